From an optimization exercise on the open Yosys and OpenROAD flow, aimed at small area and a short achievable clock period; shortcuts taken in it are not production practice. At most, simulation tests tie the RTL to the original design; equivalence was not proved. Runs are listed by start time; runs that overlapped did not see each other's results, and the first one shown may already differ from the original design. Not every run is shown, and edits may drop behaviour that the tests do not exercise. Function not checked in runs 3, 20, 25, 27, 28, 32, 34 to 36, 38 and 40: the RTL went through the layout flow alone. Power is estimated from default activity; no workload was simulated.

**flow/run.sh**
```bash
#!/bin/bash
# synth_recipe.tcl (not shown) runs the flow's synth.tcl, then flattens the netlist and writes it again
# the make line also repeats each setting of config.mk as NAME=value (left out here)
make -C /OpenROAD-flow-scripts/flow DESIGN_CONFIG=/design/flow/config.mk WORK_HOME=/design/flow/orfs CLKGATE_MAP_FILE= SYNTH_SCRIPT=/design/flow/synth_recipe.tcl finish
```
**flow/config.mk**
```make
export PLATFORM = sky130hd
export DESIGN_NAME = synthesis_direct_FIR
export DESIGN_NICKNAME = synthesis_direct_FIR
export VERILOG_FILES = /design/flow/design.v
export SDC_FILE = /design/flow/constraint.sdc
export NUM_CORES = 4
export LEC_CHECK = 0
export CAP_MARGIN = 20
export CORE_MARGIN = 2
export CORE_UTILIZATION = 40
export SLEW_MARGIN = 20
```
**flow/constraint.sdc**
```tcl
create_clock -name core_clock -period 11.5 [get_ports {clk}]
set_input_delay 2.3000 -clock core_clock [delete_from_list [all_inputs] [get_ports {clk}]]
set_output_delay 2.3000 -clock core_clock [all_outputs]
set_load 0.01 [all_outputs]
```
**flow/design.v**
```verilog
module DFF_8bit(out, inp, clk, rstn);
    output reg [8-1:0] out;
    input [8-1:0] inp;
    input clk, rstn;
    always @ (posedge clk) begin
        if(!rstn) begin
            out <= 8'b0;
        end
        else begin
            out <= inp;
        end
    end
endmodule
module DFF_16bit(out, inp, clk, rstn);
    output reg [16-1:0] out;
    input [16-1:0] inp;
    input clk, rstn;
    always @ (posedge clk) begin
        if(!rstn) begin
            out <= 16'b0;
        end
        else begin
            out <= inp;
        end
    end
endmodule
module DFF_19bit(out, inp, clk, rstn);
    output reg [19-1:0] out;
    input [19-1:0] inp;
    input clk, rstn;
    always @ (posedge clk) begin
        if(!rstn) begin
            out <= 19'b0;
        end
        else begin
            out <= inp;
        end
    end
endmodule
module DFF_20bit(out, inp, clk, rstn);
    output reg [20-1:0] out;
    input [20-1:0] inp;
    input clk, rstn;
    always @ (posedge clk) begin
        if(!rstn) begin
            out <= 20'b0;
        end
        else begin
            out <= inp;
        end
    end
endmodule
module DFF_26bit(out, inp, clk, rstn);
    output reg [26-1:0] out;
    input [26-1:0] inp;
    input clk, rstn;
    always @ (posedge clk) begin
        if(!rstn) begin
            out <= 26'b0;
        end
        else begin
            out <= inp;
        end
    end
endmodule
module DFF_30bit(out, inp, clk, rstn);
    output reg [30-1:0] out;
    input [30-1:0] inp;
    input clk, rstn;
    always @ (posedge clk) begin
        if(!rstn) begin
            out <= 30'b0;
        end
        else begin
            out <= inp;
        end
    end
endmodule
module direct_FIR (out, inp, c0, c1, c2, c3, c4, c5, cnt, clk, rstn);
    localparam INP_SIZE = 16;  
    localparam COEFF_SIZE = 14;  
    localparam ADD_SIZE = 24;  
    localparam OUT_SIZE = 26;  
    localparam CNT_SIZE = 10;
    localparam A_SIZE = 20;
    localparam B_SIZE = 19;
    localparam C_SIZE = 20;
    output signed [OUT_SIZE-1:0] out;
    input signed [INP_SIZE-1:0] inp;
    input [CNT_SIZE-1:0] cnt;
    input [COEFF_SIZE-1:0] c0, c1, c2, c3, c4, c5;
    input clk, rstn;
    wire signed [INP_SIZE-1:0] X[0:6];
    assign X[0] = inp;
    DFF_16bit DFF_INP_0 (X[1], X[0], clk, rstn);
    DFF_16bit DFF_INP_1 (X[2], X[1], clk, rstn);
    DFF_16bit DFF_INP_2 (X[3], X[2], clk, rstn);
    DFF_16bit DFF_INP_3 (X[4], X[3], clk, rstn);
    DFF_16bit DFF_INP_4 (X[5], X[4], clk, rstn);
    DFF_16bit DFF_INP_5 (X[6], X[5], clk, rstn);
    wire signed [A_SIZE-1:0] A[0:3];
    wire signed [B_SIZE-1:0] B[0:3];
    wire signed [C_SIZE-1:0] C[0:5];
    assign A[0] = (X[1]<<3) + (X[1]<<2) + (X[1]);
    assign B[0] = (X[1]<<2) + (X[1]);
    assign C[0] = (X[1]<<3) - (X[1]);
    DFF_20bit DFF_A_0 (A[1], A[0], clk, rstn);
    DFF_20bit DFF_A_1 (A[2], A[1], clk, rstn);
    DFF_20bit DFF_A_2 (A[3], A[2], clk, rstn);
    DFF_19bit DFF_B_0 (B[1], B[0], clk, rstn);
    DFF_19bit DFF_B_1 (B[2], B[1], clk, rstn);
    DFF_19bit DFF_B_2 (B[3], B[2], clk, rstn);
    DFF_20bit DFF_C_0 (C[1], C[0], clk, rstn);
    DFF_20bit DFF_C_1 (C[2], C[1], clk, rstn);
    DFF_20bit DFF_C_2 (C[3], C[2], clk, rstn);
    DFF_20bit DFF_C_3 (C[4], C[3], clk, rstn);
    DFF_20bit DFF_C_4 (C[5], C[4], clk, rstn);
    wire signed [30-1:0] after_mul[0:5];
    assign after_mul[0] = -(X[1]<<13) + (A[0]<<9) + (B[0]<<5) + (X[1]<<2);
    assign after_mul[1] = (B[1]<<10) + (C[1]<<3) - (B[1]);
    assign after_mul[2] = (C[2]<<9) + (C[2]<<3) - (X[3]);
    assign after_mul[3] = (A[3]<<9) + (B[3]<<4) + (C[3]);
    assign after_mul[4] = (C[4]<<8) + (X[5]<<9) + (X[5]<<4) + (C[4]);
    assign after_mul[5] = -(C[5]<<10) + (X[6]<<11) + (C[5]<<2) + (X[6]);
    wire signed [ADD_SIZE-1:0] after_mul_round_off[0:5];  
    assign after_mul_round_off[0] = after_mul[0][28:5] + {23'b0, after_mul[0][4]};
    assign after_mul_round_off[1] = after_mul[1][28:5] + {23'b0, after_mul[1][4]};
    assign after_mul_round_off[2] = after_mul[2][28:5] + {23'b0, after_mul[2][4]};
    assign after_mul_round_off[3] = after_mul[3][28:5] + {23'b0, after_mul[3][4]};
    assign after_mul_round_off[4] = after_mul[4][28:5] + {23'b0, after_mul[4][4]};
    assign after_mul_round_off[5] = after_mul[5][28:5] + {23'b0, after_mul[5][4]};
    wire signed [OUT_SIZE-1:0] after_add;
    assign after_add = after_mul_round_off[0] + after_mul_round_off[1] + after_mul_round_off[2] + after_mul_round_off[3] + after_mul_round_off[4] + after_mul_round_off[5]; 
    DFF_26bit DFF_OUT (out, after_add, clk, rstn); 
endmodule
module synthesis_direct_FIR(out, inp, clk, rstn);
    localparam X_SIZE = 16;    
    localparam Y_SIZE = 26;    
    output [Y_SIZE-1:0] out;
    input [X_SIZE-1:0] inp;
    input clk, rstn;
    localparam [13:0] C_TIE = 14'd0;
    localparam [9:0] CNT_TIE = 10'd0;
    wire [X_SIZE-1:0] DIRECT_input;
    DFF_16bit DFFINPUT (DIRECT_input, inp, clk, rstn);
    wire [Y_SIZE-1:0] direct_out;
    direct_FIR DIR_FIR(.out(direct_out), .inp(DIRECT_input), .c0(C_TIE), .c1(C_TIE), .c2(C_TIE), .c3(C_TIE), .c4(C_TIE), .c5(C_TIE), .cnt(CNT_TIE), .clk(clk), .rstn(rstn));
    DFF_26bit DFFOUTPUT(out, direct_out, clk, rstn);
endmodule
```
==> flow_summary_export.csv, run 1 <==
group,metric,value,unit
run_status,status,"timing/DRC/antenna clean",
floorplanning,die-area,75900,sq um
worst_hold_path,min_delay_path_depth,1,
clocking,cts.sinks,355,
final_layout,fillCellCount,7093,
synthesis,ys.flop_type,"dfxtp_1",
synthesis,ys_seq_area_share,24.1,%
global_route,grt_pass1_wl,114000,um
timing,fin_crit,10.75,ns
timing,maxSlewHeadroom,27.4,%
synthesis,avgSynthCellArea,9.15,sq um
final_layout,synthToLayoutAreaGrowth,10.2,%
floorplanning,ios,44,
clocking,postCtsHoldBufs,0,
clocking,clk_latency,0.61,ns
timing,period_share,93.5,%
routing,dr.pass1.iters,5,
routing,drc,0,
timing,fmax,0.0930,GHz
timing,maxSlewViolCount,0,
synthesis,synth_nets,3811,
routing,avgViaCountPerCell,4.99,
floorplanning,start_util,40.4,%
routing,postRouteAntennaNets,0,
worst_hold_path,min_path_type,"reg2reg",
clocking,cts_tree,"done",
critical_path,criticalPathCategory,"reg2reg",
synthesis,synth_edf_count,0,
routing,vias,21236,
worst_hold_path,worstHoldEndpoint,"DFFOUTPUT.out[4]",
floorplanning,die_w,276,um
floorplanning,die_h,276,um
final_layout,final_nets,3850,
routing,wl_met1,33400,um
critical_path,crit_path_max_fanout,5,
global_route,grt_max_degree,122,
final_layout,drive_gt1_share,3.76,%
synthesis,synth_area,29500,sq um
routing,wl_met2,34100,um
routing,first_iter_violations,1234,
flow_run,cap_violations,0,
global_route,grt-ovfl-total,0,
critical_path,reg2reg_slack,0.75,ns
synthesis,yosysWarnings,5,
timing,setup_viol,0,
synthesis,ys_ff_latch,355,
critical_path,cp-start-kind,"flip-flop",
placed_design,io_buffers,43,
floorplanning,core_area,73000,sq um
synthesis,yosysUniqueCellTypes,82,
synthesis,async_reset_ff_share,0,%
critical_path,path_common_cell,"fa_1",
routing,top_layer_used,"met4",
timing,worst_slew_pin_slew,1.08,ns
critical_path,cp.required,11.95,ns
critical_path,r2r_start,"DIR_FIR.DFF_INP_0.out[2]",
routing,wl_met3,2380,um
worst_hold_path,worstHoldStart,"DIR_FIR.DFF_OUT.out[4]",
timing,clock_skew,0.0409,ns
global_route,antenna_found_initial,2,
placed_design,gp_routability_congestion,0.898,
critical_path,critPathSlowestCell,"fa_1",
placed_design,place.detailed.hpwl,58800,um
clocking,cts.path.max_buffers,3,
clocking,cts_max_level,2,
critical_path,rr_worst_depth,47,
timing,report.final.hold_viol_count,0,
clocking,cts_buffers,43,
floorplanning,rows,99,
critical_path,cp-end-kind,"flip-flop",
routing,postRouteWirelength,71400,um
timing,setup-tns-final,0,ns
timing,grt_setup_unrepaired,"false",
clocking,clk_pin_slew,0.06,ns
critical_path,r2r_end,"DIR_FIR.DFF_OUT.out[25]",
critical_path,cpPeakStageDelay,0.54,ns
routing,detail_route.wl_per_cell,16.8,um
global_route,grt_pass1_vias,21628,
global_route,grt.total_usage,19.2,%
synthesis,syn_inst,3224,
clocking,cts_root_buffer,"clkbuf_16",
critical_path,worstPathArrival,11.20,ns
[cell families (layout without fill, tap and decap cells)]
kind of cell,count (synthesis),count (layout),synth area share (%)
other,0,1,0
and+or+nand+nor,949,949,16.9
muxes,7,7,0.242
buffers and inverters,458,528,5.88
AOI/OAI and AO/OA,542,542,12.2
xor gates and xnor gates,344,344,10.2
adders and majority gates,569,569,30.5
DFF,355,355,24.1
[critical path: cells and delay by family, from the launching register on]
kind / cells / cell delay (ns)
buffers and inverters: 3 / 0.15
flip-flops: 1 / 0.31
XOR/XNOR: 3 / 0.61
multiplexers: 1 / 0.13
AO/OA/AOI/OAI: 19 / 3.40
AND/OR/NAND/NOR: 11 / 1.90
adder cells (fa/ha/maj): 10 / 4.08
[synth_stat cells, types with 9 or more instances]
cell | instances | area [sq um]
nor3_1 | 55 | 275
nand2_1 | 129 | 484
dfxtp_1 | 355 | 7110
inv_1 | 398 | 1490
o21bai_1 | 29 | 218
a211o_1 | 15 | 131
xnor2_1 | 210 | 1840
a21boi_0 | 11 | 82.6
nand4_1 | 28 | 175
nor2_1 | 256 | 961
o21a_1 | 35 | 263
o21ai_0 | 97 | 485
o31ai_1 | 10 | 75.1
and2_1 | 227 | 1420
nand2b_1 | 35 | 219
nand3_1 | 71 | 355
nor2b_1 | 29 | 181
clkbuf_1 | 56 | 210
nor3b_1 | 12 | 90.1
and3_1 | 29 | 181
ha_1 | 321 | 4020
a211oi_1 | 21 | 158
a21o_1 | 61 | 458
or3_1 | 16 | 100
xor2_1 | 134 | 1170
a31oi_1 | 16 | 100
a21oi_1 | 150 | 751
o211ai_1 | 9 | 67.6
fa_1 | 248 | 4960
or2_2 | 11 | 68.8
[per-stage QoR]
| step | hold WS, ns | util (%) | area, sq um | cells | worst slack [ns] |
|---|---|---|---|---|---|
| after detailed placement | 0.417 | 42.4 | 31000 | 4177 | 0.470 |
| after floorplan | 0.412 | - | 29500 | 3224 | 1.34 |
| final | 0.424 | 44.6 | 32500 | 4254 | 0.749 |
| after CTS | 0.429 | 44.5 | 32500 | 4253 | 0.399 |
| after global routing | 0.437 | 44.6 | 32500 | 4253 | 0.00978 |
| after global placement | 0.413 | 42.4 | 31000 | 4177 | 0.602 |
[state kept, by name (all words and copies together) (netlist names)]
name and cells:
DIR_FIR.DFF_C_2.out 20, DIR_FIR.DFF_C_3.out 20, DIR_FIR.DFF_INP_3.out 13, DIR_FIR.DFF_B_0.out 18, DIR_FIR.DFF_INP_0.out 16, DIR_FIR.DFF_A_2.out 16
DIR_FIR.DFF_C_0.out 20, DIR_FIR.DFF_B_1.out 18, DIR_FIR.DFF_OUT.out 26, DIR_FIR.DFF_C_1.out 20, DIR_FIR.DFF_B_2.out 18, DIR_FIR.DFF_INP_2.out 13
DIR_FIR.DFF_INP_5.out 15, DIR_FIR.DFF_A_1.out 16, DIR_FIR.DFF_INP_1.out 13, DFFINPUT.out 16, DIR_FIR.DFF_INP_4.out 15, DIR_FIR.DFF_A_0.out 16
DFFOUTPUT.out 26, DIR_FIR.DFF_C_4.out 20
[placed cells by master (no fill, tap or decap), drive strengths merged, types with 10 or more instances in the layout]
cell type and count:
nor3b 12, nor2 256, a21oi 150, nor3 56
ha 321, nor2b 29, or2 11, fa 248
nand2b 35, o21a 35, a21boi 12, clkdlybuf4s50 42
and3 29, dfxtp 355, or3 16, nand3 71
buf 11, xor2 134, inv 405, nand4 28
clkbuf 52, a211oi 21, o21bai 29, o21ai 98
o31ai 11, and2 228, a21o 62, a211o 15
nor4 10, nand2 129, xnor2 210, a31oi 16
[worst max path at each step]
stage | startpoint | endpoint | slack [ns]
after global routing | DIR_FIR.DFF_INP_0.out[2] | DIR_FIR.DFF_OUT.out[25] | 0.01
after global placement | DIR_FIR.DFF_INP_0.out[3] | DIR_FIR.DFF_OUT.out[25] | 0.60
after floorplan | DIR_FIR.DFF_INP_0.out[2] | DIR_FIR.DFF_OUT.out[25] | 1.34
after CTS | DIR_FIR.DFF_INP_0.out[3] | DIR_FIR.DFF_OUT.out[25] | 0.40
after detailed placement | DIR_FIR.DFF_INP_0.out[3] | DIR_FIR.DFF_OUT.out[25] | 0.47
final | DIR_FIR.DFF_INP_0.out[2] | DIR_FIR.DFF_OUT.out[25] | 0.75
[final cells by class]
cell class | count | area, sq um | area share, %
multi-input combinational | 2411 | 20700 | 63.6
sequential | 355 | 7110 | 21.9
inverter | 399 | 1500 | 4.62
tap | 959 | 1200 | 3.69
clock buffer | 52 | 1190 | 3.66
timing repair buffer | 53 | 507 | 1.56
clock inverter | 24 | 332 | 1.02
antenna | 1 | 2.50 | 0.00770
[layer usage]
metal | up-vias | GRT usage, %
li1 | 10819 | -
met1 | 9975 | 25.1
met2 | 351 | 33.6
met3 | 91 | 2.46
met4 | 0 | 4.24
met5 | - | 0
[what timing repair did]
action,4_1_cts,5_1_grt
setup buffers,0,0
setup endpoints to repair,0,1
resized for setup,0,8
Power of run 1 is left out: the tool's default activity adds up to more than one toggle a clock period on the data nets, which glitch-free logic cannot reach.
==> run 2, diff against run 1 <==
==> flow/design.v (replaced) <==
module direct_FIR (out, inp, clk, rstn);
    output [25:0] out;
    input [15:0] inp;
    input clk, rstn;
    reg [15:0] x0;
    reg [15:0] x1;
    reg [15:0] x2;
    reg [15:0] x3;
    reg [15:0] x4;
    reg [15:0] x5;
    reg [25:0] out;
    always @(posedge clk) begin
        x0 <= rstn ? inp : 16'd0;
        x1 <= x0;
        x2 <= x1;
        x3 <= x2;
        x4 <= x3;
        x5 <= x4;
    end
    wire s1;
    wire c2;
    wire s3;
    wire c4;
    wire s5;
    wire c6;
    wire s7;
    wire c8;
    wire s9;
    wire c10;
    wire s11;
    wire c12;
    wire s13;
    wire c14;
    wire s15;
    wire c16;
    wire s17;
    wire c18;
    wire s19;
    wire c20;
    wire s21;
    wire c22;
    wire s23;
    wire c24;
    wire s25;
    wire c26;
    wire s27;
    wire c28;
    wire s29;
    wire c30;
    wire s31;
    wire c32;
    wire s33;
    wire c34;
    wire s35;
    wire c36;
    wire s37;
    wire c38;
    wire s39;
    wire c40;
    wire s41;
    wire c42;
    wire s43;
    wire c44;
    wire s45;
    wire c46;
    wire s47;
    wire c48;
    wire s49;
    wire c50;
    wire s51;
    wire c52;
    wire s53;
    wire c54;
    wire s55;
    wire c56;
    wire s57;
    wire c58;
    wire s59;
    wire c60;
    wire s61;
    wire c62;
    wire s63;
    wire c64;
    wire s65;
    wire c66;
    wire s67;
    wire c68;
    wire s69;
    wire c70;
    wire s71;
    wire c72;
    wire s73;
    wire c74;
    wire s75;
    wire c76;
    wire s77;
    wire c78;
    wire s79;
    wire c80;
    wire s81;
    wire c82;
    wire s83;
    wire c84;
    wire s85;
    wire c86;
    wire s87;
    wire c88;
    wire s89;
    wire c90;
    wire s91;
    wire c92;
    wire s93;
    wire c94;
    wire s95;
    wire c96;
    wire s97;
    wire c98;
    wire s99;
    wire c100;
    wire s101;
    wire c102;
    wire s103;
    wire c104;
    wire s105;
    wire c106;
    wire s107;
    wire c108;
    wire s109;
    wire c110;
    wire s111;
    wire c112;
    wire s113;
    wire c114;
    wire s115;
    wire c116;
    wire s117;
    wire c118;
    wire s119;
    wire c120;
    wire s121;
    wire c122;
    wire s123;
    wire c124;
    wire s125;
    wire c126;
    wire s127;
    wire c128;
    wire s129;
    wire c130;
    wire s131;
    wire c132;
    wire s133;
    wire c134;
    wire s135;
    wire c136;
    wire s137;
    wire c138;
    wire s139;
    wire c140;
    wire s141;
    wire c142;
    wire s143;
    wire c144;
    wire s145;
    wire c146;
    wire s147;
    wire c148;
    wire s149;
    wire c150;
    wire s151;
    wire c152;
    wire s153;
    wire c154;
    wire s155;
    wire c156;
    wire s157;
    wire c158;
    wire s159;
    wire c160;
    wire s161;
    wire c162;
    wire s163;
    wire c164;
    wire s165;
    wire c166;
    wire s167;
    wire c168;
    wire s169;
    wire c170;
    wire s171;
    wire c172;
    wire s173;
    wire c174;
    wire s175;
    wire c176;
    wire s177;
    wire c178;
    wire s179;
    wire c180;
    wire s181;
    wire c182;
    wire s183;
    wire c184;
    wire s185;
    wire c186;
    wire s187;
    wire c188;
    wire s189;
    wire c190;
    wire s191;
    wire c192;
    wire s193;
    wire c194;
    wire s195;
    wire c196;
    wire s197;
    wire c198;
    wire s199;
    wire c200;
    wire s201;
    wire c202;
    wire s203;
    wire c204;
    wire s205;
    wire c206;
    wire s207;
    wire c208;
    wire s209;
    wire c210;
    wire s211;
    wire c212;
    wire s213;
    wire c214;
    wire s215;
    wire c216;
    wire s217;
    wire c218;
    wire s219;
    wire c220;
    wire s221;
    wire c222;
    wire s223;
    wire c224;
    wire s225;
    wire c226;
    wire s227;
    wire c228;
    wire s229;
    wire c230;
    wire s231;
    wire c232;
    wire s233;
    wire c234;
    wire s235;
    wire c236;
    wire s237;
    wire c238;
    wire s239;
    wire c240;
    wire s241;
    wire c242;
    wire s243;
    wire c244;
    wire s245;
    wire c246;
    wire s247;
    wire c248;
    wire s249;
    wire c250;
    wire s251;
    wire c252;
    wire s253;
    wire c254;
    wire s255;
    wire c256;
    wire s257;
    wire c258;
    wire s259;
    wire c260;
    wire s261;
    wire c262;
    wire s263;
    wire c264;
    wire s265;
    wire c266;
    wire s267;
    wire c268;
    wire s269;
    wire c270;
    wire s271;
    wire c272;
    wire s273;
    wire c274;
    wire s275;
    wire c276;
    wire s277;
    wire c278;
    wire s279;
    wire c280;
    wire s281;
    wire c282;
    wire s283;
    wire c284;
    wire s285;
    wire c286;
    wire s287;
    wire c288;
    wire s289;
    wire c290;
    wire s291;
    wire c292;
    wire s293;
    wire c294;
    wire s295;
    wire c296;
    wire s297;
    wire c298;
    wire s299;
    wire c300;
    wire s301;
    wire c302;
    wire s303;
    wire c304;
    wire s305;
    wire c306;
    wire s307;
    wire c308;
    wire s309;
    wire c310;
    wire s311;
    wire c312;
    wire s313;
    wire c314;
    wire s315;
    wire c316;
    wire s317;
    wire c318;
    wire s319;
    wire c320;
    wire s321;
    wire c322;
    wire s323;
    wire c324;
    wire s325;
    wire c326;
    wire s327;
    wire c328;
    wire s329;
    wire c330;
    wire s331;
    wire c332;
    wire s333;
    wire c334;
    wire s335;
    wire c336;
    wire s337;
    wire c338;
    wire s339;
    wire c340;
    wire s341;
    wire c342;
    wire s343;
    wire c344;
    wire s345;
    wire c346;
    wire s347;
    wire c348;
    wire s349;
    wire c350;
    wire s351;
    wire c352;
    wire s353;
    wire c354;
    wire s355;
    wire c356;
    wire s357;
    wire c358;
    wire s359;
    wire c360;
    wire s361;
    wire c362;
    wire s363;
    wire c364;
    wire s365;
    wire c366;
    wire s367;
    wire c368;
    wire s369;
    wire c370;
    wire s371;
    wire c372;
    wire s373;
    wire c374;
    wire s375;
    wire c376;
    wire s377;
    wire c378;
    wire s379;
    wire c380;
    wire s381;
    wire c382;
    wire s383;
    wire c384;
    wire s385;
    wire c386;
    wire s387;
    wire c388;
    wire s389;
    wire c390;
    wire s391;
    wire c392;
    wire s393;
    wire c394;
    wire s395;
    wire c396;
    wire s397;
    wire c398;
    wire s399;
    wire c400;
    wire s401;
    wire c402;
    wire s403;
    wire c404;
    wire s405;
    wire c406;
    wire s407;
    wire c408;
    wire s409;
    wire c410;
    wire s411;
    wire c412;
    wire s413;
    wire c414;
    wire s415;
    wire c416;
    wire s417;
    wire c418;
    wire s419;
    wire c420;
    wire s421;
    wire c422;
    wire s423;
    wire c424;
    wire s425;
    wire c426;
    wire s427;
    wire c428;
    wire s429;
    wire c430;
    wire s431;
    wire c432;
    wire s433;
    wire c434;
    wire s435;
    wire c436;
    wire s437;
    wire c438;
    wire s439;
    wire c440;
    wire s441;
    wire c442;
    wire s443;
    wire c444;
    wire s445;
    wire c446;
    wire s447;
    wire c448;
    wire s449;
    wire c450;
    wire s451;
    wire c452;
    wire s453;
    wire c454;
    wire s455;
    wire c456;
    wire s457;
    wire c458;
    wire s459;
    wire c460;
    wire s461;
    wire c462;
    wire s463;
    wire c464;
    wire s465;
    wire c466;
    wire s467;
    wire c468;
    wire s469;
    wire c470;
    wire s471;
    wire c472;
    wire s473;
    wire c474;
    wire s475;
    wire c476;
    wire s477;
    wire c478;
    wire s479;
    wire c480;
    wire s481;
    wire c482;
    wire s483;
    wire c484;
    wire s485;
    wire c486;
    wire s487;
    wire c488;
    wire s489;
    wire c490;
    wire s491;
    wire c492;
    wire s493;
    wire c494;
    wire s495;
    wire c496;
    wire s497;
    wire c498;
    wire s499;
    wire c500;
    wire s501;
    wire c502;
    wire s503;
    wire c504;
    wire s505;
    wire c506;
    wire s507;
    wire c508;
    wire s509;
    wire c510;
    wire s511;
    wire c512;
    wire s513;
    wire c514;
    wire s515;
    wire c516;
    wire s517;
    wire c518;
    wire s519;
    wire c520;
    wire s521;
    wire c522;
    wire s523;
    wire c524;
    wire s525;
    wire c526;
    wire s527;
    wire c528;
    wire s529;
    wire c530;
    wire s531;
    wire c532;
    wire s533;
    wire c534;
    wire s535;
    wire c536;
    wire s537;
    wire c538;
    wire s539;
    wire c540;
    wire s541;
    wire c542;
    wire s543;
    wire c544;
    wire s545;
    wire c546;
    wire s547;
    wire c548;
    wire s549;
    wire c550;
    wire s551;
    wire c552;
    wire s553;
    wire c554;
    wire s555;
    wire c556;
    wire s557;
    wire c558;
    wire s559;
    wire c560;
    wire s561;
    wire c562;
    wire s563;
    wire c564;
    wire s565;
    wire c566;
    wire s567;
    wire c568;
    wire s569;
    wire c570;
    wire s571;
    wire c572;
    wire s573;
    wire c574;
    wire s575;
    wire c576;
    wire s577;
    wire c578;
    wire s579;
    wire c580;
    wire s581;
    wire c582;
    wire s583;
    wire c584;
    wire s585;
    wire c586;
    wire s587;
    wire c588;
    wire s589;
    wire c590;
    wire s591;
    wire c592;
    wire s593;
    wire c594;
    wire s595;
    wire c596;
    wire s597;
    wire c598;
    wire s599;
    wire c600;
    wire s601;
    wire c602;
    wire s603;
    wire c604;
    wire s605;
    wire c606;
    wire s607;
    wire c608;
    wire s609;
    wire c610;
    wire s611;
    wire c612;
    wire s613;
    wire c614;
    wire s615;
    wire c616;
    wire s617;
    wire c618;
    wire s619;
    wire c620;
    wire s621;
    wire c622;
    wire s623;
    wire c624;
    wire s625;
    wire c626;
    wire s627;
    wire c628;
    wire s629;
    wire c630;
    wire s631;
    wire c632;
    wire s633;
    wire c634;
    wire s635;
    wire c636;
    wire s637;
    wire c638;
    wire s639;
    wire c640;
    wire s641;
    wire c642;
    wire s643;
    wire c644;
    wire s645;
    wire c646;
    wire s647;
    wire c648;
    wire s649;
    wire c650;
    wire s651;
    wire c652;
    wire s653;
    wire c654;
    wire s655;
    wire c656;
    wire s657;
    wire c658;
    wire s659;
    wire c660;
    wire s661;
    wire c662;
    wire s663;
    wire c664;
    wire s665;
    wire c666;
    wire s667;
    wire c668;
    wire s669;
    wire c670;
    wire s671;
    wire c672;
    wire s673;
    wire c674;
    wire s675;
    wire c676;
    wire s677;
    wire c678;
    wire s679;
    wire c680;
    wire s681;
    wire c682;
    wire s683;
    wire c684;
    wire s685;
    wire c686;
    wire s687;
    wire c688;
    wire s689;
    wire c690;
    wire s691;
    wire c692;
    wire s693;
    wire c694;
    wire s695;
    wire c696;
    wire s697;
    wire c698;
    wire s699;
    wire c700;
    wire s701;
    wire c702;
    wire s703;
    wire c704;
    wire s705;
    wire c706;
    wire s707;
    wire c708;
    wire s709;
    wire c710;
    wire s711;
    wire c712;
    wire s713;
    wire c714;
    wire s715;
    wire c716;
    wire s717;
    wire c718;
    wire s719;
    wire c720;
    wire s721;
    wire c722;
    wire s723;
    wire c724;
    wire s725;
    wire c726;
    wire s727;
    wire c728;
    wire s729;
    wire c730;
    wire s731;
    wire c732;
    wire s733;
    wire c734;
    wire s735;
    wire c736;
    wire s737;
    wire c738;
    wire s739;
    wire c740;
    wire s741;
    wire c742;
    wire s743;
    wire c744;
    wire s745;
    wire c746;
    wire s747;
    wire c748;
    wire s749;
    wire c750;
    wire s751;
    wire c752;
    wire s753;
    wire c754;
    wire s755;
    wire c756;
    wire s757;
    wire c758;
    wire s759;
    wire c760;
    wire s761;
    wire c762;
    wire s763;
    wire c764;
    wire s765;
    wire c766;
    wire s767;
    wire c768;
    wire s769;
    wire c770;
    wire s771;
    wire c772;
    wire s773;
    wire c774;
    wire s775;
    wire c776;
    wire s777;
    wire c778;
    wire s779;
    wire c780;
    wire s781;
    wire c782;
    wire s783;
    wire c784;
    wire s785;
    wire c786;
    wire s787;
    wire c788;
    wire s789;
    wire c790;
    wire s791;
    wire c792;
    wire s793;
    wire c794;
    wire s795;
    wire c796;
    wire s797;
    wire c798;
    wire s799;
    wire c800;
    wire s801;
    wire c802;
    wire s803;
    wire c804;
    wire s805;
    wire c806;
    wire s807;
    wire c808;
    wire s809;
    wire c810;
    wire s811;
    wire c812;
    wire s813;
    wire c814;
    wire s815;
    wire c816;
    wire s817;
    wire c818;
    wire s819;
    wire c820;
    wire s821;
    wire c822;
    wire s823;
    wire c824;
    wire s825;
    wire c826;
    wire s827;
    wire c828;
    wire s829;
    wire c830;
    wire s831;
    wire c832;
    wire s833;
    wire c834;
    wire s835;
    wire c836;
    wire s837;
    wire c838;
    wire s839;
    wire c840;
    wire s841;
    wire c842;
    wire s843;
    wire c844;
    wire s845;
    wire c846;
    wire s847;
    wire c848;
    wire s849;
    wire c850;
    wire s851;
    wire c852;
    wire s853;
    wire c854;
    wire s855;
    wire c856;
    wire s857;
    wire c858;
    wire s859;
    wire c860;
    wire s861;
    wire c862;
    wire s863;
    wire c864;
    wire s865;
    wire c866;
    wire s867;
    wire c868;
    wire s869;
    wire c870;
    wire s871;
    wire c872;
    wire s873;
    wire c874;
    wire s875;
    wire c876;
    wire s877;
    wire c878;
    wire s879;
    wire c880;
    wire s881;
    wire c882;
    wire s883;
    wire c884;
    wire s885;
    wire c886;
    wire s887;
    wire c888;
    wire s889;
    wire c890;
    wire s891;
    wire c892;
    wire s893;
    wire c894;
    wire s895;
    wire c896;
    wire s897;
    wire c898;
    wire s899;
    wire c900;
    wire s901;
    wire c902;
    wire s903;
    wire c904;
    wire s905;
    wire c906;
    wire s907;
    wire c908;
    wire s909;
    wire c910;
    wire s911;
    wire c912;
    wire s913;
    wire c914;
    wire s915;
    wire c916;
    wire s917;
    wire c918;
    wire s919;
    wire c920;
    wire s921;
    wire c922;
    wire s923;
    wire c924;
    wire s925;
    wire c926;
    wire s927;
    wire c928;
    wire s929;
    wire c930;
    wire s931;
    wire c932;
    wire s933;
    wire c934;
    wire s935;
    wire c936;
    wire s937;
    wire c938;
    wire s939;
    wire c940;
    wire s941;
    wire c942;
    wire s943;
    wire c944;
    wire s945;
    wire c946;
    wire s947;
    wire c948;
    wire s949;
    wire c950;
    wire s951;
    wire c952;
    wire s953;
    wire c954;
    wire s955;
    wire c956;
    wire s957;
    wire c958;
    wire s959;
    wire c960;
    wire s961;
    wire c962;
    wire s963;
    wire c964;
    wire s965;
    wire c966;
    wire s967;
    wire c968;
    wire s969;
    wire c970;
    wire s971;
    wire c972;
    wire s973;
    wire c974;
    wire s975;
    wire c976;
    wire s977;
    wire c978;
    wire s979;
    wire c980;
    wire s981;
    wire c982;
    wire s983;
    wire c984;
    wire s985;
    wire c986;
    wire s987;
    wire c988;
    wire s989;
    wire c990;
    wire s991;
    wire c992;
    wire s993;
    wire c994;
    wire s995;
    wire c996;
    wire s997;
    wire c998;
    wire s999;
    wire c1000;
    wire s1001;
    wire c1002;
    wire s1003;
    wire c1004;
    wire s1005;
    wire c1006;
    wire s1007;
    wire c1008;
    wire s1009;
    wire c1010;
    wire s1011;
    wire c1012;
    wire s1013;
    wire c1014;
    wire s1015;
    wire c1016;
    wire s1017;
    wire c1018;
    wire s1019;
    wire c1020;
    wire s1021;
    wire c1022;
    wire s1023;
    wire c1024;
    assign s1 = x0[2] ^ ~1'b0;
    assign c2 = x0[2] & ~1'b0;
    assign s3 = ~x1[0] ^ ~1'b0;
    assign c4 = ~x1[0] & ~1'b0;
    assign s5 = ~x1[1] ^ c4;
    assign c6 = ~x1[1] & c4;
    fa3 us7 (.a(~x1[2]), .b(x1[0]), .c(c6), .s(s7), .co(c8));
    fa3 us9 (.a(~x1[3]), .b(x1[1]), .c(c8), .s(s9), .co(c10));
    fa3 us11 (.a(~x1[4]), .b(x1[2]), .c(~x1[0]), .s(s11), .co(c12));
    assign s13 = s11 ^ c10;
    assign c14 = s11 & c10;
    assign s15 = ~x2[0] ^ ~1'b0;
    assign c16 = ~x2[0] & ~1'b0;
    assign s17 = ~x2[1] ^ c16;
    assign c18 = ~x2[1] & c16;
    assign s19 = ~x2[2] ^ c18;
    assign c20 = ~x2[2] & c18;
    assign s21 = x2[3] ^ x2[0] ^ 1'b0;
    assign c22 = (x2[3] & x2[0]) | (x2[3] & 1'b0) | (x2[0] & 1'b0);
    assign s23 = ~s21 ^ c20;
    assign c24 = ~s21 & c20;
    assign s25 = x2[4] ^ x2[1] ^ 1'b0;
    assign c26 = (x2[4] & x2[1]) | (x2[4] & 1'b0) | (x2[1] & 1'b0);
    fa3 us27 (.a(~c22), .b(~s25), .c(c24), .s(s27), .co(c28));
    assign s29 = ~x3[0] ^ ~1'b0;
    assign c30 = ~x3[0] & ~1'b0;
    assign s31 = ~x3[1] ^ c30;
    assign c32 = ~x3[1] & c30;
    assign s33 = ~x3[2] ^ c32;
    assign c34 = ~x3[2] & c32;
    assign s35 = x3[3] ^ x3[0] ^ 1'b0;
    assign c36 = (x3[3] & x3[0]) | (x3[3] & 1'b0) | (x3[0] & 1'b0);
    assign s37 = ~s35 ^ c34;
    assign c38 = ~s35 & c34;
    assign s39 = x3[4] ^ x3[1] ^ 1'b0;
    assign c40 = (x3[4] & x3[1]) | (x3[4] & 1'b0) | (x3[1] & 1'b0);
    fa3 us41 (.a(~c36), .b(~s39), .c(c38), .s(s41), .co(c42));
    assign s43 = ~x4[0] ^ ~1'b0;
    assign c44 = ~x4[0] & ~1'b0;
    assign s45 = ~x4[1] ^ c44;
    assign c46 = ~x4[1] & c44;
    assign s47 = ~x4[2] ^ c46;
    assign c48 = ~x4[2] & c46;
    assign s49 = x4[3] ^ x4[0] ^ 1'b0;
    assign c50 = (x4[3] & x4[0]) | (x4[3] & 1'b0) | (x4[0] & 1'b0);
    assign s51 = ~s49 ^ c48;
    assign c52 = ~s49 & c48;
    assign s53 = x4[4] ^ x4[1] ^ 1'b0;
    assign c54 = (x4[4] & x4[1]) | (x4[4] & 1'b0) | (x4[1] & 1'b0);
    fa3 us55 (.a(~c50), .b(~s53), .c(c52), .s(s55), .co(c56));
    assign s57 = x5[2] ^ ~x5[0] ^ ~1'b0;
    assign c58 = (x5[2] & ~x5[0]) | (x5[2] & ~1'b0) | (~x5[0] & ~1'b0);
    fa3 us59 (.a(x5[3]), .b(~x5[1]), .c(c58), .s(s59), .co(c60));
    assign s61 = x5[4] ^ ~x5[2] ^ ~1'b0;
    assign c62 = (x5[4] & ~x5[2]) | (x5[4] & ~1'b0) | (~x5[2] & ~1'b0);
    assign s63 = s61 ^ c60;
    assign c64 = s61 & c60;
    assign s65 = x0[9] ^ x0[6];
    assign c66 = x0[9] & x0[6];
    fa3 us67 (.a(x0[10]), .b(x0[7]), .c(x0[5]), .s(s67), .co(c68));
    fa3 us69 (.a(x0[3]), .b(x1[10]), .c(x1[6]), .s(s69), .co(c70));
    assign s71 = ~x0[1] ^ ~x1[12];
    assign c72 = ~x0[1] & ~x1[12];
    fa3 us73 (.a(x0[11]), .b(x0[8]), .c(x0[6]), .s(s73), .co(c74));
    fa3 us75 (.a(x0[4]), .b(x1[11]), .c(x1[7]), .s(s75), .co(c76));
    fa3 us77 (.a(x1[3]), .b(x1[1]), .c(x2[7]), .s(s77), .co(c78));
    fa3 us79 (.a(x2[1]), .b(x3[6]), .c(x3[4]), .s(s79), .co(c80));
    assign s81 = ~x0[2] ^ ~x1[13];
    assign c82 = ~x0[2] & ~x1[13];
    fa3 us83 (.a(x0[12]), .b(x0[9]), .c(x0[7]), .s(s83), .co(c84));
    fa3 us85 (.a(x0[5]), .b(x1[12]), .c(x1[8]), .s(s85), .co(c86));
    fa3 us87 (.a(x1[4]), .b(x1[2]), .c(x2[8]), .s(s87), .co(c88));
    fa3 us89 (.a(x2[2]), .b(x3[7]), .c(x3[5]), .s(s89), .co(c90));
    fa3 us91 (.a(x3[1]), .b(x4[9]), .c(x4[6]), .s(s91), .co(c92));
    fa3 us93 (.a(x0[13]), .b(x0[10]), .c(x0[8]), .s(s93), .co(c94));
    fa3 us95 (.a(x0[6]), .b(x1[15]), .c(x1[13]), .s(s95), .co(c96));
    fa3 us97 (.a(x1[9]), .b(x1[5]), .c(x1[3]), .s(s97), .co(c98));
    fa3 us99 (.a(x2[15]), .b(x2[9]), .c(x2[3]), .s(s99), .co(c100));
    fa3 us101 (.a(x3[15]), .b(x3[8]), .c(x3[6]), .s(s101), .co(c102));
    assign s103 = ~x0[4] ^ ~x1[11];
    assign c104 = ~x0[4] & ~x1[11];
    fa3 us105 (.a(x0[14]), .b(x0[11]), .c(x0[9]), .s(s105), .co(c106));
    fa3 us107 (.a(x0[7]), .b(x1[14]), .c(x1[10]), .s(s107), .co(c108));
    fa3 us109 (.a(x1[6]), .b(x1[4]), .c(x2[10]), .s(s109), .co(c110));
    assign s111 = ~x0[5] ^ ~x1[12];
    assign c112 = ~x0[5] & ~x1[12];
    fa3 us113 (.a(x0[12]), .b(x0[10]), .c(x0[8]), .s(s113), .co(c114));
    fa3 us115 (.a(x1[11]), .b(x1[7]), .c(x1[5]), .s(s115), .co(c116));
    assign s117 = ~x0[15] ^ ~x0[6];
    assign c118 = ~x0[15] & ~x0[6];
    fa3 us119 (.a(x0[3]), .b(x0[0]), .c(x1[3]), .s(s119), .co(c120));
    fa3 us121 (.a(x4[0]), .b(x5[5]), .c(x5[0]), .s(s121), .co(c122));
    fa3 us123 (.a(x1[5]), .b(x1[1]), .c(x2[5]), .s(s123), .co(c124));
    fa3 us125 (.a(x2[2]), .b(x3[5]), .c(x3[2]), .s(s125), .co(c126));
    fa3 us127 (.a(x0[4]), .b(x0[1]), .c(x1[4]), .s(s127), .co(c128));
    fa3 us129 (.a(x1[0]), .b(x2[0]), .c(x4[1]), .s(s129), .co(c130));
    fa3 us131 (.a(x0[5]), .b(x0[2]), .c(x0[0]), .s(s131), .co(c132));
    assign s133 = ~x1[7] ^ x1[5];
    assign c134 = ~x1[7] & x1[5];
    fa3 us135 (.a(x0[6]), .b(x0[3]), .c(x0[1]), .s(s135), .co(c136));
    fa3 us137 (.a(x1[6]), .b(x1[2]), .c(x2[2]), .s(s137), .co(c138));
    fa3 us139 (.a(x0[7]), .b(x0[4]), .c(x0[2]), .s(s139), .co(c140));
    fa3 us141 (.a(x0[0]), .b(x1[7]), .c(x1[3]), .s(s141), .co(c142));
    fa3 us143 (.a(x2[3]), .b(x3[2]), .c(x3[0]), .s(s143), .co(c144));
    fa3 us145 (.a(x4[4]), .b(x4[1]), .c(x5[9]), .s(s145), .co(c146));
    fa3 us147 (.a(x0[8]), .b(x0[5]), .c(x0[3]), .s(s147), .co(c148));
    fa3 us149 (.a(x0[1]), .b(x1[8]), .c(x1[4]), .s(s149), .co(c150));
    fa3 us151 (.a(x1[0]), .b(x2[4]), .c(x3[3]), .s(s151), .co(c152));
    fa3 us153 (.a(x3[1]), .b(x4[5]), .c(x4[2]), .s(s153), .co(c154));
    fa3 us155 (.a(x1[10]), .b(x1[6]), .c(x2[10]), .s(s155), .co(c156));
    fa3 us157 (.a(x2[7]), .b(x2[1]), .c(x3[10]), .s(s157), .co(c158));
    fa3 us159 (.a(x0[4]), .b(x0[2]), .c(x1[9]), .s(s159), .co(c160));
    fa3 us161 (.a(x1[5]), .b(x1[1]), .c(x2[5]), .s(s161), .co(c162));
    fa3 us163 (.a(x3[4]), .b(x3[2]), .c(x4[6]), .s(s163), .co(c164));
    fa3 us165 (.a(x4[3]), .b(x4[0]), .c(x5[11]), .s(s165), .co(c166));
    fa3 us167 (.a(x0[0]), .b(x1[11]), .c(x1[7]), .s(s167), .co(c168));
    fa3 us169 (.a(x2[11]), .b(x2[8]), .c(x2[2]), .s(s169), .co(c170));
    fa3 us171 (.a(x3[11]), .b(x3[8]), .c(x3[6]), .s(s171), .co(c172));
    assign s173 = ~x3[0] ^ ~x4[11];
    assign c174 = ~x3[0] & ~x4[11];
    fa3 us175 (.a(x1[2]), .b(x1[0]), .c(x2[6]), .s(s175), .co(c176));
    fa3 us177 (.a(x2[0]), .b(x3[5]), .c(x3[3]), .s(s177), .co(c178));
    fa3 us179 (.a(x4[7]), .b(x4[4]), .c(x4[1]), .s(s179), .co(c180));
    fa3 us181 (.a(x1[8]), .b(x2[12]), .c(x2[9]), .s(s181), .co(c182));
    fa3 us183 (.a(x2[3]), .b(x3[12]), .c(x3[9]), .s(s183), .co(c184));
    fa3 us185 (.a(x3[7]), .b(x3[1]), .c(x4[12]), .s(s185), .co(c186));
    fa3 us187 (.a(x4[9]), .b(x5[10]), .c(x5[2]), .s(s187), .co(c188));
    fa3 us189 (.a(x5[12]), .b(x5[7]), .c(~x5[0]), .s(s189), .co(c190));
    assign s191 = c66 ^ s71;
    assign c192 = c66 & s71;
    fa3 us193 (.a(x3[0]), .b(x4[8]), .c(x4[5]), .s(s193), .co(c194));
    fa3 us195 (.a(x4[2]), .b(x5[13]), .c(x5[8]), .s(s195), .co(c196));
    fa3 us197 (.a(x1[9]), .b(x2[13]), .c(x2[10]), .s(s197), .co(c198));
    fa3 us199 (.a(x2[4]), .b(x3[13]), .c(x3[10]), .s(s199), .co(c200));
    fa3 us201 (.a(x3[8]), .b(x3[2]), .c(x4[13]), .s(s201), .co(c202));
    fa3 us203 (.a(x4[10]), .b(x5[11]), .c(x5[3]), .s(s203), .co(c204));
    assign s205 = ~x5[1] ^ ~1'b0 ^ c72;
    assign c206 = (~x5[1] & ~1'b0) | (~x5[1] & c72) | (~1'b0 & c72);
    fa3 us207 (.a(s81), .b(c68), .c(c70), .s(s207), .co(c208));
    fa3 us209 (.a(s73), .b(s75), .c(s77), .s(s209), .co(c210));
    fa3 us211 (.a(x4[3]), .b(x5[14]), .c(x5[9]), .s(s211), .co(c212));
    fa3 us213 (.a(x0[3]), .b(x1[14]), .c(x1[10]), .s(s213), .co(c214));
    fa3 us215 (.a(x2[14]), .b(x2[11]), .c(x2[5]), .s(s215), .co(c216));
    fa3 us217 (.a(x3[14]), .b(x3[11]), .c(x3[9]), .s(s217), .co(c218));
    fa3 us219 (.a(x3[3]), .b(x4[14]), .c(x4[11]), .s(s219), .co(c220));
    fa3 us221 (.a(x5[12]), .b(x5[4]), .c(x5[2]), .s(s221), .co(c222));
    fa3 us223 (.a(c82), .b(c74), .c(c76), .s(s223), .co(c224));
    fa3 us225 (.a(c78), .b(c80), .c(s83), .s(s225), .co(c226));
    fa3 us227 (.a(s85), .b(s87), .c(s89), .s(s227), .co(c228));
    fa3 us229 (.a(x3[2]), .b(x4[15]), .c(x4[10]), .s(s229), .co(c230));
    fa3 us231 (.a(x4[7]), .b(x4[4]), .c(x5[10]), .s(s231), .co(c232));
    fa3 us233 (.a(x2[12]), .b(x2[6]), .c(x3[12]), .s(s233), .co(c234));
    fa3 us235 (.a(x3[10]), .b(x3[4]), .c(x4[12]), .s(s235), .co(c236));
    fa3 us237 (.a(x5[15]), .b(x5[13]), .c(x5[5]), .s(s237), .co(c238));
    fa3 us239 (.a(s103), .b(c84), .c(c86), .s(s239), .co(c240));
    fa3 us241 (.a(c88), .b(c90), .c(c92), .s(s241), .co(c242));
    fa3 us243 (.a(s93), .b(s95), .c(s97), .s(s243), .co(c244));
    assign s245 = ~x5[3] ^ ~1'b0 ^ s99;
    assign c246 = (~x5[3] & ~1'b0) | (~x5[3] & s99) | (~1'b0 & s99);
    fa3 us247 (.a(x2[4]), .b(x3[9]), .c(x3[7]), .s(s247), .co(c248));
    fa3 us249 (.a(x3[3]), .b(x4[11]), .c(x4[8]), .s(s249), .co(c250));
    fa3 us251 (.a(x2[13]), .b(x2[7]), .c(x3[13]), .s(s251), .co(c252));
    fa3 us253 (.a(x3[11]), .b(x3[5]), .c(x4[13]), .s(s253), .co(c254));
    fa3 us255 (.a(x5[14]), .b(x5[6]), .c(x5[4]), .s(s255), .co(c256));
    assign s257 = x4[5] ^ x5[11] ^ ~1'b0;
    assign c258 = (x4[5] & x5[11]) | (x4[5] & ~1'b0) | (x5[11] & ~1'b0);
    fa3 us259 (.a(c104), .b(s111), .c(c94), .s(s259), .co(c260));
    fa3 us261 (.a(c96), .b(c98), .c(c100), .s(s261), .co(c262));
    fa3 us263 (.a(c102), .b(s105), .c(s107), .s(s263), .co(c264));
    fa3 us265 (.a(x2[11]), .b(x2[5]), .c(x3[10]), .s(s265), .co(c266));
    fa3 us267 (.a(x3[8]), .b(x3[4]), .c(x4[12]), .s(s267), .co(c268));
    fa3 us269 (.a(x4[9]), .b(x4[6]), .c(x5[15]), .s(s269), .co(c270));
    fa3 us271 (.a(x1[15]), .b(x1[13]), .c(x2[14]), .s(s271), .co(c272));
    fa3 us273 (.a(x2[8]), .b(x3[14]), .c(x3[12]), .s(s273), .co(c274));
    fa3 us275 (.a(x3[6]), .b(x4[14]), .c(x5[7]), .s(s275), .co(c276));
    assign s277 = x5[12] ^ ~x5[5] ^ ~1'b0;
    assign c278 = (x5[12] & ~x5[5]) | (x5[12] & ~1'b0) | (~x5[5] & ~1'b0);
    fa3 us279 (.a(c112), .b(s117), .c(c106), .s(s279), .co(c280));
    fa3 us281 (.a(c108), .b(c110), .c(s113), .s(s281), .co(c282));
    fa3 us283 (.a(x0[13]), .b(x0[11]), .c(x0[9]), .s(s283), .co(c284));
    fa3 us285 (.a(x1[12]), .b(x1[8]), .c(x1[6]), .s(s285), .co(c286));
    fa3 us287 (.a(x2[15]), .b(x2[12]), .c(x2[6]), .s(s287), .co(c288));
    fa3 us289 (.a(x3[15]), .b(x3[11]), .c(x3[9]), .s(s289), .co(c290));
    fa3 us291 (.a(x3[5]), .b(x4[15]), .c(x4[13]), .s(s291), .co(c292));
    fa3 us293 (.a(x4[10]), .b(x4[7]), .c(x5[13]), .s(s293), .co(c294));
    fa3 us295 (.a(x0[7]), .b(x1[14]), .c(x2[9]), .s(s295), .co(c296));
    fa3 us297 (.a(x3[13]), .b(x3[7]), .c(x5[8]), .s(s297), .co(c298));
    fa3 us299 (.a(c118), .b(c114), .c(c116), .s(s299), .co(c300));
    fa3 us301 (.a(x0[14]), .b(x0[12]), .c(x0[10]), .s(s301), .co(c302));
    fa3 us303 (.a(x1[15]), .b(x1[13]), .c(x1[9]), .s(s303), .co(c304));
    fa3 us305 (.a(x1[7]), .b(x2[13]), .c(x2[7]), .s(s305), .co(c306));
    fa3 us307 (.a(x3[12]), .b(x3[10]), .c(x3[6]), .s(s307), .co(c308));
    fa3 us309 (.a(x4[14]), .b(x4[11]), .c(x4[8]), .s(s309), .co(c310));
    fa3 us311 (.a(x0[8]), .b(x2[10]), .c(x3[14]), .s(s311), .co(c312));
    fa3 us313 (.a(x0[13]), .b(x0[11]), .c(x1[14]), .s(s313), .co(c314));
    fa3 us315 (.a(x1[10]), .b(x1[8]), .c(x2[14]), .s(s315), .co(c316));
    fa3 us317 (.a(x2[8]), .b(x3[15]), .c(x3[13]), .s(s317), .co(c318));
    fa3 us319 (.a(x3[11]), .b(x3[7]), .c(x4[12]), .s(s319), .co(c320));
    fa3 us321 (.a(x0[14]), .b(x0[12]), .c(x1[11]), .s(s321), .co(c322));
    assign s323 = ~x0[10] ^ ~x1[15];
    assign c324 = ~x0[10] & ~x1[15];
    fa3 us325 (.a(x3[0]), .b(x4[5]), .c(x4[2]), .s(s325), .co(c326));
    fa3 us327 (.a(x5[3]), .b(c26), .c(c40), .s(s327), .co(c328));
    fa3 us329 (.a(c2), .b(s119), .c(s121), .s(s329), .co(c330));
    fa3 us331 (.a(x1[6]), .b(x1[2]), .c(x2[6]), .s(s331), .co(c332));
    fa3 us333 (.a(x2[3]), .b(x3[6]), .c(x3[3]), .s(s333), .co(c334));
    fa3 us335 (.a(x3[1]), .b(x4[6]), .c(x4[3]), .s(s335), .co(c336));
    fa3 us337 (.a(x5[6]), .b(~x5[4]), .c(x5[1]), .s(s337), .co(c338));
    assign s339 = ~1'b0 ^ c120;
    assign c340 = ~1'b0 & c120;
    fa3 us341 (.a(x1[1]), .b(x2[1]), .c(x3[0]), .s(s341), .co(c342));
    fa3 us343 (.a(x4[2]), .b(x5[7]), .c(x5[2]), .s(s343), .co(c344));
    fa3 us345 (.a(x1[3]), .b(x2[7]), .c(x2[4]), .s(s345), .co(c346));
    fa3 us347 (.a(x3[7]), .b(x3[4]), .c(x3[2]), .s(s347), .co(c348));
    fa3 us349 (.a(x4[7]), .b(x4[4]), .c(x5[5]), .s(s349), .co(c350));
    assign s351 = s133 ^ c128;
    assign c352 = s133 & c128;
    fa3 us353 (.a(x3[1]), .b(x4[3]), .c(x4[0]), .s(s353), .co(c354));
    fa3 us355 (.a(x1[8]), .b(x1[4]), .c(x2[8]), .s(s355), .co(c356));
    fa3 us357 (.a(x2[5]), .b(x3[8]), .c(x3[5]), .s(s357), .co(c358));
    fa3 us359 (.a(x3[3]), .b(x4[8]), .c(x4[5]), .s(s359), .co(c360));
    fa3 us361 (.a(x5[8]), .b(~x5[6]), .c(x5[3]), .s(s361), .co(c362));
    fa3 us363 (.a(c134), .b(c132), .c(s135), .s(s363), .co(c364));
    fa3 us365 (.a(x1[9]), .b(x1[5]), .c(x2[9]), .s(s365), .co(c366));
    fa3 us367 (.a(x2[6]), .b(x2[0]), .c(x3[9]), .s(s367), .co(c368));
    fa3 us369 (.a(x3[6]), .b(x3[4]), .c(x4[9]), .s(s369), .co(c370));
    assign s371 = x4[6] ^ x5[7] ^ 1'b0;
    assign c372 = (x4[6] & x5[7]) | (x4[6] & 1'b0) | (x5[7] & 1'b0);
    fa3 us373 (.a(x5[4]), .b(c136), .c(c138), .s(s373), .co(c374));
    fa3 us375 (.a(s139), .b(s141), .c(s143), .s(s375), .co(c376));
    fa3 us377 (.a(x3[7]), .b(x3[5]), .c(x4[10]), .s(s377), .co(c378));
    fa3 us379 (.a(x4[7]), .b(x5[8]), .c(x5[0]), .s(s379), .co(c380));
    assign s381 = x5[10] ^ x5[5] ^ ~1'b0;
    assign c382 = (x5[10] & x5[5]) | (x5[10] & ~1'b0) | (x5[5] & ~1'b0);
    fa3 us383 (.a(c140), .b(c142), .c(c144), .s(s383), .co(c384));
    fa3 us385 (.a(c146), .b(s147), .c(s149), .s(s385), .co(c386));
    fa3 us387 (.a(s151), .b(s153), .c(~s155), .s(s387), .co(c388));
    fa3 us389 (.a(x4[8]), .b(x5[9]), .c(x5[1]), .s(s389), .co(c390));
    fa3 us391 (.a(x5[6]), .b(s173), .c(s65), .s(s391), .co(c392));
    fa3 us393 (.a(c148), .b(c150), .c(c152), .s(s393), .co(c394));
    fa3 us395 (.a(c154), .b(s159), .c(s161), .s(s395), .co(c396));
    fa3 us397 (.a(c156), .b(c158), .c(s167), .s(s397), .co(c398));
    fa3 us399 (.a(s163), .b(s165), .c(~s169), .s(s399), .co(c400));
    fa3 us401 (.a(c174), .b(c160), .c(c162), .s(s401), .co(c402));
    fa3 us403 (.a(c168), .b(c170), .c(c172), .s(s403), .co(c404));
    fa3 us405 (.a(c164), .b(c166), .c(s175), .s(s405), .co(c406));
    fa3 us407 (.a(s177), .b(s179), .c(s67), .s(s407), .co(c408));
    fa3 us409 (.a(s181), .b(s183), .c(s185), .s(s409), .co(c410));
    fa3 us411 (.a(s69), .b(s189), .c(s191), .s(s411), .co(c412));
    fa3 us413 (.a(c176), .b(c178), .c(c180), .s(s413), .co(c414));
    fa3 us415 (.a(c182), .b(c184), .c(c186), .s(s415), .co(c416));
    fa3 us417 (.a(s193), .b(s195), .c(s79), .s(s417), .co(c418));
    fa3 us419 (.a(c188), .b(s197), .c(s199), .s(s419), .co(c420));
    fa3 us421 (.a(~s201), .b(~s203), .c(c190), .s(s421), .co(c422));
    fa3 us423 (.a(c192), .b(s205), .c(s207), .s(s423), .co(c424));
    fa3 us425 (.a(c198), .b(c200), .c(c202), .s(s425), .co(c426));
    fa3 us427 (.a(c194), .b(c196), .c(s211), .s(s427), .co(c428));
    fa3 us429 (.a(c204), .b(s213), .c(s215), .s(s429), .co(c430));
    fa3 us431 (.a(s217), .b(s219), .c(s221), .s(s431), .co(c432));
    fa3 us433 (.a(s91), .b(c206), .c(c208), .s(s433), .co(c434));
    fa3 us435 (.a(c210), .b(s223), .c(s225), .s(s435), .co(c436));
    fa3 us437 (.a(c214), .b(c216), .c(c218), .s(s437), .co(c438));
    fa3 us439 (.a(c212), .b(s229), .c(s231), .s(s439), .co(c440));
    fa3 us441 (.a(c220), .b(c222), .c(s233), .s(s441), .co(c442));
    fa3 us443 (.a(~s235), .b(~s237), .c(s101), .s(s443), .co(c444));
    fa3 us445 (.a(c224), .b(c226), .c(c228), .s(s445), .co(c446));
    fa3 us447 (.a(s239), .b(s241), .c(s243), .s(s447), .co(c448));
    fa3 us449 (.a(c234), .b(c236), .c(c238), .s(s449), .co(c450));
    fa3 us451 (.a(c230), .b(c232), .c(s247), .s(s451), .co(c452));
    fa3 us453 (.a(s251), .b(s253), .c(s255), .s(s453), .co(c454));
    fa3 us455 (.a(s249), .b(s109), .c(s257), .s(s455), .co(c456));
    fa3 us457 (.a(c240), .b(c242), .c(c244), .s(s457), .co(c458));
    fa3 us459 (.a(s259), .b(s261), .c(s263), .s(s459), .co(c460));
    fa3 us461 (.a(c252), .b(c254), .c(c256), .s(s461), .co(c462));
    fa3 us463 (.a(c248), .b(c250), .c(s265), .s(s463), .co(c464));
    fa3 us465 (.a(s267), .b(s269), .c(s115), .s(s465), .co(c466));
    fa3 us467 (.a(s271), .b(s273), .c(s275), .s(s467), .co(c468));
    fa3 us469 (.a(c258), .b(s277), .c(c260), .s(s469), .co(c470));
    fa3 us471 (.a(c262), .b(c264), .c(s279), .s(s471), .co(c472));
    fa3 us473 (.a(c266), .b(c268), .c(c270), .s(s473), .co(c474));
    fa3 us475 (.a(x5[6]), .b(c272), .c(c274), .s(s475), .co(c476));
    fa3 us477 (.a(s283), .b(s285), .c(s287), .s(s477), .co(c478));
    fa3 us479 (.a(s289), .b(s291), .c(s293), .s(s479), .co(c480));
    fa3 us481 (.a(c276), .b(s295), .c(s297), .s(s481), .co(c482));
    fa3 us483 (.a(c278), .b(c280), .c(c282), .s(s483), .co(c484));
    fa3 us485 (.a(x3[8]), .b(x5[9]), .c(x5[7]), .s(s485), .co(c486));
    fa3 us487 (.a(x5[14]), .b(c284), .c(c286), .s(s487), .co(c488));
    fa3 us489 (.a(c288), .b(c290), .c(c292), .s(s489), .co(c490));
    fa3 us491 (.a(c294), .b(s301), .c(s303), .s(s491), .co(c492));
    fa3 us493 (.a(s305), .b(s307), .c(s309), .s(s493), .co(c494));
    fa3 us495 (.a(c296), .b(c298), .c(s311), .s(s495), .co(c496));
    fa3 us497 (.a(x0[15]), .b(x0[9]), .c(x2[11]), .s(s497), .co(c498));
    fa3 us499 (.a(x3[9]), .b(x4[15]), .c(x5[15]), .s(s499), .co(c500));
    fa3 us501 (.a(x4[9]), .b(~x5[10]), .c(~x5[8]), .s(s501), .co(c502));
    fa3 us503 (.a(c302), .b(c304), .c(c306), .s(s503), .co(c504));
    fa3 us505 (.a(c308), .b(c310), .c(s313), .s(s505), .co(c506));
    fa3 us507 (.a(s315), .b(s317), .c(s319), .s(s507), .co(c508));
    fa3 us509 (.a(x1[9]), .b(x2[9]), .c(x3[14]), .s(s509), .co(c510));
    fa3 us511 (.a(x3[12]), .b(x3[8]), .c(x4[13]), .s(s511), .co(c512));
    fa3 us513 (.a(x2[15]), .b(x2[12]), .c(x3[10]), .s(s513), .co(c514));
    assign s515 = x5[11] ^ x5[9] ^ 1'b0;
    assign c516 = (x5[11] & x5[9]) | (x5[11] & 1'b0) | (x5[9] & 1'b0);
    fa3 us517 (.a(x4[10]), .b(s323), .c(c314), .s(s517), .co(c518));
    fa3 us519 (.a(c316), .b(c318), .c(c320), .s(s519), .co(c520));
    fa3 us521 (.a(x0[13]), .b(x1[12]), .c(x1[10]), .s(s521), .co(c522));
    fa3 us523 (.a(x2[10]), .b(x3[13]), .c(x3[9]), .s(s523), .co(c524));
    fa3 us525 (.a(x0[15]), .b(x0[11]), .c(x2[13]), .s(s525), .co(c526));
    fa3 us527 (.a(x3[15]), .b(x3[11]), .c(x5[12]), .s(s527), .co(c528));
    fa3 us529 (.a(x4[14]), .b(x4[11]), .c(~x5[10]), .s(s529), .co(c530));
    assign s531 = ~1'b0 ^ c324;
    assign c532 = ~1'b0 & c324;
    fa3 us533 (.a(x0[14]), .b(x1[13]), .c(x1[11]), .s(s533), .co(c534));
    fa3 us535 (.a(x2[11]), .b(x3[14]), .c(x3[10]), .s(s535), .co(c536));
    fa3 us537 (.a(x0[12]), .b(x2[14]), .c(x3[12]), .s(s537), .co(c538));
    fa3 us539 (.a(x1[14]), .b(x1[12]), .c(x2[15]), .s(s539), .co(c540));
    assign s541 = ~x0[15] ^ ~x0[13];
    assign c542 = ~x0[15] & ~x0[13];
    fa3 us543 (.a(c54), .b(s325), .c(s123), .s(s543), .co(c544));
    fa3 us545 (.a(~s125), .b(c12), .c(c62), .s(s545), .co(c546));
    fa3 us547 (.a(c326), .b(c124), .c(c126), .s(s547), .co(c548));
    fa3 us549 (.a(c122), .b(s127), .c(s129), .s(s549), .co(c550));
    fa3 us551 (.a(s331), .b(s333), .c(s335), .s(s551), .co(c552));
    fa3 us553 (.a(c332), .b(c334), .c(c336), .s(s553), .co(c554));
    fa3 us555 (.a(c130), .b(s341), .c(s343), .s(s555), .co(c556));
    fa3 us557 (.a(s345), .b(s347), .c(s349), .s(s557), .co(c558));
    assign s559 = s131 ^ c338;
    assign c560 = s131 & c338;
    fa3 us561 (.a(c346), .b(c348), .c(c350), .s(s561), .co(c562));
    fa3 us563 (.a(c342), .b(c344), .c(s353), .s(s563), .co(c564));
    fa3 us565 (.a(s355), .b(s357), .c(s359), .s(s565), .co(c566));
    fa3 us567 (.a(s137), .b(s361), .c(c352), .s(s567), .co(c568));
    fa3 us569 (.a(c356), .b(c358), .c(c360), .s(s569), .co(c570));
    fa3 us571 (.a(s365), .b(s367), .c(s369), .s(s571), .co(c572));
    fa3 us573 (.a(c354), .b(s145), .c(c362), .s(s573), .co(c574));
    fa3 us575 (.a(c364), .b(s373), .c(s375), .s(s575), .co(c576));
    fa3 us577 (.a(c366), .b(c368), .c(c370), .s(s577), .co(c578));
    fa3 us579 (.a(c372), .b(s377), .c(s379), .s(s579), .co(c580));
    fa3 us581 (.a(s381), .b(c374), .c(c376), .s(s581), .co(c582));
    fa3 us583 (.a(s383), .b(s385), .c(s387), .s(s583), .co(c584));
    fa3 us585 (.a(c378), .b(c380), .c(s389), .s(s585), .co(c586));
    fa3 us587 (.a(c382), .b(s391), .c(c384), .s(s587), .co(c588));
    fa3 us589 (.a(c386), .b(s393), .c(s395), .s(s589), .co(c590));
    fa3 us591 (.a(~s171), .b(~s397), .c(c388), .s(s591), .co(c592));
    fa3 us593 (.a(~c390), .b(~s187), .c(c392), .s(s593), .co(c594));
    fa3 us595 (.a(c394), .b(c396), .c(s401), .s(s595), .co(c596));
    fa3 us597 (.a(c398), .b(s403), .c(s409), .s(s597), .co(c598));
    fa3 us599 (.a(s405), .b(s407), .c(c400), .s(s599), .co(c600));
    fa3 us601 (.a(c402), .b(c406), .c(c408), .s(s601), .co(c602));
    fa3 us603 (.a(c404), .b(c410), .c(s415), .s(s603), .co(c604));
    fa3 us605 (.a(s413), .b(s417), .c(s209), .s(s605), .co(c606));
    fa3 us607 (.a(~s419), .b(c412), .c(s421), .s(s607), .co(c608));
    fa3 us609 (.a(c416), .b(c420), .c(s425), .s(s609), .co(c610));
    fa3 us611 (.a(c414), .b(c418), .c(s427), .s(s611), .co(c612));
    fa3 us613 (.a(~s429), .b(~s431), .c(s227), .s(s613), .co(c614));
    fa3 us615 (.a(c422), .b(c424), .c(s433), .s(s615), .co(c616));
    fa3 us617 (.a(c426), .b(c430), .c(c432), .s(s617), .co(c618));
    fa3 us619 (.a(c428), .b(s439), .c(s443), .s(s619), .co(c620));
    fa3 us621 (.a(~s437), .b(~s441), .c(s245), .s(s621), .co(c622));
    fa3 us623 (.a(c434), .b(c436), .c(s445), .s(s623), .co(c624));
    fa3 us625 (.a(c438), .b(c442), .c(s449), .s(s625), .co(c626));
    fa3 us627 (.a(c440), .b(s451), .c(c444), .s(s627), .co(c628));
    fa3 us629 (.a(~s453), .b(c246), .c(s455), .s(s629), .co(c630));
    fa3 us631 (.a(c446), .b(c448), .c(s457), .s(s631), .co(c632));
    fa3 us633 (.a(c450), .b(c454), .c(s461), .s(s633), .co(c634));
    fa3 us635 (.a(c452), .b(s463), .c(s465), .s(s635), .co(c636));
    fa3 us637 (.a(~s467), .b(s281), .c(c456), .s(s637), .co(c638));
    fa3 us639 (.a(c458), .b(s469), .c(c460), .s(s639), .co(c640));
    fa3 us641 (.a(c464), .b(c466), .c(s473), .s(s641), .co(c642));
    fa3 us643 (.a(c462), .b(c468), .c(s475), .s(s643), .co(c644));
    fa3 us645 (.a(s299), .b(s477), .c(s479), .s(s645), .co(c646));
    fa3 us647 (.a(c470), .b(c472), .c(s483), .s(s647), .co(c648));
    fa3 us649 (.a(c474), .b(c300), .c(c478), .s(s649), .co(c650));
    fa3 us651 (.a(c480), .b(s487), .c(s489), .s(s651), .co(c652));
    fa3 us653 (.a(s485), .b(c476), .c(c482), .s(s653), .co(c654));
    fa3 us655 (.a(s491), .b(s493), .c(~s495), .s(s655), .co(c656));
    fa3 us657 (.a(c486), .b(c312), .c(s497), .s(s657), .co(c658));
    fa3 us659 (.a(s501), .b(c488), .c(c490), .s(s659), .co(c660));
    fa3 us661 (.a(c492), .b(c494), .c(s503), .s(s661), .co(c662));
    fa3 us663 (.a(~s499), .b(~c496), .c(s505), .s(s663), .co(c664));
    fa3 us665 (.a(s509), .b(s511), .c(s321), .s(s665), .co(c666));
    fa3 us667 (.a(c498), .b(c500), .c(s513), .s(s667), .co(c668));
    fa3 us669 (.a(c502), .b(c504), .c(c506), .s(s669), .co(c670));
    fa3 us671 (.a(c508), .b(s517), .c(s519), .s(s671), .co(c672));
    fa3 us673 (.a(c510), .b(c512), .c(c322), .s(s673), .co(c674));
    fa3 us675 (.a(c514), .b(c516), .c(s525), .s(s675), .co(c676));
    fa3 us677 (.a(s521), .b(s523), .c(s529), .s(s677), .co(c678));
    fa3 us679 (.a(s531), .b(c518), .c(c520), .s(s679), .co(c680));
    fa3 us681 (.a(x4[15]), .b(x5[13]), .c(x5[11]), .s(s681), .co(c682));
    fa3 us683 (.a(x4[12]), .b(c522), .c(c524), .s(s683), .co(c684));
    fa3 us685 (.a(c526), .b(c528), .c(s537), .s(s685), .co(c686));
    fa3 us687 (.a(s533), .b(s535), .c(c530), .s(s687), .co(c688));
    fa3 us689 (.a(x2[12]), .b(x3[11]), .c(x4[13]), .s(s689), .co(c690));
    fa3 us691 (.a(x3[15]), .b(x3[13]), .c(x5[14]), .s(s691), .co(c692));
    fa3 us693 (.a(s541), .b(c534), .c(c536), .s(s693), .co(c694));
    assign s695 = x5[12] ^ 1'b0 ^ c538;
    assign c696 = (x5[12] & 1'b0) | (x5[12] & c538) | (1'b0 & c538);
    fa3 us697 (.a(x1[13]), .b(x2[13]), .c(x3[12]), .s(s697), .co(c698));
    fa3 us699 (.a(x0[14]), .b(x1[15]), .c(x3[14]), .s(s699), .co(c700));
    fa3 us701 (.a(x4[14]), .b(x5[15]), .c(~x5[13]), .s(s701), .co(c702));
    assign s703 = ~1'b0 ^ c542;
    assign c704 = ~1'b0 & c542;
    fa3 us705 (.a(x0[15]), .b(x1[14]), .c(x2[14]), .s(s705), .co(c706));
    fa3 us707 (.a(~s327), .b(~s543), .c(s329), .s(s707), .co(c708));
    assign s709 = s545 ^ c64;
    assign c710 = s545 & c64;
    fa3 us711 (.a(s337), .b(s339), .c(c330), .s(s711), .co(c712));
    fa3 us713 (.a(c328), .b(c544), .c(s547), .s(s713), .co(c714));
    assign s715 = s549 ^ ~s551;
    assign c716 = s549 & ~s551;
    fa3 us717 (.a(c340), .b(s351), .c(s559), .s(s717), .co(c718));
    fa3 us719 (.a(c548), .b(c552), .c(s553), .s(s719), .co(c720));
    fa3 us721 (.a(c550), .b(s555), .c(~s557), .s(s721), .co(c722));
    fa3 us723 (.a(c554), .b(c558), .c(s561), .s(s723), .co(c724));
    fa3 us725 (.a(c560), .b(c556), .c(s563), .s(s725), .co(c726));
    fa3 us727 (.a(~s565), .b(s363), .c(s567), .s(s727), .co(c728));
    fa3 us729 (.a(s371), .b(c562), .c(c566), .s(s729), .co(c730));
    fa3 us731 (.a(c564), .b(~s569), .c(~s571), .s(s731), .co(c732));
    fa3 us733 (.a(s573), .b(c568), .c(s575), .s(s733), .co(c734));
    fa3 us735 (.a(s157), .b(c570), .c(c572), .s(s735), .co(c736));
    fa3 us737 (.a(~s577), .b(c574), .c(~s579), .s(s737), .co(c738));
    fa3 us739 (.a(c576), .b(s581), .c(s583), .s(s739), .co(c740));
    fa3 us741 (.a(c578), .b(c580), .c(s585), .s(s741), .co(c742));
    fa3 us743 (.a(s399), .b(c582), .c(s587), .s(s743), .co(c744));
    fa3 us745 (.a(s589), .b(c584), .c(s591), .s(s745), .co(c746));
    fa3 us747 (.a(s411), .b(c588), .c(s593), .s(s747), .co(c748));
    fa3 us749 (.a(c590), .b(s595), .c(s599), .s(s749), .co(c750));
    fa3 us751 (.a(~c586), .b(~s597), .c(c592), .s(s751), .co(c752));
    fa3 us753 (.a(c594), .b(c596), .c(s601), .s(s753), .co(c754));
    fa3 us755 (.a(s423), .b(c600), .c(s605), .s(s755), .co(c756));
    fa3 us757 (.a(~c598), .b(~s603), .c(s607), .s(s757), .co(c758));
    fa3 us759 (.a(c602), .b(c606), .c(s611), .s(s759), .co(c760));
    fa3 us761 (.a(~c604), .b(~s609), .c(s435), .s(s761), .co(c762));
    fa3 us763 (.a(s613), .b(c608), .c(s615), .s(s763), .co(c764));
    fa3 us765 (.a(c612), .b(s447), .c(c614), .s(s765), .co(c766));
    fa3 us767 (.a(~c610), .b(~s617), .c(s619), .s(s767), .co(c768));
    fa3 us769 (.a(s621), .b(c616), .c(s623), .s(s769), .co(c770));
    fa3 us771 (.a(s459), .b(c620), .c(s627), .s(s771), .co(c772));
    fa3 us773 (.a(~c618), .b(~s625), .c(c622), .s(s773), .co(c774));
    fa3 us775 (.a(s629), .b(c624), .c(s631), .s(s775), .co(c776));
    fa3 us777 (.a(s471), .b(c628), .c(s635), .s(s777), .co(c778));
    fa3 us779 (.a(~c626), .b(~s633), .c(c630), .s(s779), .co(c780));
    fa3 us781 (.a(s637), .b(c632), .c(s639), .s(s781), .co(c782));
    fa3 us783 (.a(s481), .b(c634), .c(s643), .s(s783), .co(c784));
    fa3 us785 (.a(c636), .b(s641), .c(s645), .s(s785), .co(c786));
    fa3 us787 (.a(c638), .b(c640), .c(s647), .s(s787), .co(c788));
    fa3 us789 (.a(c642), .b(c484), .c(c646), .s(s789), .co(c790));
    fa3 us791 (.a(~c644), .b(s649), .c(s651), .s(s791), .co(c792));
    fa3 us793 (.a(~s653), .b(s655), .c(c648), .s(s793), .co(c794));
    fa3 us795 (.a(s507), .b(c650), .c(c652), .s(s795), .co(c796));
    fa3 us797 (.a(~s657), .b(~c654), .c(s659), .s(s797), .co(c798));
    fa3 us799 (.a(s661), .b(c656), .c(s663), .s(s799), .co(c800));
    fa3 us801 (.a(s515), .b(c658), .c(s667), .s(s801), .co(c802));
    fa3 us803 (.a(s665), .b(c660), .c(c662), .s(s803), .co(c804));
    fa3 us805 (.a(s669), .b(s671), .c(c664), .s(s805), .co(c806));
    fa3 us807 (.a(s527), .b(c668), .c(s675), .s(s807), .co(c808));
    fa3 us809 (.a(c666), .b(s673), .c(s677), .s(s809), .co(c810));
    fa3 us811 (.a(c670), .b(c672), .c(s679), .s(s811), .co(c812));
    fa3 us813 (.a(c532), .b(c674), .c(s683), .s(s813), .co(c814));
    fa3 us815 (.a(s681), .b(c676), .c(s685), .s(s815), .co(c816));
    fa3 us817 (.a(s687), .b(c678), .c(c680), .s(s817), .co(c818));
    fa3 us819 (.a(~c682), .b(s689), .c(~s691), .s(s819), .co(c820));
    fa3 us821 (.a(s539), .b(c684), .c(s693), .s(s821), .co(c822));
    fa3 us823 (.a(~c686), .b(~s695), .c(c688), .s(s823), .co(c824));
    fa3 us825 (.a(c690), .b(c540), .c(s697), .s(s825), .co(c826));
    fa3 us827 (.a(~c692), .b(~s699), .c(s701), .s(s827), .co(c828));
    fa3 us829 (.a(s703), .b(c694), .c(~c696), .s(s829), .co(c830));
    fa3 us831 (.a(x3[15]), .b(x3[13]), .c(~x4[15]), .s(s831), .co(c832));
    fa3 us833 (.a(c698), .b(s705), .c(c702), .s(s833), .co(c834));
    fa3 us835 (.a(~x5[14]), .b(~c700), .c(c704), .s(s835), .co(c836));
    fa3 us837 (.a(~x1[15]), .b(~x2[15]), .c(x3[14]), .s(s837), .co(c838));
    fa3 us839 (.a(s707), .b(c28), .c(c42), .s(s839), .co(c840));
    fa3 us841 (.a(c546), .b(s715), .c(s711), .s(s841), .co(c842));
    assign s843 = ~s713 ^ c708;
    assign c844 = ~s713 & c708;
    fa3 us845 (.a(c716), .b(c712), .c(s717), .s(s845), .co(c846));
    fa3 us847 (.a(~c714), .b(~s719), .c(s721), .s(s847), .co(c848));
    fa3 us849 (.a(c718), .b(s725), .c(c722), .s(s849), .co(c850));
    fa3 us851 (.a(~c720), .b(~s723), .c(s727), .s(s851), .co(c852));
    fa3 us853 (.a(~c724), .b(c726), .c(~s729), .s(s853), .co(c854));
    fa3 us855 (.a(s731), .b(c728), .c(s733), .s(s855), .co(c856));
    fa3 us857 (.a(~c730), .b(~s735), .c(c732), .s(s857), .co(c858));
    fa3 us859 (.a(s737), .b(c734), .c(s739), .s(s859), .co(c860));
    fa3 us861 (.a(~c736), .b(~s741), .c(c738), .s(s861), .co(c862));
    fa3 us863 (.a(s743), .b(c740), .c(s745), .s(s863), .co(c864));
    fa3 us865 (.a(~c742), .b(c744), .c(s747), .s(s865), .co(c866));
    fa3 us867 (.a(s749), .b(c746), .c(s751), .s(s867), .co(c868));
    fa3 us869 (.a(c748), .b(s753), .c(s755), .s(s869), .co(c870));
    fa3 us871 (.a(c750), .b(c752), .c(s757), .s(s871), .co(c872));
    fa3 us873 (.a(c754), .b(c756), .c(s759), .s(s873), .co(c874));
    fa3 us875 (.a(s761), .b(c758), .c(s763), .s(s875), .co(c876));
    fa3 us877 (.a(c760), .b(s765), .c(c762), .s(s877), .co(c878));
    fa3 us879 (.a(s767), .b(c764), .c(s769), .s(s879), .co(c880));
    fa3 us881 (.a(c766), .b(s771), .c(c768), .s(s881), .co(c882));
    fa3 us883 (.a(s773), .b(c770), .c(s775), .s(s883), .co(c884));
    fa3 us885 (.a(s777), .b(c772), .c(c774), .s(s885), .co(c886));
    fa3 us887 (.a(s779), .b(c776), .c(s781), .s(s887), .co(c888));
    fa3 us889 (.a(c778), .b(~s783), .c(s785), .s(s889), .co(c890));
    fa3 us891 (.a(c780), .b(c782), .c(s787), .s(s891), .co(c892));
    fa3 us893 (.a(c786), .b(s789), .c(s791), .s(s893), .co(c894));
    fa3 us895 (.a(~c784), .b(c788), .c(s793), .s(s895), .co(c896));
    fa3 us897 (.a(s795), .b(c790), .c(s797), .s(s897), .co(c898));
    fa3 us899 (.a(c792), .b(s799), .c(c794), .s(s899), .co(c900));
    fa3 us901 (.a(c796), .b(s803), .c(c798), .s(s901), .co(c902));
    fa3 us903 (.a(~s801), .b(s805), .c(c800), .s(s903), .co(c904));
    fa3 us905 (.a(~c802), .b(~s807), .c(s809), .s(s905), .co(c906));
    fa3 us907 (.a(c804), .b(s811), .c(c806), .s(s907), .co(c908));
    fa3 us909 (.a(~c808), .b(s813), .c(~s815), .s(s909), .co(c910));
    fa3 us911 (.a(c810), .b(c812), .c(s817), .s(s911), .co(c912));
    fa3 us913 (.a(s819), .b(c814), .c(s821), .s(s913), .co(c914));
    fa3 us915 (.a(~c816), .b(s823), .c(c818), .s(s915), .co(c916));
    fa3 us917 (.a(s825), .b(c820), .c(s827), .s(s917), .co(c918));
    fa3 us919 (.a(c822), .b(s829), .c(c824), .s(s919), .co(c920));
    fa3 us921 (.a(s831), .b(c826), .c(s833), .s(s921), .co(c922));
    fa3 us923 (.a(c828), .b(s835), .c(c830), .s(s923), .co(c924));
    fa3 us925 (.a(x5[15]), .b(c706), .c(c832), .s(s925), .co(c926));
    fa3 us927 (.a(s837), .b(c834), .c(c836), .s(s927), .co(c928));
    assign s929 = c56 ^ s709;
    assign c930 = c56 & s709;
    fa3 us931 (.a(c710), .b(s843), .c(s841), .s(s931), .co(c932));
    fa3 us933 (.a(c844), .b(s845), .c(c842), .s(s933), .co(c934));
    fa3 us935 (.a(c846), .b(s849), .c(c848), .s(s935), .co(c936));
    fa3 us937 (.a(c850), .b(s853), .c(c852), .s(s937), .co(c938));
    fa3 us939 (.a(c854), .b(s857), .c(c856), .s(s939), .co(c940));
    fa3 us941 (.a(c858), .b(s861), .c(c860), .s(s941), .co(c942));
    fa3 us943 (.a(c862), .b(s865), .c(c864), .s(s943), .co(c944));
    fa3 us945 (.a(c866), .b(s869), .c(c868), .s(s945), .co(c946));
    fa3 us947 (.a(c870), .b(s873), .c(c872), .s(s947), .co(c948));
    fa3 us949 (.a(c874), .b(s877), .c(c876), .s(s949), .co(c950));
    fa3 us951 (.a(c878), .b(s881), .c(c880), .s(s951), .co(c952));
    fa3 us953 (.a(c882), .b(s885), .c(c884), .s(s953), .co(c954));
    fa3 us955 (.a(s889), .b(c886), .c(c888), .s(s955), .co(c956));
    fa3 us957 (.a(c890), .b(s893), .c(c892), .s(s957), .co(c958));
    fa3 us959 (.a(c894), .b(s897), .c(s899), .s(s959), .co(c960));
    fa3 us961 (.a(c898), .b(s901), .c(s903), .s(s961), .co(c962));
    fa3 us963 (.a(s905), .b(c902), .c(s907), .s(s963), .co(c964));
    fa3 us965 (.a(s909), .b(c906), .c(s911), .s(s965), .co(c966));
    fa3 us967 (.a(s913), .b(c910), .c(c912), .s(s967), .co(c968));
    fa3 us969 (.a(s917), .b(c914), .c(s919), .s(s969), .co(c970));
    fa3 us971 (.a(s921), .b(c918), .c(s923), .s(s971), .co(c972));
    fa3 us973 (.a(s925), .b(c922), .c(s927), .s(s973), .co(c974));
    fa3 us975 (.a(~x3[15]), .b(c838), .c(c926), .s(s975), .co(c976));
    assign s977 = c14 ^ s929;
    assign c978 = c14 & s929;
    fa3 us979 (.a(c930), .b(c840), .c(s931), .s(s979), .co(c980));
    fa3 us981 (.a(s847), .b(c932), .c(s933), .s(s981), .co(c982));
    fa3 us983 (.a(c934), .b(s851), .c(s935), .s(s983), .co(c984));
    fa3 us985 (.a(s855), .b(c936), .c(s937), .s(s985), .co(c986));
    fa3 us987 (.a(s859), .b(c938), .c(s939), .s(s987), .co(c988));
    fa3 us989 (.a(s863), .b(c940), .c(s941), .s(s989), .co(c990));
    fa3 us991 (.a(s867), .b(c942), .c(s943), .s(s991), .co(c992));
    fa3 us993 (.a(s871), .b(c944), .c(s945), .s(s993), .co(c994));
    fa3 us995 (.a(s875), .b(c946), .c(s947), .s(s995), .co(c996));
    fa3 us997 (.a(s879), .b(c948), .c(s949), .s(s997), .co(c998));
    fa3 us999 (.a(s883), .b(c950), .c(s951), .s(s999), .co(c1000));
    fa3 us1001 (.a(s887), .b(c952), .c(s953), .s(s1001), .co(c1002));
    fa3 us1003 (.a(s891), .b(c954), .c(s955), .s(s1003), .co(c1004));
    fa3 us1005 (.a(s895), .b(c956), .c(s957), .s(s1005), .co(c1006));
    fa3 us1007 (.a(c896), .b(c958), .c(s959), .s(s1007), .co(c1008));
    fa3 us1009 (.a(c900), .b(s961), .c(c960), .s(s1009), .co(c1010));
    fa3 us1011 (.a(c904), .b(s963), .c(c962), .s(s1011), .co(c1012));
    fa3 us1013 (.a(c908), .b(s965), .c(c964), .s(s1013), .co(c1014));
    fa3 us1015 (.a(s915), .b(c966), .c(s967), .s(s1015), .co(c1016));
    fa3 us1017 (.a(c916), .b(s969), .c(c968), .s(s1017), .co(c1018));
    fa3 us1019 (.a(c920), .b(s971), .c(c970), .s(s1019), .co(c1020));
    fa3 us1021 (.a(c924), .b(s973), .c(c972), .s(s1021), .co(c1022));
    fa3 us1023 (.a(c928), .b(s975), .c(c974), .s(s1023), .co(c1024));
    wire [25:0] ra = {~1'b0, c1024, c1022, c1020, c1018, c1016, c1014, c1012, c1010, c1008, c1006, c1004, c1002, c1000, c998, c996, c994, c992, c990, c988, c986, c984, c982, c980, c978, s977};
    wire [25:0] rb = {1'b0, c976, s1023, s1021, s1019, s1017, s1015, s1013, s1011, s1009, s1007, s1005, s1003, s1001, s999, s997, s995, s993, s991, s989, s987, s985, s983, s981, s979, s839};
    reg [25:0] pa, pb;
    always @(posedge clk) begin pa <= ra; pb <= rb; end
    wire [25:0] sum = pa + pb;
    always @(posedge clk) out <= sum;
endmodule
module fa3 (a, b, c, s, co);
    input a, b, c;
    output s, co;
    assign s = a ^ b ^ c;
    assign co = (a & b) | (a & c) | (b & c);
endmodule
module synthesis_direct_FIR(out, inp, clk, rstn);
    localparam X_SIZE = 16;    
    localparam Y_SIZE = 26;    
    output [Y_SIZE-1:0] out;
    input [X_SIZE-1:0] inp;
    input clk, rstn;
    direct_FIR DIR_FIR(.out(out), .inp(inp), .clk(clk), .rstn(rstn));
endmodule
--- a/flow/config.mk
+++ b/flow/config.mk
@@ -11 +11,3 @@
 export SLEW_MARGIN = 20
+export SYNTH_HIERARCHICAL = 1
+export SYNTH_MINIMUM_KEEP_SIZE = 0
==> run 2 against run 1 <==
Core utilization about the same. Worst setup slack better by 6.1 ns. First-iteration DRC count decreased by 55%. Sequential share of layout area down 1.2 points. Critical path depth down 39. Critical path type unchanged.
==> flow_summary_export.csv, run 2 <==
group,metric,value,unit
run_status,status,"timing/DRC/antenna clean",
final_layout,multi_input_area,11100,sq um
power_and_ir_drop,swShare,43.8,%
timing,clock_skew,0.0169,ns
flow_run,cap_violations,0,
timing,period_share,40.5,%
floorplanning,rows,71,
final_layout,fin_cells,1597,
power_and_ir_drop,p_sw,2.19,mW
final_layout,fillCellCount,3372,
placed_design,dp_slack,6.88,ns
global_route,grt-ovfl-total,0,
synthesis,ys_ff_latch,172,
synthesis,synth_area,15100,sq um
timing,maxSlewViolCount,0,
clocking,cts_root_buffer,"clkbuf_16",
synthesis,synth_top_area_share,61.0,%
clocking,cts_setup_buffers,0,
synthesis,avgSynthCellArea,14.8,sq um
synthesis,synthTopCellsByCount,"fa_1, dfxtp_1, inv_1, ha_1, a21oi_1",
timing,setup-tns-final,0,ns
clocking,cts.sinks,172,
synthesis,ys_seq_area_share,22.9,%
final_layout,synthToLayoutAreaGrowth,10.7,%
power_and_ir_drop,p_comb_share,68.6,%
synthesis,yosysUniqueCellTypes,42,
timing,fin_crit,4.65,ns
placed_design,io_buffers,43,
synthesis,synth.most_common_cell,"fa_1",
critical_path,cp_cell_sequence,"fa_1 -> fa_1 -> fa_1 -> fa_1 -> fa_1 -> fa_1 -> fa_1 -> fa_1",
floorplanning,start_util,40.3,%
floorplanning,die_w,198,um
timing,setup_viol,0,
global_route,grt_pass1_wl,61000,um
final_layout,seq_area,3440,sq um
floorplanning,die_h,198,um
floorplanning,core_area,37400,sq um
timing,fmax,0.215,GHz
final_layout,final_cell_mix,"fa_1, dfxtp_1, inv_1",
timing,whs,0.441,ns
critical_path,worstPathArrival,4.99,ns
synthesis,async_reset_ff_share,0,%
power_and_ir_drop,power_frac_seq,19.7,%
timing,worst_slack,6.85,ns
routing,vias,7949,
critical_path,cp-start-kind,"flip-flop",
synthesis,synth_area_leaders,"fa_1, dfxtp_1, ha_1",
synthesis,syn_inst,1018,
floorplanning,die-area,39200,sq um
worst_hold_path,min_path_type,"reg2reg",
synthesis,synth_edf_count,0,
routing,dr.pass1.iters,5,
global_route,antenna_found_initial,0,
critical_path,path_common_cell,"fa_1",
power_and_ir_drop,power_density,300,nW/um^2
global_route,grt.total_usage,22.7,%
critical_path,critPathSlowestCell,"dfxtp_1",
power_and_ir_drop,ir_worst_vdd,0.000212,V
timing,report.final.hold_viol_count,0,
timing,worst_slew_pin_slew,0.738,ns
routing,postRouteAntennaNets,0,
final_layout,drive_gt1_share,3.22,%
global_route,grt_pass1_vias,9481,
routing,postRouteWirelength,39800,um
global_route,grt_max_degree,17,
power_and_ir_drop,intPower,2.81,mW
placed_design,place_inst,1565,
critical_path,criticalPathCategory,"reg2reg",
floorplanning,ios,44,
routing,avgViaCountPerCell,4.98,
clocking,cts.path.max_buffers,2,
clocking,cts_max_level,4,
final_layout,n_antenna_cell,0,
final_layout,regMostFlops,"DIR_FIR.out",
clocking,postCtsHoldBufs,0,
timing,maxSlewHeadroom,50.7,%
final_layout,largest_register_ffs,26,
clocking,cts_buffers,17,
critical_path,crit_path_max_fanout,8,
critical_path,cp-startpoint,"DIR_FIR.x3[7]",
placed_design,place.detailed.hpwl,34600,um
clocking,cts_tree,"done",
critical_path,cpPeakStageDelay,0.72,ns
clocking,clk_latency,0.47,ns
critical_path,r2r_start,"DIR_FIR.x3[7]",
critical_path,reg2reg_slack,6.85,ns
placed_design,gp_routability_congestion,0.956,
critical_path,cp-end-kind,"flip-flop",
final_layout,layout_commonest_cell,"fa_1",
routing,detail_route.wl_per_cell,24.9,um
routing,drc,0,
final_layout,reg_top3,"DIR_FIR.out: 26 flops, DIR_FIR.pa: 25 flops, DIR_FIR.pb: 25 flops",
worst_hold_path,worstHoldStart,"DIR_FIR.pb[0]",
synthesis,ys.flop_type,"dfxtp_1",
power_and_ir_drop,leakage,7.17,nW
clocking,cts_resized,0,
power_and_ir_drop,p_clk_share,11.7,%
critical_path,cp.required,11.84,ns
routing,first_iter_violations,558,
synthesis,synth_largest_area_cell,"fa_1",
final_layout,final_nets,1608,
clocking,clk_pin_slew,0.08,ns
synthesis,yosysWarnings,7,
synthesis,synth_nets,1553,
timing,grt_setup_unrepaired,"false",
[run 2: changes by cell type after synthesis, sizes merged, moves of 56 or more]
| cell | delta |
|---|---|
| nand3 | -62 |
| nand2 | -110 |
| nor2 | -241 |
| a21oi | -127 |
| o21ai | -88 |
| fa | +211 |
| xor2 | -129 |
| ha | -263 |
| inv | -262 |
| nor3 | -56 |
| and2 | -210 |
| xnor2 | -195 |
| dfxtp | -183 |
[run 2: area by class of cell]
type                    count  share of cell area [%]
well taps                 511                    3.83
inverters                 137                    3.08
repair buffers             43                    2.58
multi-input cells         702                    66.4
clock inverters            14                   0.878
clock buffers              18                    2.57
flip-flops and latches    172                    20.6
[run 2: per-layer routing]
| metal | up-vias | part of all wire [%] | GRT usage (%) |
|---|---|---|---|
| li1 | 3241 | - | - |
| met1 | 4384 | 41 | 28.8 |
| met2 | 249 | 50 | 37.8 |
| met3 | 75 | 5.8 | 5.02 |
| met4 | 0 | 3.7 | 9.19 |
| met5 | - | 0 | 0 |
[run 2: critical path: cells and delay by family, from the launching register on]
| kind | cells | cell delay (ns) |
|---|---|---|
| DFF | 1 | 0.72 |
| adders and majority gates | 8 | 3.81 |
[run 2: Yosys stat by module, one instance, submodules excluded, excerpt]
module	cell area, sq um	flip-flops and latches
direct_FIR	5900	172
fa3	20.0	0
[run 2: stage by stage]
step	area, sq um	utilization [%]	power [mW]
2_1_floorplan	15100	-	3.51
4_1_cts	16700	44.6	5.14
3_3_place_gp	16100	43.0	4.45
5_1_grt	16700	44.6	5.71
3_5_place_dp	16100	43.0	4.54
6_report	16700	44.6	5.01
[run 2: worst paths after layout]
check | endpoint | cells past startpoint
worst max-delay path | DIR_FIR.pb[11] | 8
worst min-delay path | DIR_FIR.out[0] | 1
worst max register to register | DIR_FIR.pb[11] | 8
worst min register to register | DIR_FIR.out[0] | 1
[run 2: cell families (layout without fill, tap and decap cells)]
logic type                 Yosys count  after routing  synth area share, %
adders and majority gates          517            517                 65.8
DFF                                172            172                 22.9
buffers and inverters              144            212                 3.65
and+or+nand+nor                     87             87                 2.99
AOI/OAI and AO/OA                   78             78                 3.53
xor gates and xnor gates            20             20                 1.16
[run 2: power by group through the flow]
| stage | Clock (mW) | Sequential [mW] | Combinational (mW) |
|---|---|---|---|
| after floorplan | 0 | 0.984 | 2.53 |
| after global placement | 0 | 1.00 | 3.45 |
| after detailed placement | 0 | 1.00 | 3.54 |
| after CTS | 0.600 | 0.990 | 3.55 |
| after global routing | 0.623 | 1.01 | 4.08 |
| final | 0.587 | 0.985 | 3.43 |
==> run 3, diff against run 2 <==
--- a/flow/design.v
+++ b/flow/design.v
@@ -1611,5 +1611,3 @@
     wire [25:0] rb = {1'b0, c976, s1023, s1021, s1019, s1017, s1015, s1013, s1011, s1009, s1007, s1005, s1003, s1001, s999, s997, s995, s993, s991, s989, s987, s985, s983, s981, s979, s839};
-    reg [25:0] pa, pb;
-    always @(posedge clk) begin pa <= ra; pb <= rb; end
-    wire [25:0] sum = pa + pb;
+    wire [25:0] sum = ra + rb;
     always @(posedge clk) out <= sum;
==> run 3 against run 2 <==
Largest cell class unchanged. Sequential share of layout area is 4.8 points lower. Global-route usage is 0.17 points lower. Clock skew is 0.0020 ns lower. Register-to-register slack worse by 1.8 ns. Routed wire length is 7.0% lower. Core utilization is 0.37 points higher. Still clean on timing, DRC and antenna. Area after synthesis is 8.1% lower.
==> flow_summary_export.csv, run 3 <==
group,metric,value,unit
final_layout,n_antenna_cell,0,
global_route,grt.total_usage,22.5,%
critical_path,cp-end-kind,"flip-flop",
routing,avgViaCountPerCell,5.12,
synthesis,yosysUniqueCellTypes,37,
floorplanning,start_util,40.4,%
synthesis,ys.flop_type,"dfxtp_1",
final_layout,largest_register_ffs,26,
synthesis,synth_area_leaders,"fa_1, dfxtp_1, ha_1",
clocking,cts_buffers,17,
floorplanning,die_w,190,um
synthesis,synth_top_area_share,66.3,%
final_layout,fillCellCount,3079,
routing,postRouteWirelength,37000,um
timing,report.final.hold_viol_count,0,
floorplanning,ios,44,
timing,period_share,56.1,%
final_layout,synthToLayoutAreaGrowth,11.3,%
timing,fin_crit,6.46,ns
synthesis,synth_area,13800,sq um
synthesis,synthTopCellsByCount,"fa_1, inv_1, dfxtp_1, ha_1, a21oi_1",
synthesis,synth.most_common_cell,"fa_1",
critical_path,cp.required,11.82,ns
flow_run,cap_violations,0,
synthesis,async_reset_ff_share,0,%
timing,clock_skew,0.0150,ns
synthesis,synth_nets,1467,
synthesis,yosysWarnings,7,
critical_path,criticalPathCategory,"reg2reg",
clocking,clk_latency,0.43,ns
clocking,clk_pin_slew,0.06,ns
clocking,postCtsHoldBufs,0,
final_layout,regMostFlops,"DIR_FIR.out",
floorplanning,rows,68,
final_layout,post-route-cell-area,15400,sq um
global_route,grtUsageMet3,5.20,%
final_layout,layout_commonest_cell,"fa_1",
timing,grt_setup_unrepaired,"false",
clocking,cts_resized,0,
global_route,use_met1,28.1,%
placed_design,gp_routability_congestion,0.941,
routing,postRouteAntennaNets,0,
synthesis,syn_inst,932,
timing,maxSlewViolCount,0,
worst_hold_path,min_path_type,"reg2reg",
final_layout,final_nets,1522,
placed_design,place_area,14800,sq um
global_route,grt-ovfl-total,0,
synthesis,avgSynthCellArea,14.9,sq um
clocking,cts_setup_buffers,0,
critical_path,crit_path_max_fanout,8,
routing,first_iter_violations,520,
final_layout,final_core_util,45.0,%
floorplanning,die-area,36100,sq um
routing,detail_route.wl_per_cell,25.5,um
run_status,status,"timing/DRC/antenna clean",
clocking,cts.path.max_buffers,2,
timing,setup_viol,0,
placed_design,dp_slack,5.08,ns
routing,drc,0,
routing,dr.pass1.iters,6,
synthesis,synth_largest_area_cell,"fa_1",
critical_path,cp-startpoint,"DIR_FIR.x3[5]",
synthesis,synth_edf_count,0,
placed_design,place.detailed.hpwl,31500,um
critical_path,r2r_start,"DIR_FIR.x3[5]",
global_route,grt_pass1_wl,56100,um
critical_path,cp-start-kind,"flip-flop",
final_layout,drive_gt1_share,3.51,%
timing,worst_slew_pin_slew,0.881,ns
floorplanning,die_h,190,um
global_route,grt_use_met2,37.4,%
floorplanning,core_area,34300,sq um
final_layout,final_cell_mix,"fa_1, inv_1, dfxtp_1",
clocking,cts_tree,"done",
critical_path,endpoint,"DIR_FIR.out[20]",
timing,maxSlewHeadroom,41.2,%
timing,fmax,0.155,GHz
critical_path,reg2reg_slack,5.04,ns
clocking,cts_max_level,4,
critical_path,rr_worst_depth,16,
clocking,cts_root_buffer,"clkbuf_16",
global_route,antenna_found_initial,0,
clocking,cts.sinks,122,
timing,worst_slack,5.04,ns
synthesis,ys_ff_latch,122,
critical_path,r2r_end,"DIR_FIR.out[20]",
routing,vias,7441,
timing,setup-tns-final,0,ns
critical_path,worstPathArrival,6.78,ns
placed_design,io_buffers,43,
synthesis,ys_seq_area_share,17.6,%
global_route,grt_max_degree,17,
global_route,grt_pass1_vias,8931,
global_route,grt_busiest_layer,"met2",
==> run 3: cell count changes in the layout (fill, tap and decap cells not counted), moves of 4 or more <==
cell     before  now
dfxtp_1     172  122
inv_1       137  133
nand2_1      19   14
nor2_1       15   10
xnor2_1      15   11
xor2_1        5   10
==> run 3: cell families (layout without fill, tap and decap cells) <==
family	Yosys count	count (layout)	synth area share, %
compound gates	66	66	3.17
xor+xnor	21	21	1.33
buf+inv	140	205	3.79
simple gates	66	66	2.48
flops	122	122	17.6
fa+ha+maj	517	517	71.6
==> run 3: through the flow <==
| stage | cells | hold slack, ns |
|---|---|---|
| final | 1452 | 0.526 |
| after global placement | 1423 | 0.523 |
| after CTS | 1452 | 0.542 |
| after detailed placement | 1423 | 0.531 |
| after global routing | 1452 | 0.552 |
| after floorplan | 932 | 0.429 |
==> run 3: layer usage <==
layer | wire [um] | vias up | part of all wire, %
met5 | 0 | - | 0
met1 | 14000 | 4126 | 38
met2 | 19000 | 272 | 51
met4 | 1690 | 0 | 4.6
met3 | 2310 | 82 | 6.2
li1 | - | 2961 | -
==> run 3: final cells by class <==
| class | instances | area (sq um) | area share (%) |
|---|---|---|---|
| tap | 455 | 569 | 3.69 |
| multi-input combinational | 670 | 10900 | 70.6 |
| inverter | 133 | 499 | 3.24 |
| sequential | 122 | 2440 | 15.8 |
| clock buffer | 21 | 470 | 3.05 |
| clock inverter | 8 | 120 | 0.779 |
| timing repair buffer | 43 | 430 | 2.79 |
==> run 3: worst max-delay path, stage by stage, from the launching register on <==
cell and delay [ns]:
dfxtp_1 0.80, fa_1 0.55, fa_1 0.39, fa_1 0.47, fa_1 0.60, fa_1 0.47, fa_1 0.39, fa_1 0.51
fa_1 0.41, ha_1 0.40, nand2_1 0.09, nor2_1 0.05, a211oi_1 0.36, a21oi_1 0.24, o211ai_1 0.34, nand2_1 0.12
xnor2_1 0.14
==> run 3: how the worst min path moves through the flow <==
stage / start / endpoint / slack [ns] / cells past startpoint
2_1_floorplan: DIR_FIR.x0[1] / DIR_FIR.x1[1] / 0.43 / 0
3_3_place_gp: DIR_FIR.x0[1] / DIR_FIR.x1[1] / 0.52 / 0
3_5_place_dp: DIR_FIR.x0[0] / DIR_FIR.x1[0] / 0.53 / 0
4_1_cts: DIR_FIR.x0[1] / DIR_FIR.x1[1] / 0.54 / 0
5_1_grt: DIR_FIR.x0[1] / DIR_FIR.x1[1] / 0.55 / 0
6_report: DIR_FIR.x0[1] / DIR_FIR.x1[1] / 0.53 / 0
==> run 3: modules after synthesis (local to each module, per instance), a selection <==
module | cells inside | flip-flops and latches | copies in the design | area (sq um)
direct_FIR | 474 | 122 | 1 | 4680
fa3 | 1 | 0 | 458 | 20.0
Power of run 3 is left out: the tool's default activity adds up to more than one toggle a clock period on the data nets, which glitch-free logic cannot reach.
==> run 4, diff against run 3 <==
--- a/flow/design.v
+++ b/flow/design.v
@@ -19,2 +19,3 @@
     end
+    reg q0, q1, q2, q3, q4, q5, q6, q7, q8, q9, q10, q11, q12, q13, q14, q15, q16, q17, q18, q19, q20, q21, q22, q23, q24, q25, q26, q27, q28, q29, q30, q31, q32, q33, q34, q35, q36, q37, q38, q39, q40, q41, q42, q43, q44, q45, q46, q47, q48, q49, q50, q51, q52, q53, q54, q55, q56, q57, q58, q59, q60, q61, q62, q63, q64, q65, q66, q67, q68, q69, q70, q71, q72, q73, q74, q75, q76, q77, q78, q79, q80, q81, q82, q83, q84, q85, q86, q87, q88, q89, q90, q91, q92, q93, q94, q95;
     wire s1;
@@ -1559,54 +1560,152 @@
     fa3 us927 (.a(s837), .b(c834), .c(c836), .s(s927), .co(c928));
-    assign s929 = c56 ^ s709;
-    assign c930 = c56 & s709;
-    fa3 us931 (.a(c710), .b(s843), .c(s841), .s(s931), .co(c932));
-    fa3 us933 (.a(c844), .b(s845), .c(c842), .s(s933), .co(c934));
-    fa3 us935 (.a(c846), .b(s849), .c(c848), .s(s935), .co(c936));
-    fa3 us937 (.a(c850), .b(s853), .c(c852), .s(s937), .co(c938));
-    fa3 us939 (.a(c854), .b(s857), .c(c856), .s(s939), .co(c940));
-    fa3 us941 (.a(c858), .b(s861), .c(c860), .s(s941), .co(c942));
-    fa3 us943 (.a(c862), .b(s865), .c(c864), .s(s943), .co(c944));
-    fa3 us945 (.a(c866), .b(s869), .c(c868), .s(s945), .co(c946));
-    fa3 us947 (.a(c870), .b(s873), .c(c872), .s(s947), .co(c948));
-    fa3 us949 (.a(c874), .b(s877), .c(c876), .s(s949), .co(c950));
-    fa3 us951 (.a(c878), .b(s881), .c(c880), .s(s951), .co(c952));
-    fa3 us953 (.a(c882), .b(s885), .c(c884), .s(s953), .co(c954));
-    fa3 us955 (.a(s889), .b(c886), .c(c888), .s(s955), .co(c956));
-    fa3 us957 (.a(c890), .b(s893), .c(c892), .s(s957), .co(c958));
-    fa3 us959 (.a(c894), .b(s897), .c(s899), .s(s959), .co(c960));
-    fa3 us961 (.a(c898), .b(s901), .c(s903), .s(s961), .co(c962));
-    fa3 us963 (.a(s905), .b(c902), .c(s907), .s(s963), .co(c964));
-    fa3 us965 (.a(s909), .b(c906), .c(s911), .s(s965), .co(c966));
-    fa3 us967 (.a(s913), .b(c910), .c(c912), .s(s967), .co(c968));
-    fa3 us969 (.a(s917), .b(c914), .c(s919), .s(s969), .co(c970));
-    fa3 us971 (.a(s921), .b(c918), .c(s923), .s(s971), .co(c972));
-    fa3 us973 (.a(s925), .b(c922), .c(s927), .s(s973), .co(c974));
-    fa3 us975 (.a(~x3[15]), .b(c838), .c(c926), .s(s975), .co(c976));
-    assign s977 = c14 ^ s929;
-    assign c978 = c14 & s929;
-    fa3 us979 (.a(c930), .b(c840), .c(s931), .s(s979), .co(c980));
-    fa3 us981 (.a(s847), .b(c932), .c(s933), .s(s981), .co(c982));
-    fa3 us983 (.a(c934), .b(s851), .c(s935), .s(s983), .co(c984));
-    fa3 us985 (.a(s855), .b(c936), .c(s937), .s(s985), .co(c986));
-    fa3 us987 (.a(s859), .b(c938), .c(s939), .s(s987), .co(c988));
-    fa3 us989 (.a(s863), .b(c940), .c(s941), .s(s989), .co(c990));
-    fa3 us991 (.a(s867), .b(c942), .c(s943), .s(s991), .co(c992));
-    fa3 us993 (.a(s871), .b(c944), .c(s945), .s(s993), .co(c994));
-    fa3 us995 (.a(s875), .b(c946), .c(s947), .s(s995), .co(c996));
-    fa3 us997 (.a(s879), .b(c948), .c(s949), .s(s997), .co(c998));
-    fa3 us999 (.a(s883), .b(c950), .c(s951), .s(s999), .co(c1000));
-    fa3 us1001 (.a(s887), .b(c952), .c(s953), .s(s1001), .co(c1002));
-    fa3 us1003 (.a(s891), .b(c954), .c(s955), .s(s1003), .co(c1004));
-    fa3 us1005 (.a(s895), .b(c956), .c(s957), .s(s1005), .co(c1006));
-    fa3 us1007 (.a(c896), .b(c958), .c(s959), .s(s1007), .co(c1008));
-    fa3 us1009 (.a(c900), .b(s961), .c(c960), .s(s1009), .co(c1010));
-    fa3 us1011 (.a(c904), .b(s963), .c(c962), .s(s1011), .co(c1012));
-    fa3 us1013 (.a(c908), .b(s965), .c(c964), .s(s1013), .co(c1014));
-    fa3 us1015 (.a(s915), .b(c966), .c(s967), .s(s1015), .co(c1016));
-    fa3 us1017 (.a(c916), .b(s969), .c(c968), .s(s1017), .co(c1018));
-    fa3 us1019 (.a(c920), .b(s971), .c(c970), .s(s1019), .co(c1020));
-    fa3 us1021 (.a(c924), .b(s973), .c(c972), .s(s1021), .co(c1022));
-    fa3 us1023 (.a(c928), .b(s975), .c(c974), .s(s1023), .co(c1024));
+    assign s929 = q0 ^ q1;
+    assign c930 = q0 & q1;
+    fa3 us931 (.a(q4), .b(q5), .c(q6), .s(s931), .co(c932));
+    fa3 us933 (.a(q8), .b(q9), .c(q10), .s(s933), .co(c934));
+    fa3 us935 (.a(q12), .b(q13), .c(q14), .s(s935), .co(c936));
+    fa3 us937 (.a(q16), .b(q17), .c(q18), .s(s937), .co(c938));
+    fa3 us939 (.a(q20), .b(q21), .c(q22), .s(s939), .co(c940));
+    fa3 us941 (.a(q24), .b(q25), .c(q26), .s(s941), .co(c942));
+    fa3 us943 (.a(q28), .b(q29), .c(q30), .s(s943), .co(c944));
+    fa3 us945 (.a(q32), .b(q33), .c(q34), .s(s945), .co(c946));
+    fa3 us947 (.a(q36), .b(q37), .c(q38), .s(s947), .co(c948));
+    fa3 us949 (.a(q40), .b(q41), .c(q42), .s(s949), .co(c950));
+    fa3 us951 (.a(q44), .b(q45), .c(q46), .s(s951), .co(c952));
+    fa3 us953 (.a(q48), .b(q49), .c(q50), .s(s953), .co(c954));
+    fa3 us955 (.a(q52), .b(q53), .c(q54), .s(s955), .co(c956));
+    fa3 us957 (.a(q56), .b(q57), .c(q58), .s(s957), .co(c958));
+    fa3 us959 (.a(q60), .b(q61), .c(q62), .s(s959), .co(c960));
+    fa3 us961 (.a(q64), .b(q65), .c(q66), .s(s961), .co(c962));
+    fa3 us963 (.a(q68), .b(q69), .c(q70), .s(s963), .co(c964));
+    fa3 us965 (.a(q72), .b(q73), .c(q74), .s(s965), .co(c966));
+    fa3 us967 (.a(q76), .b(q77), .c(q78), .s(s967), .co(c968));
+    fa3 us969 (.a(q80), .b(q81), .c(q82), .s(s969), .co(c970));
+    fa3 us971 (.a(q84), .b(q85), .c(q86), .s(s971), .co(c972));
+    fa3 us973 (.a(q88), .b(q89), .c(q90), .s(s973), .co(c974));
+    fa3 us975 (.a(q92), .b(q93), .c(q95), .s(s975), .co(c976));
+    assign s977 = q2 ^ q3;
+    assign c978 = q2 & q3;
+    fa3 us979 (.a(q7), .b(c930), .c(s931), .s(s979), .co(c980));
+    fa3 us981 (.a(q11), .b(c932), .c(s933), .s(s981), .co(c982));
+    fa3 us983 (.a(q15), .b(c934), .c(s935), .s(s983), .co(c984));
+    fa3 us985 (.a(q19), .b(c936), .c(s937), .s(s985), .co(c986));
+    fa3 us987 (.a(q23), .b(c938), .c(s939), .s(s987), .co(c988));
+    fa3 us989 (.a(q27), .b(c940), .c(s941), .s(s989), .co(c990));
+    fa3 us991 (.a(q31), .b(c942), .c(s943), .s(s991), .co(c992));
+    fa3 us993 (.a(q35), .b(c944), .c(s945), .s(s993), .co(c994));
+    fa3 us995 (.a(q39), .b(c946), .c(s947), .s(s995), .co(c996));
+    fa3 us997 (.a(q43), .b(c948), .c(s949), .s(s997), .co(c998));
+    fa3 us999 (.a(q47), .b(c950), .c(s951), .s(s999), .co(c1000));
+    fa3 us1001 (.a(q51), .b(c952), .c(s953), .s(s1001), .co(c1002));
+    fa3 us1003 (.a(q55), .b(c954), .c(s955), .s(s1003), .co(c1004));
+    fa3 us1005 (.a(q59), .b(c956), .c(s957), .s(s1005), .co(c1006));
+    fa3 us1007 (.a(q63), .b(c958), .c(s959), .s(s1007), .co(c1008));
+    fa3 us1009 (.a(q67), .b(c960), .c(s961), .s(s1009), .co(c1010));
+    fa3 us1011 (.a(q71), .b(c962), .c(s963), .s(s1011), .co(c1012));
+    fa3 us1013 (.a(q75), .b(c964), .c(s965), .s(s1013), .co(c1014));
+    fa3 us1015 (.a(q79), .b(c966), .c(s967), .s(s1015), .co(c1016));
+    fa3 us1017 (.a(q83), .b(c968), .c(s969), .s(s1017), .co(c1018));
+    fa3 us1019 (.a(q87), .b(c970), .c(s971), .s(s1019), .co(c1020));
+    fa3 us1021 (.a(q91), .b(c972), .c(s973), .s(s1021), .co(c1022));
+    fa3 us1023 (.a(~q94), .b(c974), .c(s975), .s(s1023), .co(c1024));
     wire [25:0] ra = {~1'b0, c1024, c1022, c1020, c1018, c1016, c1014, c1012, c1010, c1008, c1006, c1004, c1002, c1000, c998, c996, c994, c992, c990, c988, c986, c984, c982, c980, c978, s977};
-    wire [25:0] rb = {1'b0, c976, s1023, s1021, s1019, s1017, s1015, s1013, s1011, s1009, s1007, s1005, s1003, s1001, s999, s997, s995, s993, s991, s989, s987, s985, s983, s981, s979, s839};
+    wire [25:0] rb = {1'b0, c976, s1023, s1021, s1019, s1017, s1015, s1013, s1011, s1009, s1007, s1005, s1003, s1001, s999, s997, s995, s993, s991, s989, s987, s985, s983, s981, s979, s929};
+    always @(posedge clk) begin
+        q0 <= s839;
+        q1 <= c56;
+        q2 <= s709;
+        q3 <= c14;
+        q4 <= c840;
+        q5 <= s841;
+        q6 <= s843;
+        q7 <= c710;
+        q8 <= c842;
+        q9 <= c844;
+        q10 <= s845;
+        q11 <= s847;
+        q12 <= c846;
+        q13 <= c848;
+        q14 <= s849;
+        q15 <= s851;
+        q16 <= c850;
+        q17 <= c852;
+        q18 <= s853;
+        q19 <= s855;
+        q20 <= c854;
+        q21 <= c856;
+        q22 <= s857;
+        q23 <= s859;
+        q24 <= c858;
+        q25 <= c860;
+        q26 <= s861;
+        q27 <= s863;
+        q28 <= c862;
+        q29 <= c864;
+        q30 <= s865;
+        q31 <= s867;
+        q32 <= c866;
+        q33 <= c868;
+        q34 <= s869;
+        q35 <= s871;
+        q36 <= c870;
+        q37 <= c872;
+        q38 <= s873;
+        q39 <= s875;
+        q40 <= c874;
+        q41 <= c876;
+        q42 <= s877;
+        q43 <= s879;
+        q44 <= c878;
+        q45 <= c880;
+        q46 <= s881;
+        q47 <= s883;
+        q48 <= c882;
+        q49 <= c884;
+        q50 <= s885;
+        q51 <= s887;
+        q52 <= c886;
+        q53 <= c888;
+        q54 <= s889;
+        q55 <= s891;
+        q56 <= c890;
+        q57 <= c892;
+        q58 <= s893;
+        q59 <= s895;
+        q60 <= c894;
+        q61 <= c896;
+        q62 <= s897;
+        q63 <= s899;
+        q64 <= c898;
+        q65 <= c900;
+        q66 <= s901;
+        q67 <= s903;
+        q68 <= c902;
+        q69 <= c904;
+        q70 <= s905;
+        q71 <= s907;
+        q72 <= c906;
+        q73 <= c908;
+        q74 <= s909;
+        q75 <= s911;
+        q76 <= c910;
+        q77 <= c912;
+        q78 <= s913;
+        q79 <= s915;
+        q80 <= c914;
+        q81 <= c916;
+        q82 <= s917;
+        q83 <= s919;
+        q84 <= c918;
+        q85 <= c920;
+        q86 <= s921;
+        q87 <= s923;
+        q88 <= c922;
+        q89 <= c924;
+        q90 <= s925;
+        q91 <= s927;
+        q92 <= c926;
+        q93 <= c928;
+        q94 <= x3[15];
+        q95 <= c838;
+    end
     wire [25:0] sum = ra + rb;
==> run 4 against run 3 <==
Die area rose by 15%. Highest routed layer unchanged. Fmax rose by 68%. Register-to-register slack improved by 2.6 ns. First-iteration DRC count fell by 0.19%. Worst hold slack improved by 0.015 ns. Still clean. Global-route usage rose by 0.12 points. Count of clock-buffer cells in the layout rose by 14. Area after synthesis rose by 15%. Flip-flop and latch count rose by 95.
==> flow_summary_export.csv, run 4 <==
group,metric,value,unit
synthesis,synth_largest_area_cell,"fa_1",
routing,vias,8300,
timing,maxSlewViolCount,0,
timing,setup_viol,0,
critical_path,worstPathArrival,4.26,ns
timing,clock_skew,0.0135,ns
timing,fmax,0.261,GHz
synthesis,synth.most_common_cell,"fa_1",
final_layout,layout_commonest_cell,"fa_1",
clocking,cts_tree,"done",
routing,wl_met1,16300,um
clocking,cts_root_buffer,"clkbuf_16",
timing,period_share,33.3,%
floorplanning,die_h,204,um
global_route,antenna_found_initial,1,
clocking,clk_pin_slew,0.06,ns
placed_design,gp_routability_congestion,0.916,
final_layout,synthToLayoutAreaGrowth,12.5,%
clocking,cts.path.max_buffers,3,
run_status,status,"timing/DRC/antenna clean",
routing,detail_route.wl_per_cell,25.5,um
final_layout,regMostFlops,"DIR_FIR.out",
routing,postRouteWirelength,42400,um
synthesis,ys.flop_type,"dfxtp_1",
synthesis,synth_edf_count,0,
synthesis,yosysWarnings,7,
timing,worst_slew_pin_slew,0.857,ns
worst_hold_path,min_path_type,"reg2reg",
synthesis,synth_area,16000,sq um
routing,first_iter_violations,519,
timing,grt_setup_unrepaired,"false",
critical_path,cp-start-kind,"flip-flop",
floorplanning,core_area,39500,sq um
clocking,cts_setup_buffers,0,
synthesis,yosysUniqueCellTypes,53,
routing,postRouteAntennaNets,0,
flow_run,cap_violations,0,
clocking,cts_resized,0,
floorplanning,die_w,204,um
critical_path,criticalPathCategory,"reg2reg",
placed_design,place.detailed.hpwl,35200,um
synthesis,synth_top_area_share,57.6,%
synthesis,ys_ff_latch,217,
placed_design,io_buffers,43,
clocking,clk_latency,0.55,ns
routing,dr.pass1.iters,5,
final_layout,fillCellCount,3530,
synthesis,avgSynthCellArea,15.2,sq um
final_layout,final_cell_mix,"fa_1, dfxtp_1, inv_1",
timing,report.final.hold_viol_count,0,
final_layout,largest_register_ffs,26,
critical_path,cp.required,11.93,ns
routing,avgViaCountPerCell,4.99,
global_route,grt-ovfl-total,0,
final_layout,drive_gt1_share,5.45,%
global_route,grt_pass1_vias,10170,
floorplanning,start_util,40.4,%
routing,drc,0,
timing,fin_crit,3.83,ns
synthesis,syn_inst,1050,
critical_path,crit_path_max_fanout,6,
final_layout,final_nets,1652,
floorplanning,die-area,41500,sq um
floorplanning,ios,44,
synthesis,async_reset_ff_share,0,%
clocking,cts_buffers,27,
critical_path,cp-end-kind,"flip-flop",
timing,setup-tns-final,0,ns
synthesis,synth_area_leaders,"fa_1, dfxtp_1, ha_1",
synthesis,ys_seq_area_share,27.2,%
timing,maxSlewHeadroom,42.8,%
global_route,grt_pass1_wl,65700,um
synthesis,synth_nets,1585,
global_route,grt.total_usage,22.6,%
clocking,cts_max_level,1,
final_layout,n_antenna_cell,0,
clocking,postCtsHoldBufs,0,
routing,top_layer_used,"met4",
global_route,grt_max_degree,17,
routing,wl_met2,21600,um
routing,wl_met3,2320,um
floorplanning,rows,73,
synthesis,synthTopCellsByCount,"fa_1, dfxtp_1, inv_1, ha_1, a21oi_1",
clocking,cts.sinks,217,
-- run 4: cell types whose count changed after synthesis, sizes merged, moves of 3 or more --
cell | before | now
a211oi | 7 | 2
xor2 | 10 | 4
inv | 133 | 136
dfxtp | 122 | 217
clkbuf | 7 | 3
or3 | 0 | 3
o21a | 0 | 5
a311o | 0 | 3
xnor2 | 11 | 15
nor2 | 10 | 18
-- run 4: path summary, 6_finish.rpt --
kind / slack (ns) / cells past startpoint / endpoint / startpoint
hold / removal: 0.54 / 0 / DIR_FIR.x1[1] / DIR_FIR.x0[1]
hold reg to reg: 0.54 / 0 / DIR_FIR.x1[1] / DIR_FIR.x0[1]
setup reg to reg: 7.67 / 6 / DIR_FIR.q43 / DIR_FIR.x0[11]
setup / recovery: 7.67 / 6 / DIR_FIR.q43 / DIR_FIR.x0[11]
-- run 4: area by class of cell --
cell class	instances	area [sq um]	area share (%)
Clock buffer	35	766	4.26
Clock inverter	14	170	0.947
Inverter	136	510	2.84
Multi-Input combinational cell	692	11100	61.7
Sequential cell	217	4340	24.2
Tap cell	525	657	3.66
Timing Repair Buffer	43	430	2.40
-- run 4: modules after synthesis, one instance, submodules excluded, excerpt --
module | cells | copies in the design | flops+latches | area, sq um
direct_FIR | 592 | 1 | 217 | 6800
fa3 | 1 | 458 | 0 | 20.0
-- run 4: per-stage QoR --
| step | setup WS (ns) | cell area [sq um] | util, % | hold WS (ns) | instances |
|---|---|---|---|---|---|
| after floorplan | 8.10 | 16000 | - | 0.429 | 1050 |
| after global placement | 7.65 | 17000 | 43.0 | 0.530 | 1613 |
| after detailed placement | 7.63 | 17000 | 43.0 | 0.530 | 1613 |
| after CTS | 7.63 | 18000 | 45.4 | 0.538 | 1662 |
| after global routing | 7.57 | 18000 | 45.4 | 0.563 | 1662 |
| final | 7.67 | 18000 | 45.4 | 0.541 | 1662 |
-- run 4: cells by family (layout without fill, tap and decap cells) --
family	Yosys count	in the layout	synth area share (%)
AO/OA/AOI/OAI	72	72	3.35
XOR/XNOR	19	19	1.04
flip-flops	217	217	27.2
multiplexers	1	1	0.0705
adder cells (fa/ha/maj)	517	517	62.1
buffers and inverters	141	228	3.38
AND/OR/NAND/NOR	83	83	2.84
-- run 4: routing by layer --
metal  track usage, %  vias to the layer above
met5                0                        -
met4             9.72                        0
met3             4.11                       87
met2             39.1                      251
met1             27.8                     4587
li1                 -                     3375
-- run 4: worst max-delay path, stage by stage (launching register included) --
cell and delay, ns:
dfxtp_1 0.74, fa_1 0.54, fa_1 0.46, fa_1 0.47, fa_1 0.50, fa_1 0.57, fa_1 0.44
Power of run 4 is not shown: the default activity estimate is doubtful for this run.
==> run 5, diff against run 4 <==
--- a/flow/config.mk
+++ b/flow/config.mk
@@ -10,2 +10,5 @@
 export CORE_UTILIZATION = 40
+export CTS_BUF_LIST = sky130_fd_sc_hd__clkbuf_4 sky130_fd_sc_hd__clkbuf_8
+export CTS_CLUSTER_DIAMETER = 60
+export CTS_CLUSTER_SIZE = 30
 export SLEW_MARGIN = 20
==> run 5 against run 4 <==
Largest cell class unchanged. Still clean on timing, DRC and antenna. Via count is 1.7% lower. Global-route usage fell by 0.21 points. Final area decreased by 1.9%. Critical endpoint unchanged. Synthesized cell count unchanged.
==> flow_summary_export.csv, run 5 <==
group,metric,value,unit
run_status,status,"timing/DRC/antenna clean",
clocking,cts.sinks,217,
global_route,grt_pass1_wl,65400,um
synthesis,synth_top_area_share,57.6,%
timing,fin_crit,3.85,ns
critical_path,rr_worst_depth,6,
floorplanning,start_util,40.4,%
synthesis,syn_inst,1050,
routing,vias,8159,
placed_design,place_area,17000,sq um
critical_path,r2r_start,"DIR_FIR.x0[11]",
timing,clock_skew,0.0306,ns
timing,setup_viol,0,
final_layout,layout_commonest_cell,"fa_1",
routing,postRouteAntennaNets,0,
timing,worst_slew_pin_slew,0.856,ns
worst_hold_path,worstHoldEndpoint,"DIR_FIR.x2[0]",
critical_path,r2r_end,"DIR_FIR.q43",
clocking,cts.path.max_buffers,3,
timing,grt_setup_unrepaired,"false",
final_layout,final_nets,1650,
synthesis,synth_nets,1585,
critical_path,reg2reg_slack,7.65,ns
routing,avgViaCountPerCell,4.92,
clocking,clk_latency,0.60,ns
final_layout,post-route-cell-area,17600,sq um
timing,maxSlewHeadroom,42.9,%
clocking,cts_buffers,25,
clocking,postCtsHoldBufs,0,
clocking,cts_resized,0,
critical_path,cp.required,11.98,ns
timing,setup-tns-final,0,ns
floorplanning,die_w,204,um
timing,maxSlewViolCount,0,
critical_path,cpPeakStageDelay,0.75,ns
floorplanning,rows,73,
clocking,cts_setup_buffers,0,
synthesis,ys_seq_area_share,27.2,%
floorplanning,ios,44,
placed_design,io_buffers,43,
global_route,grt_pass1_vias,10075,
worst_hold_path,min_path_type,"reg2reg",
clocking,cts_max_level,1,
global_route,grt.total_usage,22.4,%
synthesis,synth_area,16000,sq um
worst_hold_path,worstHoldStart,"DIR_FIR.x1[0]",
synthesis,yosysUniqueCellTypes,53,
routing,drc,0,
flow_run,cap_violations,0,
final_layout,drive_gt1_share,5.38,%
routing,first_iter_violations,472,
synthesis,ys.flop_type,"dfxtp_1",
final_layout,seq_area,4340,sq um
floorplanning,core_area,39500,sq um
critical_path,worstPathArrival,4.33,ns
critical_path,crit_path_max_fanout,7,
placed_design,place.detailed.hpwl,35200,um
synthesis,synth_largest_area_cell,"fa_1",
critical_path,critPathSlowestCell,"dfxtp_1",
synthesis,avgSynthCellArea,15.2,sq um
critical_path,cp_cell_sequence,"fa_1 -> fa_1 -> fa_1 -> fa_1 -> fa_1 -> fa_1",
global_route,antenna_found_initial,1,
timing,fmax,0.260,GHz
final_layout,fillCellCount,3579,
routing,detail_route.wl_per_cell,25.2,um
routing,postRouteWirelength,41800,um
worst_hold_path,min_delay_path_depth,0,
final_layout,synthToLayoutAreaGrowth,10.3,%
synthesis,yosysWarnings,7,
synthesis,synth_area_leaders,"fa_1, dfxtp_1, ha_1",
critical_path,cp-end-kind,"flip-flop",
clocking,cts_tree,"done",
synthesis,ys_ff_latch,217,
critical_path,path_common_cell,"fa_1",
final_layout,final_cell_mix,"fa_1, dfxtp_1, inv_1",
floorplanning,die_h,204,um
floorplanning,die-area,41500,sq um
clocking,clk_pin_slew,0.11,ns
clocking,cts_root_buffer,"clkbuf_8",
synthesis,synthTopCellsByCount,"fa_1, dfxtp_1, inv_1, ha_1, a21oi_1",
synthesis,synth_edf_count,0,
routing,dr.pass1.iters,4,
final_layout,multi_input_area,11100,sq um
global_route,grt_max_degree,19,
synthesis,async_reset_ff_share,0,%
final_layout,largest_register_ffs,26,
global_route,grt-ovfl-total,0,
timing,report.final.hold_viol_count,0,
timing,whs,0.530,ns
placed_design,gp_routability_congestion,0.916,
final_layout,regMostFlops,"DIR_FIR.out",
critical_path,cp-start-kind,"flip-flop",
timing,period_share,33.5,%
synthesis,synth.most_common_cell,"fa_1",
critical_path,criticalPathCategory,"reg2reg",
-- run 5: changes by cell type in the layout (fill, tap and decap cells not counted), sizes merged --
cell,before,now
bufinv,3,0
clkbuf,35,27
clkinv,8,9
clkinvlp,0,3
diode,0,1
inv,139,143
-- run 5: layout make-up --
type / count / area share, %
Multi-Input combinational cell: 692 / 62.9
Tap cell: 525 / 3.73
Clock buffer: 27 / 2.11
Sequential cell: 217 / 24.7
Clock inverter: 19 / 1.23
Inverter: 136 / 2.90
Antenna cell: 1 / 0.0142
Timing Repair Buffer: 43 / 2.44
-- run 5: logic make-up (layout without fill, tap and decap cells) --
| logic type | Yosys count | after routing | synth area share, % |
|---|---|---|---|
| xor gates and xnor gates | 19 | 19 | 1.04 |
| and+or+nand+nor | 83 | 83 | 2.84 |
| buffers and inverters | 141 | 225 | 3.38 |
| DFF | 217 | 217 | 27.2 |
| muxes | 1 | 1 | 0.0705 |
| other | 0 | 1 | 0 |
| adders and majority gates | 517 | 517 | 62.1 |
| AOI/OAI and AO/OA | 72 | 72 | 3.35 |
-- run 5: critical path, delay by kind of cell, from the launching register on --
kind                       cells  cell delay [ns]
adders and majority gates      6             2.99
DFF                            1             0.75
-- run 5: worst max-delay path by stage --
stage / start / to / slack [ns] / depth (start not counted)
6_report: DIR_FIR.x0[11] / DIR_FIR.q43 / 7.65 / 6
5_1_grt: DIR_FIR.out[25] / out[25] / 7.57 / 1
4_1_cts: DIR_FIR.out[25] / out[25] / 7.59 / 1
3_5_place_dp: DIR_FIR.x0[11] / DIR_FIR.q43 / 7.63 / 6
3_3_place_gp: DIR_FIR.x0[11] / DIR_FIR.q43 / 7.65 / 6
2_1_floorplan: DIR_FIR.x1[8] / DIR_FIR.q43 / 8.10 / 6
-- run 5: per-module statistics from Yosys (local to each module, per instance), a selection --
module / copies in the design / flip-flops and latches / area (sq um) / cells
direct_FIR: 1 / 217 / 6800 / 592
fa3: 458 / 0 / 20.0 / 1
-- run 5: per-stage QoR --
stage | std cells | setup slack [ns] | util [%]
finish | 1660 | 7.65 | 44.5
global route | 1659 | 7.57 | 44.5
CTS | 1659 | 7.59 | 44.5
detailed placement | 1613 | 7.63 | 43.0
global placement | 1613 | 7.65 | 43.0
floorplan | 1050 | 8.10 | -
-- run 5: routing by layer --
metal / up-vias / routed length (um) / share of wire, % / track usage, %
met3: 55 / 2000 / 4.8 / 2.92
met4: 0 / 1270 / 3.0 / 6.83
met5: - / 0 / 0 / 0
li1: 3369 / - / - / -
met2: 196 / 22100 / 53 / 40.3
met1: 4539 / 16500 / 39 / 28.1
Power of run 5 is not shown: the default activity estimate is doubtful for this run.
==> run 6, diff against run 5 <==
--- a/flow/config.mk
+++ b/flow/config.mk
@@ -10,5 +10,4 @@
 export CORE_UTILIZATION = 40
-export CTS_BUF_LIST = sky130_fd_sc_hd__clkbuf_4 sky130_fd_sc_hd__clkbuf_8
-export CTS_CLUSTER_DIAMETER = 60
-export CTS_CLUSTER_SIZE = 30
+export CTS_BUF_LIST = sky130_fd_sc_hd__clkbuf_8
+export CTS_CLUSTER_SIZE = 20
 export SLEW_MARGIN = 20
==> run 6 against run 5 <==
Core utilization rose by 0.66 points. Critical path depth unchanged. Synthesized cell count is the same. Fmax increased by 0.15%. Register-to-register slack about the same. Sequential share of layout area decreased by 0.36 points. Worst hold slack improved by 0.0046 ns. Final area up 1.5%. Global-route usage rose by 0.41 points. Die area unchanged. Still clean. Area after synthesis unchanged. Critical endpoint unchanged. Flip-flop and latch count did not move.
==> flow_summary_export.csv, run 6 <==
group,metric,value,unit
critical_path,cpPeakStageDelay,0.74,ns
global_route,grt_pass1_wl,65800,um
routing,detail_route.wl_per_cell,25.2,um
synthesis,synth.most_common_cell,"fa_1",
critical_path,r2r_end,"DIR_FIR.q43",
floorplanning,start_util,40.4,%
timing,grt_setup_unrepaired,"false",
global_route,grt_pass1_vias,10260,
synthesis,yosys.area_share.adder,62.1,%
synthesis,ys_seq_area_share,27.2,%
timing,report.final.hold_viol_count,0,
clocking,cts_tree,"done",
clocking,cts_resized,0,
global_route,grt_use_met2,39.4,%
synthesis,yosysUniqueCellTypes,53,
clocking,cts_root_buffer,"clkbuf_8",
synthesis,synth_top_area_share,57.6,%
synthesis,avgSynthCellArea,15.2,sq um
timing,maxSlewHeadroom,41.2,%
synthesis,synth_area,16000,sq um
global_route,antenna_found_initial,1,
global_route,grt_busiest_layer,"met2",
timing,setup-tns-final,0,ns
routing,postRouteWirelength,42500,um
clocking,clk_latency,0.59,ns
critical_path,path_common_cell,"fa_1",
critical_path,cp.required,11.95,ns
placed_design,place_inst,1613,
clocking,cts_buffers,41,
floorplanning,die-area,41500,sq um
synthesis,ys_ff_latch,217,
synthesis,synth-simple-area-share,2.84,%
worst_hold_path,worstHoldEndpoint,"DIR_FIR.x1[1]",
synthesis,synth_mux_area_share,0.0705,%
synthesis,synthTopCellsByCount,"fa_1, dfxtp_1, inv_1, ha_1, a21oi_1",
final_layout,regMostFlops,"DIR_FIR.out",
critical_path,critPathSlowestCell,"dfxtp_1",
critical_path,cp-start-kind,"flip-flop",
critical_path,path_buf_inv,0,
clocking,cts_max_level,2,
worst_hold_path,worstHoldStart,"DIR_FIR.x0[1]",
synthesis,synth_top_family_by_area,"adder cells",
timing,fmax,0.260,GHz
final_layout,final_cell_mix,"fa_1, dfxtp_1, inv_1",
critical_path,worstPathArrival,4.30,ns
final_layout,fin_cells,1684,
floorplanning,die_w,204,um
routing,first_iter_violations,497,
clocking,cts_setup_buffers,0,
worst_hold_path,min_delay_path_depth,0,
global_route,grtUsageMet3,4.28,%
floorplanning,core_area,39500,sq um
global_route,use_met1,27.6,%
critical_path,cp_cell_sequence,"fa_1 -> fa_1 -> fa_1 -> fa_1 -> fa_1 -> fa_1",
clocking,cts.path.max_buffers,3,
flow_run,cap_violations,0,
synthesis,synth_edf_count,0,
critical_path,crit_path_max_fanout,7,
synthesis,yosysWarnings,7,
final_layout,final_nets,1666,
timing,worst_slew_pin_slew,0.881,ns
critical_path,cp-end-kind,"flip-flop",
routing,postRouteAntennaNets,0,
synthesis,synth-xor-area-share,1.04,%
clocking,clk_pin_slew,0.06,ns
synthesis,synth_nets,1585,
floorplanning,die_h,204,um
placed_design,place.detailed.hpwl,35200,um
floorplanning,ios,44,
global_route,grt_max_degree,17,
synthesis,syn_inst,1050,
routing,vias,8294,
synthesis,synth_compound_area_share,3.35,%
routing,dr.pass1.iters,4,
run_status,status,"timing/DRC/antenna clean",
final_layout,drive_gt1_share,6.73,%
synthesis,async_reset_ff_share,0,%
final_layout,fillCellCount,3537,
global_route,grt.total_usage,22.8,%
placed_design,io_buffers,43,
routing,drc,0,
critical_path,crit_family,"adder cells",
timing,period_share,33.5,%
routing,avgViaCountPerCell,4.93,
global_route,grt-ovfl-total,0,
final_layout,largest_register_ffs,26,
timing,fin_crit,3.85,ns
critical_path,reg2reg_slack,7.65,ns
clocking,cts.sinks,217,
synthesis,ys.flop_type,"dfxtp_1",
floorplanning,rows,73,
synthesis,synth_largest_area_cell,"fa_1",
timing,maxSlewViolCount,0,
clocking,postCtsHoldBufs,0,
worst_hold_path,min_path_type,"reg2reg",
synthesis,synth_area_leaders,"fa_1, dfxtp_1, ha_1",
placed_design,gp_routability_congestion,0.916,
timing,setup_viol,0,
final_layout,layout_commonest_cell,"fa_1",
critical_path,r2r_start,"DIR_FIR.x1[8]",
final_layout,synthToLayoutAreaGrowth,12.0,%
critical_path,rr_worst_depth,6,
final_layout,n_antenna_cell,0,
timing,clock_skew,0.0207,ns
critical_path,criticalPathCategory,"reg2reg",
-- run 6: kinds of logic (layout without fill, tap and decap cells) --
family / Yosys count / after routing
AOI/OAI and AO/OA: 72 / 72
xor gates and xnor gates: 19 / 19
adders and majority gates: 517 / 517
buffers and inverters: 141 / 250
DFF: 217 / 217
muxes: 1 / 1
and+or+nand+nor: 83 / 83
-- run 6: Yosys stat by module, one instance, submodules excluded, a selection --
module,copies in the design,flops+latches,cells
fa3,458,0,1
direct_FIR,1,217,592
-- run 6: worst max path at each step --
| stage | start | to | slack (ns) | cells after the start |
|---|---|---|---|---|
| floorplan | DIR_FIR.x1[8] | DIR_FIR.q43 | 8.10 | 6 |
| global placement | DIR_FIR.x0[11] | DIR_FIR.q43 | 7.65 | 6 |
| CTS | DIR_FIR.x0[11] | DIR_FIR.q43 | 7.62 | 6 |
| finish | DIR_FIR.x1[8] | DIR_FIR.q43 | 7.65 | 6 |
| detailed placement | DIR_FIR.x0[11] | DIR_FIR.q43 | 7.63 | 6 |
| global route | DIR_FIR.x0[11] | DIR_FIR.q43 | 7.56 | 6 |
-- run 6: worst register-to-register path, cell delays in order, from the launching register on --
cell     delay [ns]
dfxtp_1        0.74
fa_1           0.58
fa_1           0.45
fa_1           0.51
fa_1           0.44
fa_1           0.56
fa_1           0.43
-- run 6: per-layer routing --
layer	routed length, um	part of all wire (%)	vias up
li1	-	-	3405
met1	16300	38	4548
met2	21700	51	245
met3	2320	5.5	96
met4	2140	5.0	0
met5	0	0	-
-- run 6: final cells by class --
cell class,instances,area (sq um),share of cell area (%)
sequential,217,4340,24.3
inverter,136,510,2.86
multi-input combinational,692,11100,62.0
clock inverter,22,178,0.994
tap,525,657,3.67
clock buffer,49,674,3.77
timing repair buffer,43,430,2.41
-- run 6: through the flow --
step	hold slack [ns]	setup WS (ns)	area, sq um	utilization (%)
6_report	0.535	7.65	17900	45.2
5_1_grt	0.554	7.56	17900	45.2
2_1_floorplan	0.429	8.10	16000	-
4_1_cts	0.536	7.62	17900	45.2
3_5_place_dp	0.530	7.63	17000	43.0
3_3_place_gp	0.530	7.65	17000	43.0
Power of run 6 is not shown: the default activity estimate is doubtful for this run.
==> run 7, diff against run 6 <==
==> flow/flow/run.sh (new file) <==
#!/bin/bash
# Own layout flow: the standard ORFS flow, with the port buffers built
# from regular buffers instead of delay buffers, and setup repair asked to
# leave a margin (SETUP_MARGIN ns) so that it also works on paths that
# already meet the design's clock period.
set -euo pipefail
cd "$(dirname "$0")/.."
export BUFFER_PORTS_ARGS="-buffer_cell sky130_fd_sc_hd__buf_4"
export SETUP_SLACK_MARGIN=${SETUP_MARGIN:-0}
bash standard.sh > standard_make.log 2>&1
==> flow/standard.sh (new file) <==
#!/bin/bash
# synth_recipe.tcl (not shown) runs the flow's synth.tcl, then flattens the netlist and writes it again
# the make line also repeats each setting of config.mk as NAME=value (left out here)
make -C /OpenROAD-flow-scripts/flow DESIGN_CONFIG=/design/flow/config.mk WORK_HOME=/design/flow/orfs CLKGATE_MAP_FILE= SYNTH_SCRIPT=/design/flow/synth_recipe.tcl "${@:-finish}"
--- a/flow/config.mk
+++ b/flow/config.mk
@@ -10,4 +10,5 @@
 export CORE_UTILIZATION = 40
-export CTS_BUF_LIST = sky130_fd_sc_hd__clkbuf_8
-export CTS_CLUSTER_SIZE = 20
+export CTS_BUF_LIST = sky130_fd_sc_hd__clkbuf_4 sky130_fd_sc_hd__clkbuf_8
+export CTS_CLUSTER_DIAMETER = 60
+export CTS_CLUSTER_SIZE = 30
 export SLEW_MARGIN = 20
removed: flow/run.sh
==> run 7 against run 6 <==
Sequential share of layout area increased by 0.52 points. Worst setup slack worse by 0.042 ns. Flip-flop and latch count is the same. Critical path depth is the same. Via count down 0.98%. Clock skew up 0.026 ns. Count of clock-buffer cells in the layout is 26 lower. Critical path type unchanged. Routed wire length shrank 2.1%. Still clean. Final cell count fell by 1.8%. Final area is 2.1% lower.
==> flow_summary_export.csv, run 7 <==
group,metric,value,unit
clocking,cts_tree,"done",
global_route,use_met1,28.5,%
global_route,grt_pass1_wl,65300,um
floorplanning,die-area,41500,sq um
global_route,grt.total_usage,22.3,%
clocking,cts_resized,0,
critical_path,worstPathArrival,4.34,ns
global_route,antenna_found_initial,1,
timing,maxSlewHeadroom,49.4,%
final_layout,fillCellCount,3548,
synthesis,ys.flop_type,"dfxtp_1",
timing,maxSlewViolCount,0,
routing,drc,0,
synthesis,synth_area,16000,sq um
critical_path,cpPeakStageDelay,0.75,ns
critical_path,r2r_end,"DIR_FIR.q43",
final_layout,drive_gt1_share,8.69,%
routing,avgViaCountPerCell,4.97,
placed_design,io_buffers,43,
global_route,grt_pass1_vias,10018,
timing,setup_viol,0,
global_route,grt_busiest_layer,"met2",
critical_path,cp-startpoint,"DIR_FIR.x0[8]",
critical_path,cp.required,11.96,ns
placed_design,place.detailed.hpwl,35200,um
final_layout,synthToLayoutAreaGrowth,9.62,%
synthesis,ys_seq_area_share,27.2,%
routing,first_iter_violations,444,
synthesis,yosysUniqueCellTypes,53,
run_status,status,"timing/DRC/antenna clean",
global_route,grtUsageMet3,2.84,%
routing,vias,8213,
critical_path,crit_path_max_fanout,6,
final_layout,final_cell_mix,"fa_1, dfxtp_1, inv_1",
routing,postRouteAntennaNets,0,
critical_path,cp-end-kind,"flip-flop",
clocking,cts_max_level,1,
floorplanning,die_h,204,um
routing,postRouteWirelength,41600,um
final_layout,final_nets,1647,
timing,worst_slew_pin_slew,0.758,ns
final_layout,layout_commonest_cell,"fa_1",
routing,dr.pass1.iters,5,
placed_design,gp_routability_congestion,0.930,
clocking,cts_root_buffer,"clkbuf_8",
timing,fmax,0.257,GHz
clocking,cts.path.max_buffers,3,
synthesis,synth_area_leaders,"fa_1, dfxtp_1, ha_1",
critical_path,path_common_cell,"fa_1",
synthesis,synth_edf_count,0,
synthesis,synth_top_area_share,57.6,%
clocking,cts_setup_buffers,0,
global_route,grt-ovfl-total,0,
synthesis,synth_largest_area_cell,"fa_1",
global_route,grt_max_degree,23,
clocking,clk_pin_slew,0.12,ns
critical_path,cp-start-kind,"flip-flop",
critical_path,critPathSlowestCell,"dfxtp_1",
clocking,clk_latency,0.59,ns
global_route,grt_use_met2,38.8,%
timing,fin_crit,3.89,ns
floorplanning,ios,44,
floorplanning,start_util,40.4,%
clocking,postCtsHoldBufs,0,
final_layout,n_antenna_cell,0,
synthesis,synth.most_common_cell,"fa_1",
floorplanning,core_area,39500,sq um
synthesis,syn_inst,1050,
timing,clock_skew,0.0465,ns
timing,period_share,33.8,%
final_layout,largest_register_ffs,26,
timing,report.final.hold_viol_count,0,
synthesis,avgSynthCellArea,15.2,sq um
floorplanning,rows,73,
timing,grt_setup_unrepaired,"false",
timing,setup-tns-final,0,ns
clocking,cts_buffers,22,
final_layout,multi_input_area,11100,sq um
clocking,cts.sinks,217,
synthesis,synthTopCellsByCount,"fa_1, dfxtp_1, inv_1, ha_1, a21oi_1",
floorplanning,die_w,204,um
worst_hold_path,min_delay_path_depth,0,
final_layout,regMostFlops,"DIR_FIR.out",
worst_hold_path,min_path_type,"reg2reg",
synthesis,async_reset_ff_share,0,%
critical_path,reg2reg_slack,7.61,ns
critical_path,cp_cell_sequence,"fa_1 -> fa_1 -> fa_1 -> fa_1 -> fa_1 -> fa_1",
synthesis,synth_nets,1585,
worst_hold_path,worstHoldStart,"DIR_FIR.x0[1]",
synthesis,ys_ff_latch,217,
final_layout,seq_area,4340,sq um
critical_path,criticalPathCategory,"reg2reg",
critical_path,rr_worst_depth,6,
critical_path,r2r_start,"DIR_FIR.x0[8]",
routing,detail_route.wl_per_cell,25.2,um
worst_hold_path,worstHoldEndpoint,"DIR_FIR.x1[1]",
flow_run,cap_violations,0,
synthesis,yosysWarnings,7,
## run 7: cell counts after synthesis
Identical to the previous run, type by type.
## run 7: metal layers
metal	part of all wire, %	vias up
met5	0	-
met4	3.9	0
met3	4.5	76
met2	52	228
met1	40	4539
li1	-	3370
## run 7: worst max-delay path by stage
stage             endpoint  slack (ns)  cells past startpoint
6_report       DIR_FIR.q43        7.61                      6
3_5_place_dp   DIR_FIR.q43        7.63                      6
5_1_grt        DIR_FIR.q43        7.49                      6
2_1_floorplan  DIR_FIR.q43        8.10                      6
3_3_place_gp   DIR_FIR.q43        7.67                      6
4_1_cts        DIR_FIR.q43        7.58                      6
## run 7: metrics by stage
step	hold slack, ns	setup slack [ns]	cells	util (%)	instance area (sq um)
2_1_floorplan	0.429	8.10	1050	-	16000
3_5_place_dp	0.510	7.63	1613	42.8	16900
5_1_grt	0.556	7.49	1653	44.3	17500
6_report	0.527	7.61	1653	44.3	17500
3_3_place_gp	0.501	7.67	1613	42.8	16900
4_1_cts	0.534	7.58	1653	44.3	17500
## run 7: per-module statistics from Yosys (local to each module, per instance), a selection
module / cells / times used / flip-flops and latches
direct_FIR: 592 / 1 / 217
fa3: 1 / 458 / 0
## run 7: cells by family (layout without fill, tap and decap cells)
| logic type | Yosys count | count (layout) | share of synthesized area, % |
|---|---|---|---|
| fa+ha+maj | 517 | 517 | 62.1 |
| flops | 217 | 217 | 27.2 |
| buf+inv | 141 | 219 | 3.38 |
| simple gates | 83 | 83 | 2.84 |
| compound gates | 72 | 72 | 3.35 |
| xor+xnor | 19 | 19 | 1.04 |
| mux | 1 | 1 | 0.0705 |
## run 7: cell type report
| cell class | instances | area share (%) |
|---|---|---|
| well taps | 525 | 3.75 |
| clock buffers | 23 | 1.81 |
| flip-flops and latches | 217 | 24.8 |
| multi-input cells | 692 | 63.3 |
| inverters | 136 | 2.92 |
| repair buffers | 43 | 1.84 |
| clock inverters | 17 | 1.53 |
## run 7: worst max-delay path, delay by kind of cell (launching register included)
family	cells	cell delay (ns)
adder cells (fa/ha/maj)	6	3.01
flip-flops	1	0.75
Power of run 7 is left out: the tool's default activity adds up to more than one toggle a clock period on the data nets, which glitch-free logic cannot reach.
==> run 8, diff against run 7 <==
--- a/flow/flow/run.sh
+++ b/flow/flow/run.sh
@@ -8,3 +8,3 @@
 export BUFFER_PORTS_ARGS="-buffer_cell sky130_fd_sc_hd__buf_4"
-export SETUP_SLACK_MARGIN=${SETUP_MARGIN:-0}
+export SETUP_SLACK_MARGIN=${SETUP_MARGIN:-8}
 bash standard.sh > standard_make.log 2>&1
==> run 8 against run 7 <==
Worst hold slack got worse by 0.12 ns. Final area increased by 2.5%. Core utilization increased by 1.1 points. Flip-flop and latch count unchanged. Clock skew increased by 0.0067 ns. Critical path depth unchanged. Count of clock-buffer cells in the layout unchanged.
==> flow_summary_export.csv, run 8 <==
group,metric,value,unit
routing,wl_met1,16900,um
synthesis,syn_inst,1050,
final_layout,layout_commonest_cell,"fa_1",
timing,setup-tns-final,0,ns
synthesis,synth_largest_area_cell,"fa_1",
routing,dr.pass1.iters,5,
clocking,postCtsHoldBufs,0,
synthesis,synth_top_area_share,57.6,%
clocking,cts_tree,"done",
clocking,cts_root_buffer,"clkbuf_8",
critical_path,path_common_cell,"fa_1",
timing,fin_crit,3.49,ns
critical_path,cpPeakStageDelay,0.74,ns
global_route,grt_pass1_vias,10000,
run_status,status,"timing/DRC/antenna clean",
floorplanning,die-area,41500,sq um
timing,maxSlewHeadroom,53.1,%
synthesis,async_reset_ff_share,0,%
synthesis,ys.flop_type,"dfxtp_1",
final_layout,synthToLayoutAreaGrowth,12.3,%
synthesis,ys_ff_latch,217,
final_layout,multi_input_area,11100,sq um
routing,postRouteWirelength,41800,um
timing,clock_skew,0.0532,ns
critical_path,cp-end-kind,"flip-flop",
timing,grt_setup_unrepaired,"true",
synthesis,yosysUniqueCellTypes,53,
placed_design,io_buffers,43,
critical_path,critPathSlowestCell,"dfxtp_1",
critical_path,crit_path_max_fanout,6,
final_layout,regMostFlops,"DIR_FIR.out",
final_layout,final_nets,1678,
synthesis,ys_seq_area_share,27.2,%
floorplanning,die_h,204,um
floorplanning,die_w,204,um
timing,maxSlewViolCount,0,
synthesis,synthTopCellsByCount,"fa_1, dfxtp_1, inv_1, ha_1, a21oi_1",
routing,detail_route.wl_per_cell,24.8,um
critical_path,worstPathArrival,3.94,ns
synthesis,synth_edf_count,0,
critical_path,cp_cell_sequence,"fa_1 -> fa_1 -> inv_1 -> fa_1 -> fa_1 -> fa_1",
routing,vias,8352,
timing,fmax,0.286,GHz
placed_design,place.detailed.hpwl,35200,um
floorplanning,ios,44,
routing,first_iter_violations,448,
clocking,cts_buffers,22,
clocking,clk_pin_slew,0.11,ns
global_route,antenna_found_initial,1,
final_layout,final_core_util,45.3,%
global_route,grt_pass1_wl,65200,um
worst_hold_path,min_path_type,"reg2reg",
critical_path,cp.required,11.95,ns
timing,period_share,30.4,%
routing,drc,0,
clocking,cts.path.max_buffers,3,
global_route,grt.total_usage,22.3,%
final_layout,largest_register_ffs,26,
synthesis,synth_area_leaders,"fa_1, dfxtp_1, ha_1",
timing,report.final.hold_viol_count,0,
synthesis,synth_nets,1585,
floorplanning,core_area,39500,sq um
final_layout,fillCellCount,3520,
synthesis,synth.most_common_cell,"fa_1",
global_route,grt-ovfl-total,0,
routing,avgViaCountPerCell,4.96,
timing,worst_slew_pin_slew,0.702,ns
routing,wl_met3,1740,um
final_layout,drive_gt1_share,17.0,%
synthesis,yosysWarnings,7,
clocking,cts.sinks,217,
routing,wl_met2,21400,um
clocking,cts_max_level,1,
final_layout,seq_area,4500,sq um
routing,top_layer_used,"met4",
routing,postRouteAntennaNets,0,
clocking,clk_latency,0.59,ns
final_layout,n_antenna_cell,0,
floorplanning,start_util,40.4,%
timing,setup_viol,0,
synthesis,synth_area,16000,sq um
final_layout,final_cell_mix,"fa_1, dfxtp_1, inv_1",
floorplanning,rows,73,
synthesis,avgSynthCellArea,15.2,sq um
placed_design,gp_routability_congestion,0.930,
critical_path,cp-start-kind,"flip-flop",
critical_path,criticalPathCategory,"reg2reg",
flow_run,cap_violations,0,
global_route,grt_max_degree,23,
## run 8: cell count changes in the layout (fill, tap and decap cells not counted)
cell,change
dfxtp_4,+33
dfxtp_1,-57
a21boi_2,-1
ha_4,+1
dfxtp_2,+24
fa_1,-10
a21boi_4,+1
fa_2,+10
ha_1,-1
buf_4,+31
## run 8: final timing paths
check / slack [ns] / startpoint / to / depth (start not counted)
worst max-delay path: 8.01 / DIR_FIR.x2[6] / DIR_FIR.q43 / 6
worst min-delay path: 0.41 / DIR_FIR.x1[4] / DIR_FIR.x2[4] / 0
worst max register to register: 8.01 / DIR_FIR.x2[6] / DIR_FIR.q43 / 6
worst min register to register: 0.41 / DIR_FIR.x1[4] / DIR_FIR.x2[4] / 0
## run 8: what timing repair did
action,4_1_cts,5_1_grt
setup endpoints to repair,24,15
setup buffers,3,28
resized for setup,59,43
cloned,0,0
pin swaps,2,8
## run 8: modules after synthesis (local to each module, per instance), excerpt
module	flops+latches	copies in the design	cells	cell area, sq um
direct_FIR	217	1	592	6800
fa3	0	458	1	20.0
## run 8: cell families after synthesis
family / synth area share, %
simple gates: 2.84
xor+xnor: 1.04
flops: 27.2
compound gates: 3.35
fa+ha+maj: 62.1
mux: 0.0705
buf+inv: 3.38
## run 8: area by class of cell
type / instances / share of cell area [%]
well taps: 525 / 3.66
repair buffers: 74 / 3.10
clock inverters: 17 / 1.49
clock buffers: 23 / 1.77
inverters: 136 / 2.85
flip-flops and latches: 217 / 25.1
multi-input cells: 692 / 62.0
## run 8: metal layers
layer	GRT usage, %	up-vias
li1	-	3430
met1	28.4	4624
met2	38.6	213
met3	3.07	85
met4	8.86	0
met5	0	-
## run 8: metrics by stage
stage / setup slack (ns) / std cells / hold slack (ns) / cell area [sq um]
floorplan: 8.10 / 1050 / 0.429 / 16000
global placement: 7.67 / 1613 / 0.501 / 16900
detailed placement: 7.63 / 1613 / 0.510 / 16900
CTS: 7.95 / 1656 / 0.458 / 17600
global route: 7.96 / 1684 / 0.420 / 17900
finish: 8.01 / 1684 / 0.412 / 17900
## run 8: critical path, delay by kind of cell (launching register included)
kind / cells / cell delay [ns]
fa+ha+maj: 5 / 2.57
flops: 1 / 0.74
buf+inv: 1 / 0.06
Power of run 8 is not shown: the default activity estimate is doubtful for this run.
## Run 9: large edit since run 8, in outline
flow/design.v: 1727 -> 1801 lines; modules unchanged: 2
  direct_FIR: edited, 1713 -> 1787 lines, shown in part
==> module direct_FIR, changes in run 9, first 3 of 573 lines <==
@@ -19,3 +19,3 @@
     end
-    reg q0, q1, q2, q3, q4, q5, q6, q7, q8, q9, q10, q11, q12, q13, q14, q15, q16, q17, q18, q19, q20, q21, q22, q23, q24, q25, q26, q27, q28, q29, q30, q31, q32, q33, q34, q35, q36, q37, q38, q39, q40, q41, q42, q43, q44, q45, q46, q47, q48, q49, q50, q51, q52, q53, q54, q55, q56, q57, q58, q59, q60, q61, q62, q63, q64, q65, q66, q67, q68, q69, q70, q71, q72, q73, q74, q75, q76, q77, q78, q79, q80, q81, q82, q83, q84, q85, q86, q87, q88, q89, q90, q91, q92, q93, q94, q95;
--- a/flow/config.mk
+++ b/flow/config.mk
@@ -10,5 +10,5 @@
 export CORE_UTILIZATION = 40
-export CTS_BUF_LIST = sky130_fd_sc_hd__clkbuf_4 sky130_fd_sc_hd__clkbuf_8
-export CTS_CLUSTER_DIAMETER = 60
-export CTS_CLUSTER_SIZE = 30
+export CTS_BUF_LIST = sky130_fd_sc_hd__clkbuf_8
+export CTS_CLUSTER_DIAMETER = 50
+export CTS_CLUSTER_SIZE = 20
 export SLEW_MARGIN = 20
==> run 9 against run 8 <==
Fmax up 1.1%. Worst setup slack better by 0.037 ns. Global-route usage down 0.39 points. Core utilization down 0.34 points. Critical endpoint is now DIR_FIR.q52.
==> flow_summary_export.csv, run 9 <==
group,metric,value,unit
synthesis,synth_edf_count,0,
floorplanning,core_area,39700,sq um
floorplanning,die_h,205,um
timing,period_share,30.0,%
placed_design,io_buffers,43,
floorplanning,die-area,41800,sq um
routing,detail_route.wl_per_cell,25.0,um
critical_path,worstPathArrival,3.95,ns
clocking,cts_max_level,1,
synthesis,ys_ff_latch,215,
synthesis,async_reset_ff_share,0,%
clocking,clk_pin_slew,0.10,ns
final_layout,fillCellCount,3572,
routing,drc,0,
timing,setup-tns-final,0,ns
global_route,grt_pass1_wl,64200,um
final_layout,final_nets,1689,
timing,grt_setup_unrepaired,"false",
run_status,status,"timing/DRC/antenna clean",
synthesis,synth_nets,1618,
global_route,grt_pass1_vias,10366,
global_route,antenna_found_initial,0,
placed_design,gp_routability_congestion,0.951,
clocking,cts.sinks,215,
routing,avgViaCountPerCell,5.03,
routing,vias,8451,
synthesis,avgSynthCellArea,15.1,sq um
floorplanning,die_w,205,um
synthesis,yosysWarnings,7,
routing,dr.pass1.iters,4,
timing,fmax,0.289,GHz
placed_design,place_inst,1627,
routing,first_iter_violations,480,
flow_run,cap_violations,0,
final_layout,largest_register_ffs,26,
synthesis,synth_top_area_share,57.0,%
timing,fin_crit,3.45,ns
critical_path,criticalPathCategory,"reg2reg",
clocking,cts_tree,"done",
timing,maxSlewHeadroom,51.8,%
floorplanning,ios,44,
global_route,grt-ovfl-total,0,
worst_hold_path,min_path_type,"reg2reg",
clocking,cts_buffers,29,
synthesis,ys_seq_area_share,26.8,%
timing,setup_viol,0,
placed_design,place.detailed.hpwl,34300,um
final_layout,synthToLayoutAreaGrowth,11.1,%
critical_path,cp.required,11.99,ns
timing,worst_slew_pin_slew,0.723,ns
routing,postRouteAntennaNets,0,
synthesis,synth_largest_area_cell,"fa_1",
critical_path,cp-start-kind,"flip-flop",
timing,maxSlewViolCount,0,
synthesis,ys.flop_type,"dfxtp_1",
synthesis,syn_inst,1064,
synthesis,synth_area_leaders,"fa_1, dfxtp_1, ha_1",
critical_path,crit_path_max_fanout,7,
synthesis,yosysUniqueCellTypes,46,
global_route,grt_max_degree,20,
synthesis,synth_area,16100,sq um
final_layout,n_antenna_cell,0,
final_layout,fin_cells,1680,
timing,report.final.hold_viol_count,0,
floorplanning,rows,73,
final_layout,regMostFlops,"DIR_FIR.out",
floorplanning,start_util,40.5,%
final_layout,layout_commonest_cell,"fa_1",
synthesis,synthTopCellsByCount,"fa_1, dfxtp_1, inv_1, ha_1, a21oi_1",
synthesis,synth.most_common_cell,"fa_1",
clocking,cts.path.max_buffers,3,
critical_path,cp-end-kind,"flip-flop",
final_layout,final_cell_mix,"fa_1, dfxtp_1, inv_1",
clocking,cts_root_buffer,"clkbuf_8",
global_route,grt.total_usage,21.9,%
final_layout,drive_gt1_share,12.2,%
routing,postRouteWirelength,42000,um
clocking,clk_latency,0.65,ns
timing,clock_skew,0.0568,ns
run 9: cell types whose count changed after synthesis, moves of 4 or more:
cell / before / now
xor2_1: 4 / 10
o21ai_0: 10 / 6
a21o_1: 11 / 3
ha_1: 58 / 78
nor2_1: 18 / 14
o21bai_1: 0 / 5
run 9: worst paths after layout:
| check | slack [ns] | endpoint | depth (start not counted) | start |
|---|---|---|---|---|
| max | 8.05 | DIR_FIR.q52 | 5 | DIR_FIR.x1[10] |
| min | 0.45 | DIR_FIR.out[0] | 1 | DIR_FIR.q1 |
| max reg2reg | 8.05 | DIR_FIR.q52 | 5 | DIR_FIR.x1[10] |
| min reg2reg | 0.45 | DIR_FIR.out[0] | 1 | DIR_FIR.q1 |
run 9: Yosys stat by module (local to each module, per instance), excerpt:
module      cells inside  flip-flops and latches  area, sq um  copies in the design
direct_FIR           607                     215         6940                     1
fa3                    1                       0         20.0                   457
run 9: routing by layer:
layer | vias to the layer above | track usage (%) | wire, um
met1 | 4564 | 25.8 | 15400
met5 | - | 0 | 0
met2 | 340 | 38.0 | 21300
li1 | 3444 | - | -
met4 | 0 | 10.5 | 2270
met3 | 103 | 4.80 | 3050
run 9: final cells by class:
type / instances / area (sq um) / share of cell area (%)
Clock buffer: 30 / 413 / 2.31
Clock inverter: 21 / 275 / 1.54
Inverter: 138 / 518 / 2.90
Multi-Input combinational cell: 706 / 11400 / 63.5
Sequential cell: 215 / 4330 / 24.2
Tap cell: 525 / 657 / 3.67
Timing Repair Buffer: 45 / 338 / 1.89
run 9: repair_timing:
item                                    in CTS  in global routing
hold buffers                                 0                  0
pin swaps                                    1                  4
endpoints found under the setup margin      12                 18
buffers inserted                             0                  2
gates resized for setup                     12                 29
run 9: critical path, cell delays in order, from the launching register on:
cell and delay, ns:
dfxtp_1 0.77, fa_1 0.55, fa_1 0.42, fa_1 0.55, fa_1 0.59, fa_1 0.42
run 9: cell families (layout without fill, tap and decap cells):
kind of cell,after synthesis,count (layout),synth area share (%)
DFF,215,215,26.8
xor gates and xnor gates,23,23,1.25
AOI/OAI and AO/OA,72,72,3.17
buffers and inverters,143,234,3.37
and+or+nand+nor,75,75,2.40
adders and majority gates,536,536,63.1
run 9: through the flow:
stage / utilization [%] / hold WS (ns) / setup WS (ns) / area [sq um]
2_1_floorplan: - / 0.420 / 8.38 / 16100
3_3_place_gp: 42.9 / 0.427 / 7.86 / 17000
3_5_place_dp: 42.9 / 0.438 / 7.82 / 17000
4_1_cts: 44.7 / 0.462 / 8.00 / 17800
5_1_grt: 45.0 / 0.463 / 8.00 / 17900
6_report: 45.0 / 0.453 / 8.05 / 17900
Power of run 9 is not shown: default switching activity piles up to over one toggle a cycle in this logic, so the estimate is an artifact.
==> run 10, diff against run 9 <==
--- a/flow/config.mk
+++ b/flow/config.mk
@@ -10,5 +10,4 @@
 export CORE_UTILIZATION = 40
-export CTS_BUF_LIST = sky130_fd_sc_hd__clkbuf_8
-export CTS_CLUSTER_DIAMETER = 50
-export CTS_CLUSTER_SIZE = 20
+export CTS_CLUSTER_DIAMETER = 60
+export CTS_CLUSTER_SIZE = 30
 export SLEW_MARGIN = 20
==> run 10 against run 9 <==
Non-clock buffer count did not move. Via count rose by 0.67%. Highest routed layer is now met5. Flip-flop and latch count did not move. Core utilization up 0.57 points. Global-route usage about the same. Final area up 1.3%. Critical path depth stayed put. Sequential share of layout area fell by 0.33 points. Routed wire length rose by 0.49%. Register-to-register slack about the same. First-iteration DRC count grew 17%.
==> flow_summary_export.csv, run 10 <==
group,metric,value,unit
run_status,status,"timing/DRC/antenna clean",
floorplanning,die_w,205,um
final_layout,final_cell_mix,"fa_1, dfxtp_1, inv_1",
critical_path,r2r_end,"DIR_FIR.q26",
critical_path,path_common_cell,"fa_1",
routing,drc,0,
synthesis,ys.flop_type,"dfxtp_1",
critical_path,critPathSlowestCell,"dfxtp_1",
timing,period_share,30.1,%
synthesis,synth_largest_area_cell,"fa_1",
placed_design,dp_slack,7.82,ns
synthesis,ys_ff_latch,215,
routing,vias,8508,
critical_path,cp.required,11.93,ns
global_route,grt_max_degree,28,
critical_path,rr_worst_depth,5,
timing,grt_setup_unrepaired,"true",
floorplanning,rows,73,
synthesis,synth_nets,1618,
critical_path,worstPathArrival,3.89,ns
floorplanning,core_area,39700,sq um
routing,postRouteAntennaNets,0,
critical_path,crit_path_max_fanout,6,
critical_path,reg2reg_slack,8.04,ns
final_layout,layout_commonest_cell,"fa_1",
placed_design,gp_routability_congestion,0.951,
synthesis,synth.most_common_cell,"fa_1",
synthesis,ys_seq_area_share,26.8,%
clocking,cts.path.max_buffers,3,
floorplanning,start_util,40.5,%
routing,avgViaCountPerCell,5.08,
timing,setup-tns-final,0,ns
synthesis,yosysWarnings,7,
critical_path,cpPeakStageDelay,0.75,ns
worst_hold_path,worstHoldEndpoint,"DIR_FIR.out[0]",
placed_design,io_buffers,43,
routing,dr.pass1.iters,4,
flow_run,cap_violations,0,
synthesis,synth_area_leaders,"fa_1, dfxtp_1, ha_1",
routing,postRouteWirelength,42200,um
final_layout,n_antenna_cell,0,
critical_path,cp_cell_sequence,"fa_1 -> fa_1 -> fa_1 -> fa_1 -> fa_1",
synthesis,synth_top_area_share,57.0,%
synthesis,yosysUniqueCellTypes,46,
floorplanning,ios,44,
timing,worst_slew_pin_slew,0.726,ns
worst_hold_path,min_delay_path_depth,1,
clocking,cts_buffers,25,
synthesis,synth_edf_count,0,
final_layout,regMostFlops,"DIR_FIR.out",
timing,maxSlewHeadroom,51.5,%
synthesis,syn_inst,1064,
synthesis,synth_area,16100,sq um
clocking,postCtsHoldBufs,0,
routing,detail_route.wl_per_cell,25.2,um
clocking,cts_root_buffer,"clkbuf_16",
floorplanning,die_h,205,um
routing,first_iter_violations,561,
floorplanning,die-area,41800,sq um
critical_path,cp-end-kind,"flip-flop",
global_route,grt_pass1_vias,10349,
clocking,cts_tree,"done",
timing,maxSlewViolCount,0,
timing,setup_viol,0,
critical_path,criticalPathCategory,"reg2reg",
critical_path,cp-startpoint,"DIR_FIR.x2[6]",
timing,fin_crit,3.46,ns
final_layout,drive_gt1_share,11.5,%
global_route,grt_pass1_wl,64400,um
timing,report.final.hold_viol_count,0,
placed_design,place.detailed.hpwl,34300,um
critical_path,r2r_start,"DIR_FIR.x2[6]",
worst_hold_path,min_path_type,"reg2reg",
final_layout,final_nets,1685,
global_route,grt-ovfl-total,0,
synthesis,async_reset_ff_share,0,%
clocking,clk_latency,0.59,ns
global_route,grt.total_usage,21.9,%
synthesis,synthTopCellsByCount,"fa_1, dfxtp_1, inv_1, ha_1, a21oi_1",
clocking,clk_pin_slew,0.09,ns
synthesis,avgSynthCellArea,15.1,sq um
final_layout,largest_register_ffs,26,
timing,worst_slack,8.04,ns
global_route,antenna_found_initial,0,
worst_hold_path,worstHoldStart,"DIR_FIR.q1",
critical_path,cp-start-kind,"flip-flop",
final_layout,fillCellCount,3545,
clocking,cts_max_level,1,
final_layout,synthToLayoutAreaGrowth,12.5,%
clocking,cts.sinks,215,
timing,fmax,0.289,GHz
timing,clock_skew,0.0403,ns
run 10: cell counts after synthesis:
Identical to the previous run, type by type.
run 10: stage by stage:
| stage | utilization [%] | std cells | instance area [sq um] | hold slack [ns] |
|---|---|---|---|---|
| after floorplan | - | 1064 | 16100 | 0.420 |
| after global placement | 42.9 | 1627 | 17000 | 0.427 |
| after detailed placement | 42.9 | 1627 | 17000 | 0.438 |
| after CTS | 45.3 | 1673 | 18000 | 0.457 |
| after global routing | 45.6 | 1675 | 18100 | 0.458 |
| final | 45.6 | 1675 | 18100 | 0.451 |
run 10: worst max path at each step:
stage / endpoint / cells past startpoint
2_1_floorplan: DIR_FIR.q88 / 6
3_3_place_gp: DIR_FIR.out[23] / 10
3_5_place_dp: DIR_FIR.out[23] / 10
4_1_cts: DIR_FIR.out[24] / 10
5_1_grt: DIR_FIR.out[22] / 10
6_report: DIR_FIR.q26 / 5
run 10: modules after synthesis (local to each module, per instance), a selection:
module,times used,cells
direct_FIR,1,607
fa3,457,1
run 10: logic make-up after synthesis:
group / share of synthesized area (%)
compound gates: 3.17
xor+xnor: 1.25
fa+ha+maj: 63.1
buf+inv: 3.37
flops: 26.8
simple gates: 2.40
run 10: timing repair:
| action | in CTS | in global routing |
|---|---|---|
| endpoints found under the setup margin | 9 | 23 |
| gates cloned | 0 | 0 |
| resized for setup | 7 | 30 |
| setup buffers | 0 | 2 |
| pin swaps | 1 | 4 |
run 10: layout make-up:
class                      count  area [sq um]  share of cell area [%]
multi-input combinational    706         11300                    62.7
sequential                   215          4320                    23.9
tap                          525           657                    3.63
clock buffer                  26           639                    3.53
inverter                     138           518                    2.86
timing repair buffer          45           338                    1.87
clock inverter                20           284                    1.57
run 10: worst max-delay path, delay by kind of cell (launching register included):
kind                     cells  cell delay [ns]
adder cells (fa/ha/maj)      5             2.55
flip-flops                   1             0.75
run 10: metal layers:
layer  up-vias  routed length [um]  global-route usage [%]
met5         -                  72                    1.31
met4         2                2280                    10.5
met3       101                2770                    4.44
met2       326               21200                    37.8
met1      4633               15800                    26.3
li1       3446                   -                       -
Power of run 10 is left out for the same reason.
==> run 11, diff against run 10 <==
--- a/flow/config.mk
+++ b/flow/config.mk
@@ -9,5 +9,6 @@
 export CORE_MARGIN = 2
-export CORE_UTILIZATION = 40
-export CTS_CLUSTER_DIAMETER = 60
-export CTS_CLUSTER_SIZE = 30
+export CORE_UTILIZATION = 65
+export CTS_BUF_LIST = sky130_fd_sc_hd__clkbuf_8
+export CTS_CLUSTER_DIAMETER = 50
+export CTS_CLUSTER_SIZE = 20
 export SLEW_MARGIN = 20
==> run 11 against run 10 <==
Final area is 2.9% lower. Synthesized cell count did not move. Critical path type unchanged. Core utilization rose by 27 points. Count of clock-buffer cells in the layout rose by 3. Sequential share of layout area increased by 0.66 points. Clock skew increased by 0.015 ns. Worst hold slack got worse by 0.012 ns. Global-route usage grew 11 points. Highest routed layer unchanged.
==> flow_summary_export.csv, run 11 <==
group,metric,value,unit
run_status,status,"timing/DRC/antenna clean",
routing,first_iter_violations,801,
floorplanning,core_area,24300,sq um
synthesis,ys_ff_latch,215,
clocking,clk_latency,0.63,ns
routing,vias,8557,
synthesis,async_reset_ff_share,0,%
synthesis,synth.most_common_cell,"fa_1",
final_layout,fin_cells,1478,
routing,avgViaCountPerCell,5.79,
routing,top_layer_used,"met5",
synthesis,synthTopCellsByCount,"fa_1, dfxtp_1, inv_1, ha_1, a21oi_1",
clocking,cts.sinks,215,
placed_design,dp_slack,7.99,ns
synthesis,ys.flop_type,"dfxtp_1",
critical_path,critPathSlowestCell,"dfxtp_1",
floorplanning,die_h,161,um
synthesis,synth_edf_count,0,
placed_design,place.detailed.hpwl,33400,um
worst_hold_path,min_path_type,"reg2reg",
final_layout,synthToLayoutAreaGrowth,9.31,%
clocking,cts.path.max_buffers,3,
timing,report.final.hold_viol_count,0,
timing,maxSlewHeadroom,52.6,%
global_route,grt_max_degree,21,
global_route,grt.total_usage,33.4,%
floorplanning,rows,57,
final_layout,largest_register_ffs,26,
global_route,grt-ovfl-total,0,
routing,detail_route.wl_per_cell,27.1,um
floorplanning,die_w,161,um
final_layout,drive_gt1_share,10.3,%
synthesis,synth_area,16100,sq um
timing,fin_crit,3.46,ns
timing,worst_slew_pin_slew,0.710,ns
floorplanning,start_util,66.2,%
clocking,cts_tree,"done",
synthesis,yosysWarnings,7,
timing,setup-tns-final,0,ns
critical_path,crit_path_max_fanout,8,
clocking,postCtsHoldBufs,0,
critical_path,cp-start-kind,"flip-flop",
clocking,cts_setup_buffers,0,
timing,maxSlewViolCount,0,
clocking,clk_pin_slew,0.11,ns
synthesis,synth_largest_area_cell,"fa_1",
timing,setup_viol,0,
synthesis,syn_inst,1064,
timing,fmax,0.289,GHz
global_route,grt_pass1_wl,61200,um
clocking,cts_buffers,28,
global_route,grt_pass1_vias,9734,
routing,dr.pass1.iters,5,
critical_path,cpPeakStageDelay,0.77,ns
timing,worst_slack,8.04,ns
final_layout,regMostFlops,"DIR_FIR.out",
final_layout,layout_commonest_cell,"fa_1",
routing,postRouteWirelength,40100,um
synthesis,yosysUniqueCellTypes,46,
floorplanning,die-area,26000,sq um
timing,clock_skew,0.0554,ns
synthesis,ys_seq_area_share,26.8,%
global_route,antenna_found_initial,0,
final_layout,final_cell_mix,"fa_1, dfxtp_1, inv_1",
routing,wl_met3,4960,um
synthesis,synth_area_leaders,"fa_1, dfxtp_1, ha_1",
timing,grt_setup_unrepaired,"true",
routing,wl_met1,16900,um
final_layout,n_antenna_cell,0,
routing,postRouteAntennaNets,0,
timing,period_share,30.1,%
final_layout,final_nets,1686,
synthesis,avgSynthCellArea,15.1,sq um
clocking,cts_max_level,1,
placed_design,io_buffers,43,
synthesis,synth_top_area_share,57.0,%
critical_path,worstPathArrival,3.92,ns
clocking,cts_root_buffer,"clkbuf_8",
critical_path,cp_cell_sequence,"fa_1 -> fa_1 -> fa_1 -> fa_1 -> fa_1",
routing,wl_met2,16700,um
floorplanning,ios,44,
routing,drc,0,
critical_path,path_common_cell,"fa_1",
critical_path,cp.required,11.96,ns
critical_path,path_buf_inv,0,
critical_path,cp-end-kind,"flip-flop",
placed_design,place_inst,1426,
critical_path,criticalPathCategory,"reg2reg",
synthesis,synth_nets,1618,
placed_design,gp_routability_congestion,1.01,
flow_run,cap_violations,0,
critical_path,crit_family,"adder cells",
==> run 11: cell counts after synthesis <==
No cell type changed its count.
==> run 11: stage by stage <==
stage | cell area [sq um] | utilization (%) | hold WS [ns]
after detailed placement | 16800 | 69.1 | 0.437
after CTS | 17600 | 72.2 | 0.445
after global placement | 16800 | 69.1 | 0.427
after floorplan | 16100 | - | 0.420
final | 17600 | 72.3 | 0.439
after global routing | 17600 | 72.3 | 0.441
==> run 11: modules after synthesis, one instance, submodules excluded, excerpt <==
| module | cell area, sq um | flops+latches | cells inside |
|---|---|---|---|
| direct_FIR | 6940 | 215 | 607 |
| fa3 | 20.0 | 0 | 1 |
==> run 11: worst paths after layout <==
| check | start | end | slack (ns) | cells after the start |
|---|---|---|---|---|
| worst max register to register | DIR_FIR.x3[9] | DIR_FIR.q57 | 8.04 | 5 |
| worst max-delay path | DIR_FIR.x3[9] | DIR_FIR.q57 | 8.04 | 5 |
| worst min register to register | DIR_FIR.q1 | DIR_FIR.out[0] | 0.44 | 1 |
| worst min-delay path | DIR_FIR.q1 | DIR_FIR.out[0] | 0.44 | 1 |
==> run 11: cell type report <==
type / instances / area [sq um]
multi-input combinational: 706 / 11300
clock buffer: 29 / 399
clock inverter: 23 / 358
fill: 1591 / 6730
timing repair buffer: 43 / 323
tap: 324 / 405
inverter: 138 / 518
sequential: 215 / 4320
==> run 11: worst register-to-register path: cells and delay by family (launching register included) <==
family / cells / cell delay, ns
DFF: 1 / 0.77
adders and majority gates: 5 / 2.52
==> run 11: what timing repair did <==
| action | in CTS | in global routing |
|---|---|---|
| pin swaps | 0 | 0 |
| gates cloned | 0 | 0 |
| setup endpoints to repair | 3 | 14 |
| resized for setup | 1 | 13 |
==> run 11: cell families after synthesis <==
group                    after synthesis  synth area share [%]
flip-flops                           215                  26.8
AO/OA/AOI/OAI                         72                  3.17
buffers and inverters                143                  3.37
XOR/XNOR                              23                  1.25
adder cells (fa/ha/maj)              536                  63.1
AND/OR/NAND/NOR                       75                  2.40
==> run 11: layer usage <==
| layer | vias to the layer above | global-route usage (%) |
|---|---|---|
| met5 | - | 0 |
| met4 | 2 | 11.0 |
| met3 | 103 | 12.5 |
| met2 | 501 | 46.6 |
| met1 | 4513 | 49.4 |
| li1 | 3438 | - |
Power of run 11 is left out for the same reason.
==> run 12, diff against run 11 <==
--- a/flow/flow/run.sh
+++ b/flow/flow/run.sh
@@ -8,3 +8,3 @@
 export BUFFER_PORTS_ARGS="-buffer_cell sky130_fd_sc_hd__buf_4"
-export SETUP_SLACK_MARGIN=${SETUP_MARGIN:-8}
+export SETUP_SLACK_MARGIN=${SETUP_MARGIN:-8.12}
 bash standard.sh > standard_make.log 2>&1
--- a/flow/config.mk
+++ b/flow/config.mk
@@ -9,3 +9,3 @@
 export CORE_MARGIN = 2
-export CORE_UTILIZATION = 65
+export CORE_UTILIZATION = 40
 export CTS_BUF_LIST = sky130_fd_sc_hd__clkbuf_8
==> run 12 against run 11 <==
Area after synthesis did not move. Die area rose by 61%. Count of clock-buffer cells in the layout rose by 1. Global-route usage fell by 11 points. Routed wire length rose by 5.2%. Clock skew rose by 0.0014 ns. Sequential share of layout area fell by 0.34 points. Final cell count rose by 14%. Non-clock buffer count rose by 9. Worst hold slack improved by 0.014 ns. Synthesized cell count did not move.
==> flow_summary_export.csv, run 12 <==
group,metric,value,unit
timing,period_share,29.4,%
final_layout,final_cell_mix,"fa_1, inv_1, dfxtp_1",
synthesis,ys_seq_area_share,26.8,%
routing,avgViaCountPerCell,5.03,
synthesis,synth_area,16100,sq um
final_layout,fin_cells,1687,
clocking,clk_pin_slew,0.10,ns
final_layout,synthToLayoutAreaGrowth,13.3,%
clocking,clk_latency,0.65,ns
synthesis,ys_ff_latch,215,
final_layout,final_nets,1696,
synthesis,yosysUniqueCellTypes,46,
timing,setup_viol,0,
floorplanning,rows,73,
critical_path,cp.required,9.20,ns
global_route,grt_max_degree,20,
synthesis,synth_largest_area_cell,"fa_1",
placed_design,place.detailed.hpwl,34300,um
final_layout,layout_commonest_cell,"fa_1",
clocking,cts_tree,"done",
global_route,grt_pass1_vias,10398,
routing,vias,8494,
routing,postRouteWirelength,42200,um
synthesis,synth_top_area_share,57.0,%
critical_path,cpPeakStageDelay,0.33,ns
final_layout,fillCellCount,3539,
synthesis,ys.flop_type,"dfxtp_1",
timing,report.final.hold_viol_count,0,
critical_path,criticalPathCategory,"reg2out",
synthesis,synth_nets,1618,
floorplanning,start_util,40.5,%
final_layout,largest_register_ffs,26,
placed_design,gp_routability_congestion,0.951,
routing,detail_route.wl_per_cell,25.0,um
timing,setup-tns-final,0,ns
critical_path,cp-start-kind,"flip-flop",
clocking,cts_root_buffer,"clkbuf_8",
synthesis,synthTopCellsByCount,"fa_1, dfxtp_1, inv_1, ha_1, a21oi_1",
timing,fmax,0.296,GHz
synthesis,synth_area_leaders,"fa_1, dfxtp_1, ha_1",
routing,postRouteAntennaNets,0,
floorplanning,die_w,205,um
timing,worst_slew_pin_slew,0.623,ns
placed_design,io_buffers,43,
critical_path,cp_cell_sequence,"buf_6",
routing,drc,0,
synthesis,avgSynthCellArea,15.1,sq um
floorplanning,core_area,39700,sq um
timing,maxSlewHeadroom,58.4,%
synthesis,synth.most_common_cell,"fa_1",
floorplanning,die_h,205,um
clocking,cts_buffers,29,
critical_path,crit_family,"flip-flops",
synthesis,synth_edf_count,0,
floorplanning,die-area,41800,sq um
routing,first_iter_violations,494,
timing,maxSlewViolCount,0,
critical_path,cp-end-kind,"output pin",
run_status,status,"timing/DRC/antenna clean",
global_route,grt.total_usage,22.0,%
clocking,cts.sinks,215,
global_route,antenna_found_initial,0,
timing,clock_skew,0.0568,ns
timing,fin_crit,3.38,ns
synthesis,syn_inst,1064,
placed_design,place_inst,1627,
final_layout,regMostFlops,"DIR_FIR.out",
global_route,grt-ovfl-total,0,
final_layout,drive_gt1_share,20.0,%
clocking,postCtsHoldBufs,0,
flow_run,cap_violations,0,
critical_path,path_buf_inv,1,
synthesis,async_reset_ff_share,0,%
critical_path,critPathSlowestCell,"dfxtp_2",
floorplanning,ios,44,
synthesis,yosysWarnings,7,
final_layout,final_core_util,45.9,%
worst_hold_path,min_path_type,"reg2reg",
critical_path,crit_path_max_fanout,1,
global_route,grt_pass1_wl,64500,um
placed_design,place_area,17000,sq um
clocking,cts_max_level,1,
critical_path,worstPathArrival,1.08,ns
routing,dr.pass1.iters,5,
timing,grt_setup_unrepaired,"true",
final_layout,n_antenna_cell,0,
clocking,cts.path.max_buffers,3,
final_layout,post-route-cell-area,18200,sq um
[run 12: cell counts after synthesis]
No cell type changed its count.
[run 12: per-stage QoR]
stage | hold WS, ns | setup WS, ns
final | 0.453 | 8.12
after global routing | 0.463 | 8.07
after CTS | 0.462 | 8.07
after detailed placement | 0.438 | 7.82
after global placement | 0.427 | 7.86
after floorplan | 0.420 | 8.38
[run 12: metal layers]
metal,wire [um],part of all wire [%],GRT usage (%),vias up
li1,-,-,-,3470
met1,15500,37,25.9,4584
met2,21400,51,38.2,335
met3,3060,7.3,4.82,105
met4,2210,5.2,10.5,0
met5,0,0,0,-
[run 12: cell families (layout without fill, tap and decap cells)]
group / count (synthesis) / count (layout) / synth area share, %
fa+ha+maj: 536 / 536 / 63.1
flops: 215 / 215 / 26.8
buf+inv: 143 / 241 / 3.37
simple gates: 75 / 75 / 2.40
compound gates: 72 / 72 / 3.17
xor+xnor: 23 / 23 / 1.25
[run 12: what timing repair did]
action | CTS | global route
gates resized for setup | 92 | 67
setup buffers | 0 | 9
pin swaps | 2 | 18
setup endpoints to repair | 69 | 54
[run 12: modules after synthesis (local to each module, per instance), a selection]
module | copies in the design | area [sq um] | cells inside | flops+latches
fa3 | 457 | 20.0 | 1 | 0
direct_FIR | 1 | 6940 | 607 | 215
[run 12: cell type report]
| cell class | instances | area (sq um) | share of cell area, % |
|---|---|---|---|
| multi-input combinational | 706 | 11500 | 62.9 |
| inverter | 138 | 518 | 2.84 |
| sequential | 215 | 4410 | 24.2 |
| clock inverter | 21 | 275 | 1.51 |
| timing repair buffer | 52 | 484 | 2.66 |
| clock buffer | 30 | 413 | 2.26 |
| tap | 525 | 657 | 3.60 |
[run 12: worst paths after layout]
| path | cells past startpoint | from | slack (ns) | endpoint |
|---|---|---|---|---|
| worst max-delay path | 1 | DIR_FIR.out[4] | 8.12 | out[4] |
| worst min-delay path | 1 | DIR_FIR.q1 | 0.45 | DIR_FIR.out[0] |
| worst max register to register | 10 | DIR_FIR.q27 | 8.14 | DIR_FIR.out[22] |
| worst min register to register | 1 | DIR_FIR.q1 | 0.45 | DIR_FIR.out[0] |
Power of run 12 is left out for the same reason.
==> run 13, diff against run 12 <==
--- a/flow/config.mk
+++ b/flow/config.mk
@@ -9,3 +9,3 @@
 export CORE_MARGIN = 2
-export CORE_UTILIZATION = 40
+export CORE_UTILIZATION = 65
 export CTS_BUF_LIST = sky130_fd_sc_hd__clkbuf_8
==> run 13 against run 12 <==
First-iteration DRC count rose by 53%. Global-route usage rose by 11 points. Synthesized cell count did not move. Final area fell by 2.7%. Final cell count fell by 12%. Worst hold slack got worse by 0.011 ns. Core utilization rose by 27 points. Clock skew fell by 0.0025 ns. Worst setup slack improved by 0.042 ns. Register-to-register slack improved by 0.02 ns. Via count rose by 1.4%. Critical endpoint is now DIR_FIR.q42.
==> flow_summary_export.csv, run 13 <==
group,metric,value,unit
synthesis,async_reset_ff_share,0,%
routing,avgViaCountPerCell,5.82,
critical_path,path_buf_inv,0,
critical_path,cp-start-kind,"flip-flop",
routing,detail_route.wl_per_cell,27.2,um
final_layout,drive_gt1_share,14.9,%
synthesis,yosysWarnings,7,
synthesis,synth.most_common_cell,"fa_1",
routing,dr.pass1.iters,5,
critical_path,crit_family,"adder cells",
synthesis,synth_top_area_share,57.0,%
routing,vias,8610,
worst_hold_path,min_path_type,"reg2reg",
critical_path,path_common_cell,"fa_1",
synthesis,synth_nets,1618,
critical_path,r2r_end,"DIR_FIR.q42",
timing,worst_slew_pin_slew,0.617,ns
global_route,grt-ovfl-total,0,
critical_path,reg2reg_slack,8.16,ns
timing,fmax,0.299,GHz
floorplanning,start_util,66.2,%
clocking,clk_latency,0.63,ns
clocking,cts_max_level,1,
synthesis,synth_largest_area_cell,"fa_1",
floorplanning,die_h,161,um
placed_design,place.detailed.hpwl,33400,um
routing,first_iter_violations,754,
synthesis,synth_area,16100,sq um
critical_path,worstPathArrival,3.82,ns
critical_path,cp-end-kind,"flip-flop",
timing,fin_crit,3.34,ns
final_layout,seq_area,4360,sq um
final_layout,synthToLayoutAreaGrowth,10.3,%
critical_path,r2r_start,"DIR_FIR.x2[3]",
flow_run,cap_violations,0,
final_layout,regMostFlops,"DIR_FIR.out",
clocking,cts_tree,"done",
timing,maxSlewViolCount,0,
run_status,status,"timing/DRC/antenna clean",
timing,setup-tns-final,0,ns
synthesis,syn_inst,1064,
final_layout,multi_input_area,11400,sq um
timing,worst_slack,8.16,ns
global_route,grt.total_usage,33.3,%
final_layout,final_cell_mix,"fa_1, dfxtp_1, inv_1",
routing,postRouteAntennaNets,0,
global_route,grt_pass1_wl,61100,um
critical_path,crit_path_max_fanout,6,
global_route,grt_max_degree,21,
floorplanning,die-area,26000,sq um
floorplanning,ios,44,
final_layout,final_nets,1687,
clocking,cts.path.max_buffers,3,
timing,maxSlewHeadroom,58.8,%
timing,setup_viol,0,
timing,grt_setup_unrepaired,"false",
clocking,clk_pin_slew,0.11,ns
critical_path,criticalPathCategory,"reg2reg",
placed_design,io_buffers,43,
placed_design,gp_routability_congestion,1.01,
final_layout,largest_register_ffs,26,
clocking,cts.sinks,215,
critical_path,cp.depth,5,
clocking,cts_buffers,28,
floorplanning,core_area,24300,sq um
routing,postRouteWirelength,40200,um
timing,period_share,29.0,%
critical_path,cpPeakStageDelay,0.65,ns
global_route,antenna_found_initial,0,
synthesis,synthTopCellsByCount,"fa_1, dfxtp_1, inv_1, ha_1, a21oi_1",
synthesis,ys_ff_latch,215,
final_layout,layout_commonest_cell,"fa_1",
floorplanning,die_w,161,um
synthesis,synth_area_leaders,"fa_1, dfxtp_1, ha_1",
critical_path,rr_worst_depth,5,
floorplanning,rows,57,
synthesis,avgSynthCellArea,15.1,sq um
clocking,postCtsHoldBufs,0,
placed_design,dp_slack,7.99,ns
synthesis,ys_seq_area_share,26.8,%
critical_path,cp-startpoint,"DIR_FIR.x2[3]",
timing,report.final.hold_viol_count,0,
final_layout,n_antenna_cell,0,
clocking,cts_root_buffer,"clkbuf_8",
routing,drc,0,
critical_path,endpoint,"DIR_FIR.q42",
synthesis,yosysUniqueCellTypes,46,
timing,clock_skew,0.0543,ns
critical_path,cp.required,11.98,ns
synthesis,ys.flop_type,"dfxtp_1",
critical_path,critPathSlowestCell,"dfxtp_1",
global_route,grt_pass1_vias,9719,
critical_path,cp_cell_sequence,"fa_1 -> fa_1 -> fa_1 -> fa_1 -> fa_1",
synthesis,synth_edf_count,0,
final_layout,fillCellCount,1572,
==> run 13: cell families (layout without fill, tap and decap cells) <==
kind of cell	after synthesis	count (layout)	share of synthesized area [%]
compound gates	72	72	3.17
xor+xnor	23	23	1.25
fa+ha+maj	536	536	63.1
buf+inv	143	234	3.37
flops	215	215	26.8
simple gates	75	75	2.40
==> run 13: repair_timing <==
| item | in CTS | in global routing |
|---|---|---|
| cloned | 0 | 0 |
| gates resized for setup | 21 | 53 |
| setup endpoints to repair | 20 | 38 |
| pin swaps | 0 | 8 |
| endpoints found under the hold margin | 0 | 0 |
| setup buffers | 0 | 1 |
==> run 13: worst min path at each step <==
stage | depth (start not counted) | slack, ns | from | to
final | 1 | 0.44 | DIR_FIR.q1 | DIR_FIR.out[0]
after global routing | 1 | 0.44 | DIR_FIR.q1 | DIR_FIR.out[0]
after CTS | 1 | 0.45 | DIR_FIR.q1 | DIR_FIR.out[0]
after detailed placement | 1 | 0.44 | DIR_FIR.q1 | DIR_FIR.out[0]
after global placement | 1 | 0.43 | DIR_FIR.q1 | DIR_FIR.out[0]
after floorplan | 1 | 0.42 | DIR_FIR.q1 | DIR_FIR.out[0]
==> run 13: metal layers <==
metal  up-vias  GRT usage [%]  wire [um]
met2       519           46.7      16800
met4         0           10.9       1480
met3       103           12.2       4930
met1      4545           49.5      17000
met5         -              0          0
li1       3443              -          -
==> run 13: metrics by stage <==
| stage | area, sq um | hold WS [ns] | instances | util [%] |
|---|---|---|---|---|
| after global routing | 17700 | 0.441 | 1479 | 73.0 |
| after detailed placement | 16800 | 0.437 | 1426 | 69.1 |
| after global placement | 16800 | 0.427 | 1426 | 69.1 |
| after floorplan | 16100 | 0.420 | 1064 | - |
| final | 17700 | 0.441 | 1479 | 73.0 |
| after CTS | 17600 | 0.445 | 1478 | 72.3 |
==> run 13: modules after synthesis (local to each module, per instance), a selection <==
module      copies in the design  cell area, sq um
direct_FIR                     1              6940
fa3                          457              20.0
==> run 13: cell type report <==
cell class / instances / area share (%)
Clock buffer: 29 / 2.25
Clock inverter: 23 / 2.02
Inverter: 138 / 2.92
Multi-Input combinational cell: 706 / 64.1
Sequential cell: 215 / 24.6
Tap cell: 324 / 2.28
Timing Repair Buffer: 44 / 1.88
Power of run 13 is left out for the same reason.
==> run 14, diff against run 13 <==
--- a/flow/config.mk
+++ b/flow/config.mk
@@ -10,5 +10,5 @@
 export CORE_UTILIZATION = 65
-export CTS_BUF_LIST = sky130_fd_sc_hd__clkbuf_8
-export CTS_CLUSTER_DIAMETER = 50
-export CTS_CLUSTER_SIZE = 20
+export CTS_BUF_LIST = sky130_fd_sc_hd__clkbuf_16
+export CTS_CLUSTER_DIAMETER = 80
+export CTS_CLUSTER_SIZE = 25
 export SLEW_MARGIN = 20
==> run 14 against run 13 <==
Still clean. Sequential share of layout area increased by 0.36 points. Core utilization decreased by 1.1 points. Die area unchanged. Count of clock-buffer cells in the layout decreased by 14. Global-route usage decreased by 0.13 points. Final area decreased by 1.5%. Worst hold slack improved by 0.012 ns. Synthesized cell count unchanged. Critical path depth unchanged. First-iteration DRC count decreased by 8.5%. Non-clock buffer count increased by 3.
==> flow_summary_export.csv, run 14 <==
group,metric,value,unit
global_route,antenna_found_initial,2,
synthesis,synth_area,16100,sq um
critical_path,cp_cell_sequence,"fa_1 -> fa_1 -> fa_1 -> fa_1 -> fa_1",
clocking,cts.sinks,215,
critical_path,rr_worst_depth,5,
critical_path,cp-start-kind,"flip-flop",
synthesis,yosysWarnings,7,
placed_design,io_buffers,43,
synthesis,yosys.area_share.adder,63.1,%
placed_design,place_inst,1426,
timing,setup-tns-final,0,ns
synthesis,syn_inst,1064,
final_layout,regMostFlops,"DIR_FIR.out",
final_layout,fillCellCount,1609,
floorplanning,start_util,66.2,%
global_route,grt.total_usage,33.2,%
clocking,clk_pin_slew,0.10,ns
clocking,cts_max_level,1,
critical_path,r2r_start,"DIR_FIR.x4[9]",
synthesis,synth_top_area_share,57.0,%
clocking,cts_tree,"done",
timing,clock_skew,0.0296,ns
final_layout,fin_cells,1455,
clocking,clk_latency,0.51,ns
synthesis,synth-simple-area-share,2.40,%
critical_path,crit_family,"adder cells",
timing,period_share,29.2,%
synthesis,ys.flop_type,"dfxtp_1",
worst_hold_path,min_path_type,"reg2reg",
floorplanning,die-area,26000,sq um
synthesis,ys_seq_area_share,26.8,%
synthesis,ys_ff_latch,215,
placed_design,place.detailed.hpwl,33400,um
timing,fin_crit,3.35,ns
timing,setup_viol,0,
routing,detail_route.wl_per_cell,27.5,um
critical_path,cp.required,11.88,ns
final_layout,drive_gt1_share,13.0,%
final_layout,n_antenna_cell,0,
synthesis,synth-xor-area-share,1.25,%
placed_design,gp_routability_congestion,1.01,
timing,fmax,0.298,GHz
critical_path,path_common_cell,"fa_1",
final_layout,final_cell_mix,"fa_1, dfxtp_1, inv_1",
synthesis,synthTopCellsByCount,"fa_1, dfxtp_1, inv_1, ha_1, a21oi_1",
timing,worst_slew_pin_slew,0.625,ns
timing,worst_slack,8.15,ns
global_route,grt-ovfl-total,0,
critical_path,cp-end-kind,"flip-flop",
synthesis,avgSynthCellArea,15.1,sq um
floorplanning,die_w,161,um
final_layout,layout_commonest_cell,"fa_1",
synthesis,synth_area_leaders,"fa_1, dfxtp_1, ha_1",
placed_design,dp_slack,7.99,ns
clocking,cts.path.max_buffers,3,
synthesis,synth.most_common_cell,"fa_1",
routing,drc,0,
critical_path,critPathSlowestCell,"dfxtp_1",
timing,grt_setup_unrepaired,"true",
synthesis,async_reset_ff_share,0,%
clocking,cts_buffers,15,
synthesis,synth_top_family_by_area,"adder cells",
synthesis,synth_nets,1618,
routing,postRouteWirelength,39900,um
critical_path,endpoint,"DIR_FIR.q52",
critical_path,cpPeakStageDelay,0.73,ns
floorplanning,core_area,24300,sq um
routing,postRouteAntennaNets,0,
synthesis,synth_compound_area_share,3.17,%
synthesis,synth_mux_area_share,0,%
final_layout,final_nets,1677,
routing,vias,8483,
critical_path,worstPathArrival,3.73,ns
flow_run,cap_violations,0,
global_route,grt_max_degree,26,
run_status,status,"timing/DRC/antenna clean",
worst_hold_path,worstHoldStart,"DIR_FIR.q1",
critical_path,crit_path_max_fanout,6,
global_route,grt_pass1_wl,60700,um
timing,maxSlewHeadroom,58.3,%
critical_path,cp-startpoint,"DIR_FIR.x4[9]",
routing,first_iter_violations,690,
clocking,cts_root_buffer,"clkbuf_16",
critical_path,path_buf_inv,0,
routing,dr.pass1.iters,5,
critical_path,r2r_end,"DIR_FIR.q52",
critical_path,criticalPathCategory,"reg2reg",
critical_path,reg2reg_slack,8.15,ns
floorplanning,rows,57,
floorplanning,ios,44,
global_route,grt_pass1_vias,9615,
final_layout,synthToLayoutAreaGrowth,8.71,%
final_layout,largest_register_ffs,26,
synthesis,yosysUniqueCellTypes,46,
synthesis,synth_largest_area_cell,"fa_1",
timing,maxSlewViolCount,0,
critical_path,cp.depth,5,
timing,report.final.hold_viol_count,0,
routing,avgViaCountPerCell,5.83,
floorplanning,die_h,161,um
synthesis,synth_edf_count,0,
run 14: cell counts after synthesis:
No cell type changed its count.
run 14: final cells by class:
class	count	area [sq um]	share of cell area (%)
timing repair buffer	47	353	2.02
inverter	138	518	2.96
clock buffer	15	375	2.15
tap	324	405	2.32
clock inverter	10	111	0.637
sequential	215	4360	24.9
multi-input combinational	706	11400	65.0
run 14: worst min-delay path by stage:
stage,endpoint,slack (ns),cells past startpoint
floorplan,DIR_FIR.out[0],0.42,1
global placement,DIR_FIR.out[0],0.43,1
detailed placement,DIR_FIR.out[0],0.44,1
CTS,DIR_FIR.out[0],0.46,1
global route,DIR_FIR.out[0],0.46,1
finish,DIR_FIR.out[0],0.45,1
run 14: metal layers:
layer	vias to the layer above	share of wire (%)	global-route usage, %
met3	94	12	12.5
met5	-	0.033	0
met2	501	42	47.2
met4	2	3.4	9.46
li1	3404	-	-
met1	4482	42	49.1
run 14: through the flow:
stage          utilization, %  hold WS, ns  instance area, sq um
2_1_floorplan               -        0.420                 16100
3_3_place_gp             69.1        0.427                 16800
3_5_place_dp             69.1        0.437                 16800
4_1_cts                  71.3        0.458                 17300
5_1_grt                  71.9        0.462                 17500
6_report                 71.9        0.454                 17500
run 14: kinds of logic (layout without fill, tap and decap cells):
family | count (synthesis) | in the layout
AND/OR/NAND/NOR | 75 | 75
AO/OA/AOI/OAI | 72 | 72
flip-flops | 215 | 215
adder cells (fa/ha/maj) | 536 | 536
XOR/XNOR | 23 | 23
buffers and inverters | 143 | 210
run 14: modules after synthesis, one instance, submodules excluded, excerpt:
module	area, sq um	cells	flops+latches
fa3	20.0	1	0
direct_FIR	6940	607	215
run 14: timing repair:
action | CTS | global route
hold buffers | 0 | 0
cloned | 0 | 0
buffers inserted | 0 | 4
gates resized for setup | 16 | 55
setup endpoints to repair | 17 | 33
pin swaps | 0 | 11
Power of run 14 is left out for the same reason.
==> run 15, diff against run 14 <==
--- a/flow/config.mk
+++ b/flow/config.mk
@@ -10,5 +10,4 @@
 export CORE_UTILIZATION = 65
-export CTS_BUF_LIST = sky130_fd_sc_hd__clkbuf_16
-export CTS_CLUSTER_DIAMETER = 80
-export CTS_CLUSTER_SIZE = 25
+export CTS_CLUSTER_DIAMETER = 70
+export CTS_CLUSTER_SIZE = 40
 export SLEW_MARGIN = 20
==> run 15 against run 14 <==
Still clean on timing, DRC and antenna. Via count hardly changed. First-iteration DRC count increased by 5.7%. Area after synthesis unchanged. Core utilization grew 0.37 points. Fmax rose by 0.45%. Non-clock buffer count is 1 lower.
==> flow_summary_export.csv, run 15 <==
group,metric,value,unit
run_status,status,"timing/DRC/antenna clean",
placed_design,io_buffers,43,
global_route,grt_max_degree,30,
synthesis,ys_ff_latch,215,
clocking,cts_buffers,16,
routing,avgViaCountPerCell,5.82,
clocking,cts_tree,"done",
critical_path,r2r_end,"DIR_FIR.q52",
timing,clock_skew,0.0137,ns
placed_design,place.detailed.hpwl,33400,um
synthesis,synth_compound_area_share,3.17,%
final_layout,fillCellCount,1585,
clocking,postCtsHoldBufs,0,
floorplanning,rows,57,
routing,dr.pass1.iters,5,
placed_design,gp_routability_congestion,1.01,
timing,maxSlewViolCount,0,
worst_hold_path,min_delay_path_depth,1,
worst_hold_path,worstHoldEndpoint,"DIR_FIR.out[0]",
synthesis,synth_mux_area_share,0,%
clocking,cts.sinks,215,
routing,postRouteWirelength,40400,um
floorplanning,core_area,24300,sq um
clocking,cts_root_buffer,"clkbuf_16",
critical_path,cp-start-kind,"flip-flop",
timing,report.final.hold_viol_count,0,
global_route,antenna_found_initial,1,
final_layout,largest_register_ffs,26,
timing,maxSlewHeadroom,56.7,%
final_layout,final_nets,1677,
synthesis,avgSynthCellArea,15.1,sq um
global_route,grt-ovfl-total,0,
routing,drc,0,
worst_hold_path,worstHoldStart,"DIR_FIR.q1",
synthesis,async_reset_ff_share,0,%
final_layout,layout_commonest_cell,"fa_1",
clocking,cts.path.max_buffers,3,
timing,grt_setup_unrepaired,"true",
synthesis,ys_seq_area_share,26.8,%
clocking,cts_max_level,1,
synthesis,synth_edf_count,0,
final_layout,n_antenna_cell,0,
routing,postRouteAntennaNets,0,
floorplanning,die_w,161,um
global_route,grt_pass1_wl,60900,um
final_layout,regMostFlops,"DIR_FIR.out",
critical_path,rr_worst_depth,5,
final_layout,final_cell_mix,"fa_1, dfxtp_1, inv_1",
critical_path,cp-end-kind,"flip-flop",
timing,worst_slew_pin_slew,0.648,ns
global_route,grt.total_usage,33.4,%
critical_path,r2r_start,"DIR_FIR.x4[9]",
critical_path,worstPathArrival,3.73,ns
synthesis,yosysUniqueCellTypes,46,
final_layout,multi_input_area,11400,sq um
critical_path,cp.required,11.89,ns
synthesis,synth-simple-area-share,2.40,%
final_layout,seq_area,4360,sq um
timing,setup-tns-final,0,ns
synthesis,syn_inst,1064,
clocking,clk_pin_slew,0.10,ns
floorplanning,ios,44,
synthesis,ys.flop_type,"dfxtp_1",
synthesis,synth_area,16100,sq um
synthesis,synth.most_common_cell,"fa_1",
final_layout,synthToLayoutAreaGrowth,9.27,%
timing,period_share,29.0,%
synthesis,synth_nets,1618,
synthesis,synthTopCellsByCount,"fa_1, dfxtp_1, inv_1, ha_1, a21oi_1",
critical_path,cp-startpoint,"DIR_FIR.x4[9]",
timing,setup_viol,0,
global_route,grt_pass1_vias,9673,
routing,detail_route.wl_per_cell,27.8,um
synthesis,synth-xor-area-share,1.25,%
synthesis,yosysWarnings,7,
timing,fin_crit,3.34,ns
routing,first_iter_violations,729,
floorplanning,start_util,66.2,%
timing,fmax,0.299,GHz
flow_run,cap_violations,0,
floorplanning,die-area,26000,sq um
synthesis,synth_largest_area_cell,"fa_1",
critical_path,criticalPathCategory,"reg2reg",
worst_hold_path,min_path_type,"reg2reg",
clocking,clk_latency,0.51,ns
synthesis,synth_top_family_by_area,"adder cells",
final_layout,drive_gt1_share,13.2,%
critical_path,reg2reg_slack,8.16,ns
synthesis,yosys.area_share.adder,63.1,%
synthesis,synth_area_leaders,"fa_1, dfxtp_1, ha_1",
critical_path,crit_path_max_fanout,6,
synthesis,synth_top_area_share,57.0,%
routing,vias,8475,
floorplanning,die_h,161,um
-- run 15: cell types whose count changed in the layout (fill, tap and decap cells not counted), moves of 2 or more --
cell and change:
inv_6 +2, clkinv_16 +2, clkbuf_16 +2, inv_12 -2, clkinv_8 -2
-- run 15: layout make-up --
cell class	count	share of cell area, %
clock buffer	19	2.52
tap	324	2.31
sequential	215	24.8
multi-input combinational	706	64.7
timing repair buffer	46	1.96
clock inverter	9	0.719
inverter	138	2.95
-- run 15: what timing repair did --
item / in CTS / in global routing
resized for setup: 18 / 55
setup endpoints to repair: 17 / 36
setup buffers: 0 / 3
pin swaps: 0 / 11
-- run 15: stage by stage --
| stage | worst slack, ns | instance area (sq um) | util, % | hold slack, ns | std cells |
|---|---|---|---|---|---|
| after floorplan | 8.38 | 16100 | - | 0.420 | 1064 |
| final | 8.16 | 17600 | 72.3 | 0.455 | 1457 |
| after detailed placement | 7.99 | 16800 | 69.1 | 0.437 | 1426 |
| after global placement | 8.04 | 16800 | 69.1 | 0.427 | 1426 |
| after CTS | 8.12 | 17400 | 71.6 | 0.460 | 1454 |
| after global routing | 8.08 | 17600 | 72.3 | 0.457 | 1457 |
-- run 15: critical path, cell delays in order (launching register included) --
cell,delay [ns]
dfxtp_1,0.75
fa_1,0.56
fa_1,0.54
fa_1,0.44
fa_1,0.52
fa_1,0.41
-- run 15: worst max-delay path by stage --
stage	endpoint	cells past startpoint
after global placement	DIR_FIR.out[21]	9
after global routing	DIR_FIR.out[23]	10
final	DIR_FIR.q52	5
after CTS	DIR_FIR.out[22]	10
after floorplan	DIR_FIR.q88	6
after detailed placement	DIR_FIR.out[21]	9
-- run 15: cells by family (layout without fill, tap and decap cells) --
logic type | after synthesis | in the layout
xor gates and xnor gates | 23 | 23
AOI/OAI and AO/OA | 72 | 72
adders and majority gates | 536 | 536
DFF | 215 | 215
and+or+nand+nor | 75 | 75
buffers and inverters | 143 | 212
-- run 15: per-layer routing --
metal	up-vias	GRT usage, %	routed length [um]
met4	0	9.29	1200
met1	4479	48.9	16800
li1	3410	-	-
met3	101	12.1	5010
met2	485	48.5	17400
met5	-	0	0
-- run 15: modules after synthesis (local to each module, per instance), a selection --
module | cell area, sq um | flops+latches
direct_FIR | 6940 | 215
fa3 | 20.0 | 0
Power of run 15 is left out for the same reason.
==> run 16, diff against run 15 <==
--- a/flow/flow/run.sh
+++ b/flow/flow/run.sh
@@ -8,3 +8,3 @@
 export BUFFER_PORTS_ARGS="-buffer_cell sky130_fd_sc_hd__buf_4"
-export SETUP_SLACK_MARGIN=${SETUP_MARGIN:-8.12}
+export SETUP_SLACK_MARGIN=${SETUP_MARGIN:-8.25}
 bash standard.sh > standard_make.log 2>&1
--- a/flow/config.mk
+++ b/flow/config.mk
@@ -10,3 +10,4 @@
 export CORE_UTILIZATION = 65
-export CTS_CLUSTER_DIAMETER = 70
+export CTS_BUF_LIST = sky130_fd_sc_hd__clkbuf_16
+export CTS_CLUSTER_DIAMETER = 100
 export CTS_CLUSTER_SIZE = 40
==> run 16 against run 15 <==
Clock skew increased by 0.014 ns. Global-route usage fell by 0.26 points. Routed wire length is 0.84% lower. Area after synthesis unchanged. Critical path type unchanged. Die area stayed put. Flip-flop and latch count did not move. Synthesized cell count unchanged. Final area up 0.12%. Fmax increased by 2.8%. First-iteration DRC count decreased by 6.9%. Non-clock buffer count is 7 higher. Sequential share of layout area grew 0.44 points.
==> flow_summary_export.csv, run 16 <==
group,metric,value,unit
timing,setup_viol,0,
final_layout,final_cell_mix,"fa_1, inv_1, dfxtp_1",
final_layout,regMostFlops,"DIR_FIR.out",
final_layout,largest_register_ffs,26,
final_layout,layout_commonest_cell,"fa_1",
placed_design,io_buffers,43,
global_route,grt_max_degree,32,
timing,maxSlewViolCount,0,
critical_path,criticalPathCategory,"reg2reg",
timing,report.final.hold_viol_count,0,
synthesis,synth_area,16100,sq um
routing,first_iter_violations,679,
routing,postRouteWirelength,40100,um
final_layout,drive_gt1_share,18.3,%
global_route,grt.total_usage,33.2,%
floorplanning,ios,44,
floorplanning,die-area,26000,sq um
clocking,cts.sinks,215,
final_layout,fillCellCount,1592,
floorplanning,core_area,24300,sq um
routing,postRouteAntennaNets,0,
routing,vias,8500,
synthesis,synth_nets,1618,
floorplanning,start_util,66.2,%
run_status,status,"timing/DRC/antenna clean",
placed_design,place.detailed.hpwl,33400,um
synthesis,synthTopCellsByCount,"fa_1, dfxtp_1, inv_1, ha_1, a21oi_1",
synthesis,synth.most_common_cell,"fa_1",
synthesis,ys.flop_type,"dfxtp_1",
global_route,grt_pass1_wl,60700,um
critical_path,crit_family,"adder cells",
critical_path,crit_path_max_fanout,5,
synthesis,synth_top_area_share,57.0,%
timing,period_share,28.2,%
global_route,antenna_found_initial,1,
clocking,clk_pin_slew,0.12,ns
floorplanning,rows,57,
critical_path,path_buf_inv,0,
placed_design,place_inst,1426,
clocking,cts.path.max_buffers,3,
final_layout,final_nets,1679,
timing,grt_setup_unrepaired,"true",
timing,maxSlewHeadroom,61.6,%
routing,detail_route.wl_per_cell,27.6,um
critical_path,cp-start-kind,"flip-flop",
synthesis,avgSynthCellArea,15.1,sq um
synthesis,async_reset_ff_share,0,%
final_layout,seq_area,4450,sq um
synthesis,synth_largest_area_cell,"fa_1",
placed_design,dp_slack,7.99,ns
synthesis,yosysWarnings,7,
final_layout,final_core_util,72.4,%
synthesis,synth_edf_count,0,
clocking,cts_tree,"done",
synthesis,yosysUniqueCellTypes,46,
synthesis,ys_ff_latch,215,
floorplanning,die_h,161,um
flow_run,cap_violations,0,
critical_path,worstPathArrival,3.63,ns
synthesis,syn_inst,1064,
timing,worst_slack,8.25,ns
timing,setup-tns-final,0,ns
critical_path,cp.required,11.88,ns
clocking,cts_max_level,1,
clocking,cts_root_buffer,"clkbuf_16",
synthesis,ys_seq_area_share,26.8,%
critical_path,cpPeakStageDelay,0.69,ns
clocking,clk_latency,0.50,ns
critical_path,path_common_cell,"fa_1",
routing,avgViaCountPerCell,5.85,
placed_design,gp_routability_congestion,1.01,
critical_path,critPathSlowestCell,"dfxtp_1",
final_layout,multi_input_area,11400,sq um
critical_path,cp-end-kind,"flip-flop",
clocking,cts_buffers,11,
timing,fin_crit,3.25,ns
synthesis,synth_area_leaders,"fa_1, dfxtp_1, ha_1",
global_route,grt-ovfl-total,0,
timing,worst_slew_pin_slew,0.575,ns
timing,clock_skew,0.0273,ns
global_route,grt_pass1_vias,9681,
floorplanning,die_w,161,um
routing,drc,0,
critical_path,cp_cell_sequence,"fa_1 -> fa_1 -> fa_1 -> fa_1 -> fa_1",
routing,dr.pass1.iters,4,
final_layout,fin_cells,1452,
worst_hold_path,min_path_type,"reg2reg",
final_layout,synthToLayoutAreaGrowth,9.40,%
timing,fmax,0.308,GHz
run 16: cell counts after synthesis:
No cell type changed its count.
run 16: worst reg2reg max path: cells and delay by family, from the launching register on:
family / cells / cell delay [ns]
fa+ha+maj: 5 / 2.44
flops: 1 / 0.69
run 16: worst paths after layout:
kind         slack [ns]      startpoint             to  depth (start not counted)
min                0.45   DIR_FIR.x2[0]  DIR_FIR.x3[0]                          0
max                8.25  DIR_FIR.x5[11]    DIR_FIR.q26                          5
max reg2reg        8.25  DIR_FIR.x5[11]    DIR_FIR.q26                          5
min reg2reg        0.45   DIR_FIR.x2[0]  DIR_FIR.x3[0]                          0
run 16: per-module statistics from Yosys (local to each module, per instance), a selection:
module	times used	cells inside
direct_FIR	1	607
fa3	457	1
run 16: logic make-up (layout without fill, tap and decap cells):
kind of cell / count (synthesis) / count (layout) / share of synthesized area [%]
AOI/OAI and AO/OA: 72 / 72 / 3.17
xor gates and xnor gates: 23 / 23 / 1.25
other: 0 / 1 / 0
and+or+nand+nor: 75 / 75 / 2.40
adders and majority gates: 536 / 536 / 63.1
DFF: 215 / 215 / 26.8
buffers and inverters: 143 / 206 / 3.37
run 16: final cells by class:
type / count / share of cell area (%)
inverter: 138 / 2.94
clock buffer: 11 / 1.56
tap: 324 / 2.30
multi-input combinational: 706 / 65.0
antenna: 1 / 0.0142
clock inverter: 4 / 0.249
timing repair buffer: 53 / 2.69
sequential: 215 / 25.3
run 16: stage by stage:
stage	cell area [sq um]	hold slack, ns
floorplan	16100	0.420
global placement	16800	0.427
detailed placement	16800	0.437
CTS	17300	0.462
global route	17600	0.453
finish	17600	0.448
run 16: timing repair:
item,4_1_cts,5_1_grt
hold buffers,0,0
setup buffers,3,7
gates resized for setup,89,77
pin swaps,9,10
endpoints found under the setup margin,58,58
run 16: metal layers:
layer / vias up / GRT usage [%] / part of all wire, %
met4: 0 / 9.98 / 3.5
li1: 3396 / - / -
met3: 102 / 11.8 / 12
met1: 4500 / 49.1 / 42
met2: 502 / 47.3 / 42
met5: - / 0 / 0
Power of run 16 is left out for the same reason.
==> run 17, diff against run 16 <==
--- a/flow/config.mk
+++ b/flow/config.mk
@@ -11,4 +11,4 @@
 export CTS_BUF_LIST = sky130_fd_sc_hd__clkbuf_16
-export CTS_CLUSTER_DIAMETER = 100
-export CTS_CLUSTER_SIZE = 40
+export CTS_CLUSTER_DIAMETER = 90
+export CTS_CLUSTER_SIZE = 32
 export SLEW_MARGIN = 20
==> run 17 against run 16 <==
Critical endpoint is now out[1]. Count of clock-buffer cells in the layout rose by 2. Final area grew 1.0%. Largest cell class unchanged. Highest routed layer unchanged. Non-clock buffer count did not move. Flip-flop and latch count is the same. Worst hold slack got worse by 0.012 ns. Core utilization grew 0.75 points. Global-route usage is 0.19 points higher. Sequential share of layout area fell by 0.22 points. Synthesized cell count did not move. Fmax is essentially flat.
==> flow_summary_export.csv, run 17 <==
group,metric,value,unit
critical_path,cp_cell_sequence,"buf_6",
synthesis,syn_inst,1064,
critical_path,cp.required,9.20,ns
worst_hold_path,min_delay_path_depth,0,
routing,first_iter_violations,680,
critical_path,cpPeakStageDelay,0.34,ns
timing,fin_crit,3.25,ns
synthesis,yosysUniqueCellTypes,46,
synthesis,synth_nets,1618,
floorplanning,die_w,161,um
final_layout,synthToLayoutAreaGrowth,10.5,%
routing,dr.pass1.iters,5,
placed_design,io_buffers,43,
synthesis,ys.flop_type,"dfxtp_1",
routing,drc,0,
synthesis,synth_area,16100,sq um
global_route,grt_pass1_wl,61000,um
critical_path,cp-end-kind,"output pin",
worst_hold_path,min_path_type,"reg2reg",
worst_hold_path,worstHoldEndpoint,"DIR_FIR.x1[15]",
final_layout,drive_gt1_share,19.7,%
final_layout,final_nets,1680,
timing,grt_setup_unrepaired,"true",
global_route,grt_max_degree,33,
clocking,cts.path.max_buffers,3,
timing,setup-tns-final,0,ns
global_route,grt.total_usage,33.4,%
synthesis,synthTopCellsByCount,"fa_1, dfxtp_1, inv_1, ha_1, a21oi_1",
floorplanning,core_area,24300,sq um
synthesis,synth.most_common_cell,"fa_1",
final_layout,final_cell_mix,"fa_1, inv_1, dfxtp_1",
final_layout,regMostFlops,"DIR_FIR.out",
critical_path,worstPathArrival,0.95,ns
clocking,cts_root_buffer,"clkbuf_16",
synthesis,ys_seq_area_share,26.8,%
synthesis,yosysWarnings,7,
critical_path,reg2reg_slack,8.25,ns
timing,maxSlewViolCount,0,
synthesis,async_reset_ff_share,0,%
synthesis,avgSynthCellArea,15.1,sq um
critical_path,criticalPathCategory,"reg2out",
synthesis,synth_edf_count,0,
synthesis,synth_top_area_share,57.0,%
floorplanning,die_h,161,um
critical_path,r2r_end,"DIR_FIR.out[23]",
timing,fmax,0.308,GHz
timing,clock_skew,0.0312,ns
global_route,grt_pass1_vias,9624,
final_layout,layout_commonest_cell,"fa_1",
routing,vias,8572,
global_route,antenna_found_initial,2,
synthesis,ys_ff_latch,215,
clocking,cts_max_level,1,
floorplanning,ios,44,
routing,postRouteAntennaNets,0,
critical_path,crit_family,"flip-flops",
critical_path,path_buf_inv,1,
timing,worst_slew_pin_slew,0.599,ns
synthesis,synth_area_leaders,"fa_1, dfxtp_1, ha_1",
critical_path,r2r_start,"DIR_FIR.q43",
clocking,cts_buffers,12,
placed_design,place.detailed.hpwl,33400,um
clocking,clk_pin_slew,0.12,ns
worst_hold_path,worstHoldStart,"DIR_FIR.x0[15]",
critical_path,critPathSlowestCell,"dfxtp_2",
timing,period_share,28.3,%
global_route,grt-ovfl-total,0,
clocking,clk_latency,0.51,ns
critical_path,crit_path_max_fanout,1,
placed_design,gp_routability_congestion,1.01,
routing,avgViaCountPerCell,5.89,
critical_path,rr_worst_depth,11,
routing,detail_route.wl_per_cell,27.7,um
timing,report.final.hold_viol_count,0,
timing,maxSlewHeadroom,60.0,%
floorplanning,die-area,26000,sq um
timing,setup_viol,0,
final_layout,largest_register_ffs,26,
run_status,status,"timing/DRC/antenna clean",
clocking,cts_tree,"done",
floorplanning,rows,57,
flow_run,cap_violations,0,
synthesis,synth_largest_area_cell,"fa_1",
critical_path,cp-start-kind,"flip-flop",
clocking,cts.sinks,215,
routing,postRouteWirelength,40300,um
floorplanning,start_util,66.2,%
run 17: cell counts after synthesis:
No cell type changed its count.
run 17: final cells by class:
type / count / area [sq um]
fillers: 1596 / 6540
well taps: 324 / 405
multi-input cells: 706 / 11500
diodes: 1 / 2.50
inverters: 138 / 518
clock inverters: 6 / 78.8
flip-flops and latches: 215 / 4450
clock buffers: 13 / 325
repair buffers: 53 / 499
run 17: cells by family (layout without fill, tap and decap cells):
kind of cell	after synthesis	count (layout)	synth area share, %
XOR/XNOR	23	23	1.25
AO/OA/AOI/OAI	72	72	3.17
flip-flops	215	215	26.8
buffers and inverters	143	210	3.37
adder cells (fa/ha/maj)	536	536	63.1
other	0	1	0
AND/OR/NAND/NOR	75	75	2.40
run 17: repair_timing:
action,in CTS,in global routing
setup endpoints to repair,63,70
hold buffers,0,0
gates resized for setup,101,88
buffers inserted,4,6
pin swaps,9,18
run 17: routing by layer:
| metal | wire length, um | track usage, % | up-vias |
|---|---|---|---|
| met5 | 0 | 0 | - |
| met4 | 1290 | 9.46 | 0 |
| met3 | 4990 | 12.1 | 94 |
| met2 | 17100 | 47.6 | 517 |
| met1 | 17000 | 49.5 | 4560 |
| li1 | - | - | 3401 |
run 17: worst max-delay path by stage:
stage | start | cells after the start | to
3_3_place_gp | DIR_FIR.q43 | 9 | DIR_FIR.out[21]
6_report | DIR_FIR.out[1] | 1 | out[1]
2_1_floorplan | DIR_FIR.x1[14] | 6 | DIR_FIR.q88
4_1_cts | DIR_FIR.q58 | 10 | DIR_FIR.out[23]
3_5_place_dp | DIR_FIR.q43 | 9 | DIR_FIR.out[21]
5_1_grt | DIR_FIR.q43 | 11 | DIR_FIR.out[23]
run 17: Yosys stat by module, one instance, submodules excluded, excerpt:
module	flip-flops and latches	cell area (sq um)
direct_FIR	215	6940
fa3	0	20.0
run 17: stage by stage:
step	hold WS [ns]	cell area [sq um]	util (%)	cells	worst slack (ns)
floorplan	0.420	16100	-	1064	8.38
global placement	0.427	16800	69.1	1426	8.04
detailed placement	0.437	16800	69.1	1426	7.99
CTS	0.462	17500	71.8	1449	8.21
global route	0.453	17800	73.1	1455	8.13
finish	0.436	17800	73.1	1456	8.25
Power of run 17 is left out for the same reason.
==> run 18, diff against run 17 <==
--- a/flow/config.mk
+++ b/flow/config.mk
@@ -11,4 +11,4 @@
 export CTS_BUF_LIST = sky130_fd_sc_hd__clkbuf_16
-export CTS_CLUSTER_DIAMETER = 90
-export CTS_CLUSTER_SIZE = 32
+export CTS_CLUSTER_DIAMETER = 100
+export CTS_CLUSTER_SIZE = 30
 export SLEW_MARGIN = 20
==> run 18 against run 17 <==
Clock skew is 0.0026 ns lower. Critical path type is now reg2reg. Critical path depth increased by 9. Flip-flop and latch count stayed put. Register-to-register slack lost 0.02 ns. Via count barely moved. Die area unchanged.
==> flow_summary_export.csv, run 18 <==
group,metric,value,unit
timing,setup_viol,0,
synthesis,synth_area_leaders,"fa_1, dfxtp_1, ha_1",
routing,dr.pass1.iters,5,
routing,postRouteWirelength,40500,um
routing,detail_route.wl_per_cell,27.9,um
floorplanning,core_area,24300,sq um
final_layout,fillCellCount,1571,
routing,first_iter_violations,741,
timing,worst_slew_pin_slew,0.581,ns
critical_path,criticalPathCategory,"reg2reg",
timing,maxSlewViolCount,0,
synthesis,synth_top_area_share,57.0,%
routing,avgViaCountPerCell,5.89,
final_layout,drive_gt1_share,18.9,%
synthesis,synth_nets,1618,
global_route,grt_pass1_wl,61100,um
critical_path,r2r_start,"DIR_FIR.q58",
global_route,grt_max_degree,31,
run_status,status,"timing/DRC/antenna clean",
floorplanning,die-area,26000,sq um
synthesis,avgSynthCellArea,15.1,sq um
global_route,grt_pass1_vias,9595,
final_layout,largest_register_ffs,26,
timing,setup-tns-final,0,ns
synthesis,synth_edf_count,0,
timing,report.final.hold_viol_count,0,
worst_hold_path,worstHoldEndpoint,"DIR_FIR.x1[15]",
floorplanning,die_w,161,um
clocking,cts_buffers,12,
synthesis,synth_largest_area_cell,"fa_1",
clocking,cts_root_buffer,"clkbuf_16",
final_layout,final_cell_mix,"fa_1, inv_1, dfxtp_1",
synthesis,ys_ff_latch,215,
timing,fin_crit,3.27,ns
flow_run,cap_violations,0,
clocking,postCtsHoldBufs,0,
placed_design,io_buffers,43,
final_layout,synthToLayoutAreaGrowth,10.1,%
synthesis,synthTopCellsByCount,"fa_1, dfxtp_1, inv_1, ha_1, a21oi_1",
clocking,clk_latency,0.51,ns
critical_path,worstPathArrival,3.71,ns
floorplanning,ios,44,
timing,fmax,0.305,GHz
clocking,clk_pin_slew,0.12,ns
critical_path,crit_path_max_fanout,5,
synthesis,synth.most_common_cell,"fa_1",
worst_hold_path,min_delay_path_depth,0,
synthesis,yosysUniqueCellTypes,46,
synthesis,synth_area,16100,sq um
clocking,cts_max_level,1,
timing,grt_setup_unrepaired,"true",
global_route,grt-ovfl-total,0,
critical_path,rr_worst_depth,10,
timing,period_share,28.5,%
critical_path,reg2reg_slack,8.23,ns
timing,clock_skew,0.0286,ns
critical_path,cp-end-kind,"flip-flop",
clocking,cts.path.max_buffers,3,
synthesis,ys_seq_area_share,26.8,%
floorplanning,start_util,66.2,%
worst_hold_path,worstHoldStart,"DIR_FIR.x0[15]",
global_route,antenna_found_initial,1,
critical_path,cp-start-kind,"flip-flop",
floorplanning,die_h,161,um
timing,maxSlewHeadroom,61.2,%
final_layout,layout_commonest_cell,"fa_1",
critical_path,r2r_end,"DIR_FIR.out[24]",
synthesis,ys.flop_type,"dfxtp_1",
final_layout,regMostFlops,"DIR_FIR.out",
synthesis,async_reset_ff_share,0,%
worst_hold_path,min_path_type,"reg2reg",
clocking,cts.sinks,215,
floorplanning,rows,57,
placed_design,place.detailed.hpwl,33400,um
placed_design,gp_routability_congestion,1.01,
global_route,grt.total_usage,33.4,%
routing,postRouteAntennaNets,0,
synthesis,yosysWarnings,7,
routing,drc,0,
routing,vias,8566,
final_layout,final_nets,1680,
synthesis,syn_inst,1064,
critical_path,cp.required,11.94,ns
clocking,cts_tree,"done",
==> run 18: per-module statistics from Yosys, one instance, submodules excluded, a selection <==
module      cells inside  copies in the design  flops+latches
fa3                    1                   457              0
direct_FIR           607                     1            215
==> run 18: how the worst max path moves through the flow <==
stage	startpoint	endpoint	slack, ns
after floorplan	DIR_FIR.x1[14]	DIR_FIR.q88	8.38
after global placement	DIR_FIR.q43	DIR_FIR.out[21]	8.04
after detailed placement	DIR_FIR.q43	DIR_FIR.out[21]	7.99
after CTS	DIR_FIR.x1[14]	DIR_FIR.q88	8.24
after global routing	DIR_FIR.q58	DIR_FIR.out[24]	8.14
final	DIR_FIR.q58	DIR_FIR.out[24]	8.23
==> run 18: per-stage QoR <==
step / util, % / hold WS (ns) / worst slack (ns) / area, sq um / instances
2_1_floorplan: - / 0.420 / 8.38 / 16100 / 1064
3_3_place_gp: 69.1 / 0.427 / 8.04 / 16800 / 1426
3_5_place_dp: 69.1 / 0.437 / 7.99 / 16800 / 1426
4_1_cts: 71.7 / 0.462 / 8.24 / 17400 / 1445
5_1_grt: 72.9 / 0.448 / 8.14 / 17700 / 1453
6_report: 72.9 / 0.433 / 8.23 / 17700 / 1454
==> run 18: layout make-up <==
type / count / area, sq um / area share [%]
antenna: 1 / 2.50 / 0.0141
timing repair buffer: 53 / 508 / 2.87
clock buffer: 13 / 325 / 1.84
sequential: 215 / 4450 / 25.1
tap: 324 / 405 / 2.29
multi-input combinational: 706 / 11400 / 64.6
inverter: 138 / 518 / 2.92
clock inverter: 4 / 65.1 / 0.367
==> run 18: routing by layer <==
layer  GRT usage [%]  up-vias  share of wire (%)
met1            50.5     4533                 42
met2            48.1      551                 43
li1                -     3402                  -
met3            10.9       80                 12
met5               0        -                  0
met4            8.12        0                2.8
==> run 18: worst max-delay path, cell delays in order (launching register included) <==
cell	delay [ns]
dfxtp_1	0.33
fa_1	0.43
fa_1	0.45
fa_1	0.55
ha_4	0.24
a21oi_2	0.19
o21ai_2	0.11
a311oi_2	0.42
nor3b_2	0.10
a211oi_2	0.24
xnor2_1	0.14
==> run 18: kinds of logic after synthesis <==
family	Yosys count	share of synthesized area (%)
flops	215	26.8
xor+xnor	23	1.25
compound gates	72	3.17
simple gates	75	2.40
buf+inv	143	3.37
fa+ha+maj	536	63.1
==> run 18: repair_timing <==
| item | in CTS | in global routing |
|---|---|---|
| pin swaps | 8 | 11 |
| resized for setup | 100 | 76 |
| setup buffers | 2 | 8 |
| setup endpoints to repair | 65 | 66 |
Power of run 18 is left out for the same reason.
==> run 19: too many edits to list; what changed since run 18 <==
flow/design.v: 1801 -> 1756 lines; modules unchanged: 2
  direct_FIR: edited, 1787 -> 1742 lines, shown in part
==> module direct_FIR as of run 19, first 21 of 1742 lines <==
module direct_FIR (out, inp, clk, rstn);
    output [25:0] out;
    input [15:0] inp;
    input clk, rstn;
    reg [15:0] x0;
    reg [15:0] x1;
    reg [15:0] x2;
    reg [15:0] x3;
    reg [15:0] x4;
    reg [15:0] x5;
    reg [25:0] out;
    always @(posedge clk) begin
        x0 <= rstn ? inp : 16'd0;
        x1 <= x0;
        x2 <= x1;
        x3 <= x2;
        x4 <= x3;
        x5 <= x4;
    end
    reg q0, q1, q2, q3, q4, q5, q6, q7, q8, q9, q10, q11, q12, q13, q14, q15, q16, q17, q18, q19, q20, q21, q22, q23, q24, q25, q26, q27, q28, q29, q30, q31, q32, q33, q34, q35, q36, q37, q38, q39, q40, q41, q42, q43, q44, q45, q46, q47, q48, q49, q50, q51, q52, q53, q54, q55, q56, q57, q58, q59, q60, q61, q62, q63, q64, q65, q66, q67, q68, q69, q70, q71, q72, q73, q74, q75, q76, q77, q78, q79, q80, q81, q82, q83, q84, q85, q86, q87, q88;
    wire s1;
--- a/flow/config.mk
+++ b/flow/config.mk
@@ -11,4 +11,4 @@
 export CTS_BUF_LIST = sky130_fd_sc_hd__clkbuf_16
-export CTS_CLUSTER_DIAMETER = 100
-export CTS_CLUSTER_SIZE = 30
+export CTS_CLUSTER_DIAMETER = 80
+export CTS_CLUSTER_SIZE = 25
 export SLEW_MARGIN = 20
==> run 19 against run 18 <==
Final area decreased by 1.0%. Core utilization fell by 0.32 points. Die area down 1.1%. Non-clock buffer count is 2 lower. Worst setup slack worse by 0.064 ns. Via count fell by 3.7%. Worst hold slack lost 0.0036 ns. Area after synthesis down 1.2%. Highest routed layer unchanged.
==> flow_summary_export.csv, run 19 <==
group,metric,value,unit
synthesis,ys_seq_area_share,26.6,%
timing,maxSlewHeadroom,69.7,%
global_route,grt_pass1_wl,60200,um
timing,setup-tns-final,0,ns
routing,postRouteWirelength,39000,um
clocking,cts_tree,"done",
synthesis,yosysWarnings,7,
final_layout,drive_gt1_share,19.6,%
critical_path,reg2reg_slack,8.16,ns
timing,period_share,29.0,%
global_route,grt.total_usage,32.8,%
flow_run,cap_violations,0,
clocking,cts_max_level,1,
synthesis,syn_inst,1057,
routing,vias,8250,
global_route,grt-ovfl-total,0,
run_status,status,"timing/DRC/antenna clean",
worst_hold_path,min_delay_path_depth,0,
synthesis,ys.flop_type,"dfxtp_1",
worst_hold_path,min_path_type,"reg2reg",
clocking,cts_buffers,13,
timing,worst_slew_pin_slew,0.453,ns
timing,report.final.hold_viol_count,0,
synthesis,synth_edf_count,0,
timing,maxSlewViolCount,0,
synthesis,synth_area,15900,sq um
critical_path,cp-start-kind,"flip-flop",
timing,clock_skew,0.0167,ns
critical_path,worstPathArrival,3.70,ns
synthesis,synth_area_leaders,"fa_1, dfxtp_1, ha_1",
synthesis,synth_largest_area_cell,"fa_1",
floorplanning,die_w,160,um
routing,avgViaCountPerCell,5.70,
synthesis,yosysUniqueCellTypes,46,
critical_path,criticalPathCategory,"reg2reg",
clocking,clk_pin_slew,0.09,ns
global_route,antenna_found_initial,0,
clocking,cts_root_buffer,"clkbuf_16",
synthesis,async_reset_ff_share,0,%
critical_path,cp.required,11.87,ns
routing,postRouteAntennaNets,0,
clocking,cts.sinks,211,
final_layout,final_cell_mix,"fa_1, inv_1, dfxtp_1",
final_layout,largest_register_ffs,26,
critical_path,cp-startpoint,"DIR_FIR.q34",
final_layout,n_antenna_cell,0,
synthesis,synthTopCellsByCount,"fa_1, dfxtp_1, inv_1, ha_1, a21oi_1",
routing,dr.pass1.iters,5,
floorplanning,rows,57,
synthesis,avgSynthCellArea,15.0,sq um
floorplanning,core_area,24200,sq um
global_route,grt_pass1_vias,9580,
critical_path,endpoint,"DIR_FIR.out[19]",
critical_path,rr_worst_depth,11,
floorplanning,ios,44,
timing,fmax,0.300,GHz
routing,detail_route.wl_per_cell,26.9,um
critical_path,crit_path_max_fanout,5,
final_layout,fillCellCount,1581,
routing,first_iter_violations,587,
synthesis,ys_ff_latch,211,
final_layout,layout_commonest_cell,"fa_1",
synthesis,synth_top_area_share,57.3,%
final_layout,final_nets,1663,
floorplanning,die-area,25700,sq um
final_layout,synthToLayoutAreaGrowth,10.3,%
timing,grt_setup_unrepaired,"true",
floorplanning,die_h,160,um
placed_design,io_buffers,43,
critical_path,r2r_end,"DIR_FIR.out[19]",
clocking,clk_latency,0.49,ns
critical_path,r2r_start,"DIR_FIR.q34",
global_route,grt_max_degree,26,
critical_path,cp-end-kind,"flip-flop",
placed_design,gp_routability_congestion,1.01,
clocking,cts.path.max_buffers,3,
timing,setup_viol,0,
clocking,postCtsHoldBufs,0,
final_layout,regMostFlops,"DIR_FIR.out",
synthesis,synth.most_common_cell,"fa_1",
routing,drc,0,
synthesis,synth_nets,1603,
placed_design,place.detailed.hpwl,33100,um
timing,fin_crit,3.34,ns
floorplanning,start_util,65.8,%
-- run 19: cell count changes in the layout (fill, tap and decap cells not counted), moves of 4 or more --
cell,before,now
dfxtp_2,91,65
dfxtp_4,9,32
buf_6,26,14
fa_1,455,443
buf_4,26,36
fa_2,3,12
ha_1,69,62
inv_1,138,142
-- run 19: logic make-up after synthesis --
logic type | count (synthesis) | synth area share, %
simple gates | 78 | 2.49
flops | 211 | 26.6
buf+inv | 146 | 3.49
fa+ha+maj | 528 | 63.0
xor+xnor | 23 | 1.27
compound gates | 71 | 3.16
-- run 19: how the worst min path moves through the flow --
stage                    endpoint           from  slack [ns]
floorplan           DIR_FIR.x1[0]  DIR_FIR.x0[0]        0.39
global placement    DIR_FIR.x1[1]  DIR_FIR.x0[1]        0.43
detailed placement  DIR_FIR.x1[1]  DIR_FIR.x0[1]        0.43
CTS                 DIR_FIR.x1[1]  DIR_FIR.x0[1]        0.44
global route        DIR_FIR.x1[1]  DIR_FIR.x0[1]        0.45
finish              DIR_FIR.x1[1]  DIR_FIR.x0[1]        0.43
-- run 19: modules after synthesis, one instance, submodules excluded, a selection --
module / area, sq um / copies in the design / flip-flops and latches
fa3: 20.0 / 454 / 0
direct_FIR: 6810 / 1 / 211
-- run 19: layout make-up --
cell class	instances	area, sq um	area share, %
multi-input combinational	700	11400	64.7
sequential	211	4430	25.2
inverter	140	526	3.00
timing repair buffer	51	448	2.55
tap	324	405	2.31
clock buffer	13	325	1.85
clock inverter	8	57.6	0.328
-- run 19: timing repair --
action / in CTS / in global routing
setup buffers: 3 / 5
setup endpoints to repair: 51 / 46
pin swaps: 2 / 9
gates resized for setup: 100 / 98
-- run 19: per-layer routing --
| metal | vias up | part of all wire, % | track usage (%) |
|---|---|---|---|
| li1 | 3375 | - | - |
| met1 | 4433 | 42 | 48.4 |
| met2 | 388 | 44 | 47.7 |
| met3 | 54 | 12 | 12.5 |
| met4 | 0 | 2.1 | 7.13 |
| met5 | - | 0 | 0 |
-- run 19: stage by stage --
stage               worst slack (ns)  instances  utilization, %  area [sq um]  hold slack [ns]
detailed placement              7.94       1418            68.7         16600            0.431
global route                    8.11       1447            72.6         17500            0.449
global placement                7.94       1418            68.7         16600            0.431
floorplan                       8.28       1057               -         15900            0.395
CTS                             8.24       1442            71.2         17200            0.436
finish                          8.16       1447            72.6         17500            0.430
-- run 19: worst max-delay path, cell delays in order, from the launching register on --
cell      delay (ns)
dfxtp_2         0.33
fa_1            0.48
fa_1            0.51
fa_2            0.46
ha_4            0.33
nand2_2         0.13
nor2_4          0.17
a31oi_2         0.12
buf_4           0.19
o31ai_4         0.25
a221oi_2        0.10
xnor2_1         0.14
Power of run 19 is left out for the same reason.
==> run 20: too many edits to list; what changed since run 19 <==
flow/design.v: 1756 -> 1768 lines; modules unchanged: 2
  direct_FIR: edited, 1742 -> 1754 lines, not shown
==> run 20 against run 19 <==
Core utilization is 0.75 points higher. Register-to-register slack improved by 0.04 ns. Routed wire length rose by 0.21%.
==> flow_summary_export.csv, run 20 <==
group,metric,value,unit
placed_design,place.detailed.hpwl,32700,um
clocking,clk_pin_slew,0.10,ns
timing,maxSlewHeadroom,63.9,%
synthesis,ys_ff_latch,211,
timing,grt_setup_unrepaired,"true",
clocking,cts_buffers,14,
clocking,cts_max_level,1,
global_route,grt_pass1_wl,59400,um
critical_path,cp-end-kind,"flip-flop",
critical_path,reg2reg_slack,8.20,ns
floorplanning,core_area,24100,sq um
final_layout,drive_gt1_share,21.6,%
timing,report.final.hold_viol_count,0,
placed_design,gp_routability_congestion,0.977,
timing,worst_slack,8.20,ns
placed_design,place_inst,1397,
critical_path,cp_cell_sequence,"fa_2 -> fa_1 -> fa_1 -> ha_4 -> nand4_1 -> buf_4 -> o311ai_4 -> a21oi_4 -> o21ai_2 -> a31oi_1 -> xnor2_1",
worst_hold_path,min_path_type,"reg2reg",
global_route,grt_pass1_vias,9472,
synthesis,synthTopCellsByCount,"fa_1, dfxtp_1, inv_1, ha_1, a21oi_1",
timing,maxSlewViolCount,0,
timing,fmax,0.303,GHz
routing,detail_route.wl_per_cell,27.2,um
final_layout,fin_cells,1435,
final_layout,final_nets,1654,
synthesis,synth_area,15800,sq um
critical_path,path_common_cell,"fa_1",
critical_path,crit_family,"adder cells",
clocking,clk_latency,0.50,ns
final_layout,fillCellCount,1575,
synthesis,yosysUniqueCellTypes,38,
clocking,cts_tree,"done",
critical_path,path_buf_inv,1,
final_layout,post-route-cell-area,17700,sq um
critical_path,cp.required,11.89,ns
placed_design,place_area,16500,sq um
global_route,grt.total_usage,32.8,%
timing,clock_skew,0.0161,ns
synthesis,async_reset_ff_share,0,%
critical_path,crit_path_max_fanout,4,
routing,postRouteAntennaNets,0,
floorplanning,die-area,25600,sq um
clocking,cts_root_buffer,"clkbuf_16",
global_route,grt_max_degree,26,
routing,dr.pass1.iters,6,
synthesis,avgSynthCellArea,15.3,sq um
global_route,grt-ovfl-total,0,
clocking,cts.sinks,211,
floorplanning,ios,44,
synthesis,synth_area_leaders,"fa_1, dfxtp_1, ha_1",
synthesis,synth.most_common_cell,"fa_1",
routing,vias,8236,
floorplanning,die_h,160,um
critical_path,worstPathArrival,3.68,ns
synthesis,syn_inst,1037,
final_layout,largest_register_ffs,26,
timing,fin_crit,3.30,ns
critical_path,cpPeakStageDelay,0.51,ns
critical_path,cp-start-kind,"flip-flop",
synthesis,synth_edf_count,0,
flow_run,cap_violations,0,
routing,drc,0,
timing,setup-tns-final,0,ns
critical_path,criticalPathCategory,"reg2reg",
placed_design,dp_slack,7.88,ns
placed_design,io_buffers,43,
final_layout,synthToLayoutAreaGrowth,11.6,%
synthesis,ys.flop_type,"dfxtp_1",
timing,period_share,28.7,%
synthesis,yosysWarnings,7,
routing,first_iter_violations,616,
clocking,cts.path.max_buffers,3,
synthesis,synth_largest_area_cell,"fa_1",
critical_path,critPathSlowestCell,"fa_1",
synthesis,synth_top_area_share,57.6,%
final_layout,n_antenna_cell,0,
synthesis,ys_seq_area_share,26.7,%
timing,setup_viol,0,
final_layout,final_cell_mix,"fa_1, inv_1, dfxtp_1",
final_layout,regMostFlops,"DIR_FIR.out",
floorplanning,start_util,65.7,%
floorplanning,die_w,160,um
routing,postRouteWirelength,39000,um
routing,avgViaCountPerCell,5.74,
floorplanning,rows,57,
global_route,antenna_found_initial,0,
clocking,postCtsHoldBufs,0,
final_layout,layout_commonest_cell,"fa_1",
synthesis,synth_nets,1586,
timing,worst_slew_pin_slew,0.541,ns
run_status,status,"timing/DRC/antenna clean",
-- run 20: changes by cell type in the layout (fill, tap and decap cells not counted), moves of 4 or more --
cell      change
buf_6         +9
nand2_1       -7
a21oi_2       +4
nand3_1       -5
ha_1          +5
dfxtp_1       -9
o211ai_1      -5
dfxtp_2       +9
nand4_1       +5
a21o_1        +6
inv_1        -11
-- run 20: layer usage --
| layer | GRT usage, % | routed length, um | up-vias |
|---|---|---|---|
| met5 | 2.27 | 76 | - |
| met4 | 7.86 | 1120 | 2 |
| met3 | 14.8 | 5110 | 75 |
| met2 | 46.8 | 16600 | 447 |
| met1 | 47.1 | 16100 | 4393 |
| li1 | - | - | 3319 |
-- run 20: cells by family after synthesis --
kind of cell / synth area share [%]
adders and majority gates: 63.6
xor gates and xnor gates: 1.33
buffers and inverters: 3.34
and+or+nand+nor: 2.44
AOI/OAI and AO/OA: 2.65
DFF: 26.7
-- run 20: Yosys stat by module, one instance, submodules excluded, a selection --
module / flip-flops and latches / cell area [sq um]
direct_FIR: 211 / 6740
fa3: 0 / 20.0
-- run 20: what timing repair did --
action                     4_1_cts  5_1_grt
pin swaps                       11       13
setup buffers                    8        8
resized for setup              119      102
cloned                           0        0
setup endpoints to repair       74       57
-- run 20: metrics by stage --
| stage | util (%) | hold WS, ns |
|---|---|---|
| 3_3_place_gp | 68.5 | 0.428 |
| 2_1_floorplan | - | 0.395 |
| 5_1_grt | 73.3 | 0.435 |
| 6_report | 73.3 | 0.433 |
| 3_5_place_dp | 68.5 | 0.440 |
| 4_1_cts | 71.8 | 0.446 |
-- run 20: worst paths after layout --
| check | start | end | cells past startpoint |
|---|---|---|---|
| max | DIR_FIR.q32 | DIR_FIR.out[22] | 11 |
| min | DIR_FIR.x2[2] | DIR_FIR.x3[2] | 0 |
| max reg2reg | DIR_FIR.q32 | DIR_FIR.out[22] | 11 |
| min reg2reg | DIR_FIR.x2[2] | DIR_FIR.x3[2] | 0 |
-- run 20: cell type report --
type | count | area (sq um) | area share, %
repair buffers | 59 | 542 | 3.07
flip-flops and latches | 211 | 4440 | 25.1
multi-input cells | 688 | 11300 | 64.2
well taps | 324 | 405 | 2.29
clock buffers | 15 | 375 | 2.12
clock inverters | 7 | 76.3 | 0.432
inverters | 131 | 492 | 2.78
Power of run 20 is left out for the same reason.
==> run 21, diff against run 20 <==
==> flow/design.v: back to that of run 9 <==
==> run 21 against run 20 <==
Synthesized cell count is 2.6% higher. Area after synthesis is 1.7% higher. Final cell count is 2.3% higher. Sequential share of layout area is 0.24 points lower.
==> flow_summary_export.csv, run 21 <==
group,metric,value,unit
run_status,status,"timing/DRC/antenna clean",
floorplanning,core_area,24300,sq um
global_route,grt_max_degree,26,
timing,fin_crit,3.24,ns
synthesis,avgSynthCellArea,15.1,sq um
routing,first_iter_violations,833,
critical_path,critPathSlowestCell,"fa_1",
critical_path,cp-start-kind,"flip-flop",
routing,postRouteWirelength,40300,um
placed_design,gp_routability_congestion,1.01,
final_layout,final_cell_mix,"fa_1, inv_1, dfxtp_1",
timing,setup-tns-final,0,ns
critical_path,crit_path_max_fanout,5,
critical_path,cp-end-kind,"flip-flop",
timing,grt_setup_unrepaired,"true",
routing,detail_route.wl_per_cell,27.5,um
clocking,cts_tree,"done",
timing,maxSlewViolCount,0,
synthesis,synth_top_area_share,57.0,%
critical_path,r2r_start,"DIR_FIR.q43",
placed_design,place_inst,1426,
floorplanning,start_util,66.2,%
critical_path,worstPathArrival,3.62,ns
synthesis,ys_ff_latch,215,
clocking,cts.path.max_buffers,3,
critical_path,criticalPathCategory,"reg2reg",
critical_path,cp.depth,11,
critical_path,endpoint,"DIR_FIR.out[23]",
synthesis,ys_seq_area_share,26.8,%
floorplanning,die_w,161,um
critical_path,rr_worst_depth,11,
timing,maxSlewHeadroom,61.4,%
routing,vias,8548,
synthesis,yosysWarnings,7,
final_layout,fin_cells,1468,
synthesis,async_reset_ff_share,0,%
clocking,cts_root_buffer,"clkbuf_16",
synthesis,synth_nets,1618,
timing,clock_skew,0.0276,ns
timing,worst_slew_pin_slew,0.579,ns
critical_path,cp_cell_sequence,"fa_2 -> fa_1 -> fa_1 -> ha_4 -> nand4_1 -> a211oi_2 -> a21oi_2 -> buf_4 -> o211ai_1 -> o211ai_1 -> xnor2_1",
clocking,cts_buffers,15,
timing,period_share,28.2,%
routing,dr.pass1.iters,7,
critical_path,crit_family,"adder cells",
final_layout,regMostFlops,"DIR_FIR.out",
synthesis,synth_edf_count,0,
global_route,antenna_found_initial,3,
clocking,clk_latency,0.51,ns
synthesis,synth_area_leaders,"fa_1, dfxtp_1, ha_1",
final_layout,drive_gt1_share,19.5,%
global_route,grt_pass1_vias,9665,
placed_design,io_buffers,43,
floorplanning,ios,44,
synthesis,syn_inst,1064,
final_layout,synthToLayoutAreaGrowth,10.9,%
synthesis,synth_area,16100,sq um
critical_path,cpPeakStageDelay,0.51,ns
critical_path,path_buf_inv,1,
synthesis,synth.most_common_cell,"fa_1",
critical_path,cp.required,11.88,ns
placed_design,place.detailed.hpwl,33400,um
worst_hold_path,min_path_type,"reg2reg",
flow_run,cap_violations,0,
clocking,cts_max_level,1,
global_route,grt.total_usage,33.3,%
final_layout,layout_commonest_cell,"fa_1",
final_layout,largest_register_ffs,26,
routing,postRouteAntennaNets,0,
timing,report.final.hold_viol_count,0,
synthesis,synth_largest_area_cell,"fa_1",
final_layout,final_nets,1687,
timing,fmax,0.309,GHz
routing,drc,0,
critical_path,cp-startpoint,"DIR_FIR.q43",
critical_path,reg2reg_slack,8.26,ns
clocking,clk_pin_slew,0.09,ns
routing,avgViaCountPerCell,5.82,
floorplanning,die-area,26000,sq um
floorplanning,rows,57,
clocking,cts.sinks,215,
global_route,grt-ovfl-total,0,
global_route,grt_pass1_wl,60700,um
timing,setup_viol,0,
synthesis,synthTopCellsByCount,"fa_1, dfxtp_1, inv_1, ha_1, a21oi_1",
critical_path,r2r_end,"DIR_FIR.out[23]",
floorplanning,die_h,161,um
synthesis,ys.flop_type,"dfxtp_1",
final_layout,fillCellCount,1569,
synthesis,yosysUniqueCellTypes,46,
run 21: final cells by class:
class / count / area, sq um / share of cell area [%]
Antenna cell: 3 / 7.51 / 0.0421
Clock buffer: 15 / 375 / 2.10
Clock inverter: 10 / 111 / 0.624
Inverter: 138 / 518 / 2.90
Multi-Input combinational cell: 706 / 11500 / 64.4
Sequential cell: 215 / 4440 / 24.9
Tap cell: 324 / 405 / 2.27
Timing Repair Buffer: 57 / 499 / 2.80
run 21: how the worst min path moves through the flow:
stage | startpoint | end | slack [ns] | depth (start not counted)
finish | DIR_FIR.q1 | DIR_FIR.out[0] | 0.45 | 1
global route | DIR_FIR.q1 | DIR_FIR.out[0] | 0.46 | 1
CTS | DIR_FIR.x1[15] | DIR_FIR.x2[15] | 0.46 | 0
detailed placement | DIR_FIR.q1 | DIR_FIR.out[0] | 0.44 | 1
global placement | DIR_FIR.q1 | DIR_FIR.out[0] | 0.43 | 1
floorplan | DIR_FIR.q1 | DIR_FIR.out[0] | 0.42 | 1
run 21: routing by layer:
metal  share of wire, %  GRT usage [%]  wire length [um]
met5                  0              0                 0
met4                3.9           10.7              1560
met3                 12           11.5              4930
met2                 42           47.0             17000
met1                 42           49.6             16900
run 21: through the flow:
stage          hold slack [ns]  util, %  setup WS (ns)  instance area (sq um)
2_1_floorplan            0.420        -           8.38                  16100
3_3_place_gp             0.427     69.1           8.04                  16800
3_5_place_dp             0.437     69.1           7.99                  16800
4_1_cts                  0.458     72.1           8.22                  17500
5_1_grt                  0.461     73.3           8.13                  17800
6_report                 0.454     73.4           8.26                  17800
run 21: Yosys stat by module, one instance, submodules excluded, excerpt:
module / cells inside / copies in the design / flops+latches
fa3: 1 / 457 / 0
direct_FIR: 607 / 1 / 215
run 21: logic make-up after synthesis:
family	synth area share (%)
AND/OR/NAND/NOR	2.40
XOR/XNOR	1.25
adder cells (fa/ha/maj)	63.1
buffers and inverters	3.37
AO/OA/AOI/OAI	3.17
flip-flops	26.8
run 21: repair_timing:
item	CTS	global route
setup endpoints to repair	59	58
hold buffers	0	0
setup buffers	4	10
gates resized for setup	94	75
pin swaps	13	21
Power of run 21 is left out for the same reason.
==> run 22, diff against run 21 <==
==> flow/design.v: back to that of run 19 <==
--- a/flow/flow/run.sh
+++ b/flow/flow/run.sh
@@ -8,3 +8,3 @@
 export BUFFER_PORTS_ARGS="-buffer_cell sky130_fd_sc_hd__buf_4"
-export SETUP_SLACK_MARGIN=${SETUP_MARGIN:-8.25}
+export SETUP_SLACK_MARGIN=${SETUP_MARGIN:-8.15}
 bash standard.sh > standard_make.log 2>&1
==> run 22 against run 21 <==
Still clean. First-iteration DRC count fell by 25%. Clock skew down 0.011 ns. Worst setup slack got worse by 0.064 ns. Final cell count is 1.5% lower. Final area decreased by 2.8%. Die area shrank 1.1%.
==> flow_summary_export.csv, run 22 <==
group,metric,value,unit
routing,first_iter_violations,628,
clocking,cts_buffers,13,
placed_design,io_buffers,43,
critical_path,worstPathArrival,3.65,ns
floorplanning,core_area,24200,sq um
synthesis,ys.flop_type,"dfxtp_1",
final_layout,largest_register_ffs,26,
synthesis,avgSynthCellArea,15.0,sq um
routing,postRouteWirelength,38500,um
timing,setup-tns-final,0,ns
timing,maxSlewViolCount,0,
global_route,grt.total_usage,32.7,%
timing,period_share,28.7,%
critical_path,cp-start-kind,"flip-flop",
synthesis,synth_top_area_share,57.3,%
clocking,cts.sinks,211,
clocking,clk_latency,0.49,ns
floorplanning,ios,44,
global_route,grt_pass1_vias,9532,
final_layout,seq_area,4340,sq um
final_layout,n_antenna_cell,0,
timing,worst_slew_pin_slew,0.563,ns
floorplanning,die_h,160,um
placed_design,gp_routability_congestion,1.01,
synthesis,synth_nets,1603,
global_route,grt_pass1_wl,59900,um
clocking,cts_max_level,1,
synthesis,synthTopCellsByCount,"fa_1, dfxtp_1, inv_1, ha_1, a21oi_1",
routing,dr.pass1.iters,7,
final_layout,regMostFlops,"DIR_FIR.out",
timing,report.final.hold_viol_count,0,
critical_path,criticalPathCategory,"reg2reg",
clocking,cts.path.max_buffers,3,
clocking,clk_pin_slew,0.11,ns
synthesis,synth.most_common_cell,"fa_1",
worst_hold_path,min_path_type,"reg2reg",
final_layout,layout_commonest_cell,"fa_1",
global_route,grt_max_degree,26,
synthesis,ys_seq_area_share,26.6,%
timing,maxSlewHeadroom,62.4,%
clocking,cts_root_buffer,"clkbuf_16",
timing,fmax,0.303,GHz
synthesis,synth_largest_area_cell,"fa_1",
synthesis,ys_ff_latch,211,
global_route,grt-ovfl-total,0,
synthesis,async_reset_ff_share,0,%
routing,vias,8211,
critical_path,crit_path_max_fanout,6,
timing,fin_crit,3.30,ns
floorplanning,die_w,160,um
floorplanning,rows,57,
timing,clock_skew,0.0171,ns
critical_path,reg2reg_slack,8.20,ns
clocking,cts_tree,"done",
final_layout,fillCellCount,1614,
synthesis,yosysUniqueCellTypes,46,
synthesis,synth_edf_count,0,
final_layout,final_nets,1662,
timing,grt_setup_unrepaired,"true",
routing,avgViaCountPerCell,5.68,
routing,detail_route.wl_per_cell,26.6,um
routing,postRouteAntennaNets,0,
global_route,antenna_found_initial,0,
floorplanning,die-area,25700,sq um
final_layout,final_cell_mix,"fa_1, inv_1, dfxtp_1",
timing,setup_viol,0,
final_layout,drive_gt1_share,16.4,%
critical_path,cp-end-kind,"flip-flop",
synthesis,synth_area_leaders,"fa_1, dfxtp_1, ha_1",
run_status,status,"timing/DRC/antenna clean",
floorplanning,start_util,65.8,%
synthesis,syn_inst,1057,
final_layout,multi_input_area,11300,sq um
placed_design,place.detailed.hpwl,33100,um
critical_path,cp.required,11.85,ns
routing,drc,0,
synthesis,yosysWarnings,7,
final_layout,synthToLayoutAreaGrowth,9.10,%
synthesis,synth_area,15900,sq um
flow_run,cap_violations,0,
-- run 22: changes by cell type in the layout (fill, tap and decap cells not counted), sizes merged, moves of 3 or more --
cell    delta
dfxtp      -4
clkinv     -4
ha         -5
inv        +3
fa         -3
nor4       -3
or2        +4
buf        -7
diode      -3
-- run 22: Yosys stat by module, one instance, submodules excluded, a selection --
module | cell area, sq um | copies in the design
direct_FIR | 6810 | 1
fa3 | 20.0 | 454
-- run 22: layout make-up --
type	count	share of cell area, %
Sequential cell	211	25.0
Multi-Input combinational cell	700	65.2
Tap cell	324	2.34
Clock inverter	8	0.332
Inverter	140	3.03
Clock buffer	13	1.88
Timing Repair Buffer	50	2.19
-- run 22: cells by family (layout without fill, tap and decap cells) --
kind of cell               count (synthesis)  count (layout)  synth area share, %
AOI/OAI and AO/OA                         71              71                 3.16
xor gates and xnor gates                  23              23                 1.27
adders and majority gates                528             528                 63.0
buffers and inverters                    146             211                 3.49
DFF                                      211             211                 26.6
and+or+nand+nor                           78              78                 2.49
-- run 22: final timing paths --
path                  from            end  depth (start not counted)
max          DIR_FIR.x4[3]     DIR_FIR.q9                          5
min          DIR_FIR.x0[1]  DIR_FIR.x1[1]                          0
max reg2reg  DIR_FIR.x4[3]     DIR_FIR.q9                          5
min reg2reg  DIR_FIR.x0[1]  DIR_FIR.x1[1]                          0
-- run 22: repair_timing --
action	CTS	global route
hold buffers	0	0
setup buffers	1	6
resized for setup	43	85
pin swaps	0	23
setup endpoints to repair	17	32
-- run 22: layer usage --
metal / routed length, um / vias to the layer above / global-route usage, % / part of all wire, %
met3: 4530 / 51 / 12.5 / 12
met5: 0 / - / 0 / 0
met1: 16500 / 4425 / 48.2 / 43
li1: - / 3364 / - / -
met2: 16600 / 371 / 47.6 / 43
met4: 920 / 0 / 6.63 / 2.4
-- run 22: through the flow --
stage	instances	hold WS [ns]	setup WS (ns)	utilization, %	cell area (sq um)
after floorplan	1057	0.395	8.28	-	15900
after global placement	1418	0.431	7.94	68.7	16600
after detailed placement	1418	0.431	7.94	68.7	16600
after CTS	1440	0.444	8.12	70.6	17100
after global routing	1446	0.450	8.09	71.7	17300
final	1446	0.430	8.20	71.7	17300
-- run 22: worst max-delay path: stages (launching register included) --
cell,delay [ns]
dfxtp_1,0.60
fa_1,0.56
fa_1,0.57
fa_1,0.52
fa_1,0.40
fa_1,0.50
Power of run 22 is left out for the same reason.
==> run 23, diff against run 22 <==
--- a/flow/flow/run.sh
+++ b/flow/flow/run.sh
@@ -7,4 +7,4 @@
 cd "$(dirname "$0")/.."
-export BUFFER_PORTS_ARGS="-buffer_cell sky130_fd_sc_hd__buf_4"
-export SETUP_SLACK_MARGIN=${SETUP_MARGIN:-8.15}
+export BUFFER_PORTS_ARGS="-buffer_cell sky130_fd_sc_hd__buf_2"
+export SETUP_SLACK_MARGIN=${SETUP_MARGIN:-8.25}
 bash standard.sh > standard_make.log 2>&1
--- a/flow/config.mk
+++ b/flow/config.mk
@@ -9,3 +9,3 @@
 export CORE_MARGIN = 2
-export CORE_UTILIZATION = 65
+export CORE_UTILIZATION = 80
 export CTS_BUF_LIST = sky130_fd_sc_hd__clkbuf_16
==> run 23 against run 22 <==
Still clean on timing, DRC and antenna. Synthesized cell count unchanged. Critical path depth up 6. Die area down 18%. Register-to-register slack worse by 0.34 ns. Critical path type unchanged. Highest routed layer is now met5.
==> flow_summary_export.csv, run 23 <==
group,metric,value,unit
run_status,status,"timing/DRC/antenna clean",
synthesis,synthTopCellsByCount,"fa_1, dfxtp_1, inv_1, ha_1, a21oi_1",
final_layout,regMostFlops,"DIR_FIR.out",
global_route,grt_pass1_wl,75800,um
clocking,clk_pin_slew,0.11,ns
synthesis,async_reset_ff_share,0,%
final_layout,post-route-cell-area,17800,sq um
final_layout,n_antenna_cell,0,
synthesis,synth_area,15900,sq um
final_layout,fillCellCount,533,
final_layout,largest_register_ffs,26,
final_layout,final_nets,1696,
synthesis,synth_area_leaders,"fa_1, dfxtp_1, ha_1",
synthesis,avgSynthCellArea,15.0,sq um
clocking,cts.path.max_buffers,3,
critical_path,cp-end-kind,"flip-flop",
floorplanning,ios,44,
timing,fin_crit,3.64,ns
flow_run,cap_violations,0,
routing,avgViaCountPerCell,7.56,
worst_hold_path,min_path_type,"reg2reg",
final_layout,seq_area,4470,sq um
synthesis,synth_largest_area_cell,"fa_1",
global_route,grt_max_degree,26,
critical_path,criticalPathCategory,"reg2reg",
timing,worst_slew_pin_slew,0.609,ns
synthesis,ys_ff_latch,211,
clocking,cts_buffers,13,
timing,clock_skew,0.0499,ns
critical_path,cp-start-kind,"flip-flop",
timing,setup_viol,0,
timing,fmax,0.275,GHz
clocking,cts_root_buffer,"clkbuf_16",
final_layout,synthToLayoutAreaGrowth,12.2,%
critical_path,rr_worst_depth,11,
timing,period_share,31.7,%
timing,maxSlewHeadroom,59.3,%
placed_design,place_area,16400,sq um
routing,first_iter_violations,1516,
routing,detail_route.wl_per_cell,41.4,um
floorplanning,die-area,21000,sq um
timing,grt_setup_unrepaired,"true",
floorplanning,core_area,19500,sq um
final_layout,final_cell_mix,"fa_1, inv_1, dfxtp_1",
global_route,grt_pass1_vias,11528,
clocking,cts.sinks,211,
timing,maxSlewViolCount,0,
floorplanning,die_h,145,um
placed_design,gp_routability_congestion,1.07,
synthesis,synth.most_common_cell,"fa_1",
floorplanning,start_util,81.7,%
synthesis,synth_nets,1603,
synthesis,synth_top_area_share,57.3,%
placed_design,place.detailed.hpwl,34600,um
synthesis,synth_edf_count,0,
synthesis,yosysUniqueCellTypes,46,
critical_path,reg2reg_slack,7.86,ns
critical_path,cp.required,11.89,ns
final_layout,layout_commonest_cell,"fa_1",
synthesis,ys.flop_type,"dfxtp_1",
critical_path,crit_path_max_fanout,7,
routing,postRouteWirelength,58800,um
global_route,grt.total_usage,51.5,%
clocking,clk_latency,0.53,ns
timing,worst_slack,7.86,ns
placed_design,dp_slack,7.89,ns
routing,drc,0,
global_route,antenna_found_initial,1,
floorplanning,die_w,145,um
synthesis,yosysWarnings,7,
final_layout,fin_cells,1421,
placed_design,place_inst,1359,
worst_hold_path,min_delay_path_depth,0,
floorplanning,rows,51,
routing,postRouteAntennaNets,0,
critical_path,worstPathArrival,4.03,ns
placed_design,io_buffers,43,
clocking,cts_tree,"done",
routing,vias,10744,
timing,report.final.hold_viol_count,0,
final_layout,multi_input_area,11500,sq um
timing,setup-tns-final,0,ns
synthesis,ys_seq_area_share,26.6,%
global_route,grt-ovfl-total,0,
clocking,cts_max_level,1,
routing,dr.pass1.iters,11,
final_layout,drive_gt1_share,24.8,%
synthesis,syn_inst,1057,
run 23: cell counts after synthesis:
No cell type changed its count.
run 23: worst max-delay path: stages, from the launching register on:
cell and delay [ns]:
dfxtp_2 0.36, inv_1 0.05, ha_1 0.25, fa_1 0.47, fa_1 0.43, ha_1 0.57
nand2_1 0.24, nor2_1 0.19, nand3_1 0.25, o211ai_1 0.39, o211ai_1 0.17, xnor2_1 0.16
run 23: Yosys stat by module (local to each module, per instance), excerpt:
module      cells  flip-flops and latches
fa3             1                       0
direct_FIR    603                     211
run 23: routing by layer:
layer / share of wire (%) / wire length, um / global-route usage [%] / up-vias
met2: 43 / 25300 / 80.1 / 1428
li1: - / - / - / 3439
met1: 29 / 17100 / 62.9 / 5280
met4: 12 / 6900 / 28.0 / 6
met3: 16 / 9300 / 20.6 / 591
met5: 0.30 / 174 / 0 / -
run 23: final timing paths:
kind,from,end
max,DIR_FIR.q68,DIR_FIR.out[23]
min,DIR_FIR.x1[12],DIR_FIR.x2[12]
max reg2reg,DIR_FIR.q68,DIR_FIR.out[23]
min reg2reg,DIR_FIR.x1[12],DIR_FIR.x2[12]
run 23: metrics by stage:
stage	hold slack [ns]	util, %
5_1_grt	0.430	91.7
6_report	0.424	91.7
4_1_cts	0.422	88.3
3_3_place_gp	0.425	84.4
3_5_place_dp	0.435	84.4
2_1_floorplan	0.395	-
run 23: cells by family after synthesis:
family	after synthesis	synth area share (%)
flops	211	26.6
compound gates	71	3.16
xor+xnor	23	1.27
simple gates	78	2.49
buf+inv	146	3.49
fa+ha+maj	528	63.0
run 23: timing repair:
action | CTS | global route
pin swaps | 8 | 35
setup buffers | 7 | 34
gates cloned | 0 | 0
hold buffers | 0 | 0
setup endpoints to repair | 73 | 51
gates resized for setup | 124 | 130
run 23: cell type report:
type	instances	share of cell area [%]
multi-input combinational	700	64.4
sequential	211	25.0
timing repair buffer	84	3.31
inverter	140	2.95
tap	265	1.86
clock buffer	13	1.82
clock inverter	8	0.617
Power of run 23 is left out for the same reason.
==> run 24, diff against run 23 <==
--- a/flow/config.mk
+++ b/flow/config.mk
@@ -9,3 +9,3 @@
 export CORE_MARGIN = 2
-export CORE_UTILIZATION = 80
+export CORE_UTILIZATION = 65
 export CTS_BUF_LIST = sky130_fd_sc_hd__clkbuf_16
==> run 24 against run 23 <==
Still clean on timing, DRC and antenna. Core utilization decreased by 19 points. Clock skew fell by 0.020 ns. Synthesized cell count did not move. Die area grew 22%.
==> flow_summary_export.csv, run 24 <==
group,metric,value,unit
clocking,cts_tree,"done",
final_layout,n_antenna_cell,0,
synthesis,async_reset_ff_share,0,%
floorplanning,start_util,65.8,%
routing,postRouteWirelength,39000,um
synthesis,synth_edf_count,0,
timing,grt_setup_unrepaired,"true",
synthesis,avgSynthCellArea,15.0,sq um
final_layout,largest_register_ffs,26,
critical_path,cp-end-kind,"output pin",
global_route,grt_pass1_vias,9477,
final_layout,final_cell_mix,"fa_1, inv_1, dfxtp_1",
critical_path,cp.depth,1,
timing,fmax,0.308,GHz
critical_path,endpoint,"out[1]",
timing,setup-tns-final,0,ns
placed_design,place.detailed.hpwl,33100,um
critical_path,critPathSlowestCell,"dfxtp_2",
routing,first_iter_violations,579,
critical_path,r2r_end,"DIR_FIR.q41",
worst_hold_path,min_delay_path_depth,0,
synthesis,syn_inst,1057,
synthesis,synthTopCellsByCount,"fa_1, dfxtp_1, inv_1, ha_1, a21oi_1",
critical_path,worstPathArrival,0.95,ns
synthesis,ys_ff_latch,211,
synthesis,yosysWarnings,7,
timing,clock_skew,0.0296,ns
synthesis,yosysUniqueCellTypes,46,
clocking,cts.sinks,211,
final_layout,layout_commonest_cell,"fa_1",
routing,dr.pass1.iters,5,
critical_path,r2r_start,"DIR_FIR.x5[7]",
clocking,cts_root_buffer,"clkbuf_16",
run_status,status,"timing/DRC/antenna clean",
timing,whs,0.424,ns
global_route,grt_pass1_wl,59300,um
floorplanning,die-area,25700,sq um
critical_path,path_buf_inv,1,
timing,maxSlewHeadroom,65.1,%
global_route,antenna_found_initial,0,
timing,setup_viol,0,
clocking,clk_pin_slew,0.10,ns
global_route,grt_max_degree,26,
timing,report.final.hold_viol_count,0,
routing,detail_route.wl_per_cell,26.8,um
critical_path,cp_cell_sequence,"buf_6",
synthesis,synth_top_area_share,57.3,%
routing,drc,0,
timing,maxSlewViolCount,0,
critical_path,reg2reg_slack,8.25,ns
final_layout,regMostFlops,"DIR_FIR.out",
final_layout,drive_gt1_share,20.1,%
synthesis,synth_area,15900,sq um
final_layout,final_nets,1670,
critical_path,rr_worst_depth,6,
floorplanning,die_w,160,um
global_route,grt-ovfl-total,0,
critical_path,cp.required,9.20,ns
critical_path,crit_path_max_fanout,1,
critical_path,cp-startpoint,"DIR_FIR.out[1]",
synthesis,synth_largest_area_cell,"fa_1",
clocking,clk_latency,0.52,ns
timing,period_share,28.3,%
routing,postRouteAntennaNets,0,
final_layout,fillCellCount,1588,
timing,worst_slew_pin_slew,0.521,ns
clocking,cts.path.max_buffers,3,
placed_design,io_buffers,43,
synthesis,synth_nets,1603,
clocking,cts_buffers,14,
critical_path,cpPeakStageDelay,0.33,ns
synthesis,synth_area_leaders,"fa_1, dfxtp_1, ha_1",
global_route,grt.total_usage,32.7,%
clocking,cts_max_level,1,
synthesis,synth.most_common_cell,"fa_1",
floorplanning,rows,57,
floorplanning,die_h,160,um
placed_design,gp_routability_congestion,1.03,
final_layout,seq_area,4430,sq um
flow_run,cap_violations,0,
synthesis,ys_seq_area_share,26.6,%
timing,fin_crit,3.25,ns
worst_hold_path,min_path_type,"reg2reg",
routing,avgViaCountPerCell,5.69,
synthesis,ys.flop_type,"dfxtp_1",
final_layout,multi_input_area,11400,sq um
critical_path,crit_family,"flip-flops",
final_layout,synthToLayoutAreaGrowth,10.4,%
floorplanning,core_area,24200,sq um
floorplanning,ios,44,
critical_path,cp-start-kind,"flip-flop",
routing,vias,8279,
critical_path,criticalPathCategory,"reg2out",
==> run 24: per-layer routing <==
layer  GRT usage, %  share of wire [%]  vias to the layer above  wire length (um)
li1               -                  -                     3393                 -
met1           45.7                 41                     4402             16100
met2           47.6                 43                      418             16700
met3           15.9                 14                       66              5300
met4           6.72                2.3                        0               902
met5              0                  0                        -                 0
==> run 24: logic make-up after synthesis <==
kind of cell | after synthesis | synth area share (%)
AO/OA/AOI/OAI | 71 | 3.16
flip-flops | 211 | 26.6
adder cells (fa/ha/maj) | 528 | 63.0
buffers and inverters | 146 | 3.49
XOR/XNOR | 23 | 1.27
AND/OR/NAND/NOR | 78 | 2.49
==> run 24: worst min-delay path by stage <==
stage	endpoint	start
global placement	DIR_FIR.out[0]	DIR_FIR.q1
CTS	DIR_FIR.x1[1]	DIR_FIR.x0[1]
detailed placement	DIR_FIR.x1[1]	DIR_FIR.x0[1]
global route	DIR_FIR.x1[1]	DIR_FIR.x0[1]
floorplan	DIR_FIR.x1[0]	DIR_FIR.x0[0]
finish	DIR_FIR.x1[1]	DIR_FIR.x0[1]
==> run 24: layout make-up <==
type	instances	area share [%]
multi-input combinational	700	64.8
sequential	211	25.2
inverter	140	2.99
tap	324	2.31
clock buffer	15	2.14
timing repair buffer	57	1.93
clock inverter	9	0.634
==> run 24: per-stage QoR <==
stage / setup slack (ns) / instances / area (sq um) / util (%)
6_report: 8.25 / 1456 / 17600 / 72.6
5_1_grt: 8.11 / 1456 / 17600 / 72.6
4_1_cts: 8.19 / 1443 / 17200 / 71.3
3_5_place_dp: 7.91 / 1418 / 16500 / 68.2
3_3_place_gp: 7.96 / 1418 / 16500 / 68.2
2_1_floorplan: 8.28 / 1057 / 15900 / -
==> run 24: Yosys stat by module (local to each module, per instance), a selection <==
module      flops+latches  area, sq um
direct_FIR            211         6810
fa3                     0         20.0
==> run 24: what timing repair did <==
action	CTS	global route
pin swaps	9	18
setup endpoints to repair	59	46
endpoints found under the hold margin	0	0
gates resized for setup	108	80
hold buffers	0	0
buffers inserted	1	13
Power of run 24 is left out for the same reason.
==> run 25: too many edits to list; what changed since run 24 <==
flow/design.v: 1756 -> 1710 lines; modules unchanged: 2
  direct_FIR: edited, 1742 -> 1696 lines, shown in part
==> module direct_FIR as of run 25, first 39 of 1696 lines <==
module direct_FIR (out, inp, clk, rstn);
    output [25:0] out;
    input [15:0] inp;
    input clk, rstn;
    reg [15:0] x0;
    reg [15:0] x1;
    reg [15:0] x2;
    reg [15:0] x3;
    reg [15:0] x4;
    reg [15:0] x5;
    reg [25:0] out;
    always @(posedge clk) begin
        x0 <= rstn ? inp : 16'd0;
        x1 <= x0;
        x2 <= x1;
        x3 <= x2;
        x4 <= x3;
        x5 <= x4;
    end
    reg q0, q1, q2, q3, q4, q5, q6, q7, q8, q9, q10, q11, q12, q13, q14, q15, q16, q17, q18, q19, q20, q21, q22, q23, q24, q25, q26, q27, q28, q29, q30, q31, q32, q33, q34, q35, q36, q37, q38, q39, q40, q41, q42, q43, q44, q45, q46, q47, q48, q49, q50, q51, q52, q53, q54, q55, q56, q57, q58, q59, q60, q61, q62, q63, q64, q65, q66, q67, q68, q69, q70, q71, q72, q73, q74, q75, q76, q77, q78, q79, q80, q81, q82, q83, q84, q85, q86, q87, q88, q89, q90, q91, q92;
    wire s1;
    wire c2;
    wire s3;
    wire c4;
    wire s5;
    wire c6;
    wire s7;
    wire c8;
    wire s9;
    wire c10;
    wire s11;
    wire c12;
    wire s13;
    wire c14;
    wire s15;
    wire c16;
    wire s17;
    wire c18;
    wire s19;
==> run 25 against run 24 <==
Synthesized cell count fell by 2.7%. First-iteration DRC count is 20% higher. Area after synthesis shrank 3.7%. Clock skew is 0.0041 ns lower.
==> flow_summary_export.csv, run 25 <==
group,metric,value,unit
timing,fmax,0.281,GHz
worst_hold_path,min_delay_path_depth,0,
final_layout,largest_register_ffs,26,
timing,fin_crit,3.56,ns
synthesis,synth_largest_area_cell,"fa_1",
clocking,cts_buffers,14,
synthesis,syn_inst,1028,
final_layout,n_antenna_cell,0,
timing,worst_slack,7.94,ns
final_layout,fin_cells,1423,
routing,vias,8008,
placed_design,place_area,15900,sq um
global_route,grt-ovfl-total,0,
final_layout,drive_gt1_share,21.1,%
timing,period_share,31.0,%
clocking,clk_latency,0.51,ns
routing,postRouteWirelength,37600,um
synthesis,synth_top_area_share,54.5,%
timing,worst_slew_pin_slew,0.507,ns
timing,report.final.hold_viol_count,0,
floorplanning,die_h,157,um
final_layout,layout_commonest_cell,"fa_1",
placed_design,place_inst,1385,
critical_path,cp_cell_sequence,"inv_2 -> ha_4 -> fa_1 -> fa_1 -> ha_4 -> a21o_1 -> a21o_1 -> a221o_1 -> a41oi_2 -> o21ai_2 -> a221oi_2 -> o21ai_1 -> xor2_1",
placed_design,gp_routability_congestion,1.00,
global_route,grt_max_degree,26,
synthesis,ys_ff_latch,215,
global_route,grt_pass1_vias,9195,
timing,maxSlewViolCount,0,
final_layout,final_cell_mix,"fa_1, inv_1, dfxtp_1",
critical_path,cpPeakStageDelay,0.55,ns
critical_path,cp.required,11.88,ns
synthesis,synth_edf_count,0,
synthesis,ys.flop_type,"dfxtp_1",
flow_run,cap_violations,0,
routing,detail_route.wl_per_cell,26.4,um
clocking,cts_root_buffer,"clkbuf_16",
synthesis,synth_nets,1551,
floorplanning,rows,56,
critical_path,cp-end-kind,"flip-flop",
clocking,cts_max_level,1,
synthesis,synth.most_common_cell,"fa_1",
synthesis,synthTopCellsByCount,"fa_1, dfxtp_1, inv_1, ha_1, a21oi_1",
synthesis,yosysUniqueCellTypes,36,
floorplanning,start_util,65.8,%
floorplanning,core_area,23300,sq um
worst_hold_path,min_path_type,"reg2reg",
run_status,status,"timing/DRC/antenna clean",
synthesis,avgSynthCellArea,14.9,sq um
global_route,grt_pass1_wl,56400,um
critical_path,cp-start-kind,"flip-flop",
routing,postRouteAntennaNets,0,
synthesis,synth_area_leaders,"fa_1, dfxtp_1, ha_1",
critical_path,crit_path_max_fanout,3,
floorplanning,die-area,24800,sq um
clocking,clk_pin_slew,0.10,ns
global_route,grt.total_usage,33.0,%
synthesis,synth_area,15300,sq um
worst_hold_path,worstHoldEndpoint,"DIR_FIR.x3[15]",
routing,drc,0,
floorplanning,die_w,157,um
global_route,antenna_found_initial,0,
clocking,cts_tree,"done",
floorplanning,ios,44,
final_layout,final_nets,1622,
timing,grt_setup_unrepaired,"true",
critical_path,criticalPathCategory,"reg2reg",
timing,setup-tns-final,0,ns
critical_path,r2r_end,"DIR_FIR.out[22]",
synthesis,yosysWarnings,7,
placed_design,io_buffers,43,
final_layout,fillCellCount,1548,
clocking,postCtsHoldBufs,0,
critical_path,rr_worst_depth,13,
timing,setup_viol,0,
critical_path,worstPathArrival,3.95,ns
final_layout,regMostFlops,"DIR_FIR.out",
final_layout,post-route-cell-area,17100,sq um
routing,avgViaCountPerCell,5.63,
clocking,cts.sinks,215,
clocking,cts.path.max_buffers,3,
critical_path,critPathSlowestCell,"fa_1",
final_layout,synthToLayoutAreaGrowth,11.6,%
routing,dr.pass1.iters,5,
critical_path,r2r_start,"DIR_FIR.q27",
routing,first_iter_violations,697,
critical_path,reg2reg_slack,7.94,ns
synthesis,async_reset_ff_share,0,%
synthesis,ys_seq_area_share,28.1,%
placed_design,place.detailed.hpwl,31600,um
timing,maxSlewHeadroom,66.2,%
timing,clock_skew,0.0255,ns
worst_hold_path,worstHoldStart,"DIR_FIR.x2[15]",
placed_design,dp_slack,7.88,ns
-- run 25: changes by cell type after synthesis, sizes merged, moves of 4 or more --
cell,delta
fa,-38
nor2,-5
a21o,+6
nand2,-4
ha,+15
dfxtp,+4
inv,+12
buf,-4
a21oi,-4
o211ai,-4
-- run 25: how the worst max path moves through the flow --
| stage | startpoint | end | slack [ns] | cells past startpoint |
|---|---|---|---|---|
| final | DIR_FIR.q27 | DIR_FIR.out[22] | 7.94 | 13 |
| after global routing | DIR_FIR.q27 | DIR_FIR.out[22] | 7.89 | 13 |
| after CTS | DIR_FIR.q27 | DIR_FIR.out[22] | 8.01 | 13 |
| after detailed placement | DIR_FIR.q33 | DIR_FIR.out[22] | 7.88 | 13 |
| after global placement | DIR_FIR.q33 | DIR_FIR.out[22] | 7.93 | 13 |
| after floorplan | DIR_FIR.q33 | DIR_FIR.out[22] | 8.08 | 13 |
-- run 25: critical path: cells and delay by family (launching register included) --
family                     cells  cell delay, ns
adders and majority gates      4            1.40
buffers and inverters          1            0.05
DFF                            1            0.34
xor gates and xnor gates       1            0.16
AOI/OAI and AO/OA              7            1.48
-- run 25: per-module statistics from Yosys, one instance, submodules excluded, a selection --
module      copies in the design  cells  flops+latches  cell area [sq um]
fa3                          416      1              0               20.0
direct_FIR                     1    612            215               6980
-- run 25: timing repair --
action,in CTS,in global routing
buffers inserted,3,14
pin swaps,11,16
setup endpoints to repair,58,56
gates cloned,0,0
gates resized for setup,93,106
-- run 25: final cells by class --
| type | count | area, sq um | area share (%) |
|---|---|---|---|
| Clock buffer | 15 | 375 | 2.20 |
| Clock inverter | 6 | 82.6 | 0.484 |
| Inverter | 152 | 571 | 3.34 |
| Multi-Input combinational cell | 656 | 10700 | 62.8 |
| Sequential cell | 215 | 4500 | 26.3 |
| Tap cell | 319 | 399 | 2.34 |
| Timing Repair Buffer | 60 | 430 | 2.52 |
-- run 25: cell families (layout without fill, tap and decap cells) --
kind of cell / Yosys count / in the layout / synth area share, %
adder cells (fa/ha/maj): 505 / 505 / 61.7
buffers and inverters: 157 / 233 / 3.85
flip-flops: 215 / 215 / 28.1
AND/OR/NAND/NOR: 67 / 67 / 2.31
AO/OA/AOI/OAI: 60 / 60 / 2.62
XOR/XNOR: 24 / 24 / 1.37
-- run 25: metrics by stage --
step	utilization, %	hold slack (ns)
3_3_place_gp	68.5	0.425
2_1_floorplan	-	0.387
4_1_cts	71.5	0.425
5_1_grt	73.4	0.424
3_5_place_dp	68.5	0.441
6_report	73.4	0.414
-- run 25: layer usage --
metal	part of all wire, %	GRT usage (%)	wire length, um	up-vias
li1	-	-	-	3293
met1	42	47.8	16000	4244
met2	43	46.9	16100	412
met3	13	14.6	4790	59
met4	2.0	7.40	746	0
met5	0	0	0	-
Power of run 25 is left out for the same reason.
## Run 26: large edit since run 25, in outline
flow/design.v: 1710 -> 1657 lines; modules unchanged: 2
  direct_FIR: edited, 1696 -> 1643 lines, shown in part
==> module direct_FIR as of run 26, first 40 of 1643 lines <==
module direct_FIR (out, inp, clk, rstn);
    output [25:0] out;
    input [15:0] inp;
    input clk, rstn;
    reg [15:0] x0;
    reg [15:0] x1;
    reg [15:0] x2;
    reg [15:0] x3;
    reg [15:0] x4;
    reg [15:0] x5;
    reg [25:0] out;
    always @(posedge clk) begin
        x0 <= rstn ? inp : 16'd0;
        x1 <= x0;
        x2 <= x1;
        x3 <= x2;
        x4 <= x3;
        x5 <= x4;
    end
    reg q0, q1, q2, q3, q4, q5, q6, q7, q8, q9, q10, q11, q12, q13, q14, q15, q16, q17, q18, q19, q20, q21, q22, q23, q24, q25, q26, q27, q28, q29, q30, q31, q32, q33, q34, q35, q36, q37, q38, q39, q40, q41, q42, q43, q44, q45, q46, q47, q48, q49, q50, q51, q52, q53, q54, q55, q56, q57, q58, q59, q60, q61, q62, q63, q64, q65, q66, q67, q68, q69, q70, q71, q72, q73, q74, q75, q76, q77, q78, q79, q80, q81, q82, q83, q84, q85, q86, q87, q88, q89, q90, q91;
    wire s1;
    wire c2;
    wire s3;
    wire c4;
    wire s5;
    wire c6;
    wire s7;
    wire c8;
    wire s9;
    wire c10;
    wire s11;
    wire c12;
    wire s13;
    wire c14;
    wire s15;
    wire c16;
    wire s17;
    wire c18;
    wire s19;
    wire c20;
==> run 26 against run 25 <==
Global-route usage up 0.83 points. Critical path depth down 12. Final cell count grew 1.7%. Final area about the same. Largest cell class unchanged. Critical endpoint is now out[7]. Fmax up 10%. Sequential share of layout area fell by 0.32 points.
==> flow_summary_export.csv, run 26 <==
group,metric,value,unit
critical_path,worstPathArrival,0.94,ns
final_layout,final_cell_mix,"fa_1, inv_1, dfxtp_1",
synthesis,syn_inst,1040,
timing,report.final.hold_viol_count,0,
routing,first_iter_violations,814,
global_route,grt_pass1_vias,9290,
clocking,cts.path.max_buffers,3,
clocking,postCtsHoldBufs,0,
global_route,grt.total_usage,33.8,%
synthesis,ys.flop_type,"dfxtp_1",
routing,avgViaCountPerCell,5.68,
routing,dr.pass1.iters,5,
routing,postRouteWirelength,38300,um
placed_design,io_buffers,43,
routing,postRouteAntennaNets,0,
final_layout,fillCellCount,1423,
global_route,grt_max_degree,26,
timing,maxSlewHeadroom,73.6,%
clocking,cts_root_buffer,"clkbuf_16",
critical_path,cp.required,9.20,ns
floorplanning,die_w,157,um
clocking,cts_buffers,14,
critical_path,cp_cell_sequence,"buf_2",
critical_path,cpPeakStageDelay,0.32,ns
synthesis,synthTopCellsByCount,"fa_1, dfxtp_1, inv_1, ha_1, a21oi_1",
final_layout,regMostFlops,"DIR_FIR.out",
synthesis,synth_area_leaders,"fa_1, dfxtp_1, ha_1",
floorplanning,rows,55,
placed_design,place_inst,1391,
timing,worst_slew_pin_slew,0.395,ns
timing,whs,0.390,ns
routing,drc,0,
critical_path,criticalPathCategory,"reg2out",
final_layout,largest_register_ffs,26,
final_layout,seq_area,4440,sq um
run_status,status,"timing/DRC/antenna clean",
timing,fmax,0.309,GHz
critical_path,cp-end-kind,"output pin",
timing,setup_viol,0,
floorplanning,ios,44,
floorplanning,core_area,22800,sq um
placed_design,dp_slack,8.01,ns
critical_path,crit_family,"flip-flops",
floorplanning,die-area,24600,sq um
clocking,clk_latency,0.51,ns
synthesis,async_reset_ff_share,0,%
synthesis,synth_nets,1548,
timing,fin_crit,3.24,ns
synthesis,ys_seq_area_share,28.2,%
worst_hold_path,min_path_type,"reg2reg",
routing,vias,8212,
final_layout,drive_gt1_share,22.0,%
final_layout,fin_cells,1447,
critical_path,cp-start-kind,"flip-flop",
synthesis,ys_ff_latch,214,
placed_design,place.detailed.hpwl,32900,um
synthesis,synth_area,15200,sq um
timing,worst_slack,8.26,ns
final_layout,layout_commonest_cell,"fa_1",
timing,period_share,28.2,%
synthesis,synth_largest_area_cell,"fa_1",
final_layout,final_nets,1635,
clocking,clk_pin_slew,0.09,ns
timing,setup-tns-final,0,ns
flow_run,cap_violations,0,
synthesis,yosysUniqueCellTypes,44,
final_layout,multi_input_area,10600,sq um
critical_path,crit_path_max_fanout,1,
synthesis,synth_top_area_share,53.8,%
routing,detail_route.wl_per_cell,26.5,um
placed_design,gp_routability_congestion,1.08,
timing,maxSlewViolCount,0,
timing,grt_setup_unrepaired,"true",
synthesis,avgSynthCellArea,14.6,sq um
floorplanning,start_util,66.8,%
final_layout,n_antenna_cell,0,
global_route,antenna_found_initial,0,
critical_path,path_buf_inv,1,
final_layout,synthToLayoutAreaGrowth,12.3,%
critical_path,critPathSlowestCell,"dfxtp_1",
clocking,cts_tree,"done",
synthesis,yosysWarnings,7,
global_route,grt-ovfl-total,0,
clocking,cts_max_level,1,
timing,clock_skew,0.0222,ns
synthesis,synth.most_common_cell,"fa_1",
global_route,grt_pass1_wl,57700,um
synthesis,synth_edf_count,0,
clocking,cts.sinks,214,
floorplanning,die_h,157,um
-- run 26: cell types whose count changed after synthesis, moves of 3 or more --
cell and delta:
a21o_1 -7, a21oi_1 +3, fa_1 -8, ha_1 -7, nand2_1 +8, nor2_1 +7, nor2b_1 -3, o211ai_1 +4
o31ai_1 +3
-- run 26: modules after synthesis (local to each module, per instance), a selection --
module,times used,flip-flops and latches,cells
fa3,408,0,1
direct_FIR,1,214,632
-- run 26: worst reg2reg max path: cells and delay by family (launching register included) --
family | cells | cell delay (ns)
adders and majority gates | 5 | 2.75
DFF | 1 | 0.35
-- run 26: cells by family (layout without fill, tap and decap cells) --
kind of cell,after synthesis,after routing,share of synthesized area (%)
flip-flops,214,214,28.2
adder cells (fa/ha/maj),490,490,60.5
AO/OA/AOI/OAI,69,69,3.09
XOR/XNOR,22,22,1.27
multiplexers,2,2,0.132
AND/OR/NAND/NOR,84,84,2.89
buffers and inverters,159,253,3.94
-- run 26: through the flow --
step,util (%),cell area [sq um]
finish,74.9,17100
CTS,72.6,16500
global placement,69.3,15800
floorplan,-,15200
global route,74.9,17100
detailed placement,69.3,15800
-- run 26: final timing paths --
kind                   from             end  slack, ns  cells after the start
max          DIR_FIR.out[7]          out[7]       8.26                      1
min reg2reg  DIR_FIR.x2[13]  DIR_FIR.x3[13]       0.39                      0
max reg2reg  DIR_FIR.x2[13]     DIR_FIR.q45       8.27                      5
min          DIR_FIR.x2[13]  DIR_FIR.x3[13]       0.39                      0
-- run 26: repair_timing --
action                     CTS  global route
setup buffers                8            25
setup endpoints to repair   40            60
resized for setup           77           115
pin swaps                   10            49
-- run 26: final cells by class --
| cell class | instances | share of cell area [%] |
|---|---|---|
| inverter | 154 | 3.39 |
| sequential | 214 | 26.0 |
| timing repair buffer | 76 | 3.06 |
| multi-input combinational | 667 | 62.3 |
| tap | 313 | 2.29 |
| clock inverter | 8 | 0.740 |
| clock buffer | 15 | 2.20 |
-- run 26: layer usage --
layer,vias up,wire length (um),track usage [%],part of all wire [%]
met1,4242,15700,47.2,41
met4,0,1510,11.0,3.9
met2,486,16600,49.4,43
met5,-,0,0,0
li1,3391,-,-,-
met3,93,4440,13.5,12
Power of run 26 is left out for the same reason.
--- run 27: outline of the changes from run 26 ---
flow/design.v: 1657 -> 1547 lines; modules unchanged: 2
  direct_FIR: edited, 1643 -> 1533 lines, shown in part
==> module direct_FIR as of run 27, first 43 of 1533 lines <==
module direct_FIR (out, inp, clk, rstn);
    output [25:0] out;
    input [15:0] inp;
    input clk, rstn;
    reg [15:0] x0;
    reg [15:0] x1;
    reg [15:0] x2;
    reg [15:0] x3;
    reg [15:0] x4;
    reg [15:0] x5;
    reg [25:0] out;
    always @(posedge clk) begin
        x0 <= rstn ? inp : 16'd0;
        x1 <= x0;
        x2 <= x1;
        x3 <= x2;
        x4 <= x3;
        x5 <= x4;
    end
    reg q0, q1, q2, q3, q4, q5, q6, q7, q8, q9, q10, q11, q12, q13, q14, q15, q16, q17, q18, q19, q20, q21, q22, q23, q24, q25, q26, q27, q28, q29, q30, q31, q32, q33, q34, q35, q36, q37, q38, q39, q40, q41, q42, q43, q44, q45, q46, q47, q48, q49, q50, q51, q52, q53, q54, q55, q56, q57, q58, q59, q60, q61, q62, q63, q64, q65, q66, q67, q68, q69, q70, q71, q72, q73, q74, q75, q76, q77, q78, q79, q80, q81, q82;
    wire s1;
    wire c2;
    wire s3;
    wire c4;
    wire s5;
    wire c6;
    wire s7;
    wire c8;
    wire s9;
    wire c10;
    wire s11;
    wire c12;
    wire s13;
    wire c14;
    wire s15;
    wire c16;
    wire s17;
    wire c18;
    wire s19;
    wire c20;
    wire s21;
    wire c22;
    wire s23;
==> run 27 against run 26 <==
Largest cell class unchanged. Sequential share of layout area down 0.40 points. Core utilization up 1.2 points. Count of clock-buffer cells in the layout unchanged. Die area down 4.0%. Final cell count down 1.8%.
==> flow_summary_export.csv, run 27 <==
group,metric,value,unit
global_route,grt_busiest_layer,"met2",
global_route,grt.total_usage,36.3,%
routing,dr.pass1.iters,5,
floorplanning,die_h,154,um
synthesis,synth_compound_area_share,3.05,%
timing,fmax,0.289,GHz
timing,worst_slew_pin_slew,0.513,ns
global_route,grt_max_degree,26,
clocking,cts.sinks,205,
timing,maxSlewHeadroom,65.8,%
synthesis,avgSynthCellArea,14.2,sq um
timing,maxSlewViolCount,0,
routing,postRouteWirelength,40900,um
synthesis,synth-simple-area-share,2.99,%
worst_hold_path,min_path_type,"reg2reg",
final_layout,regMostFlops,"DIR_FIR.out",
timing,report.final.hold_viol_count,0,
flow_run,cap_violations,0,
synthesis,synth_nets,1507,
clocking,cts_max_level,1,
floorplanning,die-area,23700,sq um
timing,fin_crit,3.46,ns
synthesis,synth_area_leaders,"fa_1, dfxtp_1, ha_1",
critical_path,cp-end-kind,"flip-flop",
floorplanning,rows,54,
synthesis,synth_edf_count,0,
routing,first_iter_violations,818,
clocking,cts_root_buffer,"clkbuf_16",
final_layout,final_cell_mix,"fa_1, inv_1, dfxtp_1",
timing,period_share,30.1,%
floorplanning,core_area,22000,sq um
synthesis,synth_area,14600,sq um
synthesis,synth-xor-area-share,1.32,%
critical_path,cp.required,11.86,ns
global_route,antenna_found_initial,0,
final_layout,fillCellCount,1322,
routing,avgViaCountPerCell,5.88,
synthesis,synth_top_family_by_area,"adder cells",
timing,grt_setup_unrepaired,"true",
routing,postRouteAntennaNets,0,
synthesis,async_reset_ff_share,0,%
routing,drc,0,
critical_path,worstPathArrival,3.82,ns
timing,clock_skew,0.0295,ns
synthesis,synthTopCellsByCount,"fa_1, dfxtp_1, inv_1, ha_1, a21oi_1",
placed_design,io_buffers,43,
critical_path,crit_path_max_fanout,3,
global_route,grt_use_met2,54.6,%
floorplanning,start_util,66.4,%
synthesis,syn_inst,1028,
final_layout,synthToLayoutAreaGrowth,14.7,%
run_status,status,"timing/DRC/antenna clean",
clocking,clk_latency,0.51,ns
critical_path,cp_cell_sequence,"fa_2 -> fa_1 -> fa_1 -> fa_1 -> fa_1 -> fa_1",
synthesis,ys_seq_area_share,28.1,%
synthesis,yosys.area_share.adder,59.6,%
routing,vias,8353,
synthesis,ys.flop_type,"dfxtp_1",
final_layout,layout_commonest_cell,"fa_1",
final_layout,drive_gt1_share,28.6,%
final_layout,final_nets,1612,
synthesis,synth_mux_area_share,0.137,%
global_route,grt-ovfl-total,0,
critical_path,critPathSlowestCell,"fa_2",
final_layout,n_antenna_cell,0,
floorplanning,ios,44,
critical_path,path_common_cell,"fa_1",
clocking,clk_pin_slew,0.09,ns
synthesis,yosysUniqueCellTypes,44,
synthesis,synth_top_area_share,53.5,%
floorplanning,die_w,154,um
critical_path,cp-start-kind,"flip-flop",
timing,setup-tns-final,0,ns
global_route,grt_pass1_vias,9299,
critical_path,criticalPathCategory,"reg2reg",
synthesis,ys_ff_latch,205,
clocking,cts_tree,"done",
routing,detail_route.wl_per_cell,28.8,um
critical_path,cpPeakStageDelay,0.63,ns
placed_design,place.detailed.hpwl,34700,um
clocking,postCtsHoldBufs,0,
clocking,cts_buffers,14,
final_layout,largest_register_ffs,26,
clocking,cts.path.max_buffers,3,
placed_design,gp_routability_congestion,1.08,
timing,setup_viol,0,
synthesis,yosysWarnings,7,
global_route,use_met1,51.5,%
synthesis,synth.most_common_cell,"fa_1",
global_route,grtUsageMet3,12.4,%
global_route,grt_pass1_wl,59800,um
synthesis,synth_largest_area_cell,"fa_1",
run 27: changes by cell type after synthesis, moves of 3 or more:
| cell | previous run | this run |
|---|---|---|
| a21oi_2 | 0 | 4 |
| o211ai_1 | 5 | 2 |
| nand3_1 | 6 | 3 |
| inv_1 | 154 | 180 |
| ha_1 | 81 | 71 |
| a31oi_1 | 3 | 6 |
| fa_1 | 409 | 390 |
| dfxtp_1 | 214 | 205 |
| nor3_1 | 3 | 6 |
| nand2b_1 | 1 | 4 |
run 27: timing repair:
item                                   in CTS  in global routing
pin swaps                                  26                 45
gates resized for setup                   131                102
buffers inserted                           31                 19
endpoints found under the hold margin       0                  0
setup endpoints to repair                  44                 61
run 27: cell families (layout without fill, tap and decap cells):
family | Yosys count | count (layout)
multiplexers | 2 | 2
adder cells (fa/ha/maj) | 461 | 461
flip-flops | 205 | 205
AO/OA/AOI/OAI | 68 | 68
XOR/XNOR | 22 | 22
AND/OR/NAND/NOR | 86 | 86
buffers and inverters | 184 | 297
run 27: metrics by stage:
| step | cell area (sq um) | std cells | hold WS, ns | worst slack (ns) | util (%) |
|---|---|---|---|---|---|
| after floorplan | 14600 | 1028 | 0.364 | 8.15 | - |
| after global placement | 15200 | 1347 | 0.371 | 7.83 | 69.1 |
| after detailed placement | 15200 | 1347 | 0.376 | 7.85 | 69.1 |
| after CTS | 16200 | 1402 | 0.383 | 8.08 | 73.9 |
| after global routing | 16700 | 1421 | 0.385 | 8.02 | 76.2 |
| final | 16700 | 1421 | 0.393 | 8.04 | 76.2 |
run 27: critical path: cells and delay by family, from the launching register on:
| kind | cells | cell delay (ns) |
|---|---|---|
| adders and majority gates | 6 | 2.96 |
| DFF | 1 | 0.37 |
run 27: final cells by class:
class / instances / area (sq um) / area share (%)
Clock inverter: 9 / 144 / 0.860
Timing Repair Buffer: 93 / 621 / 3.71
Sequential cell: 205 / 4280 / 25.6
Clock buffer: 15 / 375 / 2.24
Tap cell: 280 / 350 / 2.09
Inverter: 180 / 676 / 4.04
Multi-Input combinational cell: 639 / 10300 / 61.4
run 27: worst paths after layout:
check	startpoint	slack, ns	depth (start not counted)	to
max	DIR_FIR.x1[4]	8.04	6	DIR_FIR.q44
min	DIR_FIR.x4[11]	0.39	0	DIR_FIR.x5[11]
min reg2reg	DIR_FIR.x4[11]	0.39	0	DIR_FIR.x5[11]
max reg2reg	DIR_FIR.x1[4]	8.04	6	DIR_FIR.q44
run 27: Yosys stat by module, one instance, submodules excluded, excerpt:
module	times used	cell area [sq um]
direct_FIR	1	6800
fa3	389	20.0
run 27: layer usage:
| layer | up-vias | routed length [um] |
|---|---|---|
| met5 | - | 0 |
| met4 | 0 | 1590 |
| met3 | 111 | 5030 |
| met2 | 519 | 18000 |
| met1 | 4383 | 16300 |
| li1 | 3340 | - |
Power of run 27 is left out for the same reason.
==> run 28, diff against run 27 <==
--- a/flow/design.v
+++ b/flow/design.v
@@ -19,3 +19,3 @@
     end
-    reg q0, q1, q2, q3, q4, q5, q6, q7, q8, q9, q10, q11, q12, q13, q14, q15, q16, q17, q18, q19, q20, q21, q22, q23, q24, q25, q26, q27, q28, q29, q30, q31, q32, q33, q34, q35, q36, q37, q38, q39, q40, q41, q42, q43, q44, q45, q46, q47, q48, q49, q50, q51, q52, q53, q54, q55, q56, q57, q58, q59, q60, q61, q62, q63, q64, q65, q66, q67, q68, q69, q70, q71, q72, q73, q74, q75, q76, q77, q78, q79, q80, q81, q82;
+    reg q0, q1, q2, q3, q4, q5, q6, q7, q8, q9, q10, q11, q12, q13, q14, q15, q16, q17, q18, q19, q20, q21, q22, q23, q24, q25, q26, q27, q28, q29, q30, q31, q32, q33, q34, q35, q36, q37, q38, q39, q40, q41, q42, q43, q44, q45, q46, q47, q48, q49, q50, q51, q52, q53, q54, q55, q56, q57, q58, q59, q60, q61, q62, q63, q64, q65, q66, q67, q68, q69, q70, q71, q72, q73, q74, q75, q76, q77;
     wire s1;
@@ -926,2 +926,8 @@
     wire c906;
+    wire s907;
+    wire c908;
+    wire s909;
+    wire c910;
+    wire s911;
+    wire c912;
     assign s1 = x0[2] ^ ~1'b0;
@@ -1310,221 +1316,221 @@
     fa3 us685 (.a(s559), .b(s557), .c(c12), .s(s685), .co(c686));
-    fa3 us687 (.a(c26), .b(c40), .c(~c52), .s(s687), .co(c688));
-    fa3 us689 (.a(s419), .b(s561), .c(s565), .s(s689), .co(c690));
-    fa3 us691 (.a(c558), .b(c560), .c(~s563), .s(s691), .co(c692));
-    fa3 us693 (.a(s689), .b(c686), .c(s691), .s(s693), .co(c694));
-    fa3 us695 (.a(c562), .b(c566), .c(s567), .s(s695), .co(c696));
-    fa3 us697 (.a(c564), .b(s569), .c(~s571), .s(s697), .co(c698));
-    fa3 us699 (.a(c690), .b(s695), .c(c692), .s(s699), .co(c700));
-    fa3 us701 (.a(c568), .b(s573), .c(c572), .s(s701), .co(c702));
-    fa3 us703 (.a(c570), .b(s575), .c(~c696), .s(s703), .co(c704));
-    fa3 us705 (.a(~s701), .b(s577), .c(c698), .s(s705), .co(c706));
-    fa3 us707 (.a(~c574), .b(c576), .c(s579), .s(s707), .co(c708));
-    fa3 us709 (.a(c578), .b(s583), .c(s707), .s(s709), .co(c710));
-    fa3 us711 (.a(s581), .b(c702), .c(~c704), .s(s711), .co(c712));
-    fa3 us713 (.a(c580), .b(s585), .c(s587), .s(s713), .co(c714));
-    fa3 us715 (.a(c582), .b(~c584), .c(s589), .s(s715), .co(c716));
-    fa3 us717 (.a(c586), .b(s591), .c(c588), .s(s717), .co(c718));
-    fa3 us719 (.a(s593), .b(c590), .c(s595), .s(s719), .co(c720));
-    fa3 us721 (.a(~c592), .b(c594), .c(s597), .s(s721), .co(c722));
-    fa3 us723 (.a(~s599), .b(c718), .c(s601), .s(s723), .co(c724));
-    fa3 us725 (.a(c598), .b(c600), .c(s603), .s(s725), .co(c726));
-    fa3 us727 (.a(c602), .b(s605), .c(s607), .s(s727), .co(c728));
-    fa3 us729 (.a(~c604), .b(c606), .c(s609), .s(s729), .co(c730));
-    fa3 us731 (.a(s611), .b(~c608), .c(c726), .s(s731), .co(c732));
-    fa3 us733 (.a(c610), .b(~c612), .c(s615), .s(s733), .co(c734));
-    fa3 us735 (.a(~s617), .b(c614), .c(c730), .s(s735), .co(c736));
-    fa3 us737 (.a(c616), .b(s621), .c(s623), .s(s737), .co(c738));
-    fa3 us739 (.a(c618), .b(c620), .c(s625), .s(s739), .co(c740));
-    fa3 us741 (.a(c622), .b(s627), .c(c624), .s(s741), .co(c742));
-    fa3 us743 (.a(~s629), .b(s631), .c(c626), .s(s743), .co(c744));
-    fa3 us745 (.a(c628), .b(s635), .c(c630), .s(s745), .co(c746));
-    fa3 us747 (.a(s633), .b(c632), .c(s637), .s(s747), .co(c748));
-    fa3 us749 (.a(s639), .b(c634), .c(~c636), .s(s749), .co(c750));
-    fa3 us751 (.a(~s641), .b(s643), .c(c638), .s(s751), .co(c752));
-    fa3 us753 (.a(c640), .b(s645), .c(~c642), .s(s753), .co(c754));
-    fa3 us755 (.a(~s647), .b(s649), .c(c644), .s(s755), .co(c756));
-    fa3 us757 (.a(~s651), .b(c646), .c(s653), .s(s757), .co(c758));
-    fa3 us759 (.a(c648), .b(~c650), .c(s655), .s(s759), .co(c760));
-    fa3 us761 (.a(c652), .b(s657), .c(~s659), .s(s761), .co(c762));
-    fa3 us763 (.a(~c654), .b(s661), .c(c656), .s(s763), .co(c764));
-    fa3 us765 (.a(s663), .b(c658), .c(s665), .s(s765), .co(c766));
-    fa3 us767 (.a(c660), .b(~c662), .c(s667), .s(s767), .co(c768));
-    fa3 us769 (.a(s669), .b(c664), .c(s671), .s(s769), .co(c770));
-    fa3 us771 (.a(c666), .b(~s673), .c(s769), .s(s771), .co(c772));
-    fa3 us773 (.a(~c668), .b(c766), .c(s771), .s(s773), .co(c774));
-    fa3 us775 (.a(s675), .b(~c670), .c(s677), .s(s775), .co(c776));
-    fa3 us777 (.a(c672), .b(s679), .c(c770), .s(s777), .co(c778));
-    fa3 us779 (.a(c674), .b(s775), .c(~s777), .s(s779), .co(c780));
-    fa3 us781 (.a(c676), .b(~c162), .c(s87), .s(s781), .co(c782));
-    fa3 us783 (.a(c678), .b(s681), .c(s781), .s(s783), .co(c784));
-    fa3 us785 (.a(~c680), .b(c776), .c(s783), .s(s785), .co(c786));
-    assign s787 = x3[14] ^ x5[15] ^ ~1'b0;
-    assign c788 = (x3[14] & x5[15]) | (x3[14] & ~1'b0) | (x5[15] & ~1'b0);
-    fa3 us789 (.a(s683), .b(c88), .c(s787), .s(s789), .co(c790));
-    fa3 us791 (.a(c682), .b(s789), .c(c782), .s(s791), .co(c792));
-    fa3 us793 (.a(c784), .b(s791), .c(c786), .s(s793), .co(c794));
-    fa3 us795 (.a(~x3[15]), .b(c684), .c(c788), .s(s795), .co(c796));
-    fa3 us797 (.a(c790), .b(s795), .c(c792), .s(s797), .co(c798));
-    assign s799 = ~q13 ^ ~q14;
-    assign c800 = ~q13 & ~q14;
-    assign s801 = ~q18 ^ ~q19;
-    assign c802 = ~q18 & ~q19;
-    assign s803 = q22 ^ q23;
-    assign c804 = q22 & q23;
-    assign s805 = q26 ^ q27;
-    assign c806 = q26 & q27;
-    assign s807 = ~q30 ^ ~q31;
-    assign c808 = ~q30 & ~q31;
-    assign s809 = q34 ^ ~q35;
-    assign c810 = q34 & ~q35;
-    assign s811 = ~q38 ^ ~q39;
-    assign c812 = ~q38 & ~q39;
-    assign s813 = ~q42 ^ ~q43;
-    assign c814 = ~q42 & ~q43;
-    assign s815 = ~q46 ^ ~q47;
-    assign c816 = ~q46 & ~q47;
-    assign s817 = q50 ^ ~q51;
-    assign c818 = q50 & ~q51;
-    assign s819 = q54 ^ q55;
-    assign c820 = q54 & q55;
-    assign s821 = q58 ^ q59;
-    assign c822 = q58 & q59;
-    assign s823 = ~q62 ^ q63;
-    assign c824 = ~q62 & q63;
-    assign s825 = ~q66 ^ ~q67;
-    assign c826 = ~q66 & ~q67;
-    assign s827 = ~q15 ^ q16;
-    assign c828 = ~q15 & q16;
-    fa3 us829 (.a(q20), .b(q21), .c(c800), .s(s829), .co(c830));
-    fa3 us831 (.a(q24), .b(c802), .c(s803), .s(s831), .co(c832));
-    fa3 us833 (.a(q28), .b(q29), .c(~c804), .s(s833), .co(c834));
-    fa3 us835 (.a(q33), .b(c806), .c(s807), .s(s835), .co(c836));
-    fa3 us837 (.a(q36), .b(c808), .c(s809), .s(s837), .co(c838));
-    fa3 us839 (.a(q40), .b(c810), .c(s811), .s(s839), .co(c840));
-    fa3 us841 (.a(q44), .b(q45), .c(c812), .s(s841), .co(c842));
-    fa3 us843 (.a(q48), .b(q49), .c(c814), .s(s843), .co(c844));
-    fa3 us845 (.a(q52), .b(q53), .c(c816), .s(s845), .co(c846));
-    fa3 us847 (.a(q56), .b(q57), .c(c818), .s(s847), .co(c848));
-    fa3 us849 (.a(q61), .b(c820), .c(s821), .s(s849), .co(c850));
-    fa3 us851 (.a(q64), .b(q65), .c(~c822), .s(s851), .co(c852));
-    fa3 us853 (.a(q68), .b(c824), .c(s825), .s(s853), .co(c854));
-    assign s855 = q70 ^ ~q71;
-    assign c856 = q70 & ~q71;
-    assign s857 = ~q72 ^ q73;
-    assign c858 = ~q72 & q73;
-    assign s859 = ~q75 ^ q76;
-    assign c860 = ~q75 & q76;
-    assign s861 = ~q4 ^ q5;
-    assign c862 = ~q4 & q5;
-    fa3 us863 (.a(q7), .b(~q8), .c(q9), .s(s863), .co(c864));
-    fa3 us865 (.a(q10), .b(q11), .c(~q12), .s(s865), .co(c866));
-    fa3 us867 (.a(q17), .b(s827), .c(s799), .s(s867), .co(c868));
-    fa3 us869 (.a(c828), .b(s801), .c(s829), .s(s869), .co(c870));
-    fa3 us871 (.a(~q25), .b(c830), .c(s831), .s(s871), .co(c872));
-    fa3 us873 (.a(s805), .b(c832), .c(~s833), .s(s873), .co(c874));
-    fa3 us875 (.a(q32), .b(c834), .c(~s835), .s(s875), .co(c876));
-    fa3 us877 (.a(~q37), .b(c836), .c(s837), .s(s877), .co(c878));
-    fa3 us879 (.a(~q41), .b(c838), .c(s839), .s(s879), .co(c880));
-    fa3 us881 (.a(s813), .b(c840), .c(s841), .s(s881), .co(c882));
-    fa3 us883 (.a(s815), .b(c842), .c(s843), .s(s883), .co(c884));
-    fa3 us885 (.a(s817), .b(c844), .c(s845), .s(s885), .co(c886));
-    fa3 us887 (.a(s819), .b(c846), .c(s847), .s(s887), .co(c888));
-    fa3 us889 (.a(~q60), .b(c848), .c(s849), .s(s889), .co(c890));
-    fa3 us891 (.a(s823), .b(c850), .c(~s851), .s(s891), .co(c892));
-    fa3 us893 (.a(q69), .b(c852), .c(~s853), .s(s893), .co(c894));
-    fa3 us895 (.a(c826), .b(s855), .c(c854), .s(s895), .co(c896));
-    fa3 us897 (.a(~q74), .b(c856), .c(s857), .s(s897), .co(c898));
-    fa3 us899 (.a(q77), .b(c858), .c(s859), .s(s899), .co(c900));
-    assign s901 = q78 ^ c860;
-    assign c902 = q78 & c860;
-    assign s903 = q79 ^ q80;
-    assign c904 = q79 & q80;
-    assign s905 = q81 ^ q82;
-    assign c906 = q81 & q82;
-    wire [25:0] ra = {c906, c904, c902, c900, c898, c896, ~c894, c892, c890, c888, c886, c884, c882, c880, c878, ~c876, c874, c872, c870, c868, ~c866, ~c864, c862, s861, ~q2, q0};
-    wire [25:0] rb = {~1'b0, s905, s903, s901, s899, s897, s895, ~s893, s891, s889, s887, s885, s883, s881, s879, s877, ~s875, s873, s871, s869, s867, ~s865, ~s863, q6, q3, ~q1};
+    fa3 us687 (.a(s419), .b(s561), .c(s565), .s(s687), .co(c688));
+    assign s689 = c558 ^ c560;
+    assign c690 = c558 & c560;
+    fa3 us691 (.a(c562), .b(c566), .c(s567), .s(s691), .co(c692));
+    fa3 us693 (.a(c564), .b(s569), .c(~s571), .s(s693), .co(c694));
+    fa3 us695 (.a(c568), .b(s573), .c(c572), .s(s695), .co(c696));
+    fa3 us697 (.a(c570), .b(s575), .c(s577), .s(s697), .co(c698));
+    fa3 us699 (.a(~c574), .b(c576), .c(s579), .s(s699), .co(c700));
+    fa3 us701 (.a(~s581), .b(c578), .c(s583), .s(s701), .co(c702));
+    fa3 us703 (.a(c580), .b(s585), .c(s587), .s(s703), .co(c704));
+    fa3 us705 (.a(c582), .b(~c584), .c(s589), .s(s705), .co(c706));
+    fa3 us707 (.a(c586), .b(s591), .c(c588), .s(s707), .co(c708));
+    fa3 us709 (.a(s593), .b(c590), .c(s595), .s(s709), .co(c710));
+    fa3 us711 (.a(~c592), .b(c594), .c(s597), .s(s711), .co(c712));
+    fa3 us713 (.a(s599), .b(~s601), .c(c596), .s(s713), .co(c714));
+    fa3 us715 (.a(c598), .b(c600), .c(s603), .s(s715), .co(c716));
+    fa3 us717 (.a(c602), .b(s605), .c(s607), .s(s717), .co(c718));
+    fa3 us719 (.a(~c604), .b(c606), .c(s609), .s(s719), .co(c720));
+    fa3 us721 (.a(~s611), .b(c608), .c(s613), .s(s721), .co(c722));
+    fa3 us723 (.a(c610), .b(~c612), .c(s615), .s(s723), .co(c724));
+    fa3 us725 (.a(s617), .b(~c614), .c(s619), .s(s725), .co(c726));
+    fa3 us727 (.a(c616), .b(s621), .c(s623), .s(s727), .co(c728));
+    fa3 us729 (.a(c618), .b(c620), .c(s625), .s(s729), .co(c730));
+    fa3 us731 (.a(c622), .b(s627), .c(c624), .s(s731), .co(c732));
+    fa3 us733 (.a(~s629), .b(s631), .c(c626), .s(s733), .co(c734));
+    fa3 us735 (.a(c628), .b(s635), .c(c630), .s(s735), .co(c736));
+    fa3 us737 (.a(s633), .b(c632), .c(s637), .s(s737), .co(c738));
+    fa3 us739 (.a(s639), .b(c634), .c(~c636), .s(s739), .co(c740));
+    fa3 us741 (.a(~s641), .b(s643), .c(c638), .s(s741), .co(c742));
+    fa3 us743 (.a(c640), .b(s645), .c(~c642), .s(s743), .co(c744));
+    fa3 us745 (.a(~s647), .b(s649), .c(c644), .s(s745), .co(c746));
+    fa3 us747 (.a(~s651), .b(c646), .c(s653), .s(s747), .co(c748));
+    fa3 us749 (.a(c648), .b(~c650), .c(s655), .s(s749), .co(c750));
+    fa3 us751 (.a(c652), .b(s657), .c(~s659), .s(s751), .co(c752));
+    fa3 us753 (.a(~c654), .b(s661), .c(c656), .s(s753), .co(c754));
+    fa3 us755 (.a(s663), .b(c658), .c(s665), .s(s755), .co(c756));
+    fa3 us757 (.a(c660), .b(~c662), .c(s667), .s(s757), .co(c758));
+    fa3 us759 (.a(s669), .b(c664), .c(s671), .s(s759), .co(c760));
+    fa3 us761 (.a(~c666), .b(s673), .c(c668), .s(s761), .co(c762));
+    fa3 us763 (.a(s675), .b(~c670), .c(s677), .s(s763), .co(c764));
+    fa3 us765 (.a(c672), .b(~c674), .c(s679), .s(s765), .co(c766));
+    fa3 us767 (.a(c676), .b(~c162), .c(s87), .s(s767), .co(c768));
+    fa3 us769 (.a(c678), .b(s681), .c(~c680), .s(s769), .co(c770));
+    assign s771 = x3[14] ^ x5[15] ^ ~1'b0;
+    assign c772 = (x3[14] & x5[15]) | (x3[14] & ~1'b0) | (x5[15] & ~1'b0);
+    fa3 us773 (.a(s683), .b(c88), .c(c682), .s(s773), .co(c774));
+    fa3 us775 (.a(c26), .b(c40), .c(~c52), .s(s775), .co(c776));
+    fa3 us777 (.a(~s563), .b(s689), .c(s687), .s(s777), .co(c778));
+    fa3 us779 (.a(c686), .b(~c776), .c(s777), .s(s779), .co(c780));
+    fa3 us781 (.a(c690), .b(c688), .c(s691), .s(s781), .co(c782));
+    fa3 us783 (.a(~s693), .b(s781), .c(c778), .s(s783), .co(c784));
+    fa3 us785 (.a(c692), .b(s695), .c(~c694), .s(s785), .co(c786));
+    fa3 us787 (.a(s699), .b(c698), .c(s701), .s(s787), .co(c788));
+    fa3 us789 (.a(c700), .b(s703), .c(c702), .s(s789), .co(c790));
+    fa3 us791 (.a(c704), .b(s707), .c(~c706), .s(s791), .co(c792));
+    fa3 us793 (.a(s755), .b(c752), .c(c754), .s(s793), .co(c794));
+    fa3 us795 (.a(s759), .b(c756), .c(~c758), .s(s795), .co(c796));
+    fa3 us797 (.a(c760), .b(~s763), .c(s765), .s(s797), .co(c798));
+    fa3 us799 (.a(s767), .b(c764), .c(s769), .s(s799), .co(c800));
+    fa3 us801 (.a(c766), .b(~s799), .c(c798), .s(s801), .co(c802));
+    fa3 us803 (.a(s771), .b(c768), .c(s773), .s(s803), .co(c804));
+    fa3 us805 (.a(s803), .b(c770), .c(c800), .s(s805), .co(c806));
+    fa3 us807 (.a(~x3[15]), .b(c684), .c(c772), .s(s807), .co(c808));
+    fa3 us809 (.a(s807), .b(c774), .c(c804), .s(s809), .co(c810));
+    assign s811 = ~q18 ^ ~q19;
+    assign c812 = ~q18 & ~q19;
+    assign s813 = q23 ^ q24;
+    assign c814 = q23 & q24;
+    assign s815 = q27 ^ ~q28;
+    assign c816 = q27 & ~q28;
+    assign s817 = ~q31 ^ ~q32;
+    assign c818 = ~q31 & ~q32;
+    assign s819 = ~q35 ^ ~q36;
+    assign c820 = ~q35 & ~q36;
+    assign s821 = ~q39 ^ ~q40;
+    assign c822 = ~q39 & ~q40;
+    assign s823 = ~q43 ^ ~q44;
+    assign c824 = ~q43 & ~q44;
+    assign s825 = q47 ^ ~q48;
+    assign c826 = q47 & ~q48;
+    assign s827 = q51 ^ q52;
+    assign c828 = q51 & q52;
+    assign s829 = q55 ^ q56;
+    assign c830 = q55 & q56;
+    assign s831 = ~q59 ^ q60;
+    assign c832 = ~q59 & q60;
+    assign s833 = q5 ^ ~q6;
+    assign c834 = q5 & ~q6;
+    assign s835 = q9 ^ q10;
+    assign c836 = q9 & q10;
+    assign s837 = q12 ^ ~q13;
+    assign c838 = q12 & ~q13;
+    assign s839 = q15 ^ ~q16;
+    assign c840 = q15 & ~q16;
+    fa3 us841 (.a(q20), .b(q21), .c(q22), .s(s841), .co(c842));
+    fa3 us843 (.a(q25), .b(c812), .c(s813), .s(s843), .co(c844));
+    fa3 us845 (.a(q29), .b(q30), .c(~c814), .s(s845), .co(c846));
+    fa3 us847 (.a(q34), .b(c816), .c(s817), .s(s847), .co(c848));
+    fa3 us849 (.a(q37), .b(q38), .c(c818), .s(s849), .co(c850));
+    fa3 us851 (.a(q41), .b(q42), .c(c820), .s(s851), .co(c852));
+    fa3 us853 (.a(q45), .b(q46), .c(c822), .s(s853), .co(c854));
+    fa3 us855 (.a(q49), .b(q50), .c(c824), .s(s855), .co(c856));
+    fa3 us857 (.a(q53), .b(q54), .c(c826), .s(s857), .co(c858));
+    fa3 us859 (.a(q58), .b(c828), .c(s829), .s(s859), .co(c860));
+    fa3 us861 (.a(q61), .b(q62), .c(~c830), .s(s861), .co(c862));
+    assign s863 = q63 ^ ~q64;
+    assign c864 = q63 & ~q64;
+    assign s865 = q65 ^ ~q66;
+    assign c866 = q65 & ~q66;
+    assign s867 = q68 ^ ~q69;
+    assign c868 = q68 & ~q69;
+    assign s869 = q7 ^ q8;
+    assign c870 = q7 & q8;
+    fa3 us871 (.a(~q11), .b(c834), .c(s835), .s(s871), .co(c872));
+    fa3 us873 (.a(~q14), .b(c836), .c(s837), .s(s873), .co(c874));
+    fa3 us875 (.a(~q17), .b(c838), .c(s839), .s(s875), .co(c876));
+    fa3 us877 (.a(c840), .b(s811), .c(s841), .s(s877), .co(c878));
+    fa3 us879 (.a(~q26), .b(c842), .c(s843), .s(s879), .co(c880));
+    fa3 us881 (.a(s815), .b(c844), .c(~s845), .s(s881), .co(c882));
+    fa3 us883 (.a(q33), .b(c846), .c(~s847), .s(s883), .co(c884));
+    fa3 us885 (.a(s819), .b(c848), .c(s849), .s(s885), .co(c886));
+    fa3 us887 (.a(s821), .b(c850), .c(s851), .s(s887), .co(c888));
+    fa3 us889 (.a(s823), .b(c852), .c(s853), .s(s889), .co(c890));
+    fa3 us891 (.a(s825), .b(c854), .c(s855), .s(s891), .co(c892));
+    fa3 us893 (.a(s827), .b(c856), .c(s857), .s(s893), .co(c894));
+    fa3 us895 (.a(~q57), .b(c858), .c(s859), .s(s895), .co(c896));
+    fa3 us897 (.a(s831), .b(c860), .c(~s861), .s(s897), .co(c898));
+    fa3 us899 (.a(c832), .b(s863), .c(~c862), .s(s899), .co(c900));
+    fa3 us901 (.a(~q67), .b(c864), .c(s865), .s(s901), .co(c902));
+    fa3 us903 (.a(~q70), .b(c866), .c(s867), .s(s903), .co(c904));
+    assign s905 = ~q71 ^ c868;
+    assign c906 = ~q71 & c868;
+    assign s907 = ~q72 ^ q73;
+    assign c908 = ~q72 & q73;
+    assign s909 = q74 ^ q75;
+    assign c910 = q74 & q75;
+    assign s911 = q76 ^ q77;
+    assign c912 = q76 & q77;
+    wire [25:0] ra = {c912, c910, c908, c906, c904, c902, c900, c898, c896, c894, c892, c890, c888, c886, ~c884, c882, c880, c878, c876, c874, c872, c870, s869, q3, q2, q0};
+    wire [25:0] rb = {~1'b0, s911, s909, s907, s905, s903, s901, s899, s897, s895, s893, s891, s889, s887, s885, ~s883, s881, s879, s877, s875, s873, s871, s833, q4, 1'b0, ~q1};
     always @(posedge clk) begin
         q0 <= s685;
-        q1 <= s687;
-        q2 <= c688;
-        q3 <= s693;
-        q4 <= s697;
-        q5 <= c694;
-        q6 <= s699;
-        q7 <= s703;
-        q8 <= c700;
-        q9 <= s705;
-        q10 <= s709;
-        q11 <= c706;
-        q12 <= s711;
-        q13 <= c708;
-        q14 <= s713;
-        q15 <= c710;
-        q16 <= s715;
-        q17 <= c712;
-        q18 <= c714;
-        q19 <= s717;
-        q20 <= c716;
-        q21 <= s719;
-        q22 <= c596;
-        q23 <= s721;
-        q24 <= c720;
-        q25 <= s723;
-        q26 <= c722;
-        q27 <= s725;
-        q28 <= c724;
-        q29 <= s727;
-        q30 <= s613;
-        q31 <= s729;
-        q32 <= c728;
-        q33 <= s731;
-        q34 <= s619;
-        q35 <= s733;
-        q36 <= c732;
-        q37 <= s735;
-        q38 <= c734;
-        q39 <= s737;
-        q40 <= s739;
-        q41 <= c736;
-        q42 <= c738;
-        q43 <= s741;
-        q44 <= c740;
-        q45 <= s743;
-        q46 <= c742;
-        q47 <= s745;
-        q48 <= s747;
-        q49 <= c744;
-        q50 <= s749;
-        q51 <= c746;
-        q52 <= c748;
-        q53 <= s751;
-        q54 <= c750;
-        q55 <= s753;
-        q56 <= s755;
-        q57 <= c752;
-        q58 <= c754;
-        q59 <= s757;
-        q60 <= s759;
-        q61 <= c756;
-        q62 <= s761;
-        q63 <= c758;
-        q64 <= c760;
-        q65 <= s763;
-        q66 <= s765;
-        q67 <= c762;
-        q68 <= s767;
-        q69 <= c764;
-        q70 <= c768;
-        q71 <= s773;
-        q72 <= c772;
-        q73 <= s779;
-        q74 <= c774;
-        q75 <= c778;
-        q76 <= s785;
-        q77 <= c780;
-        q78 <= s793;
-        q79 <= c794;
-        q80 <= s797;
-        q81 <= c796;
-        q82 <= c798;
+        q1 <= s775;
+        q2 <= s779;
+        q3 <= c780;
+        q4 <= s783;
+        q5 <= c782;
+        q6 <= s697;
+        q7 <= s785;
+        q8 <= c784;
+        q9 <= c696;
+        q10 <= c786;
+        q11 <= s787;
+        q12 <= s705;
+        q13 <= c788;
+        q14 <= s789;
+        q15 <= s709;
+        q16 <= c790;
+        q17 <= s791;
+        q18 <= c708;
+        q19 <= c792;
+        q20 <= s711;
+        q21 <= c710;
+        q22 <= s713;
+        q23 <= c712;
+        q24 <= s715;
+        q25 <= c714;
+        q26 <= s717;
+        q27 <= c716;
+        q28 <= s719;
+        q29 <= c718;
+        q30 <= s721;
+        q31 <= c720;
+        q32 <= s723;
+        q33 <= c722;
+        q34 <= s725;
+        q35 <= c724;
+        q36 <= s727;
+        q37 <= s729;
+        q38 <= c726;
+        q39 <= c728;
+        q40 <= s731;
+        q41 <= c730;
+        q42 <= s733;
+        q43 <= c732;
+        q44 <= s735;
+        q45 <= s737;
+        q46 <= c734;
+        q47 <= s739;
+        q48 <= c736;
+        q49 <= c738;
+        q50 <= s741;
+        q51 <= c740;
+        q52 <= s743;
+        q53 <= s745;
+        q54 <= c742;
+        q55 <= c744;
+        q56 <= s747;
+        q57 <= s749;
+        q58 <= c746;
+        q59 <= s751;
+        q60 <= c748;
+        q61 <= c750;
+        q62 <= s753;
+        q63 <= s757;
+        q64 <= s793;
+        q65 <= s761;
+        q66 <= c794;
+        q67 <= s795;
+        q68 <= c762;
+        q69 <= s797;
+        q70 <= c796;
+        q71 <= s801;
+        q72 <= c802;
+        q73 <= s805;
+        q74 <= c806;
+        q75 <= s809;
+        q76 <= c808;
+        q77 <= c810;
     end
==> run 28 against run 27 <==
Worst setup slack worse by 0.081 ns. Area after synthesis down 0.33%. Final cell count up 0.77%. Clock skew down 0.013 ns. Routed wire length about the same. Final area up 0.61%. Critical path depth unchanged. Critical path type unchanged. Highest routed layer is now met5.
==> flow_summary_export.csv, run 28 <==
group,metric,value,unit
global_route,antenna_found_initial,1,
timing,fmax,0.283,GHz
clocking,clk_latency,0.46,ns
floorplanning,ios,44,
critical_path,cp.depth,6,
routing,dr.pass1.iters,5,
flow_run,cap_violations,0,
worst_hold_path,min_path_type,"reg2reg",
global_route,grt_pass1_wl,59700,um
critical_path,rr_worst_depth,6,
clocking,cts_tree,"done",
floorplanning,die-area,23600,sq um
timing,worst_slew_pin_slew,0.469,ns
critical_path,cp-end-kind,"flip-flop",
floorplanning,rows,54,
placed_design,gp_routability_congestion,1.05,
final_layout,largest_register_ffs,26,
global_route,grt_max_degree,22,
critical_path,cp.required,11.83,ns
synthesis,yosysUniqueCellTypes,43,
final_layout,final_nets,1620,
floorplanning,die_h,154,um
clocking,cts.path.max_buffers,2,
placed_design,io_buffers,43,
clocking,cts.sinks,200,
placed_design,place_inst,1345,
critical_path,cp-startpoint,"DIR_FIR.x4[5]",
timing,setup-tns-final,0,ns
critical_path,cp_cell_sequence,"fa_2 -> fa_1 -> fa_1 -> fa_1 -> fa_1 -> fa_1",
synthesis,ys_ff_latch,200,
critical_path,cp-start-kind,"flip-flop",
routing,vias,8351,
timing,setup_viol,0,
clocking,postCtsHoldBufs,0,
timing,grt_setup_unrepaired,"true",
synthesis,ys_seq_area_share,27.5,%
synthesis,async_reset_ff_share,0,%
routing,drc,0,
critical_path,endpoint,"DIR_FIR.q37",
global_route,grt_use_met2,54.3,%
synthesis,synthTopCellsByCount,"fa_1, dfxtp_1, inv_1, ha_1, a21oi_1",
timing,whs,0.394,ns
synthesis,synth_area,14500,sq um
global_route,grt-ovfl-total,0,
critical_path,r2r_end,"DIR_FIR.q37",
synthesis,syn_inst,1027,
synthesis,synth_top_area_share,53.7,%
critical_path,reg2reg_slack,7.96,ns
synthesis,synth_area_leaders,"fa_1, dfxtp_1, ha_1",
floorplanning,die_w,154,um
synthesis,synth_largest_area_cell,"fa_1",
critical_path,crit_path_max_fanout,3,
synthesis,avgSynthCellArea,14.2,sq um
critical_path,path_common_cell,"fa_1",
critical_path,r2r_start,"DIR_FIR.x4[5]",
final_layout,fillCellCount,1276,
final_layout,fin_cells,1432,
floorplanning,start_util,66.4,%
timing,maxSlewHeadroom,68.8,%
critical_path,worstPathArrival,3.87,ns
critical_path,crit_family,"adder cells",
global_route,grt_busiest_layer,"met2",
clocking,cts_buffers,17,
routing,postRouteAntennaNets,0,
routing,detail_route.wl_per_cell,28.5,um
floorplanning,core_area,21900,sq um
synthesis,synth_edf_count,0,
clocking,clk_pin_slew,0.09,ns
timing,fin_crit,3.54,ns
critical_path,critPathSlowestCell,"fa_2",
global_route,grt_pass1_vias,9505,
timing,report.final.hold_viol_count,0,
run_status,status,"timing/DRC/antenna clean",
clocking,cts_root_buffer,"clkbuf_16",
routing,avgViaCountPerCell,5.83,
final_layout,regMostFlops,"DIR_FIR.out",
global_route,grtUsageMet3,15.6,%
critical_path,path_buf_inv,0,
final_layout,drive_gt1_share,31.2,%
critical_path,criticalPathCategory,"reg2reg",
timing,period_share,30.8,%
synthesis,ys.flop_type,"dfxtp_1",
timing,clock_skew,0.0167,ns
routing,postRouteWirelength,40900,um
clocking,cts_max_level,4,
final_layout,layout_commonest_cell,"fa_1",
synthesis,synth.most_common_cell,"fa_1",
final_layout,final_cell_mix,"fa_1, inv_1, dfxtp_1",
routing,first_iter_violations,815,
final_layout,n_antenna_cell,0,
placed_design,place.detailed.hpwl,33800,um
final_layout,synthToLayoutAreaGrowth,15.7,%
global_route,use_met1,48.9,%
synthesis,synth_nets,1508,
synthesis,yosysWarnings,7,
timing,maxSlewViolCount,0,
critical_path,cpPeakStageDelay,0.68,ns
global_route,grt.total_usage,36.5,%
[run 28: changes by cell type after synthesis, sizes merged, moves of 3 or more]
cell | previous run | this run
o21ai | 10 | 19
a211oi | 2 | 7
nor3 | 6 | 9
inv | 180 | 169
a211o | 0 | 3
xnor2 | 16 | 12
nand2b | 4 | 0
nor2 | 18 | 21
dfxtp | 205 | 200
xor2 | 6 | 10
[run 28: timing repair]
action / CTS / global route
buffers inserted: 29 / 26
setup endpoints to repair: 54 / 50
pin swaps: 30 / 50
resized for setup: 142 / 105
hold endpoints to repair: 0 / 0
[run 28: metrics by stage]
stage               setup WS, ns  area [sq um]  utilization [%]
floorplan                   8.18         14600                -
finish                      7.96         16800             76.9
CTS                         8.00         16300             74.5
global placement            7.89         15200             69.3
global route                7.93         16800             76.9
detailed placement          7.90         15200             69.3
[run 28: routing by layer]
| layer | vias to the layer above | wire (um) |
|---|---|---|
| met3 | 111 | 4890 |
| met4 | 2 | 1550 |
| met5 | - | 49 |
| li1 | 3376 | - |
| met1 | 4340 | 16100 |
| met2 | 522 | 18200 |
[run 28: worst register-to-register path: stages, from the launching register on]
cell     delay, ns
dfxtp_4       0.37
fa_2          0.68
fa_1          0.48
fa_1          0.52
fa_1          0.44
fa_1          0.52
fa_1          0.40
[run 28: layout make-up]
class                   instances  area [sq um]  area share [%]
clock buffers                  17           425            2.53
clock inverters                15           199            1.18
inverters                     169           638            3.79
multi-input cells             653         10300            61.3
flip-flops and latches        200          4220            25.1
well taps                     280           350            2.08
repair buffers                 98           672            3.99
[run 28: how the worst min path moves through the flow]
stage                   startpoint              to  cells after the start  slack [ns]
finish              DIR_FIR.x4[11]  DIR_FIR.x5[11]                      0        0.39
global route        DIR_FIR.x4[11]  DIR_FIR.x5[11]                      0        0.40
CTS                 DIR_FIR.x4[11]  DIR_FIR.x5[11]                      0        0.38
detailed placement  DIR_FIR.x4[11]  DIR_FIR.x5[11]                      0        0.38
global placement    DIR_FIR.x4[11]  DIR_FIR.x5[11]                      0        0.37
floorplan           DIR_FIR.x4[11]  DIR_FIR.x5[11]                      0        0.36
[run 28: logic make-up (layout without fill, tap and decap cells)]
kind of cell	count (synthesis)	in the layout	share of synthesized area, %
fa+ha+maj	463	463	60.0
simple gates	88	88	3.15
flops	200	200	27.5
compound gates	79	79	3.44
buf+inv	174	299	4.51
mux	1	1	0.0774
xor+xnor	22	22	1.32
[run 28: modules after synthesis (local to each module, per instance), excerpt]
| module | flops+latches | cells | cell area [sq um] | times used |
|---|---|---|---|---|
| direct_FIR | 200 | 637 | 6740 | 1 |
| fa3 | 0 | 1 | 20.0 | 390 |
Power of run 28 is left out for the same reason.
==> run 29, diff against run 28 <==
--- a/flow/design.v
+++ b/flow/design.v
@@ -19,3 +19,3 @@
     end
-    reg q0, q1, q2, q3, q4, q5, q6, q7, q8, q9, q10, q11, q12, q13, q14, q15, q16, q17, q18, q19, q20, q21, q22, q23, q24, q25, q26, q27, q28, q29, q30, q31, q32, q33, q34, q35, q36, q37, q38, q39, q40, q41, q42, q43, q44, q45, q46, q47, q48, q49, q50, q51, q52, q53, q54, q55, q56, q57, q58, q59, q60, q61, q62, q63, q64, q65, q66, q67, q68, q69, q70, q71, q72, q73, q74, q75, q76, q77;
+    reg q0, q1, q2, q3, q4, q5, q6, q7, q8, q9, q10, q11, q12, q13, q14, q15, q16, q17, q18, q19, q20, q21, q22, q23, q24, q25, q26, q27, q28, q29, q30, q31, q32, q33, q34, q35, q36, q37, q38, q39, q40, q41, q42, q43, q44, q45, q46, q47, q48, q49, q50, q51, q52, q53, q54, q55, q56, q57, q58, q59, q60, q61, q62, q63, q64, q65, q66, q67, q68, q69, q70, q71, q72, q73, q74, q75, q76, q77, q78, q79, q80, q81, q82, q83, q84, q85, q86, q87, q88, q89, q90;
     wire s1;
@@ -928,6 +928,2 @@
     wire c908;
-    wire s909;
-    wire c910;
-    wire s911;
-    wire c912;
     assign s1 = x0[2] ^ ~1'b0;
@@ -1316,221 +1312,231 @@
     fa3 us685 (.a(s559), .b(s557), .c(c12), .s(s685), .co(c686));
-    fa3 us687 (.a(s419), .b(s561), .c(s565), .s(s687), .co(c688));
-    assign s689 = c558 ^ c560;
-    assign c690 = c558 & c560;
-    fa3 us691 (.a(c562), .b(c566), .c(s567), .s(s691), .co(c692));
-    fa3 us693 (.a(c564), .b(s569), .c(~s571), .s(s693), .co(c694));
-    fa3 us695 (.a(c568), .b(s573), .c(c572), .s(s695), .co(c696));
-    fa3 us697 (.a(c570), .b(s575), .c(s577), .s(s697), .co(c698));
-    fa3 us699 (.a(~c574), .b(c576), .c(s579), .s(s699), .co(c700));
-    fa3 us701 (.a(~s581), .b(c578), .c(s583), .s(s701), .co(c702));
-    fa3 us703 (.a(c580), .b(s585), .c(s587), .s(s703), .co(c704));
-    fa3 us705 (.a(c582), .b(~c584), .c(s589), .s(s705), .co(c706));
-    fa3 us707 (.a(c586), .b(s591), .c(c588), .s(s707), .co(c708));
-    fa3 us709 (.a(s593), .b(c590), .c(s595), .s(s709), .co(c710));
-    fa3 us711 (.a(~c592), .b(c594), .c(s597), .s(s711), .co(c712));
-    fa3 us713 (.a(s599), .b(~s601), .c(c596), .s(s713), .co(c714));
-    fa3 us715 (.a(c598), .b(c600), .c(s603), .s(s715), .co(c716));
-    fa3 us717 (.a(c602), .b(s605), .c(s607), .s(s717), .co(c718));
-    fa3 us719 (.a(~c604), .b(c606), .c(s609), .s(s719), .co(c720));
-    fa3 us721 (.a(~s611), .b(c608), .c(s613), .s(s721), .co(c722));
-    fa3 us723 (.a(c610), .b(~c612), .c(s615), .s(s723), .co(c724));
-    fa3 us725 (.a(s617), .b(~c614), .c(s619), .s(s725), .co(c726));
-    fa3 us727 (.a(c616), .b(s621), .c(s623), .s(s727), .co(c728));
-    fa3 us729 (.a(c618), .b(c620), .c(s625), .s(s729), .co(c730));
+    fa3 us687 (.a(c26), .b(c40), .c(~c52), .s(s687), .co(c688));
+    fa3 us689 (.a(s419), .b(s561), .c(s565), .s(s689), .co(c690));
+    fa3 us691 (.a(c558), .b(c560), .c(~s563), .s(s691), .co(c692));
+    fa3 us693 (.a(s689), .b(c686), .c(s691), .s(s693), .co(c694));
+    fa3 us695 (.a(c562), .b(c566), .c(s567), .s(s695), .co(c696));
+    fa3 us697 (.a(c564), .b(s569), .c(~s571), .s(s697), .co(c698));
+    fa3 us699 (.a(c690), .b(s695), .c(c692), .s(s699), .co(c700));
+    fa3 us701 (.a(c568), .b(s573), .c(c572), .s(s701), .co(c702));
+    fa3 us703 (.a(c570), .b(s575), .c(~c696), .s(s703), .co(c704));
+    fa3 us705 (.a(~s701), .b(s577), .c(c698), .s(s705), .co(c706));
+    fa3 us707 (.a(~c574), .b(c576), .c(s579), .s(s707), .co(c708));
+    fa3 us709 (.a(c578), .b(s583), .c(s707), .s(s709), .co(c710));
+    fa3 us711 (.a(c580), .b(s585), .c(s587), .s(s711), .co(c712));
+    fa3 us713 (.a(c582), .b(~c584), .c(s589), .s(s713), .co(c714));
+    fa3 us715 (.a(c586), .b(s591), .c(c588), .s(s715), .co(c716));
+    fa3 us717 (.a(s593), .b(c590), .c(s595), .s(s717), .co(c718));
+    fa3 us719 (.a(~c592), .b(c594), .c(s597), .s(s719), .co(c720));
+    fa3 us721 (.a(~s599), .b(c716), .c(s601), .s(s721), .co(c722));
+    fa3 us723 (.a(c598), .b(c600), .c(s603), .s(s723), .co(c724));
+    fa3 us725 (.a(~c604), .b(c606), .c(s609), .s(s725), .co(c726));
+    fa3 us727 (.a(c610), .b(~c612), .c(s615), .s(s727), .co(c728));
+    fa3 us729 (.a(c616), .b(s621), .c(s623), .s(s729), .co(c730));
     fa3 us731 (.a(c622), .b(s627), .c(c624), .s(s731), .co(c732));
-    fa3 us733 (.a(~s629), .b(s631), .c(c626), .s(s733), .co(c734));
-    fa3 us735 (.a(c628), .b(s635), .c(c630), .s(s735), .co(c736));
-    fa3 us737 (.a(s633), .b(c632), .c(s637), .s(s737), .co(c738));
-    fa3 us739 (.a(s639), .b(c634), .c(~c636), .s(s739), .co(c740));
-    fa3 us741 (.a(~s641), .b(s643), .c(c638), .s(s741), .co(c742));
-    fa3 us743 (.a(c640), .b(s645), .c(~c642), .s(s743), .co(c744));
-    fa3 us745 (.a(~s647), .b(s649), .c(c644), .s(s745), .co(c746));
-    fa3 us747 (.a(~s651), .b(c646), .c(s653), .s(s747), .co(c748));
-    fa3 us749 (.a(c648), .b(~c650), .c(s655), .s(s749), .co(c750));
-    fa3 us751 (.a(c652), .b(s657), .c(~s659), .s(s751), .co(c752));
-    fa3 us753 (.a(~c654), .b(s661), .c(c656), .s(s753), .co(c754));
-    fa3 us755 (.a(s663), .b(c658), .c(s665), .s(s755), .co(c756));
-    fa3 us757 (.a(c660), .b(~c662), .c(s667), .s(s757), .co(c758));
-    fa3 us759 (.a(s669), .b(c664), .c(s671), .s(s759), .co(c760));
-    fa3 us761 (.a(~c666), .b(s673), .c(c668), .s(s761), .co(c762));
-    fa3 us763 (.a(s675), .b(~c670), .c(s677), .s(s763), .co(c764));
-    fa3 us765 (.a(c672), .b(~c674), .c(s679), .s(s765), .co(c766));
-    fa3 us767 (.a(c676), .b(~c162), .c(s87), .s(s767), .co(c768));
-    fa3 us769 (.a(c678), .b(s681), .c(~c680), .s(s769), .co(c770));
+    fa3 us733 (.a(c628), .b(s635), .c(c630), .s(s733), .co(c734));
+    fa3 us735 (.a(s639), .b(c634), .c(~c636), .s(s735), .co(c736));
+    fa3 us737 (.a(c640), .b(s645), .c(~c642), .s(s737), .co(c738));
+    fa3 us739 (.a(~s647), .b(s649), .c(c644), .s(s739), .co(c740));
+    fa3 us741 (.a(~s651), .b(c646), .c(s653), .s(s741), .co(c742));
+    fa3 us743 (.a(c648), .b(~c650), .c(s655), .s(s743), .co(c744));
+    fa3 us745 (.a(c652), .b(s657), .c(~s659), .s(s745), .co(c746));
+    fa3 us747 (.a(~c654), .b(s661), .c(c656), .s(s747), .co(c748));
+    fa3 us749 (.a(s663), .b(c658), .c(s665), .s(s749), .co(c750));
+    fa3 us751 (.a(c660), .b(~c662), .c(s667), .s(s751), .co(c752));
+    fa3 us753 (.a(s669), .b(c664), .c(s671), .s(s753), .co(c754));
+    fa3 us755 (.a(c666), .b(~s673), .c(s753), .s(s755), .co(c756));
+    fa3 us757 (.a(~c668), .b(c750), .c(s755), .s(s757), .co(c758));
+    fa3 us759 (.a(s675), .b(~c670), .c(s677), .s(s759), .co(c760));
+    fa3 us761 (.a(c672), .b(s679), .c(c754), .s(s761), .co(c762));
+    fa3 us763 (.a(c674), .b(s759), .c(~s761), .s(s763), .co(c764));
+    fa3 us765 (.a(c676), .b(~c162), .c(s87), .s(s765), .co(c766));
+    fa3 us767 (.a(c678), .b(s681), .c(s765), .s(s767), .co(c768));
+    fa3 us769 (.a(~c680), .b(c760), .c(s767), .s(s769), .co(c770));
     assign s771 = x3[14] ^ x5[15] ^ ~1'b0;
     assign c772 = (x3[14] & x5[15]) | (x3[14] & ~1'b0) | (x5[15] & ~1'b0);
-    fa3 us773 (.a(s683), .b(c88), .c(c682), .s(s773), .co(c774));
-    fa3 us775 (.a(c26), .b(c40), .c(~c52), .s(s775), .co(c776));
-    fa3 us777 (.a(~s563), .b(s689), .c(s687), .s(s777), .co(c778));
-    fa3 us779 (.a(c686), .b(~c776), .c(s777), .s(s779), .co(c780));
-    fa3 us781 (.a(c690), .b(c688), .c(s691), .s(s781), .co(c782));
-    fa3 us783 (.a(~s693), .b(s781), .c(c778), .s(s783), .co(c784));
-    fa3 us785 (.a(c692), .b(s695), .c(~c694), .s(s785), .co(c786));
-    fa3 us787 (.a(s699), .b(c698), .c(s701), .s(s787), .co(c788));
-    fa3 us789 (.a(c700), .b(s703), .c(c702), .s(s789), .co(c790));
-    fa3 us791 (.a(c704), .b(s707), .c(~c706), .s(s791), .co(c792));
-    fa3 us793 (.a(s755), .b(c752), .c(c754), .s(s793), .co(c794));
-    fa3 us795 (.a(s759), .b(c756), .c(~c758), .s(s795), .co(c796));
-    fa3 us797 (.a(c760), .b(~s763), .c(s765), .s(s797), .co(c798));
-    fa3 us799 (.a(s767), .b(c764), .c(s769), .s(s799), .co(c800));
-    fa3 us801 (.a(c766), .b(~s799), .c(c798), .s(s801), .co(c802));
-    fa3 us803 (.a(s771), .b(c768), .c(s773), .s(s803), .co(c804));
-    fa3 us805 (.a(s803), .b(c770), .c(c800), .s(s805), .co(c806));
-    fa3 us807 (.a(~x3[15]), .b(c684), .c(c772), .s(s807), .co(c808));
-    fa3 us809 (.a(s807), .b(c774), .c(c804), .s(s809), .co(c810));
-    assign s811 = ~q18 ^ ~q19;
-    assign c812 = ~q18 & ~q19;
-    assign s813 = q23 ^ q24;
-    assign c814 = q23 & q24;
-    assign s815 = q27 ^ ~q28;
-    assign c816 = q27 & ~q28;
-    assign s817 = ~q31 ^ ~q32;
-    assign c818 = ~q31 & ~q32;
-    assign s819 = ~q35 ^ ~q36;
-    assign c820 = ~q35 & ~q36;
-    assign s821 = ~q39 ^ ~q40;
-    assign c822 = ~q39 & ~q40;
-    assign s823 = ~q43 ^ ~q44;
-    assign c824 = ~q43 & ~q44;
-    assign s825 = q47 ^ ~q48;
-    assign c826 = q47 & ~q48;
-    assign s827 = q51 ^ q52;
-    assign c828 = q51 & q52;
-    assign s829 = q55 ^ q56;
-    assign c830 = q55 & q56;
-    assign s831 = ~q59 ^ q60;
-    assign c832 = ~q59 & q60;
-    assign s833 = q5 ^ ~q6;
-    assign c834 = q5 & ~q6;
-    assign s835 = q9 ^ q10;
-    assign c836 = q9 & q10;
-    assign s837 = q12 ^ ~q13;
-    assign c838 = q12 & ~q13;
-    assign s839 = q15 ^ ~q16;
-    assign c840 = q15 & ~q16;
-    fa3 us841 (.a(q20), .b(q21), .c(q22), .s(s841), .co(c842));
-    fa3 us843 (.a(q25), .b(c812), .c(s813), .s(s843), .co(c844));
-    fa3 us845 (.a(q29), .b(q30), .c(~c814), .s(s845), .co(c846));
-    fa3 us847 (.a(q34), .b(c816), .c(s817), .s(s847), .co(c848));
-    fa3 us849 (.a(q37), .b(q38), .c(c818), .s(s849), .co(c850));
-    fa3 us851 (.a(q41), .b(q42), .c(c820), .s(s851), .co(c852));
-    fa3 us853 (.a(q45), .b(q46), .c(c822), .s(s853), .co(c854));
-    fa3 us855 (.a(q49), .b(q50), .c(c824), .s(s855), .co(c856));
-    fa3 us857 (.a(q53), .b(q54), .c(c826), .s(s857), .co(c858));
-    fa3 us859 (.a(q58), .b(c828), .c(s829), .s(s859), .co(c860));
-    fa3 us861 (.a(q61), .b(q62), .c(~c830), .s(s861), .co(c862));
-    assign s863 = q63 ^ ~q64;
-    assign c864 = q63 & ~q64;
-    assign s865 = q65 ^ ~q66;
-    assign c866 = q65 & ~q66;
-    assign s867 = q68 ^ ~q69;
-    assign c868 = q68 & ~q69;
-    assign s869 = q7 ^ q8;
-    assign c870 = q7 & q8;
-    fa3 us871 (.a(~q11), .b(c834), .c(s835), .s(s871), .co(c872));
-    fa3 us873 (.a(~q14), .b(c836), .c(s837), .s(s873), .co(c874));
-    fa3 us875 (.a(~q17), .b(c838), .c(s839), .s(s875), .co(c876));
-    fa3 us877 (.a(c840), .b(s811), .c(s841), .s(s877), .co(c878));
-    fa3 us879 (.a(~q26), .b(c842), .c(s843), .s(s879), .co(c880));
-    fa3 us881 (.a(s815), .b(c844), .c(~s845), .s(s881), .co(c882));
-    fa3 us883 (.a(q33), .b(c846), .c(~s847), .s(s883), .co(c884));
-    fa3 us885 (.a(s819), .b(c848), .c(s849), .s(s885), .co(c886));
-    fa3 us887 (.a(s821), .b(c850), .c(s851), .s(s887), .co(c888));
-    fa3 us889 (.a(s823), .b(c852), .c(s853), .s(s889), .co(c890));
-    fa3 us891 (.a(s825), .b(c854), .c(s855), .s(s891), .co(c892));
-    fa3 us893 (.a(s827), .b(c856), .c(s857), .s(s893), .co(c894));
-    fa3 us895 (.a(~q57), .b(c858), .c(s859), .s(s895), .co(c896));
-    fa3 us897 (.a(s831), .b(c860), .c(~s861), .s(s897), .co(c898));
-    fa3 us899 (.a(c832), .b(s863), .c(~c862), .s(s899), .co(c900));
-    fa3 us901 (.a(~q67), .b(c864), .c(s865), .s(s901), .co(c902));
-    fa3 us903 (.a(~q70), .b(c866), .c(s867), .s(s903), .co(c904));
-    assign s905 = ~q71 ^ c868;
-    assign c906 = ~q71 & c868;
-    assign s907 = ~q72 ^ q73;
-    assign c908 = ~q72 & q73;
-    assign s909 = q74 ^ q75;
-    assign c910 = q74 & q75;
-    assign s911 = q76 ^ q77;
-    assign c912 = q76 & q77;
-    wire [25:0] ra = {c912, c910, c908, c906, c904, c902, c900, c898, c896, c894, c892, c890, c888, c886, ~c884, c882, c880, c878, c876, c874, c872, c870, s869, q3, q2, q0};
-    wire [25:0] rb = {~1'b0, s911, s909, s907, s905, s903, s901, s899, s897, s895, s893, s891, s889, s887, s885, ~s883, s881, s879, s877, s875, s873, s871, s833, q4, 1'b0, ~q1};
+    fa3 us773 (.a(s683), .b(c88), .c(s771), .s(s773), .co(c774));
+    fa3 us775 (.a(c682), .b(s773), .c(c766), .s(s775), .co(c776));
+    fa3 us777 (.a(c768), .b(s775), .c(c770), .s(s777), .co(c778));
+    fa3 us779 (.a(~x3[15]), .b(c684), .c(c772), .s(s779), .co(c780));
+    fa3 us781 (.a(c774), .b(s779), .c(c776), .s(s781), .co(c782));
+    assign s783 = q10 ^ q11;
+    assign c784 = q10 & q11;
+    assign s785 = ~q15 ^ ~q16;
+    assign c786 = ~q15 & ~q16;
+    assign s787 = ~q19 ^ ~q20;
+    assign c788 = ~q19 & ~q20;
+    assign s789 = q23 ^ q24;
+    assign c790 = q23 & q24;
+    fa3 us791 (.a(q27), .b(q28), .c(q29), .s(s791), .co(c792));
+    assign s793 = q30 ^ q31;
+    assign c794 = q30 & q31;
+    fa3 us795 (.a(q34), .b(q36), .c(q37), .s(s795), .co(c796));
+    assign s797 = q33 ^ q35;
+    assign c798 = q33 & q35;
+    fa3 us799 (.a(q39), .b(q40), .c(q42), .s(s799), .co(c800));
+    assign s801 = q38 ^ q41;
+    assign c802 = q38 & q41;
+    fa3 us803 (.a(q43), .b(q44), .c(q45), .s(s803), .co(c804));
+    assign s805 = ~q46 ^ ~q47;
+    assign c806 = ~q46 & ~q47;
+    fa3 us807 (.a(q48), .b(q51), .c(q52), .s(s807), .co(c808));
+    assign s809 = q49 ^ q50;
+    assign c810 = q49 & q50;
+    fa3 us811 (.a(q53), .b(q54), .c(q55), .s(s811), .co(c812));
+    assign s813 = ~q56 ^ ~q57;
+    assign c814 = ~q56 & ~q57;
+    fa3 us815 (.a(q59), .b(q60), .c(q61), .s(s815), .co(c816));
+    assign s817 = ~q58 ^ ~q62;
+    assign c818 = ~q58 & ~q62;
+    assign s819 = q63 ^ q64;
+    assign c820 = q63 & q64;
+    assign s821 = q66 ^ q67;
+    assign c822 = q66 & q67;
+    assign s823 = ~q70 ^ q71;
+    assign c824 = ~q70 & q71;
+    assign s825 = ~q74 ^ ~q75;
+    assign c826 = ~q74 & ~q75;
+    assign s827 = ~q12 ^ ~q13;
+    assign c828 = ~q12 & ~q13;
+    fa3 us829 (.a(q18), .b(c784), .c(s785), .s(s829), .co(c830));
+    fa3 us831 (.a(q21), .b(q22), .c(c786), .s(s831), .co(c832));
+    fa3 us833 (.a(q25), .b(c788), .c(s789), .s(s833), .co(c834));
+    fa3 us835 (.a(~q32), .b(c790), .c(s793), .s(s835), .co(c836));
+    fa3 us837 (.a(c794), .b(s797), .c(~c792), .s(s837), .co(c838));
+    fa3 us839 (.a(c798), .b(s801), .c(~c796), .s(s839), .co(c840));
+    fa3 us841 (.a(c802), .b(s805), .c(s803), .s(s841), .co(c842));
+    fa3 us843 (.a(c806), .b(s809), .c(c804), .s(s843), .co(c844));
+    fa3 us845 (.a(c810), .b(s813), .c(s811), .s(s845), .co(c846));
+    fa3 us847 (.a(c814), .b(s817), .c(c812), .s(s847), .co(c848));
+    fa3 us849 (.a(q65), .b(c818), .c(s819), .s(s849), .co(c850));
+    fa3 us851 (.a(q69), .b(c820), .c(s821), .s(s851), .co(c852));
+    fa3 us853 (.a(q72), .b(q73), .c(~c822), .s(s853), .co(c854));
+    fa3 us855 (.a(q76), .b(c824), .c(s825), .s(s855), .co(c856));
+    assign s857 = q78 ^ ~q79;
+    assign c858 = q78 & ~q79;
+    assign s859 = ~q80 ^ q81;
+    assign c860 = ~q80 & q81;
+    assign s861 = ~q83 ^ q84;
+    assign c862 = ~q83 & q84;
+    assign s863 = ~q4 ^ q5;
+    assign c864 = ~q4 & q5;
+    fa3 us865 (.a(q7), .b(~q8), .c(q9), .s(s865), .co(c866));
+    fa3 us867 (.a(~q14), .b(s827), .c(s783), .s(s867), .co(c868));
+    fa3 us869 (.a(~q17), .b(c828), .c(s829), .s(s869), .co(c870));
+    fa3 us871 (.a(s787), .b(c830), .c(s831), .s(s871), .co(c872));
+    fa3 us873 (.a(~q26), .b(c832), .c(s833), .s(s873), .co(c874));
+    fa3 us875 (.a(~s791), .b(c834), .c(s835), .s(s875), .co(c876));
+    fa3 us877 (.a(~s795), .b(c836), .c(s837), .s(s877), .co(c878));
+    fa3 us879 (.a(~s799), .b(c838), .c(s839), .s(s879), .co(c880));
+    fa3 us881 (.a(~c800), .b(c840), .c(s841), .s(s881), .co(c882));
+    fa3 us883 (.a(~s807), .b(c842), .c(s843), .s(s883), .co(c884));
+    fa3 us885 (.a(~c808), .b(c844), .c(s845), .s(s885), .co(c886));
+    fa3 us887 (.a(s815), .b(c846), .c(s847), .s(s887), .co(c888));
+    fa3 us889 (.a(c816), .b(s849), .c(c848), .s(s889), .co(c890));
+    fa3 us891 (.a(~q68), .b(c850), .c(s851), .s(s891), .co(c892));
+    fa3 us893 (.a(s823), .b(c852), .c(~s853), .s(s893), .co(c894));
+    fa3 us895 (.a(q77), .b(c854), .c(~s855), .s(s895), .co(c896));
+    fa3 us897 (.a(c826), .b(s857), .c(c856), .s(s897), .co(c898));
+    fa3 us899 (.a(~q82), .b(c858), .c(s859), .s(s899), .co(c900));
+    fa3 us901 (.a(q85), .b(c860), .c(s861), .s(s901), .co(c902));
+    assign s903 = q86 ^ c862;
+    assign c904 = q86 & c862;
+    assign s905 = q87 ^ q88;
+    assign c906 = q87 & q88;
+    assign s907 = q89 ^ q90;
+    assign c908 = q89 & q90;
+    wire [25:0] ra = {c908, c906, c904, c902, c900, c898, ~c896, c894, c892, c890, c888, c886, c884, c882, c880, c878, c876, c874, c872, c870, c868, ~c866, c864, s863, ~q2, q0};
+    wire [25:0] rb = {~1'b0, s907, s905, s903, s901, s899, s897, ~s895, s893, s891, s889, s887, s885, s883, s881, s879, s877, s875, s873, s871, s869, s867, ~s865, q6, q3, ~q1};
     always @(posedge clk) begin
         q0 <= s685;
-        q1 <= s775;
-        q2 <= s779;
-        q3 <= c780;
-        q4 <= s783;
-        q5 <= c782;
-        q6 <= s697;
-        q7 <= s785;
-        q8 <= c784;
-        q9 <= c696;
-        q10 <= c786;
-        q11 <= s787;
-        q12 <= s705;
-        q13 <= c788;
-        q14 <= s789;
-        q15 <= s709;
-        q16 <= c790;
-        q17 <= s791;
-        q18 <= c708;
-        q19 <= c792;
-        q20 <= s711;
-        q21 <= c710;
-        q22 <= s713;
-        q23 <= c712;
-        q24 <= s715;
-        q25 <= c714;
-        q26 <= s717;
-        q27 <= c716;
-        q28 <= s719;
-        q29 <= c718;
-        q30 <= s721;
-        q31 <= c720;
-        q32 <= s723;
-        q33 <= c722;
-        q34 <= s725;
+        q1 <= s687;
+        q2 <= c688;
+        q3 <= s693;
+        q4 <= s697;
+        q5 <= c694;
+        q6 <= s699;
+        q7 <= s703;
+        q8 <= c700;
+        q9 <= s705;
+        q10 <= s581;
+        q11 <= c702;
+        q12 <= c704;
+        q13 <= s709;
+        q14 <= c706;
+        q15 <= c708;
+        q16 <= s711;
+        q17 <= c710;
+        q18 <= s713;
+        q19 <= c712;
+        q20 <= s715;
+        q21 <= c714;
+        q22 <= s717;
+        q23 <= c596;
+        q24 <= s719;
+        q25 <= c718;
+        q26 <= s721;
+        q27 <= c602;
+        q28 <= s605;
+        q29 <= s607;
+        q30 <= c720;
+        q31 <= s723;
+        q32 <= c722;
+        q33 <= s611;
+        q34 <= c608;
         q35 <= c724;
-        q36 <= s727;
-        q37 <= s729;
-        q38 <= c726;
-        q39 <= c728;
-        q40 <= s731;
-        q41 <= c730;
-        q42 <= s733;
-        q43 <= c732;
-        q44 <= s735;
-        q45 <= s737;
-        q46 <= c734;
-        q47 <= s739;
-        q48 <= c736;
-        q49 <= c738;
-        q50 <= s741;
-        q51 <= c740;
-        q52 <= s743;
-        q53 <= s745;
-        q54 <= c742;
-        q55 <= c744;
-        q56 <= s747;
-        q57 <= s749;
-        q58 <= c746;
-        q59 <= s751;
-        q60 <= c748;
-        q61 <= c750;
-        q62 <= s753;
-        q63 <= s757;
-        q64 <= s793;
-        q65 <= s761;
-        q66 <= c794;
-        q67 <= s795;
-        q68 <= c762;
-        q69 <= s797;
-        q70 <= c796;
-        q71 <= s801;
-        q72 <= c802;
-        q73 <= s805;
-        q74 <= c806;
-        q75 <= s809;
-        q76 <= c808;
-        q77 <= c810;
+        q36 <= s613;
+        q37 <= s725;
+        q38 <= s617;
+        q39 <= c614;
+        q40 <= c726;
+        q41 <= s619;
+        q42 <= s727;
+        q43 <= c618;
+        q44 <= c620;
+        q45 <= s625;
+        q46 <= c728;
+        q47 <= s729;
+        q48 <= s629;
+        q49 <= s631;
+        q50 <= c626;
+        q51 <= c730;
+        q52 <= s731;
+        q53 <= s633;
+        q54 <= c632;
+        q55 <= s637;
+        q56 <= c732;
+        q57 <= s733;
+        q58 <= s641;
+        q59 <= s643;
+        q60 <= c638;
+        q61 <= s735;
+        q62 <= c734;
+        q63 <= c736;
+        q64 <= s737;
+        q65 <= s739;
+        q66 <= c738;
+        q67 <= s741;
+        q68 <= s743;
+        q69 <= c740;
+        q70 <= s745;
+        q71 <= c742;
+        q72 <= c744;
+        q73 <= s747;
+        q74 <= s749;
+        q75 <= c746;
+        q76 <= s751;
+        q77 <= c748;
+        q78 <= c752;
+        q79 <= s757;
+        q80 <= c756;
+        q81 <= s763;
+        q82 <= c758;
+        q83 <= c762;
+        q84 <= s769;
+        q85 <= c764;
+        q86 <= s777;
+        q87 <= c778;
+        q88 <= s781;
+        q89 <= c780;
+        q90 <= c782;
     end
==> run 29 against run 28 <==
Non-clock buffer count fell by 45. Critical path type unchanged. Routed wire length fell by 5.8%. Critical path depth rose by 6.
==> flow_summary_export.csv, run 29 <==
group,metric,value,unit
final_layout,fin_cells,1385,
timing,period_share,29.1,%
final_layout,final_nets,1574,
routing,first_iter_violations,616,
synthesis,async_reset_ff_share,0,%
synthesis,synth_top_area_share,52.9,%
clocking,cts.sinks,213,
critical_path,reg2reg_slack,8.15,ns
run_status,status,"timing/DRC/antenna clean",
critical_path,critPathSlowestCell,"fa_1",
worst_hold_path,worstHoldStart,"DIR_FIR.x2[5]",
routing,postRouteWirelength,38500,um
timing,fin_crit,3.35,ns
worst_hold_path,min_delay_path_depth,0,
critical_path,r2r_end,"DIR_FIR.out[24]",
final_layout,seq_area,4360,sq um
placed_design,place.detailed.hpwl,33400,um
floorplanning,core_area,22400,sq um
critical_path,rr_worst_depth,12,
timing,report.final.hold_viol_count,0,
synthesis,yosysUniqueCellTypes,45,
routing,avgViaCountPerCell,5.78,
timing,grt_setup_unrepaired,"true",
final_layout,layout_commonest_cell,"fa_1",
timing,maxSlewHeadroom,70.9,%
routing,vias,8008,
critical_path,cp-start-kind,"flip-flop",
synthesis,syn_inst,1030,
timing,fmax,0.299,GHz
final_layout,drive_gt1_share,19.7,%
global_route,grt_pass1_vias,9251,
worst_hold_path,worstHoldEndpoint,"DIR_FIR.x3[5]",
timing,clock_skew,0.0156,ns
critical_path,worstPathArrival,3.77,ns
timing,setup-tns-final,0,ns
floorplanning,rows,55,
worst_hold_path,min_path_type,"reg2reg",
synthesis,synth_nets,1510,
final_layout,final_core_util,72.5,%
global_route,grt_pass1_wl,57800,um
synthesis,ys_ff_latch,213,
synthesis,synth_area_leaders,"fa_1, dfxtp_1, ha_1",
synthesis,avgSynthCellArea,14.3,sq um
critical_path,cp.required,11.93,ns
flow_run,cap_violations,0,
final_layout,largest_register_ffs,26,
critical_path,r2r_start,"DIR_FIR.q16",
synthesis,synth_edf_count,0,
final_layout,fillCellCount,1502,
synthesis,ys.flop_type,"dfxtp_1",
timing,whs,0.394,ns
timing,setup_viol,0,
routing,dr.pass1.iters,7,
critical_path,criticalPathCategory,"reg2reg",
critical_path,cp-end-kind,"flip-flop",
timing,maxSlewViolCount,0,
final_layout,multi_input_area,10100,sq um
routing,detail_route.wl_per_cell,27.8,um
floorplanning,die-area,23900,sq um
floorplanning,die_w,155,um
clocking,clk_pin_slew,0.09,ns
clocking,cts_buffers,14,
synthesis,synth_area,14800,sq um
placed_design,gp_routability_congestion,1.08,
clocking,cts.path.max_buffers,3,
clocking,cts_root_buffer,"clkbuf_16",
placed_design,place_inst,1353,
floorplanning,start_util,65.8,%
critical_path,cp_cell_sequence,"inv_2 -> ha_4 -> fa_2 -> fa_1 -> ha_4 -> o211a_1 -> o31a_1 -> buf_4 -> o31a_1 -> or2_4 -> a211oi_2 -> xnor2_1",
final_layout,n_antenna_cell,0,
global_route,grt_max_degree,26,
critical_path,crit_path_max_fanout,4,
placed_design,io_buffers,43,
routing,drc,0,
clocking,clk_latency,0.50,ns
global_route,grt.total_usage,34.7,%
synthesis,yosysWarnings,7,
clocking,postCtsHoldBufs,0,
synthesis,synth_largest_area_cell,"fa_1",
clocking,cts_tree,"done",
synthesis,synth.most_common_cell,"fa_1",
critical_path,cpPeakStageDelay,0.60,ns
synthesis,synthTopCellsByCount,"fa_1, dfxtp_1, inv_1, ha_1, a21oi_1",
floorplanning,die_h,155,um
global_route,antenna_found_initial,0,
routing,postRouteAntennaNets,0,
final_layout,final_cell_mix,"fa_1, inv_1, dfxtp_1",
global_route,grt-ovfl-total,0,
clocking,cts_max_level,1,
final_layout,synthToLayoutAreaGrowth,10.1,%
final_layout,regMostFlops,"DIR_FIR.out",
synthesis,ys_seq_area_share,28.9,%
floorplanning,ios,44,
timing,worst_slew_pin_slew,0.436,ns
[run 29: changes by cell type after synthesis, moves of 4 or more]
cell      delta
o211ai_1     +5
nor3_1       -4
a21oi_1      -6
o21ai_0      -8
nand2_1      -5
dfxtp_1     +13
a211oi_1     -5
nand3_1      +5
[run 29: how the worst max path moves through the flow]
stage	slack, ns	from	cells past startpoint	to
CTS	8.19	DIR_FIR.q53	10	DIR_FIR.out[25]
finish	8.15	DIR_FIR.q16	12	DIR_FIR.out[24]
global placement	7.92	DIR_FIR.q43	10	DIR_FIR.out[25]
floorplan	8.28	DIR_FIR.q43	9	DIR_FIR.out[14]
global route	8.06	DIR_FIR.q15	12	DIR_FIR.out[24]
detailed placement	7.87	DIR_FIR.q43	10	DIR_FIR.out[25]
[run 29: final cells by class]
| cell class | count | share of cell area, % |
|---|---|---|
| tap | 285 | 2.19 |
| timing repair buffer | 53 | 1.86 |
| sequential | 213 | 26.8 |
| clock buffer | 15 | 2.31 |
| clock inverter | 7 | 0.485 |
| multi-input combinational | 641 | 62.4 |
| inverter | 171 | 3.95 |
[run 29: metrics by stage]
| step | setup slack [ns] | area [sq um] |
|---|---|---|
| finish | 8.15 | 16300 |
| floorplan | 8.28 | 14800 |
| detailed placement | 7.87 | 15300 |
| global route | 8.06 | 16300 |
| CTS | 8.19 | 16000 |
| global placement | 7.92 | 15300 |
[run 29: logic make-up (layout without fill, tap and decap cells)]
kind of cell	count (synthesis)	in the layout	share of synthesized area, %
adder cells (fa/ha/maj)	462	462	59.0
AO/OA/AOI/OAI	68	68	3.14
XOR/XNOR	22	22	1.31
flip-flops	213	213	28.9
AND/OR/NAND/NOR	87	87	3.06
multiplexers	2	2	0.136
buffers and inverters	176	246	4.48
[run 29: what timing repair did]
action / CTS / global route
resized for setup: 74 / 81
pin swaps: 5 / 20
cloned: 0 / 0
setup buffers: 0 / 10
setup endpoints to repair: 35 / 56
[run 29: Yosys stat by module, one instance, submodules excluded, excerpt]
module	area, sq um	copies in the design	cells	flip-flops and latches
direct_FIR	6980	1	641	213
fa3	20.0	389	1	0
[run 29: critical path: cells and delay by family, from the launching register on]
kind	cells	cell delay (ns)
AND/OR/NAND/NOR	1	0.29
XOR/XNOR	1	0.14
adder cells (fa/ha/maj)	4	1.53
AO/OA/AOI/OAI	4	0.80
buffers and inverters	2	0.20
flip-flops	1	0.33
[run 29: routing by layer]
| metal | routed length [um] | up-vias | GRT usage [%] |
|---|---|---|---|
| li1 | - | 3277 | - |
| met1 | 15400 | 4190 | 47.7 |
| met2 | 17400 | 457 | 53.7 |
| met3 | 4460 | 84 | 12.4 |
| met4 | 1240 | 0 | 8.95 |
| met5 | 0 | - | 0 |
Power of run 29 is left out for the same reason.
==> run 30, diff against run 29 <==
--- a/flow/flow/run.sh
+++ b/flow/flow/run.sh
@@ -8,3 +8,3 @@
 export BUFFER_PORTS_ARGS="-buffer_cell sky130_fd_sc_hd__buf_2"
-export SETUP_SLACK_MARGIN=${SETUP_MARGIN:-8.25}
+export SETUP_SLACK_MARGIN=${SETUP_MARGIN:-7.95}
 bash standard.sh > standard_make.log 2>&1
==> run 30 against run 29 <==
Non-clock buffer count decreased by 10. Still clean. Final area is 2.6% lower. Global-route usage fell by 0.060 points.
==> flow_summary_export.csv, run 30 <==
group,metric,value,unit
critical_path,path_buf_inv,0,
global_route,grt-ovfl-total,0,
floorplanning,start_util,65.8,%
final_layout,fillCellCount,1574,
synthesis,ys_seq_area_share,28.9,%
placed_design,dp_slack,7.87,ns
synthesis,avgSynthCellArea,14.3,sq um
critical_path,cpPeakStageDelay,0.52,ns
timing,grt_setup_unrepaired,"true",
synthesis,synth_largest_area_cell,"fa_1",
floorplanning,ios,44,
placed_design,place.detailed.hpwl,33400,um
final_layout,layout_commonest_cell,"fa_1",
routing,avgViaCountPerCell,5.83,
synthesis,synth.most_common_cell,"fa_1",
flow_run,cap_violations,0,
floorplanning,die_h,155,um
critical_path,r2r_start,"DIR_FIR.q43",
routing,postRouteAntennaNets,0,
critical_path,r2r_end,"DIR_FIR.out[25]",
synthesis,synth_area_leaders,"fa_1, dfxtp_1, ha_1",
global_route,grt.total_usage,34.6,%
routing,dr.pass1.iters,7,
clocking,clk_latency,0.50,ns
global_route,grt_pass1_wl,58000,um
synthesis,synth_edf_count,0,
synthesis,synth_top_area_share,52.9,%
synthesis,syn_inst,1030,
critical_path,cp-start-kind,"flip-flop",
critical_path,reg2reg_slack,8.07,ns
synthesis,ys.flop_type,"dfxtp_1",
timing,setup-tns-final,0,ns
floorplanning,die-area,23900,sq um
synthesis,yosysUniqueCellTypes,45,
critical_path,path_common_cell,"fa_1",
timing,clock_skew,0.0162,ns
timing,maxSlewViolCount,0,
final_layout,seq_area,4260,sq um
floorplanning,core_area,22400,sq um
worst_hold_path,min_delay_path_depth,0,
worst_hold_path,worstHoldEndpoint,"DIR_FIR.x3[5]",
final_layout,final_cell_mix,"fa_1, dfxtp_1, inv_1",
placed_design,place_inst,1353,
global_route,antenna_found_initial,0,
synthesis,async_reset_ff_share,0,%
synthesis,synth_area,14800,sq um
clocking,cts.sinks,213,
final_layout,drive_gt1_share,7.71,%
routing,first_iter_violations,688,
placed_design,gp_routability_congestion,1.08,
clocking,cts.path.max_buffers,3,
floorplanning,rows,55,
final_layout,synthToLayoutAreaGrowth,7.22,%
final_layout,final_core_util,70.6,%
critical_path,cp-startpoint,"DIR_FIR.q43",
synthesis,ys_ff_latch,213,
routing,drc,0,
timing,fmax,0.291,GHz
worst_hold_path,min_path_type,"reg2reg",
floorplanning,die_w,155,um
final_layout,final_nets,1564,
critical_path,crit_path_max_fanout,6,
synthesis,synthTopCellsByCount,"fa_1, dfxtp_1, inv_1, ha_1, a21oi_1",
run_status,status,"timing/DRC/antenna clean",
clocking,cts_setup_buffers,0,
global_route,grt_pass1_vias,9210,
final_layout,largest_register_ffs,26,
routing,vias,8015,
timing,period_share,29.8,%
timing,report.final.hold_viol_count,0,
final_layout,fin_cells,1375,
critical_path,criticalPathCategory,"reg2reg",
timing,maxSlewHeadroom,62.8,%
critical_path,cp-end-kind,"flip-flop",
timing,worst_slack,8.07,ns
worst_hold_path,worstHoldStart,"DIR_FIR.x2[5]",
critical_path,critPathSlowestCell,"fa_1",
critical_path,cp_cell_sequence,"fa_1 -> fa_1 -> fa_1 -> ha_1 -> a21oi_1 -> o221ai_1 -> a31oi_4 -> o211ai_1 -> nand2_1 -> xor2_1",
critical_path,cp.required,11.92,ns
synthesis,yosysWarnings,7,
critical_path,rr_worst_depth,10,
timing,worst_slew_pin_slew,0.558,ns
clocking,cts_max_level,1,
clocking,cts_tree,"done",
final_layout,n_antenna_cell,0,
placed_design,io_buffers,43,
clocking,cts_buffers,14,
clocking,cts_root_buffer,"clkbuf_16",
global_route,grt_max_degree,26,
critical_path,crit_family,"adder cells",
timing,fin_crit,3.43,ns
timing,setup_viol,0,
synthesis,synth_nets,1510,
clocking,clk_pin_slew,0.09,ns
routing,postRouteWirelength,38100,um
final_layout,multi_input_area,9900,sq um
critical_path,worstPathArrival,3.85,ns
final_layout,regMostFlops,"DIR_FIR.out",
routing,detail_route.wl_per_cell,27.7,um
run 30: cell counts after synthesis:
Identical to the previous run, type by type.
run 30: final cells by class:
cell class | instances | area share [%]
clock buffers | 15 | 2.37
well taps | 285 | 2.25
repair buffers | 43 | 1.36
clock inverters | 7 | 0.498
inverters | 171 | 4.06
multi-input cells | 641 | 62.5
flip-flops and latches | 213 | 26.9
run 30: cells by family after synthesis:
kind of cell,synth area share (%)
XOR/XNOR,1.31
adder cells (fa/ha/maj),59.0
flip-flops,28.9
AO/OA/AOI/OAI,3.14
multiplexers,0.136
AND/OR/NAND/NOR,3.06
buffers and inverters,4.48
run 30: routing by layer:
metal / wire, um / up-vias / part of all wire [%] / GRT usage [%]
met5: 0 / - / 0 / 0
met4: 1400 / 0 / 3.7 / 9.74
met3: 4370 / 101 / 11 / 10.3
met2: 16900 / 471 / 44 / 52.8
met1: 15500 / 4186 / 41 / 49.5
li1: - / 3257 / - / -
run 30: how the worst max path moves through the flow:
stage | to | slack (ns) | cells past startpoint
finish | DIR_FIR.out[25] | 8.07 | 10
global route | DIR_FIR.out[24] | 7.93 | 10
CTS | DIR_FIR.out[25] | 7.95 | 10
detailed placement | DIR_FIR.out[25] | 7.87 | 10
global placement | DIR_FIR.out[25] | 7.92 | 10
floorplan | DIR_FIR.out[14] | 8.28 | 9
run 30: repair_timing:
item | CTS | global route
hold buffers | 0 | 0
gates resized for setup | 1 | 14
endpoints found under the setup margin | 4 | 10
pin swaps | 0 | 2
run 30: through the flow:
step | hold WS (ns) | instance area [sq um]
2_1_floorplan | 0.372 | 14800
3_3_place_gp | 0.381 | 15300
3_5_place_dp | 0.388 | 15300
4_1_cts | 0.401 | 15800
5_1_grt | 0.414 | 15800
6_report | 0.397 | 15800
run 30: modules after synthesis, one instance, submodules excluded, a selection:
module	times used	cells inside	flip-flops and latches	area (sq um)
direct_FIR	1	641	213	6980
fa3	389	1	0	20.0
Power of run 30 is left out for the same reason.
==> run 31, diff against run 30 <==
--- a/flow/flow/run.sh
+++ b/flow/flow/run.sh
@@ -8,3 +8,3 @@
 export BUFFER_PORTS_ARGS="-buffer_cell sky130_fd_sc_hd__buf_2"
-export SETUP_SLACK_MARGIN=${SETUP_MARGIN:-7.95}
+export SETUP_SLACK_MARGIN=${SETUP_MARGIN:-8.1}
 bash standard.sh > standard_make.log 2>&1
==> run 31 against run 30 <==
Flip-flop and latch count did not move. Register-to-register slack improved by 0.08 ns. Final cell count rose by 0.36%. Non-clock buffer count rose by 5. Largest cell class unchanged. Synthesized cell count did not move. Critical path type unchanged. Highest routed layer unchanged. Final area rose by 1.1%. Still clean. Worst setup slack improved by 0.075 ns. Core utilization rose by 0.79 points. Fmax rose by 2.2%.
==> flow_summary_export.csv, run 31 <==
group,metric,value,unit
final_layout,regMostFlops,"DIR_FIR.out",
timing,grt_setup_unrepaired,"true",
routing,drc,0,
synthesis,synth_area,14800,sq um
final_layout,drive_gt1_share,11.3,%
synthesis,synthTopCellsByCount,"fa_1, dfxtp_1, inv_1, ha_1, a21oi_1",
floorplanning,die_h,155,um
clocking,cts.sinks,213,
floorplanning,ios,44,
global_route,antenna_found_initial,0,
final_layout,layout_commonest_cell,"fa_1",
critical_path,cp-start-kind,"flip-flop",
clocking,cts_root_buffer,"clkbuf_16",
final_layout,final_cell_mix,"fa_1, dfxtp_1, inv_1",
synthesis,ys_ff_latch,213,
final_layout,n_antenna_cell,0,
routing,vias,8012,
routing,dr.pass1.iters,5,
placed_design,gp_routability_congestion,1.08,
synthesis,ys_seq_area_share,28.9,%
timing,period_share,29.2,%
routing,detail_route.wl_per_cell,27.9,um
synthesis,syn_inst,1030,
final_layout,largest_register_ffs,26,
global_route,grt-ovfl-total,0,
critical_path,cp.required,11.87,ns
synthesis,synth_top_area_share,52.9,%
synthesis,async_reset_ff_share,0,%
critical_path,cpPeakStageDelay,0.60,ns
synthesis,synth.most_common_cell,"fa_1",
routing,postRouteAntennaNets,0,
global_route,grt.total_usage,34.6,%
critical_path,criticalPathCategory,"reg2reg",
placed_design,place_area,15300,sq um
timing,maxSlewHeadroom,60.4,%
routing,first_iter_violations,813,
clocking,cts_buffers,14,
timing,worst_slew_pin_slew,0.591,ns
floorplanning,die-area,23900,sq um
synthesis,avgSynthCellArea,14.3,sq um
timing,setup-tns-final,0,ns
clocking,cts_tree,"done",
critical_path,path_common_cell,"fa_1",
synthesis,synth_nets,1510,
run_status,status,"timing/DRC/antenna clean",
floorplanning,start_util,65.8,%
final_layout,synthToLayoutAreaGrowth,8.42,%
floorplanning,rows,55,
critical_path,critPathSlowestCell,"fa_1",
synthesis,yosysUniqueCellTypes,45,
placed_design,place_inst,1353,
timing,fin_crit,3.36,ns
timing,clock_skew,0.0192,ns
critical_path,worstPathArrival,3.73,ns
routing,avgViaCountPerCell,5.81,
timing,setup_viol,0,
global_route,grt_pass1_vias,9192,
routing,postRouteWirelength,38400,um
critical_path,crit_path_max_fanout,3,
synthesis,synth_edf_count,0,
floorplanning,die_w,155,um
global_route,grt_max_degree,26,
placed_design,io_buffers,43,
timing,report.final.hold_viol_count,0,
timing,fmax,0.298,GHz
synthesis,ys.flop_type,"dfxtp_1",
critical_path,cp-end-kind,"flip-flop",
critical_path,path_buf_inv,0,
clocking,cts.path.max_buffers,3,
synthesis,yosysWarnings,7,
global_route,grt_pass1_wl,57800,um
clocking,clk_pin_slew,0.10,ns
critical_path,cp_cell_sequence,"fa_1 -> fa_1 -> fa_1 -> fa_1 -> fa_1",
flow_run,cap_violations,0,
timing,whs,0.397,ns
worst_hold_path,min_path_type,"reg2reg",
final_layout,final_nets,1569,
clocking,cts_max_level,1,
placed_design,place.detailed.hpwl,33400,um
clocking,clk_latency,0.50,ns
critical_path,crit_family,"adder cells",
final_layout,fin_cells,1380,
floorplanning,core_area,22400,sq um
timing,maxSlewViolCount,0,
synthesis,synth_area_leaders,"fa_1, dfxtp_1, ha_1",
final_layout,post-route-cell-area,16000,sq um
clocking,postCtsHoldBufs,0,
synthesis,synth_largest_area_cell,"fa_1",
run 31: cell count changes in the layout (fill, tap and decap cells not counted), sizes merged:
| cell | before | now |
|---|---|---|
| buf | 43 | 48 |
run 31: final cells by class:
| cell class | instances | area [sq um] |
|---|---|---|
| multi-input cells | 641 | 10000 |
| clock inverters | 7 | 78.8 |
| repair buffers | 48 | 253 |
| fillers | 1547 | 6430 |
| inverters | 171 | 642 |
| flip-flops and latches | 213 | 4280 |
| well taps | 285 | 357 |
| clock buffers | 15 | 375 |
run 31: routing by layer:
metal | wire, um | track usage (%) | up-vias
met5 | 0 | 0 | -
met4 | 1170 | 8.73 | 0
met3 | 4610 | 12.6 | 81
met2 | 17300 | 53.4 | 482
met1 | 15400 | 47.8 | 4187
li1 | - | - | 3262
run 31: worst paths after layout:
path | startpoint | to | slack, ns | cells after the start
worst max register to register | DIR_FIR.x5[6] | DIR_FIR.q47 | 8.14 | 5
worst max-delay path | DIR_FIR.x5[6] | DIR_FIR.q47 | 8.14 | 5
worst min register to register | DIR_FIR.x2[5] | DIR_FIR.x3[5] | 0.40 | 0
worst min-delay path | DIR_FIR.x2[5] | DIR_FIR.x3[5] | 0.40 | 0
run 31: kinds of logic (layout without fill, tap and decap cells):
kind of cell / Yosys count / in the layout / share of synthesized area [%]
AOI/OAI and AO/OA: 68 / 68 / 3.14
buffers and inverters: 176 / 241 / 4.48
adders and majority gates: 462 / 462 / 59.0
xor gates and xnor gates: 22 / 22 / 1.31
DFF: 213 / 213 / 28.9
muxes: 2 / 2 / 0.136
and+or+nand+nor: 87 / 87 / 3.06
run 31: repair_timing:
item / in CTS / in global routing
gates resized for setup: 10 / 46
endpoints found under the setup margin: 9 / 19
setup buffers: 0 / 5
cloned: 0 / 0
hold endpoints to repair: 0 / 0
pin swaps: 1 / 12
run 31: Yosys stat by module (local to each module, per instance), excerpt:
module,flip-flops and latches,cells,copies in the design
fa3,0,1,389
direct_FIR,213,641,1
run 31: stage by stage:
stage / worst slack, ns / utilization, %
3_5_place_dp: 7.87 / 68.3
3_3_place_gp: 7.92 / 68.3
5_1_grt: 8.07 / 71.3
6_report: 8.14 / 71.3
2_1_floorplan: 8.28 / -
4_1_cts: 8.07 / 70.5
Power of run 31 is left out for the same reason.
==> run 32, diff against run 31 <==
==> flow/design.v: back to that of run 27 <==
==> run 32 against run 31 <==
Die area decreased by 1.1%. Register-to-register slack got worse by 0.13 ns. Count of clock-buffer cells in the layout down 1. Fmax fell by 3.6%. Flip-flop and latch count is 8 lower. Worst hold slack got worse by 0.0018 ns. Final area up 2.2%. Final cell count is 1.9% higher. Largest cell class unchanged. Synthesized cell count fell by 0.19%.
==> flow_summary_export.csv, run 32 <==
group,metric,value,unit
clocking,cts.sinks,205,
synthesis,syn_inst,1028,
clocking,clk_latency,0.52,ns
floorplanning,die_h,154,um
critical_path,r2r_end,"DIR_FIR.q40",
final_layout,final_nets,1599,
routing,vias,8093,
synthesis,synth_area_leaders,"fa_1, dfxtp_1, ha_1",
timing,setup-tns-final,0,ns
critical_path,cp.required,11.91,ns
routing,first_iter_violations,835,
routing,postRouteWirelength,38500,um
synthesis,yosysUniqueCellTypes,44,
floorplanning,ios,44,
global_route,grt.total_usage,35.0,%
global_route,grt_max_degree,26,
global_route,antenna_found_initial,2,
clocking,clk_pin_slew,0.10,ns
timing,worst_slack,8.02,ns
placed_design,io_buffers,43,
clocking,cts_buffers,14,
timing,fin_crit,3.48,ns
final_layout,final_cell_mix,"fa_1, inv_1, dfxtp_1",
final_layout,regMostFlops,"DIR_FIR.out",
global_route,grt_pass1_wl,58000,um
routing,avgViaCountPerCell,5.76,
critical_path,rr_worst_depth,6,
timing,fmax,0.287,GHz
routing,postRouteAntennaNets,0,
final_layout,seq_area,4270,sq um
synthesis,avgSynthCellArea,14.2,sq um
final_layout,drive_gt1_share,22.2,%
timing,grt_setup_unrepaired,"true",
critical_path,worstPathArrival,3.89,ns
timing,setup_viol,0,
synthesis,synth_area,14600,sq um
final_layout,final_core_util,74.5,%
timing,worst_slew_pin_slew,0.504,ns
global_route,grt_pass1_vias,9165,
flow_run,cap_violations,0,
floorplanning,die_w,154,um
synthesis,synth_nets,1507,
timing,report.final.hold_viol_count,0,
placed_design,gp_routability_congestion,1.05,
clocking,cts_max_level,1,
floorplanning,core_area,22000,sq um
synthesis,yosysWarnings,7,
synthesis,synth.most_common_cell,"fa_1",
synthesis,ys.flop_type,"dfxtp_1",
final_layout,largest_register_ffs,26,
floorplanning,start_util,66.4,%
synthesis,ys_seq_area_share,28.1,%
timing,maxSlewViolCount,0,
final_layout,synthToLayoutAreaGrowth,12.2,%
critical_path,cp-end-kind,"flip-flop",
clocking,cts_root_buffer,"clkbuf_16",
timing,clock_skew,0.0509,ns
routing,detail_route.wl_per_cell,27.4,um
routing,drc,0,
placed_design,place.detailed.hpwl,33300,um
critical_path,cp-start-kind,"flip-flop",
timing,maxSlewHeadroom,66.4,%
critical_path,crit_path_max_fanout,2,
final_layout,layout_commonest_cell,"fa_1",
synthesis,async_reset_ff_share,0,%
critical_path,cp-startpoint,"DIR_FIR.x1[4]",
global_route,grt-ovfl-total,0,
floorplanning,die-area,23700,sq um
critical_path,r2r_start,"DIR_FIR.x1[4]",
routing,dr.pass1.iters,7,
worst_hold_path,min_path_type,"reg2reg",
run_status,status,"timing/DRC/antenna clean",
timing,period_share,30.3,%
clocking,cts_tree,"done",
critical_path,reg2reg_slack,8.02,ns
critical_path,criticalPathCategory,"reg2reg",
placed_design,dp_slack,7.78,ns
clocking,cts.path.max_buffers,3,
critical_path,endpoint,"DIR_FIR.q40",
synthesis,ys_ff_latch,205,
synthesis,synth_edf_count,0,
synthesis,synthTopCellsByCount,"fa_1, dfxtp_1, inv_1, ha_1, a21oi_1",
final_layout,fillCellCount,1362,
floorplanning,rows,54,
synthesis,synth_top_area_share,53.5,%
synthesis,synth_largest_area_cell,"fa_1",
final_layout,multi_input_area,10100,sq um
[run 32: cell count changes after synthesis, sizes merged, moves of 4 or more]
cell   previous run  this run
inv             171       180
dfxtp           213       205
a21oi            22        28
a21o              3         7
[run 32: worst min path at each step]
stage,startpoint,to,slack [ns],depth (start not counted)
6_report,DIR_FIR.x4[11],DIR_FIR.x5[11],0.39,0
4_1_cts,DIR_FIR.x4[11],DIR_FIR.x5[11],0.39,0
3_5_place_dp,DIR_FIR.x1[6],DIR_FIR.x2[6],0.40,0
2_1_floorplan,DIR_FIR.x1[5],DIR_FIR.x2[5],0.37,0
3_3_place_gp,DIR_FIR.x1[6],DIR_FIR.x2[6],0.39,0
5_1_grt,DIR_FIR.x2[5],DIR_FIR.x3[5],0.40,0
[run 32: modules after synthesis, one instance, submodules excluded, a selection]
module      flops+latches  cell area, sq um  cells inside  times used
fa3                     0              20.0             1         389
direct_FIR            205              6800           639           1
[run 32: timing repair]
action,CTS,global route
endpoints found under the setup margin,17,22
setup buffers,18,19
hold buffers,0,0
gates resized for setup,123,56
pin swaps,14,29
[run 32: metal layers]
| metal | vias up | GRT usage, % | part of all wire (%) |
|---|---|---|---|
| li1 | 3302 | - | - |
| met1 | 4246 | 49.6 | 40 |
| met2 | 457 | 53.5 | 45 |
| met3 | 88 | 11.6 | 11 |
| met4 | 0 | 8.95 | 3.3 |
| met5 | - | 0 | 0 |
[run 32: area by class of cell]
cell class                 instances  share of cell area [%]
antenna                            1                  0.0153
clock buffer                      14                    2.14
clock inverter                     7                   0.619
inverter                         180                    4.13
multi-input combinational        639                    61.8
sequential                       205                    26.1
tap                              280                    2.14
timing repair buffer              80                    3.09
[run 32: per-stage QoR]
step           hold slack (ns)  area (sq um)  std cells
2_1_floorplan            0.372         14600       1028
3_3_place_gp             0.387         15100       1347
3_5_place_dp             0.401         15100       1347
4_1_cts                  0.393         16000       1386
5_1_grt                  0.401         16400       1406
6_report                 0.395         16400       1406
[run 32: kinds of logic (layout without fill, tap and decap cells)]
family                   Yosys count  after routing  synth area share [%]
buffers and inverters            184            281                  4.77
AND/OR/NAND/NOR                   86             86                  2.99
other                              0              1                     0
adder cells (fa/ha/maj)          461            461                  59.6
flip-flops                       205            205                  28.1
AO/OA/AOI/OAI                     68             68                  3.05
multiplexers                       2              2                 0.137
XOR/XNOR                          22             22                  1.32
[run 32: critical path, cell delays in order, from the launching register on]
cell and delay (ns):
dfxtp_4 0.37, fa_2 0.62, fa_1 0.43, fa_2 0.57, fa_1 0.44, fa_1 0.52
fa_2 0.44
Power of run 32 is left out for the same reason.
==> run 33, diff against run 32 <==
==> flow/design.v: back to that of run 29 <==
--- a/flow/config.mk
+++ b/flow/config.mk
@@ -16 +16,2 @@
 export SYNTH_MINIMUM_KEEP_SIZE = 0
+export TNS_END_PERCENT = 5
==> run 33 against run 32 <==
Final area down 2.8%. Worst hold slack improved by 0.0014 ns. Still clean on timing, DRC and antenna. Flip-flop and latch count increased by 8. Largest cell class unchanged.
==> flow_summary_export.csv, run 33 <==
group,metric,value,unit
run_status,status,"timing/DRC/antenna clean",
synthesis,ys_seq_area_share,28.9,%
critical_path,rr_worst_depth,6,
floorplanning,rows,55,
synthesis,async_reset_ff_share,0,%
synthesis,synth_edf_count,0,
final_layout,n_antenna_cell,0,
critical_path,criticalPathCategory,"reg2reg",
routing,detail_route.wl_per_cell,27.8,um
clocking,cts.sinks,213,
timing,maxSlewHeadroom,61.8,%
placed_design,place.detailed.hpwl,33400,um
final_layout,largest_register_ffs,26,
floorplanning,die-area,23900,sq um
synthesis,synth.most_common_cell,"fa_1",
global_route,grt_pass1_wl,57700,um
synthesis,synth_largest_area_cell,"fa_1",
synthesis,synth_nets,1510,
final_layout,drive_gt1_share,8.88,%
timing,grt_setup_unrepaired,"true",
synthesis,ys.flop_type,"dfxtp_1",
routing,avgViaCountPerCell,5.82,
critical_path,worstPathArrival,3.76,ns
placed_design,gp_routability_congestion,1.08,
timing,worst_slew_pin_slew,0.573,ns
clocking,cts_max_level,1,
routing,vias,8011,
routing,postRouteAntennaNets,0,
routing,first_iter_violations,682,
clocking,postCtsHoldBufs,0,
global_route,grt.total_usage,34.6,%
flow_run,cap_violations,0,
timing,setup_viol,0,
timing,fmax,0.295,GHz
timing,maxSlewViolCount,0,
synthesis,synth_top_area_share,52.9,%
synthesis,synthTopCellsByCount,"fa_1, dfxtp_1, inv_1, ha_1, a21oi_1",
routing,postRouteWirelength,38300,um
final_layout,regMostFlops,"DIR_FIR.out",
final_layout,synthToLayoutAreaGrowth,7.70,%
worst_hold_path,min_delay_path_depth,0,
final_layout,final_nets,1566,
critical_path,crit_path_max_fanout,5,
synthesis,syn_inst,1030,
synthesis,avgSynthCellArea,14.3,sq um
critical_path,cp.required,11.87,ns
synthesis,ys_ff_latch,213,
floorplanning,die_h,155,um
floorplanning,ios,44,
clocking,cts.path.max_buffers,3,
critical_path,cp-end-kind,"flip-flop",
global_route,grt_max_degree,26,
routing,drc,0,
synthesis,yosysWarnings,7,
clocking,clk_latency,0.50,ns
floorplanning,die_w,155,um
clocking,cts_root_buffer,"clkbuf_16",
final_layout,layout_commonest_cell,"fa_1",
clocking,clk_pin_slew,0.09,ns
global_route,grt_pass1_vias,9184,
floorplanning,start_util,65.8,%
timing,fin_crit,3.39,ns
synthesis,synth_area,14800,sq um
clocking,cts_tree,"done",
timing,clock_skew,0.0184,ns
global_route,antenna_found_initial,0,
synthesis,yosysUniqueCellTypes,45,
timing,report.final.hold_viol_count,0,
clocking,cts_buffers,14,
worst_hold_path,min_path_type,"reg2reg",
routing,dr.pass1.iters,5,
critical_path,cp-start-kind,"flip-flop",
timing,setup-tns-final,0,ns
final_layout,final_cell_mix,"fa_1, dfxtp_1, inv_1",
placed_design,io_buffers,43,
global_route,grt-ovfl-total,0,
timing,period_share,29.4,%
floorplanning,core_area,22400,sq um
synthesis,synth_area_leaders,"fa_1, dfxtp_1, ha_1",
==> run 33: worst paths after layout <==
kind,slack (ns),start,to
setup reg to reg,8.11,DIR_FIR.x3[15],DIR_FIR.q47
setup / recovery,8.11,DIR_FIR.x3[15],DIR_FIR.q47
hold reg to reg,0.40,DIR_FIR.x2[5],DIR_FIR.x3[5]
hold / removal,0.40,DIR_FIR.x2[5],DIR_FIR.x3[5]
==> run 33: cell type report <==
| type | instances | area [sq um] |
|---|---|---|
| Timing Repair Buffer | 45 | 230 |
| Tap cell | 285 | 357 |
| Sequential cell | 213 | 4270 |
| Multi-Input combinational cell | 641 | 9950 |
| Clock buffer | 15 | 375 |
| Clock inverter | 7 | 78.8 |
| Inverter | 171 | 642 |
| Fill cell | 1566 | 6530 |
==> run 33: Yosys stat by module, one instance, submodules excluded, a selection <==
module	cells inside	flip-flops and latches
direct_FIR	641	213
fa3	1	0
==> run 33: cell families after synthesis <==
group,Yosys count,share of synthesized area [%]
xor+xnor,22,1.31
fa+ha+maj,462,59.0
simple gates,87,3.06
flops,213,28.9
compound gates,68,3.14
mux,2,0.136
buf+inv,176,4.48
==> run 33: metrics by stage <==
stage	hold WS (ns)	util, %	area [sq um]	cells	worst slack, ns
3_5_place_dp	0.388	68.3	15300	1353	7.87
5_1_grt	0.414	70.9	15900	1377	8.00
6_report	0.396	70.9	15900	1377	8.11
2_1_floorplan	0.372	-	14800	1030	8.28
4_1_cts	0.401	70.4	15800	1375	8.04
3_3_place_gp	0.381	68.3	15300	1353	7.92
==> run 33: repair_timing <==
item / in CTS / in global routing
pin swaps: 0 / 4
endpoints found under the setup margin: 9 / 19
gates resized for setup: 6 / 23
setup buffers: 0 / 2
==> run 33: critical path, cell delays in order (launching register included) <==
cell and delay, ns:
dfxtp_1 0.50, inv_1 0.16, fa_1 0.54, fa_1 0.60, fa_1 0.48, fa_1 0.54
fa_1 0.44
==> run 33: routing by layer <==
metal	wire (um)	track usage (%)	up-vias	part of all wire, %
li1	-	-	3263	-
met1	15500	47.8	4193	41
met2	17200	53.3	469	45
met3	4370	12.6	86	11
met4	1190	8.73	0	3.1
met5	0	0	-	0
Power of run 33 is left out for the same reason.
--- run 34: outline of the changes from run 33 ---
flow/design.v: 1559 -> 1456 lines; modules unchanged: 2
  direct_FIR: edited, 1545 -> 1442 lines, shown in part
==> module direct_FIR, changes in run 34, first 19 of 1256 lines <==
@@ -19,2 +19,19 @@
     end
+    wire [0:0] lc0;
+    assign lc0[0] = 32'hf0f0f0f0 >> x0[4:0];
+    wire [1:0] lc1;
+    assign lc1[0] = 32'h057f57ea >> x1[4:0];
+    assign lc1[1] = 32'hfa80a800 >> x1[4:0];
+    wire [1:0] lc2;
+    assign lc2[0] = 32'h77feeecc >> x2[4:0];
+    assign lc2[1] = 32'h00011133 >> x2[4:0];
+    wire [1:0] lc3;
+    assign lc3[0] = 32'h77feeecc >> x3[4:0];
+    assign lc3[1] = 32'h00011133 >> x3[4:0];
+    wire [1:0] lc4;
+    assign lc4[0] = 32'hee677755 >> x4[4:0];
+    assign lc4[1] = 32'h008888aa >> x4[4:0];
+    wire [1:0] lc5;
+    assign lc5[0] = 32'hf8feff3f >> x5[4:0];
+    assign lc5[1] = 32'h07010000 >> x5[4:0];
--- a/flow/config.mk
+++ b/flow/config.mk
@@ -16,2 +16 @@
 export SYNTH_MINIMUM_KEEP_SIZE = 0
-export TNS_END_PERCENT = 5
==> run 34 against run 33 <==
Still clean. Worst setup slack better by 0.020 ns. Synthesized cell count increased by 2.9%. Routed wire length up 0.88%. Global-route usage decreased by 0.25 points.
==> flow_summary_export.csv, run 34 <==
group,metric,value,unit
synthesis,ys_seq_area_share,28.7,%
timing,period_share,29.3,%
final_layout,final_cell_mix,"fa_1, dfxtp_1, inv_1",
synthesis,ys.flop_type,"dfxtp_1",
critical_path,cp-start-kind,"flip-flop",
critical_path,criticalPathCategory,"reg2reg",
timing,fmax,0.297,GHz
critical_path,cp_cell_sequence,"fa_1 -> fa_1 -> fa_1 -> fa_1 -> inv_1 -> fa_1",
timing,clock_skew,0.0445,ns
synthesis,synthTopCellsByCount,"fa_1, dfxtp_1, inv_1, ha_1, a21oi_1",
final_layout,regMostFlops,"DIR_FIR.out",
global_route,grt_pass1_vias,9215,
critical_path,cp-end-kind,"flip-flop",
synthesis,synth_area_leaders,"fa_1, dfxtp_1, ha_1",
final_layout,layout_commonest_cell,"fa_1",
timing,maxSlewHeadroom,64.7,%
timing,grt_setup_unrepaired,"true",
final_layout,n_antenna_cell,0,
synthesis,yosysWarnings,7,
synthesis,ys_ff_latch,213,
synthesis,synth_edf_count,0,
clocking,clk_latency,0.51,ns
routing,avgViaCountPerCell,5.95,
floorplanning,rows,55,
synthesis,avgSynthCellArea,14.0,sq um
placed_design,place_inst,1377,
critical_path,crit_family,"adder cells",
final_layout,final_nets,1578,
critical_path,worstPathArrival,3.75,ns
timing,worst_slew_pin_slew,0.528,ns
synthesis,syn_inst,1060,
timing,worst_slack,8.13,ns
synthesis,synth.most_common_cell,"fa_1",
synthesis,async_reset_ff_share,0,%
critical_path,path_common_cell,"fa_1",
timing,fin_crit,3.37,ns
critical_path,reg2reg_slack,8.13,ns
floorplanning,core_area,22500,sq um
routing,first_iter_violations,888,
critical_path,crit_path_max_fanout,4,
synthesis,synth_top_area_share,51.5,%
placed_design,dp_slack,7.92,ns
synthesis,synth_largest_area_cell,"fa_1",
global_route,grt_pass1_wl,57900,um
placed_design,io_buffers,43,
worst_hold_path,worstHoldStart,"DIR_FIR.x4[11]",
timing,report.final.hold_viol_count,0,
routing,dr.pass1.iters,5,
synthesis,synth_area,14800,sq um
synthesis,synth_nets,1529,
timing,setup-tns-final,0,ns
global_route,grt-ovfl-total,0,
floorplanning,start_util,65.9,%
final_layout,synthToLayoutAreaGrowth,7.83,%
clocking,postCtsHoldBufs,0,
global_route,grt.total_usage,34.3,%
critical_path,cpPeakStageDelay,0.61,ns
critical_path,r2r_end,"DIR_FIR.q9",
global_route,antenna_found_initial,0,
clocking,cts_buffers,14,
critical_path,rr_worst_depth,6,
worst_hold_path,min_path_type,"reg2reg",
routing,vias,8336,
critical_path,critPathSlowestCell,"fa_1",
placed_design,place.detailed.hpwl,33700,um
floorplanning,die-area,24100,sq um
global_route,grt_max_degree,26,
timing,setup_viol,0,
synthesis,yosysUniqueCellTypes,47,
floorplanning,die_h,155,um
timing,maxSlewViolCount,0,
clocking,cts.sinks,213,
floorplanning,die_w,155,um
clocking,cts_tree,"done",
placed_design,gp_routability_congestion,1.07,
final_layout,fin_cells,1400,
flow_run,cap_violations,0,
clocking,cts.path.max_buffers,3,
final_layout,largest_register_ffs,26,
critical_path,cp.required,11.88,ns
clocking,cts_root_buffer,"clkbuf_16",
critical_path,r2r_start,"DIR_FIR.x0[0]",
clocking,cts_max_level,1,
clocking,clk_pin_slew,0.10,ns
routing,postRouteWirelength,38600,um
critical_path,endpoint,"DIR_FIR.q9",
critical_path,path_buf_inv,1,
run_status,status,"timing/DRC/antenna clean",
routing,postRouteAntennaNets,0,
critical_path,cp-startpoint,"DIR_FIR.x0[0]",
routing,detail_route.wl_per_cell,27.6,um
floorplanning,ios,44,
final_layout,drive_gt1_share,11.4,%
critical_path,cp.depth,6,
routing,drc,0,
==> run 34: cell types whose count changed after synthesis, moves of 4 or more <==
cell	change
a21oi_1	+4
xnor2_1	-6
and3_1	+6
a211oi_1	+7
fa_1	-8
a21o_1	+12
o21ai_0	+11
inv_1	-13
nand2_1	+5
==> run 34: worst min-delay path by stage <==
| stage | end | slack (ns) | cells past startpoint |
|---|---|---|---|
| floorplan | DIR_FIR.x2[5] | 0.37 | 0 |
| global placement | DIR_FIR.x5[11] | 0.39 | 0 |
| detailed placement | DIR_FIR.x5[11] | 0.40 | 0 |
| CTS | DIR_FIR.x5[11] | 0.41 | 0 |
| global route | DIR_FIR.x2[6] | 0.42 | 0 |
| finish | DIR_FIR.x5[11] | 0.41 | 0 |
==> run 34: area by class of cell <==
class | instances | area (sq um)
clock buffer | 15 | 375
timing repair buffer | 44 | 223
multi-input combinational | 678 | 10100
sequential | 213 | 4300
tap | 285 | 357
inverter | 158 | 593
clock inverter | 7 | 73.8
fill | 1555 | 6500
==> run 34: logic make-up after synthesis <==
logic type	share of synthesized area (%)
AO/OA/AOI/OAI	5.09
XOR/XNOR	1.06
adder cells (fa/ha/maj)	57.4
buffers and inverters	4.45
flip-flops	28.7
multiplexers	0.135
AND/OR/NAND/NOR	3.11
==> run 34: worst register-to-register path: cells and delay by family, from the launching register on <==
kind	cells	cell delay (ns)
fa+ha+maj	5	2.60
flops	1	0.60
buf+inv	1	0.07
==> run 34: Yosys stat by module, one instance, submodules excluded, excerpt <==
module / cells inside / flops+latches / times used / area (sq um)
direct_FIR: 679 / 213 / 1 / 7210
fa3: 1 / 0 / 381 / 20.0
==> run 34: timing repair <==
item | 4_1_cts | 5_1_grt
hold endpoints to repair | 0 | 0
setup buffers | 0 | 1
gates resized for setup | 5 | 59
endpoints found under the setup margin | 9 | 26
pin swaps | 1 | 9
==> run 34: metrics by stage <==
step | hold slack (ns) | cell area [sq um] | util [%]
CTS | 0.412 | 15800 | 70.3
global placement | 0.393 | 15300 | 68.2
floorplan | 0.372 | 14800 | -
finish | 0.414 | 16000 | 71.1
global route | 0.421 | 16000 | 71.1
detailed placement | 0.398 | 15300 | 68.2
==> run 34: layer usage <==
layer	global-route usage, %	vias to the layer above	wire length, um
met5	0	-	0
met4	12.8	0	1730
met3	10.6	105	4420
met2	50.1	507	16600
li1	-	3411	-
met1	49.4	4313	15900
Power of run 34 is left out for the same reason.
==> run 35: too many edits to list; what changed since run 34 <==
flow/design.v: 1456 -> 1456 lines; modules unchanged: 2
  direct_FIR: edited, 1442 -> 1442 lines, shown in part
==> module direct_FIR, changes in run 35, first 27 of 458 lines <==
@@ -935,4 +935,4 @@
     fa3 us107 (.a(x0[3]), .b(x2[11]), .c(x2[2]), .s(s107), .co(c108));
-    assign s109 = ~x3[2] ^ ~x3[1];
-    assign c110 = ~x3[2] & ~x3[1];
+    assign s109 = x4[0] ^ x5[11];
+    assign c110 = x4[0] & x5[11];
     fa3 us111 (.a(x1[11]), .b(x1[2]), .c(x1[0]), .s(s111), .co(c112));
@@ -952,4 +952,4 @@
     fa3 us137 (.a(c46), .b(s3), .c(s17), .s(s137), .co(c138));
-    assign s139 = ~c36 ^ s19;
-    assign c140 = ~c36 & s19;
+    assign s139 = s19 ^ s47;
+    assign c140 = s19 & s47;
     fa3 us141 (.a(x1[14]), .b(x2[15]), .c(x4[15]), .s(s141), .co(c142));
@@ -972,6 +972,6 @@
     fa3 us169 (.a(x0[14]), .b(x2[13]), .c(x3[14]), .s(s169), .co(c170));
-    assign s171 = ~x0[11] ^ ~x1[15];
-    assign c172 = ~x0[11] & ~x1[15];
-    assign s173 = ~x0[15] ^ ~x0[12];
-    assign c174 = ~x0[15] & ~x0[12];
+    assign s171 = x4[11] ^ x5[14];
+    assign c172 = x4[11] & x5[14];
+    assign s173 = x2[14] ^ x3[14];
+    assign c174 = x2[14] & x3[14];
     fa3 us175 (.a(x1[4]), .b(x1[0]), .c(x4[1]), .s(s175), .co(c176));
@@ -1001,3 +1001,3 @@
     assign c220 = s11 & s39;
==> run 35 against run 34 <==
Still clean on timing, DRC and antenna. Core utilization grew 1.5 points. Global-route usage rose by 2.0 points. Final area shrank 0.34%. Worst setup slack worse by 0.058 ns. Area after synthesis down 1.7%. Routed wire length increased by 3.3%. Die area is 1.6% lower. Sequential share of layout area increased by 0.16 points. First-iteration DRC count down 13%. Critical path type unchanged.
==> flow_summary_export.csv, run 35 <==
group,metric,value,unit
run_status,status,"timing/DRC/antenna clean",
clocking,cts_root_buffer,"clkbuf_16",
floorplanning,core_area,22000,sq um
global_route,grt_max_degree,26,
placed_design,gp_routability_congestion,1.05,
critical_path,cp_cell_sequence,"fa_1 -> fa_1 -> fa_1 -> ha_4 -> nand4_1 -> a211oi_4 -> buf_6 -> o21ai_2 -> a211o_1 -> o2111a_1",
critical_path,path_buf_inv,1,
clocking,cts.sinks,213,
global_route,grt-ovfl-total,0,
timing,fin_crit,3.42,ns
routing,drc,0,
clocking,clk_pin_slew,0.10,ns
final_layout,final_core_util,72.6,%
clocking,cts.path.max_buffers,3,
synthesis,yosysWarnings,7,
synthesis,ys.flop_type,"dfxtp_1",
final_layout,layout_commonest_cell,"fa_1",
timing,fmax,0.292,GHz
timing,setup_viol,0,
timing,grt_setup_unrepaired,"true",
floorplanning,die_w,154,um
final_layout,synthToLayoutAreaGrowth,9.31,%
synthesis,synth-xor-area-share,1.38,%
critical_path,path_common_cell,"fa_1",
critical_path,crit_path_max_fanout,7,
clocking,clk_latency,0.51,ns
routing,vias,8090,
placed_design,io_buffers,43,
final_layout,seq_area,4310,sq um
critical_path,crit_family,"adder cells",
routing,first_iter_violations,771,
final_layout,drive_gt1_share,13.3,%
placed_design,place.detailed.hpwl,34600,um
final_layout,largest_register_ffs,26,
synthesis,synth.most_common_cell,"fa_1",
synthesis,synth_nets,1484,
final_layout,post-route-cell-area,15900,sq um
critical_path,worstPathArrival,3.80,ns
routing,avgViaCountPerCell,5.91,
final_layout,fillCellCount,1406,
synthesis,synth_mux_area_share,0.206,%
clocking,cts_buffers,14,
synthesis,synth_area_leaders,"fa_1, dfxtp_1, ha_1",
global_route,antenna_found_initial,0,
synthesis,yosysUniqueCellTypes,47,
synthesis,synth_edf_count,0,
floorplanning,rows,54,
flow_run,cap_violations,0,
clocking,cts_max_level,1,
critical_path,critPathSlowestCell,"fa_1",
routing,dr.pass1.iters,8,
floorplanning,ios,44,
routing,top_layer_used,"met4",
synthesis,ys_seq_area_share,29.2,%
synthesis,synth_area,14600,sq um
timing,report.final.hold_viol_count,0,
timing,whs,0.407,ns
synthesis,ys_ff_latch,213,
clocking,cts_tree,"done",
synthesis,synth-simple-area-share,2.87,%
synthesis,synth_compound_area_share,3.96,%
synthesis,avgSynthCellArea,14.4,sq um
global_route,grt_pass1_vias,9251,
floorplanning,start_util,66.4,%
final_layout,n_antenna_cell,0,
final_layout,final_cell_mix,"fa_1, dfxtp_1, inv_1",
timing,setup-tns-final,0,ns
floorplanning,die-area,23700,sq um
final_layout,multi_input_area,9940,sq um
synthesis,yosys.area_share.adder,58.3,%
synthesis,synth_largest_area_cell,"fa_1",
critical_path,criticalPathCategory,"reg2reg",
clocking,postCtsHoldBufs,0,
timing,maxSlewViolCount,0,
synthesis,syn_inst,1016,
routing,wl_met1,15100,um
floorplanning,die_h,154,um
critical_path,cp-start-kind,"flip-flop",
synthesis,async_reset_ff_share,0,%
synthesis,synthTopCellsByCount,"fa_1, dfxtp_1, inv_1, ha_1, a21oi_1",
routing,wl_met2,18200,um
routing,postRouteAntennaNets,0,
synthesis,synth_top_family_by_area,"adder cells",
critical_path,cp.required,11.87,ns
timing,period_share,29.8,%
timing,clock_skew,0.0340,ns
timing,maxSlewHeadroom,66.4,%
critical_path,cp-end-kind,"flip-flop",
timing,worst_slew_pin_slew,0.503,ns
routing,detail_route.wl_per_cell,29.1,um
final_layout,regMostFlops,"DIR_FIR.out",
global_route,grt.total_usage,36.3,%
critical_path,cpPeakStageDelay,0.55,ns
synthesis,synth_top_area_share,52.4,%
routing,postRouteWirelength,39900,um
routing,wl_met3,5030,um
global_route,grt_pass1_wl,59600,um
worst_hold_path,min_path_type,"reg2reg",
final_layout,final_nets,1549,
placed_design,place_area,15100,sq um
-- run 35: what timing repair did --
item                                    4_1_cts  5_1_grt
setup buffers                                 4        7
pin swaps                                     7       15
gates resized for setup                      22       61
endpoints found under the setup margin       10       24
-- run 35: final timing paths --
path	start	end	slack (ns)	cells after the start
worst min-delay path	DIR_FIR.x2[2]	DIR_FIR.x3[2]	0.41	0
worst max register to register	DIR_FIR.q38	DIR_FIR.out[25]	8.08	10
worst max-delay path	DIR_FIR.q38	DIR_FIR.out[25]	8.08	10
worst min register to register	DIR_FIR.x2[2]	DIR_FIR.x3[2]	0.41	0
-- run 35: layout make-up --
type / count / area share (%)
multi-input combinational: 645 / 62.3
inverter: 153 / 3.60
timing repair buffer: 54 / 1.91
sequential: 213 / 27.0
tap: 280 / 2.20
clock buffer: 15 / 2.35
clock inverter: 9 / 0.612
-- run 35: per-stage QoR --
| step | std cells | setup slack [ns] |
|---|---|---|
| final | 1369 | 8.08 |
| after global routing | 1369 | 7.99 |
| after CTS | 1362 | 8.09 |
| after detailed placement | 1334 | 7.73 |
| after global placement | 1334 | 7.78 |
| after floorplan | 1016 | 8.29 |
-- run 35: worst reg2reg max path, delay by kind of cell (launching register included) --
kind	cells	cell delay, ns
and+or+nand+nor	1	0.22
AOI/OAI and AO/OA	4	0.80
DFF	1	0.33
adders and majority gates	4	1.81
buffers and inverters	1	0.16
-- run 35: per-module statistics from Yosys (local to each module, per instance), a selection --
module / cell area (sq um) / flops+latches
fa3: 20.0 / 0
direct_FIR: 6960 / 213
-- run 35: per-layer routing --
metal | vias up | global-route usage, %
met5 | - | 0
met4 | 0 | 10.6
met1 | 4268 | 48.1
met3 | 86 | 15.2
li1 | 3283 | -
met2 | 453 | 56.0
-- run 35: kinds of logic (layout without fill, tap and decap cells) --
family,Yosys count,count (layout)
xor+xnor,23,23
flops,213,213
fa+ha+maj,450,450
mux,3,3
simple gates,81,81
buf+inv,158,231
compound gates,88,88
Power of run 35 is left out for the same reason.
## Run 36: large edit since run 35, in outline
flow/design.v: 1456 -> 1559 lines; modules unchanged: 2
  direct_FIR: edited, 1442 -> 1545 lines, shown in part
==> module direct_FIR as of run 36, first 40 of 1545 lines <==
module direct_FIR (out, inp, clk, rstn);
    output [25:0] out;
    input [15:0] inp;
    input clk, rstn;
    reg [15:0] x0;
    reg [15:0] x1;
    reg [15:0] x2;
    reg [15:0] x3;
    reg [15:0] x4;
    reg [15:0] x5;
    reg [25:0] out;
    always @(posedge clk) begin
        x0 <= rstn ? inp : 16'd0;
        x1 <= x0;
        x2 <= x1;
        x3 <= x2;
        x4 <= x3;
        x5 <= x4;
    end
    reg q0, q1, q2, q3, q4, q5, q6, q7, q8, q9, q10, q11, q12, q13, q14, q15, q16, q17, q18, q19, q20, q21, q22, q23, q24, q25, q26, q27, q28, q29, q30, q31, q32, q33, q34, q35, q36, q37, q38, q39, q40, q41, q42, q43, q44, q45, q46, q47, q48, q49, q50, q51, q52, q53, q54, q55, q56, q57, q58, q59, q60, q61, q62, q63, q64, q65, q66, q67, q68, q69, q70, q71, q72, q73, q74, q75, q76, q77, q78, q79, q80, q81, q82, q83, q84, q85, q86, q87, q88, q89, q90;
    wire s1;
    wire c2;
    wire s3;
    wire c4;
    wire s5;
    wire c6;
    wire s7;
    wire c8;
    wire s9;
    wire c10;
    wire s11;
    wire c12;
    wire s13;
    wire c14;
    wire s15;
    wire c16;
    wire s17;
    wire c18;
    wire s19;
    wire c20;
==> run 36 against run 35 <==
Critical endpoint is now DIR_FIR.q52. Final cell count up 0.29%. Clock skew decreased by 0.018 ns. Still clean. Count of clock-buffer cells in the layout stayed put. Register-to-register slack improved by 0.05 ns. Sequential share of layout area decreased by 0.25 points.
==> flow_summary_export.csv, run 36 <==
group,metric,value,unit
critical_path,path_buf_inv,0,
final_layout,synthToLayoutAreaGrowth,8.61,%
floorplanning,core_area,22400,sq um
timing,period_share,29.3,%
routing,dr.pass1.iters,5,
placed_design,dp_slack,7.84,ns
global_route,grt.total_usage,34.3,%
critical_path,path_common_cell,"fa_1",
global_route,grt_max_degree,26,
critical_path,cpPeakStageDelay,0.62,ns
timing,grt_setup_unrepaired,"true",
worst_hold_path,min_path_type,"reg2reg",
timing,clock_skew,0.0157,ns
placed_design,io_buffers,43,
synthesis,synth_largest_area_cell,"fa_1",
critical_path,cp-end-kind,"flip-flop",
placed_design,place.detailed.hpwl,33900,um
synthesis,async_reset_ff_share,0,%
timing,setup_viol,0,
final_layout,fin_cells,1373,
floorplanning,die-area,23900,sq um
timing,worst_slack,8.13,ns
critical_path,critPathSlowestCell,"fa_1",
critical_path,cp.required,11.88,ns
synthesis,ys.flop_type,"dfxtp_1",
synthesis,synth_nets,1501,
placed_design,gp_routability_congestion,1.12,
routing,postRouteWirelength,38700,um
routing,drc,0,
global_route,antenna_found_initial,1,
critical_path,crit_family,"adder cells",
clocking,cts.path.max_buffers,3,
critical_path,cp_cell_sequence,"fa_1 -> fa_1 -> fa_1 -> fa_1 -> fa_1",
timing,maxSlewHeadroom,60.9,%
final_layout,final_nets,1559,
critical_path,crit_path_max_fanout,4,
synthesis,ys_seq_area_share,29.0,%
final_layout,final_cell_mix,"fa_1, dfxtp_1, inv_1",
critical_path,criticalPathCategory,"reg2reg",
timing,report.final.hold_viol_count,0,
routing,avgViaCountPerCell,5.80,
timing,worst_slew_pin_slew,0.584,ns
flow_run,cap_violations,0,
timing,setup-tns-final,0,ns
routing,vias,7967,
run_status,status,"timing/DRC/antenna clean",
critical_path,cp-start-kind,"flip-flop",
floorplanning,rows,55,
final_layout,layout_commonest_cell,"fa_1",
global_route,grt-ovfl-total,0,
clocking,cts_buffers,15,
synthesis,synth_top_area_share,53.0,%
placed_design,place_inst,1344,
synthesis,yosysWarnings,7,
floorplanning,die_w,155,um
synthesis,synthTopCellsByCount,"fa_1, dfxtp_1, inv_1, ha_1, a21oi_1",
synthesis,syn_inst,1021,
floorplanning,die_h,155,um
routing,detail_route.wl_per_cell,28.2,um
final_layout,largest_register_ffs,26,
clocking,clk_pin_slew,0.10,ns
clocking,cts_tree,"done",
global_route,grt_pass1_wl,57000,um
routing,first_iter_violations,829,
synthesis,synth_edf_count,0,
floorplanning,ios,44,
synthesis,synth.most_common_cell,"fa_1",
timing,maxSlewViolCount,0,
final_layout,regMostFlops,"DIR_FIR.out",
clocking,clk_latency,0.50,ns
critical_path,worstPathArrival,3.75,ns
routing,postRouteAntennaNets,0,
clocking,cts_max_level,1,
timing,fmax,0.297,GHz
clocking,cts.sinks,213,
synthesis,synth_area_leaders,"fa_1, dfxtp_1, ha_1",
floorplanning,start_util,65.6,%
synthesis,ys_ff_latch,213,
synthesis,yosysUniqueCellTypes,46,
timing,fin_crit,3.37,ns
synthesis,avgSynthCellArea,14.4,sq um
synthesis,synth_area,14700,sq um
final_layout,drive_gt1_share,10.8,%
global_route,grt_pass1_vias,9032,
final_layout,fillCellCount,1483,
clocking,cts_root_buffer,"clkbuf_16",
==> run 36: changes by cell type in the layout (fill, tap and decap cells not counted), sizes merged, moves of 4 or more <==
cell	change
inv	+9
a21oi	-8
buf	-8
fa	+8
o21ai	-8
a21o	-6
nand4	-6
ha	+4
nand3	+4
==> run 36: logic make-up (layout without fill, tap and decap cells) <==
group | after synthesis | in the layout | share of synthesized area (%)
compound gates | 69 | 69 | 3.20
xor+xnor | 22 | 22 | 1.31
fa+ha+maj | 462 | 462 | 59.1
buf+inv | 168 | 234 | 4.29
flops | 213 | 213 | 29.0
mux | 2 | 2 | 0.136
other cells | 0 | 1 | 0
simple gates | 85 | 85 | 2.98
==> run 36: stage by stage <==
step,instance area [sq um],hold WS [ns],utilization [%]
floorplan,14700,0.372,-
global placement,15300,0.391,68.1
detailed placement,15300,0.388,68.1
CTS,15800,0.401,70.5
global route,16000,0.403,71.3
finish,16000,0.391,71.3
==> run 36: timing repair <==
item | CTS | global route
hold endpoints to repair | 0 | 0
pin swaps | 0 | 10
hold buffers | 0 | 0
setup endpoints to repair | 8 | 17
gates resized for setup | 7 | 43
buffers inserted | 0 | 3
==> run 36: worst register-to-register path, stage by stage (launching register included) <==
cell and delay (ns):
dfxtp_1 0.57, fa_1 0.61, fa_1 0.55, fa_1 0.44, fa_1 0.62, fa_1 0.45
==> run 36: layer usage <==
layer	share of wire (%)	vias to the layer above	global-route usage (%)	wire length, um
met4	3.1	0	9.35	1200
li1	-	3247	-	-
met5	0	-	0	0
met3	12	76	13.1	4780
met1	40	4208	48.3	15400
met2	45	436	51.3	17300
==> run 36: cell type report <==
class	count	area (sq um)	area share, %
multi-input combinational	640	10000	62.5
timing repair buffer	46	238	1.49
sequential	213	4280	26.7
clock inverter	10	130	0.813
antenna	1	2.50	0.0156
clock buffer	15	375	2.35
tap	285	357	2.23
inverter	163	612	3.82
==> run 36: final timing paths <==
kind                      start             to  slack, ns  depth (start not counted)
setup / recovery  DIR_FIR.x0[7]    DIR_FIR.q52       8.13                          5
setup reg to reg  DIR_FIR.x0[7]    DIR_FIR.q52       8.13                          5
hold / removal    DIR_FIR.x2[5]  DIR_FIR.x3[5]       0.39                          0
hold reg to reg   DIR_FIR.x2[5]  DIR_FIR.x3[5]       0.39                          0
==> run 36: Yosys stat by module, one instance, submodules excluded, excerpt <==
module / flops+latches / cell area (sq um) / times used
direct_FIR: 213 / 6940 / 1
fa3: 0 / 20.0 / 389
Power of run 36 is left out for the same reason.
==> run 37, diff against run 36 <==
==> flow/design.v: back to that of run 29 <==
--- a/flow/config.mk
+++ b/flow/config.mk
@@ -11,4 +11,4 @@
 export CTS_BUF_LIST = sky130_fd_sc_hd__clkbuf_16
-export CTS_CLUSTER_DIAMETER = 80
-export CTS_CLUSTER_SIZE = 25
+export CTS_CLUSTER_DIAMETER = 90
+export CTS_CLUSTER_SIZE = 30
 export SLEW_MARGIN = 20
==> run 37 against run 36 <==
Still clean. Final cell count increased by 0.15%. Count of clock-buffer cells in the layout decreased by 2. First-iteration DRC count decreased by 22%. Global-route usage about the same. Final area decreased by 0.62%. Sequential share of layout area increased by 0.19 points. Register-to-register slack about the same. Worst hold slack improved by 0.011 ns. Critical endpoint is now DIR_FIR.q47. Highest routed layer is now met5.
==> flow_summary_export.csv, run 37 <==
group,metric,value,unit
global_route,use_met1,47.9,%
clocking,postCtsHoldBufs,0,
timing,grt_setup_unrepaired,"true",
floorplanning,rows,55,
global_route,grt.total_usage,34.3,%
synthesis,synth_largest_area_cell,"fa_1",
routing,drc,0,
floorplanning,die_w,155,um
placed_design,place.detailed.hpwl,33400,um
timing,worst_slew_pin_slew,0.562,ns
flow_run,cap_violations,0,
synthesis,ys.flop_type,"dfxtp_1",
timing,setup-tns-final,0,ns
final_layout,fillCellCount,1554,
final_layout,largest_register_ffs,26,
synthesis,synthTopCellsByCount,"fa_1, dfxtp_1, inv_1, ha_1, a21oi_1",
global_route,grt_use_met2,52.5,%
synthesis,ys_ff_latch,213,
timing,fin_crit,3.36,ns
routing,vias,7918,
global_route,grtUsageMet3,11.7,%
clocking,cts_root_buffer,"clkbuf_16",
timing,clock_skew,0.0180,ns
timing,maxSlewHeadroom,62.4,%
timing,maxSlewViolCount,0,
clocking,clk_pin_slew,0.11,ns
global_route,grt_busiest_layer,"met2",
routing,avgViaCountPerCell,5.76,
critical_path,path_common_cell,"fa_1",
synthesis,synth_nets,1510,
critical_path,cp-start-kind,"flip-flop",
timing,fmax,0.298,GHz
synthesis,ys_seq_area_share,28.9,%
clocking,cts.sinks,213,
placed_design,gp_routability_congestion,1.08,
synthesis,yosysUniqueCellTypes,45,
final_layout,n_antenna_cell,0,
synthesis,yosysWarnings,7,
final_layout,final_core_util,70.9,%
floorplanning,die_h,155,um
critical_path,criticalPathCategory,"reg2reg",
synthesis,synth_area,14800,sq um
synthesis,synth_area_leaders,"fa_1, dfxtp_1, ha_1",
final_layout,layout_commonest_cell,"fa_1",
global_route,grt_pass1_wl,57300,um
placed_design,io_buffers,43,
clocking,cts_max_level,1,
routing,postRouteAntennaNets,0,
floorplanning,ios,44,
synthesis,syn_inst,1030,
routing,dr.pass1.iters,5,
synthesis,avgSynthCellArea,14.3,sq um
timing,setup_viol,0,
timing,whs,0.402,ns
clocking,cts_tree,"done",
synthesis,synth_top_area_share,52.9,%
global_route,grt-ovfl-total,0,
final_layout,multi_input_area,9990,sq um
synthesis,synth_edf_count,0,
critical_path,cp_cell_sequence,"fa_1 -> fa_1 -> fa_1 -> fa_1 -> fa_1",
routing,postRouteWirelength,37800,um
final_layout,synthToLayoutAreaGrowth,7.69,%
synthesis,async_reset_ff_share,0,%
clocking,clk_latency,0.49,ns
timing,period_share,29.2,%
final_layout,final_nets,1564,
critical_path,path_buf_inv,0,
global_route,grt_max_degree,31,
clocking,cts_buffers,12,
floorplanning,core_area,22400,sq um
routing,first_iter_violations,647,
critical_path,crit_path_max_fanout,3,
floorplanning,die-area,23900,sq um
final_layout,final_cell_mix,"fa_1, dfxtp_1, inv_1",
clocking,cts.path.max_buffers,3,
worst_hold_path,min_path_type,"reg2reg",
global_route,grt_pass1_vias,9132,
synthesis,synth.most_common_cell,"fa_1",
final_layout,drive_gt1_share,10.3,%
global_route,antenna_found_initial,0,
critical_path,cp-end-kind,"flip-flop",
final_layout,seq_area,4280,sq um
critical_path,cp.required,11.87,ns
critical_path,crit_family,"adder cells",
final_layout,regMostFlops,"DIR_FIR.out",
timing,report.final.hold_viol_count,0,
run_status,status,"timing/DRC/antenna clean",
critical_path,worstPathArrival,3.73,ns
critical_path,critPathSlowestCell,"dfxtp_1",
critical_path,cpPeakStageDelay,0.60,ns
routing,detail_route.wl_per_cell,27.5,um
floorplanning,start_util,65.8,%
[run 37: routing by layer]
metal	share of wire, %	vias to the layer above
met4	3.2	2
li1	-	3246
met1	40	4112
met2	44	484
met5	0.12	-
met3	12	74
[run 37: final timing paths]
check,startpoint,end,slack (ns),cells past startpoint
hold / removal,DIR_FIR.x2[5],DIR_FIR.x3[5],0.40,0
setup reg to reg,DIR_FIR.x5[6],DIR_FIR.q47,8.14,5
setup / recovery,DIR_FIR.x5[6],DIR_FIR.q47,8.14,5
hold reg to reg,DIR_FIR.x2[5],DIR_FIR.x3[5],0.40,0
[run 37: area by class of cell]
cell class	count	area share [%]
clock inverter	7	0.441
timing repair buffer	45	1.45
inverter	171	4.04
multi-input combinational	641	62.9
tap	285	2.24
clock buffer	13	2.05
sequential	213	26.9
[run 37: Yosys stat by module (local to each module, per instance), a selection]
| module | cells | copies in the design | cell area (sq um) |
|---|---|---|---|
| fa3 | 1 | 389 | 20.0 |
| direct_FIR | 641 | 1 | 6980 |
[run 37: per-stage QoR]
| stage | std cells | setup slack [ns] | area (sq um) |
|---|---|---|---|
| floorplan | 1030 | 8.28 | 14800 |
| global placement | 1353 | 7.92 | 15300 |
| detailed placement | 1353 | 7.87 | 15300 |
| CTS | 1373 | 8.07 | 15700 |
| global route | 1375 | 8.07 | 15900 |
| finish | 1375 | 8.14 | 15900 |
[run 37: worst register-to-register path: stages, from the launching register on]
cell and delay [ns]:
dfxtp_1 0.60, fa_1 0.59, fa_1 0.60, fa_1 0.47, fa_1 0.54, fa_1 0.44
[run 37: timing repair]
| action | in CTS | in global routing |
|---|---|---|
| endpoints found under the setup margin | 8 | 18 |
| resized for setup | 9 | 41 |
| setup buffers | 0 | 2 |
| pin swaps | 1 | 6 |
[run 37: cells by family after synthesis]
kind of cell,count (synthesis),share of synthesized area [%]
fa+ha+maj,462,59.0
simple gates,87,3.06
buf+inv,176,4.48
compound gates,68,3.14
xor+xnor,22,1.31
mux,2,0.136
flops,213,28.9
Power of run 37 is left out for the same reason.
==> run 38, diff against run 37 <==
==> flow/design.v: back to that of run 35 <==
==> run 38 against run 37 <==
Non-clock buffer count up 4. Register-to-register slack worse by 0.07 ns. Synthesized cell count down 1.4%. Critical path depth up 5. Critical path type unchanged. Largest cell class unchanged. Sequential share of layout area up 0.20 points.
==> flow_summary_export.csv, run 38 <==
group,metric,value,unit
critical_path,crit_path_max_fanout,7,
synthesis,ys_ff_latch,213,
synthesis,yosysUniqueCellTypes,47,
run_status,status,"timing/DRC/antenna clean",
placed_design,gp_routability_congestion,1.05,
clocking,cts.path.max_buffers,3,
timing,setup-tns-final,0,ns
floorplanning,rows,54,
global_route,grt.total_usage,36.2,%
critical_path,cp-start-kind,"flip-flop",
timing,period_share,29.8,%
synthesis,synth_largest_area_cell,"fa_1",
synthesis,syn_inst,1016,
synthesis,synthTopCellsByCount,"fa_1, dfxtp_1, inv_1, ha_1, a21oi_1",
clocking,cts_tree,"done",
critical_path,criticalPathCategory,"reg2reg",
global_route,grt_pass1_vias,9315,
floorplanning,ios,44,
critical_path,reg2reg_slack,8.07,ns
routing,avgViaCountPerCell,5.91,
critical_path,worstPathArrival,3.83,ns
clocking,clk_pin_slew,0.12,ns
clocking,cts_root_buffer,"clkbuf_16",
synthesis,synth_area_leaders,"fa_1, dfxtp_1, ha_1",
final_layout,final_nets,1542,
worst_hold_path,min_path_type,"reg2reg",
synthesis,avgSynthCellArea,14.4,sq um
critical_path,critPathSlowestCell,"fa_1",
timing,fin_crit,3.43,ns
final_layout,largest_register_ffs,26,
critical_path,cp-end-kind,"flip-flop",
critical_path,cpPeakStageDelay,0.55,ns
clocking,postCtsHoldBufs,0,
floorplanning,die_h,154,um
floorplanning,die-area,23700,sq um
synthesis,synth.most_common_cell,"fa_1",
clocking,cts_buffers,12,
routing,first_iter_violations,628,
timing,maxSlewHeadroom,66.0,%
critical_path,cp_cell_sequence,"fa_1 -> fa_1 -> fa_1 -> ha_4 -> nand4_1 -> a211oi_4 -> buf_6 -> o21ai_2 -> a211o_1 -> o2111a_1",
final_layout,drive_gt1_share,11.3,%
final_layout,fillCellCount,1433,
final_layout,synthToLayoutAreaGrowth,8.50,%
synthesis,synth_edf_count,0,
timing,maxSlewViolCount,0,
synthesis,ys_seq_area_share,29.2,%
critical_path,path_common_cell,"fa_1",
global_route,grt-ovfl-total,0,
flow_run,cap_violations,0,
final_layout,n_antenna_cell,0,
synthesis,synth_area,14600,sq um
final_layout,final_core_util,72.1,%
timing,fmax,0.292,GHz
synthesis,synth_nets,1484,
global_route,grt_max_degree,31,
routing,detail_route.wl_per_cell,29.2,um
synthesis,ys.flop_type,"dfxtp_1",
floorplanning,core_area,22000,sq um
global_route,grt_pass1_wl,59400,um
floorplanning,die_w,154,um
routing,dr.pass1.iters,5,
placed_design,io_buffers,43,
timing,report.final.hold_viol_count,0,
final_layout,regMostFlops,"DIR_FIR.out",
synthesis,async_reset_ff_share,0,%
timing,whs,0.406,ns
clocking,cts_max_level,1,
routing,vias,8027,
routing,postRouteWirelength,39700,um
placed_design,place.detailed.hpwl,34600,um
final_layout,final_cell_mix,"fa_1, dfxtp_1, inv_1",
synthesis,yosysWarnings,7,
timing,grt_setup_unrepaired,"true",
timing,setup_viol,0,
clocking,clk_latency,0.50,ns
routing,drc,0,
synthesis,synth_top_area_share,52.4,%
clocking,cts.sinks,213,
global_route,antenna_found_initial,0,
timing,worst_slew_pin_slew,0.509,ns
floorplanning,start_util,66.4,%
routing,postRouteAntennaNets,0,
timing,clock_skew,0.0335,ns
critical_path,cp.required,11.90,ns
final_layout,layout_commonest_cell,"fa_1",
[run 38: cell count changes in the layout (fill, tap and decap cells not counted), moves of 5 or more]
cell / delta
a21o_1: +6
a21oi_1: +12
dfxtp_1: -11
dfxtp_2: +11
fa_1: -13
fa_2: +5
ha_1: -6
inv_1: -17
nand4_1: +6
o21ai_0: +6
[run 38: stage by stage]
stage,setup slack [ns],instances,cell area (sq um)
final,8.07,1359,15800
after global routing,7.99,1359,15800
after CTS,8.09,1356,15700
after detailed placement,7.73,1334,15100
after global placement,7.78,1334,15100
after floorplan,8.29,1016,14600
[run 38: worst max-delay path: cells and delay by family, from the launching register on]
family / cells / cell delay, ns
DFF: 1 / 0.34
AOI/OAI and AO/OA: 4 / 0.81
and+or+nand+nor: 1 / 0.22
buffers and inverters: 1 / 0.17
adders and majority gates: 4 / 1.81
[run 38: metal layers]
metal / global-route usage, % / vias to the layer above / routed length (um)
met2: 55.7 / 472 / 18000
met1: 47.7 / 4204 / 15200
met5: 0 / - / 0
met4: 11.7 / 0 / 1550
met3: 15.2 / 89 / 4920
li1: - / 3262 / -
[run 38: path summary, 6_finish.rpt]
path | from | cells after the start | end
min | DIR_FIR.x2[8] | 0 | DIR_FIR.x3[8]
max | DIR_FIR.q38 | 10 | DIR_FIR.out[25]
min reg2reg | DIR_FIR.x2[8] | 0 | DIR_FIR.x3[8]
max reg2reg | DIR_FIR.q38 | 10 | DIR_FIR.out[25]
[run 38: final cells by class]
type                            count  area (sq um)  area share (%)
Clock inverter                      6           111           0.704
Inverter                          153           574            3.63
Clock buffer                       13           325            2.06
Timing Repair Buffer               49           264            1.67
Sequential cell                   213          4300            27.1
Multi-Input combinational cell    645          9910            62.6
Tap cell                          280           350            2.21
[run 38: per-module statistics from Yosys (local to each module, per instance), excerpt]
module | area, sq um | flip-flops and latches | copies in the design | cells
direct_FIR | 6960 | 213 | 1 | 635
fa3 | 20.0 | 0 | 381 | 1
[run 38: cell families after synthesis]
kind of cell / count (synthesis) / synth area share [%]
AND/OR/NAND/NOR: 81 / 2.87
XOR/XNOR: 23 / 1.38
buffers and inverters: 158 / 4.10
multiplexers: 3 / 0.206
AO/OA/AOI/OAI: 88 / 3.96
flip-flops: 213 / 29.2
adder cells (fa/ha/maj): 450 / 58.3
[run 38: timing repair]
action / in CTS / in global routing
gates resized for setup: 18 / 49
endpoints found under the setup margin: 11 / 25
setup buffers: 3 / 3
pin swaps: 8 / 7
Power of run 38 is left out for the same reason.
==> run 39, diff against run 38 <==
==> flow/design.v: back to that of run 29 <==
==> flow/run.sh (new file) <==
#!/bin/bash
# synth_recipe.tcl (not shown) runs the flow's synth.tcl, then flattens the netlist and writes it again
# the make line also repeats each setting of config.mk as NAME=value (left out here)
make -C /OpenROAD-flow-scripts/flow DESIGN_CONFIG=/design/flow/config.mk WORK_HOME=/design/flow/orfs CLKGATE_MAP_FILE= SYNTH_SCRIPT=/design/flow/synth_recipe.tcl finish
--- a/flow/config.mk
+++ b/flow/config.mk
@@ -11,4 +11,5 @@
 export CTS_BUF_LIST = sky130_fd_sc_hd__clkbuf_16
-export CTS_CLUSTER_DIAMETER = 90
-export CTS_CLUSTER_SIZE = 30
+export CTS_CLUSTER_DIAMETER = 80
+export CTS_CLUSTER_SIZE = 25
+export SETUP_SLACK_MARGIN = 5
 export SLEW_MARGIN = 20
removed: flow/flow/run.sh
removed: flow/standard.sh
==> run 39 against run 38 <==
Largest cell class unchanged. Worst hold slack got worse by 0.010 ns. Clock skew decreased by 0.0036 ns. Fmax decreased by 7.7%. Critical endpoint unchanged. Flip-flop and latch count unchanged. Area after synthesis increased by 1.2%.
==> flow_summary_export.csv, run 39 <==
group,metric,value,unit
run_status,status,"timing/DRC/antenna clean",
timing,clock_skew,0.0299,ns
placed_design,place_area,15500,sq um
global_route,antenna_found_initial,0,
clocking,cts_root_buffer,"clkbuf_16",
clocking,cts_setup_buffers,0,
critical_path,criticalPathCategory,"reg2reg",
final_layout,post-route-cell-area,16000,sq um
flow_run,cap_violations,0,
synthesis,ys_ff_latch,213,
routing,drc,0,
critical_path,cp.required,11.92,ns
floorplanning,die_w,155,um
synthesis,synth_edf_count,0,
final_layout,seq_area,4260,sq um
timing,setup-tns-final,0,ns
placed_design,place.detailed.hpwl,32200,um
floorplanning,ios,44,
timing,worst_slew_pin_slew,0.809,ns
synthesis,avgSynthCellArea,14.3,sq um
global_route,grt.total_usage,33.2,%
synthesis,synth_nets,1510,
synthesis,synth_largest_area_cell,"fa_1",
clocking,cts_resized,0,
routing,postRouteWirelength,36600,um
final_layout,synthToLayoutAreaGrowth,8.19,%
floorplanning,core_area,22400,sq um
synthesis,async_reset_ff_share,0,%
final_layout,fillCellCount,1554,
clocking,clk_latency,0.51,ns
clocking,postCtsHoldBufs,0,
floorplanning,start_util,65.8,%
synthesis,yosysWarnings,7,
timing,grt_setup_unrepaired,"false",
synthesis,synth_area,14800,sq um
placed_design,io_buffers,43,
routing,dr.pass1.iters,5,
routing,avgViaCountPerCell,5.69,
final_layout,largest_register_ffs,26,
final_layout,final_cell_mix,"fa_1, dfxtp_1, inv_1",
global_route,grt-ovfl-total,0,
synthesis,synth.most_common_cell,"fa_1",
synthesis,ys_seq_area_share,28.9,%
placed_design,dp_slack,7.86,ns
final_layout,final_core_util,71.2,%
timing,fmax,0.269,GHz
routing,first_iter_violations,519,
critical_path,reg2reg_slack,7.79,ns
clocking,cts.sinks,213,
timing,maxSlewHeadroom,45.8,%
critical_path,cp-start-kind,"flip-flop",
synthesis,synth_top_area_share,52.9,%
routing,vias,7836,
global_route,grt_pass1_wl,55700,um
worst_hold_path,min_delay_path_depth,0,
placed_design,gp_routability_congestion,1.06,
synthesis,yosysUniqueCellTypes,45,
floorplanning,die-area,23900,sq um
timing,report.final.hold_viol_count,0,
final_layout,layout_commonest_cell,"fa_1",
timing,fin_crit,3.71,ns
critical_path,worstPathArrival,4.13,ns
clocking,cts_tree,"done",
timing,period_share,32.3,%
clocking,cts_buffers,14,
final_layout,regMostFlops,"DIR_FIR.out",
routing,postRouteAntennaNets,0,
final_layout,drive_gt1_share,2.47,%
clocking,cts.path.max_buffers,3,
timing,setup_viol,0,
routing,detail_route.wl_per_cell,26.6,um
final_layout,final_nets,1564,
timing,worst_slack,7.79,ns
synthesis,syn_inst,1030,
global_route,grt_pass1_vias,9084,
final_layout,multi_input_area,9840,sq um
critical_path,crit_path_max_fanout,6,
worst_hold_path,min_path_type,"reg2reg",
critical_path,rr_worst_depth,10,
critical_path,cp-end-kind,"flip-flop",
synthesis,ys.flop_type,"dfxtp_1",
clocking,clk_pin_slew,0.09,ns
global_route,grt_max_degree,26,
synthesis,synth_area_leaders,"fa_1, dfxtp_1, ha_1",
synthesis,synthTopCellsByCount,"fa_1, dfxtp_1, inv_1, ha_1, a21oi_1",
floorplanning,rows,55,
floorplanning,die_h,155,um
timing,maxSlewViolCount,0,
clocking,cts_max_level,1,
==> run 39: per-layer routing <==
layer / GRT usage [%] / vias to the layer above / routed length, um
met1: 44.3 / 4093 / 14600
met5: 3.73 / - / 119
met4: 10.8 / 4 / 1270
met3: 14.2 / 88 / 4400
met2: 49.9 / 398 / 16200
li1: - / 3253 / -
==> run 39: logic make-up after synthesis <==
| kind of cell | share of synthesized area (%) |
|---|---|
| XOR/XNOR | 1.31 |
| AO/OA/AOI/OAI | 3.14 |
| AND/OR/NAND/NOR | 3.06 |
| buffers and inverters | 4.48 |
| adder cells (fa/ha/maj) | 59.0 |
| flip-flops | 28.9 |
| multiplexers | 0.136 |
==> run 39: critical path, cell delays in order, from the launching register on <==
cell	delay [ns]
dfxtp_1	0.33
fa_1	0.56
fa_1	0.43
fa_1	0.38
ha_1	0.41
a21oi_1	0.24
o221ai_1	0.15
a31oi_1	0.63
o211ai_1	0.20
nand2_1	0.15
xor2_1	0.15
==> run 39: final timing paths <==
kind,from,endpoint
min reg2reg,DIR_FIR.x2[5],DIR_FIR.x3[5]
min,DIR_FIR.x2[5],DIR_FIR.x3[5]
max,DIR_FIR.q43,DIR_FIR.out[25]
max reg2reg,DIR_FIR.q43,DIR_FIR.out[25]
==> run 39: per-module statistics from Yosys, one instance, submodules excluded, a selection <==
module	flip-flops and latches	copies in the design
fa3	0	389
direct_FIR	213	1
==> run 39: cell type report <==
cell class / instances / area share [%]
inverter: 171 / 4.02
antenna: 1 / 0.0157
timing repair buffer: 43 / 2.69
multi-input combinational: 641 / 61.6
clock inverter: 8 / 0.400
sequential: 213 / 26.7
tap: 285 / 2.23
clock buffer: 15 / 2.35
==> run 39: per-stage QoR <==
stage / hold WS, ns / instances
2_1_floorplan: 0.372 / 1030
3_3_place_gp: 0.384 / 1353
3_5_place_dp: 0.388 / 1353
4_1_cts: 0.402 / 1376
5_1_grt: 0.408 / 1376
6_report: 0.395 / 1377
Power of run 39 is left out for the same reason.
==> run 40, diff against run 39 <==
--- a/flow/design.v
+++ b/flow/design.v
@@ -1542,5 +1542,11 @@
     end
-    wire [25:0] sum = ra + rb;
+    wire [25:0] sum;
+    cpa_add u_cpa (.a(ra), .b(rb), .s(sum));
     always @(posedge clk) out <= sum;
 endmodule
+module cpa_add (a, b, s);
+    input [25:0] a, b;
+    output [25:0] s;
+    assign s = a + b;
+endmodule
 module fa3 (a, b, c, s, co);
==> flow/flow/run.sh (new file) <==
#!/bin/bash
# Own layout flow: the standard ORFS flow, with the port buffers built
# from regular buffers instead of delay buffers, and setup repair asked to
# leave a margin (SETUP_MARGIN ns) so that it also works on paths that
# already meet the design's clock period.
set -euo pipefail
cd "$(dirname "$0")/.."
export BUFFER_PORTS_ARGS="-buffer_cell sky130_fd_sc_hd__buf_2"
export SETUP_SLACK_MARGIN=${SETUP_MARGIN:-8.1}
bash standard.sh > standard_make.log 2>&1
==> flow/standard.sh (new file) <==
#!/bin/bash
# synth_recipe.tcl (not shown) runs the flow's synth.tcl, then flattens the netlist and writes it again
# the make line also repeats each setting of config.mk as NAME=value (left out here)
make -C /OpenROAD-flow-scripts/flow DESIGN_CONFIG=/design/flow/config.mk WORK_HOME=/design/flow/orfs CLKGATE_MAP_FILE= SYNTH_SCRIPT=/design/flow/synth_recipe.tcl "${@:-finish}"
--- a/flow/config.mk
+++ b/flow/config.mk
@@ -11,5 +11,4 @@
 export CTS_BUF_LIST = sky130_fd_sc_hd__clkbuf_16
-export CTS_CLUSTER_DIAMETER = 80
-export CTS_CLUSTER_SIZE = 25
-export SETUP_SLACK_MARGIN = 5
+export CTS_CLUSTER_DIAMETER = 90
+export CTS_CLUSTER_SIZE = 30
 export SLEW_MARGIN = 20
removed: flow/run.sh
==> run 40 against run 39 <==
Register-to-register slack better by 0.32 ns. First-iteration DRC count grew 56%. Sequential share of layout area about the same. Clock skew up 0.0022 ns. Critical endpoint is now DIR_FIR.q52.
==> flow_summary_export.csv, run 40 <==
group,metric,value,unit
clocking,cts_max_level,1,
synthesis,ys_ff_latch,213,
timing,fin_crit,3.40,ns
synthesis,ys_seq_area_share,28.5,%
synthesis,syn_inst,1058,
global_route,grt_max_degree,29,
critical_path,cp-start-kind,"flip-flop",
synthesis,avgSynthCellArea,14.1,sq um
synthesis,ys.flop_type,"dfxtp_1",
placed_design,io_buffers,43,
timing,setup-tns-final,0,ns
timing,setup_viol,0,
routing,avgViaCountPerCell,5.79,
global_route,grt_pass1_vias,9332,
final_layout,drive_gt1_share,10.4,%
worst_hold_path,min_path_type,"reg2reg",
critical_path,cp-end-kind,"flip-flop",
final_layout,synthToLayoutAreaGrowth,7.28,%
floorplanning,ios,44,
placed_design,place_area,15500,sq um
timing,fmax,0.294,GHz
synthesis,synthTopCellsByCount,"fa_1, dfxtp_1, inv_1, ha_1, a21oi_1",
synthesis,yosysWarnings,7,
final_layout,final_nets,1589,
clocking,clk_latency,0.50,ns
routing,detail_route.wl_per_cell,26.8,um
clocking,cts_buffers,12,
timing,maxSlewViolCount,0,
synthesis,synth_top_area_share,52.2,%
run_status,status,"timing/DRC/antenna clean",
floorplanning,start_util,66.0,%
global_route,antenna_found_initial,0,
placed_design,gp_routability_congestion,1.09,
routing,dr.pass1.iters,5,
synthesis,synth.most_common_cell,"fa_1",
floorplanning,die_h,156,um
critical_path,crit_path_max_fanout,5,
timing,period_share,29.5,%
floorplanning,die_w,156,um
global_route,grt.total_usage,33.5,%
synthesis,synth_area_leaders,"fa_1, dfxtp_1, ha_1",
routing,postRouteWirelength,37500,um
routing,first_iter_violations,810,
final_layout,regMostFlops,"DIR_FIR.out",
synthesis,async_reset_ff_share,0,%
clocking,cts.path.max_buffers,3,
routing,drc,0,
global_route,grt-ovfl-total,0,
synthesis,synth_edf_count,0,
placed_design,place.detailed.hpwl,32800,um
critical_path,cp.required,11.84,ns
timing,whs,0.411,ns
final_layout,layout_commonest_cell,"fa_1",
timing,grt_setup_unrepaired,"true",
synthesis,synth_largest_area_cell,"fa_1",
final_layout,largest_register_ffs,26,
clocking,cts.sinks,213,
clocking,cts_root_buffer,"clkbuf_16",
critical_path,reg2reg_slack,8.10,ns
clocking,cts_tree,"done",
critical_path,criticalPathCategory,"reg2reg",
synthesis,yosysUniqueCellTypes,49,
floorplanning,core_area,22600,sq um
timing,report.final.hold_viol_count,0,
routing,vias,8106,
timing,clock_skew,0.0321,ns
synthesis,synth_nets,1538,
routing,postRouteAntennaNets,0,
final_layout,final_cell_mix,"fa_1, dfxtp_1, inv_1",
floorplanning,rows,55,
global_route,grt_pass1_wl,56500,um
clocking,clk_pin_slew,0.11,ns
floorplanning,die-area,24200,sq um
final_layout,n_antenna_cell,0,
synthesis,synth_area,15000,sq um
final_layout,post-route-cell-area,16000,sq um
flow_run,cap_violations,0,
critical_path,worstPathArrival,3.74,ns
run 40: changes by cell type after synthesis, sizes merged, moves of 4 or more:
cell,previous run,this run
nand2,19,13
a21oi,22,31
and3,1,5
a21o,3,7
buf,1,8
a211oi,2,6
o21ai,10,17
run 40: routing by layer:
layer | up-vias | GRT usage, % | wire length (um)
met2 | 412 | 51.5 | 16900
met1 | 4261 | 46.4 | 15300
met5 | - | 0 | 0
met3 | 75 | 11.6 | 4040
li1 | 3358 | - | -
met4 | 0 | 9.35 | 1220
run 40: what timing repair did:
action / CTS / global route
resized for setup: 18 / 36
hold buffers: 0 / 0
buffers inserted: 0 / 3
pin swaps: 2 / 12
endpoints found under the setup margin: 9 / 15
run 40: logic make-up after synthesis:
family,Yosys count,synth area share (%)
xor gates and xnor gates,19,1.11
AOI/OAI and AO/OA,87,3.83
and+or+nand+nor,95,3.49
buffers and inverters,179,4.64
muxes,2,0.134
other,1,0.0251
DFF,213,28.5
adders and majority gates,462,58.2
run 40: worst max-delay path, stage by stage (launching register included):
cell and delay, ns:
dfxtp_1 0.62, fa_1 0.59, fa_1 0.54, fa_1 0.44, fa_1 0.47, fa_1 0.56
run 40: cell type report:
class	instances	area, sq um
multi-input combinational	666	10100
fill	1566	6600
sequential	213	4290
inverter	170	638
tap	285	357
clock buffer	13	325
timing repair buffer	46	238
clock inverter	7	46.3
run 40: modules after synthesis (local to each module, per instance), excerpt:
module	area, sq um	cells	copies in the design	flops+latches
fa3	20.0	1	389	0
direct_FIR	5620	448	1	213
cpa_add	1550	221	1	0
run 40: per-stage QoR:
step           setup WS, ns  std cells  utilization, %
2_1_floorplan          8.23       1058               -
3_3_place_gp           8.05       1377            68.3
3_5_place_dp           7.95       1377            68.3
4_1_cts                8.10       1397            70.3
5_1_grt                8.03       1400            70.8
6_report               8.10       1400            70.8
run 40: worst paths after layout:
check	end	from	cells past startpoint
max	DIR_FIR.q52	DIR_FIR.x0[10]	5
min reg2reg	DIR_FIR.x1[6]	DIR_FIR.x0[6]	0
min	DIR_FIR.x1[6]	DIR_FIR.x0[6]	0
max reg2reg	DIR_FIR.q52	DIR_FIR.x0[10]	5
Power of run 40 is left out for the same reason.

[separate check: timing with driven ports]
The results above use ideal ports. As a check the final layouts listed here were re-extracted and re-timed, cells and wires unchanged.
Step 1, drivers: a clkbuf_16 drives clk and a buf_2 each remaining input, both assumed.
Step 2 also shifts input and output timing later by t, the mid clock arrival at the registers, as if the neighbouring blocks saw the same clock.
a / b / c = ideal / step 1 / step 2; a / b = the first two.
| run | t, ns | slack for setup (ns) | hold slack, ns | worst setup path after step 2 | latest minus earliest clock arrival (ns) |
|---|---|---|---|---|---|
| run 1 | 0.649 | 0.749 / 0.749 / 0.749 | 0.424 / 0.424 / 0.424 | register to register | 0.041 / 0.042 |
| run 2 | 0.514 | 6.848 / 6.848 / 6.848 | 0.441 / 0.441 / 0.441 | register to register | 0.017 / 0.017 |
| run 3 | 0.475 | 5.044 / 5.044 / 5.044 | 0.526 / 0.526 / 0.526 | register to register | 0.016 / 0.016 |
| run 4 | 0.601 | 7.667 / 7.648 / 7.667 | 0.541 / 0.541 / 0.541 | register to register | 0.014 / 0.013 |
| run 5 | 0.629 | 7.647 / 7.612 / 7.647 | 0.530 / 0.530 / 0.530 | register to register | 0.032 / 0.033 |
| run 6 | 0.623 | 7.653 / 7.624 / 7.653 | 0.535 / 0.535 / 0.535 | register to register | 0.020 / 0.021 |
| run 7 | 0.618 | 7.612 / 7.612 / 7.612 | 0.527 / 0.527 / 0.527 | register to register | 0.050 / 0.050 |
| run 8 | 0.616 | 8.009 / 8.009 / 8.009 | 0.412 / 0.412 / 0.412 | register to register | 0.054 / 0.054 |
| run 9 | 0.667 | 8.046 / 8.046 / 8.046 | 0.453 / 0.453 / 0.453 | register to register | 0.060 / 0.059 |
| run 10 | 0.619 | 8.041 / 8.041 / 8.041 | 0.451 / 0.451 / 0.451 | register to register | 0.045 / 0.045 |
| run 11 | 0.653 | 8.043 / 8.043 / 8.043 | 0.439 / 0.439 / 0.439 | register to register | 0.056 / 0.055 |
| run 12 | 0.668 | 8.117 / 8.069 / 8.136 | 0.453 / 0.453 / 0.453 | register to register | 0.058 / 0.058 |
| run 13 | 0.649 | 8.159 / 8.125 / 8.159 | 0.441 / 0.441 / 0.441 | register to register | 0.054 / 0.055 |
| run 14 | 0.550 | 8.146 / 8.146 / 8.146 | 0.454 / 0.454 / 0.454 | register to register | 0.032 / 0.032 |
| run 15 | 0.552 | 8.161 / 8.161 / 8.161 | 0.455 / 0.455 / 0.455 | register to register | 0.017 / 0.017 |
| run 16 | 0.534 | 8.253 / 8.219 / 8.253 | 0.448 / 0.448 / 0.448 | register to register | 0.027 / 0.027 |
| run 17 | 0.552 | 8.251 / 8.197 / 8.253 | 0.436 / 0.436 / 0.436 | register to register | 0.033 / 0.034 |
| run 18 | 0.540 | 8.226 / 8.201 / 8.226 | 0.433 / 0.433 / 0.433 | register to register | 0.032 / 0.031 |
| run 19 | 0.532 | 8.162 / 8.162 / 8.162 | 0.430 / 0.430 / 0.430 | register to register | 0.017 / 0.017 |
| run 20 | 0.544 | 8.205 / 8.165 / 8.205 | 0.433 / 0.433 / 0.433 | register to register | 0.016 / 0.017 |
| run 21 | 0.547 | 8.261 / 8.222 / 8.261 | 0.454 / 0.454 / 0.454 | register to register | 0.030 / 0.030 |
| run 22 | 0.536 | 8.198 / 8.198 / 8.198 | 0.430 / 0.430 / 0.430 | register to register | 0.017 / 0.017 |
| run 23 | 0.550 | 7.857 / 7.857 / 7.857 | 0.424 / 0.424 / 0.424 | register to register | 0.050 / 0.050 |
| run 24 | 0.550 | 8.250 / 8.199 / 8.250 | 0.424 / 0.424 / 0.424 | register to register | 0.031 / 0.031 |
| run 25 | 0.547 | 7.936 / 7.936 / 7.936 | 0.414 / 0.414 / 0.414 | register to register | 0.026 / 0.026 |
| run 26 | 0.547 | 8.259 / 8.211 / 8.272 | 0.390 / 0.390 / 0.390 | register to register | 0.023 / 0.024 |
| run 27 | 0.545 | 8.043 / 8.043 / 8.043 | 0.393 / 0.393 / 0.393 | register to register | 0.029 / 0.030 |
| run 28 | 0.499 | 7.962 / 7.962 / 7.962 | 0.394 / 0.394 / 0.394 | register to register | 0.017 / 0.017 |
| run 29 | 0.541 | 8.152 / 8.152 / 8.152 | 0.394 / 0.394 / 0.394 | register to register | 0.018 / 0.018 |
| run 30 | 0.544 | 8.069 / 8.069 / 8.069 | 0.397 / 0.397 / 0.397 | register to register | 0.016 / 0.016 |
| run 31 | 0.542 | 8.144 / 8.144 / 8.144 | 0.397 / 0.397 / 0.397 | register to register | 0.020 / 0.019 |
| run 32 | 0.546 | 8.017 / 8.017 / 8.017 | 0.395 / 0.395 / 0.395 | register to register | 0.051 / 0.051 |
| run 33 | 0.544 | 8.114 / 8.114 / 8.114 | 0.396 / 0.396 / 0.396 | register to register | 0.019 / 0.019 |
| run 34 | 0.538 | 8.134 / 8.134 / 8.134 | 0.414 / 0.414 / 0.414 | register to register | 0.044 / 0.044 |
| run 35 | 0.540 | 8.076 / 8.076 / 8.076 | 0.407 / 0.407 / 0.407 | register to register | 0.034 / 0.034 |
| run 36 | 0.545 | 8.128 / 8.128 / 8.128 | 0.391 / 0.391 / 0.391 | register to register | 0.016 / 0.016 |
| run 37 | 0.536 | 8.142 / 8.142 / 8.142 | 0.402 / 0.402 / 0.402 | register to register | 0.018 / 0.019 |
| run 38 | 0.532 | 8.074 / 8.074 / 8.074 | 0.406 / 0.406 / 0.406 | register to register | 0.034 / 0.034 |
| run 39 | 0.542 | 7.788 / 7.788 / 7.788 | 0.395 / 0.395 / 0.395 | register to register | 0.030 / 0.030 |
| run 40 | 0.532 | 8.103 / 8.103 / 8.103 | 0.411 / 0.411 / 0.411 | register to register | 0.032 / 0.032 |
After both steps every run listed still meets setup and hold.
